From an optimization exercise on the open Yosys and OpenROAD flow, aimed at small area and few clock cycles per item; shortcuts taken in it are not production practice.
Function was checked by simulation only, so behaviour that the tests miss may differ from the original.
The runs stand in the order in which they began. Some may have run side by side, so a run need not build on the results above it, and the first need not be the original design.
The series may have gaps, and a smaller design here may also do less where the tests do not look.
In run 25 the design's own scripts or RTL, not TritonCTS, make the clock network.
The clock input has no modelled driver; a real chip could not lean on it and would need a root buffer or a full tree.
Power is estimated from default activity; no workload was simulated.

$ cat flow/design.v
`default_nettype none
module skidbuffer(i_clk, i_reset,
		i_valid, o_ready, i_data,
		o_valid, i_ready, o_data);
	parameter	[0:0]	OPT_LOWPOWER = 0;
	parameter	[0:0]	OPT_OUTREG = 1;
	parameter	[0:0]	OPT_PASSTHROUGH = 0;
	parameter		DW = 8;
	input	wire			i_clk, i_reset;
	input	wire			i_valid;
	output	reg			o_ready;
	input	wire	[DW-1:0]	i_data;
	output	reg			o_valid;
	input	wire			i_ready;
	output	reg	[DW-1:0]	o_data;
	reg	[DW-1:0]	r_data;
	generate if (OPT_PASSTHROUGH)
	begin
		always @(*)
			o_ready = i_ready;
		always @(*)
			o_valid = i_valid;
		always @(*)
		if (!i_valid && OPT_LOWPOWER)
			o_data = 0;
		else
			o_data = i_data;
		always @(*)
			r_data = 0;
	end else begin
		reg			r_valid;
		always @(posedge i_clk)
		if (i_reset)
			r_valid <= 0;
		else if ((i_valid && o_ready) && (o_valid && !i_ready))
			r_valid <= 1;
		else if (i_ready)
			r_valid <= 0;
		always @(posedge i_clk)
		if (OPT_LOWPOWER && i_reset)
			r_data <= 0;
		else if (OPT_LOWPOWER && (!o_valid || i_ready))
			r_data <= 0;
		else if ((!OPT_LOWPOWER || !OPT_OUTREG || i_valid) && o_ready)
			r_data <= i_data;
		always @(*)
			o_ready = !r_valid;
		if (!OPT_OUTREG)
		begin
			always @(*)
				o_valid = !i_reset && (i_valid || r_valid);
			always @(*)
			if (r_valid)
				o_data = r_data;
			else if (!OPT_LOWPOWER || i_valid)
				o_data = i_data;
			else
				o_data = 0;
		end else begin
			always @(posedge i_clk)
			if (i_reset)
				o_valid <= 0;
			else if (!o_valid || i_ready)
				o_valid <= (i_valid || r_valid);
			always @(posedge i_clk)
			if (OPT_LOWPOWER && i_reset)
				o_data <= 0;
			else if (!o_valid || i_ready)
			begin
				if (r_valid)
					o_data <= r_data;
				else if (!OPT_LOWPOWER || i_valid)
					o_data <= i_data;
				else
					o_data <= 0;
			end
		end
	end endgenerate
endmodule
`default_nettype wire
`default_nettype none
module	axi_addr(i_last_addr,
		i_size,
		i_burst,
		i_len,
		o_next_addr);
	parameter	AW = 32,
			DW = 32;
	input	wire	[AW-1:0]	i_last_addr;
	input	wire	[2:0]		i_size;  
	input	wire	[1:0]		i_burst;  
	input	wire	[7:0]		i_len;
	output	reg	[AW-1:0]	o_next_addr;
	localparam		DSZ = $clog2(DW)-3;
	localparam [1:0]	FIXED     = 2'b00;
	localparam [1:0]	INCREMENT = 2'b01;
	localparam [1:0]	WRAP      = 2'b10;
	reg	[AW-1:0]	wrap_mask, increment;
	always @(*)
	begin
		increment = 0;
		if (i_burst != 0)
		begin
			if (DSZ == 0)
				increment = 1;
			else if (DSZ == 1)
				increment = (i_size[0]) ? 2 : 1;
			else if (DSZ == 2)
				increment = (i_size[1]) ? 4 : ((i_size[0]) ? 2 : 1);
			else if (DSZ == 3)
				case(i_size[1:0])
				2'b00: increment = 1;
				2'b01: increment = 2;
				2'b10: increment = 4;
				2'b11: increment = 8;
				endcase
			else
				increment = (1<<i_size);
		end
	end
	always @(*)
	begin
		wrap_mask = 1;
		if (DSZ < 2)
			wrap_mask = wrap_mask | ({{(AW-4){1'b0}},i_len[3:0]} << (i_size[0]));
		else if (DSZ < 4)
			wrap_mask = wrap_mask | ({{(AW-4){1'b0}},i_len[3:0]} << (i_size[1:0]));
		else
			wrap_mask = wrap_mask | ({{(AW-4){1'b0}},i_len[3:0]} << (i_size));
		if (AW > 12)
			wrap_mask[((AW>12)?(AW-1):(AW-1)):((AW>12)?12:(AW-1))] = 0;
	end
	always @(*)
	begin
		o_next_addr = i_last_addr + increment;
		if (i_burst != FIXED)
		begin
			if (DSZ < 2)
			begin
				if (i_size[0])
					o_next_addr[  0] = 0;
			end else if (DSZ < 4)
			begin
				case(i_size[1:0])
				2'b00:  o_next_addr = o_next_addr;
				2'b01:  o_next_addr[  0] = 0;
				2'b10:  o_next_addr[(AW-1>1) ? 1 : (AW-1):0]= 0;
				2'b11:  o_next_addr[(AW-1>2) ? 2 : (AW-1):0]= 0;
				endcase
			end else
			begin
				case(i_size)
				3'b001:  o_next_addr[  0] = 0;
				3'b010:  o_next_addr[(AW-1>1) ? 1 : (AW-1):0]=0;
				3'b011:  o_next_addr[(AW-1>2) ? 2 : (AW-1):0]=0;
				3'b100:  o_next_addr[(AW-1>3) ? 3 : (AW-1):0]=0;
				3'b101:  o_next_addr[(AW-1>4) ? 4 : (AW-1):0]=0;
				3'b110:  o_next_addr[(AW-1>5) ? 5 : (AW-1):0]=0;
				3'b111:  o_next_addr[(AW-1>6) ? 6 : (AW-1):0]=0;
				default: o_next_addr = o_next_addr;
				endcase
			end
		end
		if (i_burst[1])
		begin
			o_next_addr[AW-1:0] = (i_last_addr & ~wrap_mask)
					| (o_next_addr & wrap_mask);
		end
		if (AW > 12)
			o_next_addr[AW-1:((AW>12)?12:(AW-1))]
				= i_last_addr[AW-1:((AW>12) ? 12:(AW-1))];
	end
	/*verilator lint_off UNUSED*/
	wire	[4:0]	unused;
	assign	unused = { i_len[7:4], i_len[0] };
	/*verilator lint_on UNUSED*/
endmodule
`default_nettype wire
`default_nettype	none
module demofull #(
	parameter integer C_S_AXI_ID_WIDTH	= 12,
	parameter integer C_S_AXI_DATA_WIDTH	= 32,
	parameter integer C_S_AXI_ADDR_WIDTH	= 32,
	localparam	AW = C_S_AXI_ADDR_WIDTH,
	localparam	DW = C_S_AXI_DATA_WIDTH,
	localparam	IW = C_S_AXI_ID_WIDTH,
	localparam	LSB = $clog2(C_S_AXI_DATA_WIDTH)-3,
	parameter [0:0]	OPT_NARROW_BURST = 1
	) (
		output	reg					o_we,
		output	reg	[C_S_AXI_ADDR_WIDTH-LSB-1:0]	o_waddr,
		output	reg	[C_S_AXI_DATA_WIDTH-1:0]	o_wdata,
		output	reg	[C_S_AXI_DATA_WIDTH/8-1:0]	o_wstrb,
		output	reg					o_rd,
		output	reg	[C_S_AXI_ADDR_WIDTH-LSB-1:0]	o_raddr,
		input	wire	[C_S_AXI_DATA_WIDTH-1:0]	i_rdata,
		input wire  S_AXI_ACLK,
		input wire  S_AXI_ARESETN,
		input wire [C_S_AXI_ID_WIDTH-1 : 0] S_AXI_AWID,
		input wire [C_S_AXI_ADDR_WIDTH-1 : 0] S_AXI_AWADDR,
		input wire [7 : 0] S_AXI_AWLEN,
		input wire [2 : 0] S_AXI_AWSIZE,
		input wire [1 : 0] S_AXI_AWBURST,
		input wire  S_AXI_AWLOCK,
		input wire [3 : 0] S_AXI_AWCACHE,
		input wire [2 : 0] S_AXI_AWPROT,
		input wire [3 : 0] S_AXI_AWQOS,
		input wire  S_AXI_AWVALID,
		output wire  S_AXI_AWREADY,
		input wire [C_S_AXI_DATA_WIDTH-1 : 0] S_AXI_WDATA,
		input wire [(C_S_AXI_DATA_WIDTH/8)-1 : 0] S_AXI_WSTRB,
		input wire  S_AXI_WLAST,
		input wire  S_AXI_WVALID,
		output wire  S_AXI_WREADY,
		output wire [C_S_AXI_ID_WIDTH-1 : 0] S_AXI_BID,
		output wire [1 : 0] S_AXI_BRESP,
		output wire  S_AXI_BVALID,
		input wire  S_AXI_BREADY,
		input wire [C_S_AXI_ID_WIDTH-1 : 0] S_AXI_ARID,
		input wire [C_S_AXI_ADDR_WIDTH-1 : 0] S_AXI_ARADDR,
		input wire [7 : 0] S_AXI_ARLEN,
		input wire [2 : 0] S_AXI_ARSIZE,
		input wire [1 : 0] S_AXI_ARBURST,
		input wire  S_AXI_ARLOCK,
		input wire [3 : 0] S_AXI_ARCACHE,
		input wire [2 : 0] S_AXI_ARPROT,
		input wire [3 : 0] S_AXI_ARQOS,
		input wire  S_AXI_ARVALID,
		output wire  S_AXI_ARREADY,
		output wire [C_S_AXI_ID_WIDTH-1 : 0] S_AXI_RID,
		output wire [C_S_AXI_DATA_WIDTH-1 : 0] S_AXI_RDATA,
		output wire [1 : 0] S_AXI_RRESP,
		output wire  S_AXI_RLAST,
		output wire  S_AXI_RVALID,
		input wire  S_AXI_RREADY
	);
	reg	[IW-1 : 0]	r_bid;
	reg			r_bvalid;
	reg	[IW-1 : 0]	axi_bid;
	reg			axi_bvalid;
	reg			axi_awready, axi_wready;
	reg	[AW-1:0]	waddr;
	wire	[AW-1:0]	next_wr_addr;
	reg	[7:0]		wlen;
	reg	[2:0]		wsize;
	reg	[1:0]		wburst;
	wire			m_awvalid;
	reg			m_awready;
	wire	[AW-1:0]	m_awaddr;
	wire	[1:0]		m_awburst;
	wire	[2:0]		m_awsize;
	wire	[7:0]		m_awlen;
	wire	[IW-1:0]	m_awid;
	skidbuffer #(.DW(AW+2+3+8+IW), .OPT_OUTREG(1'b0))
		awbuf(S_AXI_ACLK, !S_AXI_ARESETN,
		S_AXI_AWVALID, S_AXI_AWREADY,
			{ S_AXI_AWADDR, S_AXI_AWBURST, S_AXI_AWSIZE,
					S_AXI_AWLEN, S_AXI_AWID },
		m_awvalid, m_awready,
			{ m_awaddr, m_awburst, m_awsize, m_awlen, m_awid });
	wire	[AW-1:0]	next_rd_addr;
	reg	[IW-1:0]	axi_rid;
	reg	[DW-1:0]	axi_rdata;
	always @(posedge S_AXI_ACLK)
	if (!S_AXI_ARESETN)
	begin
		axi_awready  <= 1;
		axi_wready   <= 0;
	end else if (m_awvalid && m_awready)
	begin
		axi_awready <= 0;
		axi_wready  <= 1;
	end else if (S_AXI_WVALID && S_AXI_WREADY)
	begin
		axi_awready <= (S_AXI_WLAST)&&(!S_AXI_BVALID || S_AXI_BREADY);
		axi_wready  <= (!S_AXI_WLAST);
	end else if (!axi_awready)
	begin
		if (S_AXI_WREADY)
			axi_awready <= 1'b0;
		else if (r_bvalid && !S_AXI_BREADY)
			axi_awready <= 1'b0;
		else
			axi_awready <= 1'b1;
	end
	always @(posedge S_AXI_ACLK)
	if (m_awready)
	begin
		waddr    <= m_awaddr;
		wburst   <= m_awburst;
		wsize    <= m_awsize;
		wlen     <= m_awlen;
	end else if (S_AXI_WVALID)
		waddr <= next_wr_addr;
	axi_addr #(.AW(AW), .DW(DW))
		get_next_wr_addr(waddr, wsize, wburst, wlen,
			next_wr_addr);
	always @(*)
	begin
		o_we = (S_AXI_WVALID && S_AXI_WREADY);
		o_waddr = waddr[AW-1:LSB];
		o_wdata = S_AXI_WDATA;
		o_wstrb = S_AXI_WSTRB;
	end
	always @(posedge S_AXI_ACLK)
	if (!S_AXI_ARESETN)
		r_bvalid <= 1'b0;
	else if (S_AXI_WVALID && S_AXI_WREADY && S_AXI_WLAST
			&&(S_AXI_BVALID && !S_AXI_BREADY))
		r_bvalid <= 1'b1;
	else if (S_AXI_BREADY)
		r_bvalid <= 1'b0;
	always @(posedge S_AXI_ACLK)
	begin
		if (m_awready)
			r_bid    <= m_awid;
		if (!S_AXI_BVALID || S_AXI_BREADY)
			axi_bid <= r_bid;
	end
	always @(posedge S_AXI_ACLK)
	if (!S_AXI_ARESETN)
		axi_bvalid <= 0;
	else if (S_AXI_WVALID && S_AXI_WREADY && S_AXI_WLAST)
		axi_bvalid <= 1;
	else if (S_AXI_BREADY)
		axi_bvalid <= r_bvalid;
	always @(*)
	begin
		m_awready = axi_awready;
		if (S_AXI_WVALID && S_AXI_WREADY && S_AXI_WLAST
			&& (!S_AXI_BVALID || S_AXI_BREADY))
			m_awready = 1;
	end
	assign	S_AXI_WREADY  = axi_wready;
	assign	S_AXI_BVALID  = axi_bvalid;
	assign	S_AXI_BID     = axi_bid;
	assign	S_AXI_BRESP = 0;
	reg	[7:0]		rlen;
	reg	[2:0]		rsize;
	reg	[1:0]		rburst;
	reg	[IW-1:0]	rid;
	reg			axi_arready, axi_rlast, axi_rvalid;
	reg	[8:0]		axi_rlen;
	reg	[AW-1:0]	raddr;
	always @(posedge S_AXI_ACLK)
	if (!S_AXI_ARESETN)
		axi_arready <= 1;
	else if (S_AXI_ARVALID && S_AXI_ARREADY)
		axi_arready <= (S_AXI_ARLEN==0)&&(o_rd);
	else if (!S_AXI_RVALID || S_AXI_RREADY)
	begin
		if ((!axi_arready)&&(S_AXI_RVALID))
			axi_arready <= (axi_rlen <= 2);
	end
	always @(posedge S_AXI_ACLK)
	if (!S_AXI_ARESETN)
		axi_rlen <= 0;
	else if (S_AXI_ARVALID && S_AXI_ARREADY)
		axi_rlen <= (S_AXI_ARLEN+1)
				+ ((S_AXI_RVALID && !S_AXI_RREADY) ? 1:0);
	else if (S_AXI_RREADY && S_AXI_RVALID)
		axi_rlen <= axi_rlen - 1;
	always @(posedge S_AXI_ACLK)
	if (o_rd)
		raddr <= next_rd_addr;
	else if (S_AXI_ARREADY)
		raddr <= S_AXI_ARADDR;
	always @(posedge S_AXI_ACLK)
	if (S_AXI_ARREADY)
	begin
		rburst   <= S_AXI_ARBURST;
		rsize    <= S_AXI_ARSIZE;
		rlen     <= S_AXI_ARLEN;
		rid      <= S_AXI_ARID;
	end
	axi_addr #(.AW(AW), .DW(DW))
		get_next_rd_addr((S_AXI_ARREADY ? S_AXI_ARADDR : raddr),
				(S_AXI_ARREADY  ? S_AXI_ARSIZE : rsize),
				(S_AXI_ARREADY  ? S_AXI_ARBURST: rburst),
				(S_AXI_ARREADY  ? S_AXI_ARLEN  : rlen),
				next_rd_addr);
	always @(*)
	begin
		o_rd = (S_AXI_ARVALID || !S_AXI_ARREADY);
		if (S_AXI_RVALID && !S_AXI_RREADY)
			o_rd = 0;
		o_raddr = (S_AXI_ARREADY ? S_AXI_ARADDR[AW-1:LSB] : raddr[AW-1:LSB]);
	end
	always @(posedge S_AXI_ACLK)
	if (!S_AXI_ARESETN)
		axi_rvalid <= 0;
	else if (o_rd)
		axi_rvalid <= 1;
	else if (S_AXI_RREADY)
		axi_rvalid <= 0;
	always @(posedge S_AXI_ACLK)
	if (!S_AXI_RVALID || S_AXI_RREADY)
	begin
		if (S_AXI_ARVALID && S_AXI_ARREADY)
			axi_rid <= S_AXI_ARID;
		else
			axi_rid <= rid;
	end
	always @(posedge S_AXI_ACLK)
	if (!S_AXI_RVALID || S_AXI_RREADY)
	begin
		if (S_AXI_ARVALID && S_AXI_ARREADY)
			axi_rlast <= (S_AXI_ARLEN == 0);
		else if (S_AXI_RVALID)
			axi_rlast <= (axi_rlen == 2);
		else
			axi_rlast <= (axi_rlen == 1);
	end
	always @(*)
		axi_rdata = i_rdata;
	assign	S_AXI_ARREADY = axi_arready;
	assign	S_AXI_RVALID  = axi_rvalid;
	assign	S_AXI_RID     = axi_rid;
	assign	S_AXI_RDATA   = axi_rdata;
	assign	S_AXI_RRESP   = 0;
	assign	S_AXI_RLAST   = axi_rlast;
	/*verilator lint_off UNUSED*/
	wire	[23:0]	unused;
	assign	unused = { S_AXI_AWLOCK, S_AXI_AWCACHE, S_AXI_AWPROT,
			S_AXI_AWQOS,
		S_AXI_ARLOCK, S_AXI_ARCACHE, S_AXI_ARPROT, S_AXI_ARQOS };
	/*verilator lint_on UNUSED*/
endmodule
`default_nettype wire
$ cat flow/config.mk
export PLATFORM = sky130hd
export DESIGN_NAME = demofull
export DESIGN_NICKNAME = demofull
export VERILOG_FILES = /design/flow/design.v
export SDC_FILE = /design/flow/constraint.sdc
export NUM_CORES = 4
export LEC_CHECK = 0
export CAP_MARGIN = 20
export CORE_MARGIN = 2
export CORE_UTILIZATION = 40
export SLEW_MARGIN = 20
$ cat flow/run.sh
#!/bin/bash
# synth_recipe.tcl (not shown) runs the flow's synth.tcl, then flattens the netlist and writes it again
# the make line also repeats each setting of config.mk as NAME=value (left out here)
make -C /OpenROAD-flow-scripts/flow DESIGN_CONFIG=/design/flow/config.mk WORK_HOME=/design/flow/orfs CLKGATE_MAP_FILE= SYNTH_SCRIPT=/design/flow/synth_recipe.tcl finish
$ cat flow/constraint.sdc
create_clock -name core_clock -period 4.0 [get_ports {S_AXI_ACLK}]
set_input_delay 0.8000 -clock core_clock [delete_from_list [all_inputs] [get_ports {S_AXI_ACLK}]]
set_output_delay 0.8000 -clock core_clock [all_outputs]
set_load 0.01 [all_outputs]
==> impl_metrics.xml, run 1 <==
<?xml version="1.0" encoding="UTF-8"?>
<metrics>
  <group name="status">
    <metric name="outcome" unit="">no timing/DRC/antenna violations</metric>
  </group>
  <group name="yosys">
    <metric name="synth_enable_flop_cells" unit="">109</metric>
    <metric name="synth_seq_cells" unit="">197</metric>
    <metric name="async_flop_share" unit="%">0</metric>
    <metric name="combined_area_of_all_synthesized_cells" unit="µm²">9160</metric>
    <metric name="synth_largest_area_cell" unit="">sky130_fd_sc_hd__edfxtp_1</metric>
    <metric name="synth-main-ff-cell" unit="">sky130_fd_sc_hd__edfxtp_1</metric>
    <metric name="synth.top_cells.by_area" unit="">sky130_fd_sc_hd__edfxtp_1 36%, sky130_fd_sc_hd__dfxtp_1 19%, sky130_fd_sc_hd__mux2_2 11%</metric>
    <metric name="synth.yosys.warnings" unit="">3</metric>
    <metric name="synth.distinct_cells" unit="">67</metric>
    <metric name="seq_area_frac_synth" unit="%">54.9</metric>
    <metric name="synthCells" unit="">768</metric>
    <metric name="synth.top_cell.area_share" unit="%">35.7</metric>
    <metric name="postSynthAreaPerCell" unit="µm²">11.9</metric>
  </group>
  <group name="timing">
    <metric name="setup_violations" unit="">0</metric>
    <metric name="max_slew_margin" unit="%">42.4</metric>
    <metric name="grt_setup_unrepaired" unit="">no</metric>
    <metric name="timing.clock.skew" unit="ns">0.0108</metric>
    <metric name="slew_viol_final" unit="">0</metric>
    <metric name="worst_slew_pin_slew" unit="ns">0.861</metric>
    <metric name="holdWs" unit="ns">0.423</metric>
    <metric name="hold_viol" unit="">0</metric>
    <metric name="fin_crit_sh" unit="%">81.9</metric>
    <metric name="setup-tns-final" unit="ns">0</metric>
    <metric name="layout_min_cycle_time" unit="ns">3.28</metric>
    <metric name="max_freq" unit="MHz">305</metric>
  </group>
  <group name="cts">
    <metric name="clk_transition_reported_paths" unit="ns">0.08</metric>
    <metric name="cts_tree" unit="">yes</metric>
    <metric name="number_of_clock_sinks_seen_by_cts" unit="">197</metric>
    <metric name="cts_made_buffers" unit="">17</metric>
    <metric name="cts_max_path_buffers" unit="">2</metric>
    <metric name="clk_latency_worst_skew_pair" unit="ns">0.43</metric>
    <metric name="cts.repair_timing.setup_buffer_count" unit="">0</metric>
    <metric name="cts_hold_repair.buffers" unit="">0</metric>
    <metric name="clockRootBuffer" unit="">sky130_fd_sc_hd__clkbuf_16</metric>
    <metric name="htree_levels" unit="">4</metric>
    <metric name="ctsResizeCount" unit="">0</metric>
  </group>
  <group name="critical_path">
    <metric name="critPathArrivalTime" unit="ns">2.48</metric>
    <metric name="cp-start-kind" unit="">primary input</metric>
    <metric name="timing.critical_path.max_delay_family" unit="">buffers and inverters</metric>
    <metric name="largest_incremental_delay_on_the_critical_path" unit="ns">0.53</metric>
    <metric name="critPathKind" unit="">in -&gt; out</metric>
    <metric name="worstPathMaxFanout" unit="">6</metric>
    <metric name="crit_buf_inv" unit="">4</metric>
    <metric name="critical_path.endpoint_type" unit="">output port</metric>
    <metric name="cp_slowest_cell" unit="">sky130_fd_sc_hd__clkdlybuf4s50_1</metric>
    <metric name="cp_cell_sequence" unit="">clkdlybuf4s50_1 &gt; nor2b_1 &gt; inv_1 &gt; nand2_1 &gt; inv_1 &gt; clkdlybuf4s50_1</metric>
    <metric name="worst-endpoint-required" unit="ns">3.20</metric>
  </group>
  <group name="routing">
    <metric name="post_drt_wl_per_cell" unit="µm">16.0</metric>
    <metric name="vias" unit="">5797</metric>
    <metric name="drt-total-wl" unit="µm">18800</metric>
    <metric name="post_route_ant_nets" unit="">0</metric>
    <metric name="drt-vias-per-instance" unit="">4.94</metric>
    <metric name="drc_marker_count_from_the_first_detailed_route_iteration" unit="">265</metric>
    <metric name="drt_drc_violations_left" unit="">0</metric>
    <metric name="detailed_routing_iteration_count_for_the_pre_antenna_repair_pass" unit="">4</metric>
  </group>
  <group name="power">
    <metric name="power-per-cell-area" unit="nW/µm²">479</metric>
    <metric name="p_leak" unit="µW">0.00432</metric>
    <metric name="peakVddDrop" unit="V">0.000254</metric>
  </group>
  <group name="grt">
    <metric name="first_global_vias" unit="">5670</metric>
    <metric name="antenna_found_initial" unit="">1</metric>
    <metric name="gr-usage-all-layers" unit="%">15.5</metric>
    <metric name="grt_first_pass_wirelength" unit="µm">29400</metric>
    <metric name="grt_max_degree" unit="">78</metric>
    <metric name="grt-ovfl-total" unit="">0</metric>
  </group>
  <group name="layout">
    <metric name="share_of_cells_above_drive_strength_1" unit="%">15.8</metric>
    <metric name="layout.cells.most_common_list" unit="">207 x sky130_fd_sc_hd__clkdlybuf4s50_1, 109 x sky130_fd_sc_hd__edfxtp_1, 87 x sky130_fd_sc_hd__mux2_2</metric>
    <metric name="layout_commonest_cell" unit="">sky130_fd_sc_hd__clkdlybuf4s50_1</metric>
    <metric name="antenna_cells_inserted" unit="">0</metric>
    <metric name="fillers" unit="">2032</metric>
    <metric name="design.final.nets" unit="">1102</metric>
    <metric name="area.growth.synth_to_final" unit="%">24.6</metric>
  </group>
  <group name="floorplan">
    <metric name="dieWidth" unit="µm">155</metric>
    <metric name="top_ports" unit="">378</metric>
    <metric name="dieHeight" unit="µm">155</metric>
    <metric name="floorplan.initialDensity" unit="%">40.6</metric>
    <metric name="floorplan.core_area" unit="µm²">22600</metric>
    <metric name="fp.dieArea" unit="µm²">24100</metric>
    <metric name="core.rowCount" unit="">55</metric>
  </group>
  <group name="placed_design">
    <metric name="dp.final_hpwl" unit="µm">13300</metric>
    <metric name="gpl.final_weighted_congestion" unit="">0.799</metric>
    <metric name="io_buffer_count" unit="">207</metric>
  </group>
  <group name="run">
    <metric name="max_cap_violations" unit="">0</metric>
  </group>
  <group name="hold_path">
    <metric name="hold_path_class" unit="">reg -&gt; reg</metric>
  </group>
</metrics>
==> sequential cells by signal, indices dropped and copies added, names as in the netlist, 4 cells and up, named ones only <==
signal,count
awbuf.r_data,52
raddr,32
waddr,26
axi_bid,12
axi_rid,12
r_bid,12
rid,12
axi_rlen,9
rlen,4
wlen,4
==> synth_stat cells, types with 13 or more instances <==
library cell               number
sky130_fd_sc_hd__and2_1        22
sky130_fd_sc_hd__edfxtp_1     109
sky130_fd_sc_hd__nor2_1        32
sky130_fd_sc_hd__inv_1         25
sky130_fd_sc_hd__xnor2_1       18
sky130_fd_sc_hd__dfxtp_1       88
sky130_fd_sc_hd__a21oi_1       17
sky130_fd_sc_hd__nand2_1       69
sky130_fd_sc_hd__mux2_2        87
sky130_fd_sc_hd__buf_4        102
sky130_fd_sc_hd__clkbuf_1      13
==> final timing paths <==
check,from,end,slack [ns],cells past startpoint
worst min register to register,r_bid[4],axi_bid[4],0.42,0
worst max register to register,axi_arready,raddr[5],1.15,8
worst min-delay path,r_bid[4],axi_bid[4],0.42,0
worst max-delay path,S_AXI_RREADY,o_rd,0.72,6
==> through the flow <==
| stage | cell area (µm²) | setup slack, ns | instances | total power, µW | util (%) |
|---|---|---|---|---|---|
| 2_1_floorplan | 9180 | 0.730 | 771 | 3350 | - |
| 3_3_place_gp | 10800 | 0.642 | 1141 | 3760 | 47.8 |
| 3_5_place_dp | 10800 | 0.627 | 1141 | 3770 | 47.8 |
| 4_1_cts | 11400 | 0.755 | 1173 | 5540 | 50.6 |
| 5_1_grt | 11400 | 0.612 | 1173 | 5750 | 50.6 |
| 6_report | 11400 | 0.724 | 1173 | 5470 | 50.6 |
==> cell type report <==
type                    count  area, µm²  area share, %
flip-flops and latches    197       5040           44.1
clock buffers              18        439           3.85
inverters                  29        111          0.975
repair buffers            215       2160           18.9
clock inverters            14        180           1.58
well taps                 285        357           3.12
multi-input cells         415       3130           27.4
==> cells by family (layout without fill, tap and decap cells) <==
family          after synthesis  after routing  share of synthesized area (%)
flops                       197            197                           54.9
buf+inv                     159            276                           11.0
compound gates               81             81                           6.34
fa+ha+maj                    13             13                           1.94
simple gates                187            187                           10.3
mux                         102            102                           12.8
other cells                   1              4                         0.0409
xor+xnor                     28             28                           2.68
==> layer usage <==
| layer | global-route usage, % | part of all wire (%) |
|---|---|---|
| met1 | 19.7 | 45 |
| met5 | 0 | 0.059 |
| met2 | 24.1 | 45 |
| met3 | 5.49 | 8.4 |
| met4 | 6.20 | 1.9 |
==> power by group <==
group	internal, µW	leakage (µW)	switching (µW)	total [µW]
clock network	872	0.000299	878	1750
registers	2420	0.00187	125	2550
logic	632	0.00216	538	1170
Testbench counts, summed over its fixed seeds: cycles 15,920, beats 22,951.
==> run 2: changes to the inputs <==
==> flow/design.v (replaced) <==
`default_nettype	none
module	axi_addr(i_last_addr, i_size, i_fixed, i_wrap, i_wlen, o_next_addr);
	input	wire	[11:0]	i_last_addr;
	input	wire	[1:0]	i_size;
	input	wire		i_fixed, i_wrap;
	input	wire	[2:0]	i_wlen;
	output	reg	[11:0]	o_next_addr;
	reg	[11:0]	incr, wrap_mask;
	always @(*)
	begin
		incr = i_last_addr;
		case(i_size)
		2'b00: incr = i_last_addr + 12'h1;
		2'b01: incr = { i_last_addr[11:1] + 11'h1, 1'b0 };
		default: incr = { i_last_addr[11:2] + 10'h1, 2'b00 };
		endcase
		case(i_size)
		2'b00: wrap_mask = { 8'h0, i_wlen, 1'b1 };
		2'b01: wrap_mask = { 7'h0, i_wlen, 2'b11 };
		default: wrap_mask = { 6'h0, i_wlen, 3'b111 };
		endcase
		if (i_fixed)
			o_next_addr = i_last_addr;
		else if (i_wrap)
			o_next_addr = (i_last_addr & ~wrap_mask)
					| (incr & wrap_mask);
		else
			o_next_addr = incr;
	end
endmodule
`default_nettype	none
module demofull #(
	parameter integer C_S_AXI_ID_WIDTH	= 12,
	parameter integer C_S_AXI_DATA_WIDTH	= 32,
	parameter integer C_S_AXI_ADDR_WIDTH	= 32,
	localparam	AW = C_S_AXI_ADDR_WIDTH,
	localparam	DW = C_S_AXI_DATA_WIDTH,
	localparam	IW = C_S_AXI_ID_WIDTH,
	localparam	LSB = $clog2(C_S_AXI_DATA_WIDTH)-3,
	parameter [0:0]	OPT_NARROW_BURST = 1
	) (
		output	reg					o_we,
		output	reg	[C_S_AXI_ADDR_WIDTH-LSB-1:0]	o_waddr,
		output	reg	[C_S_AXI_DATA_WIDTH-1:0]	o_wdata,
		output	reg	[C_S_AXI_DATA_WIDTH/8-1:0]	o_wstrb,
		output	reg					o_rd,
		output	reg	[C_S_AXI_ADDR_WIDTH-LSB-1:0]	o_raddr,
		input	wire	[C_S_AXI_DATA_WIDTH-1:0]	i_rdata,
		input wire  S_AXI_ACLK,
		input wire  S_AXI_ARESETN,
		input wire [C_S_AXI_ID_WIDTH-1 : 0] S_AXI_AWID,
		input wire [C_S_AXI_ADDR_WIDTH-1 : 0] S_AXI_AWADDR,
		input wire [7 : 0] S_AXI_AWLEN,
		input wire [2 : 0] S_AXI_AWSIZE,
		input wire [1 : 0] S_AXI_AWBURST,
		input wire  S_AXI_AWLOCK,
		input wire [3 : 0] S_AXI_AWCACHE,
		input wire [2 : 0] S_AXI_AWPROT,
		input wire [3 : 0] S_AXI_AWQOS,
		input wire  S_AXI_AWVALID,
		output wire  S_AXI_AWREADY,
		input wire [C_S_AXI_DATA_WIDTH-1 : 0] S_AXI_WDATA,
		input wire [(C_S_AXI_DATA_WIDTH/8)-1 : 0] S_AXI_WSTRB,
		input wire  S_AXI_WLAST,
		input wire  S_AXI_WVALID,
		output wire  S_AXI_WREADY,
		output wire [C_S_AXI_ID_WIDTH-1 : 0] S_AXI_BID,
		output wire [1 : 0] S_AXI_BRESP,
		output wire  S_AXI_BVALID,
		input wire  S_AXI_BREADY,
		input wire [C_S_AXI_ID_WIDTH-1 : 0] S_AXI_ARID,
		input wire [C_S_AXI_ADDR_WIDTH-1 : 0] S_AXI_ARADDR,
		input wire [7 : 0] S_AXI_ARLEN,
		input wire [2 : 0] S_AXI_ARSIZE,
		input wire [1 : 0] S_AXI_ARBURST,
		input wire  S_AXI_ARLOCK,
		input wire [3 : 0] S_AXI_ARCACHE,
		input wire [2 : 0] S_AXI_ARPROT,
		input wire [3 : 0] S_AXI_ARQOS,
		input wire  S_AXI_ARVALID,
		output wire  S_AXI_ARREADY,
		output wire [C_S_AXI_ID_WIDTH-1 : 0] S_AXI_RID,
		output wire [C_S_AXI_DATA_WIDTH-1 : 0] S_AXI_RDATA,
		output wire [1 : 0] S_AXI_RRESP,
		output wire  S_AXI_RLAST,
		output wire  S_AXI_RVALID,
		input wire  S_AXI_RREADY
	);
	reg			wfirst;
	reg	[11:0]		wa;
	wire	[11:0]		wcur, wnext;
	reg			axi_bvalid;
	reg	[IW-1:0]	axi_bid;
	wire			wstall, wready, whs;
	assign	wstall = axi_bvalid && !S_AXI_BREADY;
	assign	wready = S_AXI_AWVALID && !wstall;
	assign	whs    = S_AXI_WVALID && wready;
	assign	wcur   = wfirst ? S_AXI_AWADDR[11:0] : wa;
	axi_addr get_next_wr_addr(wcur, S_AXI_AWSIZE[1:0],
			(S_AXI_AWBURST == 2'b00), S_AXI_AWBURST[1],
			S_AXI_AWLEN[3:1], wnext);
	always @(posedge S_AXI_ACLK)
	if (whs)
		wa <= wnext;
	always @(posedge S_AXI_ACLK)
	if (!S_AXI_ARESETN)
		wfirst <= 1'b1;
	else if (whs)
		wfirst <= S_AXI_WLAST;
	always @(posedge S_AXI_ACLK)
	if (!S_AXI_ARESETN)
		axi_bvalid <= 1'b0;
	else if (whs && S_AXI_WLAST)
		axi_bvalid <= 1'b1;
	else if (S_AXI_BREADY)
		axi_bvalid <= 1'b0;
	always @(posedge S_AXI_ACLK)
	if (whs && S_AXI_WLAST)
		axi_bid <= S_AXI_AWID;
	always @(*)
	begin
		o_we    = whs;
		o_waddr = { S_AXI_AWADDR[AW-1:12], wcur[11:LSB] };
		o_wdata = S_AXI_WDATA;
		o_wstrb = S_AXI_WSTRB;
	end
	assign	S_AXI_AWREADY = whs && S_AXI_WLAST;
	assign	S_AXI_WREADY  = wready;
	assign	S_AXI_BVALID  = axi_bvalid;
	assign	S_AXI_BID     = axi_bid;
	assign	S_AXI_BRESP   = 2'b00;
	reg	[AW-1:0]	raddr;
	reg	[7:0]		rcnt;
	reg	[1:0]		rsize;
	reg			rfixed, rwrap;
	reg	[2:0]		rwlen;
	reg	[IW-1:0]	axi_rid;
	reg			axi_rvalid, axi_rlast;
	wire			ractive, rstall, arready, arhs;
	wire	[11:0]		rcur, rnext;
	assign	ractive = (rcnt != 0);
	assign	rstall  = axi_rvalid && !S_AXI_RREADY;
	assign	arready = !ractive && !rstall;
	assign	arhs    = S_AXI_ARVALID && arready;
	assign	rcur    = ractive ? raddr[11:0] : S_AXI_ARADDR[11:0];
	axi_addr get_next_rd_addr(rcur,
			ractive ? rsize  : S_AXI_ARSIZE[1:0],
			ractive ? rfixed : (S_AXI_ARBURST == 2'b00),
			ractive ? rwrap  : S_AXI_ARBURST[1],
			ractive ? rwlen  : S_AXI_ARLEN[3:1],
			rnext);
	always @(*)
	begin
		o_rd    = (S_AXI_ARVALID || ractive) && !rstall;
		o_raddr = { (ractive ? raddr[AW-1:12] : S_AXI_ARADDR[AW-1:12]),
				rcur[11:LSB] };
	end
	always @(posedge S_AXI_ACLK)
	if (o_rd)
		raddr[11:0] <= rnext;
	always @(posedge S_AXI_ACLK)
	if (arhs)
	begin
		raddr[AW-1:12] <= S_AXI_ARADDR[AW-1:12];
		rsize   <= S_AXI_ARSIZE[1:0];
		rfixed  <= (S_AXI_ARBURST == 2'b00);
		rwrap   <= S_AXI_ARBURST[1];
		rwlen   <= S_AXI_ARLEN[3:1];
		axi_rid <= S_AXI_ARID;
	end
	always @(posedge S_AXI_ACLK)
	if (!S_AXI_ARESETN)
		rcnt <= 0;
	else if (arhs)
		rcnt <= S_AXI_ARLEN;
	else if (o_rd)
		rcnt <= rcnt - 1;
	always @(posedge S_AXI_ACLK)
	if (!S_AXI_ARESETN)
		axi_rvalid <= 1'b0;
	else if (o_rd)
		axi_rvalid <= 1'b1;
	else if (S_AXI_RREADY)
		axi_rvalid <= 1'b0;
	always @(posedge S_AXI_ACLK)
	if (o_rd)
		axi_rlast <= ractive ? (rcnt == 1) : (S_AXI_ARLEN == 0);
	assign	S_AXI_ARREADY = arready;
	assign	S_AXI_RVALID  = axi_rvalid;
	assign	S_AXI_RID     = axi_rid;
	assign	S_AXI_RDATA   = i_rdata;
	assign	S_AXI_RRESP   = 2'b00;
	assign	S_AXI_RLAST   = axi_rlast;
	/*verilator lint_off UNUSED*/
	wire	[23:0]	unused;
	assign	unused = { S_AXI_AWLOCK, S_AXI_AWCACHE, S_AXI_AWPROT,
			S_AXI_AWQOS,
		S_AXI_ARLOCK, S_AXI_ARCACHE, S_AXI_ARPROT, S_AXI_ARQOS };
	/*verilator lint_on UNUSED*/
endmodule
`default_nettype wire
==> run 2 against run 1 <==
Net effect:
- register-to-register slack lost 0.44 ns
- cell count fell by 29%
- count of clock-buffer cells in the layout is 7 lower
- core utilization is 1.5 points higher
- first-iteration DRC count shrank 0.38%
- still clean
- largest power group is now combinational logic
- die area is 39% lower
- via count down 24%
- flip-flop and latch count is 110 lower
- worst hold slack gained 0.092 ns
- clock skew shrank 0.0063 ns
- combinational power is 130% higher
- non-clock buffer count is 40 lower
- highest routed layer unchanged
==> impl_metrics.xml, run 2 <==
<?xml version="1.0" encoding="UTF-8"?>
<metrics>
  <group name="yosys">
    <metric name="synth-main-ff-cell" unit="">sky130_fd_sc_hd__edfxtp_1</metric>
    <metric name="postSynthAreaPerCell" unit="µm²">9.69</metric>
    <metric name="synth.top_cells.by_area" unit="">sky130_fd_sc_hd__edfxtp_1 41%, sky130_fd_sc_hd__buf_4 13%, sky130_fd_sc_hd__nand2_1 8.3%</metric>
    <metric name="combined_area_of_all_synthesized_cells" unit="µm²">5530</metric>
    <metric name="synthCells" unit="">570</metric>
    <metric name="synth_largest_area_cell" unit="">sky130_fd_sc_hd__edfxtp_1</metric>
    <metric name="synth.distinct_cells" unit="">66</metric>
    <metric name="cell_types_with_the_highest_counts_after_synthesis" unit="">122 x sky130_fd_sc_hd__nand2_1, 93 x sky130_fd_sc_hd__buf_4, 76 x sky130_fd_sc_hd__edfxtp_1, 20 x sky130_fd_sc_hd__nor2_1</metric>
    <metric name="synth.top_cell.area_share" unit="%">41.3</metric>
    <metric name="yosys.cell_count.top_type" unit="">sky130_fd_sc_hd__nand2_1</metric>
    <metric name="synth_enable_flop_cells" unit="">76</metric>
    <metric name="async_flop_share" unit="%">0</metric>
    <metric name="seq_area_frac_synth" unit="%">45.3</metric>
    <metric name="synth_seq_cells" unit="">87</metric>
    <metric name="synth.yosys.warnings" unit="">2</metric>
  </group>
  <group name="critical_path">
    <metric name="critPathKind" unit="">reg -&gt; out</metric>
    <metric name="timing.rr.start" unit="">rcnt[0]</metric>
    <metric name="cp_cell_sequence" unit="">inv_1 &gt; ha_1 &gt; or3b_1 &gt; nor2_8 &gt; buf_12 &gt; nand2_1 &gt; nand2_1 &gt; clkdlybuf4s50_1</metric>
    <metric name="timing.critical_path.max_delay_family" unit="">simple AND/OR/NAND/NOR gates</metric>
    <metric name="largest_incremental_delay_on_the_critical_path" unit="ns">0.60</metric>
    <metric name="worstPathMaxFanout" unit="">25</metric>
    <metric name="worst-endpoint-required" unit="ns">3.20</metric>
    <metric name="cp-start-kind" unit="">register</metric>
    <metric name="cpMostUsedCell" unit="">sky130_fd_sc_hd__nand2_1</metric>
    <metric name="reg2reg_to" unit="">raddr[5]</metric>
    <metric name="critPathArrivalTime" unit="ns">2.89</metric>
    <metric name="ff2ff_setup_slack" unit="ns">0.71</metric>
    <metric name="crit_buf_inv" unit="">3</metric>
    <metric name="critical_path.endpoint_type" unit="">output port</metric>
    <metric name="reg2regPathDepth" unit="">12</metric>
    <metric name="cp_slowest_cell" unit="">sky130_fd_sc_hd__clkdlybuf4s50_1</metric>
  </group>
  <group name="routing">
    <metric name="detailed_routing_iteration_count_for_the_pre_antenna_repair_pass" unit="">4</metric>
    <metric name="drc_marker_count_from_the_first_detailed_route_iteration" unit="">264</metric>
    <metric name="post_drt_wl_per_cell" unit="µm">22.1</metric>
    <metric name="drt-total-wl" unit="µm">18300</metric>
    <metric name="drt-vias-per-instance" unit="">5.35</metric>
    <metric name="drt_drc_violations_left" unit="">0</metric>
    <metric name="vias" unit="">4430</metric>
    <metric name="post_route_ant_nets" unit="">0</metric>
  </group>
  <group name="timing">
    <metric name="worst_slew_pin_slew" unit="ns">0.677</metric>
    <metric name="fin_crit_sh" unit="%">92.3</metric>
    <metric name="setup_violations" unit="">0</metric>
    <metric name="setup-tns-final" unit="ns">0</metric>
    <metric name="max_freq" unit="MHz">271</metric>
    <metric name="hold_viol" unit="">0</metric>
    <metric name="layout_min_cycle_time" unit="ns">3.69</metric>
    <metric name="timing.clock.skew" unit="ns">0.00451</metric>
    <metric name="grt_setup_unrepaired" unit="">no</metric>
    <metric name="holdWs" unit="ns">0.516</metric>
    <metric name="max_slew_margin" unit="%">54.8</metric>
    <metric name="slew_viol_final" unit="">0</metric>
  </group>
  <group name="layout">
    <metric name="multiInputGateArea" unit="µm²">2160</metric>
    <metric name="share_of_cells_above_drive_strength_1" unit="%">7.06</metric>
    <metric name="final-seq-area" unit="µm²">2500</metric>
    <metric name="layout.cells.most_common_list" unit="">166 x sky130_fd_sc_hd__clkdlybuf4s50_1, 122 x sky130_fd_sc_hd__nand2_1, 76 x sky130_fd_sc_hd__edfxtp_1</metric>
    <metric name="layout_commonest_cell" unit="">sky130_fd_sc_hd__clkdlybuf4s50_1</metric>
    <metric name="fillers" unit="">1247</metric>
    <metric name="largest_reg_flops" unit="">32</metric>
    <metric name="fin_util" unit="%">52.1</metric>
    <metric name="area.growth.synth_to_final" unit="%">25.9</metric>
    <metric name="antenna_cells_inserted" unit="">0</metric>
    <metric name="design.final.nets" unit="">868</metric>
    <metric name="postLayoutCellArea" unit="µm²">6960</metric>
    <metric name="largest-register" unit="">raddr</metric>
  </group>
  <group name="floorplan">
    <metric name="floorplan.core_area" unit="µm²">13300</metric>
    <metric name="dieHeight" unit="µm">122</metric>
    <metric name="fp.dieArea" unit="µm²">14800</metric>
    <metric name="dieWidth" unit="µm">122</metric>
    <metric name="floorplan.initialDensity" unit="%">41.4</metric>
    <metric name="core.rowCount" unit="">42</metric>
    <metric name="top_ports" unit="">378</metric>
  </group>
  <group name="cts">
    <metric name="number_of_clock_sinks_seen_by_cts" unit="">87</metric>
    <metric name="cts_max_path_buffers" unit="">2</metric>
    <metric name="ctsResizeCount" unit="">0</metric>
    <metric name="clk_latency_worst_skew_pair" unit="ns">0.34</metric>
    <metric name="cts_hold_repair.buffers" unit="">0</metric>
    <metric name="htree_levels" unit="">3</metric>
    <metric name="cts_made_buffers" unit="">9</metric>
    <metric name="cts.repair_timing.setup_buffer_count" unit="">0</metric>
    <metric name="clockRootBuffer" unit="">sky130_fd_sc_hd__clkbuf_16</metric>
    <metric name="clk_transition_reported_paths" unit="ns">0.06</metric>
    <metric name="cts_tree" unit="">yes</metric>
  </group>
  <group name="hold_path">
    <metric name="hold_end" unit="">rcnt[0]</metric>
    <metric name="hold_path_depth" unit="">2</metric>
    <metric name="min_from" unit="">rcnt[0]</metric>
    <metric name="hold_path_class" unit="">reg -&gt; reg</metric>
  </group>
  <group name="power">
    <metric name="p_seq_share" unit="%">29.1</metric>
    <metric name="switching_share" unit="%">40.0</metric>
    <metric name="p_sw" unit="µW">1970</metric>
    <metric name="power_frac_comb" unit="%">55.1</metric>
    <metric name="p_leak" unit="µW">0.00263</metric>
    <metric name="p_clk_share" unit="%">15.9</metric>
    <metric name="peakVddDrop" unit="V">0.000232</metric>
    <metric name="internal_power" unit="µW">2940</metric>
    <metric name="power-per-cell-area" unit="nW/µm²">705</metric>
  </group>
  <group name="status">
    <metric name="outcome" unit="">no timing/DRC/antenna violations</metric>
  </group>
  <group name="placed_design">
    <metric name="dp.final_hpwl" unit="µm">14800</metric>
    <metric name="gpl.final_weighted_congestion" unit="">0.873</metric>
    <metric name="io_buffer_count" unit="">166</metric>
    <metric name="dpl_cell_area" unit="µm²">6690</metric>
  </group>
  <group name="run">
    <metric name="max_cap_violations" unit="">0</metric>
  </group>
  <group name="grt">
    <metric name="grt-ovfl-total" unit="">0</metric>
    <metric name="antenna_found_initial" unit="">0</metric>
    <metric name="grt_first_pass_wirelength" unit="µm">26100</metric>
    <metric name="first_global_vias" unit="">4224</metric>
    <metric name="grt_max_degree" unit="">41</metric>
    <metric name="gr-usage-all-layers" unit="%">24.5</metric>
  </group>
</metrics>
-- run 2: changes by cell type after synthesis, sizes merged, moves of 10 or more --
cell    delta
and2      -21
mux2      -74
nand2     +54
edfxtp    -33
nor2      -11
dfxtp     -77
buf       -13
inv       -10
-- run 2: cell type report --
class | count | area share [%]
well taps | 176 | 3.16
clock inverters | 5 | 0.486
flip-flops and latches | 87 | 36.0
repair buffers | 175 | 25.0
inverters | 18 | 0.971
clock buffers | 11 | 3.34
multi-input cells | 356 | 31.0
-- run 2: power groups by stage --
stage | registers, µW | logic, µW | clock network [µW]
2_1_floorplan | 1410 | 1710 | 0
3_3_place_gp | 1430 | 2670 | 0
3_5_place_dp | 1440 | 2710 | 0
4_1_cts | 1420 | 2720 | 796
5_1_grt | 1450 | 2950 | 829
6_report | 1430 | 2700 | 778
-- run 2: worst max-delay path by stage --
stage,from,endpoint,cells after the start
after floorplan,rcnt[0],raddr[10],16
after global placement,S_AXI_ARVALID,o_rd,4
after detailed placement,S_AXI_ARVALID,o_rd,4
after CTS,rcnt[0],o_raddr[28],8
after global routing,rcnt[0],o_raddr[4],8
final,rcnt[0],o_raddr[28],8
-- run 2: logic make-up (layout without fill, tap and decap cells) --
kind of cell / Yosys count / in the layout / share of synthesized area [%]
flip-flops: 87 / 87 / 45.3
adder cells (fa/ha/maj): 7 / 7 / 1.59
AO/OA/AOI/OAI: 81 / 81 / 9.67
multiplexers: 27 / 27 / 5.19
other: 1 / 4 / 0.0679
XOR/XNOR: 17 / 17 / 2.69
buffers and inverters: 130 / 209 / 15.8
AND/OR/NAND/NOR: 220 / 220 / 19.7
-- run 2: worst reg2reg max path: stages (launching register included) --
cell	delay, ns
sky130_fd_sc_hd__dfxtp_1	0.35
sky130_fd_sc_hd__inv_1	0.09
sky130_fd_sc_hd__ha_1	0.20
sky130_fd_sc_hd__or3b_1	0.58
sky130_fd_sc_hd__nor2_8	0.36
sky130_fd_sc_hd__nand2_1	0.09
sky130_fd_sc_hd__nand2_1	0.12
sky130_fd_sc_hd__ha_1	0.17
sky130_fd_sc_hd__o21ai_0	0.08
sky130_fd_sc_hd__o21a_1	0.23
sky130_fd_sc_hd__a2111oi_0	0.50
sky130_fd_sc_hd__xnor2_1	0.17
sky130_fd_sc_hd__mux2i_1	0.08
-- run 2: metrics by stage --
stage / std cells / worst slack [ns] / total power [µW]
after floorplan: 573 / 1.03 / 3110
after global placement: 812 / 0.661 / 4100
after detailed placement: 812 / 0.635 / 4150
after CTS: 828 / 0.282 / 4940
after global routing: 828 / 0.161 / 5230
final: 828 / 0.308 / 4910
-- run 2: layer usage --
metal | wire, µm | share of wire [%] | vias to the layer above | global-route usage, %
met5 | 74 | 0.40 | - | 3.47
met4 | 357 | 2.0 | 2 | 8.91
met3 | 2420 | 13 | 33 | 11.4
met2 | 8530 | 47 | 262 | 40.1
met1 | 6910 | 38 | 2059 | 27.7
li1 | - | - | 2074 | -
Testbench counts for the RTL of run 2, summed over its fixed seeds: cycles 15,874, beats 22,951.
==> run 3: changes to the inputs <==
--- a/flow/config.mk
+++ b/flow/config.mk
@@ -6,6 +6,10 @@
 export NUM_CORES = 4
 export LEC_CHECK = 0
+export ABC_AREA = 1
 export CAP_MARGIN = 20
 export CORE_MARGIN = 2
-export CORE_UTILIZATION = 40
+export CORE_UTILIZATION = 60
+export CTS_BUF_LIST = sky130_fd_sc_hd__clkbuf_4
+export CTS_CLUSTER_DIAMETER = 100
+export CTS_CLUSTER_SIZE = 30
 export SLEW_MARGIN = 20
==> run 3 against run 2 <==
Net effect:
- the flow now stops in I/O pin placement (3_2_place_iop)
- synthesized area rose by 2.0%
- synthesized cell count rose by 20%
==> impl_metrics.xml, run 3 <==
<?xml version="1.0" encoding="UTF-8"?>
<metrics>
  <group name="status">
    <metric name="outcome" unit="">stopped before the end</metric>
    <metric name="stop_stage" unit="">I/O pin placement (3_2_place_iop)</metric>
    <metric name="error" unit="">[ERROR PPL-0024] Number of IO pins (378) exceeds maximum number of available positions (356). Increase the die perimeter from 403.66um to 514.08um.</metric>
  </group>
  <group name="yosys">
    <metric name="synth.distinct_cells" unit="">45</metric>
    <metric name="synth_largest_area_cell" unit="">sky130_fd_sc_hd__edfxtp_1</metric>
    <metric name="combined_area_of_all_synthesized_cells" unit="µm²">5640</metric>
    <metric name="postSynthAreaPerCell" unit="µm²">8.26</metric>
    <metric name="seq_area_frac_synth" unit="%">44.4</metric>
    <metric name="synth_seq_cells" unit="">87</metric>
    <metric name="synthCells" unit="">682</metric>
    <metric name="synth.top_cells.by_area" unit="">sky130_fd_sc_hd__edfxtp_1 40%, sky130_fd_sc_hd__nand2_1 13%, sky130_fd_sc_hd__buf_4 13%</metric>
    <metric name="yosys.cell_count.top_type" unit="">sky130_fd_sc_hd__nand2_1</metric>
    <metric name="synth-main-ff-cell" unit="">sky130_fd_sc_hd__edfxtp_1</metric>
    <metric name="cell_types_with_the_highest_counts_after_synthesis" unit="">202 x sky130_fd_sc_hd__nand2_1, 94 x sky130_fd_sc_hd__buf_4, 76 x sky130_fd_sc_hd__edfxtp_1, 75 x sky130_fd_sc_hd__inv_1, 42 x sky130_fd_sc_hd__nor2_1</metric>
    <metric name="async_flop_share" unit="%">0</metric>
    <metric name="synth_enable_flop_cells" unit="">76</metric>
    <metric name="synth.yosys.warnings" unit="">2</metric>
    <metric name="synth.top_cell.area_share" unit="%">40.5</metric>
  </group>
  <group name="floorplan">
    <metric name="core.rowCount" unit="">35</metric>
    <metric name="dieHeight" unit="µm">101</metric>
    <metric name="dieWidth" unit="µm">101</metric>
    <metric name="floorplan.initialDensity" unit="%">61.3</metric>
  </group>
</metrics>
run 3: kinds of logic after synthesis:
logic type / after synthesis / synth area share (%)
other cells: 1 / 0.0665
fa+ha+maj: 7 / 1.55
buf+inv: 183 / 19.0
xor+xnor: 7 / 1.09
mux: 1 / 0.178
simple gates: 315 / 24.4
compound gates: 81 / 9.26
flops: 87 / 44.4
==> run 4: changes to the inputs <==
--- a/flow/config.mk
+++ b/flow/config.mk
@@ -9,7 +9,4 @@
 export CAP_MARGIN = 20
 export CORE_MARGIN = 2
-export CORE_UTILIZATION = 60
-export CTS_BUF_LIST = sky130_fd_sc_hd__clkbuf_4
-export CTS_CLUSTER_DIAMETER = 100
-export CTS_CLUSTER_SIZE = 30
+export CORE_UTILIZATION = 40
 export SLEW_MARGIN = 20
==> run 4 against run 3 <==
Net effect:
- synthesized area is the same
- synthesized cell count is the same
- now clean on timing, DRC and antenna
==> impl_metrics.xml, run 4 <==
<?xml version="1.0" encoding="UTF-8"?>
<metrics>
  <group name="status">
    <metric name="outcome" unit="">no timing/DRC/antenna violations</metric>
  </group>
  <group name="yosys">
    <metric name="synth_enable_flop_cells" unit="">76</metric>
    <metric name="synth.yosys.warnings" unit="">2</metric>
    <metric name="cell_types_with_the_highest_counts_after_synthesis" unit="">202 x sky130_fd_sc_hd__nand2_1, 94 x sky130_fd_sc_hd__buf_4, 76 x sky130_fd_sc_hd__edfxtp_1, 75 x sky130_fd_sc_hd__inv_1, 42 x sky130_fd_sc_hd__nor2_1</metric>
    <metric name="synth_compound_gate_area_share" unit="%">9.26</metric>
    <metric name="synth_seq_cells" unit="">87</metric>
    <metric name="yosys.cell_count.top_type" unit="">sky130_fd_sc_hd__nand2_1</metric>
    <metric name="synth.distinct_cells" unit="">45</metric>
    <metric name="synth_largest_area_cell" unit="">sky130_fd_sc_hd__edfxtp_1</metric>
    <metric name="synth.top_cell.area_share" unit="%">40.5</metric>
    <metric name="synth_xor_xnor_area_share" unit="%">1.09</metric>
    <metric name="yosys.area_share.simple" unit="%">24.4</metric>
    <metric name="synthCells" unit="">682</metric>
    <metric name="postSynthAreaPerCell" unit="µm²">8.26</metric>
    <metric name="synth_mux_area_share" unit="%">0.178</metric>
    <metric name="synth-main-ff-cell" unit="">sky130_fd_sc_hd__edfxtp_1</metric>
    <metric name="combined_area_of_all_synthesized_cells" unit="µm²">5640</metric>
    <metric name="seq_area_frac_synth" unit="%">44.4</metric>
    <metric name="synthAdderAreaFrac" unit="%">1.55</metric>
    <metric name="main_combinational_cell_family_by_area_after_synthesis" unit="">simple AND/OR/NAND/NOR gates</metric>
    <metric name="async_flop_share" unit="%">0</metric>
    <metric name="synth.top_cells.by_area" unit="">sky130_fd_sc_hd__edfxtp_1 40%, sky130_fd_sc_hd__nand2_1 13%, sky130_fd_sc_hd__buf_4 13%</metric>
  </group>
  <group name="cts">
    <metric name="ctsResizeCount" unit="">0</metric>
    <metric name="cts_made_buffers" unit="">9</metric>
    <metric name="cts_tree" unit="">yes</metric>
    <metric name="clockRootBuffer" unit="">sky130_fd_sc_hd__clkbuf_16</metric>
    <metric name="clk_transition_reported_paths" unit="ns">0.06</metric>
    <metric name="cts_hold_repair.buffers" unit="">0</metric>
    <metric name="cts.repair_timing.setup_buffer_count" unit="">0</metric>
    <metric name="cts_max_path_buffers" unit="">2</metric>
    <metric name="clk_latency_worst_skew_pair" unit="ns">0.34</metric>
    <metric name="htree_levels" unit="">3</metric>
    <metric name="number_of_clock_sinks_seen_by_cts" unit="">87</metric>
  </group>
  <group name="layout">
    <metric name="layout.cells.most_common_list" unit="">202 x sky130_fd_sc_hd__nand2_1, 166 x sky130_fd_sc_hd__clkdlybuf4s50_1, 76 x sky130_fd_sc_hd__edfxtp_1</metric>
    <metric name="design.final.nets" unit="">987</metric>
    <metric name="area.growth.synth_to_final" unit="%">26.3</metric>
    <metric name="antenna_cells_inserted" unit="">0</metric>
    <metric name="layout_commonest_cell" unit="">sky130_fd_sc_hd__nand2_1</metric>
    <metric name="share_of_cells_above_drive_strength_1" unit="%">8.18</metric>
    <metric name="largest-register" unit="">raddr</metric>
    <metric name="fin_util" unit="%">51.5</metric>
    <metric name="largest_reg_flops" unit="">32</metric>
  </group>
  <group name="placed_design">
    <metric name="gpl.final_weighted_congestion" unit="">0.925</metric>
    <metric name="dp.final_hpwl" unit="µm">10200</metric>
    <metric name="io_buffer_count" unit="">166</metric>
    <metric name="placement_setup_slack" unit="ns">0.746</metric>
  </group>
  <group name="critical_path">
    <metric name="crit_path_start" unit="">rcnt[0]</metric>
    <metric name="critPathArrivalTime" unit="ns">2.63</metric>
    <metric name="critPathKind" unit="">reg -&gt; out</metric>
    <metric name="critical_path.endpoint_type" unit="">output port</metric>
    <metric name="cp-start-kind" unit="">register</metric>
    <metric name="timing.rr.start" unit="">rcnt[0]</metric>
    <metric name="worstPathMaxFanout" unit="">39</metric>
    <metric name="worst-endpoint-required" unit="ns">3.20</metric>
  </group>
  <group name="power">
    <metric name="total_power" unit="µW">4640</metric>
    <metric name="p_leak" unit="µW">0.00299</metric>
    <metric name="power-per-cell-area" unit="nW/µm²">653</metric>
    <metric name="peakVddDrop" unit="V">0.000215</metric>
  </group>
  <group name="routing">
    <metric name="vias" unit="">4603</metric>
    <metric name="drt-vias-per-instance" unit="">4.85</metric>
    <metric name="drt_drc_violations_left" unit="">0</metric>
    <metric name="detailed_routing_iteration_count_for_the_pre_antenna_repair_pass" unit="">4</metric>
    <metric name="drc_marker_count_from_the_first_detailed_route_iteration" unit="">214</metric>
    <metric name="post_route_ant_nets" unit="">0</metric>
    <metric name="post_drt_wl_per_cell" unit="µm">14.0</metric>
    <metric name="drt-total-wl" unit="µm">13300</metric>
  </group>
  <group name="grt">
    <metric name="first_global_vias" unit="">4331</metric>
    <metric name="grt_first_pass_wirelength" unit="µm">20300</metric>
    <metric name="gr-usage-all-layers" unit="%">17.1</metric>
    <metric name="grt-ovfl-total" unit="">0</metric>
    <metric name="grt_max_degree" unit="">40</metric>
    <metric name="antenna_found_initial" unit="">0</metric>
  </group>
  <group name="timing">
    <metric name="grt_setup_unrepaired" unit="">no</metric>
    <metric name="setup_violations" unit="">0</metric>
    <metric name="hold_viol" unit="">0</metric>
    <metric name="final_critical_path_setup_slack" unit="ns">0.572</metric>
    <metric name="max_slew_margin" unit="%">60.5</metric>
    <metric name="setup-tns-final" unit="ns">0</metric>
    <metric name="slew_viol_final" unit="">0</metric>
    <metric name="worst_slew_pin_slew" unit="ns">0.592</metric>
    <metric name="fin_crit_sh" unit="%">85.7</metric>
    <metric name="max_freq" unit="MHz">292</metric>
    <metric name="timing.clock.skew" unit="ns">0.00769</metric>
    <metric name="layout_min_cycle_time" unit="ns">3.43</metric>
  </group>
  <group name="floorplan">
    <metric name="dieHeight" unit="µm">123</metric>
    <metric name="floorplan.core_area" unit="µm²">13800</metric>
    <metric name="dieWidth" unit="µm">123</metric>
    <metric name="core.rowCount" unit="">43</metric>
    <metric name="top_ports" unit="">378</metric>
    <metric name="floorplan.initialDensity" unit="%">40.8</metric>
    <metric name="fp.dieArea" unit="µm²">15100</metric>
  </group>
  <group name="hold_path">
    <metric name="min_from" unit="">rcnt[7]</metric>
    <metric name="hold_path_class" unit="">reg -&gt; reg</metric>
  </group>
  <group name="run">
    <metric name="max_cap_violations" unit="">0</metric>
  </group>
</metrics>
==> run 4: cell counts after synthesis <==
No cell type changed its count.
==> run 4: cells by family (layout without fill, tap and decap cells) <==
kind of cell / Yosys count / after routing
mux: 1 / 1
flops: 87 / 87
simple gates: 315 / 315
fa+ha+maj: 7 / 7
buf+inv: 183 / 268
compound gates: 81 / 81
xor+xnor: 7 / 7
other cells: 1 / 4
==> run 4: power by group <==
part	internal, µW	switching (µW)	total [µW]
logic	1030	1440	2480
registers	1250	81.7	1330
clock network	484	351	835
total	2770	1880	4640
==> run 4: final timing paths <==
kind	end	slack (ns)	depth (start not counted)
hold reg to reg	rcnt[7]	0.50	2
setup / recovery	o_raddr[16]	0.57	8
setup reg to reg	raddr[10]	1.28	16
hold / removal	rcnt[7]	0.50	2
==> run 4: final cells by class <==
type,count,area (µm²)
timing repair buffer,172,1720
clock inverter,6,71.3
tap,180,225
multi-input combinational,415,2070
clock buffer,9,225
inverter,81,304
fill,1292,6710
sequential,87,2500
==> run 4: critical path: stages (launching register included) <==
cell                              delay [ns]
sky130_fd_sc_hd__dfxtp_1                0.33
sky130_fd_sc_hd__inv_1                  0.11
sky130_fd_sc_hd__ha_1                   0.24
sky130_fd_sc_hd__nand2_4                0.11
sky130_fd_sc_hd__nor2_8                 0.49
sky130_fd_sc_hd__buf_4                  0.32
sky130_fd_sc_hd__nand2_1                0.07
sky130_fd_sc_hd__nand2_1                0.07
sky130_fd_sc_hd__clkdlybuf4s50_1        0.54
==> run 4: layer usage <==
metal / global-route usage, % / share of wire, % / up-vias
li1: - / - / 2290
met1: 20.7 / 43 / 2096
met2: 28.0 / 47 / 186
met3: 5.11 / 7.6 / 31
met4: 7.76 / 2.2 / 0
met5: 0 / 0 / -
==> run 4: metrics by stage <==
| step | cell area [µm²] | std cells | hold slack (ns) |
|---|---|---|---|
| after global routing | 7120 | 950 | 0.520 |
| after detailed placement | 6820 | 935 | 0.487 |
| after global placement | 6820 | 935 | 0.478 |
| after CTS | 7120 | 950 | 0.496 |
| final | 7120 | 950 | 0.495 |
| after floorplan | 5650 | 685 | 0.459 |
==> run 5: changes to the inputs <==
--- a/flow/design.v
+++ b/flow/design.v
@@ -135,38 +135,41 @@
 	reg			rfixed, rwrap;
 	reg	[2:0]		rwlen;
+	reg			rpend;
 	reg	[IW-1:0]	axi_rid;
 	reg			axi_rvalid, axi_rlast;
-	wire			ractive, rstall, arready, arhs;
-	wire	[11:0]		rcur, rnext;
+	wire			ractive, rstall, rfree, rload, arhs;
+	wire	[11:0]		rnext;
 	assign	ractive = (rcnt != 0);
 	assign	rstall  = axi_rvalid && !S_AXI_RREADY;
-	assign	arready = !ractive && !rstall;
-	assign	arhs    = S_AXI_ARVALID && arready;
-	assign	rcur    = ractive ? raddr[11:0] : S_AXI_ARADDR[11:0];
-	axi_addr get_next_rd_addr(rcur,
-			ractive ? rsize  : S_AXI_ARSIZE[1:0],
-			ractive ? rfixed : (S_AXI_ARBURST == 2'b00),
-			ractive ? rwrap  : S_AXI_ARBURST[1],
-			ractive ? rwlen  : S_AXI_ARLEN[3:1],
+	assign	rfree   = ractive ? ((rcnt == 1) && !rstall) : !rpend;
+	assign	rload   = S_AXI_ARVALID && rfree;
+	assign	arhs    = rpend && !rstall;
+	axi_addr get_next_rd_addr(raddr[11:0], rsize, rfixed, rwrap, rwlen,
 			rnext);
 	always @(*)
 	begin
-		o_rd    = (S_AXI_ARVALID || ractive) && !rstall;
-		o_raddr = { (ractive ? raddr[AW-1:12] : S_AXI_ARADDR[AW-1:12]),
-				rcur[11:LSB] };
+		o_rd    = (rpend || ractive) && !rstall;
+		o_raddr = raddr[AW-1:LSB];
 	end
 	always @(posedge S_AXI_ACLK)
-	if (o_rd)
-		raddr[11:0] <= rnext;
-	always @(posedge S_AXI_ACLK)
-	if (arhs)
-	begin
-		raddr[AW-1:12] <= S_AXI_ARADDR[AW-1:12];
+	if (rload)
+	begin
+		raddr   <= S_AXI_ARADDR;
 		rsize   <= S_AXI_ARSIZE[1:0];
 		rfixed  <= (S_AXI_ARBURST == 2'b00);
 		rwrap   <= S_AXI_ARBURST[1];
 		rwlen   <= S_AXI_ARLEN[3:1];
+	end else if (o_rd)
+		raddr[11:0] <= rnext;
+	always @(posedge S_AXI_ACLK)
+	if (!S_AXI_ARESETN)
+		rpend <= 1'b0;
+	else if (rload)
+		rpend <= 1'b1;
+	else if (arhs)
+		rpend <= 1'b0;
+	always @(posedge S_AXI_ACLK)
+	if (arhs)
 		axi_rid <= S_AXI_ARID;
-	end
 	always @(posedge S_AXI_ACLK)
 	if (!S_AXI_ARESETN)
@@ -186,5 +189,5 @@
 	if (o_rd)
 		axi_rlast <= ractive ? (rcnt == 1) : (S_AXI_ARLEN == 0);
-	assign	S_AXI_ARREADY = arready;
+	assign	S_AXI_ARREADY = arhs;
 	assign	S_AXI_RVALID  = axi_rvalid;
 	assign	S_AXI_RID     = axi_rid;
--- a/flow/config.mk
+++ b/flow/config.mk
@@ -6,5 +6,4 @@
 export NUM_CORES = 4
 export LEC_CHECK = 0
-export ABC_AREA = 1
 export CAP_MARGIN = 20
 export CORE_MARGIN = 2
==> run 5 against run 4 <==
Net effect:
- still clean on timing, DRC and antenna
- flip-flop and latch count grew 1
- synthesized cell count shrank 33%
- critical path depth shrank 2
- core utilization grew 1.1 points
- critical endpoint is now S_AXI_AWREADY
- largest cell class unchanged
- largest power group is now registers
==> impl_metrics.xml, run 5 <==
<?xml version="1.0" encoding="UTF-8"?>
<metrics>
  <group name="layout">
    <metric name="largest-register" unit="">raddr</metric>
    <metric name="fillers" unit="">1127</metric>
    <metric name="layout_commonest_cell" unit="">sky130_fd_sc_hd__clkdlybuf4s50_1</metric>
    <metric name="area.growth.synth_to_final" unit="%">27.4</metric>
    <metric name="largest_reg_flops" unit="">27</metric>
    <metric name="design.final.nets" unit="">749</metric>
    <metric name="antenna_cells_inserted" unit="">0</metric>
    <metric name="fin_util" unit="%">52.6</metric>
    <metric name="share_of_cells_above_drive_strength_1" unit="%">6.97</metric>
    <metric name="layout.cells.most_common_list" unit="">166 x sky130_fd_sc_hd__clkdlybuf4s50_1, 76 x sky130_fd_sc_hd__edfxtp_1, 34 x sky130_fd_sc_hd__nand2_1</metric>
  </group>
  <group name="critical_path">
    <metric name="cp-start-kind" unit="">primary input</metric>
    <metric name="worstPathMaxFanout" unit="">3</metric>
    <metric name="critPathArrivalTime" unit="ns">2.47</metric>
    <metric name="reg2regPathDepth" unit="">7</metric>
    <metric name="crit_path_start" unit="">S_AXI_BREADY</metric>
    <metric name="critPathKind" unit="">in -&gt; out</metric>
    <metric name="timing.rr.start" unit="">wfirst</metric>
    <metric name="ff2ff_setup_slack" unit="ns">1.32</metric>
    <metric name="reg2reg_to" unit="">wa[8]</metric>
    <metric name="worst-endpoint-required" unit="ns">3.20</metric>
    <metric name="critical_path.endpoint_type" unit="">output port</metric>
  </group>
  <group name="hold_path">
    <metric name="hold_path_class" unit="">reg -&gt; reg</metric>
    <metric name="hold_path_depth" unit="">2</metric>
    <metric name="min_from" unit="">axi_bvalid</metric>
    <metric name="hold_end" unit="">axi_bvalid</metric>
  </group>
  <group name="timing">
    <metric name="slew_viol_final" unit="">0</metric>
    <metric name="max_freq" unit="MHz">306</metric>
    <metric name="fin_crit_sh" unit="%">81.6</metric>
    <metric name="timing.clock.skew" unit="ns">0.00647</metric>
    <metric name="max_slew_margin" unit="%">44.7</metric>
    <metric name="setup-tns-final" unit="ns">0</metric>
    <metric name="holdWs" unit="ns">0.530</metric>
    <metric name="layout_min_cycle_time" unit="ns">3.27</metric>
    <metric name="setup_violations" unit="">0</metric>
    <metric name="hold_viol" unit="">0</metric>
    <metric name="grt_setup_unrepaired" unit="">no</metric>
    <metric name="worst_slew_pin_slew" unit="ns">0.828</metric>
  </group>
  <group name="yosys">
    <metric name="synth.top_cell.area_share" unit="%">45.7</metric>
    <metric name="synth_largest_area_cell" unit="">sky130_fd_sc_hd__edfxtp_1</metric>
    <metric name="synthCells" unit="">454</metric>
    <metric name="synth-main-ff-cell" unit="">sky130_fd_sc_hd__edfxtp_1</metric>
    <metric name="yosys.cell_count.top_type" unit="">sky130_fd_sc_hd__buf_4</metric>
    <metric name="synth.top_cells.by_area" unit="">sky130_fd_sc_hd__edfxtp_1 46%, sky130_fd_sc_hd__buf_4 16%, sky130_fd_sc_hd__dfxtp_1 4.8%</metric>
    <metric name="synth.distinct_cells" unit="">57</metric>
    <metric name="synth.yosys.warnings" unit="">2</metric>
    <metric name="combined_area_of_all_synthesized_cells" unit="µm²">4990</metric>
    <metric name="seq_area_frac_synth" unit="%">50.5</metric>
    <metric name="cell_types_with_the_highest_counts_after_synthesis" unit="">104 x sky130_fd_sc_hd__buf_4, 76 x sky130_fd_sc_hd__edfxtp_1, 34 x sky130_fd_sc_hd__nand2_1, 19 x sky130_fd_sc_hd__o21ai_0, 18 x sky130_fd_sc_hd__a21oi_1</metric>
    <metric name="async_flop_share" unit="%">0</metric>
    <metric name="postSynthAreaPerCell" unit="µm²">11.0</metric>
    <metric name="synth_enable_flop_cells" unit="">76</metric>
    <metric name="synth_seq_cells" unit="">88</metric>
  </group>
  <group name="grt">
    <metric name="grt_max_degree" unit="">46</metric>
    <metric name="grt_first_pass_wirelength" unit="µm">19800</metric>
    <metric name="gr-usage-all-layers" unit="%">20.0</metric>
    <metric name="antenna_found_initial" unit="">0</metric>
    <metric name="grt-ovfl-total" unit="">0</metric>
    <metric name="first_global_vias" unit="">3520</metric>
  </group>
  <group name="placed_design">
    <metric name="io_buffer_count" unit="">166</metric>
    <metric name="dp.final_hpwl" unit="µm">10800</metric>
    <metric name="gpl.final_weighted_congestion" unit="">0.897</metric>
  </group>
  <group name="routing">
    <metric name="post_drt_wl_per_cell" unit="µm">19.5</metric>
    <metric name="vias" unit="">3592</metric>
    <metric name="post_route_ant_nets" unit="">0</metric>
    <metric name="drt-total-wl" unit="µm">13600</metric>
    <metric name="drt-vias-per-instance" unit="">5.14</metric>
    <metric name="detailed_routing_iteration_count_for_the_pre_antenna_repair_pass" unit="">4</metric>
    <metric name="drt_drc_violations_left" unit="">0</metric>
    <metric name="drc_marker_count_from_the_first_detailed_route_iteration" unit="">300</metric>
  </group>
  <group name="floorplan">
    <metric name="floorplan.core_area" unit="µm²">12100</metric>
    <metric name="dieHeight" unit="µm">116</metric>
    <metric name="top_ports" unit="">378</metric>
    <metric name="fp.dieArea" unit="µm²">13400</metric>
    <metric name="dieWidth" unit="µm">116</metric>
    <metric name="core.rowCount" unit="">40</metric>
    <metric name="floorplan.initialDensity" unit="%">41.2</metric>
  </group>
  <group name="cts">
    <metric name="cts.repair_timing.setup_buffer_count" unit="">0</metric>
    <metric name="number_of_clock_sinks_seen_by_cts" unit="">88</metric>
    <metric name="clk_transition_reported_paths" unit="ns">0.06</metric>
    <metric name="cts_hold_repair.buffers" unit="">0</metric>
    <metric name="htree_levels" unit="">3</metric>
    <metric name="clockRootBuffer" unit="">sky130_fd_sc_hd__clkbuf_16</metric>
    <metric name="ctsResizeCount" unit="">0</metric>
    <metric name="clk_latency_worst_skew_pair" unit="ns">0.35</metric>
    <metric name="cts_max_path_buffers" unit="">2</metric>
    <metric name="cts_made_buffers" unit="">9</metric>
    <metric name="cts_tree" unit="">yes</metric>
  </group>
  <group name="run">
    <metric name="max_cap_violations" unit="">0</metric>
  </group>
  <group name="status">
    <metric name="outcome" unit="">no timing/DRC/antenna violations</metric>
  </group>
  <group name="power">
    <metric name="power-per-cell-area" unit="nW/µm²">569</metric>
    <metric name="peakVddDrop" unit="V">0.000224</metric>
    <metric name="total_power" unit="µW">3620</metric>
    <metric name="p_leak" unit="µW">0.00224</metric>
  </group>
</metrics>
-- run 5: cell types whose count changed in the layout (fill, tap and decap cells not counted), sizes merged, moves of 10 or more --
cell / change
nand2: -179
inv: -58
nor2: -33
nand3: -21
o21ai: -17
mux2: +11
xnor2: +10
-- run 5: critical path, cell delays in order --
cell and delay, ns:
sky130_fd_sc_hd__clkdlybuf4s50_1 0.45, sky130_fd_sc_hd__nand2b_1 0.13, sky130_fd_sc_hd__and3_1 0.26, sky130_fd_sc_hd__nand2_1 0.15
sky130_fd_sc_hd__inv_1 0.10, sky130_fd_sc_hd__clkdlybuf4s50_1 0.57
-- run 5: power breakdown --
| group | switching [µW] | total, µW | internal (µW) |
|---|---|---|---|
| Clock | 384 | 820 | 436 |
| Combinational | 703 | 1350 | 646 |
| Sequential | 169 | 1450 | 1280 |
| Total | 1260 | 3620 | 2360 |
-- run 5: cell type report --
type / instances / area [µm²] / share of cell area (%)
Clock buffer: 9 / 225 / 3.54
Clock inverter: 7 / 62.6 / 0.983
Inverter: 18 / 72.6 / 1.14
Multi-Input combinational cell: 240 / 1590 / 24.9
Sequential cell: 88 / 2520 / 39.6
Tap cell: 168 / 210 / 3.30
Timing Repair Buffer: 169 / 1680 / 26.5
-- run 5: cells by family after synthesis --
| kind of cell | after synthesis | synth area share [%] |
|---|---|---|
| compound gates | 82 | 10.6 |
| xor+xnor | 17 | 2.98 |
| fa+ha+maj | 9 | 2.25 |
| buf+inv | 129 | 17.9 |
| flops | 88 | 50.5 |
| mux | 17 | 3.76 |
| other cells | 1 | 0.0751 |
| simple gates | 111 | 11.9 |
-- run 5: metal layers --
metal | part of all wire [%] | global-route usage (%) | vias up
met4 | 2.5 | 8.57 | 2
li1 | - | - | 1681
met5 | 0.35 | 2.59 | -
met3 | 15 | 13.0 | 40
met2 | 43 | 28.8 | 228
met1 | 39 | 23.4 | 1641
-- run 5: worst max path at each step --
stage                                to  slack [ns]  cells past startpoint
after CTS                 S_AXI_AWREADY        0.71                      6
after floorplan           S_AXI_AWREADY        1.29                      4
after global routing      S_AXI_AWREADY        0.62                      6
final                     S_AXI_AWREADY        0.73                      6
after detailed placement  S_AXI_AWREADY        0.71                      6
after global placement    S_AXI_AWREADY        0.75                      6
-- run 5: metrics by stage --
step                instance area, µm²  setup slack [ns]  instances
CTS                               6360             0.713        699
floorplan                         5010              1.29        457
finish                            6360             0.735        699
global route                      6360             0.621        699
detailed placement                6080             0.714        683
global placement                  6080             0.752        683
Testbench counts for the RTL of run 5, summed over its fixed seeds: cycles 15,969, beats 22,951.
==> run 6: changes to the inputs <==
--- a/flow/config.mk
+++ b/flow/config.mk
@@ -9,3 +9,4 @@
 export CORE_MARGIN = 2
 export CORE_UTILIZATION = 40
+export CTS_BUF_LIST = sky130_fd_sc_hd__clkbuf_8
 export SLEW_MARGIN = 20
==> run 6 against run 5 <==
Net effect:
- still clean on timing, DRC and antenna
- clock skew rose by 0.0028 ns
- worst setup slack worse by 0.0024 ns
- flip-flop and latch count unchanged
- design area down 1.6%
- critical path type unchanged
- critical endpoint unchanged
- largest cell class unchanged
- highest routed layer unchanged
==> impl_metrics.xml, run 6 <==
<?xml version="1.0" encoding="UTF-8"?>
<metrics>
  <group name="layout">
    <metric name="fin_util" unit="%">51.7</metric>
    <metric name="final-seq-area" unit="µm²">2520</metric>
    <metric name="stdcell_count" unit="">699</metric>
    <metric name="layout.cells.most_common_list" unit="">166 x sky130_fd_sc_hd__clkdlybuf4s50_1, 76 x sky130_fd_sc_hd__edfxtp_1, 34 x sky130_fd_sc_hd__nand2_1</metric>
    <metric name="antenna_cells_inserted" unit="">0</metric>
    <metric name="layout_commonest_cell" unit="">sky130_fd_sc_hd__clkdlybuf4s50_1</metric>
    <metric name="area.growth.synth_to_final" unit="%">25.4</metric>
    <metric name="design.final.nets" unit="">749</metric>
    <metric name="largest_reg_flops" unit="">27</metric>
    <metric name="largest-register" unit="">raddr</metric>
    <metric name="multiInputGateArea" unit="µm²">1590</metric>
    <metric name="share_of_cells_above_drive_strength_1" unit="%">6.97</metric>
    <metric name="fillers" unit="">1135</metric>
  </group>
  <group name="critical_path">
    <metric name="ff2ff_setup_slack" unit="ns">1.32</metric>
    <metric name="critPathKind" unit="">in -&gt; out</metric>
    <metric name="critical_path.endpoint_type" unit="">output port</metric>
    <metric name="timing.rr.start" unit="">wfirst</metric>
    <metric name="worst-endpoint-required" unit="ns">3.20</metric>
    <metric name="reg2reg_to" unit="">wa[8]</metric>
    <metric name="worstPathMaxFanout" unit="">3</metric>
    <metric name="critPathArrivalTime" unit="ns">2.47</metric>
    <metric name="cp-start-kind" unit="">primary input</metric>
    <metric name="reg2regPathDepth" unit="">7</metric>
  </group>
  <group name="power">
    <metric name="power-per-cell-area" unit="nW/µm²">541</metric>
    <metric name="p_clk_share" unit="%">17.5</metric>
    <metric name="total_power" unit="µW">3390</metric>
    <metric name="power_frac_comb" unit="%">39.8</metric>
    <metric name="p_sw" unit="µW">1230</metric>
    <metric name="peakVddDrop" unit="V">0.000227</metric>
    <metric name="switching_share" unit="%">36.1</metric>
    <metric name="p_leak" unit="µW">0.00219</metric>
    <metric name="internal_power" unit="µW">2170</metric>
    <metric name="p_seq_share" unit="%">42.6</metric>
  </group>
  <group name="grt">
    <metric name="grt_first_pass_wirelength" unit="µm">19800</metric>
    <metric name="first_global_vias" unit="">3520</metric>
    <metric name="grt-ovfl-total" unit="">0</metric>
    <metric name="gr-usage-all-layers" unit="%">20.0</metric>
    <metric name="grt_max_degree" unit="">46</metric>
    <metric name="antenna_found_initial" unit="">0</metric>
  </group>
  <group name="cts">
    <metric name="clk_latency_worst_skew_pair" unit="ns">0.37</metric>
    <metric name="cts_hold_repair.buffers" unit="">0</metric>
    <metric name="htree_levels" unit="">3</metric>
    <metric name="number_of_clock_sinks_seen_by_cts" unit="">88</metric>
    <metric name="cts_tree" unit="">yes</metric>
    <metric name="cts_max_path_buffers" unit="">2</metric>
    <metric name="clk_transition_reported_paths" unit="ns">0.09</metric>
    <metric name="clockRootBuffer" unit="">sky130_fd_sc_hd__clkbuf_8</metric>
    <metric name="cts.repair_timing.setup_buffer_count" unit="">0</metric>
    <metric name="cts_made_buffers" unit="">9</metric>
    <metric name="ctsResizeCount" unit="">0</metric>
  </group>
  <group name="placed_design">
    <metric name="dp.final_hpwl" unit="µm">10800</metric>
    <metric name="gpl.final_weighted_congestion" unit="">0.897</metric>
    <metric name="numPlacedInstances" unit="">683</metric>
    <metric name="io_buffer_count" unit="">166</metric>
    <metric name="placement_setup_slack" unit="ns">0.714</metric>
  </group>
  <group name="run">
    <metric name="max_cap_violations" unit="">0</metric>
  </group>
  <group name="routing">
    <metric name="vias" unit="">3579</metric>
    <metric name="drt-vias-per-instance" unit="">5.12</metric>
    <metric name="detailed_routing_iteration_count_for_the_pre_antenna_repair_pass" unit="">4</metric>
    <metric name="drt_drc_violations_left" unit="">0</metric>
    <metric name="drc_marker_count_from_the_first_detailed_route_iteration" unit="">317</metric>
    <metric name="post_drt_wl_per_cell" unit="µm">19.4</metric>
    <metric name="post_route_ant_nets" unit="">0</metric>
    <metric name="drt-total-wl" unit="µm">13600</metric>
  </group>
  <group name="hold_path">
    <metric name="hold_path_class" unit="">reg -&gt; reg</metric>
    <metric name="hold_end" unit="">rcnt[5]</metric>
    <metric name="hold_path_depth" unit="">2</metric>
    <metric name="min_from" unit="">rcnt[5]</metric>
  </group>
  <group name="floorplan">
    <metric name="dieHeight" unit="µm">116</metric>
    <metric name="floorplan.core_area" unit="µm²">12100</metric>
    <metric name="floorplan.initialDensity" unit="%">41.2</metric>
    <metric name="dieWidth" unit="µm">116</metric>
    <metric name="fp.dieArea" unit="µm²">13400</metric>
    <metric name="top_ports" unit="">378</metric>
    <metric name="core.rowCount" unit="">40</metric>
  </group>
  <group name="yosys">
    <metric name="async_flop_share" unit="%">0</metric>
    <metric name="synth.yosys.warnings" unit="">2</metric>
    <metric name="synthCells" unit="">454</metric>
    <metric name="synth-main-ff-cell" unit="">sky130_fd_sc_hd__edfxtp_1</metric>
    <metric name="seq_area_frac_synth" unit="%">50.5</metric>
    <metric name="postSynthAreaPerCell" unit="µm²">11.0</metric>
    <metric name="cell_types_with_the_highest_counts_after_synthesis" unit="">104 x sky130_fd_sc_hd__buf_4, 76 x sky130_fd_sc_hd__edfxtp_1, 34 x sky130_fd_sc_hd__nand2_1, 19 x sky130_fd_sc_hd__o21ai_0, 18 x sky130_fd_sc_hd__a21oi_1</metric>
    <metric name="synth.distinct_cells" unit="">57</metric>
    <metric name="synth_seq_cells" unit="">88</metric>
    <metric name="yosys.cell_count.top_type" unit="">sky130_fd_sc_hd__buf_4</metric>
    <metric name="synth.top_cells.by_area" unit="">sky130_fd_sc_hd__edfxtp_1 46%, sky130_fd_sc_hd__buf_4 16%, sky130_fd_sc_hd__dfxtp_1 4.8%</metric>
    <metric name="combined_area_of_all_synthesized_cells" unit="µm²">4990</metric>
    <metric name="synth_largest_area_cell" unit="">sky130_fd_sc_hd__edfxtp_1</metric>
    <metric name="synth.top_cell.area_share" unit="%">45.7</metric>
    <metric name="synth_enable_flop_cells" unit="">76</metric>
  </group>
  <group name="timing">
    <metric name="fin_crit_sh" unit="%">81.7</metric>
    <metric name="grt_setup_unrepaired" unit="">no</metric>
    <metric name="setup_violations" unit="">0</metric>
    <metric name="hold_viol" unit="">0</metric>
    <metric name="layout_min_cycle_time" unit="ns">3.27</metric>
    <metric name="final_critical_path_setup_slack" unit="ns">0.732</metric>
    <metric name="setup-tns-final" unit="ns">0</metric>
    <metric name="timing.clock.skew" unit="ns">0.00931</metric>
    <metric name="max_freq" unit="MHz">306</metric>
    <metric name="worst_slew_pin_slew" unit="ns">0.807</metric>
    <metric name="max_slew_margin" unit="%">46.1</metric>
    <metric name="slew_viol_final" unit="">0</metric>
  </group>
  <group name="status">
    <metric name="outcome" unit="">no timing/DRC/antenna violations</metric>
  </group>
</metrics>
-- run 6: cell counts after synthesis --
No cell type changed its count.
-- run 6: worst max-delay path by stage --
stage,startpoint,to,slack [ns],cells past startpoint
final,S_AXI_BREADY,S_AXI_AWREADY,0.73,6
after floorplan,S_AXI_BREADY,S_AXI_AWREADY,1.29,4
after global routing,S_AXI_BREADY,S_AXI_AWREADY,0.62,6
after global placement,S_AXI_BREADY,S_AXI_AWREADY,0.75,6
after CTS,S_AXI_BREADY,S_AXI_AWREADY,0.71,6
after detailed placement,S_AXI_BREADY,S_AXI_AWREADY,0.71,6
-- run 6: worst max-delay path, cell delays in order --
cell	delay, ns
sky130_fd_sc_hd__clkdlybuf4s50_1	0.45
sky130_fd_sc_hd__nand2b_1	0.13
sky130_fd_sc_hd__and3_1	0.26
sky130_fd_sc_hd__nand2_1	0.15
sky130_fd_sc_hd__inv_1	0.10
sky130_fd_sc_hd__clkdlybuf4s50_1	0.57
-- run 6: through the flow --
stage | hold slack, ns | area (µm²)
after CTS | 0.533 | 6260
final | 0.533 | 6260
after floorplan | 0.490 | 5010
after global routing | 0.584 | 6260
after detailed placement | 0.519 | 6080
after global placement | 0.505 | 6080
-- run 6: cell type report --
class	instances	area share (%)
clock buffer	9	1.98
clock inverter	7	0.999
inverter	18	1.16
multi-input combinational	240	25.3
sequential	88	40.3
tap	168	3.36
timing repair buffer	169	26.9
-- run 6: logic make-up after synthesis --
| family | Yosys count | share of synthesized area (%) |
|---|---|---|
| other | 1 | 0.0751 |
| and+or+nand+nor | 111 | 11.9 |
| adders and majority gates | 9 | 2.25 |
| buffers and inverters | 129 | 17.9 |
| muxes | 17 | 3.76 |
| xor gates and xnor gates | 17 | 2.98 |
| AOI/OAI and AO/OA | 82 | 10.6 |
| DFF | 88 | 50.5 |
-- run 6: power by group through the flow --
stage / Combinational (µW) / Sequential [µW] / Clock, µW
after global placement: 1330 / 1460 / 0
final: 1350 / 1450 / 595
after floorplan: 961 / 1450 / 0
after detailed placement: 1350 / 1470 / 0
after global routing: 1480 / 1480 / 658
after CTS: 1360 / 1450 / 624
-- run 6: layer usage --
layer	vias to the layer above	wire [µm]	global-route usage, %
met4	2	314	8.10
met3	38	2030	12.9
met5	-	48	2.59
met1	1640	5230	23.5
li1	1674	-	-
met2	225	5950	28.8
==> run 7: changes to the inputs <==
==> flow/flow/run.sh (new file) <==
#!/bin/bash
# Layout: the standard flow (standard.sh), with the smallest buffer cell
# (buf_1) as the port buffer of every input and output port, in place of the
# cell buffer_ports picks by itself.
set -euo pipefail
export BUFFER_PORTS_ARGS="-buffer_cell sky130_fd_sc_hd__buf_1"
bash standard.sh > standard.log 2>&1
==> flow/standard.sh (new file) <==
#!/bin/bash
# synth_recipe.tcl (not shown) runs the flow's synth.tcl, then flattens the netlist and writes it again
# the make line also repeats each setting of config.mk as NAME=value (left out here)
make -C /OpenROAD-flow-scripts/flow DESIGN_CONFIG=/design/flow/config.mk WORK_HOME=/design/flow/orfs CLKGATE_MAP_FILE= SYNTH_SCRIPT=/design/flow/synth_recipe.tcl "${@:-finish}"
--- a/flow/config.mk
+++ b/flow/config.mk
@@ -9,4 +9,3 @@
 export CORE_MARGIN = 2
 export CORE_UTILIZATION = 40
-export CTS_BUF_LIST = sky130_fd_sc_hd__clkbuf_8
 export SLEW_MARGIN = 20
removed: flow/run.sh
==> run 7 against run 6 <==
Net effect:
- critical endpoint unchanged
- global-route usage is 1.2 points lower
- still clean on timing, DRC and antenna
- count of clock-buffer cells in the layout stayed put
- worst hold slack got worse by 0.0042 ns
- first-iteration DRC count down 22%
- largest power group unchanged
- register-to-register slack better by 0.19 ns
- combinational power decreased by 18%
- die area unchanged
- routed wire length fell by 4.5%
- critical path type unchanged
- flip-flop and latch count unchanged
- synthesized cell count unchanged
- design area fell by 15%
- clock power grew 41%
==> impl_metrics.xml, run 7 <==
<?xml version="1.0" encoding="UTF-8"?>
<metrics>
  <group name="status">
    <metric name="outcome" unit="">no timing/DRC/antenna violations</metric>
  </group>
  <group name="critical_path">
    <metric name="cpMostUsedCell" unit="">sky130_fd_sc_hd__buf_1</metric>
    <metric name="crit_buf_inv" unit="">3</metric>
    <metric name="ff2ff_setup_slack" unit="ns">1.51</metric>
    <metric name="reg2regPathDepth" unit="">8</metric>
    <metric name="worstPathMaxFanout" unit="">13</metric>
    <metric name="worst-endpoint-required" unit="ns">3.20</metric>
    <metric name="crit_path_end" unit="">S_AXI_AWREADY</metric>
    <metric name="critPathKind" unit="">in -&gt; out</metric>
    <metric name="crit_path_start" unit="">S_AXI_BREADY</metric>
    <metric name="largest_incremental_delay_on_the_critical_path" unit="ns">0.44</metric>
    <metric name="cp_num_cells" unit="">6</metric>
    <metric name="timing.rr.start" unit="">wfirst</metric>
    <metric name="critPathArrivalTime" unit="ns">1.93</metric>
    <metric name="cp_cell_sequence" unit="">buf_1 &gt; nand2b_1 &gt; and3_1 &gt; nand2_1 &gt; inv_1 &gt; buf_1</metric>
    <metric name="critical_path.endpoint_type" unit="">output port</metric>
    <metric name="cp-start-kind" unit="">primary input</metric>
    <metric name="timing.critical_path.max_delay_family" unit="">buffers and inverters</metric>
    <metric name="cp_slowest_cell" unit="">sky130_fd_sc_hd__inv_1</metric>
    <metric name="reg2reg_to" unit="">wa[8]</metric>
  </group>
  <group name="routing">
    <metric name="drc_marker_count_from_the_first_detailed_route_iteration" unit="">247</metric>
    <metric name="drt-vias-per-instance" unit="">5.11</metric>
    <metric name="drt-total-wl" unit="µm">13000</metric>
    <metric name="detailed_routing_iteration_count_for_the_pre_antenna_repair_pass" unit="">4</metric>
    <metric name="drt_drc_violations_left" unit="">0</metric>
    <metric name="post_drt_wl_per_cell" unit="µm">18.6</metric>
    <metric name="post_route_ant_nets" unit="">0</metric>
    <metric name="vias" unit="">3573</metric>
  </group>
  <group name="yosys">
    <metric name="async_flop_share" unit="%">0</metric>
    <metric name="postSynthAreaPerCell" unit="µm²">11.0</metric>
    <metric name="synth.yosys.warnings" unit="">2</metric>
    <metric name="synth_largest_area_cell" unit="">sky130_fd_sc_hd__edfxtp_1</metric>
    <metric name="cell_types_with_the_highest_counts_after_synthesis" unit="">104 x sky130_fd_sc_hd__buf_4, 76 x sky130_fd_sc_hd__edfxtp_1, 34 x sky130_fd_sc_hd__nand2_1, 19 x sky130_fd_sc_hd__o21ai_0, 18 x sky130_fd_sc_hd__a21oi_1</metric>
    <metric name="synth.top_cells.by_area" unit="">sky130_fd_sc_hd__edfxtp_1 46%, sky130_fd_sc_hd__buf_4 16%, sky130_fd_sc_hd__dfxtp_1 4.8%</metric>
    <metric name="synth.distinct_cells" unit="">57</metric>
    <metric name="seq_area_frac_synth" unit="%">50.5</metric>
    <metric name="synthCells" unit="">454</metric>
    <metric name="synth_seq_cells" unit="">88</metric>
    <metric name="combined_area_of_all_synthesized_cells" unit="µm²">4990</metric>
    <metric name="synth-main-ff-cell" unit="">sky130_fd_sc_hd__edfxtp_1</metric>
    <metric name="synth_enable_flop_cells" unit="">76</metric>
    <metric name="synth.top_cell.area_share" unit="%">45.7</metric>
    <metric name="yosys.cell_count.top_type" unit="">sky130_fd_sc_hd__buf_4</metric>
  </group>
  <group name="floorplan">
    <metric name="floorplan.core_area" unit="µm²">12100</metric>
    <metric name="top_ports" unit="">378</metric>
    <metric name="fp.dieArea" unit="µm²">13400</metric>
    <metric name="core.rowCount" unit="">40</metric>
    <metric name="floorplan.initialDensity" unit="%">41.2</metric>
    <metric name="dieHeight" unit="µm">116</metric>
    <metric name="dieWidth" unit="µm">116</metric>
  </group>
  <group name="grt">
    <metric name="grt-ovfl-total" unit="">0</metric>
    <metric name="grt_first_pass_wirelength" unit="µm">18700</metric>
    <metric name="antenna_found_initial" unit="">0</metric>
    <metric name="gr-usage-all-layers" unit="%">18.8</metric>
    <metric name="grt_max_degree" unit="">46</metric>
    <metric name="first_global_vias" unit="">3443</metric>
  </group>
  <group name="power">
    <metric name="total_power" unit="µW">3400</metric>
    <metric name="power-per-cell-area" unit="nW/µm²">637</metric>
    <metric name="p_leak" unit="µW">0.00179</metric>
    <metric name="peakVddDrop" unit="V">0.000238</metric>
  </group>
  <group name="cts">
    <metric name="clk_transition_reported_paths" unit="ns">0.07</metric>
    <metric name="clockRootBuffer" unit="">sky130_fd_sc_hd__clkbuf_16</metric>
    <metric name="cts_max_path_buffers" unit="">2</metric>
    <metric name="clk_latency_worst_skew_pair" unit="ns">0.34</metric>
    <metric name="cts_tree" unit="">yes</metric>
    <metric name="cts_hold_repair.buffers" unit="">0</metric>
    <metric name="ctsResizeCount" unit="">0</metric>
    <metric name="number_of_clock_sinks_seen_by_cts" unit="">88</metric>
    <metric name="cts.repair_timing.setup_buffer_count" unit="">0</metric>
    <metric name="cts_made_buffers" unit="">9</metric>
    <metric name="htree_levels" unit="">3</metric>
  </group>
  <group name="placed_design">
    <metric name="gpl.final_weighted_congestion" unit="">0.872</metric>
    <metric name="dp.final_hpwl" unit="µm">10100</metric>
    <metric name="placement_setup_slack" unit="ns">1.23</metric>
    <metric name="numPlacedInstances" unit="">683</metric>
    <metric name="io_buffer_count" unit="">166</metric>
  </group>
  <group name="timing">
    <metric name="holdWs" unit="ns">0.528</metric>
    <metric name="slew_viol_final" unit="">0</metric>
    <metric name="worst_slew_pin_slew" unit="ns">0.801</metric>
    <metric name="fin_crit_sh" unit="%">68.2</metric>
    <metric name="max_freq" unit="MHz">367</metric>
    <metric name="max_slew_margin" unit="%">46.0</metric>
    <metric name="timing.clock.skew" unit="ns">0.00739</metric>
    <metric name="setup_violations" unit="">0</metric>
    <metric name="final_critical_path_setup_slack" unit="ns">1.27</metric>
    <metric name="layout_min_cycle_time" unit="ns">2.73</metric>
    <metric name="grt_setup_unrepaired" unit="">no</metric>
    <metric name="setup-tns-final" unit="ns">0</metric>
    <metric name="hold_viol" unit="">0</metric>
  </group>
  <group name="layout">
    <metric name="area.growth.synth_to_final" unit="%">6.81</metric>
    <metric name="layout_commonest_cell" unit="">sky130_fd_sc_hd__buf_1</metric>
    <metric name="antenna_cells_inserted" unit="">0</metric>
    <metric name="stdcell_count" unit="">699</metric>
    <metric name="layout.cells.most_common_list" unit="">166 x sky130_fd_sc_hd__buf_1, 76 x sky130_fd_sc_hd__edfxtp_1, 34 x sky130_fd_sc_hd__nand2_1</metric>
    <metric name="share_of_cells_above_drive_strength_1" unit="%">6.97</metric>
    <metric name="largest_reg_flops" unit="">27</metric>
    <metric name="fillers" unit="">1193</metric>
    <metric name="design.final.nets" unit="">749</metric>
    <metric name="largest-register" unit="">raddr</metric>
  </group>
  <group name="run">
    <metric name="max_cap_violations" unit="">0</metric>
  </group>
  <group name="hold_path">
    <metric name="hold_path_class" unit="">reg -&gt; reg</metric>
  </group>
</metrics>
run 7: cell counts after synthesis:
Identical to the previous run, type by type.
run 7: worst min-delay path by stage:
stage,from,endpoint,slack (ns),cells after the start
after global routing,axi_bvalid,axi_bvalid,0.57,2
final,axi_bvalid,axi_bvalid,0.53,2
after CTS,axi_bvalid,axi_bvalid,0.53,2
after detailed placement,axi_bvalid,axi_bvalid,0.52,2
after floorplan,rcnt[5],rcnt[5],0.49,2
after global placement,axi_bvalid,axi_bvalid,0.50,2
run 7: area by class of cell:
type,count,area [µm²],share of cell area [%]
Tap cell,168,210,3.94
Multi-Input combinational cell,240,1590,29.8
Clock buffer,9,225,4.22
Clock inverter,7,71.3,1.34
Inverter,18,72.6,1.36
Timing Repair Buffer,169,646,12.1
Sequential cell,88,2520,47.3
run 7: metal layers:
metal	GRT usage, %	vias up	part of all wire [%]
li1	-	1669	-
met1	21.1	1646	38
met2	29.2	229	45
met3	12.6	27	15
met4	4.92	2	1.3
met5	2.59	-	0.35
run 7: worst reg2reg max path: stages (launching register included):
cell and delay, ns:
sky130_fd_sc_hd__dfxtp_1 0.64, sky130_fd_sc_hd__buf_4 0.27, sky130_fd_sc_hd__mux2_2 0.22, sky130_fd_sc_hd__ha_1 0.16
sky130_fd_sc_hd__o31a_1 0.11, sky130_fd_sc_hd__o21ai_0 0.12, sky130_fd_sc_hd__nor3_1 0.36, sky130_fd_sc_hd__a21boi_1 0.26
sky130_fd_sc_hd__xnor2_1 0.10
run 7: logic make-up (layout without fill, tap and decap cells):
logic type | Yosys count | count (layout) | synth area share, %
muxes | 17 | 17 | 3.76
buffers and inverters | 129 | 203 | 17.9
AOI/OAI and AO/OA | 82 | 82 | 10.6
DFF | 88 | 88 | 50.5
xor gates and xnor gates | 17 | 17 | 2.98
adders and majority gates | 9 | 9 | 2.25
and+or+nand+nor | 111 | 111 | 11.9
other | 1 | 4 | 0.0751
run 7: metrics by stage:
| stage | util (%) | cell area [µm²] |
|---|---|---|
| 6_report | 44.0 | 5340 |
| 2_1_floorplan | - | 5010 |
| 3_3_place_gp | 41.6 | 5040 |
| 5_1_grt | 44.0 | 5340 |
| 4_1_cts | 44.0 | 5340 |
| 3_5_place_dp | 41.6 | 5040 |
run 7: power by group:
part / switching (µW) / leakage, µW / internal, µW / total, µW
logic: 687 / 0.000839 / 427 / 1110
clock network: 396 / 0.000146 / 440 / 836
registers: 168 / 0.000805 / 1280 / 1450
==> run 8: changes to the inputs <==
--- a/flow/config.mk
+++ b/flow/config.mk
@@ -9,3 +9,4 @@
 export CORE_MARGIN = 2
 export CORE_UTILIZATION = 40
+export CTS_BUF_LIST = sky130_fd_sc_hd__clkbuf_8
 export SLEW_MARGIN = 20
==> run 8 against run 7 <==
Net effect:
- sequential power is essentially flat
- non-clock buffer count stayed put
- critical path type unchanged
- design area shrank 1.9%
==> impl_metrics.xml, run 8 <==
<?xml version="1.0" encoding="UTF-8"?>
<metrics>
  <group name="status">
    <metric name="outcome" unit="">no timing/DRC/antenna violations</metric>
  </group>
  <group name="power">
    <metric name="p_leak" unit="µW">0.00174</metric>
    <metric name="power-per-cell-area" unit="nW/µm²">608</metric>
    <metric name="peakVddDrop" unit="V">0.000199</metric>
  </group>
  <group name="hold_path">
    <metric name="hold_end" unit="">axi_bvalid</metric>
    <metric name="hold_path_depth" unit="">2</metric>
    <metric name="hold_path_class" unit="">reg -&gt; reg</metric>
    <metric name="min_from" unit="">axi_bvalid</metric>
  </group>
  <group name="layout">
    <metric name="antenna_cells_inserted" unit="">0</metric>
    <metric name="largest-register" unit="">raddr</metric>
    <metric name="largest_reg_flops" unit="">27</metric>
    <metric name="area.growth.synth_to_final" unit="%">4.78</metric>
    <metric name="stdcell_count" unit="">699</metric>
    <metric name="share_of_cells_above_drive_strength_1" unit="%">6.97</metric>
    <metric name="layout_commonest_cell" unit="">sky130_fd_sc_hd__buf_1</metric>
    <metric name="design.final.nets" unit="">749</metric>
    <metric name="layout.cells.most_common_list" unit="">166 x sky130_fd_sc_hd__buf_1, 76 x sky130_fd_sc_hd__edfxtp_1, 34 x sky130_fd_sc_hd__nand2_1</metric>
  </group>
  <group name="critical_path">
    <metric name="cpMostUsedCell" unit="">sky130_fd_sc_hd__buf_1</metric>
    <metric name="worstPathMaxFanout" unit="">13</metric>
    <metric name="timing.critical_path.max_delay_family" unit="">buffers and inverters</metric>
    <metric name="timing.rr.start" unit="">wfirst</metric>
    <metric name="cp-start-kind" unit="">primary input</metric>
    <metric name="cp_slowest_cell" unit="">sky130_fd_sc_hd__inv_1</metric>
    <metric name="critPathKind" unit="">in -&gt; out</metric>
    <metric name="cp_cell_sequence" unit="">buf_1 &gt; nand2b_1 &gt; and3_1 &gt; nand2_1 &gt; inv_1 &gt; buf_1</metric>
    <metric name="critical_path.endpoint_type" unit="">output port</metric>
    <metric name="ff2ff_setup_slack" unit="ns">1.51</metric>
    <metric name="reg2regPathDepth" unit="">8</metric>
    <metric name="worst-endpoint-required" unit="ns">3.20</metric>
    <metric name="critPathArrivalTime" unit="ns">1.92</metric>
    <metric name="reg2reg_to" unit="">wa[8]</metric>
    <metric name="crit_buf_inv" unit="">3</metric>
    <metric name="largest_incremental_delay_on_the_critical_path" unit="ns">0.44</metric>
  </group>
  <group name="timing">
    <metric name="slew_viol_final" unit="">0</metric>
    <metric name="fin_crit_sh" unit="%">68.1</metric>
    <metric name="layout_min_cycle_time" unit="ns">2.72</metric>
    <metric name="setup-tns-final" unit="ns">0</metric>
    <metric name="hold_viol" unit="">0</metric>
    <metric name="worst_slew_pin_slew" unit="ns">0.804</metric>
    <metric name="max_freq" unit="MHz">367</metric>
    <metric name="timing.clock.skew" unit="ns">0.0160</metric>
    <metric name="max_slew_margin" unit="%">45.9</metric>
    <metric name="grt_setup_unrepaired" unit="">no</metric>
    <metric name="setup_violations" unit="">0</metric>
  </group>
  <group name="routing">
    <metric name="detailed_routing_iteration_count_for_the_pre_antenna_repair_pass" unit="">4</metric>
    <metric name="post_drt_wl_per_cell" unit="µm">18.7</metric>
    <metric name="drt-vias-per-instance" unit="">5.09</metric>
    <metric name="vias" unit="">3557</metric>
    <metric name="drt_drc_violations_left" unit="">0</metric>
    <metric name="drt-total-wl" unit="µm">13000</metric>
    <metric name="drc_marker_count_from_the_first_detailed_route_iteration" unit="">278</metric>
    <metric name="post_route_ant_nets" unit="">0</metric>
  </group>
  <group name="yosys">
    <metric name="synthCells" unit="">454</metric>
    <metric name="seq_area_frac_synth" unit="%">50.5</metric>
    <metric name="cell_types_with_the_highest_counts_after_synthesis" unit="">104 x sky130_fd_sc_hd__buf_4, 76 x sky130_fd_sc_hd__edfxtp_1, 34 x sky130_fd_sc_hd__nand2_1, 19 x sky130_fd_sc_hd__o21ai_0, 18 x sky130_fd_sc_hd__a21oi_1</metric>
    <metric name="synth-main-ff-cell" unit="">sky130_fd_sc_hd__edfxtp_1</metric>
    <metric name="combined_area_of_all_synthesized_cells" unit="µm²">4990</metric>
    <metric name="synth.yosys.warnings" unit="">2</metric>
    <metric name="synth.distinct_cells" unit="">57</metric>
    <metric name="synth_seq_cells" unit="">88</metric>
    <metric name="synth.top_cells.by_area" unit="">sky130_fd_sc_hd__edfxtp_1 46%, sky130_fd_sc_hd__buf_4 16%, sky130_fd_sc_hd__dfxtp_1 4.8%</metric>
    <metric name="synth_enable_flop_cells" unit="">76</metric>
    <metric name="synth.top_cell.area_share" unit="%">45.7</metric>
    <metric name="synth_largest_area_cell" unit="">sky130_fd_sc_hd__edfxtp_1</metric>
    <metric name="postSynthAreaPerCell" unit="µm²">11.0</metric>
    <metric name="async_flop_share" unit="%">0</metric>
    <metric name="yosys.cell_count.top_type" unit="">sky130_fd_sc_hd__buf_4</metric>
  </group>
  <group name="floorplan">
    <metric name="floorplan.initialDensity" unit="%">41.2</metric>
    <metric name="top_ports" unit="">378</metric>
    <metric name="floorplan.core_area" unit="µm²">12100</metric>
    <metric name="dieWidth" unit="µm">116</metric>
    <metric name="dieHeight" unit="µm">116</metric>
    <metric name="fp.dieArea" unit="µm²">13400</metric>
    <metric name="core.rowCount" unit="">40</metric>
  </group>
  <group name="cts">
    <metric name="clockRootBuffer" unit="">sky130_fd_sc_hd__clkbuf_8</metric>
    <metric name="cts_tree" unit="">yes</metric>
    <metric name="clk_transition_reported_paths" unit="ns">0.10</metric>
    <metric name="cts_made_buffers" unit="">9</metric>
    <metric name="htree_levels" unit="">3</metric>
    <metric name="cts_hold_repair.buffers" unit="">0</metric>
    <metric name="cts_max_path_buffers" unit="">2</metric>
    <metric name="ctsResizeCount" unit="">0</metric>
    <metric name="clk_latency_worst_skew_pair" unit="ns">0.39</metric>
    <metric name="cts.repair_timing.setup_buffer_count" unit="">0</metric>
    <metric name="number_of_clock_sinks_seen_by_cts" unit="">88</metric>
  </group>
  <group name="run">
    <metric name="max_cap_violations" unit="">0</metric>
  </group>
  <group name="placed_design">
    <metric name="numPlacedInstances" unit="">683</metric>
    <metric name="dp.final_hpwl" unit="µm">10100</metric>
    <metric name="io_buffer_count" unit="">166</metric>
    <metric name="gpl.final_weighted_congestion" unit="">0.872</metric>
  </group>
  <group name="grt">
    <metric name="grt_first_pass_wirelength" unit="µm">18900</metric>
    <metric name="grt-ovfl-total" unit="">0</metric>
    <metric name="grt_max_degree" unit="">46</metric>
    <metric name="first_global_vias" unit="">3419</metric>
    <metric name="antenna_found_initial" unit="">0</metric>
    <metric name="gr-usage-all-layers" unit="%">19.1</metric>
  </group>
</metrics>
[run 8: layout make-up]
cell class | instances | area [µm²]
fillers | 1199 | 6880
flip-flops and latches | 88 | 2520
multi-input cells | 240 | 1590
repair buffers | 169 | 646
well taps | 168 | 210
clock buffers | 9 | 124
inverters | 18 | 72.6
clock inverters | 7 | 71.3
[run 8: power breakdown]
group | internal [µW] | total [µW] | switching [µW]
registers | 1280 | 1450 | 169
logic | 427 | 1110 | 686
clock network | 244 | 621 | 377
[run 8: stage by stage]
stage               instance area (µm²)  total power (µW)  utilization (%)  setup slack (ns)  hold WS [ns]
floorplan                          5010              2410                -              1.29         0.490
global placement                   5040              2550             41.6              1.26         0.503
detailed placement                 5040              2580             41.6              1.23         0.515
CTS                                5230              3210             43.2              1.24         0.538
global route                       5230              3420             43.2              1.13         0.547
finish                             5230              3180             43.2              1.28         0.533
[run 8: cell families (layout without fill, tap and decap cells)]
| family | Yosys count | after routing | share of synthesized area [%] |
|---|---|---|---|
| flip-flops | 88 | 88 | 50.5 |
| buffers and inverters | 129 | 203 | 17.9 |
| AND/OR/NAND/NOR | 111 | 111 | 11.9 |
| AO/OA/AOI/OAI | 82 | 82 | 10.6 |
| XOR/XNOR | 17 | 17 | 2.98 |
| other | 1 | 4 | 0.0751 |
| adder cells (fa/ha/maj) | 9 | 9 | 2.25 |
| multiplexers | 17 | 17 | 3.76 |
[run 8: per-layer routing]
| metal | track usage [%] | share of wire (%) | vias to the layer above |
|---|---|---|---|
| li1 | - | - | 1675 |
| met1 | 20.7 | 37 | 1630 |
| met2 | 29.1 | 45 | 225 |
| met3 | 14.9 | 16 | 25 |
| met4 | 5.16 | 1.1 | 2 |
| met5 | 2.59 | 0.38 | - |
[run 8: worst max path at each step]
| stage | from | end | slack [ns] | cells past startpoint |
|---|---|---|---|---|
| 2_1_floorplan | S_AXI_BREADY | S_AXI_AWREADY | 1.29 | 4 |
| 3_5_place_dp | S_AXI_BREADY | S_AXI_AWREADY | 1.23 | 6 |
| 6_report | S_AXI_BREADY | S_AXI_AWREADY | 1.28 | 6 |
| 5_1_grt | S_AXI_BREADY | S_AXI_AWREADY | 1.13 | 6 |
| 4_1_cts | S_AXI_BREADY | S_AXI_AWREADY | 1.24 | 6 |
| 3_3_place_gp | S_AXI_BREADY | S_AXI_AWREADY | 1.26 | 6 |
[run 8: tightest hold or removal path, delay by kind of cell, from the launching register on]
kind             cells  cell delay [ns]
AND/OR/NAND/NOR      1             0.10
AO/OA/AOI/OAI        1             0.07
flip-flops           1             0.33
==> run 9: changes to the inputs <==
--- a/flow/config.mk
+++ b/flow/config.mk
@@ -9,4 +9,4 @@
 export CORE_MARGIN = 2
 export CORE_UTILIZATION = 40
-export CTS_BUF_LIST = sky130_fd_sc_hd__clkbuf_8
+export CTS_BUF_LIST = sky130_fd_sc_hd__clkbuf_2 sky130_fd_sc_hd__clkbuf_4 sky130_fd_sc_hd__clkbuf_8
 export SLEW_MARGIN = 20
==> run 9 against run 8 <==
Net effect:
- global-route usage did not move
- clock power hardly changed
- flip-flop and latch count stayed put
- via count did not move
- sequential share of layout area did not move
- worst setup slack did not move
- critical path depth unchanged
- combinational power barely moved
- maximum frequency did not move
- critical endpoint unchanged
==> impl_metrics.xml, run 9 <==
<?xml version="1.0" encoding="UTF-8"?>
<metrics>
  <group name="status">
    <metric name="outcome" unit="">no timing/DRC/antenna violations</metric>
  </group>
  <group name="critical_path">
    <metric name="timing.rr.start" unit="">wfirst</metric>
    <metric name="critical_path.endpoint_type" unit="">output port</metric>
    <metric name="worst-endpoint-required" unit="ns">3.20</metric>
    <metric name="critPathArrivalTime" unit="ns">1.92</metric>
    <metric name="worstPathMaxFanout" unit="">13</metric>
    <metric name="crit_path_end" unit="">S_AXI_AWREADY</metric>
    <metric name="cp-start-kind" unit="">primary input</metric>
    <metric name="crit_path_start" unit="">S_AXI_BREADY</metric>
    <metric name="reg2regPathDepth" unit="">8</metric>
    <metric name="critPathKind" unit="">in -&gt; out</metric>
    <metric name="reg2reg_to" unit="">wa[8]</metric>
    <metric name="ff2ff_setup_slack" unit="ns">1.51</metric>
  </group>
  <group name="yosys">
    <metric name="synth.top_cell.area_share" unit="%">45.7</metric>
    <metric name="synth_compound_gate_area_share" unit="%">10.6</metric>
    <metric name="synth_enable_flop_cells" unit="">76</metric>
    <metric name="combined_area_of_all_synthesized_cells" unit="µm²">4990</metric>
    <metric name="synth-main-ff-cell" unit="">sky130_fd_sc_hd__edfxtp_1</metric>
    <metric name="cell_types_with_the_highest_counts_after_synthesis" unit="">104 x sky130_fd_sc_hd__buf_4, 76 x sky130_fd_sc_hd__edfxtp_1, 34 x sky130_fd_sc_hd__nand2_1, 19 x sky130_fd_sc_hd__o21ai_0, 18 x sky130_fd_sc_hd__a21oi_1</metric>
    <metric name="synth.top_cells.by_area" unit="">sky130_fd_sc_hd__edfxtp_1 46%, sky130_fd_sc_hd__buf_4 16%, sky130_fd_sc_hd__dfxtp_1 4.8%</metric>
    <metric name="synth.distinct_cells" unit="">57</metric>
    <metric name="postSynthAreaPerCell" unit="µm²">11.0</metric>
    <metric name="synth.yosys.warnings" unit="">2</metric>
    <metric name="synth_largest_area_cell" unit="">sky130_fd_sc_hd__edfxtp_1</metric>
    <metric name="async_flop_share" unit="%">0</metric>
    <metric name="main_combinational_cell_family_by_area_after_synthesis" unit="">buffers and inverters</metric>
    <metric name="yosys.cell_count.top_type" unit="">sky130_fd_sc_hd__buf_4</metric>
    <metric name="synthCells" unit="">454</metric>
    <metric name="synthAdderAreaFrac" unit="%">2.25</metric>
    <metric name="synth_seq_cells" unit="">88</metric>
    <metric name="seq_area_frac_synth" unit="%">50.5</metric>
    <metric name="yosys.area_share.simple" unit="%">11.9</metric>
    <metric name="synth_xor_xnor_area_share" unit="%">2.98</metric>
    <metric name="synth_mux_area_share" unit="%">3.76</metric>
  </group>
  <group name="floorplan">
    <metric name="top_ports" unit="">378</metric>
    <metric name="fp.dieArea" unit="µm²">13400</metric>
    <metric name="floorplan.core_area" unit="µm²">12100</metric>
    <metric name="floorplan.initialDensity" unit="%">41.2</metric>
    <metric name="dieHeight" unit="µm">116</metric>
    <metric name="core.rowCount" unit="">40</metric>
    <metric name="dieWidth" unit="µm">116</metric>
  </group>
  <group name="layout">
    <metric name="largest_reg_flops" unit="">27</metric>
    <metric name="share_of_cells_above_drive_strength_1" unit="%">6.97</metric>
    <metric name="fin_util" unit="%">43.2</metric>
    <metric name="area.growth.synth_to_final" unit="%">4.78</metric>
    <metric name="largest-register" unit="">raddr</metric>
    <metric name="layout.cells.most_common_list" unit="">166 x sky130_fd_sc_hd__buf_1, 76 x sky130_fd_sc_hd__edfxtp_1, 34 x sky130_fd_sc_hd__nand2_1</metric>
    <metric name="design.final.nets" unit="">749</metric>
    <metric name="stdcell_count" unit="">699</metric>
    <metric name="layout_commonest_cell" unit="">sky130_fd_sc_hd__buf_1</metric>
    <metric name="antenna_cells_inserted" unit="">0</metric>
  </group>
  <group name="cts">
    <metric name="cts_max_path_buffers" unit="">2</metric>
    <metric name="clk_transition_reported_paths" unit="ns">0.10</metric>
    <metric name="cts_hold_repair.buffers" unit="">0</metric>
    <metric name="clk_latency_worst_skew_pair" unit="ns">0.39</metric>
    <metric name="clockRootBuffer" unit="">sky130_fd_sc_hd__clkbuf_8</metric>
    <metric name="cts.repair_timing.setup_buffer_count" unit="">0</metric>
    <metric name="number_of_clock_sinks_seen_by_cts" unit="">88</metric>
    <metric name="htree_levels" unit="">3</metric>
    <metric name="cts_tree" unit="">yes</metric>
    <metric name="ctsResizeCount" unit="">0</metric>
    <metric name="cts_made_buffers" unit="">9</metric>
  </group>
  <group name="timing">
    <metric name="layout_min_cycle_time" unit="ns">2.72</metric>
    <metric name="max_freq" unit="MHz">367</metric>
    <metric name="holdWs" unit="ns">0.533</metric>
    <metric name="timing.clock.skew" unit="ns">0.0160</metric>
    <metric name="slew_viol_final" unit="">0</metric>
    <metric name="max_slew_margin" unit="%">45.9</metric>
    <metric name="setup_violations" unit="">0</metric>
    <metric name="setup-tns-final" unit="ns">0</metric>
    <metric name="worst_slew_pin_slew" unit="ns">0.804</metric>
    <metric name="fin_crit_sh" unit="%">68.1</metric>
    <metric name="hold_viol" unit="">0</metric>
    <metric name="grt_setup_unrepaired" unit="">no</metric>
  </group>
  <group name="routing">
    <metric name="post_drt_wl_per_cell" unit="µm">18.7</metric>
    <metric name="drt-vias-per-instance" unit="">5.09</metric>
    <metric name="detailed_routing_iteration_count_for_the_pre_antenna_repair_pass" unit="">4</metric>
    <metric name="vias" unit="">3557</metric>
    <metric name="drt_drc_violations_left" unit="">0</metric>
    <metric name="drc_marker_count_from_the_first_detailed_route_iteration" unit="">278</metric>
    <metric name="post_route_ant_nets" unit="">0</metric>
    <metric name="drt-total-wl" unit="µm">13000</metric>
  </group>
  <group name="hold_path">
    <metric name="hold_path_class" unit="">reg -&gt; reg</metric>
  </group>
  <group name="grt">
    <metric name="grt_first_pass_wirelength" unit="µm">18900</metric>
    <metric name="grt_max_degree" unit="">46</metric>
    <metric name="antenna_found_initial" unit="">0</metric>
    <metric name="gr-usage-all-layers" unit="%">19.1</metric>
    <metric name="first_global_vias" unit="">3419</metric>
    <metric name="grt-ovfl-total" unit="">0</metric>
  </group>
  <group name="power">
    <metric name="peakVddDrop" unit="V">0.000199</metric>
    <metric name="power-per-cell-area" unit="nW/µm²">608</metric>
    <metric name="p_leak" unit="µW">0.00174</metric>
    <metric name="total_power" unit="µW">3180</metric>
  </group>
  <group name="run">
    <metric name="max_cap_violations" unit="">0</metric>
  </group>
  <group name="placed_design">
    <metric name="numPlacedInstances" unit="">683</metric>
    <metric name="dp.final_hpwl" unit="µm">10100</metric>
    <metric name="io_buffer_count" unit="">166</metric>
    <metric name="gpl.final_weighted_congestion" unit="">0.872</metric>
  </group>
</metrics>
[run 9: cell counts after synthesis]
No cell type changed its count.
[run 9: area by class of cell]
type                    instances  area [µm²]
flip-flops and latches         88        2520
inverters                      18        72.6
repair buffers                169         646
multi-input cells             240        1590
well taps                     168         210
clock buffers                   9         124
fillers                      1199        6880
clock inverters                 7        71.3
[run 9: how the worst min path moves through the flow]
stage,cells after the start,start,to
after floorplan,2,rcnt[5],rcnt[5]
after global routing,1,S_AXI_ARID[7],axi_rid[7]
after CTS,2,axi_bvalid,axi_bvalid
after global placement,2,axi_bvalid,axi_bvalid
after detailed placement,2,axi_bvalid,axi_bvalid
final,2,axi_bvalid,axi_bvalid
[run 9: per-layer routing]
layer | global-route usage, % | vias up | routed length (µm)
met5 | 2.59 | - | 49
met4 | 5.16 | 2 | 144
met3 | 14.9 | 25 | 2110
met2 | 29.1 | 225 | 5890
met1 | 20.7 | 1630 | 4850
li1 | - | 1675 | -
[run 9: cell families after synthesis]
logic type / after synthesis
compound gates: 82
xor+xnor: 17
fa+ha+maj: 9
buf+inv: 129
flops: 88
mux: 17
other cells: 1
simple gates: 111
[run 9: metrics by stage]
| step | setup WS (ns) | cell area [µm²] |
|---|---|---|
| 2_1_floorplan | 1.29 | 5010 |
| 3_3_place_gp | 1.26 | 5040 |
| 3_5_place_dp | 1.23 | 5040 |
| 4_1_cts | 1.24 | 5230 |
| 5_1_grt | 1.13 | 5230 |
| 6_report | 1.28 | 5230 |
[run 9: critical path, stage by stage]
cell and delay [ns]:
sky130_fd_sc_hd__buf_1 0.06, sky130_fd_sc_hd__nand2b_1 0.12, sky130_fd_sc_hd__and3_1 0.18, sky130_fd_sc_hd__nand2_1 0.11, sky130_fd_sc_hd__inv_1 0.44, sky130_fd_sc_hd__buf_1 0.21
[run 9: report_power, final]
| group | switching [µW] | leakage, µW | internal [µW] |
|---|---|---|---|
| clock | 377 | 0.0000995 | 244 |
| sequential | 169 | 0.000805 | 1280 |
| combinational | 686 | 0.000839 | 427 |
==> run 10: changes to the inputs <==
--- a/flow/design.v
+++ b/flow/design.v
@@ -6,26 +6,35 @@
 	input	wire	[2:0]	i_wlen;
 	output	reg	[11:0]	o_next_addr;
-	reg	[11:0]	incr, wrap_mask;
+	reg	[11:0]	m;
+	reg	[12:0]	c;
+	integer		k;
 	always @(*)
 	begin
-		incr = i_last_addr;
 		case(i_size)
-		2'b00: incr = i_last_addr + 12'h1;
-		2'b01: incr = { i_last_addr[11:1] + 11'h1, 1'b0 };
-		default: incr = { i_last_addr[11:2] + 10'h1, 2'b00 };
+		2'b00: m[5:0] = { 2'b00, i_wlen, 1'b1 };
+		2'b01: m[5:0] = { 1'b0, i_wlen, 2'b11 };
+		default: m[5:0] = { i_wlen, 3'b111 };
 		endcase
-		case(i_size)
-		2'b00: wrap_mask = { 8'h0, i_wlen, 1'b1 };
-		2'b01: wrap_mask = { 7'h0, i_wlen, 2'b11 };
-		default: wrap_mask = { 6'h0, i_wlen, 3'b111 };
-		endcase
+		m[11:6] = 6'h0;
+		if (!i_wrap)
+			m = 12'hfff;
 		if (i_fixed)
-			o_next_addr = i_last_addr;
-		else if (i_wrap)
-			o_next_addr = (i_last_addr & ~wrap_mask)
-					| (incr & wrap_mask);
-		else
-			o_next_addr = incr;
+			m = 12'h0;
+		c[0] = (i_size == 2'b00);
+		c[1] = (i_size == 2'b01) || (c[0] && i_last_addr[0]);
+		c[2] = (i_size[1]) || (c[1] && i_last_addr[1]);
+		for(k=2; k<12; k=k+1)
+			c[k+1] = c[k] && i_last_addr[k];
+		for(k=0; k<12; k=k+1)
+			o_next_addr[k] = i_last_addr[k] ^ (m[k] && c[k]);
+		if (!i_fixed && i_size != 2'b00)
+			o_next_addr[0] = 1'b0;
+		if (!i_fixed && i_size[1])
+			o_next_addr[1] = 1'b0;
 	end
+	/*verilator lint_off UNUSED*/
+	wire	unused;
+	assign	unused = c[12];
+	/*verilator lint_on UNUSED*/
 endmodule
 `default_nettype	none
@@ -133,9 +142,8 @@
 	reg	[7:0]		rcnt;
 	reg	[1:0]		rsize;
-	reg			rfixed, rwrap;
 	reg	[2:0]		rwlen;
 	reg			rpend;
 	reg	[IW-1:0]	axi_rid;
-	reg			axi_rvalid, axi_rlast;
+	reg			axi_rvalid;
 	wire			ractive, rstall, rfree, rload, arhs;
 	wire	[11:0]		rnext;
@@ -145,6 +153,6 @@
 	assign	rload   = S_AXI_ARVALID && rfree;
 	assign	arhs    = rpend && !rstall;
-	axi_addr get_next_rd_addr(raddr[11:0], rsize, rfixed, rwrap, rwlen,
-			rnext);
+	axi_addr get_next_rd_addr(raddr[11:0], rsize, (rsize == 2'b11),
+			!(rwlen == 3'b010), rwlen, rnext);
 	always @(*)
 	begin
@@ -156,8 +164,6 @@
 	begin
 		raddr   <= S_AXI_ARADDR;
-		rsize   <= S_AXI_ARSIZE[1:0];
-		rfixed  <= (S_AXI_ARBURST == 2'b00);
-		rwrap   <= S_AXI_ARBURST[1];
-		rwlen   <= S_AXI_ARLEN[3:1];
+		rsize   <= (S_AXI_ARBURST == 2'b00) ? 2'b11 : S_AXI_ARSIZE[1:0];
+		rwlen   <= S_AXI_ARBURST[1] ? S_AXI_ARLEN[3:1] : 3'b010;
 	end else if (o_rd)
 		raddr[11:0] <= rnext;
@@ -186,7 +192,4 @@
 	else if (S_AXI_RREADY)
 		axi_rvalid <= 1'b0;
-	always @(posedge S_AXI_ACLK)
-	if (o_rd)
-		axi_rlast <= ractive ? (rcnt == 1) : (S_AXI_ARLEN == 0);
 	assign	S_AXI_ARREADY = arhs;
 	assign	S_AXI_RVALID  = axi_rvalid;
@@ -194,5 +197,5 @@
 	assign	S_AXI_RDATA   = i_rdata;
 	assign	S_AXI_RRESP   = 2'b00;
-	assign	S_AXI_RLAST   = axi_rlast;
+	assign	S_AXI_RLAST   = !ractive;
 	/*verilator lint_off UNUSED*/
 	wire	[23:0]	unused;
==> flow/flow/run.sh (replaced) <==
#!/bin/bash
# Layout: the standard flow (standard.sh), with the smallest buffer cell
# (buf_1) as the port buffer of every input and output port, in place of the
# cell buffer_ports picks by itself, and a clock tree of clkbuf_8 buffers
# without dummy loads.
set -euo pipefail
export BUFFER_PORTS_ARGS="-buffer_cell sky130_fd_sc_hd__buf_1"
export CTS_ARGS="-sink_clustering_enable -repair_clock_nets -buf_list sky130_fd_sc_hd__clkbuf_16 -sink_clustering_size 30 -sink_clustering_max_diameter 200 -dont_use_dummy_load"
bash standard.sh > standard.log 2>&1
--- a/flow/config.mk
+++ b/flow/config.mk
@@ -9,4 +9,4 @@
 export CORE_MARGIN = 2
 export CORE_UTILIZATION = 40
-export CTS_BUF_LIST = sky130_fd_sc_hd__clkbuf_2 sky130_fd_sc_hd__clkbuf_4 sky130_fd_sc_hd__clkbuf_8
+export CTS_BUF_LIST = sky130_fd_sc_hd__clkbuf_8
 export SLEW_MARGIN = 20
==> run 10 against run 9 <==
Net effect:
- critical endpoint unchanged
- flip-flop and latch count shrank 3
- still clean
- worst setup slack lost 0.17 ns
- global-route usage shrank 2.8 points
==> impl_metrics.xml, run 10 <==
<?xml version="1.0" encoding="UTF-8"?>
<metrics>
  <group name="layout">
    <metric name="fin_util" unit="%">43.5</metric>
    <metric name="share_of_cells_above_drive_strength_1" unit="%">5.37</metric>
    <metric name="largest-register" unit="">raddr</metric>
    <metric name="area.growth.synth_to_final" unit="%">5.20</metric>
    <metric name="layout_commonest_cell" unit="">sky130_fd_sc_hd__buf_1</metric>
    <metric name="layout.cells.most_common_list" unit="">166 x sky130_fd_sc_hd__buf_1, 73 x sky130_fd_sc_hd__edfxtp_1, 35 x sky130_fd_sc_hd__nand2_1</metric>
    <metric name="design.final.nets" unit="">726</metric>
    <metric name="largest_reg_flops" unit="">32</metric>
    <metric name="antenna_cells_inserted" unit="">0</metric>
  </group>
  <group name="timing">
    <metric name="setup-tns-final" unit="ns">0</metric>
    <metric name="setup_violations" unit="">0</metric>
    <metric name="slew_viol_final" unit="">0</metric>
    <metric name="grt_setup_unrepaired" unit="">no</metric>
    <metric name="hold_viol" unit="">0</metric>
    <metric name="max_freq" unit="MHz">346</metric>
    <metric name="fin_crit_sh" unit="%">72.3</metric>
    <metric name="timing.clock.skew" unit="ns">0.0188</metric>
    <metric name="layout_min_cycle_time" unit="ns">2.89</metric>
    <metric name="worst_slew_pin_slew" unit="ns">0.815</metric>
    <metric name="max_slew_margin" unit="%">45.6</metric>
  </group>
  <group name="status">
    <metric name="outcome" unit="">no timing/DRC/antenna violations</metric>
  </group>
  <group name="cts">
    <metric name="cts.repair_timing.setup_buffer_count" unit="">0</metric>
    <metric name="clk_transition_reported_paths" unit="ns">0.05</metric>
    <metric name="clk_latency_worst_skew_pair" unit="ns">0.34</metric>
    <metric name="number_of_clock_sinks_seen_by_cts" unit="">85</metric>
    <metric name="cts_tree" unit="">yes</metric>
    <metric name="cts_max_path_buffers" unit="">2</metric>
    <metric name="ctsResizeCount" unit="">0</metric>
    <metric name="cts_hold_repair.buffers" unit="">0</metric>
    <metric name="htree_levels" unit="">3</metric>
    <metric name="clockRootBuffer" unit="">sky130_fd_sc_hd__clkbuf_16</metric>
    <metric name="cts_made_buffers" unit="">9</metric>
  </group>
  <group name="critical_path">
    <metric name="cpMostUsedCell" unit="">sky130_fd_sc_hd__buf_1</metric>
    <metric name="critical_path.endpoint_type" unit="">output port</metric>
    <metric name="critPathKind" unit="">in -&gt; out</metric>
    <metric name="worstPathMaxFanout" unit="">15</metric>
    <metric name="crit_buf_inv" unit="">4</metric>
    <metric name="cp-start-kind" unit="">primary input</metric>
    <metric name="critPathArrivalTime" unit="ns">2.09</metric>
    <metric name="cp_cell_sequence" unit="">buf_1 &gt; nand2b_1 &gt; and3_1 &gt; buf_4 &gt; nand2_1 &gt; inv_1 &gt; buf_1</metric>
    <metric name="timing.critical_path.max_delay_family" unit="">buffers and inverters</metric>
    <metric name="cp_slowest_cell" unit="">sky130_fd_sc_hd__inv_1</metric>
    <metric name="worst-endpoint-required" unit="ns">3.20</metric>
    <metric name="largest_incremental_delay_on_the_critical_path" unit="ns">0.38</metric>
  </group>
  <group name="placed_design">
    <metric name="dp.final_hpwl" unit="µm">8190</metric>
    <metric name="io_buffer_count" unit="">166</metric>
    <metric name="gpl.final_weighted_congestion" unit="">0.782</metric>
  </group>
  <group name="routing">
    <metric name="detailed_routing_iteration_count_for_the_pre_antenna_repair_pass" unit="">6</metric>
    <metric name="drt-vias-per-instance" unit="">5.10</metric>
    <metric name="vias" unit="">3292</metric>
    <metric name="post_drt_wl_per_cell" unit="µm">16.5</metric>
    <metric name="post_route_ant_nets" unit="">0</metric>
    <metric name="drt-total-wl" unit="µm">10700</metric>
    <metric name="drt_drc_violations_left" unit="">0</metric>
    <metric name="drc_marker_count_from_the_first_detailed_route_iteration" unit="">215</metric>
  </group>
  <group name="floorplan">
    <metric name="top_ports" unit="">378</metric>
    <metric name="fp.dieArea" unit="µm²">12700</metric>
    <metric name="core.rowCount" unit="">39</metric>
    <metric name="dieHeight" unit="µm">113</metric>
    <metric name="dieWidth" unit="µm">113</metric>
    <metric name="floorplan.initialDensity" unit="%">41.3</metric>
    <metric name="floorplan.core_area" unit="µm²">11500</metric>
  </group>
  <group name="power">
    <metric name="p_leak" unit="µW">0.00173</metric>
    <metric name="power-per-cell-area" unit="nW/µm²">601</metric>
    <metric name="peakVddDrop" unit="V">0.000344</metric>
  </group>
  <group name="grt">
    <metric name="antenna_found_initial" unit="">0</metric>
    <metric name="gr-usage-met3" unit="%">10.6</metric>
    <metric name="top_usage_layer" unit="">met2</metric>
    <metric name="gr-usage-all-layers" unit="%">16.4</metric>
    <metric name="grt_util_met2" unit="%">22.6</metric>
    <metric name="first_global_vias" unit="">3247</metric>
    <metric name="gr-usage-met1" unit="%">19.7</metric>
    <metric name="grt_max_degree" unit="">48</metric>
    <metric name="grt_first_pass_wirelength" unit="µm">16300</metric>
    <metric name="grt-ovfl-total" unit="">0</metric>
  </group>
  <group name="yosys">
    <metric name="cell_types_with_the_highest_counts_after_synthesis" unit="">104 x sky130_fd_sc_hd__buf_4, 73 x sky130_fd_sc_hd__edfxtp_1, 35 x sky130_fd_sc_hd__nand2_1, 20 x sky130_fd_sc_hd__inv_1, 19 x sky130_fd_sc_hd__nor2_1</metric>
    <metric name="seq_area_frac_synth" unit="%">51.3</metric>
    <metric name="synth.distinct_cells" unit="">59</metric>
    <metric name="synth_enable_flop_cells" unit="">73</metric>
    <metric name="synth_seq_cells" unit="">85</metric>
    <metric name="yosys.cell_count.top_type" unit="">sky130_fd_sc_hd__buf_4</metric>
    <metric name="async_flop_share" unit="%">0</metric>
    <metric name="postSynthAreaPerCell" unit="µm²">10.9</metric>
    <metric name="combined_area_of_all_synthesized_cells" unit="µm²">4740</metric>
    <metric name="synth.top_cell.area_share" unit="%">46.3</metric>
    <metric name="synth.yosys.warnings" unit="">2</metric>
    <metric name="synthCells" unit="">433</metric>
    <metric name="synth.top_cells.by_area" unit="">sky130_fd_sc_hd__edfxtp_1 46%, sky130_fd_sc_hd__buf_4 16%, sky130_fd_sc_hd__dfxtp_1 5.1%</metric>
    <metric name="synth-main-ff-cell" unit="">sky130_fd_sc_hd__edfxtp_1</metric>
    <metric name="synth_largest_area_cell" unit="">sky130_fd_sc_hd__edfxtp_1</metric>
  </group>
  <group name="hold_path">
    <metric name="hold_path_class" unit="">reg -&gt; reg</metric>
  </group>
  <group name="run">
    <metric name="max_cap_violations" unit="">0</metric>
  </group>
</metrics>
==> run 10: cell types whose count changed after synthesis, moves of 4 or more <==
cell | before | now
sky130_fd_sc_hd__mux2_2 | 10 | 4
sky130_fd_sc_hd__nand4_1 | 8 | 3
sky130_fd_sc_hd__inv_1 | 15 | 20
sky130_fd_sc_hd__or3_1 | 0 | 5
sky130_fd_sc_hd__and3_1 | 5 | 1
sky130_fd_sc_hd__nor3_1 | 11 | 4
sky130_fd_sc_hd__a21oi_1 | 18 | 12
sky130_fd_sc_hd__nand3_1 | 6 | 12
sky130_fd_sc_hd__xor2_1 | 5 | 9
==> run 10: final timing paths <==
path | start | endpoint | slack [ns] | cells past startpoint
worst max-delay path | S_AXI_BREADY | S_AXI_AWREADY | 1.11 | 7
worst min-delay path | rcnt[6] | rcnt[6] | 0.50 | 2
worst max register to register | rcnt[0] | raddr[4] | 1.52 | 7
worst min register to register | rcnt[6] | rcnt[6] | 0.50 | 2
==> run 10: report_power, final <==
part / internal (µW) / switching, µW / leakage (µW)
logic: 345 / 570 / 0.000834
registers: 1240 / 146 / 0.000782
clock network: 395 / 304 / 0.000111
total: 1980 / 1020 / 0.00173
==> run 10: final cells by class <==
cell class / count / area (µm²)
Clock buffer: 9 / 225
Fill cell: 1145 / 6480
Inverter: 23 / 86.3
Multi-Input combinational cell: 218 / 1430
Sequential cell: 85 / 2430
Tap cell: 143 / 179
Timing Repair Buffer: 168 / 638
==> run 10: kinds of logic after synthesis <==
group,after synthesis,share of synthesized area [%]
flops,85,51.3
other cells,1,0.0791
compound gates,65,9.45
mux,12,2.64
fa+ha+maj,7,1.85
xor+xnor,21,3.88
simple gates,109,11.9
buf+inv,133,18.8
==> run 10: metrics by stage <==
step	setup slack [ns]	std cells	hold slack [ns]	area, µm²	total power [µW]
6_report	1.11	646	0.496	4990	3000
5_1_grt	0.930	646	0.526	4990	3200
4_1_cts	1.07	646	0.499	4990	3030
3_5_place_dp	1.08	637	0.490	4760	2320
3_3_place_gp	1.12	637	0.483	4760	2300
2_1_floorplan	1.29	436	0.467	4750	2180
==> run 10: metal layers <==
layer / share of wire (%) / up-vias
li1: - / 1552
met1: 41 / 1497
met2: 41 / 209
met3: 15 / 32
met4: 2.0 / 2
met5: 0.54 / -
==> run 10: worst register-to-register path, delay by kind of cell (launching register included) <==
kind	cells	cell delay, ns
buffers and inverters	2	0.74
flip-flops	1	0.44
AND/OR/NAND/NOR	2	0.37
AO/OA/AOI/OAI	2	0.37
adder cells (fa/ha/maj)	1	0.29
Testbench counts for the RTL of run 10, summed over its fixed seeds: cycles 15,969, beats 22,951.
==> run 11: changes to the inputs <==
--- a/flow/flow/run.sh
+++ b/flow/flow/run.sh
@@ -6,4 +6,4 @@
 set -euo pipefail
 export BUFFER_PORTS_ARGS="-buffer_cell sky130_fd_sc_hd__buf_1"
-export CTS_ARGS="-sink_clustering_enable -repair_clock_nets -buf_list sky130_fd_sc_hd__clkbuf_16 -sink_clustering_size 30 -sink_clustering_max_diameter 200 -dont_use_dummy_load"
+export CTS_ARGS="-repair_clock_nets -buf_list sky130_fd_sc_hd__clkbuf_8 -dont_use_dummy_load"
 bash standard.sh > standard.log 2>&1
==> run 11 against run 10 <==
Net effect:
- combinational power about the same
- worst setup slack worse by 0.0068 ns
- worst hold slack better by 0.0026 ns
- die area unchanged
- sequential power about the same
- largest power group unchanged
- total power down 7.5%
- first-iteration DRC count down 2.3%
==> impl_metrics.xml, run 11 <==
<?xml version="1.0" encoding="UTF-8"?>
<metrics>
  <group name="cts">
    <metric name="cts.repair_timing.setup_buffer_count" unit="">0</metric>
    <metric name="cts_max_path_buffers" unit="">2</metric>
    <metric name="number_of_clock_sinks_seen_by_cts" unit="">85</metric>
    <metric name="cts_made_buffers" unit="">9</metric>
    <metric name="clk_latency_worst_skew_pair" unit="ns">0.36</metric>
    <metric name="clk_transition_reported_paths" unit="ns">0.07</metric>
    <metric name="ctsResizeCount" unit="">0</metric>
    <metric name="htree_levels" unit="">3</metric>
    <metric name="cts_hold_repair.buffers" unit="">0</metric>
    <metric name="cts_tree" unit="">yes</metric>
    <metric name="clockRootBuffer" unit="">sky130_fd_sc_hd__clkbuf_8</metric>
  </group>
  <group name="grt">
    <metric name="gr-usage-all-layers" unit="%">16.4</metric>
    <metric name="antenna_found_initial" unit="">0</metric>
    <metric name="grt_first_pass_wirelength" unit="µm">16200</metric>
    <metric name="first_global_vias" unit="">3259</metric>
    <metric name="grt_max_degree" unit="">48</metric>
    <metric name="grt-ovfl-total" unit="">0</metric>
  </group>
  <group name="critical_path">
    <metric name="worstPathMaxFanout" unit="">15</metric>
    <metric name="critPathKind" unit="">in -&gt; out</metric>
    <metric name="cp-start-kind" unit="">primary input</metric>
    <metric name="cp_cell_sequence" unit="">buf_1 &gt; nand2b_1 &gt; and3_1 &gt; buf_4 &gt; nand2_1 &gt; inv_1 &gt; buf_1</metric>
    <metric name="largest_incremental_delay_on_the_critical_path" unit="ns">0.38</metric>
    <metric name="cp_slowest_cell" unit="">sky130_fd_sc_hd__inv_1</metric>
    <metric name="critPathArrivalTime" unit="ns">2.10</metric>
    <metric name="worst-endpoint-required" unit="ns">3.20</metric>
    <metric name="cpMostUsedCell" unit="">sky130_fd_sc_hd__buf_1</metric>
    <metric name="critical_path.endpoint_type" unit="">output port</metric>
  </group>
  <group name="floorplan">
    <metric name="dieHeight" unit="µm">113</metric>
    <metric name="floorplan.initialDensity" unit="%">41.3</metric>
    <metric name="core.rowCount" unit="">39</metric>
    <metric name="dieWidth" unit="µm">113</metric>
    <metric name="top_ports" unit="">378</metric>
    <metric name="floorplan.core_area" unit="µm²">11500</metric>
    <metric name="fp.dieArea" unit="µm²">12700</metric>
  </group>
  <group name="routing">
    <metric name="vias" unit="">3296</metric>
    <metric name="detailed_routing_iteration_count_for_the_pre_antenna_repair_pass" unit="">4</metric>
    <metric name="drt-total-wl" unit="µm">10600</metric>
    <metric name="drc_marker_count_from_the_first_detailed_route_iteration" unit="">210</metric>
    <metric name="drt-vias-per-instance" unit="">5.10</metric>
    <metric name="post_drt_wl_per_cell" unit="µm">16.4</metric>
    <metric name="post_route_ant_nets" unit="">0</metric>
    <metric name="drt_drc_violations_left" unit="">0</metric>
  </group>
  <group name="yosys">
    <metric name="synth_largest_area_cell" unit="">sky130_fd_sc_hd__edfxtp_1</metric>
    <metric name="postSynthAreaPerCell" unit="µm²">10.9</metric>
    <metric name="async_flop_share" unit="%">0</metric>
    <metric name="synth.distinct_cells" unit="">59</metric>
    <metric name="seq_area_frac_synth" unit="%">51.3</metric>
    <metric name="synthCells" unit="">433</metric>
    <metric name="synth-main-ff-cell" unit="">sky130_fd_sc_hd__edfxtp_1</metric>
    <metric name="synth.yosys.warnings" unit="">2</metric>
    <metric name="synth.top_cell.area_share" unit="%">46.3</metric>
    <metric name="synth_enable_flop_cells" unit="">73</metric>
    <metric name="combined_area_of_all_synthesized_cells" unit="µm²">4740</metric>
    <metric name="synth_seq_cells" unit="">85</metric>
    <metric name="yosys.cell_count.top_type" unit="">sky130_fd_sc_hd__buf_4</metric>
    <metric name="cell_types_with_the_highest_counts_after_synthesis" unit="">104 x sky130_fd_sc_hd__buf_4, 73 x sky130_fd_sc_hd__edfxtp_1, 35 x sky130_fd_sc_hd__nand2_1, 20 x sky130_fd_sc_hd__inv_1, 19 x sky130_fd_sc_hd__nor2_1</metric>
    <metric name="synth.top_cells.by_area" unit="">sky130_fd_sc_hd__edfxtp_1 46%, sky130_fd_sc_hd__buf_4 16%, sky130_fd_sc_hd__dfxtp_1 5.1%</metric>
  </group>
  <group name="timing">
    <metric name="setup-tns-final" unit="ns">0</metric>
    <metric name="max_slew_margin" unit="%">45.7</metric>
    <metric name="setup_violations" unit="">0</metric>
    <metric name="slew_viol_final" unit="">0</metric>
    <metric name="fin_crit_sh" unit="%">72.5</metric>
    <metric name="hold_viol" unit="">0</metric>
    <metric name="max_freq" unit="MHz">345</metric>
    <metric name="timing.clock.skew" unit="ns">0.0282</metric>
    <metric name="worst_slew_pin_slew" unit="ns">0.813</metric>
    <metric name="grt_setup_unrepaired" unit="">no</metric>
    <metric name="layout_min_cycle_time" unit="ns">2.90</metric>
  </group>
  <group name="layout">
    <metric name="area.growth.synth_to_final" unit="%">3.06</metric>
    <metric name="largest_reg_flops" unit="">32</metric>
    <metric name="layout_commonest_cell" unit="">sky130_fd_sc_hd__buf_1</metric>
    <metric name="antenna_cells_inserted" unit="">0</metric>
    <metric name="stdcell_count" unit="">646</metric>
    <metric name="design.final.nets" unit="">726</metric>
    <metric name="largest-register" unit="">raddr</metric>
    <metric name="layout.cells.most_common_list" unit="">166 x sky130_fd_sc_hd__buf_1, 73 x sky130_fd_sc_hd__edfxtp_1, 35 x sky130_fd_sc_hd__nand2_1</metric>
    <metric name="share_of_cells_above_drive_strength_1" unit="%">5.37</metric>
  </group>
  <group name="hold_path">
    <metric name="hold_path_class" unit="">reg -&gt; reg</metric>
  </group>
  <group name="placed_design">
    <metric name="dp.final_hpwl" unit="µm">8190</metric>
    <metric name="io_buffer_count" unit="">166</metric>
    <metric name="numPlacedInstances" unit="">637</metric>
    <metric name="gpl.final_weighted_congestion" unit="">0.782</metric>
  </group>
  <group name="power">
    <metric name="peakVddDrop" unit="V">0.000288</metric>
    <metric name="p_leak" unit="µW">0.00168</metric>
    <metric name="power-per-cell-area" unit="nW/µm²">567</metric>
  </group>
  <group name="status">
    <metric name="outcome" unit="">no timing/DRC/antenna violations</metric>
  </group>
  <group name="run">
    <metric name="max_cap_violations" unit="">0</metric>
  </group>
</metrics>
run 11: kinds of logic (layout without fill, tap and decap cells):
group | after synthesis | after routing | synth area share, %
AOI/OAI and AO/OA | 65 | 65 | 9.45
buffers and inverters | 133 | 200 | 18.8
other | 1 | 4 | 0.0791
DFF | 85 | 85 | 51.3
adders and majority gates | 7 | 7 | 1.85
xor gates and xnor gates | 21 | 21 | 3.88
muxes | 12 | 12 | 2.64
and+or+nand+nor | 109 | 109 | 11.9
run 11: metrics by stage:
stage / power [µW] / hold slack, ns / area [µm²] / utilization, % / setup slack, ns
finish: 2770 / 0.499 / 4880 / 42.6 / 1.10
global route: 2970 / 0.529 / 4880 / 42.6 / 0.930
CTS: 2810 / 0.501 / 4880 / 42.6 / 1.07
detailed placement: 2320 / 0.490 / 4760 / 41.5 / 1.08
global placement: 2300 / 0.483 / 4760 / 41.5 / 1.12
floorplan: 2180 / 0.467 / 4750 / - / 1.29
run 11: area by class of cell:
type,instances,area [µm²]
Timing Repair Buffer,168,638
Clock buffer,9,124
Tap cell,143,179
Inverter,23,86.3
Fill cell,1154,6580
Multi-Input combinational cell,218,1430
Sequential cell,85,2430
run 11: worst paths after layout:
| path | from | to | slack (ns) | cells past startpoint |
|---|---|---|---|---|
| min | rcnt[6] | rcnt[6] | 0.50 | 2 |
| min reg2reg | rcnt[6] | rcnt[6] | 0.50 | 2 |
| max reg2reg | rcnt[0] | raddr[4] | 1.53 | 7 |
| max | S_AXI_BREADY | S_AXI_AWREADY | 1.10 | 7 |
run 11: power breakdown:
group	total (µW)	leakage, µW	internal (µW)	switching (µW)
combinational	915	0.000834	345	570
sequential	1380	0.000782	1230	146
clock	475	0.0000647	202	274
total	2770	0.00168	1780	990
run 11: critical path: cells and delay by family:
kind	cells	cell delay, ns
AND/OR/NAND/NOR	3	0.42
buffers and inverters	4	0.87
run 11: per-layer routing:
layer	vias to the layer above	global-route usage, %	wire [µm]
met2	204	22.6	4420
li1	1550	-	-
met5	-	3.14	57
met1	1509	19.6	4270
met4	2	7.72	229
met3	31	10.4	1610
==> run 12: changes to the inputs <==
--- a/flow/flow/run.sh
+++ b/flow/flow/run.sh
@@ -6,4 +6,4 @@
 set -euo pipefail
 export BUFFER_PORTS_ARGS="-buffer_cell sky130_fd_sc_hd__buf_1"
-export CTS_ARGS="-repair_clock_nets -buf_list sky130_fd_sc_hd__clkbuf_8 -dont_use_dummy_load"
+export CTS_ARGS="-sink_clustering_enable -repair_clock_nets -buf_list sky130_fd_sc_hd__clkbuf_8 -dont_use_dummy_load"
 bash standard.sh > standard.log 2>&1
==> run 12 against run 11 <==
Net effect:
- via count is the same
- worst hold slack is the same
- cell count stayed put
- die area unchanged
- highest routed layer unchanged
- sequential share of layout area is the same
- global-route usage unchanged
- still clean on timing, DRC and antenna
==> impl_metrics.xml, run 12 <==
<?xml version="1.0" encoding="UTF-8"?>
<metrics>
  <group name="status">
    <metric name="outcome" unit="">no timing/DRC/antenna violations</metric>
  </group>
  <group name="hold_path">
    <metric name="hold_path_depth" unit="">2</metric>
    <metric name="hold_path_class" unit="">reg -&gt; reg</metric>
    <metric name="hold_end" unit="">rcnt[6]</metric>
    <metric name="min_from" unit="">rcnt[6]</metric>
  </group>
  <group name="grt">
    <metric name="grt-ovfl-total" unit="">0</metric>
    <metric name="grt_max_degree" unit="">48</metric>
    <metric name="first_global_vias" unit="">3259</metric>
    <metric name="gr-usage-all-layers" unit="%">16.4</metric>
    <metric name="antenna_found_initial" unit="">0</metric>
    <metric name="grt_first_pass_wirelength" unit="µm">16200</metric>
  </group>
  <group name="critical_path">
    <metric name="cpMostUsedCell" unit="">sky130_fd_sc_hd__buf_1</metric>
    <metric name="largest_incremental_delay_on_the_critical_path" unit="ns">0.38</metric>
    <metric name="cp_slowest_cell" unit="">sky130_fd_sc_hd__inv_1</metric>
    <metric name="critPathArrivalTime" unit="ns">2.10</metric>
    <metric name="cp_cell_sequence" unit="">buf_1 &gt; nand2b_1 &gt; and3_1 &gt; buf_4 &gt; nand2_1 &gt; inv_1 &gt; buf_1</metric>
    <metric name="ff2ff_setup_slack" unit="ns">1.53</metric>
    <metric name="critical_path.endpoint_type" unit="">output port</metric>
    <metric name="critPathKind" unit="">in -&gt; out</metric>
    <metric name="reg2regPathDepth" unit="">7</metric>
    <metric name="reg2reg_to" unit="">raddr[4]</metric>
    <metric name="cp-start-kind" unit="">primary input</metric>
    <metric name="worst-endpoint-required" unit="ns">3.20</metric>
    <metric name="timing.rr.start" unit="">rcnt[0]</metric>
    <metric name="worstPathMaxFanout" unit="">15</metric>
  </group>
  <group name="yosys">
    <metric name="synth_largest_area_cell" unit="">sky130_fd_sc_hd__edfxtp_1</metric>
    <metric name="synth_seq_cells" unit="">85</metric>
    <metric name="yosys.cell_count.top_type" unit="">sky130_fd_sc_hd__buf_4</metric>
    <metric name="postSynthAreaPerCell" unit="µm²">10.9</metric>
    <metric name="cell_types_with_the_highest_counts_after_synthesis" unit="">104 x sky130_fd_sc_hd__buf_4, 73 x sky130_fd_sc_hd__edfxtp_1, 35 x sky130_fd_sc_hd__nand2_1, 20 x sky130_fd_sc_hd__inv_1, 19 x sky130_fd_sc_hd__nor2_1</metric>
    <metric name="synth-main-ff-cell" unit="">sky130_fd_sc_hd__edfxtp_1</metric>
    <metric name="synthCells" unit="">433</metric>
    <metric name="synth.top_cells.by_area" unit="">sky130_fd_sc_hd__edfxtp_1 46%, sky130_fd_sc_hd__buf_4 16%, sky130_fd_sc_hd__dfxtp_1 5.1%</metric>
    <metric name="synth.top_cell.area_share" unit="%">46.3</metric>
    <metric name="synth.distinct_cells" unit="">59</metric>
    <metric name="async_flop_share" unit="%">0</metric>
    <metric name="synth.yosys.warnings" unit="">2</metric>
    <metric name="synth_enable_flop_cells" unit="">73</metric>
    <metric name="seq_area_frac_synth" unit="%">51.3</metric>
    <metric name="combined_area_of_all_synthesized_cells" unit="µm²">4740</metric>
  </group>
  <group name="layout">
    <metric name="layout_commonest_cell" unit="">sky130_fd_sc_hd__buf_1</metric>
    <metric name="largest-register" unit="">raddr</metric>
    <metric name="layout.cells.most_common_list" unit="">166 x sky130_fd_sc_hd__buf_1, 73 x sky130_fd_sc_hd__edfxtp_1, 35 x sky130_fd_sc_hd__nand2_1</metric>
    <metric name="antenna_cells_inserted" unit="">0</metric>
    <metric name="area.growth.synth_to_final" unit="%">3.06</metric>
    <metric name="largest_reg_flops" unit="">32</metric>
    <metric name="share_of_cells_above_drive_strength_1" unit="%">5.37</metric>
    <metric name="postLayoutCellArea" unit="µm²">4880</metric>
    <metric name="design.final.nets" unit="">726</metric>
  </group>
  <group name="routing">
    <metric name="post_drt_wl_per_cell" unit="µm">16.4</metric>
    <metric name="drt-vias-per-instance" unit="">5.10</metric>
    <metric name="post_route_ant_nets" unit="">0</metric>
    <metric name="vias" unit="">3296</metric>
    <metric name="drt-total-wl" unit="µm">10600</metric>
    <metric name="detailed_routing_iteration_count_for_the_pre_antenna_repair_pass" unit="">4</metric>
    <metric name="drt_drc_violations_left" unit="">0</metric>
    <metric name="drc_marker_count_from_the_first_detailed_route_iteration" unit="">210</metric>
  </group>
  <group name="timing">
    <metric name="fin_crit_sh" unit="%">72.5</metric>
    <metric name="setup-tns-final" unit="ns">0</metric>
    <metric name="timing.clock.skew" unit="ns">0.0282</metric>
    <metric name="final_critical_path_setup_slack" unit="ns">1.10</metric>
    <metric name="worst_slew_pin_slew" unit="ns">0.813</metric>
    <metric name="slew_viol_final" unit="">0</metric>
    <metric name="hold_viol" unit="">0</metric>
    <metric name="grt_setup_unrepaired" unit="">no</metric>
    <metric name="layout_min_cycle_time" unit="ns">2.90</metric>
    <metric name="setup_violations" unit="">0</metric>
    <metric name="max_slew_margin" unit="%">45.7</metric>
    <metric name="holdWs" unit="ns">0.499</metric>
    <metric name="max_freq" unit="MHz">345</metric>
  </group>
  <group name="floorplan">
    <metric name="dieWidth" unit="µm">113</metric>
    <metric name="core.rowCount" unit="">39</metric>
    <metric name="floorplan.core_area" unit="µm²">11500</metric>
    <metric name="floorplan.initialDensity" unit="%">41.3</metric>
    <metric name="dieHeight" unit="µm">113</metric>
    <metric name="fp.dieArea" unit="µm²">12700</metric>
    <metric name="top_ports" unit="">378</metric>
  </group>
  <group name="run">
    <metric name="max_cap_violations" unit="">0</metric>
  </group>
  <group name="cts">
    <metric name="clk_latency_worst_skew_pair" unit="ns">0.36</metric>
    <metric name="number_of_clock_sinks_seen_by_cts" unit="">85</metric>
    <metric name="htree_levels" unit="">3</metric>
    <metric name="cts_max_path_buffers" unit="">2</metric>
    <metric name="clk_transition_reported_paths" unit="ns">0.07</metric>
    <metric name="cts_tree" unit="">yes</metric>
    <metric name="cts_hold_repair.buffers" unit="">0</metric>
    <metric name="cts_made_buffers" unit="">9</metric>
    <metric name="cts.repair_timing.setup_buffer_count" unit="">0</metric>
    <metric name="ctsResizeCount" unit="">0</metric>
    <metric name="clockRootBuffer" unit="">sky130_fd_sc_hd__clkbuf_8</metric>
  </group>
  <group name="placed_design">
    <metric name="dpl_cell_area" unit="µm²">4760</metric>
    <metric name="placement_setup_slack" unit="ns">1.08</metric>
    <metric name="io_buffer_count" unit="">166</metric>
    <metric name="dp.final_hpwl" unit="µm">8190</metric>
    <metric name="gpl.final_weighted_congestion" unit="">0.782</metric>
  </group>
  <group name="power">
    <metric name="power-per-cell-area" unit="nW/µm²">567</metric>
    <metric name="peakVddDrop" unit="V">0.000288</metric>
    <metric name="p_leak" unit="µW">0.00168</metric>
  </group>
</metrics>
-- run 12: logic make-up after synthesis --
logic type	after synthesis	share of synthesized area [%]
AO/OA/AOI/OAI	65	9.45
other	1	0.0791
XOR/XNOR	21	3.88
adder cells (fa/ha/maj)	7	1.85
multiplexers	12	2.64
AND/OR/NAND/NOR	109	11.9
flip-flops	85	51.3
buffers and inverters	133	18.8
-- run 12: critical path: cells and delay by family --
| kind | cells | cell delay (ns) |
|---|---|---|
| AND/OR/NAND/NOR | 3 | 0.42 |
| buffers and inverters | 4 | 0.87 |
-- run 12: worst max path at each step --
stage,from,endpoint,slack (ns),cells after the start
2_1_floorplan,S_AXI_BREADY,S_AXI_AWREADY,1.29,4
3_3_place_gp,S_AXI_BREADY,S_AXI_AWREADY,1.12,7
3_5_place_dp,S_AXI_BREADY,S_AXI_AWREADY,1.08,7
4_1_cts,S_AXI_BREADY,S_AXI_AWREADY,1.07,7
5_1_grt,S_AXI_BREADY,S_AXI_AWREADY,0.93,7
6_report,S_AXI_BREADY,S_AXI_AWREADY,1.10,7
-- run 12: stage by stage --
step | instances | total power, µW | util, %
finish | 646 | 2770 | 42.6
global route | 646 | 2970 | 42.6
CTS | 646 | 2810 | 42.6
detailed placement | 637 | 2320 | 41.5
global placement | 637 | 2300 | 41.5
floorplan | 436 | 2180 | -
-- run 12: area by class of cell --
class | instances | area, µm²
clock buffers | 9 | 124
fillers | 1154 | 6580
inverters | 23 | 86.3
multi-input cells | 218 | 1430
flip-flops and latches | 85 | 2430
well taps | 143 | 179
repair buffers | 168 | 638
-- run 12: per-layer routing --
metal	GRT usage (%)	routed length [µm]
met4	7.72	229
met1	19.6	4270
met5	3.14	57
met3	10.4	1610
met2	22.6	4420
-- run 12: power by group --
group	internal [µW]	total, µW	switching [µW]	leakage (µW)
sequential	1230	1380	146	0.000782
combinational	345	915	570	0.000834
clock	202	475	274	0.0000647
==> run 13: changes to the inputs <==
==> flow/flow/run.sh (replaced) <==
#!/bin/bash
# Layout: the standard flow (standard.sh), with the smallest buffer cell
# (buf_1) as the port buffer of every input and output port, in place of the
# cell buffer_ports picks by itself, a clock tree of clkbuf_8 buffers
# without dummy loads, and cells sized down where timing allows after CTS.
set -euo pipefail
export BUFFER_PORTS_ARGS="-buffer_cell sky130_fd_sc_hd__buf_1"
export CTS_ARGS="-sink_clustering_enable -repair_clock_nets -buf_list sky130_fd_sc_hd__clkbuf_8 -dont_use_dummy_load"
export POST_CTS_TCL="$PWD/flow/post_cts.tcl"
bash standard.sh > standard.log 2>&1
==> flow/flow/post_cts.tcl (new file) <==
# After clock tree synthesis: size cells down where the timing slack allows
# (OpenROAD's power recovery), then legalise the placement again.
estimate_parasitics -placement
repair_timing -recover_power 100 -verbose
detailed_placement
check_placement -verbose
==> run 13 against run 12 <==
Net effect:
- clock power hardly changed
- clock skew about the same
- maximum frequency decreased by 15%
- die area did not move
- core utilization down 0.20 points
- flip-flop and latch count stayed put
- design area decreased by 0.46%
==> impl_metrics.xml, run 13 <==
<?xml version="1.0" encoding="UTF-8"?>
<metrics>
  <group name="floorplan">
    <metric name="core.rowCount" unit="">39</metric>
    <metric name="floorplan.core_area" unit="µm²">11500</metric>
    <metric name="dieHeight" unit="µm">113</metric>
    <metric name="fp.dieArea" unit="µm²">12700</metric>
    <metric name="top_ports" unit="">378</metric>
    <metric name="dieWidth" unit="µm">113</metric>
    <metric name="floorplan.initialDensity" unit="%">41.3</metric>
  </group>
  <group name="timing">
    <metric name="final_critical_path_setup_slack" unit="ns">0.590</metric>
    <metric name="max_freq" unit="MHz">293</metric>
    <metric name="layout_min_cycle_time" unit="ns">3.41</metric>
    <metric name="max_slew_margin" unit="%">35.7</metric>
    <metric name="worst_slew_pin_slew" unit="ns">0.957</metric>
    <metric name="fin_crit_sh" unit="%">85.3</metric>
    <metric name="setup_violations" unit="">0</metric>
    <metric name="grt_setup_unrepaired" unit="">no</metric>
    <metric name="timing.clock.skew" unit="ns">0.0284</metric>
    <metric name="holdWs" unit="ns">0.498</metric>
    <metric name="hold_viol" unit="">0</metric>
    <metric name="setup-tns-final" unit="ns">0</metric>
    <metric name="slew_viol_final" unit="">0</metric>
  </group>
  <group name="power">
    <metric name="p_leak" unit="µW">0.00168</metric>
    <metric name="peakVddDrop" unit="V">0.000299</metric>
    <metric name="power-per-cell-area" unit="nW/µm²">567</metric>
    <metric name="total_power" unit="µW">2760</metric>
  </group>
  <group name="yosys">
    <metric name="synth-main-ff-cell" unit="">sky130_fd_sc_hd__edfxtp_1</metric>
    <metric name="synth_compound_gate_area_share" unit="%">9.45</metric>
    <metric name="synth.yosys.warnings" unit="">2</metric>
    <metric name="main_combinational_cell_family_by_area_after_synthesis" unit="">buffers and inverters</metric>
    <metric name="async_flop_share" unit="%">0</metric>
    <metric name="synth_largest_area_cell" unit="">sky130_fd_sc_hd__edfxtp_1</metric>
    <metric name="synth_mux_area_share" unit="%">2.64</metric>
    <metric name="synth.distinct_cells" unit="">59</metric>
    <metric name="synthAdderAreaFrac" unit="%">1.85</metric>
    <metric name="synth.top_cell.area_share" unit="%">46.3</metric>
    <metric name="postSynthAreaPerCell" unit="µm²">10.9</metric>
    <metric name="synth_seq_cells" unit="">85</metric>
    <metric name="cell_types_with_the_highest_counts_after_synthesis" unit="">104 x sky130_fd_sc_hd__buf_4, 73 x sky130_fd_sc_hd__edfxtp_1, 35 x sky130_fd_sc_hd__nand2_1, 20 x sky130_fd_sc_hd__inv_1, 19 x sky130_fd_sc_hd__nor2_1</metric>
    <metric name="yosys.area_share.simple" unit="%">11.9</metric>
    <metric name="synth_xor_xnor_area_share" unit="%">3.88</metric>
    <metric name="synth.top_cells.by_area" unit="">sky130_fd_sc_hd__edfxtp_1 46%, sky130_fd_sc_hd__buf_4 16%, sky130_fd_sc_hd__dfxtp_1 5.1%</metric>
    <metric name="synthCells" unit="">433</metric>
    <metric name="yosys.cell_count.top_type" unit="">sky130_fd_sc_hd__buf_4</metric>
    <metric name="combined_area_of_all_synthesized_cells" unit="µm²">4740</metric>
    <metric name="synth_enable_flop_cells" unit="">73</metric>
    <metric name="seq_area_frac_synth" unit="%">51.3</metric>
  </group>
  <group name="cts">
    <metric name="cts_tree" unit="">yes</metric>
    <metric name="number_of_clock_sinks_seen_by_cts" unit="">85</metric>
    <metric name="clk_transition_reported_paths" unit="ns">0.07</metric>
    <metric name="clk_latency_worst_skew_pair" unit="ns">0.36</metric>
  </group>
  <group name="layout">
    <metric name="layout_commonest_cell" unit="">sky130_fd_sc_hd__buf_1</metric>
    <metric name="fillers" unit="">1162</metric>
    <metric name="antenna_cells_inserted" unit="">0</metric>
    <metric name="fin_util" unit="%">42.4</metric>
    <metric name="largest-register" unit="">raddr</metric>
    <metric name="design.final.nets" unit="">727</metric>
    <metric name="area.growth.synth_to_final" unit="%">2.59</metric>
    <metric name="largest_reg_flops" unit="">32</metric>
    <metric name="share_of_cells_above_drive_strength_1" unit="%">3.37</metric>
    <metric name="layout.cells.most_common_list" unit="">165 x sky130_fd_sc_hd__buf_1, 73 x sky130_fd_sc_hd__edfxtp_1, 35 x sky130_fd_sc_hd__nand2_1</metric>
  </group>
  <group name="grt">
    <metric name="grt_first_pass_wirelength" unit="µm">16300</metric>
    <metric name="grt-ovfl-total" unit="">0</metric>
    <metric name="antenna_found_initial" unit="">0</metric>
    <metric name="first_global_vias" unit="">3264</metric>
    <metric name="gr-usage-all-layers" unit="%">16.4</metric>
    <metric name="grt_max_degree" unit="">48</metric>
  </group>
  <group name="critical_path">
    <metric name="worst-endpoint-required" unit="ns">3.20</metric>
    <metric name="cp_slowest_cell" unit="">sky130_fd_sc_hd__clkbuf_1</metric>
    <metric name="worstPathMaxFanout" unit="">15</metric>
    <metric name="largest_incremental_delay_on_the_critical_path" unit="ns">0.62</metric>
    <metric name="critPathKind" unit="">in -&gt; out</metric>
    <metric name="critPathArrivalTime" unit="ns">2.61</metric>
    <metric name="cpMostUsedCell" unit="">sky130_fd_sc_hd__buf_1</metric>
    <metric name="cp-start-kind" unit="">primary input</metric>
    <metric name="critical_path.endpoint_type" unit="">output port</metric>
    <metric name="cp_cell_sequence" unit="">buf_1 &gt; nand2b_1 &gt; and3_1 &gt; clkbuf_1 &gt; nand2_1 &gt; inv_1 &gt; buf_1</metric>
  </group>
  <group name="routing">
    <metric name="drt-vias-per-instance" unit="">5.11</metric>
    <metric name="drt-total-wl" unit="µm">10600</metric>
    <metric name="drc_marker_count_from_the_first_detailed_route_iteration" unit="">205</metric>
    <metric name="vias" unit="">3308</metric>
    <metric name="post_drt_wl_per_cell" unit="µm">16.4</metric>
    <metric name="drt_drc_violations_left" unit="">0</metric>
    <metric name="post_route_ant_nets" unit="">0</metric>
    <metric name="detailed_routing_iteration_count_for_the_pre_antenna_repair_pass" unit="">4</metric>
  </group>
  <group name="run">
    <metric name="max_cap_violations" unit="">0</metric>
  </group>
  <group name="status">
    <metric name="outcome" unit="">no timing/DRC/antenna violations</metric>
  </group>
  <group name="placed_design">
    <metric name="io_buffer_count" unit="">166</metric>
    <metric name="dp.final_hpwl" unit="µm">8190</metric>
    <metric name="placement_setup_slack" unit="ns">1.08</metric>
    <metric name="gpl.final_weighted_congestion" unit="">0.782</metric>
  </group>
  <group name="hold_path">
    <metric name="hold_path_class" unit="">reg -&gt; reg</metric>
  </group>
</metrics>
[run 13: worst max-delay path: cells and delay by family]
family | cells | cell delay [ns]
buffers and inverters | 4 | 1.30
and+or+nand+nor | 3 | 0.51
[run 13: worst paths after layout]
path,to,cells past startpoint,startpoint,slack [ns]
max,S_AXI_AWREADY,7,S_AXI_BREADY,0.59
min,rcnt[6],2,rcnt[6],0.50
max reg2reg,raddr[8],5,rcnt[0],1.29
min reg2reg,rcnt[6],2,rcnt[6],0.50
[run 13: logic make-up after synthesis]
group,count (synthesis)
xor+xnor,21
simple gates,109
other cells,1
flops,85
compound gates,65
buf+inv,133
mux,12
fa+ha+maj,7
[run 13: layer usage]
layer	wire length (µm)	track usage, %	vias up
li1	-	-	1550
met1	4200	19.6	1514
met2	4450	22.6	211
met3	1680	10.5	31
met4	229	7.72	2
met5	57	3.14	-
[run 13: cell type report]
type	instances	area, µm²	area share [%]
Sequential cell	85	2430	50.0
Multi-Input combinational cell	218	1390	28.6
Timing Repair Buffer	169	651	13.4
Tap cell	143	179	3.68
Clock buffer	9	124	2.55
Inverter	23	86.3	1.78
[run 13: metrics by stage]
step | cells | area, µm²
6_report | 647 | 4860
5_1_grt | 647 | 4860
3_5_place_dp | 637 | 4760
3_3_place_gp | 637 | 4760
2_1_floorplan | 436 | 4750
[run 13: where the power goes]
group	leakage [µW]	internal [µW]	switching [µW]	total (µW)
Sequential	0.000782	1230	146	1380
Clock	0.0000647	202	273	475
Combinational	0.000829	343	560	903
==> run 14: changes to the inputs <==
==> flow/flow/run.sh (replaced) <==
#!/bin/bash
# Layout: the standard flow (standard.sh), with
# - synthesis by flow/synth.tcl: the standard flow's synthesis with an area-oriented ABC
#   script (flow/area.abc) for the logic between the registers;
# - the smallest buffer cell (buf_1) as the port buffer of every input and
#   output port, in place of the cell buffer_ports picks by itself;
# - a clock tree of clkbuf_8 buffers without dummy loads;
# - cells sized down where timing allows after CTS (flow/post_cts.tcl).
set -euo pipefail
export BUFFER_PORTS_ARGS="-buffer_cell sky130_fd_sc_hd__buf_1"
export CTS_ARGS="-sink_clustering_enable -repair_clock_nets -buf_list sky130_fd_sc_hd__clkbuf_8 -dont_use_dummy_load"
export POST_CTS_TCL="$PWD/flow/post_cts.tcl"
export AREA_ABC_SCRIPT="$PWD/flow/area.abc"
sed "s|SYNTH_SCRIPT=[^ ]*|SYNTH_SCRIPT=$PWD/flow/synth.tcl|" standard.sh > flow_standard.sh
grep -q "SYNTH_SCRIPT=$PWD/flow/synth.tcl" flow_standard.sh
bash flow_standard.sh > standard.log 2>&1
==> flow/flow/area.abc (new file) <==
strash
dc2
dch -f
amap -m -F 4 -A 8
topo
==> flow/flow/synth.tcl (new file) <==
# The standard flow's synthesis script (synth_recipe.tcl) with one change: Yosys's abc
# step, which maps the logic between the registers to library cells, runs
# flow/area.abc, an area-oriented ABC script, in place of ORFS's
# abc_speed.script.  Everything else (the registers, their names and cells)
# stays as the standard synthesis makes it.
proc synth {args} { yosys synth -nofsm -noshare {*}$args }
proc abc {args} {
  set i [lsearch -exact $args -script]
  if { $i >= 0 } {
    lset args [expr { $i + 1 }] $::env(AREA_ABC_SCRIPT)
  }
  yosys abc {*}$args
}
source $::env(SCRIPTS_DIR)/synth.tcl
# left out here: clear keep_hierarchy, flatten, clean up, hide names made inside functions, write 1_2_yosys.v
==> run 14 against run 13 <==
Net effect:
- still clean
- design area decreased by 4.3%
- combinational power is 2% higher
- cell count is 0.62% lower
- maximum frequency increased by 3.7%
- synthesized area fell by 6.0%
- sequential power about the same
- routed wire length grew 3.5%
- total power is 0.11% lower
==> impl_metrics.xml, run 14 <==
<?xml version="1.0" encoding="UTF-8"?>
<metrics>
  <group name="run">
    <metric name="max_cap_violations" unit="">0</metric>
  </group>
  <group name="placed_design">
    <metric name="io_buffer_count" unit="">166</metric>
    <metric name="placement_setup_slack" unit="ns">0.982</metric>
    <metric name="gpl.final_weighted_congestion" unit="">0.809</metric>
    <metric name="numPlacedInstances" unit="">634</metric>
    <metric name="dp.final_hpwl" unit="µm">8820</metric>
  </group>
  <group name="power">
    <metric name="p_leak" unit="µW">0.00150</metric>
    <metric name="power-per-cell-area" unit="nW/µm²">592</metric>
    <metric name="peakVddDrop" unit="V">0.000251</metric>
  </group>
  <group name="layout">
    <metric name="layout_commonest_cell" unit="">sky130_fd_sc_hd__buf_1</metric>
    <metric name="stdcell_count" unit="">643</metric>
    <metric name="largest-register" unit="">raddr</metric>
    <metric name="largest_reg_flops" unit="">32</metric>
    <metric name="area.growth.synth_to_final" unit="%">4.38</metric>
    <metric name="share_of_cells_above_drive_strength_1" unit="%">2.19</metric>
    <metric name="antenna_cells_inserted" unit="">0</metric>
    <metric name="layout.cells.most_common_list" unit="">166 x sky130_fd_sc_hd__buf_1, 73 x sky130_fd_sc_hd__edfxtp_1, 38 x sky130_fd_sc_hd__clkinv_1</metric>
    <metric name="design.final.nets" unit="">726</metric>
    <metric name="fin_util" unit="%">42.9</metric>
  </group>
  <group name="grt">
    <metric name="grt_max_degree" unit="">38</metric>
    <metric name="gr-usage-all-layers" unit="%">17.6</metric>
    <metric name="grt_first_pass_wirelength" unit="µm">15400</metric>
    <metric name="antenna_found_initial" unit="">0</metric>
    <metric name="grt-ovfl-total" unit="">0</metric>
    <metric name="first_global_vias" unit="">2980</metric>
  </group>
  <group name="yosys">
    <metric name="synth.yosys.warnings" unit="">2</metric>
    <metric name="cell_types_with_the_highest_counts_after_synthesis" unit="">102 x sky130_fd_sc_hd__buf_4, 73 x sky130_fd_sc_hd__edfxtp_1, 38 x sky130_fd_sc_hd__clkinv_1, 36 x sky130_fd_sc_hd__nor2_1, 28 x sky130_fd_sc_hd__nand2_1</metric>
    <metric name="synth_seq_cells" unit="">85</metric>
    <metric name="synth_largest_area_cell" unit="">sky130_fd_sc_hd__edfxtp_1</metric>
    <metric name="combined_area_of_all_synthesized_cells" unit="µm²">4460</metric>
    <metric name="yosys.cell_count.top_type" unit="">sky130_fd_sc_hd__buf_4</metric>
    <metric name="seq_area_frac_synth" unit="%">54.6</metric>
    <metric name="synth_enable_flop_cells" unit="">73</metric>
    <metric name="synth.distinct_cells" unit="">35</metric>
    <metric name="postSynthAreaPerCell" unit="µm²">10.6</metric>
    <metric name="async_flop_share" unit="%">0</metric>
    <metric name="synthCells" unit="">421</metric>
    <metric name="synth-main-ff-cell" unit="">sky130_fd_sc_hd__edfxtp_1</metric>
    <metric name="synth.top_cells.by_area" unit="">sky130_fd_sc_hd__edfxtp_1 49%, sky130_fd_sc_hd__buf_4 17%, sky130_fd_sc_hd__dfxtp_1 5.4%</metric>
    <metric name="synth.top_cell.area_share" unit="%">49.2</metric>
  </group>
  <group name="hold_path">
    <metric name="hold_path_class" unit="">reg -&gt; reg</metric>
    <metric name="hold_path_depth" unit="">2</metric>
  </group>
  <group name="timing">
    <metric name="worst_slew_pin_slew" unit="ns">1.05</metric>
    <metric name="layout_min_cycle_time" unit="ns">3.29</metric>
    <metric name="setup_violations" unit="">0</metric>
    <metric name="slew_viol_final" unit="">0</metric>
    <metric name="final_critical_path_setup_slack" unit="ns">0.711</metric>
    <metric name="timing.clock.skew" unit="ns">0.0180</metric>
    <metric name="grt_setup_unrepaired" unit="">no</metric>
    <metric name="hold_viol" unit="">0</metric>
    <metric name="max_slew_margin" unit="%">29.9</metric>
    <metric name="setup-tns-final" unit="ns">0</metric>
    <metric name="max_freq" unit="MHz">304</metric>
    <metric name="fin_crit_sh" unit="%">82.2</metric>
  </group>
  <group name="critical_path">
    <metric name="cpMostUsedCell" unit="">sky130_fd_sc_hd__nor2_1</metric>
    <metric name="critPathArrivalTime" unit="ns">3.37</metric>
    <metric name="cp-start-kind" unit="">register</metric>
    <metric name="largest_incremental_delay_on_the_critical_path" unit="ns">0.56</metric>
    <metric name="worstPathMaxFanout" unit="">13</metric>
    <metric name="cp_slowest_cell" unit="">sky130_fd_sc_hd__clkinv_1</metric>
    <metric name="reg2regPathDepth" unit="">16</metric>
    <metric name="cp_cell_sequence" unit="">clkbuf_1 &gt; clkinv_1 &gt; o22ai_1 &gt; nand2_1 &gt; a21oi_1 &gt; nor2_1 &gt; nand2_1 &gt; nor2_1 &gt; nand3_1 &gt; nor2_1 &gt; nand2_1 &gt; nor2_1 &gt; nand2_1 &gt; nor2_1 &gt; nor2_1 &gt; a21oi_1</metric>
    <metric name="critPathKind" unit="">reg -&gt; reg</metric>
    <metric name="critical_path.endpoint_type" unit="">register</metric>
    <metric name="worst-endpoint-required" unit="ns">4.09</metric>
  </group>
  <group name="floorplan">
    <metric name="dieWidth" unit="µm">110</metric>
    <metric name="dieHeight" unit="µm">110</metric>
    <metric name="floorplan.initialDensity" unit="%">41.1</metric>
    <metric name="core.rowCount" unit="">38</metric>
    <metric name="top_ports" unit="">378</metric>
    <metric name="floorplan.core_area" unit="µm²">10800</metric>
    <metric name="fp.dieArea" unit="µm²">12000</metric>
  </group>
  <group name="cts">
    <metric name="cts_tree" unit="">yes</metric>
    <metric name="clk_latency_worst_skew_pair" unit="ns">0.35</metric>
    <metric name="clk_transition_reported_paths" unit="ns">0.08</metric>
    <metric name="number_of_clock_sinks_seen_by_cts" unit="">85</metric>
  </group>
  <group name="status">
    <metric name="outcome" unit="">no timing/DRC/antenna violations</metric>
  </group>
  <group name="routing">
    <metric name="drt-total-wl" unit="µm">11000</metric>
    <metric name="detailed_routing_iteration_count_for_the_pre_antenna_repair_pass" unit="">4</metric>
    <metric name="drt_drc_violations_left" unit="">0</metric>
    <metric name="vias" unit="">3191</metric>
    <metric name="post_drt_wl_per_cell" unit="µm">17.1</metric>
    <metric name="drt-vias-per-instance" unit="">4.96</metric>
    <metric name="post_route_ant_nets" unit="">0</metric>
    <metric name="drc_marker_count_from_the_first_detailed_route_iteration" unit="">216</metric>
  </group>
</metrics>
## run 14: cell types whose count changed in the layout (fill, tap and decap cells not counted), moves of 7 or more
| cell | before | now |
|---|---|---|
| sky130_fd_sc_hd__mux2i_1 | 8 | 0 |
| sky130_fd_sc_hd__nand2b_1 | 9 | 0 |
| sky130_fd_sc_hd__a21oi_1 | 12 | 22 |
| sky130_fd_sc_hd__nand3_1 | 13 | 4 |
| sky130_fd_sc_hd__xnor2_1 | 12 | 0 |
| sky130_fd_sc_hd__xor2_1 | 9 | 0 |
| sky130_fd_sc_hd__nor3_1 | 4 | 12 |
| sky130_fd_sc_hd__nor2_1 | 19 | 36 |
| sky130_fd_sc_hd__inv_1 | 21 | 0 |
| sky130_fd_sc_hd__clkinv_1 | 1 | 38 |
| sky130_fd_sc_hd__nand2_1 | 35 | 28 |
## run 14: final cells by class
class                   instances  area (µm²)
fillers                      1088        6190
well taps                     140         175
flip-flops and latches         85        2430
repair buffers                172         651
inverters                      38         143
multi-input cells             199        1130
clock buffers                   9         124
## run 14: kinds of logic after synthesis
kind of cell	share of synthesized area, %
buf+inv	20.4
other cells	0.0841
flops	54.6
compound gates	13.5
fa+ha+maj	1.97
simple gates	9.49
## run 14: metrics by stage
step / hold WS [ns] / power [µW] / area, µm²
5_1_grt: 0.559 / 2960 / 4650
3_5_place_dp: 0.511 / 2310 / 4550
6_report: 0.532 / 2750 / 4650
3_3_place_gp: 0.490 / 2280 / 4550
2_1_floorplan: 0.472 / 2150 / 4470
## run 14: layer usage
layer | GRT usage [%] | part of all wire (%)
met1 | 18.7 | 36
met2 | 27.8 | 46
met3 | 10.7 | 15
met4 | 6.42 | 1.3
met5 | 6.25 | 0.97
## run 14: worst paths after layout
kind | startpoint | to | slack [ns]
worst max-delay path | wfirst | wa[11] | 0.71
worst min-delay path | rcnt[3] | rcnt[3] | 0.53
worst min register to register | rcnt[3] | rcnt[3] | 0.53
worst max register to register | wfirst | wa[11] | 0.71
## run 14: report_power, final
group	total (µW)	internal [µW]	leakage [µW]	switching [µW]
sequential	1360	1250	0.000782	116
combinational	920	320	0.000650	600
clock	469	202	0.0000647	267
total	2750	1770	0.00150	983
## run 14: critical path, delay by kind of cell (launching register included)
kind	cells	cell delay (ns)
simple gates	11	1.15
buf+inv	2	1.05
flops	1	0.31
compound gates	3	0.53
==> run 15: changes to the inputs <==
--- a/flow/flow/run.sh
+++ b/flow/flow/run.sh
@@ -9,5 +9,5 @@
 set -euo pipefail
 export BUFFER_PORTS_ARGS="-buffer_cell sky130_fd_sc_hd__buf_1"
-export CTS_ARGS="-sink_clustering_enable -repair_clock_nets -buf_list sky130_fd_sc_hd__clkbuf_8 -dont_use_dummy_load"
+export CTS_ARGS="-sink_clustering_enable -repair_clock_nets -buf_list sky130_fd_sc_hd__clkbuf_16 -sink_clustering_size 30 -sink_clustering_max_diameter 300 -sink_buffer_max_cap_derate 1.0 -dont_use_dummy_load"
 export POST_CTS_TCL="$PWD/flow/post_cts.tcl"
 export AREA_ABC_SCRIPT="$PWD/flow/area.abc"
==> run 15 against run 14 <==
Net effect:
- worst hold slack got worse by 0.0038 ns
- largest power group unchanged
- critical path depth decreased by 7
- cell count unchanged
- sequential share of layout area decreased by 1.1 points
- maximum frequency increased by 0.18%
- die area unchanged
==> impl_metrics.xml, run 15 <==
<?xml version="1.0" encoding="UTF-8"?>
<metrics>
  <group name="yosys">
    <metric name="synthCells" unit="">421</metric>
    <metric name="seq_area_frac_synth" unit="%">54.6</metric>
    <metric name="synth-main-ff-cell" unit="">sky130_fd_sc_hd__edfxtp_1</metric>
    <metric name="postSynthAreaPerCell" unit="µm²">10.6</metric>
    <metric name="synth_enable_flop_cells" unit="">73</metric>
    <metric name="synth.distinct_cells" unit="">35</metric>
    <metric name="synth.yosys.warnings" unit="">2</metric>
    <metric name="synth.top_cell.area_share" unit="%">49.2</metric>
    <metric name="cell_types_with_the_highest_counts_after_synthesis" unit="">102 x sky130_fd_sc_hd__buf_4, 73 x sky130_fd_sc_hd__edfxtp_1, 38 x sky130_fd_sc_hd__clkinv_1, 36 x sky130_fd_sc_hd__nor2_1, 28 x sky130_fd_sc_hd__nand2_1</metric>
    <metric name="synth_largest_area_cell" unit="">sky130_fd_sc_hd__edfxtp_1</metric>
    <metric name="async_flop_share" unit="%">0</metric>
    <metric name="synth.top_cells.by_area" unit="">sky130_fd_sc_hd__edfxtp_1 49%, sky130_fd_sc_hd__buf_4 17%, sky130_fd_sc_hd__dfxtp_1 5.4%</metric>
    <metric name="synth_seq_cells" unit="">85</metric>
    <metric name="combined_area_of_all_synthesized_cells" unit="µm²">4460</metric>
    <metric name="yosys.cell_count.top_type" unit="">sky130_fd_sc_hd__buf_4</metric>
  </group>
  <group name="hold_path">
    <metric name="hold_end" unit="">rcnt[1]</metric>
    <metric name="min_from" unit="">rcnt[1]</metric>
    <metric name="hold_path_class" unit="">reg -&gt; reg</metric>
    <metric name="hold_path_depth" unit="">2</metric>
  </group>
  <group name="routing">
    <metric name="post_route_ant_nets" unit="">0</metric>
    <metric name="vias" unit="">3194</metric>
    <metric name="drc_marker_count_from_the_first_detailed_route_iteration" unit="">242</metric>
    <metric name="drt_drc_violations_left" unit="">0</metric>
    <metric name="detailed_routing_iteration_count_for_the_pre_antenna_repair_pass" unit="">4</metric>
    <metric name="post_drt_wl_per_cell" unit="µm">17.1</metric>
    <metric name="drt-total-wl" unit="µm">11000</metric>
    <metric name="drt-vias-per-instance" unit="">4.97</metric>
  </group>
  <group name="power">
    <metric name="internal_power" unit="µW">1970</metric>
    <metric name="power_frac_comb" unit="%">30.9</metric>
    <metric name="peakVddDrop" unit="V">0.000262</metric>
    <metric name="power-per-cell-area" unit="nW/µm²">626</metric>
    <metric name="switching_share" unit="%">33.9</metric>
    <metric name="p_sw" unit="µW">1010</metric>
    <metric name="p_clk_share" unit="%">23.1</metric>
    <metric name="p_seq_share" unit="%">46.0</metric>
    <metric name="p_leak" unit="µW">0.00154</metric>
  </group>
  <group name="layout">
    <metric name="share_of_cells_above_drive_strength_1" unit="%">2.19</metric>
    <metric name="fin_util" unit="%">43.8</metric>
    <metric name="antenna_cells_inserted" unit="">0</metric>
    <metric name="design.final.nets" unit="">726</metric>
    <metric name="largest-register" unit="">raddr</metric>
    <metric name="largest_reg_flops" unit="">32</metric>
    <metric name="layout.cells.most_common_list" unit="">166 x sky130_fd_sc_hd__buf_1, 73 x sky130_fd_sc_hd__edfxtp_1, 38 x sky130_fd_sc_hd__clkinv_1</metric>
    <metric name="area.growth.synth_to_final" unit="%">6.65</metric>
    <metric name="layout_commonest_cell" unit="">sky130_fd_sc_hd__buf_1</metric>
  </group>
  <group name="timing">
    <metric name="grt_setup_unrepaired" unit="">no</metric>
    <metric name="worst_slew_pin_slew" unit="ns">1.07</metric>
    <metric name="timing.clock.skew" unit="ns">0.0115</metric>
    <metric name="holdWs" unit="ns">0.529</metric>
    <metric name="layout_min_cycle_time" unit="ns">3.28</metric>
    <metric name="fin_crit_sh" unit="%">82.1</metric>
    <metric name="max_slew_margin" unit="%">28.7</metric>
    <metric name="max_freq" unit="MHz">305</metric>
    <metric name="setup_violations" unit="">0</metric>
    <metric name="hold_viol" unit="">0</metric>
    <metric name="slew_viol_final" unit="">0</metric>
    <metric name="setup-tns-final" unit="ns">0</metric>
  </group>
  <group name="status">
    <metric name="outcome" unit="">no timing/DRC/antenna violations</metric>
  </group>
  <group name="placed_design">
    <metric name="gpl.final_weighted_congestion" unit="">0.809</metric>
    <metric name="io_buffer_count" unit="">166</metric>
    <metric name="dp.final_hpwl" unit="µm">8820</metric>
  </group>
  <group name="floorplan">
    <metric name="dieWidth" unit="µm">110</metric>
    <metric name="dieHeight" unit="µm">110</metric>
    <metric name="floorplan.initialDensity" unit="%">41.1</metric>
    <metric name="core.rowCount" unit="">38</metric>
    <metric name="top_ports" unit="">378</metric>
    <metric name="floorplan.core_area" unit="µm²">10800</metric>
    <metric name="fp.dieArea" unit="µm²">12000</metric>
  </group>
  <group name="grt">
    <metric name="antenna_found_initial" unit="">0</metric>
    <metric name="grt_first_pass_wirelength" unit="µm">15400</metric>
    <metric name="first_global_vias" unit="">2979</metric>
    <metric name="grt_max_degree" unit="">38</metric>
    <metric name="gr-usage-all-layers" unit="%">17.5</metric>
    <metric name="grt-ovfl-total" unit="">0</metric>
  </group>
  <group name="critical_path">
    <metric name="critical_path.endpoint_type" unit="">output port</metric>
    <metric name="crit_path_start" unit="">S_AXI_BREADY</metric>
    <metric name="worst-endpoint-required" unit="ns">3.20</metric>
    <metric name="ff2ff_setup_slack" unit="ns">0.73</metric>
    <metric name="timing.rr.start" unit="">wfirst</metric>
    <metric name="reg2regPathDepth" unit="">16</metric>
    <metric name="reg2reg_to" unit="">wa[11]</metric>
    <metric name="critPathArrivalTime" unit="ns">2.48</metric>
    <metric name="worstPathMaxFanout" unit="">15</metric>
    <metric name="cp-start-kind" unit="">primary input</metric>
    <metric name="critPathKind" unit="">in -&gt; out</metric>
  </group>
  <group name="cts">
    <metric name="cts_tree" unit="">yes</metric>
    <metric name="clk_transition_reported_paths" unit="ns">0.06</metric>
    <metric name="number_of_clock_sinks_seen_by_cts" unit="">85</metric>
    <metric name="clk_latency_worst_skew_pair" unit="ns">0.33</metric>
  </group>
  <group name="run">
    <metric name="max_cap_violations" unit="">0</metric>
  </group>
</metrics>
-- run 15: power by group through the flow --
stage	registers [µW]	clock network, µW	logic [µW]
global route	1390	737	1050
detailed placement	1380	0	932
finish	1370	688	920
floorplan	1400	0	755
global placement	1380	0	907
-- run 15: layout make-up --
cell class                      instances  area (µm²)
Fill cell                            1078        6090
Sequential cell                        85        2430
Multi-Input combinational cell        199        1130
Timing Repair Buffer                  172         651
Clock buffer                            9         225
Tap cell                              140         175
Inverter                               38         143
-- run 15: worst max path at each step --
stage | slack [ns] | end | cells past startpoint
5_1_grt | 0.37 | wa[11] | 16
3_5_place_dp | 0.98 | wa[11] | 14
3_3_place_gp | 1.09 | wa[11] | 14
6_report | 0.72 | S_AXI_AWREADY | 9
2_1_floorplan | 0.89 | raddr[11] | 5
-- run 15: cell families (layout without fill, tap and decap cells) --
kind of cell               count (synthesis)  after routing  share of synthesized area (%)
DFF                                       85             85                           54.6
buffers and inverters                    140            219                           20.4
and+or+nand+nor                           96             96                           9.49
adders and majority gates                  7              7                           1.97
AOI/OAI and AO/OA                         92             92                           13.5
other                                      1              4                         0.0841
-- run 15: per-stage QoR --
| stage | total power (µW) | setup WS (ns) | instance area, µm² | cells |
|---|---|---|---|---|
| 5_1_grt | 3180 | 0.374 | 4750 | 643 |
| 6_report | 2970 | 0.717 | 4750 | 643 |
| 2_1_floorplan | 2150 | 0.893 | 4470 | 424 |
| 3_5_place_dp | 2310 | 0.982 | 4550 | 634 |
| 3_3_place_gp | 2280 | 1.09 | 4550 | 634 |
-- run 15: per-layer routing --
layer	routed length (µm)	part of all wire [%]	GRT usage, %
met5	106	0.97	6.25
met4	108	0.98	5.33
met3	1660	15	11.1
met2	5110	47	27.8
met1	3990	36	18.9
-- run 15: critical path, cell delays in order --
cell and delay [ns]:
sky130_fd_sc_hd__buf_1 0.06, sky130_fd_sc_hd__nor2b_1 0.05, sky130_fd_sc_hd__nor2b_1 0.14, sky130_fd_sc_hd__and2_0 0.14, sky130_fd_sc_hd__clkbuf_1 0.62, sky130_fd_sc_hd__nand2_1 0.18, sky130_fd_sc_hd__clkinv_1 0.08, sky130_fd_sc_hd__buf_4 0.21
sky130_fd_sc_hd__buf_1 0.19
==> run 16: changes to the inputs <==
--- a/flow/design.v
+++ b/flow/design.v
@@ -1,5 +1,6 @@
 `default_nettype	none
-module	axi_addr(i_last_addr, i_size, i_fixed, i_wrap, i_wlen, o_next_addr);
+module	axi_addr(i_last_addr, i_step, i_size, i_fixed, i_wrap, i_wlen, o_next_addr);
 	input	wire	[11:0]	i_last_addr;
+	input	wire		i_step;
 	input	wire	[1:0]	i_size;
 	input	wire		i_fixed, i_wrap;
@@ -21,7 +22,7 @@
 		if (i_fixed)
 			m = 12'h0;
-		c[0] = (i_size == 2'b00);
-		c[1] = (i_size == 2'b01) || (c[0] && i_last_addr[0]);
-		c[2] = (i_size[1]) || (c[1] && i_last_addr[1]);
+		c[0] = i_step && (i_size == 2'b00);
+		c[1] = (i_step && (i_size == 2'b01)) || (c[0] && i_last_addr[0]);
+		c[2] = (i_step && i_size[1]) || (c[1] && i_last_addr[1]);
 		for(k=2; k<12; k=k+1)
 			c[k+1] = c[k] && i_last_addr[k];
@@ -106,9 +107,8 @@
 	assign	whs    = S_AXI_WVALID && wready;
 	assign	wcur   = wfirst ? S_AXI_AWADDR[11:0] : wa;
-	axi_addr get_next_wr_addr(wcur, S_AXI_AWSIZE[1:0],
+	axi_addr get_next_wr_addr(wcur, whs, S_AXI_AWSIZE[1:0],
 			(S_AXI_AWBURST == 2'b00), S_AXI_AWBURST[1],
 			S_AXI_AWLEN[3:1], wnext);
 	always @(posedge S_AXI_ACLK)
-	if (whs)
 		wa <= wnext;
 	always @(posedge S_AXI_ACLK)
@@ -148,4 +148,16 @@
 	wire			ractive, rstall, rfree, rload, arhs;
 	wire	[11:0]		rnext;
+	reg	[7:0]		rcnt_dec;
+	reg	[8:0]		rborrow;
+	integer			k;
+	always @(*)
+	begin
+		rborrow[0] = o_rd;
+		for(k=0; k<8; k=k+1)
+		begin
+			rcnt_dec[k]  = rcnt[k] ^ rborrow[k];
+			rborrow[k+1] = rborrow[k] && !rcnt[k];
+		end
+	end
 	assign	ractive = (rcnt != 0);
 	assign	rstall  = axi_rvalid && !S_AXI_RREADY;
@@ -153,5 +165,5 @@
 	assign	rload   = S_AXI_ARVALID && rfree;
 	assign	arhs    = rpend && !rstall;
-	axi_addr get_next_rd_addr(raddr[11:0], rsize, (rsize == 2'b11),
+	axi_addr get_next_rd_addr(raddr[11:0], o_rd, rsize, (rsize == 2'b11),
 			!(rwlen == 3'b010), rwlen, rnext);
 	always @(*)
@@ -166,5 +178,5 @@
 		rsize   <= (S_AXI_ARBURST == 2'b00) ? 2'b11 : S_AXI_ARSIZE[1:0];
 		rwlen   <= S_AXI_ARBURST[1] ? S_AXI_ARLEN[3:1] : 3'b010;
-	end else if (o_rd)
+	end else
 		raddr[11:0] <= rnext;
 	always @(posedge S_AXI_ACLK)
@@ -183,6 +195,6 @@
 	else if (arhs)
 		rcnt <= S_AXI_ARLEN;
-	else if (o_rd)
-		rcnt <= rcnt - 1;
+	else
+		rcnt <= rcnt_dec;
 	always @(posedge S_AXI_ACLK)
 	if (!S_AXI_ARESETN)
--- a/flow/flow/run.sh
+++ b/flow/flow/run.sh
@@ -9,5 +9,5 @@
 set -euo pipefail
 export BUFFER_PORTS_ARGS="-buffer_cell sky130_fd_sc_hd__buf_1"
-export CTS_ARGS="-sink_clustering_enable -repair_clock_nets -buf_list sky130_fd_sc_hd__clkbuf_16 -sink_clustering_size 30 -sink_clustering_max_diameter 300 -sink_buffer_max_cap_derate 1.0 -dont_use_dummy_load"
+export CTS_ARGS="-sink_clustering_enable -repair_clock_nets -buf_list sky130_fd_sc_hd__clkbuf_8 -dont_use_dummy_load"
 export POST_CTS_TCL="$PWD/flow/post_cts.tcl"
 export AREA_ABC_SCRIPT="$PWD/flow/area.abc"
==> run 16 against run 15 <==
Net effect:
- the run now fails in I/O pin placement (3_2_place_iop)
- synthesized cell count decreased by 3.6%
- synthesized area decreased by 7.2%
==> impl_metrics.xml, run 16 <==
<?xml version="1.0" encoding="UTF-8"?>
<metrics>
  <group name="yosys">
    <metric name="synth-main-ff-cell" unit="">sky130_fd_sc_hd__edfxtp_1</metric>
    <metric name="synth.yosys.warnings" unit="">2</metric>
    <metric name="combined_area_of_all_synthesized_cells" unit="µm²">4140</metric>
    <metric name="synth_largest_area_cell" unit="">sky130_fd_sc_hd__edfxtp_1</metric>
    <metric name="seq_area_frac_synth" unit="%">53.0</metric>
    <metric name="cell_types_with_the_highest_counts_after_synthesis" unit="">102 x sky130_fd_sc_hd__buf_4, 49 x sky130_fd_sc_hd__edfxtp_1, 37 x sky130_fd_sc_hd__clkinv_1, 36 x sky130_fd_sc_hd__dfxtp_1, 28 x sky130_fd_sc_hd__nor2_1</metric>
    <metric name="synth_seq_cells" unit="">85</metric>
    <metric name="yosys.cell_count.top_type" unit="">sky130_fd_sc_hd__buf_4</metric>
    <metric name="synth.top_cell.area_share" unit="%">35.6</metric>
    <metric name="synthCells" unit="">406</metric>
    <metric name="synth.distinct_cells" unit="">33</metric>
    <metric name="synth_enable_flop_cells" unit="">49</metric>
    <metric name="synth.top_cells.by_area" unit="">sky130_fd_sc_hd__edfxtp_1 36%, sky130_fd_sc_hd__buf_4 19%, sky130_fd_sc_hd__dfxtp_1 17%</metric>
    <metric name="postSynthAreaPerCell" unit="µm²">10.2</metric>
    <metric name="async_flop_share" unit="%">0</metric>
  </group>
  <group name="status">
    <metric name="stop_stage" unit="">I/O pin placement (3_2_place_iop)</metric>
    <metric name="outcome" unit="">stopped before the end</metric>
    <metric name="error" unit="">[ERROR PPL-0024] Number of IO pins (378) exceeds maximum number of available positions (374). Increase the die perimeter from 422.82um to 514.08um.</metric>
  </group>
  <group name="floorplan">
    <metric name="core.rowCount" unit="">37</metric>
    <metric name="dieHeight" unit="µm">106</metric>
    <metric name="dieWidth" unit="µm">106</metric>
    <metric name="floorplan.initialDensity" unit="%">40.6</metric>
  </group>
</metrics>
==> run 16: cell families after synthesis <==
family,after synthesis,share of synthesized area (%)
fa+ha+maj,11,3.33
flops,85,53.0
simple gates,82,8.95
buf+inv,139,21.9
other cells,1,0.0906
compound gates,88,12.8
Testbench counts for the RTL of run 16, summed over its fixed seeds: cycles 15,969, beats 22,951.
==> run 17: changes to the inputs <==
--- a/flow/config.mk
+++ b/flow/config.mk
@@ -7,6 +7,6 @@
 export LEC_CHECK = 0
 export CAP_MARGIN = 20
-export CORE_MARGIN = 2
-export CORE_UTILIZATION = 40
+export CORE_AREA = 4 4 136 136
 export CTS_BUF_LIST = sky130_fd_sc_hd__clkbuf_8
+export DIE_AREA = 0 0 140 140
 export SLEW_MARGIN = 20
==> run 17 against run 16 <==
Net effect:
- now clean on timing, DRC and antenna
- synthesized cell count did not move
- synthesized area stayed put
==> impl_metrics.xml, run 17 <==
<?xml version="1.0" encoding="UTF-8"?>
<metrics>
  <group name="status">
    <metric name="outcome" unit="">no timing/DRC/antenna violations</metric>
  </group>
  <group name="layout">
    <metric name="layout.cells.most_common_list" unit="">166 x sky130_fd_sc_hd__buf_1, 49 x sky130_fd_sc_hd__edfxtp_1, 37 x sky130_fd_sc_hd__clkinv_1</metric>
    <metric name="fillers" unit="">1933</metric>
    <metric name="multiInputGateArea" unit="µm²">1050</metric>
    <metric name="share_of_cells_above_drive_strength_1" unit="%">2.25</metric>
    <metric name="stdcell_count" unit="">716</metric>
    <metric name="largest_reg_flops" unit="">32</metric>
    <metric name="largest-register" unit="">raddr</metric>
    <metric name="design.final.nets" unit="">716</metric>
    <metric name="final-seq-area" unit="µm²">2190</metric>
    <metric name="area.growth.synth_to_final" unit="%">7.80</metric>
    <metric name="fin_util" unit="%">26.0</metric>
    <metric name="layout_commonest_cell" unit="">sky130_fd_sc_hd__buf_1</metric>
  </group>
  <group name="critical_path">
    <metric name="cp_slowest_cell" unit="">sky130_fd_sc_hd__clkinv_1</metric>
    <metric name="critPathArrivalTime" unit="ns">2.41</metric>
    <metric name="cp-start-kind" unit="">register</metric>
    <metric name="critPathKind" unit="">reg -&gt; out</metric>
    <metric name="timing.critical_path.max_delay_family" unit="">buffers and inverters</metric>
    <metric name="cp_cell_sequence" unit="">clkbuf_1 &gt; clkinv_1 &gt; o22ai_1 &gt; clkinv_1 &gt; buf_1</metric>
    <metric name="worst-endpoint-required" unit="ns">3.20</metric>
    <metric name="largest_incremental_delay_on_the_critical_path" unit="ns">0.54</metric>
    <metric name="cpMostUsedCell" unit="">sky130_fd_sc_hd__clkinv_1</metric>
    <metric name="worstPathMaxFanout" unit="">13</metric>
    <metric name="crit_buf_inv" unit="">4</metric>
    <metric name="critical_path.endpoint_type" unit="">output port</metric>
  </group>
  <group name="power">
    <metric name="power-per-cell-area" unit="nW/µm²">549</metric>
    <metric name="p_leak" unit="µW">0.00143</metric>
    <metric name="total_power" unit="µW">2450</metric>
    <metric name="peakVddDrop" unit="V">0.000214</metric>
  </group>
  <group name="yosys">
    <metric name="async_flop_share" unit="%">0</metric>
    <metric name="postSynthAreaPerCell" unit="µm²">10.2</metric>
    <metric name="synth_largest_area_cell" unit="">sky130_fd_sc_hd__edfxtp_1</metric>
    <metric name="synth.yosys.warnings" unit="">2</metric>
    <metric name="synth_mux_area_share" unit="%">0</metric>
    <metric name="synthAdderAreaFrac" unit="%">3.33</metric>
    <metric name="cell_types_with_the_highest_counts_after_synthesis" unit="">102 x sky130_fd_sc_hd__buf_4, 49 x sky130_fd_sc_hd__edfxtp_1, 37 x sky130_fd_sc_hd__clkinv_1, 36 x sky130_fd_sc_hd__dfxtp_1, 28 x sky130_fd_sc_hd__nor2_1</metric>
    <metric name="synth.distinct_cells" unit="">33</metric>
    <metric name="combined_area_of_all_synthesized_cells" unit="µm²">4140</metric>
    <metric name="synth_seq_cells" unit="">85</metric>
    <metric name="main_combinational_cell_family_by_area_after_synthesis" unit="">buffers and inverters</metric>
    <metric name="seq_area_frac_synth" unit="%">53.0</metric>
    <metric name="yosys.area_share.simple" unit="%">8.95</metric>
    <metric name="synth_xor_xnor_area_share" unit="%">0</metric>
    <metric name="synth_compound_gate_area_share" unit="%">12.8</metric>
    <metric name="yosys.cell_count.top_type" unit="">sky130_fd_sc_hd__buf_4</metric>
    <metric name="synthCells" unit="">406</metric>
    <metric name="synth.top_cell.area_share" unit="%">35.6</metric>
    <metric name="synth_enable_flop_cells" unit="">49</metric>
    <metric name="synth.top_cells.by_area" unit="">sky130_fd_sc_hd__edfxtp_1 36%, sky130_fd_sc_hd__buf_4 19%, sky130_fd_sc_hd__dfxtp_1 17%</metric>
    <metric name="synth-main-ff-cell" unit="">sky130_fd_sc_hd__edfxtp_1</metric>
  </group>
  <group name="timing">
    <metric name="hold_viol" unit="">0</metric>
    <metric name="max_slew_margin" unit="%">38.3</metric>
    <metric name="layout_min_cycle_time" unit="ns">3.21</metric>
    <metric name="worst_slew_pin_slew" unit="ns">0.925</metric>
    <metric name="setup-tns-final" unit="ns">0</metric>
    <metric name="slew_viol_final" unit="">0</metric>
    <metric name="fin_crit_sh" unit="%">80.3</metric>
    <metric name="max_freq" unit="MHz">311</metric>
    <metric name="setup_violations" unit="">0</metric>
    <metric name="grt_setup_unrepaired" unit="">no</metric>
    <metric name="timing.clock.skew" unit="ns">0.0236</metric>
  </group>
  <group name="floorplan">
    <metric name="fp.dieArea" unit="µm²">19600</metric>
    <metric name="dieHeight" unit="µm">140</metric>
    <metric name="floorplan.initialDensity" unit="%">24.1</metric>
    <metric name="floorplan.core_area" unit="µm²">17200</metric>
    <metric name="core.rowCount" unit="">48</metric>
    <metric name="top_ports" unit="">378</metric>
    <metric name="dieWidth" unit="µm">140</metric>
  </group>
  <group name="grt">
    <metric name="grt_first_pass_wirelength" unit="µm">16100</metric>
    <metric name="gr-usage-met1" unit="%">10.7</metric>
    <metric name="first_global_vias" unit="">2871</metric>
    <metric name="gr-usage-all-layers" unit="%">10.8</metric>
    <metric name="grt_max_degree" unit="">46</metric>
    <metric name="gr-usage-met3" unit="%">5.80</metric>
    <metric name="antenna_found_initial" unit="">0</metric>
    <metric name="grt_util_met2" unit="%">18.3</metric>
    <metric name="top_usage_layer" unit="">met2</metric>
    <metric name="grt-ovfl-total" unit="">0</metric>
  </group>
  <group name="hold_path">
    <metric name="hold_path_class" unit="">reg -&gt; reg</metric>
  </group>
  <group name="routing">
    <metric name="detailed_routing_iteration_count_for_the_pre_antenna_repair_pass" unit="">4</metric>
    <metric name="vias" unit="">2985</metric>
    <metric name="drt_drc_violations_left" unit="">0</metric>
    <metric name="post_drt_wl_per_cell" unit="µm">15.6</metric>
    <metric name="drc_marker_count_from_the_first_detailed_route_iteration" unit="">84</metric>
    <metric name="drt-total-wl" unit="µm">11200</metric>
    <metric name="post_route_ant_nets" unit="">0</metric>
    <metric name="drt-vias-per-instance" unit="">4.17</metric>
  </group>
  <group name="run">
    <metric name="max_cap_violations" unit="">0</metric>
  </group>
  <group name="cts">
    <metric name="clk_transition_reported_paths" unit="ns">0.08</metric>
    <metric name="number_of_clock_sinks_seen_by_cts" unit="">85</metric>
    <metric name="cts_tree" unit="">yes</metric>
    <metric name="clk_latency_worst_skew_pair" unit="ns">0.37</metric>
  </group>
  <group name="placed_design">
    <metric name="gpl.final_weighted_congestion" unit="">0.796</metric>
    <metric name="dp.final_hpwl" unit="µm">9150</metric>
    <metric name="io_buffer_count" unit="">166</metric>
    <metric name="numPlacedInstances" unit="">704</metric>
  </group>
</metrics>
run 17: cell families (layout without fill, tap and decap cells):
logic type,Yosys count,count (layout)
AO/OA/AOI/OAI,88,88
adder cells (fa/ha/maj),11,11
buffers and inverters,139,219
flip-flops,85,85
other,1,6
AND/OR/NAND/NOR,82,82
run 17: path summary, 6_finish.rpt:
path / startpoint / endpoint / cells after the start / slack [ns]
max: wfirst / o_waddr[0] / 5 / 0.79
min: rpend / rpend / 2 / 0.49
max reg2reg: wfirst / wa[11] / 16 / 0.90
min reg2reg: rpend / rpend / 2 / 0.49
run 17: metrics by stage:
| step | setup WS [ns] | hold slack (ns) | instance area, µm² |
|---|---|---|---|
| floorplan | 0.927 | 0.447 | 4150 |
| global placement | 0.643 | 0.465 | 4330 |
| detailed placement | 0.615 | 0.482 | 4330 |
| global route | 0.484 | 0.507 | 4460 |
| finish | 0.788 | 0.486 | 4460 |
run 17: layer usage:
layer | part of all wire, % | vias up
met5 | 0 | -
met1 | 36 | 1313
li1 | - | 1472
met3 | 12 | 33
met4 | 3.1 | 0
met2 | 49 | 167
run 17: cell type report:
| type | count | area share, % |
|---|---|---|
| antenna | 2 | 0.112 |
| inverter | 37 | 3.11 |
| tap | 225 | 6.31 |
| sequential | 85 | 49.1 |
| timing repair buffer | 173 | 15.0 |
| clock buffer | 9 | 2.78 |
| multi-input combinational | 185 | 23.6 |
run 17: power breakdown:
part,total (µW),leakage (µW),internal (µW),switching [µW]
registers,1240,0.000748,1140,92.8
logic,730,0.000622,276,454
clock network,485,0.0000647,202,283
run 17: worst min-delay path, delay by kind of cell (launching register included):
| family | cells | cell delay (ns) |
|---|---|---|
| AO/OA/AOI/OAI | 1 | 0.06 |
| AND/OR/NAND/NOR | 1 | 0.06 |
| flip-flops | 1 | 0.32 |
==> run 18: changes to the inputs <==
--- a/flow/flow/run.sh
+++ b/flow/flow/run.sh
@@ -11,4 +11,5 @@
 export CTS_ARGS="-sink_clustering_enable -repair_clock_nets -buf_list sky130_fd_sc_hd__clkbuf_8 -dont_use_dummy_load"
 export POST_CTS_TCL="$PWD/flow/post_cts.tcl"
+export REMOVE_ABC_BUFFERS=1
 export AREA_ABC_SCRIPT="$PWD/flow/area.abc"
 sed "s|SYNTH_SCRIPT=[^ ]*|SYNTH_SCRIPT=$PWD/flow/synth.tcl|" standard.sh > flow_standard.sh
--- a/flow/config.mk
+++ b/flow/config.mk
@@ -10,3 +10,4 @@
 export CTS_BUF_LIST = sky130_fd_sc_hd__clkbuf_8
 export DIE_AREA = 0 0 140 140
+export GPL_TIMING_DRIVEN = 0
 export SLEW_MARGIN = 20
==> run 18 against run 17 <==
Net effect:
- design area shrank 0.65%
- sequential share of layout area grew 0.32 points
- maximum frequency shrank 3.7%
- count of clock-buffer cells in the layout is the same
- combinational power grew 0.8%
- first-iteration DRC count grew 51%
- synthesized cell count is the same
- critical path depth grew 1
- cell count shrank 1.1%
- flip-flop and latch count is the same
- sequential power is essentially flat
- critical path type is now in -> out
==> impl_metrics.xml, run 18 <==
<?xml version="1.0" encoding="UTF-8"?>
<metrics>
  <group name="placed_design">
    <metric name="io_buffer_count" unit="">166</metric>
    <metric name="gpl.final_weighted_congestion" unit="">0.968</metric>
    <metric name="placement_setup_slack" unit="ns">0.469</metric>
    <metric name="dp.final_hpwl" unit="µm">20200</metric>
    <metric name="numPlacedInstances" unit="">698</metric>
  </group>
  <group name="layout">
    <metric name="largest_reg_flops" unit="">32</metric>
    <metric name="layout_commonest_cell" unit="">sky130_fd_sc_hd__buf_1</metric>
    <metric name="multiInputGateArea" unit="µm²">1050</metric>
    <metric name="largest-register" unit="">raddr</metric>
    <metric name="fillers" unit="">1929</metric>
    <metric name="antenna_cells_inserted" unit="">0</metric>
    <metric name="final-seq-area" unit="µm²">2190</metric>
    <metric name="design.final.nets" unit="">710</metric>
    <metric name="share_of_cells_above_drive_strength_1" unit="%">2.28</metric>
    <metric name="stdcell_count" unit="">708</metric>
    <metric name="layout.cells.most_common_list" unit="">166 x sky130_fd_sc_hd__buf_1, 49 x sky130_fd_sc_hd__edfxtp_1, 36 x sky130_fd_sc_hd__clkinv_1, 36 x sky130_fd_sc_hd__dfxtp_1, 28 x sky130_fd_sc_hd__nor2_1</metric>
    <metric name="area.growth.synth_to_final" unit="%">7.11</metric>
  </group>
  <group name="timing">
    <metric name="max_slew_margin" unit="%">38.4</metric>
    <metric name="final_critical_path_setup_slack" unit="ns">0.664</metric>
    <metric name="slew_viol_final" unit="">0</metric>
    <metric name="hold_viol" unit="">0</metric>
    <metric name="setup_violations" unit="">0</metric>
    <metric name="max_freq" unit="MHz">300</metric>
    <metric name="worst_slew_pin_slew" unit="ns">0.915</metric>
    <metric name="fin_crit_sh" unit="%">83.4</metric>
    <metric name="setup-tns-final" unit="ns">0</metric>
    <metric name="holdWs" unit="ns">0.486</metric>
    <metric name="timing.clock.skew" unit="ns">0.0266</metric>
    <metric name="layout_min_cycle_time" unit="ns">3.34</metric>
    <metric name="grt_setup_unrepaired" unit="">no</metric>
  </group>
  <group name="critical_path">
    <metric name="critPathArrivalTime" unit="ns">2.54</metric>
    <metric name="worst-endpoint-required" unit="ns">3.20</metric>
    <metric name="critPathKind" unit="">in -&gt; out</metric>
    <metric name="worstPathMaxFanout" unit="">16</metric>
    <metric name="critical_path.endpoint_type" unit="">output port</metric>
    <metric name="cp-start-kind" unit="">primary input</metric>
  </group>
  <group name="yosys">
    <metric name="synth_seq_cells" unit="">85</metric>
    <metric name="seq_area_frac_synth" unit="%">53.0</metric>
    <metric name="cell_types_with_the_highest_counts_after_synthesis" unit="">102 x sky130_fd_sc_hd__buf_4, 49 x sky130_fd_sc_hd__edfxtp_1, 37 x sky130_fd_sc_hd__clkinv_1, 36 x sky130_fd_sc_hd__dfxtp_1, 28 x sky130_fd_sc_hd__nor2_1</metric>
    <metric name="yosys.cell_count.top_type" unit="">sky130_fd_sc_hd__buf_4</metric>
    <metric name="synth_enable_flop_cells" unit="">49</metric>
    <metric name="postSynthAreaPerCell" unit="µm²">10.2</metric>
    <metric name="synth.distinct_cells" unit="">33</metric>
    <metric name="synth.top_cell.area_share" unit="%">35.6</metric>
    <metric name="synthCells" unit="">406</metric>
    <metric name="synth.yosys.warnings" unit="">2</metric>
    <metric name="combined_area_of_all_synthesized_cells" unit="µm²">4140</metric>
    <metric name="synth-main-ff-cell" unit="">sky130_fd_sc_hd__edfxtp_1</metric>
    <metric name="synth_largest_area_cell" unit="">sky130_fd_sc_hd__edfxtp_1</metric>
    <metric name="synth.top_cells.by_area" unit="">sky130_fd_sc_hd__edfxtp_1 36%, sky130_fd_sc_hd__buf_4 19%, sky130_fd_sc_hd__dfxtp_1 17%</metric>
    <metric name="async_flop_share" unit="%">0</metric>
  </group>
  <group name="hold_path">
    <metric name="hold_path_class" unit="">reg -&gt; reg</metric>
  </group>
  <group name="power">
    <metric name="total_power" unit="µW">2470</metric>
    <metric name="peakVddDrop" unit="V">0.000239</metric>
    <metric name="p_leak" unit="µW">0.00143</metric>
    <metric name="power-per-cell-area" unit="nW/µm²">558</metric>
  </group>
  <group name="routing">
    <metric name="drt-total-wl" unit="µm">22300</metric>
    <metric name="post_drt_wl_per_cell" unit="µm">31.5</metric>
    <metric name="detailed_routing_iteration_count_for_the_pre_antenna_repair_pass" unit="">4</metric>
    <metric name="drt-vias-per-instance" unit="">4.39</metric>
    <metric name="vias" unit="">3106</metric>
    <metric name="drc_marker_count_from_the_first_detailed_route_iteration" unit="">127</metric>
    <metric name="post_route_ant_nets" unit="">0</metric>
    <metric name="drt_drc_violations_left" unit="">0</metric>
  </group>
  <group name="grt">
    <metric name="grt-ovfl-total" unit="">0</metric>
    <metric name="first_global_vias" unit="">2837</metric>
    <metric name="grt_first_pass_wirelength" unit="µm">27900</metric>
    <metric name="antenna_found_initial" unit="">0</metric>
    <metric name="gr-usage-all-layers" unit="%">21.9</metric>
    <metric name="grt_max_degree" unit="">46</metric>
  </group>
  <group name="floorplan">
    <metric name="top_ports" unit="">378</metric>
    <metric name="dieHeight" unit="µm">140</metric>
    <metric name="floorplan.initialDensity" unit="%">24.1</metric>
    <metric name="dieWidth" unit="µm">140</metric>
    <metric name="floorplan.core_area" unit="µm²">17200</metric>
    <metric name="fp.dieArea" unit="µm²">19600</metric>
    <metric name="core.rowCount" unit="">48</metric>
  </group>
  <group name="cts">
    <metric name="number_of_clock_sinks_seen_by_cts" unit="">85</metric>
    <metric name="clk_latency_worst_skew_pair" unit="ns">0.38</metric>
    <metric name="cts_tree" unit="">yes</metric>
    <metric name="clk_transition_reported_paths" unit="ns">0.08</metric>
  </group>
  <group name="run">
    <metric name="max_cap_violations" unit="">0</metric>
  </group>
  <group name="status">
    <metric name="outcome" unit="">no timing/DRC/antenna violations</metric>
  </group>
</metrics>
run 18: kinds of logic (layout without fill, tap and decap cells):
family | count (synthesis) | in the layout | synth area share [%]
AO/OA/AOI/OAI | 88 | 88 | 12.8
adder cells (fa/ha/maj) | 11 | 11 | 3.33
buffers and inverters | 139 | 213 | 21.9
flip-flops | 85 | 85 | 53.0
other | 1 | 4 | 0.0906
AND/OR/NAND/NOR | 82 | 82 | 8.95
run 18: metrics by stage:
step	util [%]	area, µm²
after floorplan	-	3380
after detailed placement	25.0	4290
after global placement	25.0	4290
final	25.8	4430
after global routing	25.8	4430
run 18: path summary, 6_finish.rpt:
kind,to,slack [ns],start,cells past startpoint
max reg2reg,raddr[11],0.98,rcnt[1],15
min reg2reg,rpend,0.49,rpend,2
min,rpend,0.49,rpend,2
max,S_AXI_ARREADY,0.66,S_AXI_RREADY,6
run 18: area by class of cell:
| class | count | share of cell area [%] |
|---|---|---|
| clock buffers | 9 | 2.80 |
| well taps | 225 | 6.35 |
| repair buffers | 167 | 14.5 |
| multi-input cells | 185 | 23.7 |
| flip-flops and latches | 85 | 49.5 |
| inverters | 37 | 3.13 |
run 18: critical path, stage by stage:
cell and delay [ns]:
sky130_fd_sc_hd__buf_1 0.07, sky130_fd_sc_hd__nor2b_1 0.27, sky130_fd_sc_hd__clkinv_1 0.14, sky130_fd_sc_hd__nand2_1 0.37, sky130_fd_sc_hd__clkinv_1 0.60, sky130_fd_sc_hd__buf_1 0.28
run 18: routing by layer:
layer | GRT usage [%] | share of wire [%] | vias up
li1 | - | - | 1456
met1 | 11.1 | 19 | 1317
met2 | 40.1 | 52 | 304
met3 | 26.3 | 25 | 29
met4 | 8.67 | 3.7 | 0
met5 | 0.251 | 0 | -
run 18: where the power goes:
group | switching, µW | internal, µW
Sequential | 96.5 | 1140
Combinational | 466 | 270
Clock | 294 | 202
==> run 19: changes to the inputs <==
--- a/flow/config.mk
+++ b/flow/config.mk
@@ -6,8 +6,8 @@
 export NUM_CORES = 4
 export LEC_CHECK = 0
-export CAP_MARGIN = 20
+export CAP_MARGIN = 0
 export CORE_AREA = 4 4 136 136
 export CTS_BUF_LIST = sky130_fd_sc_hd__clkbuf_8
 export DIE_AREA = 0 0 140 140
 export GPL_TIMING_DRIVEN = 0
-export SLEW_MARGIN = 20
+export SLEW_MARGIN = 0
==> run 19 against run 18 <==
Net effect:
- still clean on timing, DRC and antenna
- worst hold slack worse by 0.0029 ns
- first-iteration DRC count up 7.1%
- sequential power about the same
- clock skew down 0.0012 ns
- flip-flop and latch count unchanged
- total power down 0.28%
- critical path type is now in -> reg
- largest power group unchanged
==> impl_metrics.xml, run 19 <==
<?xml version="1.0" encoding="UTF-8"?>
<metrics>
  <group name="status">
    <metric name="outcome" unit="">no timing/DRC/antenna violations</metric>
  </group>
  <group name="layout">
    <metric name="layout.cells.most_common_list" unit="">166 x sky130_fd_sc_hd__buf_1, 49 x sky130_fd_sc_hd__edfxtp_1, 37 x sky130_fd_sc_hd__clkinv_1</metric>
    <metric name="stdcell_count" unit="">708</metric>
    <metric name="fillers" unit="">1936</metric>
    <metric name="area.growth.synth_to_final" unit="%">6.74</metric>
    <metric name="largest-register" unit="">raddr</metric>
    <metric name="multiInputGateArea" unit="µm²">1050</metric>
    <metric name="antenna_cells_inserted" unit="">0</metric>
    <metric name="postLayoutCellArea" unit="µm²">4420</metric>
    <metric name="fin_util" unit="%">25.7</metric>
    <metric name="share_of_cells_above_drive_strength_1" unit="%">2.07</metric>
    <metric name="final-seq-area" unit="µm²">2190</metric>
    <metric name="largest_reg_flops" unit="">32</metric>
    <metric name="design.final.nets" unit="">710</metric>
    <metric name="layout_commonest_cell" unit="">sky130_fd_sc_hd__buf_1</metric>
  </group>
  <group name="critical_path">
    <metric name="crit_path_start" unit="">S_AXI_RREADY</metric>
    <metric name="cp-start-kind" unit="">primary input</metric>
    <metric name="worstPathMaxFanout" unit="">29</metric>
    <metric name="critical_path.endpoint_type" unit="">register</metric>
    <metric name="timing.rr.start" unit="">axi_rvalid</metric>
    <metric name="worst-endpoint-required" unit="ns">4.22</metric>
    <metric name="reg2regPathDepth" unit="">7</metric>
    <metric name="reg2reg_to" unit="">raddr[10]</metric>
    <metric name="ff2ff_setup_slack" unit="ns">0.60</metric>
    <metric name="critPathArrivalTime" unit="ns">3.78</metric>
    <metric name="critPathKind" unit="">in -&gt; reg</metric>
    <metric name="crit_path_end" unit="">raddr[10]</metric>
  </group>
  <group name="placed_design">
    <metric name="io_buffer_count" unit="">166</metric>
    <metric name="dpl_cell_area" unit="µm²">4320</metric>
    <metric name="gpl.final_weighted_congestion" unit="">0.968</metric>
    <metric name="dp.final_hpwl" unit="µm">20300</metric>
    <metric name="numPlacedInstances" unit="">699</metric>
  </group>
  <group name="cts">
    <metric name="cts_tree" unit="">yes</metric>
    <metric name="clk_latency_worst_skew_pair" unit="ns">0.38</metric>
    <metric name="clk_transition_reported_paths" unit="ns">0.08</metric>
    <metric name="number_of_clock_sinks_seen_by_cts" unit="">85</metric>
  </group>
  <group name="power">
    <metric name="peakVddDrop" unit="V">0.000203</metric>
    <metric name="p_leak" unit="µW">0.00142</metric>
    <metric name="power-per-cell-area" unit="nW/µm²">558</metric>
  </group>
  <group name="timing">
    <metric name="setup_violations" unit="">0</metric>
    <metric name="max_freq" unit="MHz">281</metric>
    <metric name="hold_viol" unit="">0</metric>
    <metric name="slew_viol_final" unit="">0</metric>
    <metric name="max_slew_margin" unit="%">32.4</metric>
    <metric name="grt_setup_unrepaired" unit="">no</metric>
    <metric name="fin_crit_sh" unit="%">88.9</metric>
    <metric name="layout_min_cycle_time" unit="ns">3.56</metric>
    <metric name="timing.clock.skew" unit="ns">0.0255</metric>
    <metric name="worst_slew_pin_slew" unit="ns">1.00</metric>
  </group>
  <group name="yosys">
    <metric name="seq_area_frac_synth" unit="%">53.0</metric>
    <metric name="synthCells" unit="">406</metric>
    <metric name="cell_types_with_the_highest_counts_after_synthesis" unit="">102 x sky130_fd_sc_hd__buf_4, 49 x sky130_fd_sc_hd__edfxtp_1, 37 x sky130_fd_sc_hd__clkinv_1, 36 x sky130_fd_sc_hd__dfxtp_1, 28 x sky130_fd_sc_hd__nor2_1</metric>
    <metric name="synth.distinct_cells" unit="">33</metric>
    <metric name="synth.yosys.warnings" unit="">2</metric>
    <metric name="synth_largest_area_cell" unit="">sky130_fd_sc_hd__edfxtp_1</metric>
    <metric name="postSynthAreaPerCell" unit="µm²">10.2</metric>
    <metric name="synth.top_cell.area_share" unit="%">35.6</metric>
    <metric name="synth-main-ff-cell" unit="">sky130_fd_sc_hd__edfxtp_1</metric>
    <metric name="yosys.cell_count.top_type" unit="">sky130_fd_sc_hd__buf_4</metric>
    <metric name="synth_enable_flop_cells" unit="">49</metric>
    <metric name="synth_seq_cells" unit="">85</metric>
    <metric name="async_flop_share" unit="%">0</metric>
    <metric name="synth.top_cells.by_area" unit="">sky130_fd_sc_hd__edfxtp_1 36%, sky130_fd_sc_hd__buf_4 19%, sky130_fd_sc_hd__dfxtp_1 17%</metric>
    <metric name="combined_area_of_all_synthesized_cells" unit="µm²">4140</metric>
  </group>
  <group name="run">
    <metric name="max_cap_violations" unit="">0</metric>
  </group>
  <group name="floorplan">
    <metric name="core.rowCount" unit="">48</metric>
    <metric name="dieHeight" unit="µm">140</metric>
    <metric name="top_ports" unit="">378</metric>
    <metric name="floorplan.core_area" unit="µm²">17200</metric>
    <metric name="dieWidth" unit="µm">140</metric>
    <metric name="floorplan.initialDensity" unit="%">24.1</metric>
    <metric name="fp.dieArea" unit="µm²">19600</metric>
  </group>
  <group name="grt">
    <metric name="antenna_found_initial" unit="">0</metric>
    <metric name="first_global_vias" unit="">2881</metric>
    <metric name="grt_first_pass_wirelength" unit="µm">28200</metric>
    <metric name="gr-usage-all-layers" unit="%">22.2</metric>
    <metric name="grt_max_degree" unit="">30</metric>
    <metric name="grt-ovfl-total" unit="">0</metric>
  </group>
  <group name="routing">
    <metric name="drt-total-wl" unit="µm">22400</metric>
    <metric name="post_drt_wl_per_cell" unit="µm">31.7</metric>
    <metric name="drc_marker_count_from_the_first_detailed_route_iteration" unit="">136</metric>
    <metric name="post_route_ant_nets" unit="">0</metric>
    <metric name="drt-vias-per-instance" unit="">4.36</metric>
    <metric name="vias" unit="">3090</metric>
    <metric name="drt_drc_violations_left" unit="">0</metric>
    <metric name="detailed_routing_iteration_count_for_the_pre_antenna_repair_pass" unit="">4</metric>
  </group>
  <group name="hold_path">
    <metric name="hold_path_class" unit="">reg -&gt; reg</metric>
  </group>
</metrics>
==> run 19: per-stage QoR <==
step	hold WS, ns	setup TNS, ns	worst slack [ns]	total power, µW
floorplan	0.447	0	0.927	1710
global placement	0.465	-6.96	-0.281	1970
detailed placement	0.472	0	0.320	2010
global route	0.526	0	0.181	2650
finish	0.483	0	0.445	2470
==> run 19: logic make-up (layout without fill, tap and decap cells) <==
| kind of cell | count (synthesis) | in the layout | share of synthesized area, % |
|---|---|---|---|
| buffers and inverters | 139 | 213 | 21.9 |
| AO/OA/AOI/OAI | 88 | 88 | 12.8 |
| flip-flops | 85 | 85 | 53.0 |
| AND/OR/NAND/NOR | 82 | 82 | 8.95 |
| adder cells (fa/ha/maj) | 11 | 11 | 3.33 |
| other | 1 | 4 | 0.0906 |
==> run 19: worst max-delay path, cell delays in order <==
cell,delay [ns]
sky130_fd_sc_hd__buf_1,0.07
sky130_fd_sc_hd__nor2b_1,0.25
sky130_fd_sc_hd__nor3_1,0.08
sky130_fd_sc_hd__o21ai_0,0.79
sky130_fd_sc_hd__clkinv_1,0.89
sky130_fd_sc_hd__clkbuf_2,0.60
sky130_fd_sc_hd__nand2_1,0.19
sky130_fd_sc_hd__o21ai_0,0.09
==> run 19: worst min-delay path by stage <==
stage / slack (ns) / cells after the start / end / from
2_1_floorplan: 0.45 / 2 / rpend / rpend
3_3_place_gp: 0.46 / 2 / rpend / rpend
3_5_place_dp: 0.47 / 2 / rpend / rpend
5_1_grt: 0.53 / 2 / rpend / rpend
6_report: 0.48 / 2 / rpend / rpend
==> run 19: metal layers <==
metal  track usage (%)  routed length [µm]  vias up
met5              3.01                  62        -
li1                  -                   -     1455
met1              11.6                4130     1312
met4              10.6                1070        2
met2              39.6               11500      293
met3              26.1                5610       28
==> run 19: final cells by class <==
cell class / instances / area share [%]
sequential: 85 / 49.6
inverter: 37 / 3.14
timing repair buffer: 167 / 14.2
tap: 225 / 6.37
clock buffer: 9 / 2.80
multi-input combinational: 185 / 23.8
==> run 19: power breakdown <==
group          switching (µW)  total [µW]  internal (µW)
Combinational             468         724            256
Clock                     297         499            202
Sequential               96.6        1240           1140
Total                     862        2470           1600
==> run 20: changes to the inputs <==
--- a/flow/flow/run.sh
+++ b/flow/flow/run.sh
@@ -7,4 +7,6 @@
 # - a clock tree of clkbuf_8 buffers without dummy loads;
 # - cells sized down where timing allows after CTS (flow/post_cts.tcl).
+# standard.log holds the output of every tool; ORFS's own logs are under
+# orfs/logs.
 set -euo pipefail
 export BUFFER_PORTS_ARGS="-buffer_cell sky130_fd_sc_hd__buf_1"
--- a/flow/config.mk
+++ b/flow/config.mk
@@ -6,8 +6,8 @@
 export NUM_CORES = 4
 export LEC_CHECK = 0
-export CAP_MARGIN = 0
+export CAP_MARGIN = 10
 export CORE_AREA = 4 4 136 136
 export CTS_BUF_LIST = sky130_fd_sc_hd__clkbuf_8
 export DIE_AREA = 0 0 140 140
 export GPL_TIMING_DRIVEN = 0
-export SLEW_MARGIN = 0
+export SLEW_MARGIN = 10
==> run 20 against run 19 <==
Net effect:
- still clean
- worst hold slack better by 0.0028 ns
- synthesized cell count unchanged
- design area down 0.11%
- non-clock buffer count down 1
- critical path type is now in -> out
- critical endpoint is now S_AXI_ARREADY
- highest routed layer is now met4
==> impl_metrics.xml, run 20 <==
<?xml version="1.0" encoding="UTF-8"?>
<metrics>
  <group name="yosys">
    <metric name="synthCells" unit="">406</metric>
    <metric name="synth_seq_cells" unit="">85</metric>
    <metric name="synth_enable_flop_cells" unit="">49</metric>
    <metric name="synth.yosys.warnings" unit="">2</metric>
    <metric name="synth.top_cells.by_area" unit="">sky130_fd_sc_hd__edfxtp_1 36%, sky130_fd_sc_hd__buf_4 19%, sky130_fd_sc_hd__dfxtp_1 17%</metric>
    <metric name="seq_area_frac_synth" unit="%">53.0</metric>
    <metric name="synth.top_cell.area_share" unit="%">35.6</metric>
    <metric name="cell_types_with_the_highest_counts_after_synthesis" unit="">102 x sky130_fd_sc_hd__buf_4, 49 x sky130_fd_sc_hd__edfxtp_1, 37 x sky130_fd_sc_hd__clkinv_1, 36 x sky130_fd_sc_hd__dfxtp_1, 28 x sky130_fd_sc_hd__nor2_1</metric>
    <metric name="postSynthAreaPerCell" unit="µm²">10.2</metric>
    <metric name="synth_largest_area_cell" unit="">sky130_fd_sc_hd__edfxtp_1</metric>
    <metric name="synth.distinct_cells" unit="">33</metric>
    <metric name="combined_area_of_all_synthesized_cells" unit="µm²">4140</metric>
    <metric name="yosys.cell_count.top_type" unit="">sky130_fd_sc_hd__buf_4</metric>
    <metric name="async_flop_share" unit="%">0</metric>
    <metric name="synth-main-ff-cell" unit="">sky130_fd_sc_hd__edfxtp_1</metric>
  </group>
  <group name="timing">
    <metric name="setup_violations" unit="">0</metric>
    <metric name="worst_slew_pin_slew" unit="ns">0.923</metric>
    <metric name="final_critical_path_setup_slack" unit="ns">0.673</metric>
    <metric name="layout_min_cycle_time" unit="ns">3.33</metric>
    <metric name="slew_viol_final" unit="">0</metric>
    <metric name="timing.clock.skew" unit="ns">0.0260</metric>
    <metric name="grt_setup_unrepaired" unit="">no</metric>
    <metric name="holdWs" unit="ns">0.486</metric>
    <metric name="fin_crit_sh" unit="%">83.2</metric>
    <metric name="max_slew_margin" unit="%">37.8</metric>
    <metric name="max_freq" unit="MHz">301</metric>
    <metric name="hold_viol" unit="">0</metric>
  </group>
  <group name="power">
    <metric name="p_leak" unit="µW">0.00142</metric>
    <metric name="total_power" unit="µW">2450</metric>
    <metric name="peakVddDrop" unit="V">0.000215</metric>
    <metric name="power-per-cell-area" unit="nW/µm²">556</metric>
  </group>
  <group name="layout">
    <metric name="final-seq-area" unit="µm²">2190</metric>
    <metric name="fillers" unit="">1929</metric>
    <metric name="design.final.nets" unit="">709</metric>
    <metric name="area.growth.synth_to_final" unit="%">6.62</metric>
    <metric name="antenna_cells_inserted" unit="">0</metric>
    <metric name="multiInputGateArea" unit="µm²">1050</metric>
    <metric name="layout_commonest_cell" unit="">sky130_fd_sc_hd__buf_1</metric>
    <metric name="layout.cells.most_common_list" unit="">166 x sky130_fd_sc_hd__buf_1, 49 x sky130_fd_sc_hd__edfxtp_1, 36 x sky130_fd_sc_hd__clkinv_1, 36 x sky130_fd_sc_hd__dfxtp_1, 28 x sky130_fd_sc_hd__nor2_1</metric>
    <metric name="largest_reg_flops" unit="">32</metric>
    <metric name="share_of_cells_above_drive_strength_1" unit="%">2.07</metric>
    <metric name="largest-register" unit="">raddr</metric>
  </group>
  <group name="grt">
    <metric name="gr-usage-all-layers" unit="%">21.9</metric>
    <metric name="first_global_vias" unit="">2837</metric>
    <metric name="grt-ovfl-total" unit="">0</metric>
    <metric name="grt_first_pass_wirelength" unit="µm">27900</metric>
    <metric name="antenna_found_initial" unit="">0</metric>
    <metric name="grt_max_degree" unit="">46</metric>
  </group>
  <group name="floorplan">
    <metric name="floorplan.initialDensity" unit="%">24.1</metric>
    <metric name="floorplan.core_area" unit="µm²">17200</metric>
    <metric name="top_ports" unit="">378</metric>
    <metric name="core.rowCount" unit="">48</metric>
    <metric name="fp.dieArea" unit="µm²">19600</metric>
    <metric name="dieWidth" unit="µm">140</metric>
    <metric name="dieHeight" unit="µm">140</metric>
  </group>
  <group name="routing">
    <metric name="drt_drc_violations_left" unit="">0</metric>
    <metric name="post_route_ant_nets" unit="">0</metric>
    <metric name="drt-vias-per-instance" unit="">4.37</metric>
    <metric name="vias" unit="">3090</metric>
    <metric name="detailed_routing_iteration_count_for_the_pre_antenna_repair_pass" unit="">5</metric>
    <metric name="drc_marker_count_from_the_first_detailed_route_iteration" unit="">123</metric>
    <metric name="drt-total-wl" unit="µm">22300</metric>
    <metric name="post_drt_wl_per_cell" unit="µm">31.5</metric>
  </group>
  <group name="critical_path">
    <metric name="cp_cell_sequence" unit="">buf_1 &gt; nor2b_1 &gt; clkinv_1 &gt; nand2_1 &gt; clkinv_1 &gt; buf_1</metric>
    <metric name="critPathKind" unit="">in -&gt; out</metric>
    <metric name="cp-start-kind" unit="">primary input</metric>
    <metric name="worst-endpoint-required" unit="ns">3.20</metric>
    <metric name="critPathArrivalTime" unit="ns">2.53</metric>
    <metric name="timing.critical_path.max_delay_family" unit="">buffers and inverters</metric>
    <metric name="worstPathMaxFanout" unit="">16</metric>
    <metric name="crit_buf_inv" unit="">4</metric>
    <metric name="cp_slowest_cell" unit="">sky130_fd_sc_hd__clkinv_1</metric>
    <metric name="critical_path.endpoint_type" unit="">output port</metric>
    <metric name="largest_incremental_delay_on_the_critical_path" unit="ns">0.60</metric>
  </group>
  <group name="placed_design">
    <metric name="dp.final_hpwl" unit="µm">20200</metric>
    <metric name="placement_setup_slack" unit="ns">0.469</metric>
    <metric name="gpl.final_weighted_congestion" unit="">0.968</metric>
    <metric name="io_buffer_count" unit="">166</metric>
  </group>
  <group name="cts">
    <metric name="number_of_clock_sinks_seen_by_cts" unit="">85</metric>
    <metric name="clk_latency_worst_skew_pair" unit="ns">0.38</metric>
    <metric name="clk_transition_reported_paths" unit="ns">0.08</metric>
    <metric name="cts_tree" unit="">yes</metric>
  </group>
  <group name="hold_path">
    <metric name="hold_path_class" unit="">reg -&gt; reg</metric>
  </group>
  <group name="status">
    <metric name="outcome" unit="">no timing/DRC/antenna violations</metric>
  </group>
  <group name="run">
    <metric name="max_cap_violations" unit="">0</metric>
  </group>
</metrics>
[run 20: cell count changes in the layout (fill, tap and decap cells not counted)]
| cell | change |
|---|---|
| sky130_fd_sc_hd__clkbuf_2 | -1 |
| sky130_fd_sc_hd__inv_2 | +1 |
| sky130_fd_sc_hd__clkinv_1 | -1 |
[run 20: power by group]
group | switching [µW] | total [µW] | internal [µW]
Sequential | 96.5 | 1240 | 1150
Combinational | 462 | 716 | 254
Clock | 293 | 495 | 202
[run 20: final cells by class]
class	count	area share [%]
Clock buffer	9	2.81
Tap cell	225	6.38
Inverter	37	3.15
Timing Repair Buffer	166	14.1
Sequential cell	85	49.7
Multi-Input combinational cell	185	23.9
[run 20: worst paths after layout]
kind / cells past startpoint / startpoint / slack, ns / to
worst min register to register: 2 / rpend / 0.49 / rpend
worst min-delay path: 2 / rpend / 0.49 / rpend
worst max-delay path: 6 / S_AXI_RREADY / 0.67 / S_AXI_ARREADY
worst max register to register: 15 / rcnt[1] / 0.99 / raddr[11]
[run 20: worst reg2reg max path: cells and delay by family, from the launching register on]
kind	cells	cell delay, ns
compound gates	2	0.21
buf+inv	2	0.23
flops	1	0.35
simple gates	11	2.09
[run 20: stage by stage]
| stage | util, % | cells | instance area, µm² | TNS, ns |
|---|---|---|---|---|
| finish | 25.7 | 707 | 4410 | 0 |
| global route | 25.7 | 707 | 4410 | 0 |
| detailed placement | 25.0 | 698 | 4290 | 0 |
| global placement | 25.0 | 698 | 4290 | -6.96 |
| floorplan | - | 307 | 3380 | 0 |
[run 20: cells by family after synthesis]
kind of cell,synth area share [%]
buffers and inverters,21.9
AOI/OAI and AO/OA,12.8
DFF,53.0
and+or+nand+nor,8.95
adders and majority gates,3.33
other,0.0906
[run 20: metal layers]
layer	wire, µm	share of wire [%]	track usage, %
met5	0	0	0.251
met4	833	3.7	8.67
met3	5660	25	26.3
met2	11700	52	40.1
met1	4110	18	11.1
==> run 21: changes to the inputs <==
--- a/flow/flow/run.sh
+++ b/flow/flow/run.sh
@@ -11,5 +11,5 @@
 set -euo pipefail
 export BUFFER_PORTS_ARGS="-buffer_cell sky130_fd_sc_hd__buf_1"
-export CTS_ARGS="-sink_clustering_enable -repair_clock_nets -buf_list sky130_fd_sc_hd__clkbuf_8 -dont_use_dummy_load"
+export CTS_ARGS="-sink_clustering_enable -repair_clock_nets -buf_list sky130_fd_sc_hd__clkbuf_16 -sink_clustering_size 25 -sink_clustering_max_diameter 250 -sink_clustering_levels 1 -dont_use_dummy_load"
 export POST_CTS_TCL="$PWD/flow/post_cts.tcl"
 export REMOVE_ABC_BUFFERS=1
==> run 21 against run 20 <==
Net effect:
- via count grew 0.26%
- worst hold slack lost 0.0043 ns
- cell count is the same
- synthesized cell count is the same
- non-clock buffer count is the same
- register-to-register slack lost 0.03 ns
- sequential power is essentially flat
- design area grew 2.3%
- global-route usage grew 0.086 points
- largest cell class unchanged
- flip-flop and latch count is the same
- critical path depth is the same
- total power grew 9.1%
==> impl_metrics.xml, run 21 <==
<?xml version="1.0" encoding="UTF-8"?>
<metrics>
  <group name="placed_design">
    <metric name="dp.final_hpwl" unit="µm">20200</metric>
    <metric name="io_buffer_count" unit="">166</metric>
    <metric name="gpl.final_weighted_congestion" unit="">0.968</metric>
    <metric name="placement_setup_slack" unit="ns">0.469</metric>
  </group>
  <group name="power">
    <metric name="peakVddDrop" unit="V">0.000215</metric>
    <metric name="p_leak" unit="µW">0.00147</metric>
    <metric name="power-per-cell-area" unit="nW/µm²">593</metric>
  </group>
  <group name="timing">
    <metric name="hold_viol" unit="">0</metric>
    <metric name="final_critical_path_setup_slack" unit="ns">0.674</metric>
    <metric name="holdWs" unit="ns">0.482</metric>
    <metric name="layout_min_cycle_time" unit="ns">3.33</metric>
    <metric name="timing.clock.skew" unit="ns">0.0133</metric>
    <metric name="fin_crit_sh" unit="%">83.2</metric>
    <metric name="max_freq" unit="MHz">301</metric>
    <metric name="setup_violations" unit="">0</metric>
    <metric name="setup-tns-final" unit="ns">0</metric>
    <metric name="grt_setup_unrepaired" unit="">no</metric>
    <metric name="worst_slew_pin_slew" unit="ns">0.933</metric>
    <metric name="max_slew_margin" unit="%">37.1</metric>
    <metric name="slew_viol_final" unit="">0</metric>
  </group>
  <group name="floorplan">
    <metric name="fp.dieArea" unit="µm²">19600</metric>
    <metric name="dieHeight" unit="µm">140</metric>
    <metric name="top_ports" unit="">378</metric>
    <metric name="dieWidth" unit="µm">140</metric>
    <metric name="floorplan.core_area" unit="µm²">17200</metric>
    <metric name="floorplan.initialDensity" unit="%">24.1</metric>
    <metric name="core.rowCount" unit="">48</metric>
  </group>
  <group name="hold_path">
    <metric name="min_from" unit="">rpend</metric>
    <metric name="hold_path_class" unit="">reg -&gt; reg</metric>
  </group>
  <group name="layout">
    <metric name="largest_reg_flops" unit="">32</metric>
    <metric name="largest-register" unit="">raddr</metric>
    <metric name="design.final.nets" unit="">709</metric>
    <metric name="layout.cells.most_common_list" unit="">166 x sky130_fd_sc_hd__buf_1, 49 x sky130_fd_sc_hd__edfxtp_1, 36 x sky130_fd_sc_hd__clkinv_1, 36 x sky130_fd_sc_hd__dfxtp_1, 28 x sky130_fd_sc_hd__nor2_1</metric>
    <metric name="layout_commonest_cell" unit="">sky130_fd_sc_hd__buf_1</metric>
    <metric name="antenna_cells_inserted" unit="">0</metric>
    <metric name="area.growth.synth_to_final" unit="%">9.07</metric>
    <metric name="share_of_cells_above_drive_strength_1" unit="%">2.07</metric>
  </group>
  <group name="grt">
    <metric name="grt_max_degree" unit="">46</metric>
    <metric name="gr-usage-all-layers" unit="%">22.0</metric>
    <metric name="grt_first_pass_wirelength" unit="µm">28000</metric>
    <metric name="grt-ovfl-total" unit="">0</metric>
    <metric name="first_global_vias" unit="">2847</metric>
    <metric name="antenna_found_initial" unit="">0</metric>
  </group>
  <group name="critical_path">
    <metric name="cp-start-kind" unit="">primary input</metric>
    <metric name="timing.critical_path.max_delay_family" unit="">buffers and inverters</metric>
    <metric name="critPathArrivalTime" unit="ns">2.53</metric>
    <metric name="critPathKind" unit="">in -&gt; out</metric>
    <metric name="timing.rr.start" unit="">rcnt[2]</metric>
    <metric name="cp_cell_sequence" unit="">buf_1 &gt; nor2b_1 &gt; clkinv_1 &gt; nand2_1 &gt; clkinv_1 &gt; buf_1</metric>
    <metric name="worstPathMaxFanout" unit="">16</metric>
    <metric name="crit_buf_inv" unit="">4</metric>
    <metric name="worst-endpoint-required" unit="ns">3.20</metric>
    <metric name="crit_path_start" unit="">S_AXI_RREADY</metric>
    <metric name="cp_slowest_cell" unit="">sky130_fd_sc_hd__clkinv_1</metric>
    <metric name="critical_path.endpoint_type" unit="">output port</metric>
    <metric name="largest_incremental_delay_on_the_critical_path" unit="ns">0.60</metric>
  </group>
  <group name="yosys">
    <metric name="postSynthAreaPerCell" unit="µm²">10.2</metric>
    <metric name="synth_seq_cells" unit="">85</metric>
    <metric name="synthCells" unit="">406</metric>
    <metric name="synth.top_cell.area_share" unit="%">35.6</metric>
    <metric name="cell_types_with_the_highest_counts_after_synthesis" unit="">102 x sky130_fd_sc_hd__buf_4, 49 x sky130_fd_sc_hd__edfxtp_1, 37 x sky130_fd_sc_hd__clkinv_1, 36 x sky130_fd_sc_hd__dfxtp_1, 28 x sky130_fd_sc_hd__nor2_1</metric>
    <metric name="synth.top_cells.by_area" unit="">sky130_fd_sc_hd__edfxtp_1 36%, sky130_fd_sc_hd__buf_4 19%, sky130_fd_sc_hd__dfxtp_1 17%</metric>
    <metric name="seq_area_frac_synth" unit="%">53.0</metric>
    <metric name="combined_area_of_all_synthesized_cells" unit="µm²">4140</metric>
    <metric name="synth.yosys.warnings" unit="">2</metric>
    <metric name="synth-main-ff-cell" unit="">sky130_fd_sc_hd__edfxtp_1</metric>
    <metric name="async_flop_share" unit="%">0</metric>
    <metric name="yosys.cell_count.top_type" unit="">sky130_fd_sc_hd__buf_4</metric>
    <metric name="synth_largest_area_cell" unit="">sky130_fd_sc_hd__edfxtp_1</metric>
    <metric name="synth.distinct_cells" unit="">33</metric>
    <metric name="synth_enable_flop_cells" unit="">49</metric>
  </group>
  <group name="cts">
    <metric name="clk_latency_worst_skew_pair" unit="ns">0.35</metric>
    <metric name="clk_transition_reported_paths" unit="ns">0.06</metric>
    <metric name="cts_tree" unit="">yes</metric>
    <metric name="number_of_clock_sinks_seen_by_cts" unit="">85</metric>
  </group>
  <group name="routing">
    <metric name="post_route_ant_nets" unit="">0</metric>
    <metric name="vias" unit="">3098</metric>
    <metric name="drt_drc_violations_left" unit="">0</metric>
    <metric name="detailed_routing_iteration_count_for_the_pre_antenna_repair_pass" unit="">5</metric>
    <metric name="drc_marker_count_from_the_first_detailed_route_iteration" unit="">132</metric>
    <metric name="drt-total-wl" unit="µm">22300</metric>
    <metric name="post_drt_wl_per_cell" unit="µm">31.6</metric>
    <metric name="drt-vias-per-instance" unit="">4.38</metric>
  </group>
  <group name="status">
    <metric name="outcome" unit="">no timing/DRC/antenna violations</metric>
  </group>
  <group name="run">
    <metric name="max_cap_violations" unit="">0</metric>
  </group>
</metrics>
-- run 21: area by class of cell --
cell class                 instances  area, µm²
inverter                          37        139
clock buffer                       9        225
multi-input combinational        185       1050
sequential                        85       2190
timing repair buffer             166        623
fill                            1915      12700
tap                              225        282
-- run 21: worst min-delay path: stages, from the launching register on --
cell and delay [ns]:
sky130_fd_sc_hd__dfxtp_1 0.32, sky130_fd_sc_hd__nand2_1 0.06, sky130_fd_sc_hd__a21oi_1 0.05
-- run 21: logic make-up (layout without fill, tap and decap cells) --
family | count (synthesis) | after routing | share of synthesized area (%)
buf+inv | 139 | 212 | 21.9
simple gates | 82 | 82 | 8.95
flops | 85 | 85 | 53.0
fa+ha+maj | 11 | 11 | 3.33
compound gates | 88 | 88 | 12.8
other cells | 1 | 4 | 0.0906
-- run 21: metrics by stage --
step	util (%)	cells	power [µW]	instance area [µm²]
2_1_floorplan	-	307	1710	3380
3_3_place_gp	25.0	698	1970	4290
3_5_place_dp	25.0	698	1990	4290
5_1_grt	26.3	707	2870	4510
6_report	26.3	707	2680	4510
-- run 21: final timing paths --
kind / to / slack (ns) / cells past startpoint
setup / recovery: S_AXI_ARREADY / 0.67 / 6
hold / removal: rpend / 0.48 / 2
setup reg to reg: raddr[11] / 0.96 / 15
hold reg to reg: rpend / 0.48 / 2
-- run 21: where the power goes --
| group | internal [µW] | switching [µW] |
|---|---|---|
| combinational | 254 | 463 |
| sequential | 1150 | 95.8 |
| clock | 396 | 320 |
-- run 21: routing by layer --
| metal | track usage, % | wire [µm] |
|---|---|---|
| met1 | 11.2 | 4130 |
| met2 | 39.2 | 11400 |
| met3 | 26.5 | 5620 |
| met4 | 10.3 | 1070 |
| met5 | 2.51 | 62 |
==> run 22: changes to the inputs <==
--- a/flow/flow/run.sh
+++ b/flow/flow/run.sh
@@ -6,11 +6,16 @@
 #   output port, in place of the cell buffer_ports picks by itself;
 # - a clock tree of clkbuf_8 buffers without dummy loads;
-# - cells sized down where timing allows after CTS (flow/post_cts.tcl).
+# - after CTS, the clock tree rebuilt as four clkbuf_16 buffers driven
+#   straight from the clock port, each driving the flip-flops of one quarter
+#   of the core (flow/clock_tree.tcl), and cells sized down where timing
+#   allows (flow/post_cts.tcl).
 # standard.log holds the output of every tool; ORFS's own logs are under
 # orfs/logs.
 set -euo pipefail
 export BUFFER_PORTS_ARGS="-buffer_cell sky130_fd_sc_hd__buf_1"
-export CTS_ARGS="-sink_clustering_enable -repair_clock_nets -buf_list sky130_fd_sc_hd__clkbuf_16 -sink_clustering_size 25 -sink_clustering_max_diameter 250 -sink_clustering_levels 1 -dont_use_dummy_load"
+export CTS_ARGS="-sink_clustering_enable -repair_clock_nets -buf_list sky130_fd_sc_hd__clkbuf_8 -dont_use_dummy_load"
 export POST_CTS_TCL="$PWD/flow/post_cts.tcl"
+export CTREE_NBUF=4
+export CTREE_BUF=sky130_fd_sc_hd__clkbuf_16
 export REMOVE_ABC_BUFFERS=1
 export AREA_ABC_SCRIPT="$PWD/flow/area.abc"
==> flow/flow/clock_tree.tcl (new file) <==
# Rebuild the clock tree that CTS made as one level: NBUF clock buffers
# (CTREE_BUF), each driving the flip-flops of one part of the core and
# each driven straight from the clock port.
set ctree_nbuf $::env(CTREE_NBUF)
set ctree_buf $::env(CTREE_BUF)
set block [ord::get_db_block]
set db [ord::get_db]
set clk_net [[$block findBTerm S_AXI_ACLK] getNet]

# Walk the tree from the clock port: collect the register clock pins and
# the clock buffers on the way
set sinks {}
set bufs {}
set todo [list $clk_net]
while { [llength $todo] > 0 } {
  set net [lindex $todo 0]
  set todo [lrange $todo 1 end]
  foreach it [$net getITerms] {
    if { [$it isOutputSignal] } { continue }
    set inst [$it getInst]
    set mname [[$inst getMaster] getName]
    if { [string match "sky130_fd_sc_hd__clkbuf_*" $mname] || [string match "sky130_fd_sc_hd__clkinv_*" $mname] } {
      if { [string match "sky130_fd_sc_hd__clkinv_*" $mname] } { error "unexpected inverter $mname in the clock tree" }
      lappend bufs $inst
      lappend todo [[$inst findITerm X] getNet]
    } else {
      lappend sinks $it
    }
  }
}
puts "clock tree: [llength $bufs] buffers, [llength $sinks] sinks"

# Remove the buffers and their nets
foreach inst $bufs {
  set onet [[$inst findITerm X] getNet]
  foreach it [$onet getITerms] { $it disconnect }
  [$inst findITerm A] disconnect
  odb::dbInst_destroy $inst
  odb::dbNet_destroy $onet
}

# Split the sinks into ctree_nbuf groups of about equal size: by x, then
# each part by y when two or four groups
proc pin_x { it } { return [lindex [$it getAvgXY] 1] }
proc pin_y { it } { return [lindex [$it getAvgXY] 2] }
proc split_by { items key n } {
  set sorted [lsort -integer -index 0 [lmap it $items { list [$key $it] $it }]]
  set out {}
  set len [llength $sorted]
  for { set k 0 } { $k < $n } { incr k } {
    set lo [expr { $k * $len / $n }]
    set hi [expr { ($k + 1) * $len / $n - 1 }]
    lappend out [lmap p [lrange $sorted $lo $hi] { lindex $p 1 }]
  }
  return $out
}
if { $ctree_nbuf == 4 } {
  set groups {}
  foreach half [split_by $sinks pin_x 2] {
    lappend groups {*}[split_by $half pin_y 2]
  }
} else {
  set groups [split_by $sinks pin_x $ctree_nbuf]
}

set master [$db findMaster $ctree_buf]
set k 0
foreach grp $groups {
  set sx 0; set sy 0
  foreach it $grp { incr sx [pin_x $it]; incr sy [pin_y $it] }
  set n [llength $grp]
  set inst [odb::dbInst_create $block $master "clkbuf_leaf_$k"]
  $inst setLocation [expr { $sx / $n }] [expr { $sy / $n }]
  $inst setPlacementStatus PLACED
  $inst setSourceType TIMING
  set net [odb::dbNet_create $block "clknet_leaf_$k"]
  $net setSigType CLOCK
  [$inst findITerm A] connect $clk_net
  [$inst findITerm X] connect $net
  foreach it $grp { $it connect $net }
  puts "clock buffer $k: $n sinks"
  incr k
}
==> flow/flow/post_cts.tcl (replaced) <==
# After clock tree synthesis: rebuild the clock tree as one level of
# clock buffers driven straight from the clock port (flow/clock_tree.tcl),
# legalise, then size cells down where the timing slack allows (OpenROAD's
# power recovery) and legalise the placement again.
source [file join [file dirname [info script]] clock_tree.tcl]
detailed_placement
estimate_parasitics -placement
report_clock_skew
repair_timing -recover_power 100 -verbose
detailed_placement
check_placement -verbose
==> run 22 against run 21 <==
Net effect:
- critical path depth unchanged
- maximum frequency grew 0.22%
- flip-flop and latch count is the same
- largest power group unchanged
- highest routed layer is now met4
- sequential power about the same
- synthesized cell count did not move
- design area fell by 2.8%
- sequential share of layout area is 1.4 points higher
- synthesized area did not move
- worst setup slack improved by 0.0073 ns
- combinational power about the same
- routed wire length down 0.61%
- register-to-register slack about the same
==> impl_metrics.xml, run 22 <==
<?xml version="1.0" encoding="UTF-8"?>
<metrics>
  <group name="status">
    <metric name="outcome" unit="">no timing/DRC/antenna violations</metric>
  </group>
  <group name="grt">
    <metric name="grt_first_pass_wirelength" unit="µm">27700</metric>
    <metric name="antenna_found_initial" unit="">0</metric>
    <metric name="gr-usage-all-layers" unit="%">21.5</metric>
    <metric name="grt-ovfl-total" unit="">0</metric>
    <metric name="first_global_vias" unit="">2797</metric>
    <metric name="grt_max_degree" unit="">46</metric>
  </group>
  <group name="layout">
    <metric name="stdcell_count" unit="">702</metric>
    <metric name="layout.cells.most_common_list" unit="">165 x sky130_fd_sc_hd__buf_1, 49 x sky130_fd_sc_hd__edfxtp_1, 36 x sky130_fd_sc_hd__clkinv_1, 36 x sky130_fd_sc_hd__dfxtp_1, 28 x sky130_fd_sc_hd__nor2_1</metric>
    <metric name="antenna_cells_inserted" unit="">0</metric>
    <metric name="design.final.nets" unit="">704</metric>
    <metric name="postLayoutCellArea" unit="µm²">4390</metric>
    <metric name="share_of_cells_above_drive_strength_1" unit="%">1.05</metric>
    <metric name="largest-register" unit="">raddr</metric>
    <metric name="largest_reg_flops" unit="">32</metric>
    <metric name="fin_util" unit="%">25.5</metric>
    <metric name="area.growth.synth_to_final" unit="%">6.05</metric>
    <metric name="layout_commonest_cell" unit="">sky130_fd_sc_hd__buf_1</metric>
  </group>
  <group name="routing">
    <metric name="post_route_ant_nets" unit="">0</metric>
    <metric name="post_drt_wl_per_cell" unit="µm">31.6</metric>
    <metric name="vias" unit="">3054</metric>
    <metric name="drt_drc_violations_left" unit="">0</metric>
    <metric name="drc_marker_count_from_the_first_detailed_route_iteration" unit="">114</metric>
    <metric name="drt-total-wl" unit="µm">22200</metric>
    <metric name="drt-vias-per-instance" unit="">4.35</metric>
    <metric name="detailed_routing_iteration_count_for_the_pre_antenna_repair_pass" unit="">4</metric>
  </group>
  <group name="yosys">
    <metric name="async_flop_share" unit="%">0</metric>
    <metric name="synth.top_cell.area_share" unit="%">35.6</metric>
    <metric name="synth.distinct_cells" unit="">33</metric>
    <metric name="synth_enable_flop_cells" unit="">49</metric>
    <metric name="synth-main-ff-cell" unit="">sky130_fd_sc_hd__edfxtp_1</metric>
    <metric name="postSynthAreaPerCell" unit="µm²">10.2</metric>
    <metric name="yosys.cell_count.top_type" unit="">sky130_fd_sc_hd__buf_4</metric>
    <metric name="synthCells" unit="">406</metric>
    <metric name="synth.top_cells.by_area" unit="">sky130_fd_sc_hd__edfxtp_1 36%, sky130_fd_sc_hd__buf_4 19%, sky130_fd_sc_hd__dfxtp_1 17%</metric>
    <metric name="synth_seq_cells" unit="">85</metric>
    <metric name="synth_largest_area_cell" unit="">sky130_fd_sc_hd__edfxtp_1</metric>
    <metric name="seq_area_frac_synth" unit="%">53.0</metric>
    <metric name="synth.yosys.warnings" unit="">2</metric>
    <metric name="cell_types_with_the_highest_counts_after_synthesis" unit="">102 x sky130_fd_sc_hd__buf_4, 49 x sky130_fd_sc_hd__edfxtp_1, 37 x sky130_fd_sc_hd__clkinv_1, 36 x sky130_fd_sc_hd__dfxtp_1, 28 x sky130_fd_sc_hd__nor2_1</metric>
    <metric name="combined_area_of_all_synthesized_cells" unit="µm²">4140</metric>
  </group>
  <group name="timing">
    <metric name="max_freq" unit="MHz">301</metric>
    <metric name="worst_slew_pin_slew" unit="ns">0.917</metric>
    <metric name="max_slew_margin" unit="%">38.2</metric>
    <metric name="setup-tns-final" unit="ns">0</metric>
    <metric name="fin_crit_sh" unit="%">83.0</metric>
    <metric name="slew_viol_final" unit="">0</metric>
    <metric name="timing.clock.skew" unit="ns">0.00588</metric>
    <metric name="final_critical_path_setup_slack" unit="ns">0.681</metric>
    <metric name="grt_setup_unrepaired" unit="">no</metric>
    <metric name="layout_min_cycle_time" unit="ns">3.32</metric>
    <metric name="hold_viol" unit="">0</metric>
    <metric name="setup_violations" unit="">0</metric>
  </group>
  <group name="floorplan">
    <metric name="core.rowCount" unit="">48</metric>
    <metric name="dieHeight" unit="µm">140</metric>
    <metric name="top_ports" unit="">378</metric>
    <metric name="floorplan.initialDensity" unit="%">24.1</metric>
    <metric name="fp.dieArea" unit="µm²">19600</metric>
    <metric name="floorplan.core_area" unit="µm²">17200</metric>
    <metric name="dieWidth" unit="µm">140</metric>
  </group>
  <group name="hold_path">
    <metric name="min_from" unit="">rpend</metric>
    <metric name="hold_path_class" unit="">reg -&gt; reg</metric>
  </group>
  <group name="critical_path">
    <metric name="worstPathMaxFanout" unit="">16</metric>
    <metric name="critPathKind" unit="">in -&gt; out</metric>
    <metric name="largest_incremental_delay_on_the_critical_path" unit="ns">0.59</metric>
    <metric name="cp_slowest_cell" unit="">sky130_fd_sc_hd__clkinv_1</metric>
    <metric name="worst-endpoint-required" unit="ns">3.20</metric>
    <metric name="cp-start-kind" unit="">primary input</metric>
    <metric name="ff2ff_setup_slack" unit="ns">0.96</metric>
    <metric name="timing.rr.start" unit="">rcnt[2]</metric>
    <metric name="cp_cell_sequence" unit="">buf_1 &gt; nor2b_1 &gt; clkinv_1 &gt; nand2_1 &gt; clkinv_1 &gt; buf_1</metric>
    <metric name="critical_path.endpoint_type" unit="">output port</metric>
    <metric name="critPathArrivalTime" unit="ns">2.52</metric>
    <metric name="crit_path_start" unit="">S_AXI_RREADY</metric>
  </group>
  <group name="placed_design">
    <metric name="placement_setup_slack" unit="ns">0.469</metric>
    <metric name="numPlacedInstances" unit="">698</metric>
    <metric name="io_buffer_count" unit="">166</metric>
    <metric name="dp.final_hpwl" unit="µm">20200</metric>
    <metric name="dpl_cell_area" unit="µm²">4290</metric>
    <metric name="gpl.final_weighted_congestion" unit="">0.968</metric>
  </group>
  <group name="power">
    <metric name="peakVddDrop" unit="V">0.000305</metric>
    <metric name="p_leak" unit="µW">0.00141</metric>
    <metric name="power-per-cell-area" unit="nW/µm²">541</metric>
  </group>
  <group name="run">
    <metric name="max_cap_violations" unit="">0</metric>
  </group>
  <group name="cts">
    <metric name="number_of_clock_sinks_seen_by_cts" unit="">85</metric>
    <metric name="clk_transition_reported_paths" unit="ns">0.09</metric>
    <metric name="clk_latency_worst_skew_pair" unit="ns">0.16</metric>
  </group>
</metrics>
==> run 22: changes by cell type in the layout (fill, tap and decap cells not counted), sizes merged <==
cell,before,now
clkbuf,9,5
buf,166,165
==> run 22: worst paths after layout <==
path / depth (start not counted) / endpoint
max: 6 / S_AXI_ARREADY
min: 2 / rpend
max reg2reg: 15 / raddr[11]
min reg2reg: 2 / rpend
==> run 22: stage by stage <==
stage          power, µW  hold WS [ns]
3_3_place_gp        1970         0.465
6_report            2370         0.487
2_1_floorplan       1710         0.447
5_1_grt             2550         0.529
3_5_place_dp        1990         0.472
==> run 22: routing by layer <==
metal	part of all wire [%]	global-route usage [%]	vias to the layer above
li1	-	-	1444
met1	18	10.8	1292
met2	52	39.6	293
met3	26	26.0	25
met4	4.3	8.26	0
met5	0	0.752	-
==> run 22: cell families after synthesis <==
group,synth area share [%]
adders and majority gates,3.33
and+or+nand+nor,8.95
AOI/OAI and AO/OA,12.8
DFF,53.0
other,0.0906
buffers and inverters,21.9
==> run 22: layout make-up, without the clock buffers <==
class	count	area [µm²]
Fill cell	1930	12800
Multi-Input combinational cell	185	1050
Sequential cell	85	2190
Timing Repair Buffer	166	623
Inverter	37	139
Tap cell	225	282
==> run 22: where the power goes <==
part	internal, µW	switching [µW]	leakage, µW
Sequential	1140	95.7	0.000748
Clock	183	234	0.0000493
Combinational	254	462	0.000608
==> run 22: critical path: cells and delay by family <==
kind	cells	cell delay [ns]
buf+inv	4	1.07
simple gates	2	0.64
==> run 23: changes to the inputs <==
--- a/flow/design.v
+++ b/flow/design.v
@@ -9,4 +9,5 @@
 	reg	[11:0]	m;
 	reg	[12:0]	c;
+	reg		go;
 	integer		k;
 	always @(*)
@@ -20,13 +21,12 @@
 		if (!i_wrap)
 			m = 12'hfff;
-		if (i_fixed)
-			m = 12'h0;
-		c[0] = i_step && (i_size == 2'b00);
-		c[1] = (i_step && (i_size == 2'b01)) || (c[0] && i_last_addr[0]);
-		c[2] = (i_step && i_size[1]) || (c[1] && i_last_addr[1]);
+		go   = i_step && !i_fixed;
+		c[0] = go && (i_size == 2'b00);
+		c[1] = (go && (i_size == 2'b01)) || (c[0] && i_last_addr[0] && m[1]);
+		c[2] = (go && i_size[1]) || (c[1] && i_last_addr[1] && m[2]);
 		for(k=2; k<12; k=k+1)
-			c[k+1] = c[k] && i_last_addr[k];
+			c[k+1] = c[k] && i_last_addr[k] && m[k+1];
 		for(k=0; k<12; k=k+1)
-			o_next_addr[k] = i_last_addr[k] ^ (m[k] && c[k]);
+			o_next_addr[k] = i_last_addr[k] ^ c[k];
 		if (!i_fixed && i_size != 2'b00)
 			o_next_addr[0] = 1'b0;
@@ -35,6 +35,6 @@
 	end
 	/*verilator lint_off UNUSED*/
-	wire	unused;
-	assign	unused = c[12];
+	wire	[1:0]	unused;
+	assign	unused = { c[12], m[0] };
 	/*verilator lint_on UNUSED*/
 endmodule
@@ -140,5 +140,5 @@
 	assign	S_AXI_BRESP   = 2'b00;
 	reg	[AW-1:0]	raddr;
-	reg	[7:0]		rcnt;
+	reg	[7:0]		rcnt_n;
 	reg	[1:0]		rsize;
 	reg	[2:0]		rwlen;
@@ -148,19 +148,19 @@
 	wire			ractive, rstall, rfree, rload, arhs;
 	wire	[11:0]		rnext;
-	reg	[7:0]		rcnt_dec;
-	reg	[8:0]		rborrow;
+	reg	[7:0]		rcnt_inc;
+	reg	[8:0]		rcarry;
 	integer			k;
 	always @(*)
 	begin
-		rborrow[0] = o_rd;
+		rcarry[0] = o_rd;
 		for(k=0; k<8; k=k+1)
 		begin
-			rcnt_dec[k]  = rcnt[k] ^ rborrow[k];
-			rborrow[k+1] = rborrow[k] && !rcnt[k];
+			rcnt_inc[k]  = rcnt_n[k] ^ rcarry[k];
+			rcarry[k+1] = rcarry[k] && rcnt_n[k];
 		end
 	end
-	assign	ractive = (rcnt != 0);
+	assign	ractive = (rcnt_n != 8'hff);
 	assign	rstall  = axi_rvalid && !S_AXI_RREADY;
-	assign	rfree   = ractive ? ((rcnt == 1) && !rstall) : !rpend;
+	assign	rfree   = ractive ? ((rcnt_n == 8'hfe) && !rstall) : !rpend;
 	assign	rload   = S_AXI_ARVALID && rfree;
 	assign	arhs    = rpend && !rstall;
@@ -192,9 +192,9 @@
 	always @(posedge S_AXI_ACLK)
 	if (!S_AXI_ARESETN)
-		rcnt <= 0;
+		rcnt_n <= 8'hff;
 	else if (arhs)
-		rcnt <= S_AXI_ARLEN;
+		rcnt_n <= ~S_AXI_ARLEN;
 	else
-		rcnt <= rcnt_dec;
+		rcnt_n <= rcnt_inc;
 	always @(posedge S_AXI_ACLK)
 	if (!S_AXI_ARESETN)
--- a/flow/flow/run.sh
+++ b/flow/flow/run.sh
@@ -2,5 +2,7 @@
 # Layout: the standard flow (standard.sh), with
 # - synthesis by flow/synth.tcl: the standard flow's synthesis with an area-oriented ABC
-#   script (flow/area.abc) for the logic between the registers;
+#   script (flow/area.abc) for the logic between the registers, and without
+#   the extraction of adders into half/full adder cells (ADDER_MAP_FILE
+#   empty), so that ABC maps that logic too;
 # - the smallest buffer cell (buf_1) as the port buffer of every input and
 #   output port, in place of the cell buffer_ports picks by itself;
@@ -20,4 +22,5 @@
 export REMOVE_ABC_BUFFERS=1
 export AREA_ABC_SCRIPT="$PWD/flow/area.abc"
+export ADDER_MAP_FILE=
 sed "s|SYNTH_SCRIPT=[^ ]*|SYNTH_SCRIPT=$PWD/flow/synth.tcl|" standard.sh > flow_standard.sh
 grep -q "SYNTH_SCRIPT=$PWD/flow/synth.tcl" flow_standard.sh
==> run 23 against run 22 <==
Net effect:
- routed wire length is 0.47% lower
- worst setup slack worse by 0.50 ns
- register-to-register slack worse by 0.68 ns
- first-iteration DRC count is 28% lower
- total power is 7.1% higher
- clock skew is 0.0014 ns higher
- cell count is 1.1% higher
- flip-flop and latch count stayed put
- sequential power hardly changed
- die area stayed put
- critical endpoint is now wa[11]
- largest power group unchanged
==> impl_metrics.xml, run 23 <==
<?xml version="1.0" encoding="UTF-8"?>
<metrics>
  <group name="timing">
    <metric name="setup_violations" unit="">0</metric>
    <metric name="layout_min_cycle_time" unit="ns">3.81</metric>
    <metric name="max_slew_margin" unit="%">31.8</metric>
    <metric name="slew_viol_final" unit="">0</metric>
    <metric name="hold_viol" unit="">0</metric>
    <metric name="holdWs" unit="ns">0.523</metric>
    <metric name="max_freq" unit="MHz">262</metric>
    <metric name="grt_setup_unrepaired" unit="">yes</metric>
    <metric name="worst_slew_pin_slew" unit="ns">1.01</metric>
    <metric name="timing.clock.skew" unit="ns">0.00728</metric>
    <metric name="fin_crit_sh" unit="%">95.4</metric>
  </group>
  <group name="layout">
    <metric name="multiInputGateArea" unit="µm²">1040</metric>
    <metric name="area.growth.synth_to_final" unit="%">11.9</metric>
    <metric name="largest_reg_flops" unit="">32</metric>
    <metric name="design.final.nets" unit="">701</metric>
    <metric name="layout_commonest_cell" unit="">sky130_fd_sc_hd__buf_1</metric>
    <metric name="largest-register" unit="">raddr</metric>
    <metric name="final-seq-area" unit="µm²">2190</metric>
    <metric name="share_of_cells_above_drive_strength_1" unit="%">9.07</metric>
    <metric name="fillers" unit="">1904</metric>
    <metric name="antenna_cells_inserted" unit="">0</metric>
    <metric name="layout.cells.most_common_list" unit="">165 x sky130_fd_sc_hd__buf_1, 49 x sky130_fd_sc_hd__edfxtp_1, 38 x sky130_fd_sc_hd__clkinv_1</metric>
  </group>
  <group name="yosys">
    <metric name="synth_enable_flop_cells" unit="">49</metric>
    <metric name="synth_largest_area_cell" unit="">sky130_fd_sc_hd__edfxtp_1</metric>
    <metric name="synth_seq_cells" unit="">85</metric>
    <metric name="cell_types_with_the_highest_counts_after_synthesis" unit="">102 x sky130_fd_sc_hd__buf_4, 49 x sky130_fd_sc_hd__edfxtp_1, 40 x sky130_fd_sc_hd__clkinv_1, 37 x sky130_fd_sc_hd__nor2_1, 36 x sky130_fd_sc_hd__dfxtp_1</metric>
    <metric name="synth.distinct_cells" unit="">31</metric>
    <metric name="seq_area_frac_synth" unit="%">54.5</metric>
    <metric name="synth.top_cell.area_share" unit="%">36.6</metric>
    <metric name="postSynthAreaPerCell" unit="µm²">10.1</metric>
    <metric name="synth.yosys.warnings" unit="">3</metric>
    <metric name="combined_area_of_all_synthesized_cells" unit="µm²">4020</metric>
    <metric name="synth-main-ff-cell" unit="">sky130_fd_sc_hd__edfxtp_1</metric>
    <metric name="yosys.cell_count.top_type" unit="">sky130_fd_sc_hd__buf_4</metric>
    <metric name="synth.top_cells.by_area" unit="">sky130_fd_sc_hd__edfxtp_1 37%, sky130_fd_sc_hd__buf_4 19%, sky130_fd_sc_hd__dfxtp_1 18%</metric>
    <metric name="synthCells" unit="">398</metric>
    <metric name="async_flop_share" unit="%">0</metric>
  </group>
  <group name="routing">
    <metric name="post_route_ant_nets" unit="">0</metric>
    <metric name="drt-vias-per-instance" unit="">4.35</metric>
    <metric name="detailed_routing_iteration_count_for_the_pre_antenna_repair_pass" unit="">4</metric>
    <metric name="drt_drc_violations_left" unit="">0</metric>
    <metric name="post_drt_wl_per_cell" unit="µm">31.1</metric>
    <metric name="drt-total-wl" unit="µm">22100</metric>
    <metric name="vias" unit="">3088</metric>
    <metric name="drc_marker_count_from_the_first_detailed_route_iteration" unit="">82</metric>
  </group>
  <group name="cts">
    <metric name="number_of_clock_sinks_seen_by_cts" unit="">85</metric>
    <metric name="clk_transition_reported_paths" unit="ns">0.10</metric>
    <metric name="clk_latency_worst_skew_pair" unit="ns">0.16</metric>
  </group>
  <group name="critical_path">
    <metric name="ff2ff_setup_slack" unit="ns">0.28</metric>
    <metric name="critPathArrivalTime" unit="ns">3.91</metric>
    <metric name="critPathKind" unit="">in -&gt; reg</metric>
    <metric name="worst-endpoint-required" unit="ns">4.10</metric>
    <metric name="critical_path.endpoint_type" unit="">register</metric>
    <metric name="cp-start-kind" unit="">primary input</metric>
    <metric name="worstPathMaxFanout" unit="">4</metric>
  </group>
  <group name="floorplan">
    <metric name="dieHeight" unit="µm">140</metric>
    <metric name="dieWidth" unit="µm">140</metric>
    <metric name="top_ports" unit="">378</metric>
    <metric name="floorplan.initialDensity" unit="%">23.4</metric>
    <metric name="core.rowCount" unit="">48</metric>
    <metric name="floorplan.core_area" unit="µm²">17200</metric>
    <metric name="fp.dieArea" unit="µm²">19600</metric>
  </group>
  <group name="grt">
    <metric name="antenna_found_initial" unit="">0</metric>
    <metric name="grt_first_pass_wirelength" unit="µm">27500</metric>
    <metric name="first_global_vias" unit="">2874</metric>
    <metric name="grt_max_degree" unit="">45</metric>
    <metric name="gr-usage-all-layers" unit="%">21.5</metric>
    <metric name="grt-ovfl-total" unit="">0</metric>
  </group>
  <group name="power">
    <metric name="peakVddDrop" unit="V">0.000254</metric>
    <metric name="total_power" unit="µW">2540</metric>
    <metric name="p_leak" unit="µW">0.00147</metric>
    <metric name="power-per-cell-area" unit="nW/µm²">565</metric>
  </group>
  <group name="placed_design">
    <metric name="io_buffer_count" unit="">166</metric>
    <metric name="dp.final_hpwl" unit="µm">19900</metric>
    <metric name="gpl.final_weighted_congestion" unit="">0.982</metric>
  </group>
  <group name="hold_path">
    <metric name="hold_path_class" unit="">reg -&gt; reg</metric>
  </group>
  <group name="run">
    <metric name="max_cap_violations" unit="">0</metric>
  </group>
  <group name="status">
    <metric name="outcome" unit="">no timing/DRC/antenna violations</metric>
  </group>
</metrics>
==> run 23: changes by cell type after synthesis, sizes merged, moves of 3 or more <==
cell    delta
ha        -11
a31oi      -3
clkinv     +3
o221ai     +7
nor4       -3
a221oi     -3
nor2       +9
a21oi      -7
or3        -3
==> run 23: per-layer routing <==
| metal | vias up | track usage, % | share of wire, % |
|---|---|---|---|
| met1 | 1300 | 11.7 | 19 |
| met3 | 19 | 26.5 | 26 |
| li1 | 1441 | - | - |
| met5 | - | 1.75 | 0 |
| met4 | 0 | 6.22 | 2.7 |
| met2 | 328 | 39.0 | 52 |
==> run 23: power breakdown <==
group          total [µW]  leakage [µW]  internal, µW  switching (µW)
sequential           1270      0.000750          1170            99.9
clock                 415     0.0000493           183             232
combinational         863      0.000672           315             549
total                2540       0.00147          1660             880
==> run 23: final timing paths <==
kind / cells past startpoint / to / start
max reg2reg: 25 / raddr[11] / rcnt_n[6]
min reg2reg: 2 / rpend / rpend
min: 2 / rpend / rpend
max: 25 / wa[11] / S_AXI_BREADY
==> run 23: cell families after synthesis <==
kind of cell | Yosys count | share of synthesized area (%)
AND/OR/NAND/NOR | 83 | 8.83
other | 1 | 0.0932
flip-flops | 85 | 54.5
AO/OA/AOI/OAI | 87 | 13.8
buffers and inverters | 142 | 22.8
==> run 23: final cells by class, without the clock buffers <==
cell class	instances	share of cell area, %
multi-input combinational	174	23.1
inverter	40	3.33
sequential	85	48.7
tap	225	6.25
timing repair buffer	182	16.4
==> run 23: critical path: stages <==
cell,delay (ns)
sky130_fd_sc_hd__buf_1,0.08
sky130_fd_sc_hd__nor2b_2,0.06
sky130_fd_sc_hd__nor2b_1,0.15
sky130_fd_sc_hd__and2_4,0.20
sky130_fd_sc_hd__o21ai_4,0.07
sky130_fd_sc_hd__nor3_2,0.21
sky130_fd_sc_hd__o21ai_1,0.09
sky130_fd_sc_hd__o21ai_1,0.12
sky130_fd_sc_hd__nand2_1,0.10
sky130_fd_sc_hd__o32a_1,0.35
sky130_fd_sc_hd__nor2_1,0.13
sky130_fd_sc_hd__o21ai_1,0.10
sky130_fd_sc_hd__nor2_1,0.17
sky130_fd_sc_hd__o21ai_2,0.10
sky130_fd_sc_hd__nor2_2,0.15
sky130_fd_sc_hd__o21ai_2,0.08
sky130_fd_sc_hd__nor2_2,0.14
sky130_fd_sc_hd__nand2_2,0.09
sky130_fd_sc_hd__nor2_4,0.15
sky130_fd_sc_hd__nand2_4,0.08
sky130_fd_sc_hd__nor2_4,0.13
sky130_fd_sc_hd__nand2_2,0.10
sky130_fd_sc_hd__nor2_4,0.14
sky130_fd_sc_hd__nor2_2,0.04
sky130_fd_sc_hd__a21oi_1,0.10
==> run 23: per-stage QoR <==
stage	utilization, %	setup TNS (ns)	setup WS [ns]	area, µm²	std cells
finish	26.2	0	0.185	4500	710
global placement	24.3	-7.43	-0.585	4170	690
detailed placement	24.3	-2.96	-0.591	4180	690
global route	26.2	-0.123	-0.0725	4500	710
floorplan	-	-0.0831	-0.0648	3270	299
Testbench counts for the RTL of run 23, summed over its fixed seeds: cycles 15,969, beats 22,951.
==> run 24: changes to the inputs <==
--- a/flow/design.v
+++ b/flow/design.v
@@ -9,5 +9,4 @@
 	reg	[11:0]	m;
 	reg	[12:0]	c;
-	reg		go;
 	integer		k;
 	always @(*)
@@ -21,12 +20,13 @@
 		if (!i_wrap)
 			m = 12'hfff;
-		go   = i_step && !i_fixed;
-		c[0] = go && (i_size == 2'b00);
-		c[1] = (go && (i_size == 2'b01)) || (c[0] && i_last_addr[0] && m[1]);
-		c[2] = (go && i_size[1]) || (c[1] && i_last_addr[1] && m[2]);
+		if (i_fixed)
+			m = 12'h0;
+		c[0] = i_step && (i_size == 2'b00);
+		c[1] = (i_step && (i_size == 2'b01)) || (c[0] && i_last_addr[0]);
+		c[2] = (i_step && i_size[1]) || (c[1] && i_last_addr[1]);
 		for(k=2; k<12; k=k+1)
-			c[k+1] = c[k] && i_last_addr[k] && m[k+1];
+			c[k+1] = c[k] && i_last_addr[k];
 		for(k=0; k<12; k=k+1)
-			o_next_addr[k] = i_last_addr[k] ^ c[k];
+			o_next_addr[k] = i_last_addr[k] ^ (m[k] && c[k]);
 		if (!i_fixed && i_size != 2'b00)
 			o_next_addr[0] = 1'b0;
@@ -35,6 +35,6 @@
 	end
 	/*verilator lint_off UNUSED*/
-	wire	[1:0]	unused;
-	assign	unused = { c[12], m[0] };
+	wire	unused;
+	assign	unused = c[12];
 	/*verilator lint_on UNUSED*/
 endmodule
==> run 24 against run 23 <==
Net effect:
- first-iteration DRC count grew 40%
- global-route usage down 0.49 points
- synthesized area grew 1.4%
- total power fell by 2.7%
- worst setup slack better by 0.48 ns
- via count increased by 0.65%
- synthesized cell count increased by 3.0%
- largest cell class unchanged
==> impl_metrics.xml, run 24 <==
<?xml version="1.0" encoding="UTF-8"?>
<metrics>
  <group name="timing">
    <metric name="fin_crit_sh" unit="%">83.3</metric>
    <metric name="max_slew_margin" unit="%">41.0</metric>
    <metric name="setup_violations" unit="">0</metric>
    <metric name="hold_viol" unit="">0</metric>
    <metric name="timing.clock.skew" unit="ns">0.00564</metric>
    <metric name="grt_setup_unrepaired" unit="">no</metric>
    <metric name="max_freq" unit="MHz">300</metric>
    <metric name="final_critical_path_setup_slack" unit="ns">0.667</metric>
    <metric name="worst_slew_pin_slew" unit="ns">0.875</metric>
    <metric name="layout_min_cycle_time" unit="ns">3.33</metric>
    <metric name="slew_viol_final" unit="">0</metric>
  </group>
  <group name="yosys">
    <metric name="seq_area_frac_synth" unit="%">53.7</metric>
    <metric name="postSynthAreaPerCell" unit="µm²">9.95</metric>
    <metric name="cell_types_with_the_highest_counts_after_synthesis" unit="">102 x sky130_fd_sc_hd__buf_4, 49 x sky130_fd_sc_hd__edfxtp_1, 39 x sky130_fd_sc_hd__clkinv_1, 36 x sky130_fd_sc_hd__dfxtp_1, 36 x sky130_fd_sc_hd__nand2_1</metric>
    <metric name="combined_area_of_all_synthesized_cells" unit="µm²">4080</metric>
    <metric name="synth_largest_area_cell" unit="">sky130_fd_sc_hd__edfxtp_1</metric>
    <metric name="synth-main-ff-cell" unit="">sky130_fd_sc_hd__edfxtp_1</metric>
    <metric name="synth.distinct_cells" unit="">30</metric>
    <metric name="yosys.area_share.simple" unit="%">9.39</metric>
    <metric name="synth_mux_area_share" unit="%">0</metric>
    <metric name="synth.top_cell.area_share" unit="%">36.1</metric>
    <metric name="synthCells" unit="">410</metric>
    <metric name="synth_seq_cells" unit="">85</metric>
    <metric name="synth_xor_xnor_area_share" unit="%">0</metric>
    <metric name="synth.yosys.warnings" unit="">2</metric>
    <metric name="async_flop_share" unit="%">0</metric>
    <metric name="main_combinational_cell_family_by_area_after_synthesis" unit="">buffers and inverters</metric>
    <metric name="synth_compound_gate_area_share" unit="%">14.4</metric>
    <metric name="synth_enable_flop_cells" unit="">49</metric>
    <metric name="synthAdderAreaFrac" unit="%">0</metric>
    <metric name="yosys.cell_count.top_type" unit="">sky130_fd_sc_hd__buf_4</metric>
    <metric name="synth.top_cells.by_area" unit="">sky130_fd_sc_hd__edfxtp_1 36%, sky130_fd_sc_hd__buf_4 19%, sky130_fd_sc_hd__dfxtp_1 18%</metric>
  </group>
  <group name="placed_design">
    <metric name="gpl.final_weighted_congestion" unit="">1.00</metric>
    <metric name="io_buffer_count" unit="">166</metric>
    <metric name="dp.final_hpwl" unit="µm">19300</metric>
    <metric name="dpl_cell_area" unit="µm²">4230</metric>
    <metric name="placement_setup_slack" unit="ns">0.492</metric>
  </group>
  <group name="layout">
    <metric name="postLayoutCellArea" unit="µm²">4330</metric>
    <metric name="layout.cells.most_common_list" unit="">165 x sky130_fd_sc_hd__buf_1, 49 x sky130_fd_sc_hd__edfxtp_1, 38 x sky130_fd_sc_hd__clkinv_1</metric>
    <metric name="multiInputGateArea" unit="µm²">986</metric>
    <metric name="design.final.nets" unit="">697</metric>
    <metric name="layout_commonest_cell" unit="">sky130_fd_sc_hd__buf_1</metric>
    <metric name="area.growth.synth_to_final" unit="%">6.20</metric>
    <metric name="final-seq-area" unit="µm²">2190</metric>
    <metric name="fillers" unit="">1895</metric>
    <metric name="largest-register" unit="">raddr</metric>
    <metric name="largest_reg_flops" unit="">32</metric>
    <metric name="share_of_cells_above_drive_strength_1" unit="%">1.04</metric>
  </group>
  <group name="critical_path">
    <metric name="reg2regPathDepth" unit="">22</metric>
    <metric name="reg2reg_to" unit="">raddr[11]</metric>
    <metric name="critPathKind" unit="">in -&gt; out</metric>
    <metric name="critical_path.endpoint_type" unit="">output port</metric>
    <metric name="ff2ff_setup_slack" unit="ns">0.81</metric>
    <metric name="critPathArrivalTime" unit="ns">2.53</metric>
    <metric name="timing.rr.start" unit="">rcnt_n[6]</metric>
    <metric name="worst-endpoint-required" unit="ns">3.20</metric>
    <metric name="worstPathMaxFanout" unit="">21</metric>
    <metric name="cp-start-kind" unit="">primary input</metric>
  </group>
  <group name="routing">
    <metric name="post_route_ant_nets" unit="">0</metric>
    <metric name="vias" unit="">3108</metric>
    <metric name="drc_marker_count_from_the_first_detailed_route_iteration" unit="">115</metric>
    <metric name="detailed_routing_iteration_count_for_the_pre_antenna_repair_pass" unit="">6</metric>
    <metric name="drt-total-wl" unit="µm">21400</metric>
    <metric name="drt_drc_violations_left" unit="">0</metric>
    <metric name="post_drt_wl_per_cell" unit="µm">30.2</metric>
    <metric name="drt-vias-per-instance" unit="">4.40</metric>
  </group>
  <group name="power">
    <metric name="p_leak" unit="µW">0.00137</metric>
    <metric name="power-per-cell-area" unit="nW/µm²">571</metric>
    <metric name="peakVddDrop" unit="V">0.000204</metric>
  </group>
  <group name="floorplan">
    <metric name="floorplan.core_area" unit="µm²">17200</metric>
    <metric name="core.rowCount" unit="">48</metric>
    <metric name="fp.dieArea" unit="µm²">19600</metric>
    <metric name="floorplan.initialDensity" unit="%">23.7</metric>
    <metric name="top_ports" unit="">378</metric>
    <metric name="dieHeight" unit="µm">140</metric>
    <metric name="dieWidth" unit="µm">140</metric>
  </group>
  <group name="cts">
    <metric name="clk_latency_worst_skew_pair" unit="ns">0.15</metric>
    <metric name="number_of_clock_sinks_seen_by_cts" unit="">85</metric>
    <metric name="clk_transition_reported_paths" unit="ns">0.09</metric>
  </group>
  <group name="grt">
    <metric name="grt_max_degree" unit="">46</metric>
    <metric name="gr-usage-all-layers" unit="%">21.0</metric>
    <metric name="grt_first_pass_wirelength" unit="µm">27100</metric>
    <metric name="antenna_found_initial" unit="">1</metric>
    <metric name="grt-ovfl-total" unit="">0</metric>
    <metric name="first_global_vias" unit="">2898</metric>
  </group>
  <group name="status">
    <metric name="outcome" unit="">no timing/DRC/antenna violations</metric>
  </group>
  <group name="hold_path">
    <metric name="min_from" unit="">rpend</metric>
    <metric name="hold_path_class" unit="">reg -&gt; reg</metric>
    <metric name="hold_end" unit="">rpend</metric>
    <metric name="hold_path_depth" unit="">2</metric>
  </group>
  <group name="run">
    <metric name="max_cap_violations" unit="">0</metric>
  </group>
</metrics>
-- run 24: cell count changes after synthesis, moves of 3 or more --
| cell | previous run | this run |
|---|---|---|
| sky130_fd_sc_hd__o21ai_0 | 25 | 35 |
| sky130_fd_sc_hd__a21oi_1 | 20 | 14 |
| sky130_fd_sc_hd__nand2_1 | 26 | 36 |
| sky130_fd_sc_hd__a31oi_1 | 0 | 6 |
| sky130_fd_sc_hd__nor2_1 | 37 | 30 |
| sky130_fd_sc_hd__o21a_1 | 2 | 5 |
| sky130_fd_sc_hd__nand3_1 | 0 | 3 |
-- run 24: area by class of cell, without the clock buffers --
class | instances | share of cell area (%)
sequential | 85 | 50.6
multi-input combinational | 187 | 22.8
antenna | 1 | 0.0578
tap | 225 | 6.50
inverter | 39 | 3.38
timing repair buffer | 166 | 14.4
-- run 24: how the worst max path moves through the flow --
stage	startpoint	end	slack (ns)	depth (start not counted)
floorplan	S_AXI_BREADY	wa[11]	0.93	17
global placement	S_AXI_RREADY	raddr[10]	-0.12	6
detailed placement	S_AXI_RREADY	raddr[10]	0.49	6
global route	S_AXI_BREADY	wa[11]	0.30	18
finish	S_AXI_RREADY	S_AXI_ARREADY	0.67	6
-- run 24: per-layer routing --
metal  vias to the layer above  GRT usage [%]  routed length (µm)
met4                         2           6.88                 704
met5                         -           1.25                  26
met1                      1311           13.1                4610
met3                        18           25.0                5530
li1                       1457              -                   -
met2                       320           36.4               10500
-- run 24: logic make-up (layout without fill, tap and decap cells) --
group / after synthesis / after routing
buffers and inverters: 141 / 209
AO/OA/AOI/OAI: 94 / 94
AND/OR/NAND/NOR: 89 / 89
flip-flops: 85 / 85
other: 1 / 5
-- run 24: power breakdown --
part / switching, µW / leakage [µW] / internal, µW
logic: 524 / 0.000569 / 266
clock network: 228 / 0.0000493 / 183
registers: 109 / 0.000749 / 1160
total: 861 / 0.00137 / 1610
-- run 24: worst max-delay path, cell delays in order --
cell and delay (ns):
sky130_fd_sc_hd__buf_1 0.07, sky130_fd_sc_hd__nor2b_1 0.24, sky130_fd_sc_hd__clkinv_1 0.13, sky130_fd_sc_hd__nand2_1 0.30
sky130_fd_sc_hd__clkinv_1 0.67, sky130_fd_sc_hd__buf_1 0.31
-- run 24: stage by stage --
stage / hold slack [ns] / setup TNS, ns / power (µW) / instances / util [%]
finish: 0.482 / 0 / 2470 / 707 / 25.2
floorplan: 0.446 / 0 / 1790 / 311 / -
global route: 0.512 / 0 / 2650 / 707 / 25.2
global placement: 0.461 / -2.80 / 2080 / 702 / 24.6
detailed placement: 0.473 / 0 / 2090 / 702 / 24.6
Testbench counts for the RTL of run 24, summed over its fixed seeds: cycles 15,969, beats 22,951.
==> run 25: changes to the inputs <==
--- a/flow/flow/run.sh
+++ b/flow/flow/run.sh
@@ -8,6 +8,6 @@
 #   output port, in place of the cell buffer_ports picks by itself;
 # - a clock tree of clkbuf_8 buffers without dummy loads;
-# - after CTS, the clock tree rebuilt as four clkbuf_16 buffers driven
-#   straight from the clock port, each driving the flip-flops of one quarter
+# - after CTS, the clock tree rebuilt as three clkbuf_16 buffers driven
+#   straight from the clock port, each driving the flip-flops of one third
 #   of the core (flow/clock_tree.tcl), and cells sized down where timing
 #   allows (flow/post_cts.tcl).
@@ -18,5 +18,5 @@
 export CTS_ARGS="-sink_clustering_enable -repair_clock_nets -buf_list sky130_fd_sc_hd__clkbuf_8 -dont_use_dummy_load"
 export POST_CTS_TCL="$PWD/flow/post_cts.tcl"
-export CTREE_NBUF=4
+export CTREE_NBUF=3
 export CTREE_BUF=sky130_fd_sc_hd__clkbuf_16
 export REMOVE_ABC_BUFFERS=1
==> run 25 against run 24 <==
Net effect:
- global-route usage is 0.19 points lower
- routed wire length decreased by 0.44%
- synthesized cell count unchanged
- worst setup slack got worse by 0.0041 ns
- core utilization shrank 0.15 points
- register-to-register slack about the same
- critical path depth did not move
==> impl_metrics.xml, run 25 <==
<?xml version="1.0" encoding="UTF-8"?>
<metrics>
  <group name="routing">
    <metric name="post_drt_wl_per_cell" unit="µm">30.1</metric>
    <metric name="drt-vias-per-instance" unit="">4.37</metric>
    <metric name="drt-total-wl" unit="µm">21300</metric>
    <metric name="drc_marker_count_from_the_first_detailed_route_iteration" unit="">133</metric>
    <metric name="detailed_routing_iteration_count_for_the_pre_antenna_repair_pass" unit="">4</metric>
    <metric name="drt_drc_violations_left" unit="">0</metric>
    <metric name="post_route_ant_nets" unit="">0</metric>
    <metric name="vias" unit="">3088</metric>
  </group>
  <group name="critical_path">
    <metric name="largest_incremental_delay_on_the_critical_path" unit="ns">0.67</metric>
    <metric name="critPathKind" unit="">in -&gt; out</metric>
    <metric name="cp_slowest_cell" unit="">sky130_fd_sc_hd__clkinv_1</metric>
    <metric name="timing.rr.start" unit="">rcnt_n[6]</metric>
    <metric name="reg2reg_to" unit="">raddr[11]</metric>
    <metric name="critical_path.endpoint_type" unit="">output port</metric>
    <metric name="timing.critical_path.max_delay_family" unit="">buffers and inverters</metric>
    <metric name="reg2regPathDepth" unit="">21</metric>
    <metric name="critPathArrivalTime" unit="ns">2.54</metric>
    <metric name="cp_num_cells" unit="">6</metric>
    <metric name="worst-endpoint-required" unit="ns">3.20</metric>
    <metric name="cp_cell_sequence" unit="">buf_1 &gt; nor2b_1 &gt; clkinv_1 &gt; nand2_1 &gt; clkinv_1 &gt; buf_1</metric>
    <metric name="worstPathMaxFanout" unit="">21</metric>
    <metric name="ff2ff_setup_slack" unit="ns">0.82</metric>
    <metric name="crit_buf_inv" unit="">4</metric>
    <metric name="cp-start-kind" unit="">primary input</metric>
  </group>
  <group name="placed_design">
    <metric name="gpl.final_weighted_congestion" unit="">1.00</metric>
    <metric name="dp.final_hpwl" unit="µm">19300</metric>
    <metric name="io_buffer_count" unit="">166</metric>
    <metric name="placement_setup_slack" unit="ns">0.492</metric>
    <metric name="dpl_cell_area" unit="µm²">4230</metric>
  </group>
  <group name="yosys">
    <metric name="seq_area_frac_synth" unit="%">53.7</metric>
    <metric name="cell_types_with_the_highest_counts_after_synthesis" unit="">102 x sky130_fd_sc_hd__buf_4, 49 x sky130_fd_sc_hd__edfxtp_1, 39 x sky130_fd_sc_hd__clkinv_1, 36 x sky130_fd_sc_hd__dfxtp_1, 36 x sky130_fd_sc_hd__nand2_1</metric>
    <metric name="synth.yosys.warnings" unit="">2</metric>
    <metric name="synth.top_cells.by_area" unit="">sky130_fd_sc_hd__edfxtp_1 36%, sky130_fd_sc_hd__buf_4 19%, sky130_fd_sc_hd__dfxtp_1 18%</metric>
    <metric name="synth_enable_flop_cells" unit="">49</metric>
    <metric name="synth_seq_cells" unit="">85</metric>
    <metric name="postSynthAreaPerCell" unit="µm²">9.95</metric>
    <metric name="synth-main-ff-cell" unit="">sky130_fd_sc_hd__edfxtp_1</metric>
    <metric name="synth.top_cell.area_share" unit="%">36.1</metric>
    <metric name="synth.distinct_cells" unit="">30</metric>
    <metric name="yosys.cell_count.top_type" unit="">sky130_fd_sc_hd__buf_4</metric>
    <metric name="async_flop_share" unit="%">0</metric>
    <metric name="synth_largest_area_cell" unit="">sky130_fd_sc_hd__edfxtp_1</metric>
    <metric name="synthCells" unit="">410</metric>
    <metric name="combined_area_of_all_synthesized_cells" unit="µm²">4080</metric>
  </group>
  <group name="floorplan">
    <metric name="dieWidth" unit="µm">140</metric>
    <metric name="dieHeight" unit="µm">140</metric>
    <metric name="floorplan.core_area" unit="µm²">17200</metric>
    <metric name="fp.dieArea" unit="µm²">19600</metric>
    <metric name="top_ports" unit="">378</metric>
    <metric name="floorplan.initialDensity" unit="%">23.7</metric>
    <metric name="core.rowCount" unit="">48</metric>
  </group>
  <group name="power">
    <metric name="switching_share" unit="%">35.5</metric>
    <metric name="p_clk_share" unit="%">15.4</metric>
    <metric name="p_seq_share" unit="%">52.2</metric>
    <metric name="p_sw" unit="µW">865</metric>
    <metric name="internal_power" unit="µW">1570</metric>
    <metric name="total_power" unit="µW">2430</metric>
    <metric name="power_frac_comb" unit="%">32.4</metric>
    <metric name="power-per-cell-area" unit="nW/µm²">565</metric>
    <metric name="peakVddDrop" unit="V">0.000373</metric>
    <metric name="p_leak" unit="µW">0.00136</metric>
  </group>
  <group name="layout">
    <metric name="layout_commonest_cell" unit="">sky130_fd_sc_hd__buf_1</metric>
    <metric name="layout.cells.most_common_list" unit="">165 x sky130_fd_sc_hd__buf_1, 49 x sky130_fd_sc_hd__edfxtp_1, 38 x sky130_fd_sc_hd__clkinv_1</metric>
    <metric name="largest-register" unit="">raddr</metric>
    <metric name="largest_reg_flops" unit="">32</metric>
    <metric name="fin_util" unit="%">25.1</metric>
    <metric name="design.final.nets" unit="">696</metric>
    <metric name="area.growth.synth_to_final" unit="%">5.58</metric>
    <metric name="share_of_cells_above_drive_strength_1" unit="%">0.833</metric>
    <metric name="fillers" unit="">1894</metric>
    <metric name="postLayoutCellArea" unit="µm²">4310</metric>
  </group>
  <group name="timing">
    <metric name="holdWs" unit="ns">0.486</metric>
    <metric name="grt_setup_unrepaired" unit="">no</metric>
    <metric name="layout_min_cycle_time" unit="ns">3.34</metric>
    <metric name="final_critical_path_setup_slack" unit="ns">0.663</metric>
    <metric name="slew_viol_final" unit="">0</metric>
    <metric name="max_slew_margin" unit="%">41.7</metric>
    <metric name="hold_viol" unit="">0</metric>
    <metric name="setup_violations" unit="">0</metric>
    <metric name="max_freq" unit="MHz">300</metric>
    <metric name="timing.clock.skew" unit="ns">0.0123</metric>
    <metric name="worst_slew_pin_slew" unit="ns">0.865</metric>
    <metric name="fin_crit_sh" unit="%">83.4</metric>
  </group>
  <group name="hold_path">
    <metric name="min_from" unit="">rpend</metric>
    <metric name="hold_path_class" unit="">reg -&gt; reg</metric>
    <metric name="hold_path_depth" unit="">2</metric>
    <metric name="hold_end" unit="">rpend</metric>
  </group>
  <group name="run">
    <metric name="max_cap_violations" unit="">0</metric>
  </group>
  <group name="grt">
    <metric name="grt-ovfl-total" unit="">0</metric>
    <metric name="grt_max_degree" unit="">46</metric>
    <metric name="grt_first_pass_wirelength" unit="µm">27100</metric>
    <metric name="antenna_found_initial" unit="">1</metric>
    <metric name="gr-usage-all-layers" unit="%">20.8</metric>
    <metric name="first_global_vias" unit="">2868</metric>
  </group>
  <group name="cts">
    <metric name="clk_latency_worst_skew_pair" unit="ns">0.18</metric>
    <metric name="clk_transition_reported_paths" unit="ns">0.11</metric>
    <metric name="number_of_clock_sinks_seen_by_cts" unit="">85</metric>
  </group>
  <group name="status">
    <metric name="outcome" unit="">no timing/DRC/antenna violations</metric>
  </group>
</metrics>
[run 25: cell counts after synthesis]
No cell type changed its count.
[run 25: cells by family after synthesis]
group	share of synthesized area, %
buffers and inverters	22.4
other	0.0919
DFF	53.7
and+or+nand+nor	9.39
AOI/OAI and AO/OA	14.4
[run 25: stage by stage]
stage / setup TNS [ns] / instances
5_1_grt: 0 / 706
6_report: 0 / 706
2_1_floorplan: 0 / 311
3_3_place_gp: -2.80 / 702
3_5_place_dp: 0 / 702
[run 25: per-layer routing]
layer / vias up / global-route usage, % / routed length, µm
li1: 1456 / - / -
met1: 1309 / 13.3 / 4640
met2: 310 / 37.0 / 10600
met3: 13 / 25.0 / 5520
met4: 0 / 4.13 / 489
met5: - / 0.501 / 0
[run 25: worst max path at each step]
stage	start	end	slack (ns)
after floorplan	S_AXI_BREADY	wa[11]	0.93
after global placement	S_AXI_RREADY	raddr[10]	-0.12
after detailed placement	S_AXI_RREADY	raddr[10]	0.49
after global routing	S_AXI_BREADY	wa[11]	0.32
final	S_AXI_RREADY	S_AXI_ARREADY	0.66
[run 25: final cells by class, without the clock buffers]
| cell class | count | area, µm² | share of cell area [%] |
|---|---|---|---|
| Antenna cell | 1 | 2.50 | 0.0581 |
| Multi-Input combinational cell | 187 | 986 | 22.9 |
| Sequential cell | 85 | 2190 | 50.9 |
| Tap cell | 225 | 282 | 6.54 |
| Inverter | 39 | 146 | 3.40 |
| Timing Repair Buffer | 166 | 623 | 14.5 |
[run 25: worst register-to-register path, delay by kind of cell (launching register included)]
family,cells,cell delay [ns]
compound gates,4,0.56
buf+inv,4,0.38
flops,1,0.38
simple gates,13,1.73
[run 25: power by group through the flow]
stage          Combinational, µW  Clock [µW]  Sequential, µW
2_1_floorplan                448           0            1340
3_3_place_gp                 789           0            1290
3_5_place_dp                 796           0            1290
5_1_grt                      891         423            1300
6_report                     788         375            1270

## static timing again, ports no longer ideal
The flow's constraints put no driver on any port. The routed layouts listed below were extracted and timed again, unchanged, in two steps. Step 1: set_driving_cell puts a clkbuf_16 on S_AXI_ACLK and a buf_2 on each other input, an assumption about the parent block. Step 2, shift: input delay + t, output delay - t, t = (earliest + latest rising clock arrival at the registers) / 2. This alone moves slack from input paths to output paths. a / b / c = ideal ports / drivers / drivers and shift; a / b = the first two.
run	shift t [ns]	slack for setup (ns)	latest minus earliest clock arrival (ns)	slew at the worst register clock pin (ns)
run 1	0.473	0.724 / 0.700 / 0.650	0.011 / 0.011	0.08 / 0.08
run 2	0.383	0.308 / 0.268 / 0.614	0.005 / 0.005	0.07 / 0.07
run 4	0.379	0.572 / 0.531 / 0.697	0.008 / 0.008	0.07 / 0.07
run 5	0.387	0.735 / 0.710 / 0.710	0.007 / 0.007	0.07 / 0.07
run 6	0.400	0.732 / 0.707 / 0.707	0.009 / 0.009	0.10 / 0.10
run 7	0.377	1.272 / 1.250 / 1.250	0.008 / 0.007	0.07 / 0.07
run 8	0.412	1.276 / 1.254 / 1.254	0.017 / 0.016	0.11 / 0.11
run 9	0.412	1.276 / 1.254 / 1.254	0.017 / 0.016	0.11 / 0.11
run 10	0.369	1.106 / 1.081 / 1.081	0.019 / 0.019	0.07 / 0.07
run 11	0.382	1.100 / 1.074 / 1.074	0.028 / 0.028	0.09 / 0.09
run 12	0.382	1.100 / 1.074 / 1.074	0.028 / 0.028	0.09 / 0.09
run 13	0.382	0.590 / 0.565 / 0.565	0.028 / 0.029	0.09 / 0.09
run 14	0.371	0.711 / 0.679 / 0.679	0.020 / 0.020	0.09 / 0.09
run 15	0.360	0.717 / 0.679 / 0.679	0.013 / 0.013	0.07 / 0.07
run 17	0.388	0.788 / 0.758 / 0.565	0.028 / 0.027	0.09 / 0.09
run 18	0.397	0.664 / 0.620 / 0.533	0.028 / 0.028	0.10 / 0.10
run 19	0.399	0.445 / 0.433 / 0.034	0.027 / 0.027	0.10 / 0.10
run 20	0.397	0.673 / 0.630 / 0.546	0.026 / 0.027	0.10 / 0.10
run 21	0.380	0.674 / 0.630 / 0.553	0.015 / 0.015	0.07 / 0.07
run 22	0.238	0.681 / 0.637 / 0.549	0.007 / 0.007	0.09 / 0.09
run 23	0.238	0.185 / 0.222 / -0.017	0.010 / 0.011	0.10 / 0.10
run 24	0.235	0.667 / 0.627 / 0.531	0.007 / 0.007	0.09 / 0.09
run 25	0.237	0.663 / 0.624 / 0.519	0.015 / 0.014	0.12 / 0.12
Met with ideal ports but missed after step 2: setup timing in run 23. For run 19, which loses most, drivers alone change the setup slack by -0.012 ns; drivers and shift together by -0.411 ns.
